This is an optimization exercise on Yosys and OpenROAD, whose aim is small area, a short achievable clock period and few clock cycles, not a production implementation. Where RTL was checked, it was by simulation tests only, not by an equivalence proof against the original. Order is by start time. A run may have started before the one above it ended, and the first run may already hold edits. Not every run is shown, and edits may drop behaviour that the tests do not exercise. No functional check of the RTL was part of runs 2 to 11, 15, 28 and 33. No activity file was given, so power comes from the tool's default toggle rates.

### design.v
module sdram_controller (
        input   clk,
        input   rst,
        output  sdram_cle,
        output  sdram_cs,
        output  sdram_cas,
        output  sdram_ras,
        output  sdram_we,
        output  [3:0]  sdram_dqm,
        output  [1:0]  sdram_ba,
        output  [12:0] sdram_a,
        input   [31:0] sdram_dqi,
        output  [31:0] sdram_dqo,
        input   [22:0] user_addr,    
        input   rw,                  
        input   [3:0]  sel_in,       
        input   [31:0] data_in,      
        output  [31:0] data_out,     
        output  busy,                
        input   in_valid,            
        output  out_valid            
    );
    localparam tCASL            = 16'd2;        
    localparam tPRE             = 16'd2;        
    localparam tACT             = 16'd2;        
    localparam tREF             = 16'd6;        
    localparam tRef_Counter     = 10'd750;     
    wire [22:0] addr;
    reg [22:0] remap_addr;
    wire [12:0] Mapped_RA;
    wire [1:0]  Mapped_BA;
    wire [7:0]  Mapped_CA;
    assign Mapped_RA = user_addr[22:10];
    assign Mapped_BA = {user_addr[8:7]};
    assign Mapped_CA = {user_addr[9],user_addr[6:0]};
    assign addr = {Mapped_RA, Mapped_BA, Mapped_CA};
    localparam CMD_UNSELECTED    = 4'b1000;
    localparam CMD_NOP           = 4'b0111;
    localparam CMD_ACTIVE        = 4'b0011;
    localparam CMD_READ          = 4'b0101;
    localparam CMD_WRITE         = 4'b0100;
    localparam CMD_TERMINATE     = 4'b0110;
    localparam CMD_PRECHARGE     = 4'b0010;
    localparam CMD_REFRESH       = 4'b0001;
    localparam CMD_LOAD_MODE_REG = 4'b0000;
    localparam Prefetch_Num = 4'd8;
    localparam SDRAM_DELAY = 4'd4;
    reg [3:0] Prefetch_Counter_r, Prefetch_Counter_w;
    reg [31:0] Prefetch_Data_Storage [0:Prefetch_Num-1];
    reg [22:0] Prefetch_Addr_Storage [0:Prefetch_Num-1];
    reg [Prefetch_Num-1:0] Prefetch_Valid_r, Prefetch_Valid_w;
    reg [31:0] Prefetch_Data_w;
    reg [22:0] Prefetch_Addr_w;
    reg        Prefetch_Store;
    reg [2:0]  Prefetch_Idx;
    reg [22:0] temp_addr_q, temp_addr_d, temp_addr_1_q, temp_addr_2_q, temp_addr_3_q;
    reg        temp_ok_q, temp_ok_d, temp_ok_1_q, temp_ok_2_q, temp_ok_3_q;
    reg [7:0]  hit_vec;
    reg [31:0] hit_data;
    localparam STATE_SIZE = 4;
    localparam INIT = 4'd0,
               WAIT = 4'd1,
               IDLE = 4'd6,
               REFRESH = 4'd7,
               ACTIVATE = 4'd8,
               READ = 4'd9,
               WRITE = 4'd11,
               PRECHARGE = 4'd12;
    reg cle_d, cle_q;
    reg [3:0] dqm_q, dqm_d;
    reg [3:0] cmd_d, cmd_q;
    reg [1:0] ba_d, ba_q;
    reg [12:0] a_d, a_q;
    reg [31:0] dq_d, dq_q;
    reg [31:0] dqi_d, dqi_q;
    assign sdram_cle = cle_q;
    assign sdram_cs = cmd_q[3];
    assign sdram_ras = cmd_q[2];
    assign sdram_cas = cmd_q[1];
    assign sdram_we = cmd_q[0];
    assign sdram_dqm = dqm_q;
    assign sdram_ba = ba_q;
    assign sdram_a = a_q;
    assign sdram_dqo = dq_q;
    reg [STATE_SIZE-1:0] state_d, state_q;
    reg [STATE_SIZE-1:0] next_state_d, next_state_q;
    reg [22:0] addr_d, addr_q;
    reg [31:0] data_d, data_q;
    reg [3:0]  sel_d, sel_q;
    reg out_valid_d, out_valid_q;
    reg [15:0] delay_ctr_d, delay_ctr_q;
    reg [9:0] refresh_ctr_d, refresh_ctr_q;
    reg refresh_flag_d, refresh_flag_q;
    reg ready_d, ready_q;
    reg saved_rw_d, saved_rw_q;
    reg [22:0] saved_addr_d, saved_addr_q;
    reg [31:0] saved_data_d, saved_data_q;
    reg [3:0]  saved_sel_d, saved_sel_q;
    reg rw_op_d, rw_op_q;
    reg [3:0] row_open_d, row_open_q;
    reg [12:0] row_addr_d[3:0], row_addr_q[3:0];
    reg [2:0] precharge_bank_d, precharge_bank_q;
    integer i;
    assign data_out = data_q;
    assign busy = !ready_q;
    assign out_valid = out_valid_q;
    always @* begin
        hit_data = 32'd0;
        for (i = Prefetch_Num - 1; i >= 0; i = i - 1) begin
            hit_vec[i] = Prefetch_Valid_r[i] && (saved_addr_q == Prefetch_Addr_Storage[i]);
            if (hit_vec[i])
                hit_data = Prefetch_Data_Storage[i];
        end
    end
    always @* begin
        dq_d = dq_q;
        dqi_d = sdram_dqi;
        cle_d = cle_q;
        cmd_d = CMD_NOP;  
        dqm_d = 4'b0000;
        ba_d = 2'd0;
        a_d = 13'd0;
        state_d = state_q;
        next_state_d = next_state_q;
        delay_ctr_d = delay_ctr_q;
        addr_d = addr_q;
        data_d = data_q;
        sel_d = sel_q;
        out_valid_d = 1'b0;
        precharge_bank_d = precharge_bank_q;
        rw_op_d = rw_op_q;
        remap_addr = 23'd0;
        row_open_d = row_open_q;
        Prefetch_Counter_w = Prefetch_Counter_r;
        Prefetch_Valid_w = Prefetch_Valid_r;
        Prefetch_Store = 1'b0;
        Prefetch_Idx = 3'd0;
        Prefetch_Addr_w = temp_addr_3_q;
        Prefetch_Data_w = dqi_q;
        temp_addr_d = temp_addr_q;
        temp_ok_d = 1'b0;
        for (i = 0; i < 4; i = i + 1)
            row_addr_d[i] = row_addr_q[i];
        refresh_flag_d = refresh_flag_q;
        refresh_ctr_d = refresh_ctr_q + 1'b1;
        if (refresh_ctr_q > tRef_Counter) begin
            refresh_ctr_d = 10'd0;
            refresh_flag_d = 1'b1;
        end
        saved_rw_d = saved_rw_q;
        saved_data_d = saved_data_q;
        saved_addr_d = saved_addr_q;
        saved_sel_d = saved_sel_q;
        ready_d = ready_q;
        if (ready_q && in_valid) begin
            saved_rw_d = rw;
            saved_data_d = data_in;
            saved_addr_d = addr;
            saved_sel_d = sel_in;
            ready_d = 1'b0;
        end
        case (state_q)
            INIT: begin
                Prefetch_Counter_w = 0;
                Prefetch_Valid_w = 8'd0;
                row_open_d = 4'b0;
                out_valid_d = 1'b0;
                a_d = {3'b000, 1'b0, 2'b00, 3'b010, 1'b0, 3'b000};
                ba_d = 2'b0;
                cle_d = 1'b1;
                state_d = WAIT;
                delay_ctr_d = 16'd0;
                next_state_d = IDLE;
                refresh_flag_d = 1'b0;
                refresh_ctr_d = 10'b1;
                ready_d = 1'b1;
            end
            WAIT: begin
                delay_ctr_d = delay_ctr_q - 1'b1;
                if (delay_ctr_q == 16'd0) begin
                    state_d = next_state_q;
                end
            end
            IDLE: begin
                Prefetch_Counter_w = 0;
                if (refresh_flag_q) begin  
                    state_d = PRECHARGE;
                    next_state_d = REFRESH;
                    precharge_bank_d = 3'b100;  
                    refresh_flag_d = 1'b0;  
                end else if (!ready_q) begin  
                    ready_d = 1'b1;  
                    rw_op_d = saved_rw_q;  
                    addr_d = saved_addr_q;
                    if (saved_rw_q) begin  
                        data_d = saved_data_q;
                        sel_d = saved_sel_q;
                        Prefetch_Valid_w = Prefetch_Valid_r & ~hit_vec;
                    end
                    if (row_open_q[saved_addr_q[9:8]]) begin
                        if (row_addr_q[saved_addr_q[9:8]] == saved_addr_q[22:10]) begin
                            if (saved_rw_q)
                                state_d = WRITE;
                            else if (|hit_vec) begin
                                data_d = hit_data;  
                                out_valid_d = 1'b1;
                                state_d = IDLE;
                            end
                            else begin
                                state_d = READ;
                            end
                        end else begin
                            state_d = PRECHARGE;  
                            precharge_bank_d = {1'b0, saved_addr_q[9:8]};
                            next_state_d = ACTIVATE;  
                        end
                    end else begin
                        state_d = ACTIVATE;  
                    end
                end
            end
            REFRESH: begin
                cmd_d = CMD_REFRESH;
                state_d = WAIT;
                delay_ctr_d = tREF;
                next_state_d = IDLE;
            end
            ACTIVATE: begin
                cmd_d = CMD_ACTIVE;
                a_d = addr_q[22:10];
                ba_d = addr_q[9:8];
                delay_ctr_d = tACT;
                state_d = WAIT;
                if (rw_op_q)
                    next_state_d = WRITE;
                else
                    next_state_d = READ;
                row_open_d[addr_q[9:8]] = 1'b1;  
                row_addr_d[addr_q[9:8]] = addr_q[22:10];
            end
            READ: begin
                if (Prefetch_Counter_r <= Prefetch_Num + SDRAM_DELAY - 1) begin
                    if (Prefetch_Counter_r == Prefetch_Num + SDRAM_DELAY - 1) begin
                        state_d = IDLE;
                        Prefetch_Counter_w = 0;
                        data_d = Prefetch_Data_Storage[0];  
                        out_valid_d = 1'b1;
                    end
                    else begin
                        Prefetch_Counter_w = Prefetch_Counter_r + 1;
                        state_d = READ;
                        if (Prefetch_Counter_r < Prefetch_Num) begin
                            remap_addr = {addr_q[22:10],addr_q[7],addr_q[9:8],addr_q[6:0]} + 4 * Prefetch_Counter_r;
                            temp_addr_d = {remap_addr[22:10],remap_addr[8:7],remap_addr[9],remap_addr[6:0]};
                            temp_ok_d = (temp_addr_d[22:8] == addr_q[22:8]);
                            if (temp_ok_d) begin
                                cmd_d = CMD_READ;
                                a_d = {2'b0, 1'b0, temp_addr_d[7:0], 2'b0};
                                ba_d = temp_addr_d[9:8];
                            end
                            else begin
                                a_d = a_q;
                                ba_d = ba_q;
                            end
                        end
                        else begin
                            temp_addr_d = temp_addr_q;
                            a_d = a_q;
                            ba_d = ba_q;
                        end
                    end
                    if (Prefetch_Counter_r >= SDRAM_DELAY) begin
                        Prefetch_Store = 1'b1;
                        Prefetch_Idx = Prefetch_Counter_r - SDRAM_DELAY;
                        Prefetch_Valid_w[Prefetch_Idx] = temp_ok_3_q;
                    end
                end
            end
            WRITE: begin
                cmd_d = CMD_WRITE;
                dq_d = data_q;
                dqm_d = ~sel_q;
                a_d = {2'b0, 1'b0, addr_q[7:0], 2'b00};
                ba_d = addr_q[9:8];
                state_d = IDLE;
            end
            PRECHARGE: begin
                cmd_d = CMD_PRECHARGE;
                a_d[10] = precharge_bank_q[2];  
                ba_d = precharge_bank_q[1:0];
                state_d = WAIT;
                delay_ctr_d = tPRE;
                if (precharge_bank_q[2]) begin
                    row_open_d = 4'b0000;  
                end else begin
                    row_open_d[precharge_bank_q[1:0]] = 1'b0;  
                end
            end
            default: state_d = INIT;
        endcase
    end
    always @(posedge clk) begin
        if(rst) begin
            cle_q <= 1'b0;
            state_q <= INIT;
            ready_q <= 1'b0;
            cmd_q <= CMD_NOP;
            out_valid_q <= 1'b0;
        end else begin
            cle_q <= cle_d;
            state_q <= state_d;
            ready_q <= ready_d;
            cmd_q <= cmd_d;
            out_valid_q <= out_valid_d;
        end
        saved_rw_q <= saved_rw_d;
        saved_data_q <= saved_data_d;
        saved_addr_q <= saved_addr_d;
        saved_sel_q <= saved_sel_d;
        dqm_q <= dqm_d;
        ba_q <= ba_d;
        a_q <= a_d;
        dq_q <= dq_d;
        dqi_q <= dqi_d;
        next_state_q <= next_state_d;
        refresh_flag_q <= refresh_flag_d;
        refresh_ctr_q <= refresh_ctr_d;
        data_q <= data_d;
        sel_q <= sel_d;
        addr_q <= addr_d;
        row_open_q <= row_open_d;
        for (i = 0; i < 4; i = i + 1)
            row_addr_q[i] <= row_addr_d[i];
        precharge_bank_q <= precharge_bank_d;
        rw_op_q <= rw_op_d;
        delay_ctr_q <= delay_ctr_d;
        Prefetch_Counter_r <= Prefetch_Counter_w;
        Prefetch_Valid_r <= Prefetch_Valid_w;
        if (Prefetch_Store) begin
            Prefetch_Addr_Storage[Prefetch_Idx] <= Prefetch_Addr_w;
            Prefetch_Data_Storage[Prefetch_Idx] <= Prefetch_Data_w;
        end
        temp_addr_q <= temp_addr_d;
        temp_addr_1_q <= temp_addr_q;
        temp_addr_2_q <= temp_addr_1_q;
        temp_addr_3_q <= temp_addr_2_q;
        temp_ok_q <= temp_ok_d;
        temp_ok_1_q <= temp_ok_q;
        temp_ok_2_q <= temp_ok_1_q;
        temp_ok_3_q <= temp_ok_2_q;
    end
endmodule
`default_nettype none
module user_proj_sdram (
    input  wire        wb_clk_i,
    input  wire        wb_rst_i,
    input  wire        wbs_stb_i,
    input  wire        wbs_cyc_i,
    input  wire        wbs_we_i,
    input  wire [3:0]  wbs_sel_i,
    input  wire [31:0] wbs_dat_i,
    input  wire [31:0] wbs_adr_i,
    output wire        wbs_ack_o,
    output wire [31:0] wbs_dat_o,
    output wire        sdram_cke,
    output wire        sdram_cs_n,
    output wire        sdram_ras_n,
    output wire        sdram_cas_n,
    output wire        sdram_we_n,
    output wire [3:0]  sdram_dqm,
    output wire [1:0]  sdram_ba,
    output wire [12:0] sdram_a,
    input  wire [31:0] sdram_dqi,
    output wire [31:0] sdram_dqo
);
    wire clk;
    wire rst;
    wire valid;
    wire [22:0] ctrl_addr;
    wire ctrl_busy;
    wire ctrl_in_valid, ctrl_out_valid, ctrl_out_valid_wb;
    reg ctrl_in_valid_q;
    assign ctrl_out_valid_wb = ctrl_out_valid;
    assign valid = wbs_stb_i && wbs_cyc_i;
    assign ctrl_in_valid = wbs_we_i ? valid : ~ctrl_in_valid_q && valid;
    assign wbs_ack_o = (wbs_we_i) ? ~ctrl_busy && valid : ctrl_out_valid_wb;
    assign ctrl_addr = wbs_adr_i[22:0];
    assign clk = wb_clk_i;
    assign rst = wb_rst_i;
    always @(posedge clk) begin
        if (rst) begin
            ctrl_in_valid_q <= 1'b0;
        end
        else begin
            if (~wbs_we_i && valid && ~ctrl_busy && ctrl_in_valid_q == 1'b0)
                ctrl_in_valid_q <= 1'b1;
            else if (ctrl_out_valid)
                ctrl_in_valid_q <= 1'b0;
        end
    end
    sdram_controller user_sdram_controller (
        .clk(clk),
        .rst(rst),
        .sdram_cle(sdram_cke),
        .sdram_cs(sdram_cs_n),
        .sdram_cas(sdram_cas_n),
        .sdram_ras(sdram_ras_n),
        .sdram_we(sdram_we_n),
        .sdram_dqm(sdram_dqm),
        .sdram_ba(sdram_ba),
        .sdram_a(sdram_a),
        .sdram_dqi(sdram_dqi),
        .sdram_dqo(sdram_dqo),
        .user_addr(ctrl_addr),
        .rw(wbs_we_i),
        .sel_in(wbs_sel_i),
        .data_in(wbs_dat_i),
        .data_out(wbs_dat_o),
        .busy(ctrl_busy),
        .in_valid(ctrl_in_valid),
        .out_valid(ctrl_out_valid)
    );
endmodule
`default_nettype wire
### run.sh
#!/bin/bash
# synth_recipe.tcl (not shown) runs the flow's synth.tcl, then flattens the netlist and writes it again
# the make line also repeats each setting of config.mk as NAME=value (left out here)
make -C /OpenROAD-flow-scripts/flow DESIGN_CONFIG=/design/flow/config.mk WORK_HOME=/design/flow/orfs CLKGATE_MAP_FILE= SYNTH_SCRIPT=/design/flow/synth_recipe.tcl finish
### config.mk
export PLATFORM = sky130hd
export DESIGN_NAME = user_proj_sdram
export DESIGN_NICKNAME = user_proj_sdram
export VERILOG_FILES = /design/flow/design.v
export SDC_FILE = /design/flow/constraint.sdc
export NUM_CORES = 4
export LEC_CHECK = 0
export CAP_MARGIN = 20
export CORE_MARGIN = 2
export CORE_UTILIZATION = 40
export SLEW_MARGIN = 20
### constraint.sdc
create_clock -name core_clock -period 4.5 [get_ports {wb_clk_i}]
set_input_delay 0.9000 -clock core_clock [delete_from_list [all_inputs] [get_ports {wb_clk_i}]]
set_output_delay 0.9000 -clock core_clock [all_outputs]
set_load 0.01 [all_outputs]
==> results of run 1 <==
==> worst min path at each step <==
stage / endpoint / start / slack, ns / cells past startpoint
floorplan: user_sdram_controller.temp_addr_2_q[0] / user_sdram_controller.temp_addr_1_q[0] / 0.31 / 0
global placement: user_sdram_controller.temp_addr_2_q[14] / user_sdram_controller.temp_addr_1_q[14] / 0.31 / 0
detailed placement: user_sdram_controller.temp_addr_3_q[18] / user_sdram_controller.temp_addr_2_q[18] / 0.31 / 0
CTS: user_sdram_controller.temp_addr_2_q[20] / user_sdram_controller.temp_addr_1_q[20] / 0.33 / 0
global route: user_sdram_controller.temp_addr_3_q[18] / user_sdram_controller.temp_addr_2_q[18] / 0.33 / 0
finish: user_sdram_controller.temp_addr_3_q[8] / user_sdram_controller.temp_addr_2_q[8] / 0.33 / 0
==> sequential cells by signal, summed over array words and instances (netlist names), 10 cells and up <==
name and cells:
user_sdram_controller.data_q 32, user_sdram_controller.temp_addr_1_q 23, user_sdram_controller.addr_q 23, user_sdram_controller.Prefetch_Addr_Storage 184
user_sdram_controller.dq_q 32, user_sdram_controller.saved_data_q 32, user_sdram_controller.a_q 13, user_sdram_controller.Prefetch_Data_Storage 256
user_sdram_controller.saved_addr_q 23, user_sdram_controller.temp_addr_3_q 23, user_sdram_controller.refresh_ctr_q 10, user_sdram_controller.row_addr_q 52
user_sdram_controller.temp_addr_q 23, user_sdram_controller.temp_addr_2_q 23, user_sdram_controller.delay_ctr_q 16, user_sdram_controller.dqi_q 32
==> layout make-up <==
cell class                 instances  area (um2)
tap                             1060        1330
sequential                       852       24300
antenna                            2        5.00
timing repair buffer             258        2610
clock buffer                     123        2590
inverter                          30         113
fill                            6849       41500
multi-input combinational       1045        7620
clock inverter                    39         359
==> cells by family after synthesis <==
family / share of synthesized area
flops: 0.749
buf+inv: 0.0189
compound gates: 0.0669
simple gates: 0.0703
fa+ha+maj: 0.00680
other cells: 0.000116
mux: 0.0222
xor+xnor: 0.0655
==> per-stage QoR <==
step           power (uW)  worst slack [ns]
2_1_floorplan       10600             0.116
5_1_grt             19200             0.588
3_3_place_gp        11300             0.810
3_5_place_dp        11300             0.764
4_1_cts             18600             0.781
6_report            18500             0.804
==> worst max-delay path: cells and delay by family, from the launching register on <==
family,cells,cell delay (ns)
DFF,1,0.78
and+or+nand+nor,4,1.25
xor gates and xnor gates,1,0.14
buffers and inverters,3,0.78
AOI/OAI and AO/OA,3,0.52
==> report_power, final <==
group / internal (uW) / switching [uW] / leakage (uW)
combinational: 732 / 1060 / 0.00351
clock: 4320 / 3010 / 0.00146
sequential: 9010 / 401 / 0.00770
total: 14100 / 4470 / 0.0127
==> layout by cell type, fill, tap and decap left out, types with 33 or more instances in the layout <==
cell / count
nand2_1: 93
edfxtp_1: 721
nor4_1: 36
a21oi_1: 63
buf_4: 58
xor2_1: 95
nand4_1: 43
a22oi_1: 33
xnor2_1: 140
clkbuf_16: 94
nor2_1: 79
nand3_1: 41
clkdlybuf4s50_1: 183
dfxtp_1: 131
==> layer usage <==
layer	wire length [um]	vias up	GRT usage
li1	-	8303	-
met3	4950	113	0.0314
met1	35100	9377	0.262
met4	1750	0	0.0603
met2	39400	664	0.318
met5	0	-	0
==> impl_results.md, run 1 <==
- Starting Density: 0.403
- Count of final setup violators: 0
- Layout Skew: approximately 0.014 ns
- Status: no timing/DRC/antenna violations
- Initial antenna violation count: 2
- Worst setup path end: user_sdram_controller.data_q[0]
- Layout Utilization: 0.484
- Root Buffer: clkbuf_16
- CTS Buffer Depth: 3
- FMAX: between 200 and 300 MHz
- Worst Setup End Kind: flip-flop
- CP Cell Sequence: buf_4 > xnor2_1 > nand4_1 > nor4_1 > buf_4 > and3_1 > nor4bb_1 > a21bo_1 > buf_12 > a32oi_1 > o21ai_0
- RSZ-0062 raised after global routing: no
- Nets: between 2000 and 2500
- Biggest area consumer among synthesized cells: edfxtp_1
- CP Launch Type: flip-flop
- I/O pin count: 194
- Drt wl/cell: 23.8 um
- CP max FO: 33
- Routed vias/inst: about 5.4
- Cts bufs inserted: 87
- Synthesized netlist cell count: ~2000
- Worst IR Drop VDD: between 0.2 and 0.25 mV
- Final Non-Filler Cells: around 3400
- Die ar.: 83300 um2
- DRT Pass-1 Iters: 5
- Die width: about 290 um
- Core Area: around 80000 um2
- Post-synth cell types: 73
- Total number of vias: between 15000 and 20000
- HPWL after DPL: ~52000 um
- Gpl congestion: approximately 0.87
- Worst path slowest cell: nor4bb_1
- Worst Setup Path Type: flip-flop to flip-flop
- Hold_ws: 0.326 ns
- Worst slew pin tran: between 1 and 1.5 ns
- Synth-to-layout area growth: 20.0%
- Cells after DPL: 3245
- TNS Setup: 0 ns
- Largest net degree at the start of global routing: between 50 and 60
- Avg Cell Area, Syn: 16.0 um2
- Reg2Reg Setup Slack: 0.80 ns
- Row count: about 100
- Post-cts resize count: 0
- Final WL: 81200 um
- CTS tree: built
- CTS H-tree lvls: 3
- Drc violations: 0
- Crit path top cell by count: buf_4
- Crit path required time: about 5.0 ns
- Gr usage total: 0.193
- Layout cells sized above 1: 0.121
- Slowest stage delay, CP: a little over 0.8 ns
- Worst-path clk slew: approximately 0.060 ns
- Chip Height: 289 um
- ANT nets after route: 0
- Syn Std Cell Area: 32400 um2
- Post-route minimum period: around 3.7 ns
- Synth Register Bits: between 800 and 900
- # port buffers: between 150 and 200
- RR Startpoint: user_sdram_controller.saved_addr_q[8]
- CTS Sinks: ~850
- Synth warn: 4
- Vias in the first global route: 18700
- Setup Fix Bufs, Post-CTS: 0
- Power density over cell area: ~480 nW/um2
- Critical path startpoint: user_sdram_controller.saved_addr_q[8]
- Top-count cell post-synth: edfxtp_1
- Final Hold Fails: 0
- Worst Reg-to-Reg Cells: 11
- Most frequent cells after synthesis: edfxtp_1, xnor2_1, dfxtp_1
- EDFF count, synth: slightly above 700
- Hold Path Class: flip-flop to flip-flop
- Global route total overflow: 0
- Synth Flop Type: edfxtp_1
- Leak Pwr: ~0.013 uW
- Worst slew margin: 0.314
- Placed Area: ~36000 um2
- Reg2reg end: user_sdram_controller.data_q[0]
- Max-cap viol count: 0
- Finished Cell Area: approximately 39000 um2
- Critical path arrival: between 4 and 5 ns
- Fin crit share: 0.821
- First-pass GRT wire length: between 100000 and 150000 um
- Number of DRC markers in iteration 0: ~1900
- Hold_buf cts: 0
- Synth top area share: 0.668
- Ranking of synthesized cells by area: edfxtp_1, dfxtp_1, xnor2_1, xor2_1, mux2_2
- Asr flop ratio synth: 0
- Sequential share of the synthesized area: 0.749
- Clk Latency, worst-skew pair: 0.63 ns
- Slew Limit Fails: 0
Testbench counts, summed over its fixed seeds: cycles 117,199.
==> run 2: changes to the inputs <==
==> design.v (replaced) <==
`default_nettype none
module sdram_controller (
    input  wire        clk,
    input  wire        rst,
    input  wire        req,
    input  wire        we,
    input  wire [3:0]  sel,
    input  wire [22:0] adr,
    input  wire [31:0] dat_i,
    output wire        ack,
    output wire [31:0] dat_o,
    output wire        sdram_cke,
    output wire        sdram_cs_n,
    output wire        sdram_ras_n,
    output wire        sdram_cas_n,
    output wire        sdram_we_n,
    output wire [3:0]  sdram_dqm,
    output wire [1:0]  sdram_ba,
    output wire [12:0] sdram_a,
    input  wire [31:0] sdram_dqi,
    output wire [31:0] sdram_dqo
);
    localparam [3:0] CMD_NOP       = 4'b0111;
    localparam [3:0] CMD_ACTIVE    = 4'b0011;
    localparam [3:0] CMD_READ      = 4'b0101;
    localparam [3:0] CMD_WRITE     = 4'b0100;
    localparam [3:0] CMD_PRECHARGE = 4'b0010;
    localparam [3:0] CMD_REFRESH   = 4'b0001;
    localparam [9:0] REF_AT = 10'd760;
    reg  [3:0]  open_q;
    reg  [12:0] row_q [0:3];
    reg  [2:0]  tact_q [0:3];    
    reg  [1:0]  tpre_q [0:3];    
    reg  [1:0]  twr_q  [0:3];    
    reg  [1:0]  tany_q;          
    reg  [2:0]  tref_q;          
    reg  [9:0]  rcnt_q;
    reg         rreq_q;
    reg         wb_v_q;
    reg  [22:0] wb_adr_q;
    reg  [31:0] wb_dat_q;
    reg  [3:0]  wb_sel_q;
    reg         av_q, bv_q;
    reg  [22:0] atag_q, btag_q;
    reg         eon_q, pdem_q;
    reg  [22:0] p0_q, p1_q, d0_q, d1_q;
    reg  [22:0] h1_q, h2_q, h3_q;
    reg  [1:0]  hcnt_q;
    integer i;
    wire rd = req & ~we;
    wire wr = req & we;
    wire hit_b = bv_q & (adr == btag_q);
    wire hit_a = av_q & (adr == atag_q);
    wire [1:0]  wbb = wb_adr_q[13:12];
    wire [12:0] wbr = {wb_adr_q[1:0], wb_adr_q[22:14]};
    wire [1:0]  p0b = p0_q[13:12];
    wire [12:0] p0r = {p0_q[1:0], p0_q[22:14]};
    wire wb_rowok = open_q[wbb] & (row_q[wbb] == wbr);
    wire p0_rowok = open_q[p0b] & (row_q[p0b] == p0r);
    reg        all_pre_ok, all_ref_ok;
    always @* begin
        all_pre_ok = 1'b1;
        all_ref_ok = (tref_q == 3'd7);
        for (i = 0; i < 4; i = i + 1) begin
            if (open_q[i] && (tact_q[i] < 3'd5 || twr_q[i] < 2'd2))
                all_pre_ok = 1'b0;
            if (open_q[i] || tpre_q[i] < 2'd2)
                all_ref_ok = 1'b0;
        end
    end
    reg  [3:0]  cmd;
    reg  [1:0]  cba;
    reg  [12:0] ca;
    reg         issue_rd, wb_go;
    reg         do_act, do_pre, do_pre_all, do_ref;
    reg         need_row;
    reg  [1:0]  nb;
    reg  [12:0] nr;
    always @* begin
        cmd = CMD_NOP;
        cba = 2'd0;
        ca = 13'd0;
        issue_rd = 1'b0;
        wb_go = 1'b0;
        do_act = 1'b0;
        do_pre = 1'b0;
        do_pre_all = 1'b0;
        do_ref = 1'b0;
        need_row = 1'b0;
        nb = wbb;
        nr = wbr;
        if (rreq_q) begin
            if (|open_q) begin
                if (all_pre_ok) begin
                    cmd = CMD_PRECHARGE;
                    ca[10] = 1'b1;
                    do_pre_all = 1'b1;
                end
            end else if (all_ref_ok) begin
                cmd = CMD_REFRESH;
                do_ref = 1'b1;
            end
        end else if (wb_v_q) begin
            if (wb_rowok) begin
                if (tact_q[wbb] >= 3'd2) begin
                    cmd = CMD_WRITE;
                    cba = wbb;
                    ca = {3'b000, wb_adr_q[11:2]};
                    wb_go = 1'b1;
                end
            end else
                need_row = 1'b1;
        end else if (eon_q) begin
            nb = p0b;
            nr = p0r;
            if (p0_rowok) begin
                if (tact_q[p0b] >= 3'd2) begin
                    cmd = CMD_READ;
                    cba = p0b;
                    ca = {3'b000, p0_q[11:2]};
                    issue_rd = 1'b1;
                end
            end else if (pdem_q)
                need_row = 1'b1;
        end
        if (need_row) begin
            cba = nb;
            if (open_q[nb]) begin
                if (tact_q[nb] >= 3'd5 && twr_q[nb] >= 2'd2) begin
                    cmd = CMD_PRECHARGE;
                    do_pre = 1'b1;
                end
            end else if (tpre_q[nb] >= 2'd2 && tact_q[nb] == 3'd7 &&
                         tany_q >= 2'd2 && tref_q == 3'd7) begin
                cmd = CMD_ACTIVE;
                ca = nr;
                do_act = 1'b1;
            end
        end
    end
    wire wb_free = ~wb_v_q | wb_go;
    wire wr_acc = wr & wb_free;
    wire rd_ack = rd & hit_b;
    wire miss = rd & ~hit_b & ~hit_a & ~(issue_rd & (adr == p0_q));
    assign ack = rd_ack | wr_acc;
    assign dat_o = sdram_dqi;
    assign sdram_cke = 1'b1;
    assign {sdram_cs_n, sdram_ras_n, sdram_cas_n, sdram_we_n} = cmd;
    assign sdram_ba = cba;
    assign sdram_a = ca;
    assign sdram_dqo = wb_dat_q;
    assign sdram_dqm = ~wb_sel_q;
    wire        dual = (hcnt_q == 2'd3) && (adr != h1_q + 23'd4) && (h1_q == h3_q + 23'd4);
    wire [22:0] t_p1 = dual ? h1_q + 23'd4 : adr + 23'd4;
    wire [22:0] t_d0 = dual ? adr - h2_q : 23'd8;
    wire [22:0] t_d1 = dual ? 23'd4 : 23'd8;
    always @(posedge clk) begin
        if (rst) begin
            open_q <= 4'd0;
            for (i = 0; i < 4; i = i + 1) begin
                tact_q[i] <= 3'd7;
                tpre_q[i] <= 2'd2;
                twr_q[i] <= 2'd2;
            end
            tany_q <= 2'd2;
            tref_q <= 3'd7;
            rcnt_q <= 10'd0;
            rreq_q <= 1'b0;
            wb_v_q <= 1'b0;
            av_q <= 1'b0;
            bv_q <= 1'b0;
            eon_q <= 1'b0;
            pdem_q <= 1'b0;
            hcnt_q <= 2'd0;
        end else begin
            for (i = 0; i < 4; i = i + 1) begin
                if (tact_q[i] != 3'd7) tact_q[i] <= tact_q[i] + 3'd1;
                if (tpre_q[i] != 2'd2) tpre_q[i] <= tpre_q[i] + 2'd1;
                if (twr_q[i] != 2'd2) twr_q[i] <= twr_q[i] + 2'd1;
            end
            if (tany_q != 2'd2) tany_q <= tany_q + 2'd1;
            if (tref_q != 3'd7) tref_q <= tref_q + 3'd1;
            if (do_act) begin
                open_q[nb] <= 1'b1;
                tact_q[nb] <= 3'd1;
                tany_q <= 2'd1;
            end
            if (do_pre) begin
                open_q[nb] <= 1'b0;
                tpre_q[nb] <= 2'd1;
            end
            if (do_pre_all) begin
                open_q <= 4'd0;
                for (i = 0; i < 4; i = i + 1)
                    tpre_q[i] <= 2'd1;
            end
            if (wb_go)
                twr_q[wbb] <= 2'd1;
            if (do_ref) begin
                tref_q <= 3'd1;
                rcnt_q <= 10'd0;
                rreq_q <= 1'b0;
            end else begin
                rcnt_q <= rcnt_q + 10'd1;
                if (rcnt_q == REF_AT)
                    rreq_q <= 1'b1;
            end
            if (wr_acc)
                wb_v_q <= 1'b1;
            else if (wb_go)
                wb_v_q <= 1'b0;
            av_q <= issue_rd & ~wr_acc;
            bv_q <= av_q & ~wr_acc;
            if (wr_acc) begin
                eon_q <= 1'b0;
                hcnt_q <= 2'd0;
            end else if (miss) begin
                eon_q <= 1'b1;
                pdem_q <= 1'b1;
            end else if (issue_rd) begin
                pdem_q <= 1'b0;
            end
            if (rd_ack && hcnt_q != 2'd3)
                hcnt_q <= hcnt_q + 2'd1;
        end
        if (do_act)
            row_q[nb] <= nr;
        if (wr_acc) begin
            wb_adr_q <= adr;
            wb_dat_q <= dat_i;
            wb_sel_q <= sel;
        end
        atag_q <= p0_q;
        btag_q <= atag_q;
        if (miss) begin
            p0_q <= adr;
            p1_q <= t_p1;
            d0_q <= t_d0;
            d1_q <= t_d1;
        end else if (issue_rd) begin
            p0_q <= p1_q;
            p1_q <= p0_q + d0_q;
            d0_q <= d1_q;
            d1_q <= d0_q;
        end
        if (rd_ack) begin
            h1_q <= adr;
            h2_q <= h1_q;
            h3_q <= h2_q;
        end
    end
endmodule
`default_nettype wire
`default_nettype none
module user_proj_sdram (
    input  wire        wb_clk_i,
    input  wire        wb_rst_i,
    input  wire        wbs_stb_i,
    input  wire        wbs_cyc_i,
    input  wire        wbs_we_i,
    input  wire [3:0]  wbs_sel_i,
    input  wire [31:0] wbs_dat_i,
    input  wire [31:0] wbs_adr_i,
    output wire        wbs_ack_o,
    output wire [31:0] wbs_dat_o,
    output wire        sdram_cke,
    output wire        sdram_cs_n,
    output wire        sdram_ras_n,
    output wire        sdram_cas_n,
    output wire        sdram_we_n,
    output wire [3:0]  sdram_dqm,
    output wire [1:0]  sdram_ba,
    output wire [12:0] sdram_a,
    input  wire [31:0] sdram_dqi,
    output wire [31:0] sdram_dqo
);
    sdram_controller u_ctrl (
        .clk      (wb_clk_i),
        .rst      (wb_rst_i),
        .req      (wbs_stb_i & wbs_cyc_i),
        .we       (wbs_we_i),
        .sel      (wbs_sel_i),
        .adr      (wbs_adr_i[22:0]),
        .dat_i    (wbs_dat_i),
        .ack      (wbs_ack_o),
        .dat_o    (wbs_dat_o),
        .sdram_cke(sdram_cke),
        .sdram_cs_n(sdram_cs_n),
        .sdram_ras_n(sdram_ras_n),
        .sdram_cas_n(sdram_cas_n),
        .sdram_we_n(sdram_we_n),
        .sdram_dqm(sdram_dqm),
        .sdram_ba (sdram_ba),
        .sdram_a  (sdram_a),
        .sdram_dqi(sdram_dqi),
        .sdram_dqo(sdram_dqo)
    );
endmodule
`default_nettype wire
==> run 2 against run 1 <==
Net effect: clock power shrank 56%; total power is 54% lower; maximum frequency down 18%; die area fell by 39%; wire length is 35% lower; non-clock buffer count down 23; still clean on timing, DRC and antenna; sequential power shrank 58%; area after synthesis shrank 39%; register-to-register slack worse by 0.41 ns.
==> impl_results.md, run 2 <==
- Status: no timing/DRC/antenna violations
- ANT nets after route: 0
- CP Launch Type: flip-flop
- Max reg flops: 44
- Asr flop ratio synth: 0
- TNS Setup: 0 ns
- Cells after DPL: between 2000 and 2500
- Avg Cell Area, Syn: 11.7 um2
- Final Hold Fails: 0
- Nets: 2020
- CP max FO: 6
- Placed Area: about 22000 um2
- Critical path arrival: 3.58 ns
- Synthesized netlist cell count: ~1700
- Pwr Total: roughly 8600 uW
- CTS Buffer Depth: 3
- Worst IR Drop VDD: ~0.20 mV
- CTS tree: built
- DRT Pass-1 Iters: 5
- RR Startpoint: u_ctrl.h1_q[2]
- HPWL after DPL: 39200 um
- Worst Setup Path Type: flip-flop to output pin
- I/O pin count: a little under 200
- Gpl congestion: about 0.96
- RSZ-0062 raised after global routing: yes
- Finished Cell Area: 23500 um2
- EDFF count, synth: around 260
- Fin crit share: 0.996
- Worst Setup End Kind: output pin
- Commonest non-fill, non-tap cell in the layout: edfxtp_1
- Power density over cell area: between 300 and 400 nW/um2
- Synth-to-layout area growth: 19.7%
- Starting Density: 0.403
- Initial antenna violation count: 0
- Clk Latency, worst-skew pair: ~0.57 ns
- First-pass GRT wire length: slightly below 80000 um
- CTS H-tree lvls: 2
- Hold Path Class: flip-flop to flip-flop
- Crit path required time: ~3.6 ns
- Die width: about 230 um
- Synth warn: 1
- Root Buffer: clkbuf_16
- Drt wl/cell: about 21 um
- Biggest area consumer among synthesized cells: edfxtp_1
- Largest net degree at the start of global routing: just under 70
- Worst slew margin: 0.397
- FMAX: between 200 and 250 MHz
- Post-route minimum period: around 4.5 ns
- Top Registers: u_ctrl.row_q x44, u_ctrl.wb_dat_q x32
- Final WL: around 53000 um
- Most frequent cells after synthesis: edfxtp_1, xnor2_1, dfxtp_1
- Post-synth cell types: 75
- Routed vias/inst: approximately 5.4
- Row count: just over 80
- Global route total overflow: 0
- Number of DRC markers in iteration 0: between 1000 and 1500
- Total number of vias: about 14000
- Largest Register: u_ctrl.row_q
- Layout cells sized above 1: 0.166
- Vias in the first global route: roughly 14000
- Gr usage total: 0.206
- Synth top area share: 0.403
- Max-cap viol count: 0
- Hold_buf cts: 0
- Cts bufs inserted: 41
- Layout Skew: around 0.017 ns
- Fillers: 4344
- Most frequent cells in the layout: edfxtp_1, xnor2_1, dfxtp_1
- Ranking of synthesized cells by area: edfxtp_1, dfxtp_1, xnor2_1, ha_1, xor2_1
- Worst-path clk slew: 0.06 ns
- Core Area: between 40000 and 50000 um2
- CTS Sinks: roughly 370
- Slew Limit Fails: 0
- Synth Register Bits: between 300 and 400
- Leak Pwr: 0.00881 uW
- Count of final setup violators: 0
- Worst slew pin tran: 0.897 ns
- Syn Std Cell Area: 19700 um2
- Antenna Cells: 0
- Chip Height: 226 um
- Hold_sp: u_ctrl.atag_q[21]
- # port buffers: 116
- Final Non-Filler Cells: around 2500
- Drc violations: 0
- Sequential share of the synthesized area: 0.510
- Die ar.: between 50000 and 60000 um2
- Synth Flop Type: edfxtp_1
- Top-count cell post-synth: edfxtp_1
[run 2: path summary, 6_finish.rpt]
check / endpoint / slack, ns / cells after the start
max reg2reg: u_ctrl.p1_q[14] / 0.39 / 11
min: u_ctrl.btag_q[21] / 0.36 / 0
max: sdram_ras_n / 0.02 / 12
min reg2reg: u_ctrl.btag_q[21] / 0.36 / 0
[run 2: logic make-up after synthesis]
| group | share of synthesized area |
|---|---|
| buffers and inverters | 0.0484 |
| AND/OR/NAND/NOR | 0.114 |
| flip-flops | 0.510 |
| adder cells (fa/ha/maj) | 0.0459 |
| other | 0.000382 |
| AO/OA/AOI/OAI | 0.0953 |
| multiplexers | 0.0830 |
| XOR/XNOR | 0.103 |
[run 2: where the power goes]
part           total, uW  switching (uW)  internal (uW)
sequential          3990             161           3830
clock               3260            1380           1880
combinational       1360             680            678
[run 2: area by class of cell]
type	instances	area, um2	area share
well taps	664	831	0.0353
flip-flops and latches	369	10000	0.426
inverters	73	275	0.0117
multi-input cells	1124	8890	0.378
clock buffers	54	1130	0.0478
clock inverters	21	159	0.00675
repair buffers	235	2220	0.0944
[run 2: timing repair]
item / in CTS / in global routing
gates cloned: 1 / 1
hold endpoints to repair: 0 / 0
buffers inserted: 8 / 2
setup endpoints to repair: 17 / 15
pin swaps: 6 / 7
gates resized for setup: 87 / 13
[run 2: metal layers]
metal	vias up	track usage	routed length, um
li1	6482	-	-
met3	94	0.0289	2720
met5	-	0	0
met4	0	0.0728	1620
met1	6718	0.286	24200
met2	408	0.331	24600
[run 2: metrics by stage]
step | util | hold WS (ns) | worst slack [ns]
global placement | 0.451 | 0.341 | -0.0218
CTS | 0.482 | 0.360 | -0.0448
finish | 0.483 | 0.362 | 0.0164
floorplan | - | 0.331 | 0.0448
detailed placement | 0.451 | 0.345 | -0.0515
global route | 0.483 | 0.361 | -0.0482
[run 2: critical path, stage by stage, from the launching register on]
cell       delay, ns
dfxtp_4         0.39
buf_12          0.15
mux4_2          0.55
xnor2_2         0.18
nand4_1         0.17
a2111oi_4       0.07
o22ai_4         0.17
nand3b_1        0.14
or4_4           0.60
buf_6           0.14
buf_4           0.14
nor3b_2         0.15
buf_2           0.18
==> run 3: changes to the inputs <==
==> design.v (replaced) <==
`default_nettype none
module sdram_controller (
    input  wire        clk,
    input  wire        rst,
    input  wire        req,
    input  wire        we,
    input  wire [3:0]  sel,
    input  wire [22:0] adr,
    input  wire [31:0] dat_i,
    output wire        ack,
    output wire [31:0] dat_o,
    output wire        sdram_cke,
    output wire        sdram_cs_n,
    output wire        sdram_ras_n,
    output wire        sdram_cas_n,
    output wire        sdram_we_n,
    output wire [3:0]  sdram_dqm,
    output wire [1:0]  sdram_ba,
    output wire [12:0] sdram_a,
    input  wire [31:0] sdram_dqi,
    output wire [31:0] sdram_dqo
);
    localparam [3:0] CMD_NOP       = 4'b0111;
    localparam [3:0] CMD_ACTIVE    = 4'b0011;
    localparam [3:0] CMD_READ      = 4'b0101;
    localparam [3:0] CMD_WRITE     = 4'b0100;
    localparam [3:0] CMD_PRECHARGE = 4'b0010;
    localparam [3:0] CMD_REFRESH   = 4'b0001;
    localparam [9:0] REF_AT = 10'd760;
    reg  [3:0]  cmd_q;
    reg  [1:0]  ba_q;
    reg  [12:0] a_q;
    reg  [31:0] dqo_q;
    reg  [3:0]  dqm_q;
    reg  [3:0]  open_q;
    reg  [12:0] row_q [0:3];
    reg  [2:0]  tact_q [0:3];    
    reg  [2:0]  tref_q;          
    reg  [9:0]  rcnt_q;
    reg         rreq_q;
    reg         cv_q, av_q, bv_q;           
    reg  [22:0] ctag_q, atag_q, btag_q;
    reg         rpend_q;                    
    reg         eon_q;
    reg  [22:0] p0_q, p1_q;
    reg  [7:0]  d0_q, d1_q;
    reg  [22:0] h1_q;
    reg  [11:0] h2_q;
    reg         hseq_q;                     
    reg  [1:0]  hcnt_q;
    integer i;
    wire rd = req & ~we;
    wire wr = req & we;
    wire hit_b = bv_q & (adr == btag_q);
    wire [1:0]  xb = adr[13:12];
    wire [12:0] xr = {adr[1:0], adr[22:14]};
    wire [1:0]  pb = p0_q[13:12];
    wire [12:0] pr = {p0_q[1:0], p0_q[22:14]};
    wire last_act = (cmd_q == CMD_ACTIVE);
    wire last_pre = (cmd_q == CMD_PRECHARGE);
    wire last_wr  = (cmd_q == CMD_WRITE);
    reg [3:0] rw_ok, pre_ok, act_ok, row_hit_x;
    reg       all_pre_ok, ref_ok;
    always @* begin
        all_pre_ok = ~last_wr;
        ref_ok = (tref_q == 3'd7) & ~last_pre & ~(|open_q);
        for (i = 0; i < 4; i = i + 1) begin
            rw_ok[i]  = open_q[i] & (tact_q[i] >= 3'd2);
            pre_ok[i] = (tact_q[i] >= 3'd5) & ~(last_wr & ba_q == i);
            act_ok[i] = (tact_q[i] == 3'd7) & ~last_pre & ~last_act & (tref_q == 3'd7);
            row_hit_x[i] = (row_q[i] == xr);
            if (open_q[i] && tact_q[i] < 3'd5)
                all_pre_ok = 1'b0;
        end
    end
    wire x_rowok = open_q[xb] & row_hit_x[xb];
    wire x_go    = rw_ok[xb] & row_hit_x[xb] & ~rreq_q;
    wire p_go    = eon_q & rw_ok[pb] & (row_q[pb] == pr) & ~rreq_q;
    wire wr_acc = wr & x_go;
    wire rd_ack = rd & hit_b;
    wire miss   = rd & ~hit_b & ~rpend_q;
    assign ack = rd_ack | wr_acc;
    assign dat_o = sdram_dqi;
    reg  [3:0]  cmd_d;
    reg  [1:0]  ba_d;
    reg  [12:0] a_d;
    reg         do_act, do_pre, do_pre_all, do_ref, dir_rd, spec_rd;
    always @* begin
        cmd_d = CMD_NOP;
        ba_d = xb;
        a_d = {3'b000, adr[11:2]};
        do_act = 1'b0;
        do_pre = 1'b0;
        do_pre_all = 1'b0;
        do_ref = 1'b0;
        dir_rd = 1'b0;
        spec_rd = 1'b0;
        if (rreq_q) begin
            a_d[10] = 1'b1;
            if (|open_q) begin
                if (all_pre_ok) begin
                    cmd_d = CMD_PRECHARGE;
                    do_pre_all = 1'b1;
                end
            end else if (ref_ok) begin
                cmd_d = CMD_REFRESH;
                do_ref = 1'b1;
            end
        end else if (wr | miss) begin
            if (x_rowok) begin
                if (x_go) begin
                    cmd_d = wr ? CMD_WRITE : CMD_READ;
                    dir_rd = rd;
                end
            end else if (open_q[xb]) begin
                if (pre_ok[xb]) begin
                    cmd_d = CMD_PRECHARGE;
                    do_pre = 1'b1;
                end
            end else if (act_ok[xb]) begin
                cmd_d = CMD_ACTIVE;
                a_d = xr;
                do_act = 1'b1;
            end
        end else if (p_go) begin
            cmd_d = CMD_READ;
            ba_d = pb;
            a_d = {3'b000, p0_q[11:2]};
            spec_rd = 1'b1;
        end
    end
    assign sdram_cke = 1'b1;
    assign {sdram_cs_n, sdram_ras_n, sdram_cas_n, sdram_we_n} = cmd_q;
    assign sdram_ba = ba_q;
    assign sdram_a = a_q;
    assign sdram_dqo = dqo_q;
    assign sdram_dqm = dqm_q;
    wire        dual = (hcnt_q == 2'd3) & hseq_q & (adr != h1_q + 23'd4);
    wire [22:0] t_p0 = dual ? h1_q + 23'd4 : adr + 23'd4;
    wire [7:0]  t_dx = adr[7:0] - h2_q[7:0];
    wire [22:0] t_p1 = dual ? adr + {15'd0, t_dx} : adr + 23'd8;
    wire [7:0]  t_d0 = dual ? 8'd4 : 8'd8;
    wire [7:0]  t_d1 = dual ? t_dx : 8'd8;
    always @(posedge clk) begin
        if (rst) begin
            cmd_q <= CMD_NOP;
            open_q <= 4'd0;
            for (i = 0; i < 4; i = i + 1)
                tact_q[i] <= 3'd7;
            tref_q <= 3'd7;
            rcnt_q <= 10'd0;
            rreq_q <= 1'b0;
            cv_q <= 1'b0;
            av_q <= 1'b0;
            bv_q <= 1'b0;
            rpend_q <= 1'b0;
            eon_q <= 1'b0;
            hcnt_q <= 2'd0;
        end else begin
            cmd_q <= cmd_d;
            for (i = 0; i < 4; i = i + 1)
                if (tact_q[i] != 3'd7) tact_q[i] <= tact_q[i] + 3'd1;
            if (tref_q != 3'd7) tref_q <= tref_q + 3'd1;
            if (do_act) begin
                open_q[xb] <= 1'b1;
                tact_q[xb] <= 3'd1;
            end
            if (do_pre)
                open_q[xb] <= 1'b0;
            if (do_pre_all)
                open_q <= 4'd0;
            if (do_ref) begin
                tref_q <= 3'd1;
                rcnt_q <= 10'd0;
                rreq_q <= 1'b0;
            end else begin
                rcnt_q <= rcnt_q + 10'd1;
                if (rcnt_q == REF_AT)
                    rreq_q <= 1'b1;
            end
            cv_q <= (dir_rd | spec_rd);
            av_q <= cv_q & ~wr_acc;
            bv_q <= av_q & ~wr_acc;
            rpend_q <= (rpend_q | dir_rd) & ~rd_ack & ~wr_acc;
            if (wr_acc) begin
                eon_q <= 1'b0;
                hcnt_q <= 2'd0;
            end else if (dir_rd)
                eon_q <= 1'b1;
            if (rd_ack && hcnt_q != 2'd3)
                hcnt_q <= hcnt_q + 2'd1;
        end
        ba_q <= ba_d;
        a_q <= a_d;
        dqo_q <= dat_i;
        dqm_q <= ~sel;
        if (do_act)
            row_q[xb] <= xr;
        ctag_q <= spec_rd ? p0_q : adr;
        atag_q <= ctag_q;
        btag_q <= atag_q;
        if (dir_rd) begin
            p0_q <= t_p0;
            p1_q <= t_p1;
            d0_q <= t_d0;
            d1_q <= t_d1;
        end else if (spec_rd) begin
            p0_q <= p1_q;
            p1_q <= p0_q + {15'd0, d0_q};
            d0_q <= d1_q;
            d1_q <= d0_q;
        end
        if (rd_ack) begin
            h1_q <= adr;
            h2_q <= h1_q[11:0];
            hseq_q <= (adr[11:0] == h2_q + 12'd4);
        end
    end
endmodule
`default_nettype wire
`default_nettype none
module user_proj_sdram (
    input  wire        wb_clk_i,
    input  wire        wb_rst_i,
    input  wire        wbs_stb_i,
    input  wire        wbs_cyc_i,
    input  wire        wbs_we_i,
    input  wire [3:0]  wbs_sel_i,
    input  wire [31:0] wbs_dat_i,
    input  wire [31:0] wbs_adr_i,
    output wire        wbs_ack_o,
    output wire [31:0] wbs_dat_o,
    output wire        sdram_cke,
    output wire        sdram_cs_n,
    output wire        sdram_ras_n,
    output wire        sdram_cas_n,
    output wire        sdram_we_n,
    output wire [3:0]  sdram_dqm,
    output wire [1:0]  sdram_ba,
    output wire [12:0] sdram_a,
    input  wire [31:0] sdram_dqi,
    output wire [31:0] sdram_dqo
);
    sdram_controller u_ctrl (
        .clk      (wb_clk_i),
        .rst      (wb_rst_i),
        .req      (wbs_stb_i & wbs_cyc_i),
        .we       (wbs_we_i),
        .sel      (wbs_sel_i),
        .adr      (wbs_adr_i[22:0]),
        .dat_i    (wbs_dat_i),
        .ack      (wbs_ack_o),
        .dat_o    (wbs_dat_o),
        .sdram_cke(sdram_cke),
        .sdram_cs_n(sdram_cs_n),
        .sdram_ras_n(sdram_ras_n),
        .sdram_cas_n(sdram_cas_n),
        .sdram_we_n(sdram_we_n),
        .sdram_dqm(sdram_dqm),
        .sdram_ba (sdram_ba),
        .sdram_a  (sdram_a),
        .sdram_dqi(sdram_dqi),
        .sdram_dqo(sdram_dqo)
    );
endmodule
`default_nettype wire
==> run 3 against run 2 <==
Net effect: clock power shrank 6.7%; design area fell by 20%; register-to-register slack better by 0.03 ns; global-route usage up 1.6 points; sequential power down 22%; die area decreased by 23%.
==> impl_results.md, run 3 <==
- Power density over cell area: ~380 nW/um2
- Drc violations: 0
- Clk Latency, worst-skew pair: about 0.54 ns
- Final WL: between 40000 and 50000 um
- Reg2Reg Setup Slack: about 0.42 ns
- Crit path required time: approximately 3.6 ns
- Synth Register Bits: around 300
- Commonest non-fill, non-tap cell in the layout: dfxtp_1
- Top Registers: u_ctrl.row_q x44, u_ctrl.dqo_q x32
- XOR/XNOR share of the synthesized area: 0.108
- Fillers: ~3300
- Hold EP: u_ctrl.btag_q[19]
- Post-placement worst setup slack: -0.458 ns
- CP max FO: 6
- Reg area: roughly 7500 um2
- Final Non-Filler Cells: roughly 2100
- Worst Reg-to-Reg Cells: 12
- Synth Flop Type: dfxtp_1
- Worst IR Drop VDD: 0.349 mV
- Largest Register: u_ctrl.row_q
- Routed wl met2: 20200 um
- Syn Std Cell Area: approximately 15000 um2
- Post-route minimum period: about 4.2 ns
- Chip Height: just under 200 um
- Cts bufs inserted: 36
- Worst Slack Setup Final: 0.258 ns
- RSZ-0062 raised after global routing: no
- Gpl congestion: 0.880
- Placed Area: about 17000 um2
- Row count: 70
- CP Launch Type: input pin
- Max reg flops: 44
- Status: no timing/DRC/antenna violations
- Drt wl/cell: just over 20 um
- Nets: roughly 1800
- Largest family of logic cells by synthesized area: simple AND/OR/NAND/NOR gates
- Worst Setup End Kind: output pin
- Layout cells sized above 1: 0.163
- # port buffers: between 100 and 150
- Worst-path clk slew: 0.06 ns
- Total number of vias: 11400
- Die ar.: between 30000 and 40000 um2
- Hold_ws: 0.323 ns
- Synth warn: 1
- Post-synthesis simple-gate area fraction: 0.131
- Hold Path Class: flip-flop to flip-flop
- Cells after DPL: between 2000 and 2500
- Slew Limit Fails: 0
- ANT nets after route: 0
- Post-synth cell types: 70
- DRT Pass-1 Iters: 5
- Reg2reg end: u_ctrl.p0_q[3]
- Critical path arrival: about 3.3 ns
- Hold_sp: u_ctrl.atag_q[19]
- Initial antenna violation count: 0
- I/O pin count: approximately 190
- Largest net degree at the start of global routing: 37
- Core Area: 36700 um2
- Layout Utilization: 0.510
- Synth-to-layout area growth: 25.1%
- FMAX: 236 MHz
- Post-synthesis compound-gate area fraction: 0.111
- Max layer used: met4
- Global route total overflow: 0
- Routed length on met3: around 2800 um
- Avg Cell Area, Syn: ~11 um2
- Fin crit share: 0.943
- EDFF count, synth: about 140
- Count of final setup violators: 0
- Vias in the first global route: ~11000
- DRT met1 WL: about 18000 um
- Top-count cell post-synth: dfxtp_1
- Adder-Cell Fraction of Synth Area: 0.0441
- Die width: ~200 um
- Most frequent cells after synthesis: dfxtp_1, edfxtp_1, nand2_1
- Worst Setup Path Type: input pin to output pin
- Number of DRC markers in iteration 0: roughly 730
- HPWL after DPL: approximately 32000 um
- Starting Density: 0.408
- Hold Path Stages: 0
- CTS Buffer Depth: 3
- Multi-input logic area: 6760 um2
- Most frequent cells in the layout: dfxtp_1, edfxtp_1, buf_4
- Synthesized netlist cell count: around 1400
- Root Buffer: clkbuf_16
- Biggest area consumer among synthesized cells: edfxtp_1
- Leak Pwr: around 0.0073 uW
- Ranking of synthesized cells by area: edfxtp_1, dfxtp_1, xnor2_1, xor2_1, ha_1
- CTS tree: built
- Max-cap viol count: 0
- Hold_buf cts: 0
- CTS Sinks: roughly 300
- First-pass GRT wire length: around 66000 um
- Final Hold Fails: 0
- Synth top area share: 0.285
- Gr usage total: 0.222
- Asr flop ratio synth: 0
- Worst slew margin: 0.463
- Finished Cell Area: 18700 um2
- Antenna Cells: 0
- Sequential share of the synthesized area: 0.499
- Worst slew pin tran: roughly 0.80 ns
- Post-synthesis mux area share: 0.0543
- RR Startpoint: u_ctrl.h1_q[3]
- Routed vias/inst: approximately 5.4
- CTS H-tree lvls: 2
- Layout Skew: around 0.016 ns
## run 3: changes by cell type after synthesis, moves of 14 or more
cell / previous run / this run
mux4_2: 30 / 15
o31ai_1: 26 / 9
edfxtp_1: 264 / 142
o21ai_0: 55 / 72
xor2_1: 95 / 80
buf_2: 23 / 9
mux2i_1: 54 / 17
nor2_1: 64 / 85
dfxtp_1: 105 / 160
ha_1: 69 / 48
xnor2_1: 136 / 104
## run 3: power breakdown
group	leakage (uW)	switching, uW	internal (uW)
logic	0.00407	484	502
clock network	0.000621	1180	1860
registers	0.00262	101	3000
## run 3: timing repair
action                     4_1_cts  5_1_grt
gates resized for setup          6        0
setup endpoints to repair        1        0
buffers inserted                 0        0
## run 3: worst max path at each step
| stage | from | endpoint | slack, ns |
|---|---|---|---|
| 3_3_place_gp | wbs_adr_i[0] | u_ctrl.d1_q[3] | -0.45 |
| 5_1_grt | wbs_adr_i[0] | u_ctrl.p1_q[11] | 0.03 |
| 6_report | wbs_adr_i[1] | wbs_ack_o | 0.26 |
| 2_1_floorplan | wbs_adr_i[0] | u_ctrl.p1_q[18] | 0.16 |
| 3_5_place_dp | wbs_adr_i[0] | u_ctrl.d1_q[3] | -0.46 |
| 4_1_cts | wbs_adr_i[1] | wbs_ack_o | 0.25 |
## run 3: kinds of logic (layout without fill, tap and decap cells)
| logic type | after synthesis | in the layout |
|---|---|---|
| adders and majority gates | 51 | 51 |
| xor gates and xnor gates | 184 | 184 |
| other | 2 | 4 |
| buffers and inverters | 170 | 389 |
| and+or+nand+nor | 393 | 393 |
| AOI/OAI and AO/OA | 252 | 252 |
| muxes | 59 | 59 |
| DFF | 302 | 302 |
## run 3: critical path, cell delays in order
cell             delay [ns]
clkdlybuf4s50_1        0.44
buf_12                 0.16
buf_4                  0.16
xor2_1                 0.15
nor4_1                 0.28
nand4_1                0.20
a31oi_4                0.26
nand2_1                0.09
or3_1                  0.33
nand2_1                0.09
dlygate4sd2_1          0.27
## run 3: final cells by class
class	instances	share of cell area
clock buffer	51	0.0599
sequential	302	0.399
multi-input combinational	943	0.361
clock inverter	13	0.00655
timing repair buffer	261	0.130
tap	468	0.0313
inverter	64	0.0128
## run 3: metrics by stage
step	power (uW)	TNS, ns
detailed placement	4140	-15.15
finish	7120	0
CTS	7200	0
global placement	4110	-13.60
floorplan	3740	0
global route	7420	0
## run 3: layer usage
layer / vias to the layer above / track usage
met5: - / 0
met3: 85 / 0.0410
li1: 5409 / -
met4: 0 / 0.101
met2: 391 / 0.366
met1: 5466 / 0.285
==> run 4: changes to the inputs <==
--- a/design.v
+++ b/design.v
@@ -40,4 +40,4 @@
     reg         rreq_q;
-    reg         cv_q, av_q, bv_q;           
-    reg  [22:0] ctag_q, atag_q, btag_q;
+    reg         av_q, bv_q;
+    reg  [11:0] atag_q, btag_q;
     reg         rpend_q;                    
@@ -45,5 +45,5 @@
     reg  [22:0] p0_q, p1_q;
-    reg  [7:0]  d0_q, d1_q;
+    reg  [7:0]  d0_q, d1_q;                 
     reg  [22:0] h1_q;
-    reg  [11:0] h2_q;
+    reg  [7:0]  h2_q;
     reg         hseq_q;                     
@@ -53,3 +53,2 @@
     wire wr = req & we;
-    wire hit_b = bv_q & (adr == btag_q);
     wire [1:0]  xb = adr[13:12];
@@ -76,2 +75,3 @@
     wire x_rowok = open_q[xb] & row_hit_x[xb];
+    wire hit_b   = bv_q & (adr[13:2] == btag_q) & row_hit_x[xb];
     wire x_go    = rw_ok[xb] & row_hit_x[xb] & ~rreq_q;
@@ -137,8 +137,10 @@
     assign sdram_dqm = dqm_q;
-    wire        dual = (hcnt_q == 2'd3) & hseq_q & (adr != h1_q + 23'd4);
-    wire [22:0] t_p0 = dual ? h1_q + 23'd4 : adr + 23'd4;
-    wire [7:0]  t_dx = adr[7:0] - h2_q[7:0];
-    wire [22:0] t_p1 = dual ? adr + {15'd0, t_dx} : adr + 23'd8;
-    wire [7:0]  t_d0 = dual ? 8'd4 : 8'd8;
-    wire [7:0]  t_d1 = dual ? t_dx : 8'd8;
+    wire        dual = (hcnt_q == 2'd3) & hseq_q & (adr[11:2] != h1_q[11:2] + 10'd1);
+    wire [7:0]  t_dx = adr[9:2] - h2_q;
+    wire [22:0] t_p0 = dual ? {h1_q[22:12], h1_q[11:2] + 10'd1, h1_q[1:0]}
+                            : {adr[22:12], adr[11:2] + 10'd1, adr[1:0]};
+    wire [22:0] t_p1 = dual ? {adr[22:12], adr[11:2] + {2'd0, t_dx}, adr[1:0]}
+                            : {adr[22:12], adr[11:2] + 10'd2, adr[1:0]};
+    wire [7:0]  t_d0 = dual ? 8'd1 : 8'd2;
+    wire [7:0]  t_d1 = dual ? t_dx : 8'd2;
     always @(posedge clk) begin
@@ -152,3 +154,2 @@
             rreq_q <= 1'b0;
-            cv_q <= 1'b0;
             av_q <= 1'b0;
@@ -180,4 +181,3 @@
             end
-            cv_q <= (dir_rd | spec_rd);
-            av_q <= cv_q & ~wr_acc;
+            av_q <= (cmd_q == CMD_READ) & ~wr_acc;
             bv_q <= av_q & ~wr_acc;
@@ -198,4 +198,3 @@
             row_q[xb] <= xr;
-        ctag_q <= spec_rd ? p0_q : adr;
-        atag_q <= ctag_q;
+        atag_q <= {ba_q, a_q[9:0]};
         btag_q <= atag_q;
@@ -208,3 +207,3 @@
             p0_q <= p1_q;
-            p1_q <= p0_q + {15'd0, d0_q};
+            p1_q <= {p0_q[22:12], p0_q[11:2] + {2'd0, d0_q}, p0_q[1:0]};
             d0_q <= d1_q;
@@ -214,4 +213,4 @@
             h1_q <= adr;
-            h2_q <= h1_q[11:0];
-            hseq_q <= (adr[11:0] == h2_q + 12'd4);
+            h2_q <= h1_q[9:2];
+            hseq_q <= (adr[9:2] == h2_q + 8'd1);
         end
--- a/config.mk
+++ b/config.mk
@@ -10,2 +10,3 @@
 export CORE_UTILIZATION = 40
+export SETUP_SLACK_MARGIN = 1.5
 export SLEW_MARGIN = 20
==> run 4 against run 3 <==
Net effect: clock power fell by 26%; largest power group unchanged; via count down 22%; clock skew fell by 0.0046 ns.
==> impl_results.md, run 4 <==
- ANT nets after route: 0
- Root Buffer: clkbuf_16
- CTS tree: built
- Layout cells sized above 1: 0.239
- Antenna Cells: 0
- Worst Reg-to-Reg Cells: 9
- Routed vias/inst: 5.25
- Post-synth cell types: 70
- Met2 usage: 0.324
- Worst Setup End Kind: output pin
- # port buffers: about 120
- Worst IR Drop VDD: between 0.2 and 0.3 mV
- EDFF count, synth: 138
- Hold_buf cts: 0
- Avg Cell Area, Syn: around 11 um2
- Drc violations: 0
- First-pass GRT wire length: about 50000 um
- Hold Path Class: flip-flop to flip-flop
- Synthesized netlist cell count: ~1100
- Die width: approximately 180 um
- Placed Area: between 10000 and 15000 um2
- Number of DRC markers in iteration 0: 601
- Top-count cell post-synth: edfxtp_1
- Asr flop ratio synth: 0
- Power density over cell area: 362 nW/um2
- Global route total overflow: 0
- CP Launch Type: input pin
- Crit path required time: 3.60 ns
- Met1 Resource Use GR: 0.250
- TNS Setup: 0 ns
- Ranking of synthesized cells by area: edfxtp_1, dfxtp_1, xnor2_1, ha_1, nand2_1
- CTS H-tree lvls: 1
- Top Registers: u_ctrl.row_q x44, u_ctrl.dqo_q x32
- DRT Pass-1 Iters: 6
- CTS Sinks: 252
- FMAX: about 290 MHz
- Biggest area consumer among synthesized cells: edfxtp_1
- Slew Limit Fails: 0
- I/O pin count: between 150 and 200
- Most frequent cells after synthesis: edfxtp_1, dfxtp_1, xnor2_1
- Largest Register: u_ctrl.row_q
- Hold_ws: approximately 0.33 ns
- Synth Flop Type: edfxtp_1
- Worst slew pin tran: 0.830 ns
- Count of final setup violators: 0
- CTS Buffer Depth: 3
- Worst-path clk slew: roughly 0.060 ns
- Synth top area share: 0.336
- Syn Std Cell Area: between 10000 and 15000 um2
- Largest net degree at the start of global routing: 34
- Final WL: about 32000 um
- Pwr Total: just under 6000 uW
- Cts bufs inserted: 29
- Vias in the first global route: around 9000
- RSZ-0062 raised after global routing: yes
- Initial antenna violation count: 1
- Post-route minimum period: around 3.5 ns
- Most frequent cells in the layout: edfxtp_1, dfxtp_1, xnor2_1
- Drt wl/cell: approximately 19 um
- Starting Density: 0.405
- Final Hold Fails: 0
- HPWL after DPL: around 22000 um
- Die ar.: between 30000 and 40000 um2
- Core Area: 30400 um2
- Gpl congestion: ~0.84
- Row count: 64
- Worst Setup Path Type: input pin to output pin
- Finished Cell Area: around 16000 um2
- Nets: around 1400
- Status: no timing/DRC/antenna violations
- Chip Height: ~180 um
- Synth Register Bits: ~250
- CP max FO: 3
- Clk Latency, worst-skew pair: approximately 0.57 ns
- Leak Pwr: 0.00614 uW
- Worst slew margin: 0.445
- Total number of vias: just under 9000
- Hold Path Stages: 0
- Layout Skew: ~0.011 ns
- Commonest non-fill, non-tap cell in the layout: edfxtp_1
- Gr usage total: 0.194
- Synth-to-layout area growth: 31.5%
- Max reg flops: 44
- Fin crit share: 0.774
- Critical path arrival: ~2.6 ns
- Max-cap viol count: 0
- Top Usage Layer GRT: met2
- GRT met3 Usage: 0.0401
- Sequential share of the synthesized area: 0.521
- Synth warn: 1
-- run 4: changes by cell type after synthesis, sizes merged, moves of 15 or more --
cell,change
clkbuf,-15
dfxtp,-46
inv,-23
mux2,-22
nor2,-34
nor4,-15
o21ai,-19
or3,-16
xor2,-58
-- run 4: power breakdown --
part / total [uW] / internal [uW] / switching, uW / leakage, uW
combinational: 952 / 498 / 454 / 0.00350
clock: 2250 / 1320 / 931 / 0.000449
sequential: 2670 / 2550 / 115 / 0.00219
-- run 4: path summary, 6_finish.rpt --
| check | slack [ns] | endpoint | start |
|---|---|---|---|
| max | 1.02 | wbs_ack_o | wbs_adr_i[18] |
| min | 0.33 | u_ctrl.btag_q[11] | u_ctrl.atag_q[11] |
| max reg2reg | 1.20 | u_ctrl.p0_q[13] | u_ctrl.row_q[2][7] |
| min reg2reg | 0.33 | u_ctrl.btag_q[11] | u_ctrl.atag_q[11] |
-- run 4: routing by layer --
| metal | vias up | routed length (um) |
|---|---|---|
| met3 | 62 | 1850 |
| met2 | 272 | 15300 |
| li1 | 4283 | - |
| met4 | 2 | 1050 |
| met5 | - | 7 |
| met1 | 4283 | 13600 |
-- run 4: cells by family (layout without fill, tap and decap cells) --
group | Yosys count | after routing | share of synthesized area
other | 2 | 4 | 0.000609
xor gates and xnor gates | 133 | 133 | 0.0956
buffers and inverters | 131 | 325 | 0.0538
adders and majority gates | 50 | 50 | 0.0526
muxes | 44 | 44 | 0.0505
DFF | 252 | 252 | 0.521
AOI/OAI and AO/OA | 203 | 203 | 0.110
and+or+nand+nor | 289 | 289 | 0.116
-- run 4: per-stage QoR --
step,std cells,utilization,worst slack (ns)
floorplan,1106,-,0.825
global placement,1591,0.468,0.0454
detailed placement,1591,0.468,0.0478
CTS,1681,0.519,0.953
global route,1696,0.533,0.946
finish,1696,0.533,1.02
-- run 4: final cells by class --
cell class	instances	area, um2
clock buffer	47	868
clock inverter	5	41.3
fill	2668	14200
inverter	41	163
multi-input combinational	723	5970
sequential	252	6430
tap	396	495
timing repair buffer	232	2250
-- run 4: what timing repair did --
item,4_1_cts,5_1_grt
buffers inserted,35,15
resized for setup,122,74
gates cloned,3,0
hold endpoints to repair,0,0
pin swaps,37,34
setup endpoints to repair,233,157
-- run 4: critical path: stages --
cell     delay [ns]
buf_6          0.10
xor2_2         0.17
or4_4          0.54
nor3_4         0.19
o21ai_2        0.12
o22ai_2        0.22
nand3_2        0.11
nand2_2        0.12
buf_6          0.10
==> run 5: changes to the inputs <==
--- a/config.mk
+++ b/config.mk
@@ -10,3 +10,2 @@
 export CORE_UTILIZATION = 40
-export SETUP_SLACK_MARGIN = 1.5
 export SLEW_MARGIN = 20
==> run 5 against run 4 <==
Net effect: combinational power shrank about 10%; highest routed layer is now met4; design area shrank 6.7%; sequential power is essentially flat; wire length shrank 5.2%; still clean; via count shrank 3.0%; setup slack lost 0.74 ns.
==> impl_results.md, run 5 <==
- Chip Height: 180 um
- Synth Register Bits: 252
- Hold EP: u_ctrl.btag_q[11]
- Fillers: 2763
- Largest Register: u_ctrl.row_q
- CP Depth: 11
- Cts bufs inserted: 29
- Drc violations: 0
- Max-cap viol count: 0
- Crit path required time: between 3 and 4 ns
- Clk Latency, worst-skew pair: about 0.55 ns
- Critical path arrival: 3.32 ns
- EDFF count, synth: 138
- CP Cell Sequence: clkdlybuf4s50_1 > buf_4 > xnor2_1 > nand4_1 > nor3_1 > buf_4 > o21ai_1 > o22ai_1 > nand3_1 > nand2_1 > dlygate4sd2_1
- Reg2Reg Setup Slack: about 0.8 ns
- Synthesized netlist cell count: roughly 1100
- Fin crit share: 0.938
- Synth-to-layout area growth: 22.7%
- Setup Fix Bufs, Post-CTS: 0
- Post-placement worst setup slack: -0.0661 ns
- Routed vias/inst: 5.20
- TNS Setup: 0 ns
- CP max FO: 5
- Avg Cell Area, Syn: approximately 11 um2
- Worst slew pin tran: roughly 0.78 ns
- Reg2reg end: u_ctrl.p0_q[13]
- Layout Skew: between 0.01 and 0.015 ns
- Worst Setup Path Type: input pin to output pin
- Layout cells sized above 1: 0.134
- Most frequent cells after synthesis: edfxtp_1, dfxtp_1, xnor2_1
- CTS Sinks: 252
- CP Launch Type: input pin
- Routed length on met3: roughly 1700 um
- Number of DRC markers in iteration 0: ~590
- Buf+Inv Stages, Crit Path: 4
- Synth warn: 1
- Largest net degree at the start of global routing: 39
- Count of final setup violators: 0
- Hold_sp: u_ctrl.atag_q[11]
- Worst IR Drop VDD: between 0.2 and 0.3 mV
- Top-count cell post-synth: edfxtp_1
- FMAX: around 240 MHz
- Syn Std Cell Area: roughly 12000 um2
- I/O pin count: between 150 and 200
- Ranking of synthesized cells by area: edfxtp_1, dfxtp_1, xnor2_1, ha_1, nand2_1
- Hold Path Class: flip-flop to flip-flop
- Global route total overflow: 0
- Cells after DPL: approximately 1600
- Family with the most delay on the worst path: buffers and inverters
- Post-route minimum period: about 4.2 ns
- Post-synth cell types: 70
- Sequential share of the synthesized area: 0.521
- Final Hold Fails: 0
- Antenna Cells: 0
- Worst path slowest cell: clkdlybuf4s50_1
- HPWL after DPL: around 22000 um
- Gr usage total: 0.184
- CTS H-tree lvls: 1
- CTS tree: built
- Biggest area consumer among synthesized cells: edfxtp_1
- # port buffers: between 100 and 150
- Asr flop ratio synth: 0
- Gpl congestion: 0.831
- Die ar.: approximately 32000 um2
- RSZ-0062 raised after global routing: no
- Drt wl/cell: 18.2 um
- Starting Density: 0.405
- Vias in the first global route: approximately 8600
- ANT nets after route: 0
- Routed wl met2: between 10000 and 15000 um
- Top Registers: u_ctrl.row_q x44, u_ctrl.dqo_q x32
- Power density over cell area: just under 400 nW/um2
- CTS Buffer Depth: 3
- Worst Reg-to-Reg Cells: 10
- First-pass GRT wire length: roughly 47000 um
- Slowest stage delay, CP: roughly 0.63 ns
- Initial antenna violation count: 0
- Commonest non-fill, non-tap cell in the layout: edfxtp_1
- Nets: 1397
- DRT met1 WL: 13300 um
- Max layer used: met4
- Synth Flop Type: edfxtp_1
- Row count: 64
- Placed Area: 14100 um2
- Slew Limit Fails: 0
- Status: no timing/DRC/antenna violations
- Worst-path clk slew: 0.06 ns
- Most frequent cells in the layout: edfxtp_1, dfxtp_1, clkdlybuf4s50_1
- Crit path top cell by count: buf_4
- Max reg flops: 44
- RR Startpoint: u_ctrl.h1_q[2]
- Root Buffer: clkbuf_16
- Hold Path Stages: 0
- Final WL: about 30000 um
- Total number of vias: 8638
- Worst Setup End Kind: output pin
- Finished Cell Area: around 15000 um2
- DRT Pass-1 Iters: 5
- Worst slew margin: 0.477
- Worst Slack Setup Final: roughly 0.28 ns
- Core Area: 30400 um2
- Final Non-Filler Cells: 1661
- Synth top area share: 0.336
- Leak Pwr: 0.00577 uW
- Die width: between 150 and 200 um
-- run 5: changes by cell type in the layout (fill, tap and decap cells not counted), sizes merged --
cell,change
clkdlybuf4s50,+22
buf,-45
dlygate4sd2,-4
inv,+6
clkinv,+7
clkbuf,-17
clkdlybuf4s15,-4
-- run 5: worst max path at each step --
stage / from / end
3_3_place_gp: wbs_adr_i[20] / wbs_ack_o
3_5_place_dp: wbs_adr_i[20] / wbs_ack_o
5_1_grt: wbs_adr_i[1] / wbs_ack_o
2_1_floorplan: wbs_adr_i[2] / u_ctrl.p1_q[11]
4_1_cts: wbs_adr_i[16] / wbs_ack_o
6_report: wbs_adr_i[14] / wbs_ack_o
-- run 5: cells by family after synthesis --
group	Yosys count	share of synthesized area
DFF	252	0.521
muxes	44	0.0505
adders and majority gates	50	0.0526
and+or+nand+nor	289	0.116
buffers and inverters	131	0.0538
other	2	0.000609
AOI/OAI and AO/OA	203	0.110
xor gates and xnor gates	133	0.0956
-- run 5: area by class of cell --
cell class                      instances  area [um2]  share of cell area
Multi-Input combinational cell        723        5260               0.348
Clock buffer                           36         868              0.0574
Tap cell                              396         495              0.0328
Sequential cell                       252        6430               0.425
Timing Repair Buffer                  195        1800               0.119
Clock inverter                         18         119             0.00786
Inverter                               41         154              0.0102
-- run 5: layer usage --
metal | GRT usage | up-vias
li1 | - | 4215
met1 | 0.241 | 4124
met2 | 0.307 | 244
met3 | 0.0334 | 55
met4 | 0.0592 | 0
met5 | 0 | -
-- run 5: worst reg2reg max path, cell delays in order, from the launching register on --
cell	delay (ns)
edfxtp_1	0.51
ha_1	0.29
xor2_1	0.28
xnor2_1	0.17
o311ai_1	0.12
or4_1	0.52
or4_1	0.57
and2_1	0.36
buf_12	0.25
mux2i_1	0.26
a21oi_1	0.12
-- run 5: what timing repair did --
item,4_1_cts,5_1_grt
hold buffers,0,0
endpoints found under the setup margin,1,0
gates resized for setup,3,0
-- run 5: stage by stage --
step           total power, uW   util  hold slack (ns)
6_report                  5890  0.497            0.325
5_1_grt                   6170  0.497            0.333
3_3_place_gp              3550  0.464            0.310
2_1_floorplan             3270      -            0.310
4_1_cts                   5950  0.497            0.326
3_5_place_dp              3580  0.464            0.312
-- run 5: where the power goes --
group          leakage [uW]  internal [uW]  switching, uW
Combinational       0.00307            448            409
Clock              0.000499           1380            986
Sequential          0.00219           2550            112
==> run 6: changes to the inputs <==
--- a/design.v
+++ b/design.v
@@ -44,5 +44,5 @@
     reg         eon_q;
-    reg  [22:0] p0_q, p1_q;
-    reg  [7:0]  d0_q, d1_q;                 
-    reg  [22:0] h1_q;
+    reg  [11:0] p0_q, p1_q;                 
+    reg  [5:0]  d0_q, d1_q;                 
+    reg  [11:0] h1_q;
     reg  [7:0]  h2_q;
@@ -55,4 +55,3 @@
     wire [12:0] xr = {adr[1:0], adr[22:14]};
-    wire [1:0]  pb = p0_q[13:12];
-    wire [12:0] pr = {p0_q[1:0], p0_q[22:14]};
+    wire [1:0]  pb = p0_q[11:10];
     wire last_act = (cmd_q == CMD_ACTIVE);
@@ -77,3 +76,3 @@
     wire x_go    = rw_ok[xb] & row_hit_x[xb] & ~rreq_q;
-    wire p_go    = eon_q & rw_ok[pb] & (row_q[pb] == pr) & ~rreq_q;
+    wire p_go    = eon_q & rw_ok[pb] & ~rreq_q;
     wire wr_acc = wr & x_go;
@@ -127,3 +126,3 @@
             ba_d = pb;
-            a_d = {3'b000, p0_q[11:2]};
+            a_d = {3'b000, p0_q[9:0]};
             spec_rd = 1'b1;
@@ -137,10 +136,9 @@
     assign sdram_dqm = dqm_q;
-    wire        dual = (hcnt_q == 2'd3) & hseq_q & (adr[11:2] != h1_q[11:2] + 10'd1);
+    wire        dual = (hcnt_q == 2'd3) & hseq_q & (adr[11:2] != h1_q[9:0] + 10'd1);
     wire [7:0]  t_dx = adr[9:2] - h2_q;
-    wire [22:0] t_p0 = dual ? {h1_q[22:12], h1_q[11:2] + 10'd1, h1_q[1:0]}
-                            : {adr[22:12], adr[11:2] + 10'd1, adr[1:0]};
-    wire [22:0] t_p1 = dual ? {adr[22:12], adr[11:2] + {2'd0, t_dx}, adr[1:0]}
-                            : {adr[22:12], adr[11:2] + 10'd2, adr[1:0]};
-    wire [7:0]  t_d0 = dual ? 8'd1 : 8'd2;
-    wire [7:0]  t_d1 = dual ? t_dx : 8'd2;
+    wire [11:0] t_p0 = dual ? {h1_q[11:10], h1_q[9:0] + 10'd1}
+                            : {adr[13:12], adr[11:2] + 10'd1};
+    wire [11:0] t_p1 = {adr[13:12], adr[11:2] + (dual ? {4'd0, t_dx[5:0]} : 10'd2)};
+    wire [5:0]  t_d0 = dual ? 6'd1 : 6'd2;
+    wire [5:0]  t_d1 = dual ? t_dx[5:0] : 6'd2;
     always @(posedge clk) begin
@@ -207,3 +205,3 @@
             p0_q <= p1_q;
-            p1_q <= {p0_q[22:12], p0_q[11:2] + {2'd0, d0_q}, p0_q[1:0]};
+            p1_q <= {p0_q[11:10], p0_q[9:0] + {4'd0, d0_q}};
             d0_q <= d1_q;
@@ -212,4 +210,4 @@
         if (rd_ack) begin
-            h1_q <= adr;
-            h2_q <= h1_q[9:2];
+            h1_q <= adr[13:2];
+            h2_q <= h1_q[7:0];
             hseq_q <= (adr[9:2] == h2_q + 8'd1);
--- a/config.mk
+++ b/config.mk
@@ -10,2 +10,3 @@
 export CORE_UTILIZATION = 40
+export SETUP_SLACK_MARGIN = 1.5
 export SLEW_MARGIN = 20
==> run 6 against run 5 <==
Net effect: count of clock-buffer cells in the layout grew 1; core utilization grew 4.0 points; wire length shrank 21%; hold slack lost 0.0014 ns; sequential power shrank 15%; critical path depth shrank 1; non-clock buffer count grew 35; die area shrank 17%; global-route usage shrank 0.47 points; first-iteration DRC count shrank 28%; total power shrank 15%; critical path type unchanged; highest routed layer unchanged.
==> impl_results.md, run 6 <==
- Number of DRC markers in iteration 0: between 400 and 500
- Max-cap viol count: 0
- Syn Std Cell Area: around 10000 um2
- Cell Int Power: roughly 3800 uW
- Sequential share of the synthesized area: 0.521
- Ranking of synthesized cells by area: edfxtp_1, dfxtp_1, xor2_1, ha_1, xnor2_1
- Slew Limit Fails: 0
- Max reg flops: 44
- ANT nets after route: 0
- Die ar.: roughly 27000 um2
- First-pass GRT wire length: between 30000 and 40000 um
- Hold_buf cts: 0
- Vias in the first global route: about 7000
- Worst slew pin tran: 0.889 ns
- I/O pin count: 194
- Pwr Total: 5020 uW
- TNS Setup: 0 ns
- Reg2reg end: u_ctrl.p1_q[9]
- Top-count cell post-synth: dfxtp_1
- Worst IR Drop VDD: about 0.32 mV
- Flop pwr share: 0.453
- RR Startpoint: u_ctrl.h1_q[1]
- Core Area: 25000 um2
- Worst Slack Setup Final: approximately 0.92 ns
- Layout cells sized above 1: 0.242
- Initial antenna violation count: 0
- Commonest non-fill, non-tap cell in the layout: dfxtp_1
- Clk Latency, worst-skew pair: 0.51 ns
- Critical path arrival: 2.68 ns
- Sw power: ~1300 uW
- Most frequent cells in the layout: dfxtp_1, edfxtp_1, buf_4
- Post-placement worst setup slack: -0.0629 ns
- Global route total overflow: 0
- Leak Pwr: about 0.0054 uW
- Asr flop ratio synth: 0
- Status: no timing/DRC/antenna violations
- Routed vias/inst: approximately 5.0
- Nets: about 1200
- Synthesized netlist cell count: 901
- Chip Height: 163 um
- Synth top area share: 0.300
- Largest net degree at the start of global routing: 37
- CTS H-tree lvls: 1
- Largest Register: u_ctrl.row_q
- Fin crit share: 0.796
- Combinational power share: 0.168
- Top Registers: u_ctrl.row_q x44, u_ctrl.dqo_q x32
- Count of final setup violators: 0
- Synth Flop Type: dfxtp_1
- Worst setup path end: wbs_ack_o
- EDFF count, synth: approximately 100
- RSZ-0062 raised after global routing: yes
- Final WL: 23800 um
- Post-synth cell types: 75
- Drt wl/cell: approximately 17 um
- Post-route minimum period: roughly 3.6 ns
- Most frequent cells after synthesis: dfxtp_1, edfxtp_1, xor2_1
- Final Hold Fails: 0
- Worst Reg-to-Reg Cells: 15
- Reg2Reg Setup Slack: between 0.9 and 1 ns
- Die width: between 150 and 200 um
- Synth warn: 1
- CTS tree: built
- Hold Path Stages: 0
- Worst slew margin: 0.406
- CTS Sinks: about 210
- Antenna Cells: 0
- Hold Path Class: flip-flop to flip-flop
- Switching Fraction: 0.253
- Gr usage total: 0.179
- Synth Register Bits: between 200 and 250
- # port buffers: approximately 120
- Root Buffer: clkbuf_16
- Worst Setup End Kind: output pin
- DRT Pass-1 Iters: 5
- Clock power share: 0.379
- Total number of vias: about 7100
- Row count: between 50 and 60
- Layout Skew: 0.0113 ns
- Synth-to-layout area growth: 32.9%
- Gpl congestion: a little over 0.8
- CP Launch Type: input pin
- CTS Buffer Depth: 3
- Critical path startpoint: wbs_adr_i[1]
- HPWL after DPL: between 15000 and 20000 um
- Power density over cell area: about 370 nW/um2
- Drc violations: 0
- Cts bufs inserted: 24
- FMAX: around 280 MHz
- Worst-path clk slew: ~0.050 ns
- CP max FO: 7
- Hold_ws: between 0.3 and 0.4 ns
- Crit path required time: 3.60 ns
- Avg Cell Area, Syn: about 11 um2
- Starting Density: 0.404
- Worst Setup Path Type: input pin to output pin
- Biggest area consumer among synthesized cells: edfxtp_1
[run 6: final cells by class]
cell class	instances	area, um2
Clock buffer	37	752
Clock inverter	6	31.3
Fill cell	2183	11600
Inverter	40	154
Multi-Input combinational cell	571	4670
Sequential cell	213	5280
Tap cell	330	413
Timing Repair Buffer	230	2150
[run 6: power by group through the flow]
stage                     Combinational, uW  Clock, uW  Sequential (uW)
after floorplan                         529          0             2300
after global placement                  769          0             2300
after detailed placement                783          0             2310
after CTS                               824       1970             2270
after global routing                    948       2050             2290
final                                   844       1910             2270
[run 6: cells by family (layout without fill, tap and decap cells)]
logic type,after synthesis,in the layout,synth area share
muxes,25,25,0.0308
DFF,213,213,0.521
adders and majority gates,43,43,0.0554
other,2,4,0.000742
xor gates and xnor gates,126,126,0.110
AOI/OAI and AO/OA,142,142,0.0913
buffers and inverters,120,313,0.0690
and+or+nand+nor,230,231,0.121
[run 6: how the worst min path moves through the flow]
stage	from	end	slack [ns]
6_report	u_ctrl.atag_q[5]	u_ctrl.btag_q[5]	0.32
3_3_place_gp	u_ctrl.atag_q[8]	u_ctrl.btag_q[8]	0.31
5_1_grt	u_ctrl.atag_q[1]	u_ctrl.btag_q[1]	0.32
3_5_place_dp	u_ctrl.atag_q[1]	u_ctrl.btag_q[1]	0.31
2_1_floorplan	u_ctrl.atag_q[0]	u_ctrl.btag_q[0]	0.31
4_1_cts	u_ctrl.atag_q[1]	u_ctrl.btag_q[1]	0.32
[run 6: metal layers]
| layer | global-route usage | vias to the layer above | share of wire | wire (um) |
|---|---|---|---|---|
| li1 | - | 3484 | - | - |
| met1 | 0.251 | 3364 | 0.47 | 11200 |
| met2 | 0.285 | 206 | 0.46 | 10900 |
| met3 | 0.0386 | 29 | 0.058 | 1380 |
| met4 | 0.0394 | 0 | 0.017 | 405 |
| met5 | 0 | - | 0 | 0 |
[run 6: critical path: stages]
cell,delay (ns)
buf_6,0.11
xor2_2,0.17
nor4_2,0.35
nand3_1,0.22
a22oi_4,0.28
buf_6,0.14
nand3_4,0.08
nor3_4,0.17
or2_4,0.16
buf_6,0.10
[run 6: repair_timing]
item	4_1_cts	5_1_grt
cloned	3	2
gates resized for setup	129	32
pin swaps	38	21
setup buffers	28	14
setup endpoints to repair	165	119
[run 6: stage by stage]
step,instances,utilization,instance area [um2]
floorplan,903,-,10300
global placement,1337,0.471,11800
detailed placement,1337,0.471,11800
CTS,1411,0.524,13100
global route,1427,0.537,13500
finish,1427,0.537,13500
==> run 7: changes to the inputs <==
--- a/config.mk
+++ b/config.mk
@@ -7,6 +7,7 @@
 export LEC_CHECK = 0
+export ABC_CLOCK_PERIOD_IN_PS = 2500
 export CAP_MARGIN = 20
 export CORE_MARGIN = 2
-export CORE_UTILIZATION = 40
-export SETUP_SLACK_MARGIN = 1.5
+export CORE_UTILIZATION = 55
+export SETUP_SLACK_MARGIN = 2.0
 export SLEW_MARGIN = 20
==> run 7 against run 6 <==
Net effect: cell count is 4.1% lower; sequential share of layout area is 2.3 points lower; largest power group unchanged; hold slack better by 0.0047 ns; largest cell class unchanged.
==> impl_results.md, run 7 <==
- CP Launch Type: input pin
- Finished Cell Area: about 14000 um2
- Slew Limit Fails: 0
- Gpl congestion: roughly 0.9
- Top Registers: u_ctrl.row_q x44, u_ctrl.dqo_q x32
- Clock power share: 0.384
- CTS Buffer Depth: 3
- Fin crit share: 0.787
- Top-count cell post-synth: dfxtp_1
- Post-placement worst setup slack: -0.0687 ns
- Flop pwr share: 0.434
- Placed Area: 11700 um2
- Combinational power share: 0.181
- Worst Setup End Kind: output pin
- DRT Pass-1 Iters: 5
- Max reg flops: between 40 and 50
- Drt wl/cell: roughly 21 um
- Status: no timing/DRC/antenna violations
- Core Area: between 15000 and 20000 um2
- Syn Std Cell Area: 10100 um2
- Sw power: roughly 1400 uW
- Layout cells sized above 1: 0.303
- Leak Pwr: about 0.0057 uW
- Worst slew pin tran: 0.842 ns
- Critical path arrival: roughly 2.6 ns
- Root Buffer: clkbuf_16
- Antenna Cells: 0
- Starting Density: 0.562
- CTS tree: built
- Avg Cell Area, Syn: 11.2 um2
- CTS Sinks: about 210
- Sequential share of the synthesized area: 0.521
- Gr usage total: 0.271
- CP max FO: 5
- Largest net degree at the start of global routing: 30
- Post-route minimum period: approximately 3.5 ns
- # port buffers: approximately 120
- Nets: 1270
- Synth warn: 1
- Worst IR Drop VDD: approximately 0.4 mV
- Chip Height: between 100 and 150 um
- Final WL: approximately 29000 um
- Most frequent cells after synthesis: dfxtp_1, edfxtp_1, xor2_1
- Routed vias/inst: around 5.7
- TNS Setup: 0 ns
- Reg2Reg Setup Slack: 1.00 ns
- Worst Slack Setup Final: between 0.9 and 1 ns
- Hold Path Class: flip-flop to flip-flop
- EDFF count, synth: a little over 100
- Worst slew margin: 0.437
- Synth-to-layout area growth: 41.4%
- Initial antenna violation count: 0
- Synth Flop Type: dfxtp_1
- Hold EP: u_ctrl.btag_q[2]
- Synth top area share: 0.300
- Vias in the first global route: 7752
- Clk Latency, worst-skew pair: between 0.5 and 0.6 ns
- Ranking of synthesized cells by area: edfxtp_1, dfxtp_1, xor2_1, ha_1, xnor2_1
- Worst Reg-to-Reg Cells: 14
- Reg2reg end: u_ctrl.p1_q[9]
- Synthesized netlist cell count: 901
- Commonest non-fill, non-tap cell in the layout: dfxtp_1
- Final Hold Fails: 0
- Number of DRC markers in iteration 0: slightly above 600
- Max-cap viol count: 0
- Post-synth cell types: 75
- ANT nets after route: 0
- I/O pin count: 194
- Most frequent cells in the layout: dfxtp_1, edfxtp_1, buf_4
- Biggest area consumer among synthesized cells: edfxtp_1
- Die width: 140 um
- Drc violations: 0
- Asr flop ratio synth: 0
- RSZ-0062 raised after global routing: yes
- Cts bufs inserted: 24
- RR Startpoint: u_ctrl.h1_q[0]
- Global route total overflow: 0
- Total number of vias: about 7800
- First-pass GRT wire length: 41600 um
- Die ar.: between 15000 and 20000 um2
- Worst Setup Path Type: input pin to output pin
- Largest Register: u_ctrl.row_q
- Synth Register Bits: between 200 and 250
- Cell Int Power: approximately 3900 uW
- CTS H-tree lvls: 1
- Hold_sp: u_ctrl.atag_q[2]
- Layout Skew: 0.0195 ns
- Hold Path Stages: 0
- Power density over cell area: 367 nW/um2
- Switching Fraction: 0.262
- Fillers: between 1000 and 1500
- FMAX: ~280 MHz
- HPWL after DPL: between 15000 and 20000 um
- Worst-path clk slew: 0.06 ns
- Row count: between 40 and 50
- Crit path required time: about 3.6 ns
- Count of final setup violators: 0
==> run 7: changes by cell type in the layout (fill, tap and decap cells not counted), sizes merged <==
cell	before	now
bufbuf	2	0
buf	123	162
clkinv	5	10
bufinv	0	2
dlygate4sd2	11	8
clkdlybuf4s15	0	2
==> run 7: critical path, stage by stage <==
cell	delay, ns
buf_8	0.11
buf_6	0.11
xor2_2	0.16
nor4_2	0.31
nand3_2	0.17
a21oi_4	0.23
buf_6	0.15
nand3_4	0.09
nor3_4	0.16
or2_4	0.16
buf_6	0.09
==> run 7: cell type report <==
type / count / area [um2] / area share
flip-flops and latches: 213 / 5280 / 0.369
multi-input cells: 571 / 5010 / 0.350
repair buffers: 271 / 2740 / 0.192
clock buffers: 32 / 708 / 0.0495
well taps: 229 / 287 / 0.0200
inverters: 40 / 168 / 0.0117
clock inverters: 12 / 109 / 0.00760
repair inverters: 1 / 11.3 / 0.000787
==> run 7: routing by layer <==
layer,track usage,part of all wire,vias up
met5,0,0,-
met4,0.114,0.048,0
met3,0.0423,0.068,107
met2,0.458,0.49,345
met1,0.350,0.39,3771
li1,-,-,3562
==> run 7: kinds of logic (layout without fill, tap and decap cells) <==
logic type / after synthesis / count (layout) / synth area share
compound gates: 142 / 142 / 0.0913
mux: 25 / 25 / 0.0308
buf+inv: 120 / 356 / 0.0690
other cells: 2 / 4 / 0.000742
xor+xnor: 126 / 126 / 0.110
fa+ha+maj: 43 / 43 / 0.0554
flops: 213 / 213 / 0.521
simple gates: 230 / 231 / 0.121
==> run 7: repair_timing <==
action	CTS	global route
pin swaps	59	48
gates cloned	7	7
setup endpoints to repair	176	177
buffers inserted	51	30
resized for setup	182	83
hold buffers	0	0
==> run 7: through the flow <==
step | hold WS [ns] | power [uW] | std cells | utilization
final | 0.328 | 5250 | 1369 | 0.794
after global routing | 0.336 | 5460 | 1369 | 0.794
after CTS | 0.326 | 5200 | 1332 | 0.753
after detailed placement | 0.312 | 3120 | 1230 | 0.651
after global placement | 0.311 | 3070 | 1230 | 0.651
after floorplan | 0.310 | 2860 | 903 | -
==> run 7: power groups by stage <==
stage / logic, uW / clock network, uW / registers, uW
finish: 951 / 2020 / 2280
global route: 1040 / 2120 / 2300
CTS: 887 / 2040 / 2280
detailed placement: 807 / 0 / 2320
global placement: 766 / 0 / 2300
floorplan: 553 / 0 / 2300
==> run 7: worst max path at each step <==
| stage | startpoint | end | slack (ns) | depth (start not counted) |
|---|---|---|---|---|
| global route | u_ctrl.h1_q[0] | u_ctrl.p1_q[8] | 0.81 | 17 |
| floorplan | wbs_adr_i[16] | wbs_ack_o | 0.75 | 8 |
| CTS | wbs_adr_i[16] | wbs_ack_o | 0.92 | 10 |
| global placement | wbs_adr_i[0] | wbs_ack_o | -0.03 | 9 |
| finish | wbs_adr_i[16] | wbs_ack_o | 0.96 | 11 |
| detailed placement | wbs_adr_i[0] | wbs_ack_o | -0.07 | 9 |
==> run 8: changes to the inputs <==
--- a/design.v
+++ b/design.v
@@ -75,2 +75,10 @@
     wire hit_b   = bv_q & (adr[13:2] == btag_q) & row_hit_x[xb];
+    wire       col_eq = (adr[11:2] == btag_q[9:0]);
+    reg  [3:0] ack_b;
+    always @* begin
+        for (i = 0; i < 4; i = i + 1)
+            ack_b[i] = (xb == i) & row_hit_x[i] &
+                       ((rd & col_eq & bv_q & (btag_q[11:10] == i)) |
+                        (wr & rw_ok[i] & ~rreq_q));
+    end
     wire x_go    = rw_ok[xb] & row_hit_x[xb] & ~rreq_q;
@@ -80,3 +88,3 @@
     wire miss   = rd & ~hit_b & ~rpend_q;
-    assign ack = rd_ack | wr_acc;
+    assign ack = |ack_b;
     assign dat_o = sdram_dqi;
--- a/config.mk
+++ b/config.mk
@@ -7,7 +7,7 @@
 export LEC_CHECK = 0
-export ABC_CLOCK_PERIOD_IN_PS = 2500
+export ABC_AREA = 1
 export CAP_MARGIN = 20
 export CORE_MARGIN = 2
-export CORE_UTILIZATION = 55
-export SETUP_SLACK_MARGIN = 2.0
+export CORE_UTILIZATION = 40
+export SETUP_SLACK_MARGIN = 1.5
 export SLEW_MARGIN = 20
==> run 8 against run 7 <==
Net effect: synthesized cell count grew 31%; flip-flop and latch count is the same; count of clock-buffer cells in the layout grew 2; setup slack gained 0.12 ns; die area grew 41%; global-route usage shrank 8.6 points; clock power is essentially flat; design area shrank 2.6%; still clean on timing, DRC and antenna; first-iteration DRC count shrank 22%; wire length shrank 8.5%; via count grew 7.5%.
==> impl_results.md, run 8 <==
- Starting Density: 0.405
- Critical path arrival: ~2.5 ns
- Largest Register: u_ctrl.row_q
- Post-route minimum period: 3.42 ns
- HPWL after DPL: roughly 18000 um
- Number of DRC markers in iteration 0: approximately 480
- Worst path slowest cell: o32ai_4
- Pwr Total: a little over 5000 uW
- Routed vias/inst: 4.88
- Count of final setup violators: 0
- CTS tree: built
- Antenna Cells: 0
- CTS H-tree lvls: 1
- Slew Limit Fails: 0
- Hold Path Stages: 0
- Root Buffer: clkbuf_16
- Ranking of synthesized cells by area: edfxtp_1, dfxtp_1, nand2_1, ha_1, xor2_1
- Worst Setup Path Type: input pin to output pin
- Asr flop ratio synth: 0
- Leak Pwr: between 0.005 and 0.006 uW
- Crit path required time: 3.60 ns
- Status: no timing/DRC/antenna violations
- Post-synth cell types: 53
- Synthesized netlist cell count: roughly 1200
- EDFF count, synth: between 100 and 150
- DRT Pass-1 Iters: 5
- I/O pin count: approximately 190
- First-pass GRT wire length: 41700 um
- Core Area: about 26000 um2
- Layout cells sized above 1: 0.206
- Initial antenna violation count: 0
- Nets: ~1500
- Most frequent cells in the layout: nand2_1, dfxtp_1, inv_1
- Row count: between 50 and 60
- Fin crit share: 0.761
- Clock power share: 0.396
- RR Startpoint: u_ctrl.h1_q[2]
- Gr usage total: 0.186
- Worst Setup End Kind: output pin
- Synth Register Bits: approximately 210
- CTS Sinks: between 200 and 250
- # port buffers: ~120
- Vias in the first global route: approximately 8100
- Sw power: 1370 uW
- Hold EP: u_ctrl.btag_q[6]
- Hold_ws: 0.320 ns
- Max reg flops: 44
- Crit path top cell by count: nand4_1
- Post-placement worst setup slack: 0.247 ns
- Reg2reg end: u_ctrl.d1_q[3]
- Most frequent cells after synthesis: nand2_1, inv_1, dfxtp_1
- Final Hold Fails: 0
- Drc violations: 0
- Clk Latency, worst-skew pair: 0.53 ns
- Synth warn: 1
- RSZ-0062 raised after global routing: yes
- Worst slew pin tran: 0.621 ns
- Global route total overflow: 0
- Chip Height: ~170 um
- Flop pwr share: 0.439
- Hold_buf cts: 0
- Top-count cell post-synth: nand2_1
- Combinational power share: 0.166
- CP Cell Sequence: buf_8 > inv_6 > or2_4 > nand4_1 > nor2_1 > nand3b_1 > nor2_2 > nand2_2 > o32ai_4 > nand2_1 > nand4_1 > buf_2
- Sequential share of the synthesized area: 0.504
- Hold_sp: u_ctrl.atag_q[6]
- Biggest area consumer among synthesized cells: edfxtp_1
- Power density over cell area: between 300 and 400 nW/um2
- Reg2Reg Setup Slack: about 1.3 ns
- Drt wl/cell: ~15 um
- Synth top area share: 0.290
- Die ar.: 27500 um2
- Finished Cell Area: 13900 um2
- Cell Int Power: approximately 3800 uW
- Placed Area: 11900 um2
- Top Registers: u_ctrl.row_q x44, u_ctrl.dqo_q x32
- Commonest non-fill, non-tap cell in the layout: nand2_1
- Avg Cell Area, Syn: roughly 8.9 um2
- ANT nets after route: 0
- Final WL: around 26000 um
- CP Launch Type: input pin
- Family with the most delay on the worst path: simple AND/OR/NAND/NOR gates
- Synth Flop Type: dfxtp_1
- Layout Skew: 0.0257 ns
- Max-cap viol count: 0
- Worst-path clk slew: ~0.060 ns
- Buf+Inv Stages, Crit Path: 3
- Switching Fraction: 0.267
- Worst Slack Setup Final: roughly 1.1 ns
- Gpl congestion: 0.886
- Cts bufs inserted: 25
- Synth-to-layout area growth: 33.3%
- Largest net degree at the start of global routing: 29
- Worst slew margin: 0.582
- Die width: approximately 170 um
- Worst IR Drop VDD: about 0.35 mV
- Hold Path Class: flip-flop to flip-flop
- CTS Buffer Depth: 3
- CP max FO: 4
- TNS Setup: 0 ns
- FMAX: between 200 and 300 MHz
- Slowest stage delay, CP: between 0.2 and 0.25 ns
- Total number of vias: 8372
- Syn Std Cell Area: between 10000 and 15000 um2
- Worst Reg-to-Reg Cells: 23
==> run 8: changes by cell type in the layout (fill, tap and decap cells not counted), sizes merged, moves of 25 or more <==
cell and delta:
nand2 +236, buf -47, nor2 +48, o21ai +42
nand3 +27, xnor2 -25, inv +89
==> run 8: power by group through the flow <==
stage	combinational, uW	sequential [uW]	clock, uW
2_1_floorplan	550	2290	0
3_3_place_gp	786	2300	0
3_5_place_dp	798	2300	0
4_1_cts	833	2260	2080
5_1_grt	970	2280	2180
6_report	854	2260	2040
==> run 8: cell type report <==
| cell class | count | area [um2] |
|---|---|---|
| fillers | 2375 | 11900 |
| flip-flops and latches | 213 | 5280 |
| multi-input cells | 775 | 4820 |
| repair buffers | 220 | 2030 |
| clock buffers | 34 | 790 |
| inverters | 129 | 539 |
| well taps | 335 | 419 |
| clock inverters | 9 | 65.1 |
==> run 8: kinds of logic (layout without fill, tap and decap cells) <==
kind of cell	count (synthesis)	count (layout)	share of synthesized area
simple gates	499	503	0.206
other cells	2	4	0.000718
fa+ha+maj	41	41	0.0512
buf+inv	195	392	0.0889
xor+xnor	83	83	0.0708
mux	1	1	0.000957
compound gates	143	143	0.0767
flops	213	213	0.504
==> run 8: how the worst max path moves through the flow <==
stage	slack, ns	from	cells after the start	endpoint
2_1_floorplan	1.20	wbs_adr_i[8]	19	u_ctrl.p1_q[8]
3_3_place_gp	0.23	wbs_adr_i[3]	10	wbs_ack_o
3_5_place_dp	0.25	wbs_adr_i[3]	10	wbs_ack_o
4_1_cts	1.08	wbs_adr_i[7]	11	wbs_ack_o
5_1_grt	1.0	wbs_adr_i[9]	12	wbs_ack_o
6_report	1.08	wbs_adr_i[9]	12	wbs_ack_o
==> run 8: worst reg2reg max path, stage by stage, from the launching register on <==
cell,delay (ns)
edfxtp_1,0.50
buf_6,0.16
nand2_8,0.06
buf_12,0.12
nor2_4,0.10
xnor3_1,0.22
nand2_1,0.08
nor2_2,0.05
nand3_2,0.10
nand2_2,0.10
inv_4,0.11
nand3b_1,0.16
buf_4,0.18
buf_6,0.10
buf_6,0.10
buf_6,0.10
buf_6,0.11
buf_6,0.11
buf_6,0.11
buf_6,0.10
buf_6,0.10
buf_6,0.10
buf_6,0.10
o21ai_2,0.11
==> run 8: per-stage QoR <==
step | instances | util
finish | 1715 | 0.540
global route | 1715 | 0.540
CTS | 1689 | 0.521
detailed placement | 1589 | 0.461
global placement | 1589 | 0.461
floorplan | 1179 | -
==> run 8: timing repair <==
item | CTS | global route
setup buffers | 54 | 25
setup endpoints to repair | 164 | 114
gates cloned | 3 | 1
pin swaps | 54 | 50
resized for setup | 142 | 76
hold endpoints to repair | 0 | 0
==> run 8: per-layer routing <==
| layer | part of all wire | track usage | routed length [um] |
|---|---|---|---|
| met2 | 0.48 | 0.310 | 12600 |
| met1 | 0.45 | 0.244 | 11900 |
| met5 | 0 | 0 | 0 |
| met4 | 0.023 | 0.0624 | 610 |
| met3 | 0.052 | 0.0337 | 1370 |
==> run 9: changes to the inputs <==
--- a/config.mk
+++ b/config.mk
@@ -7,3 +7,2 @@
 export LEC_CHECK = 0
-export ABC_AREA = 1
 export CAP_MARGIN = 20
==> run 9 against run 8 <==
Net effect: clock power about the same; wire length fell by 4.2%; synthesized cell count fell by 23%; sequential share of layout area is essentially flat; non-clock buffer count increased by 27; via count shrank 11%; clock skew shrank 0.011 ns; global-route usage is 0.30 points lower; critical path depth rose by 5; largest cell class unchanged; highest routed layer unchanged.
==> impl_results.md, run 9 <==
- Status: no timing/DRC/antenna violations
- Synth Flop Type: dfxtp_1
- Cts bufs inserted: 25
- Number of DRC markers in iteration 0: ~410
- Finished Cell Area: about 14000 um2
- CTS Buffer Depth: 3
- Max-cap viol count: 0
- Worst Setup Path Type: flip-flop to flip-flop
- Reg2reg end: u_ctrl.p1_q[9]
- Vias in the first global route: just over 7000
- CTS H-tree lvls: 1
- Drc violations: 0
- RR Startpoint: u_ctrl.h1_q[0]
- Gpl congestion: just over 0.8
- Avg Cell Area, Syn: roughly 11 um2
- Layout Skew: 0.0146 ns
- CTS tree: built
- Post-synth cell types: between 60 and 70
- Synth warn: 1
- Worst Reg-to-Reg Cells: 17
- I/O pin count: 194
- Layout cells sized above 1: 0.277
- Worst IR Drop VDD: about 0.31 mV
- Reg2Reg Setup Slack: ~1.0 ns
- Leak Pwr: between 0.005 and 0.006 uW
- Most frequent cells after synthesis: dfxtp_1, edfxtp_1, xnor2_1
- Synth top area share: 0.299
- Critical path startpoint: u_ctrl.h1_q[0]
- First-pass GRT wire length: approximately 38000 um
- TNS Setup: 0 ns
- Slew Limit Fails: 0
- Starting Density: 0.405
- XOR/XNOR share of the synthesized area: 0.103
- Post-route minimum period: 3.45 ns
- Routed vias/inst: between 5 and 6
- Drt wl/cell: 17.5 um
- Core Area: roughly 25000 um2
- CTS Sinks: between 200 and 250
- Sequential share of the synthesized area: 0.521
- FMAX: 290 MHz
- EDFF count, synth: approximately 100
- Power density over cell area: about 370 nW/um2
- Clk Latency, worst-skew pair: roughly 0.52 ns
- Top Registers: u_ctrl.row_q x44, u_ctrl.dqo_q x32
- Max reg flops: between 40 and 50
- Syn Std Cell Area: around 10000 um2
- Switching Fraction: 0.251
- Final WL: around 25000 um
- Ranking of synthesized cells by area: edfxtp_1, dfxtp_1, xnor2_1, ha_1, xor2_1
- Synth-to-layout area growth: 37.5%
- Row count: 58
- Worst slew pin tran: between 0.7 and 0.8 ns
- Sw power: 1300 uW
- Placed Area: about 12000 um2
- Top-count cell post-synth: dfxtp_1
- Flop pwr share: 0.441
- Hold_buf cts: 0
- Cell Int Power: a little under 4000 uW
- Initial antenna violation count: 0
- Critical path arrival: between 3 and 4 ns
- Hold Path Class: flip-flop to flip-flop
- Root Buffer: clkbuf_16
- Fin crit share: 0.767
- Largest Register: u_ctrl.row_q
- Biggest area consumer among synthesized cells: edfxtp_1
- Antenna Cells: 0
- Synthesized netlist cell count: around 900
- Die ar.: around 27000 um2
- Total number of vias: around 7400
- Synth Register Bits: around 210
- Gr usage total: 0.183
- Worst-path clk slew: around 0.060 ns
- Clock power share: 0.394
- CP max FO: 6
- HPWL after DPL: about 17000 um
- Largest net degree at the start of global routing: 53
- ANT nets after route: 0
- Worst Setup End Kind: flip-flop
- Worst slew margin: 0.501
- Post-synthesis compound-gate area fraction: 0.104
- Die width: approximately 160 um
- Chip Height: 163 um
- DRT Pass-1 Iters: 5
- Count of final setup violators: 0
- Asr flop ratio synth: 0
- CP Launch Type: flip-flop
- Post-synthesis mux area share: 0.0309
- RSZ-0062 raised after global routing: yes
- Worst setup path end: u_ctrl.p1_q[9]
- Global route total overflow: 0
- Crit path required time: 4.76 ns
- Commonest non-fill, non-tap cell in the layout: dfxtp_1
- # port buffers: roughly 120
- Adder-Cell Fraction of Synth Area: 0.0529
- Post-synthesis simple-gate area fraction: 0.119
- Most frequent cells in the layout: dfxtp_1, edfxtp_1, clkdlybuf4s50_1
- Nets: 1246
- Fillers: between 2000 and 2500
- Combinational power share: 0.165
- Largest family of logic cells by synthesized area: simple AND/OR/NAND/NOR gates
- Final Hold Fails: 0
## run 9: cell types whose count changed in the layout (fill, tap and decap cells not counted), moves of 17 or more
cell and change:
nor2_1 -39, inv_1 -67, nand2_1 -218, xnor2_2 +21, nand3_1 -17, o21ai_0 -29
## run 9: cells by family after synthesis
kind of cell               Yosys count
muxes                               24
and+or+nand+nor                    234
xor gates and xnor gates           116
buffers and inverters              122
AOI/OAI and AO/OA                  151
other                                2
DFF                                213
adders and majority gates           41
## run 9: final cells by class
class,count,area [um2],area share
flip-flops and latches,213,5280,0.379
multi-input cells,570,4790,0.344
repair buffers,247,2440,0.175
clock buffers,36,764,0.0549
well taps,330,413,0.0296
inverters,43,161,0.0116
clock inverters,9,81.3,0.00584
## run 9: critical path: stages, from the launching register on
cell	delay, ns
edfxtp_1	0.50
ha_4	0.31
xnor2_2	0.15
o211ai_1	0.10
a21oi_1	0.13
nand4_1	0.20
o211ai_4	0.36
buf_6	0.15
buf_6	0.09
nor2_4	0.04
ha_4	0.30
nand4b_1	0.11
nor2_1	0.14
o21ai_1	0.09
a31oi_1	0.20
buf_4	0.17
a21o_1	0.10
a31oi_1	0.07
## run 9: power groups by stage
stage                     clock network, uW  registers (uW)  logic [uW]
after floorplan                           0            2310         535
after detailed placement                  0            2320         773
after global routing                   2150            2300         951
after CTS                              2090            2280         828
final                                  2040            2280         853
after global placement                    0            2310         755
## run 9: worst min-delay path by stage
stage,slack (ns),depth (start not counted),startpoint,end
2_1_floorplan,0.31,0,u_ctrl.atag_q[0],u_ctrl.btag_q[0]
6_report,0.31,0,u_ctrl.atag_q[11],u_ctrl.btag_q[11]
5_1_grt,0.33,0,u_ctrl.atag_q[3],u_ctrl.btag_q[3]
4_1_cts,0.32,0,u_ctrl.atag_q[11],u_ctrl.btag_q[11]
3_5_place_dp,0.31,0,u_ctrl.atag_q[11],u_ctrl.btag_q[11]
3_3_place_gp,0.31,0,u_ctrl.atag_q[6],u_ctrl.btag_q[6]
## run 9: through the flow
step           cells  power [uW]  setup WS, ns  hold WS [ns]   util
6_report        1448        5170          1.05         0.315  0.556
5_1_grt         1448        5410         0.804         0.326  0.556
4_1_cts         1426        5190          1.08         0.323  0.538
3_5_place_dp    1325        3090        0.0383         0.312  0.467
3_3_place_gp    1325        3070        0.0838         0.310  0.467
2_1_floorplan    905        2840         0.935         0.310      -
## run 9: timing repair
action                     CTS  global route
resized for setup          197            46
pin swaps                   57            22
setup endpoints to repair  174           137
setup buffers               53            16
gates cloned                 3             6
## run 9: routing by layer
metal | vias to the layer above | GRT usage | wire length, um
li1 | 3573 | - | -
met1 | 3551 | 0.255 | 11600
met2 | 253 | 0.289 | 11600
met3 | 44 | 0.0312 | 1470
met4 | 0 | 0.0599 | 713
met5 | - | 0 | 0
==> run 10: changes to the inputs <==
--- a/design.v
+++ b/design.v
@@ -46,4 +46,4 @@
     reg  [5:0]  d0_q, d1_q;                 
-    reg  [11:0] h1_q;
-    reg  [7:0]  h2_q;
+    reg  [11:0] h1n_q;                      
+    reg  [9:0]  h2_q;                       
     reg         hseq_q;                     
@@ -144,7 +144,7 @@
     assign sdram_dqm = dqm_q;
-    wire        dual = (hcnt_q == 2'd3) & hseq_q & (adr[11:2] != h1_q[9:0] + 10'd1);
-    wire [7:0]  t_dx = adr[9:2] - h2_q;
-    wire [11:0] t_p0 = dual ? {h1_q[11:10], h1_q[9:0] + 10'd1}
-                            : {adr[13:12], adr[11:2] + 10'd1};
-    wire [11:0] t_p1 = {adr[13:12], adr[11:2] + (dual ? {4'd0, t_dx[5:0]} : 10'd2)};
+    wire        dual = (hcnt_q == 2'd3) & hseq_q & (adr[11:2] != h1n_q[9:0]);
+    wire [9:0]  t_dx = adr[11:2] - h2_q;
+    wire [9:0]  t_2x = {adr[10:2], 1'b0} - h2_q;    
+    wire [11:0] t_p0 = dual ? h1n_q : {adr[13:12], adr[11:2] + 10'd1};
+    wire [11:0] t_p1 = {adr[13:12], dual ? t_2x : adr[11:2] + 10'd2};
     wire [5:0]  t_d0 = dual ? 6'd1 : 6'd2;
@@ -218,5 +218,5 @@
         if (rd_ack) begin
-            h1_q <= adr[13:2];
-            h2_q <= h1_q[7:0];
-            hseq_q <= (adr[9:2] == h2_q + 8'd1);
+            h1n_q <= {adr[13:12], adr[11:2] + 10'd1};
+            h2_q <= h1n_q[9:0] - 10'd1;
+            hseq_q <= (adr[11:2] == h2_q + 10'd1);
         end
==> flow/run.sh (new file) <==
#!/bin/bash
# Standard layout, with the smallest buffer on the ports (buffer_ports
# otherwise picks clkdlybuf4s50_1); timing repair still sizes them up where
# needed. Each tool writes its own log under orfs/logs; make's output goes
# to flow_make.log.
set -euo pipefail
export BUFFER_PORTS_ARGS="-buffer_cell sky130_fd_sc_hd__buf_1"
bash standard.sh > flow_make.log 2>&1
==> standard.sh (new file) <==
#!/bin/bash
# synth_recipe.tcl (not shown) runs the flow's synth.tcl, then flattens the netlist and writes it again
# the make line also repeats each setting of config.mk as NAME=value (left out here)
make -C /OpenROAD-flow-scripts/flow DESIGN_CONFIG=/design/flow/config.mk WORK_HOME=/design/flow/orfs CLKGATE_MAP_FILE= SYNTH_SCRIPT=/design/flow/synth_recipe.tcl "${@:-finish}"
--- a/config.mk
+++ b/config.mk
@@ -7,2 +7,3 @@
 export LEC_CHECK = 0
+export ABC_AREA = 1
 export CAP_MARGIN = 20
removed: run.sh
==> run 10 against run 9 <==
Net effect: sequential share of layout area increased by 4.7 points; first-iteration DRC count up 32%; area after synthesis is 7.4% higher; non-clock buffer count is 95 lower; combinational power hardly changed; via count increased by 15%; clock power decreased by 6%; critical path depth decreased by 4; total power is 1.6% lower; largest power group unchanged.
==> impl_results.md, run 10 <==
- Status: no timing/DRC/antenna violations
- Asr flop ratio synth: 0
- Crit path required time: 3.60 ns
- Post-route minimum period: 3.28 ns
- Top Registers: u_ctrl.row_q x44, u_ctrl.dqo_q x32
- CP Cell Sequence: buf_8 > inv_2 > buf_6 > nand2_2 > o211ai_1 > nor3_2 > nand2_2 > nor2_2 > nand2_2 > o31ai_2 > nand2_1 > nand4_1 > buf_2
- CP Launch Type: input pin
- Synth-to-layout area growth: 15.3%
- Initial antenna violation count: 0
- Fin crit share: 0.729
- TNS Setup: 0 ns
- Synth Register Bits: approximately 220
- Die ar.: between 20000 and 30000 um2
- Adder-Cell Fraction of Synth Area: 0.0538
- Count of final setup violators: 0
- Combinational power share: 0.168
- CTS H-tree lvls: 1
- Worst Setup Path Type: input pin to output pin
- Root Buffer: clkbuf_16
- Largest Register: u_ctrl.row_q
- Synth Flop Type: dfxtp_1
- HPWL after DPL: roughly 19000 um
- Final Hold Fails: 0
- Synthesized netlist cell count: 1273
- Flop pwr share: 0.454
- Max-cap viol count: 0
- EDFF count, synth: just over 100
- Worst slew pin tran: 0.716 ns
- Gpl congestion: around 0.9
- Hold_sp: u_ctrl.atag_q[2]
- Post-synth cell types: 44
- Leak Pwr: ~0.0054 uW
- Row count: 60
- I/O pin count: about 190
- Slowest stage delay, CP: ~0.24 ns
- Layout Skew: around 0.011 ns
- Power density over cell area: about 400 nW/um2
- Drt wl/cell: about 15 um
- Reg2reg end: u_ctrl.d0_q[2]
- Worst IR Drop VDD: about 0.36 mV
- Hold Path Class: flip-flop to flip-flop
- Worst path slowest cell: o31ai_2
- First-pass GRT wire length: slightly above 40000 um
- Final WL: 26200 um
- Fillers: around 2600
- Worst-path clk slew: ~0.06 ns
- Crit path top cell by count: nand2_2
- Vias in the first global route: around 8100
- Post-synthesis mux area share: 0.00368
- Post-synthesis compound-gate area fraction: 0.0880
- Clock power share: 0.378
- Sequential share of the synthesized area: 0.490
- Synth top area share: 0.284
- XOR/XNOR share of the synthesized area: 0.0684
- Sw power: between 1000 and 1500 uW
- Global route total overflow: 0
- Layout Utilization: 0.468
- # port buffers: between 100 and 150
- Core Area: around 27000 um2
- CTS Sinks: roughly 220
- Nets: roughly 1500
- Commonest non-fill, non-tap cell in the layout: nand2_1
- Syn Std Cell Area: between 10000 and 15000 um2
- Cell Int Power: 3660 uW
- Hold_buf cts: 0
- Antenna Cells: 0
- Worst Setup End Kind: output pin
- Starting Density: 0.406
- FMAX: approximately 300 MHz
- Reg2Reg Setup Slack: roughly 1.8 ns
- Gr usage total: 0.180
- CTS tree: built
- Drc violations: 0
- Critical path arrival: 2.38 ns
- Die width: around 170 um
- Slew Limit Fails: 0
- CP max FO: 4
- Worst Reg-to-Reg Cells: 10
- Most frequent cells after synthesis: nand2_1, inv_1, dfxtp_1
- Max reg flops: 44
- ANT nets after route: 0
- Post-synthesis simple-gate area fraction: 0.202
- RSZ-0062 raised after global routing: yes
- Most frequent cells in the layout: nand2_1, inv_1, dfxtp_1
- RR Startpoint: u_ctrl.tact_q[1][1]
- Total number of vias: between 8000 and 9000
- Top-count cell post-synth: nand2_1
- Worst slew margin: 0.522
- Chip Height: 169 um
- Layout cells sized above 1: 0.0985
- Ranking of synthesized cells by area: edfxtp_1, dfxtp_1, nand2_1, ha_1, inv_1
- CTS Buffer Depth: 3
- Number of DRC markers in iteration 0: 537
- Routed vias/inst: 4.90
- Worst setup path end: wbs_ack_o
- Cts bufs inserted: 25
- Largest net degree at the start of global routing: 38
- Avg Cell Area, Syn: between 8 and 9 um2
- DRT Pass-1 Iters: 5
- Biggest area consumer among synthesized cells: edfxtp_1
- Largest family of logic cells by synthesized area: simple AND/OR/NAND/NOR gates
- Critical path startpoint: wbs_adr_i[3]
- Clk Latency, worst-skew pair: about 0.52 ns
- Synth warn: 1
- Switching Fraction: 0.280
[run 10: cell types whose count changed in the layout (fill, tap and decap cells not counted), sizes merged, moves of 24 or more]
cell | previous run | this run
clkdlybuf4s50 | 90 | 0
inv | 45 | 141
nand2 | 53 | 331
nor2 | 50 | 110
o21ai | 39 | 111
xnor2 | 64 | 40
[run 10: per-stage QoR]
stage | std cells | power (uW) | hold WS [ns] | setup slack, ns | area [um2]
finish | 1742 | 5090 | 0.323 | 1.22 | 12500
global route | 1742 | 5370 | 0.327 | 1.12 | 12500
CTS | 1732 | 5110 | 0.325 | 1.11 | 12400
detailed placement | 1677 | 3160 | 0.312 | 0.681 | 11400
global placement | 1677 | 3130 | 0.312 | 0.755 | 11400
floorplan | 1275 | 2970 | 0.310 | 1.52 | 10900
[run 10: worst min-delay path by stage]
stage / end / slack (ns) / cells after the start
2_1_floorplan: u_ctrl.btag_q[0] / 0.31 / 0
3_3_place_gp: u_ctrl.btag_q[4] / 0.31 / 0
3_5_place_dp: u_ctrl.btag_q[5] / 0.31 / 0
4_1_cts: u_ctrl.btag_q[5] / 0.33 / 0
5_1_grt: u_ctrl.btag_q[5] / 0.33 / 0
6_report: u_ctrl.btag_q[2] / 0.32 / 0
[run 10: worst max-delay path, delay by kind of cell]
| family | cells | cell delay, ns |
|---|---|---|
| AO/OA/AOI/OAI | 2 | 0.33 |
| buffers and inverters | 4 | 0.39 |
| AND/OR/NAND/NOR | 7 | 0.76 |
[run 10: area by class of cell]
| cell class | count | area (um2) | area share |
|---|---|---|---|
| flip-flops and latches | 215 | 5340 | 0.425 |
| multi-input cells | 845 | 4610 | 0.368 |
| repair buffers | 152 | 807 | 0.0643 |
| clock buffers | 35 | 693 | 0.0553 |
| inverters | 144 | 582 | 0.0464 |
| well taps | 341 | 427 | 0.0340 |
| clock inverters | 9 | 80.1 | 0.00638 |
| repair inverters | 1 | 7.51 | 0.000598 |
[run 10: power by group through the flow]
stage	Combinational [uW]	Sequential (uW)	Clock, uW
2_1_floorplan	625	2340	0
3_5_place_dp	808	2350	0
4_1_cts	838	2310	1970
6_report	855	2310	1920
5_1_grt	989	2330	2060
3_3_place_gp	788	2340	0
[run 10: per-layer routing]
metal / vias to the layer above / GRT usage / routed length [um]
met1: 3907 / 0.236 / 11800
li1: 4323 / - / -
met3: 56 / 0.0325 / 1560
met2: 247 / 0.301 / 12100
met5: - / 0 / 0
met4: 0 / 0.0596 / 798
[run 10: cells by family (layout without fill, tap and decap cells)]
group                      count (synthesis)  count (layout)
AOI/OAI and AO/OA                        175             175
xor gates and xnor gates                  85              85
adders and majority gates                 45              45
buffers and inverters                    216             341
DFF                                      215             215
muxes                                      4               4
other                                      2               4
and+or+nand+nor                          531             532
[run 10: timing repair]
item | in CTS | in global routing
pin swaps | 8 | 8
buffers inserted | 11 | 8
endpoints found under the setup margin | 111 | 101
resized for setup | 52 | 21
cloned | 0 | 2
==> run 11: changes to the inputs <==
==> run.sh (new file) <==
#!/bin/bash
# synth_recipe.tcl (not shown) runs the flow's synth.tcl, then flattens the netlist and writes it again
# the make line also repeats each setting of config.mk as NAME=value (left out here)
make -C /OpenROAD-flow-scripts/flow DESIGN_CONFIG=/design/flow/config.mk WORK_HOME=/design/flow/orfs CLKGATE_MAP_FILE= SYNTH_SCRIPT=/design/flow/synth_recipe.tcl finish
removed: flow/run.sh
removed: standard.sh
==> run 11 against run 10 <==
Net effect: core utilization is 2.8 points higher; die area is the same; maximum frequency grew 1.4%; cell count increased by 0.40%; hold slack worse by 0.0013 ns; flip-flop and latch count did not move; design area increased by 5.9%; critical path type unchanged; critical endpoint unchanged; largest cell class unchanged.
==> impl_results.md, run 11 <==
- Synth top area share: 0.284
- GRT met3 Usage: 0.0290
- Core Area: roughly 27000 um2
- Worst slew margin: 0.537
- Layout Skew: ~0.012 ns
- Final Hold Fails: 0
- TNS Setup: 0 ns
- HPWL after DPL: ~19000 um
- Avg Cell Area, Syn: ~8.5 um2
- Max reg flops: 44
- Hold_sp: u_ctrl.atag_q[1]
- Syn Std Cell Area: approximately 11000 um2
- Crit path required time: about 3.6 ns
- Slew Limit Fails: 0
- Nets: around 1500
- Hold_ws: roughly 0.32 ns
- Post-synth cell types: 44
- Critical path arrival: 2.33 ns
- Biggest area consumer among synthesized cells: edfxtp_1
- CTS tree: built
- Initial antenna violation count: 0
- Worst-path clk slew: ~0.060 ns
- Chip Height: 169 um
- CP Launch Type: input pin
- Post-route minimum period: 3.23 ns
- Synthesized netlist cell count: about 1300
- Hold EP: u_ctrl.btag_q[1]
- Largest net degree at the start of global routing: 42
- Worst path slowest cell: clkdlybuf4s50_1
- Hold Path Class: flip-flop to flip-flop
- Status: no timing/DRC/antenna violations
- EDFF count, synth: approximately 100
- Layout cells sized above 1: 0.114
- RR Startpoint: u_ctrl.tact_q[1][0]
- CTS H-tree lvls: 1
- Worst Setup Path Type: input pin to output pin
- Synth-to-layout area growth: 22.2%
- Max-cap viol count: 0
- Vias in the first global route: a little over 8000
- Row count: 60
- Worst slew pin tran: between 0.6 and 0.7 ns
- Die ar.: 28500 um2
- Met2 usage: 0.307
- Top-count cell post-synth: nand2_1
- Die width: around 170 um
- Reg2reg end: u_ctrl.p1_q[4]
- Fin crit share: 0.719
- Top Usage Layer GRT: met2
- Post-placement worst setup slack: about 0.34 ns
- Met1 Resource Use GR: 0.233
- Clk Latency, worst-skew pair: 0.52 ns
- Synth Register Bits: 215
- Root Buffer: clkbuf_16
- Synth warn: 1
- Worst IR Drop VDD: between 0.3 and 0.4 mV
- Leak Pwr: between 0.005 and 0.006 uW
- Reg2Reg Setup Slack: 1.71 ns
- CP Cell Sequence: clkdlybuf4s50_1 > nand3_2 > inv_2 > nand2_1 > o22ai_1 > nand2_1 > nand4_1 > buf_2
- RSZ-0062 raised after global routing: yes
- Total number of vias: between 8000 and 9000
- CTS Sinks: 215
- DRT Pass-1 Iters: 5
- Synth Flop Type: dfxtp_1
- Largest Register: u_ctrl.row_q
- First-pass GRT wire length: a little over 40000 um
- Hold Path Stages: 0
- Global route total overflow: 0
- Drc violations: 0
- Most frequent cells in the layout: nand2_1, inv_1, dfxtp_1
- Hold_buf cts: 0
- Pwr Total: between 5000 and 6000 uW
- FMAX: 309 MHz
- Gpl congestion: 0.857
- # port buffers: 116
- Drt wl/cell: between 10 and 15 um
- Top Registers: u_ctrl.row_q x44, u_ctrl.dqo_q x32
- Ranking of synthesized cells by area: edfxtp_1, dfxtp_1, nand2_1, ha_1, inv_1
- Most frequent cells after synthesis: nand2_1, inv_1, dfxtp_1
- Final WL: 26200 um
- Layout Utilization: 0.496
- Power density over cell area: between 300 and 400 nW/um2
- Starting Density: 0.406
- Gr usage total: 0.178
- Worst Slack Setup Final: around 1.3 ns
- CP max FO: 4
- Worst Setup End Kind: output pin
- Worst Reg-to-Reg Cells: 11
- Slowest stage delay, CP: 0.54 ns
- ANT nets after route: 0
- Count of final setup violators: 0
- I/O pin count: about 190
- CTS Buffer Depth: 3
- Sequential share of the synthesized area: 0.490
- Asr flop ratio synth: 0
- Routed vias/inst: between 4 and 5
- Commonest non-fill, non-tap cell in the layout: nand2_1
- Crit path top cell by count: nand2_1
- Cts bufs inserted: 24
- Antenna Cells: 0
- Number of DRC markers in iteration 0: 440
## run 11: cell counts after synthesis
No cell type changed its count.
## run 11: metal layers
metal  up-vias  wire (um)
met2       229      12400
met4         0        524
met1      3931      11600
met5         -          0
li1       4336          -
met3        39       1580
## run 11: final cells by class
type                       count  area, um2
fill                        2549      13500
clock buffer                  31        672
multi-input combinational    844       4670
clock inverter                13        108
inverter                     144        563
sequential                   215       5340
timing repair inverter         5       37.5
tap                          341        427
timing repair buffer         156       1480
## run 11: how the worst max path moves through the flow
stage	from	endpoint	slack [ns]	depth (start not counted)
3_5_place_dp	wbs_adr_i[10]	wbs_ack_o	0.34	12
3_3_place_gp	wbs_adr_i[10]	wbs_ack_o	0.34	12
2_1_floorplan	wbs_adr_i[21]	u_ctrl.d0_q[0]	1.52	13
5_1_grt	wbs_we_i	wbs_ack_o	1.20	8
4_1_cts	wbs_adr_i[5]	wbs_ack_o	1.24	12
6_report	wbs_we_i	wbs_ack_o	1.27	8
## run 11: repair_timing
action | CTS | global route
setup endpoints to repair | 146 | 124
gates resized for setup | 118 | 28
cloned | 1 | 4
setup buffers | 9 | 10
pin swaps | 15 | 8
## run 11: cells by family after synthesis
| logic type | share of synthesized area |
|---|---|
| adder cells (fa/ha/maj) | 0.0538 |
| buffers and inverters | 0.0932 |
| other | 0.000690 |
| AND/OR/NAND/NOR | 0.202 |
| XOR/XNOR | 0.0684 |
| multiplexers | 0.00368 |
| flip-flops | 0.490 |
| AO/OA/AOI/OAI | 0.0880 |
## run 11: worst max-delay path, delay by kind of cell
kind,cells,cell delay (ns)
buffers and inverters,3,0.81
AOI/OAI and AO/OA,1,0.18
and+or+nand+nor,4,0.43
## run 11: through the flow
stage | area (um2) | std cells
final | 13300 | 1749
after CTS | 13100 | 1735
after detailed placement | 12200 | 1681
after global placement | 12200 | 1681
after global routing | 13300 | 1749
after floorplan | 10900 | 1275
## run 11: where the power goes
part	internal (uW)	switching, uW
registers	2200	108
logic	411	524
clock network	1120	796
total	3730	1430
==> run 12: changes to the inputs <==
--- a/design.v
+++ b/design.v
@@ -35,3 +35,3 @@
     reg  [3:0]  open_q;
-    reg  [12:0] row_q [0:3];
+    reg  [10:0] row_q [0:3];
     reg  [2:0]  tact_q [0:3];    
@@ -47,3 +47,3 @@
     reg  [11:0] h1n_q;                      
-    reg  [9:0]  h2_q;                       
+    reg  [9:0]  h2n_q;                      
     reg         hseq_q;                     
@@ -54,3 +54,3 @@
     wire [1:0]  xb = adr[13:12];
-    wire [12:0] xr = {adr[1:0], adr[22:14]};
+    wire [10:0] xr = {adr[1:0], adr[22:14]};
     wire [1:0]  pb = p0_q[11:10];
@@ -128,3 +128,3 @@
                 cmd_d = CMD_ACTIVE;
-                a_d = xr;
+                a_d = {2'b00, xr};
                 do_act = 1'b1;
@@ -145,4 +145,4 @@
     wire        dual = (hcnt_q == 2'd3) & hseq_q & (adr[11:2] != h1n_q[9:0]);
-    wire [9:0]  t_dx = adr[11:2] - h2_q;
-    wire [9:0]  t_2x = {adr[10:2], 1'b0} - h2_q;    
+    wire [5:0]  t_dx = adr[7:2] - h2n_q[5:0] + 6'd1;
+    wire [9:0]  t_2x = {adr[10:2], 1'b1} - h2n_q;   
     wire [11:0] t_p0 = dual ? h1n_q : {adr[13:12], adr[11:2] + 10'd1};
@@ -219,4 +219,4 @@
             h1n_q <= {adr[13:12], adr[11:2] + 10'd1};
-            h2_q <= h1n_q[9:0] - 10'd1;
-            hseq_q <= (adr[11:2] == h2_q + 10'd1);
+            h2n_q <= h1n_q[9:0];
+            hseq_q <= (adr[11:2] == h2n_q);
         end
==> run 12 against run 11 <==
Net effect: area after synthesis is 3.1% lower; count of clock-buffer cells in the layout is 1 higher; total power is 1.8% higher; clock skew is 0.0016 ns lower; die area is 3.0% lower; first-iteration DRC count is 46% higher; hold slack better by 0.00097 ns; register-to-register slack better by 0.27 ns; highest routed layer unchanged.
==> impl_results.md, run 12 <==
- Synth-to-layout area growth: 23.6%
- Gr usage total: 0.181
- CTS Buffer Depth: 3
- Slowest stage delay, CP: ~0.28 ns
- Final WL: around 26000 um
- Most frequent cells in the layout: nand2_1, inv_1, dfxtp_1
- First-pass GRT wire length: a little over 40000 um
- Gpl congestion: approximately 0.87
- Sequential share of the synthesized area: 0.506
- Syn Std Cell Area: 10500 um2
- Critical path startpoint: wbs_adr_i[5]
- Avg Cell Area, Syn: ~8.7 um2
- # port buffers: approximately 120
- CP max FO: 4
- EDFF count, synth: 103
- Fin crit share: 0.760
- Worst Setup End Kind: output pin
- RSZ-0062 raised after global routing: yes
- Crit path required time: 3.60 ns
- Synth Flop Type: dfxtp_1
- Pwr Total: around 5300 uW
- Vias in the first global route: ~7800
- Cts bufs inserted: 26
- Leak Pwr: between 0.005 and 0.006 uW
- Synth Register Bits: 215
- FMAX: around 300 MHz
- Die ar.: about 28000 um2
- Worst path slowest cell: nand4_1
- Drt wl/cell: 15.3 um
- Top-count cell post-synth: nand2_1
- Starting Density: 0.406
- TNS Setup: 0 ns
- Most frequent cells after synthesis: nand2_1, inv_1, dfxtp_1
- Total number of vias: between 8000 and 9000
- ANT nets after route: 0
- Buf+Inv Stages, Crit Path: 5
- CP Launch Type: input pin
- Post-synth cell types: 50
- Chip Height: about 170 um
- CP Cell Sequence: buf_8 > inv_4 > buf_4 > nor2_1 > nor3_4 > nand4_1 > buf_4 > o22ai_2 > nand2_1 > nand2_1 > nand3b_1 > buf_2
- Nets: between 1000 and 1500
- Synth warn: 1
- Biggest area consumer among synthesized cells: edfxtp_1
- Largest net degree at the start of global routing: 45
- Worst IR Drop VDD: 0.411 mV
- Worst-path clk slew: around 0.06 ns
- Core Area: 26000 um2
- Critical path arrival: roughly 2.5 ns
- Power density over cell area: between 400 and 500 nW/um2
- Worst slew pin tran: 0.647 ns
- Max-cap viol count: 0
- DRT Pass-1 Iters: 5
- Count of final setup violators: 0
- Commonest non-fill, non-tap cell in the layout: nand2_1
- Worst slew margin: 0.564
- Asr flop ratio synth: 0
- I/O pin count: 194
- Antenna Cells: 0
- Row count: 59
- Synthesized netlist cell count: between 1000 and 1500
- Initial antenna violation count: 0
- Layout Skew: 0.0107 ns
- Ranking of synthesized cells by area: edfxtp_1, dfxtp_1, nand2_1, ha_1, inv_1
- Clk Latency, worst-skew pair: 0.54 ns
- Hold Path Class: flip-flop to flip-flop
- Family with the most delay on the worst path: simple AND/OR/NAND/NOR gates
- Max reg flops: 44
- CTS Sinks: ~220
- Root Buffer: clkbuf_16
- Die width: between 150 and 200 um
- Slew Limit Fails: 0
- Status: no timing/DRC/antenna violations
- Layout cells sized above 1: 0.134
- CTS tree: built
- Post-route minimum period: approximately 3.4 ns
- Routed vias/inst: a little under 5
- Number of DRC markers in iteration 0: ~640
- Hold_sp: u_ctrl.atag_q[7]
- Largest Register: u_ctrl.row_q
- Drc violations: 0
- Global route total overflow: 0
- HPWL after DPL: 18300 um
- CTS H-tree lvls: 1
- Worst Setup Path Type: input pin to output pin
- Top Registers: u_ctrl.row_q x44, u_ctrl.dqo_q x32
- Final Hold Fails: 0
- RR Startpoint: u_ctrl.row_q[2][0]
- Synth top area share: 0.293
==> run 12: timing repair <==
item	CTS	global route
hold buffers	0	0
cloned	2	2
pin swaps	18	10
endpoints found under the setup margin	131	127
setup buffers	10	3
resized for setup	96	33
hold endpoints to repair	0	0
==> run 12: stage by stage <==
step	instances	cell area, um2	hold slack, ns	utilization	worst slack, ns
2_1_floorplan	1214	10700	0.310	-	1.45
3_3_place_gp	1615	12000	0.311	0.460	0.222
3_5_place_dp	1615	12000	0.313	0.460	0.234
4_1_cts	1675	12900	0.323	0.497	1.07
5_1_grt	1680	13000	0.329	0.501	0.984
6_report	1680	13000	0.323	0.501	1.08
==> run 12: worst reg2reg max path, cell delays in order (launching register included) <==
cell and delay [ns]:
edfxtp_1 0.41, xnor2_2 0.16, nand2_1 0.06, nor2_1 0.19, nand3_2 0.12, nand2_1 0.10
nand2_2 0.07, nor2_4 0.17, nand2_2 0.10, nand2_2 0.12, nand2_8 0.14, nand4_1 0.29
clkinvlp_4 0.28
==> run 12: worst paths after layout <==
path	to	slack (ns)	depth (start not counted)
hold / removal	u_ctrl.btag_q[7]	0.32	0
hold reg to reg	u_ctrl.btag_q[7]	0.32	0
setup / recovery	wbs_ack_o	1.08	12
setup reg to reg	u_ctrl.row_q[1][4]	1.98	12
==> run 12: report_power, final <==
group / internal [uW] / leakage, uW / switching, uW
logic: 404 / 0.00334 / 535
clock network: 1150 / 0.000426 / 853
registers: 2200 / 0.00186 / 108
total: 3760 / 0.00564 / 1500
==> run 12: logic make-up after synthesis <==
kind of cell	synth area share
compound gates	0.0883
xor+xnor	0.0582
fa+ha+maj	0.0579
buf+inv	0.0942
flops	0.506
other cells	0.000712
simple gates	0.195
==> run 12: layer usage <==
metal,wire length [um],part of all wire,track usage,vias to the layer above
met5,0,0,0,-
met4,660,0.026,0.0484,0
met3,1600,0.062,0.0329,41
met2,11600,0.45,0.293,240
met1,11800,0.46,0.250,3757
li1,-,-,-,4131
==> run 12: final cells by class <==
| class | instances | area, um2 |
|---|---|---|
| Fill cell | 2493 | 13000 |
| Sequential cell | 215 | 5340 |
| Multi-Input combinational cell | 784 | 4400 |
| Timing Repair Buffer | 154 | 1460 |
| Clock buffer | 32 | 717 |
| Inverter | 141 | 558 |
| Tap cell | 335 | 419 |
| Clock inverter | 16 | 115 |
| Timing Repair inverter | 3 | 22.5 |
Testbench counts for the RTL of run 12, summed over its fixed seeds: cycles 23,166.
==> run 13: changes to the inputs <==
==> flow/run.sh (new file) <==
#!/bin/bash
# Standard layout, with the smallest buffer on the ports (buffer_ports
# otherwise picks clkdlybuf4s50_1); timing repair still sizes them up where
# needed. Each tool writes its own log under orfs/logs; make's output goes
# to flow_make.log.
set -euo pipefail
export BUFFER_PORTS_ARGS="-buffer_cell sky130_fd_sc_hd__buf_1"
bash standard.sh > flow_make.log 2>&1
==> standard.sh (new file) <==
#!/bin/bash
# synth_recipe.tcl (not shown) runs the flow's synth.tcl, then flattens the netlist and writes it again
# the make line also repeats each setting of config.mk as NAME=value (left out here)
make -C /OpenROAD-flow-scripts/flow DESIGN_CONFIG=/design/flow/config.mk WORK_HOME=/design/flow/orfs CLKGATE_MAP_FILE= SYNTH_SCRIPT=/design/flow/synth_recipe.tcl "${@:-finish}"
removed: run.sh
==> run 13 against run 12 <==
Net effect: clock skew about the same; flip-flop and latch count unchanged; via count fell by 0.87%; non-clock buffer count is 15 lower; hold slack worse by 0.0023 ns; first-iteration DRC count fell by 28%; core utilization decreased by 3.3 points; critical path type unchanged; largest cell class unchanged; largest power group unchanged.
==> impl_results.md, run 13 <==
- Ranking of synthesized cells by area: edfxtp_1, dfxtp_1, nand2_1, ha_1, inv_1
- Post-placement worst setup slack: ~0.73 ns
- Synth Flop Type: dfxtp_1
- Worst slew margin: 0.539
- Reg2Reg Setup Slack: roughly 1.8 ns
- Routed vias/inst: between 4 and 5
- CTS Sinks: ~220
- RR Startpoint: u_ctrl.tact_q[3][0]
- Sequential share of the synthesized area: 0.506
- Nets: 1460
- Leak Pwr: approximately 0.0052 uW
- TNS Setup: 0 ns
- Gr usage total: 0.177
- Critical path arrival: approximately 2.5 ns
- ANT nets after route: 0
- EDFF count, synth: roughly 100
- Layout Utilization: 0.468
- Initial antenna violation count: 0
- Hold EP: u_ctrl.btag_q[10]
- Asr flop ratio synth: 0
- Top-count cell post-synth: nand2_1
- Gpl congestion: 0.862
- Final WL: around 25000 um
- Biggest area consumer among synthesized cells: edfxtp_1
- Worst Slack Setup Final: 1.09 ns
- Commonest non-fill, non-tap cell in the layout: nand2_1
- Count of final setup violators: 0
- Slew Limit Fails: 0
- Worst Reg-to-Reg Cells: 10
- CTS H-tree lvls: 1
- Largest net degree at the start of global routing: 38
- Layout Skew: ~0.011 ns
- HPWL after DPL: roughly 18000 um
- Avg Cell Area, Syn: 8.70 um2
- Fin crit share: 0.758
- Cells after DPL: around 1600
- Max reg flops: 44
- Die ar.: roughly 28000 um2
- Cts bufs inserted: 25
- Post-route minimum period: 3.41 ns
- Synth warn: 1
- RSZ-0062 raised after global routing: yes
- CTS Buffer Depth: 3
- Hold Path Class: flip-flop to flip-flop
- Worst Setup End Kind: output pin
- Global route total overflow: 0
- Layout cells sized above 1: 0.108
- Largest Register: u_ctrl.row_q
- Synth Register Bits: 215
- Hold_sp: u_ctrl.atag_q[10]
- Synth-to-layout area growth: 15.4%
- Worst IR Drop VDD: between 0.3 and 0.4 mV
- Die width: between 150 and 200 um
- Most frequent cells in the layout: nand2_1, inv_1, dfxtp_1
- Row count: between 50 and 60
- Core Area: around 26000 um2
- Root Buffer: clkbuf_16
- CP max FO: 10
- Hold_buf cts: 0
- Hold Path Stages: 0
- Clk Latency, worst-skew pair: 0.54 ns
- CTS tree: built
- Drc violations: 0
- Vias in the first global route: 7666
- Status: no timing/DRC/antenna violations
- # port buffers: between 100 and 150
- Starting Density: 0.406
- Crit path required time: between 3 and 4 ns
- FMAX: 293 MHz
- Synthesized netlist cell count: around 1200
- Synth top area share: 0.293
- Drt wl/cell: roughly 15 um
- Antenna Cells: 0
- Chip Height: 166 um
- Power density over cell area: 426 nW/um2
- Most frequent cells after synthesis: nand2_1, inv_1, dfxtp_1
- Worst slew pin tran: ~0.7 ns
- I/O pin count: about 190
- Syn Std Cell Area: about 11000 um2
- Top Registers: u_ctrl.row_q x44, u_ctrl.dqo_q x32
- Worst Setup Path Type: input pin to output pin
- Final Hold Fails: 0
- Worst-path clk slew: 0.06 ns
- Final Non-Filler Cells: 1661
- Total number of vias: about 8100
- Number of DRC markers in iteration 0: roughly 460
- First-pass GRT wire length: just under 40000 um
- Reg2reg end: u_ctrl.row_q[1][9]
- CP Launch Type: input pin
- Post-synth cell types: 50
- DRT Pass-1 Iters: 5
- Max-cap viol count: 0
-- run 13: cells by family after synthesis --
logic type | count (synthesis) | share of synthesized area
AO/OA/AOI/OAI | 167 | 0.0883
flip-flops | 215 | 0.506
XOR/XNOR | 70 | 0.0582
adder cells (fa/ha/maj) | 47 | 0.0579
other | 2 | 0.000712
AND/OR/NAND/NOR | 496 | 0.195
buffers and inverters | 215 | 0.0942
-- run 13: area by class of cell --
class                   count  area (um2)
fillers                  2520       13800
flip-flops and latches    215        5340
multi-input cells         784        4350
clock buffers              37         778
repair buffers            139         648
inverters                 141         544
well taps                 335         419
clock inverters             8        75.1
repair inverters            2        12.5
-- run 13: timing repair --
action / 4_1_cts / 5_1_grt
setup endpoints to repair: 81 / 69
pin swaps: 3 / 2
gates resized for setup: 25 / 9
setup buffers: 3 / 1
cloned: 0 / 2
endpoints found under the hold margin: 0 / 0
-- run 13: metal layers --
metal	track usage	vias to the layer above	part of all wire
li1	-	4112	-
met1	0.238	3697	0.46
met2	0.296	244	0.46
met3	0.0272	45	0.054
met4	0.0551	0	0.025
met5	0	-	0
-- run 13: per-stage QoR --
step	hold WS (ns)	total power, uW	area [um2]
after floorplan	0.310	2970	10700
after global placement	0.310	3140	11200
after detailed placement	0.313	3160	11200
after CTS	0.322	5230	12100
after global routing	0.324	5450	12200
final	0.321	5180	12200
-- run 13: power by group --
group          switching (uW)  internal [uW]  total (uW)
clock network             830           1220        2050
logic                     519            311         830
registers                 106           2200        2310
-- run 13: how the worst max path moves through the flow --
stage | from | endpoint | slack, ns
3_3_place_gp | wbs_adr_i[14] | u_ctrl.d0_q[4] | 0.79
5_1_grt | wbs_adr_i[6] | wbs_ack_o | 0.98
6_report | wbs_adr_i[7] | wbs_ack_o | 1.09
3_5_place_dp | wbs_adr_i[17] | u_ctrl.d0_q[5] | 0.73
4_1_cts | wbs_adr_i[3] | wbs_ack_o | 1.08
2_1_floorplan | wbs_adr_i[16] | u_ctrl.d0_q[0] | 1.45
-- run 13: critical path, cell delays in order --
cell	delay, ns
buf_1	0.07
buf_4	0.18
xor2_1	0.20
nor3_4	0.24
nand4_1	0.15
buf_6	0.16
o31ai_4	0.17
nand2_1	0.07
nand2_1	0.05
nand3b_1	0.16
buf_2	0.16
==> run 14: changes to the inputs <==
--- a/config.mk
+++ b/config.mk
@@ -11,2 +11,3 @@
 export CORE_UTILIZATION = 40
+export CTS_BUF_LIST = sky130_fd_sc_hd__clkbuf_4 sky130_fd_sc_hd__clkbuf_8
 export SETUP_SLACK_MARGIN = 1.5
==> run 14 against run 13 <==
Net effect: still clean on timing, DRC and antenna; largest power group unchanged; critical path depth did not move; count of clock-buffer cells in the layout is 20 higher; flip-flop and latch count stayed put; area after synthesis unchanged; design area about the same; clock power shrank 7%; register-to-register slack better by 0.03 ns; largest cell class unchanged; highest routed layer unchanged; setup slack gained 0.028 ns; synthesized cell count unchanged.
==> impl_results.md, run 14 <==
- Status: no timing/DRC/antenna violations
- Gr usage total: 0.179
- Reg2reg end: u_ctrl.d0_q[5]
- I/O pin count: between 150 and 200
- Biggest area consumer among synthesized cells: edfxtp_1
- Slew Limit Fails: 0
- RSZ-0062 raised after global routing: yes
- RR Startpoint: u_ctrl.row_q[2][0]
- Largest Register: u_ctrl.row_q
- ANT nets after route: 0
- Post-route minimum period: approximately 3.4 ns
- Drt wl/cell: around 15 um
- Worst-path clk slew: about 0.05 ns
- Worst slew margin: 0.539
- Syn Std Cell Area: between 10000 and 15000 um2
- CP max FO: 7
- HPWL after DPL: 18000 um
- Post-synth cell types: 50
- Asr flop ratio synth: 0
- Hold_sp: u_ctrl.atag_q[3]
- Synth Flop Type: dfxtp_1
- Initial antenna violation count: 0
- EDFF count, synth: 103
- Pwr Total: around 5000 uW
- Clk Latency, worst-skew pair: roughly 0.54 ns
- Root Buffer: clkbuf_8
- Sequential share of the synthesized area: 0.506
- Commonest non-fill, non-tap cell in the layout: nand2_1
- Cts bufs inserted: 39
- Critical path arrival: between 2 and 2.5 ns
- Max reg flops: 44
- Max-cap viol count: 0
- Routed vias/inst: approximately 4.8
- Core Area: 26000 um2
- Crit path required time: about 3.6 ns
- Worst path slowest cell: nor3_2
- Post-synthesis compound-gate area fraction: 0.0883
- Synth top area share: 0.293
- Slowest stage delay, CP: about 0.26 ns
- CTS H-tree lvls: 2
- Final Hold Fails: 0
- # port buffers: 116
- Worst Slack Setup Final: roughly 1.1 ns
- Most frequent cells after synthesis: nand2_1, inv_1, dfxtp_1
- CP Cell Sequence: buf_1 > inv_2 > o22ai_1 > nor3_2 > nand4_1 > buf_6 > o31ai_4 > nand2_1 > nand2_1 > nand3b_1 > buf_2
- CTS Buffer Depth: 3
- Worst setup path end: wbs_ack_o
- Die width: 166 um
- Antenna Cells: 0
- Worst slew pin tran: 0.691 ns
- Leak Pwr: between 0.005 and 0.006 uW
- DRT Pass-1 Iters: 6
- Layout Skew: roughly 0.022 ns
- Adder-Cell Fraction of Synth Area: 0.0579
- Drc violations: 0
- Top-count cell post-synth: nand2_1
- Row count: 59
- Critical path startpoint: wbs_adr_i[2]
- Synth warn: 1
- Post-synthesis mux area share: 0
- Fin crit share: 0.752
- Gpl congestion: 0.862
- Power density over cell area: 415 nW/um2
- Crit path top cell by count: nand2_1
- Hold_buf cts: 0
- Vias in the first global route: a little under 8000
- Largest family of logic cells by synthesized area: simple AND/OR/NAND/NOR gates
- Synth-to-layout area growth: 15.4%
- Final WL: 25200 um
- Count of final setup violators: 0
- Starting Density: 0.406
- Avg Cell Area, Syn: 8.70 um2
- Post-synthesis simple-gate area fraction: 0.195
- Largest net degree at the start of global routing: 38
- Nets: around 1500
- Chip Height: around 170 um
- Most frequent cells in the layout: nand2_1, inv_1, dfxtp_1
- Hold Path Class: flip-flop to flip-flop
- Worst Setup End Kind: output pin
- Worst IR Drop VDD: slightly above 0.3 mV
- Reg2Reg Setup Slack: about 1.8 ns
- CTS Sinks: between 200 and 250
- Synthesized netlist cell count: ~1200
- Worst Setup Path Type: input pin to output pin
- Worst Reg-to-Reg Cells: 14
- Ranking of synthesized cells by area: edfxtp_1, dfxtp_1, nand2_1, ha_1, inv_1
- Total number of vias: a little over 8000
- Top Registers: u_ctrl.row_q x44, u_ctrl.dqo_q x32
- Synth Register Bits: around 220
- Number of DRC markers in iteration 0: 480
- Die ar.: 27700 um2
- CTS tree: built
- XOR/XNOR share of the synthesized area: 0.0582
- Post-placement worst setup slack: between 0.7 and 0.8 ns
- Layout cells sized above 1: 0.130
- FMAX: 296 MHz
- First-pass GRT wire length: 40000 um
- Global route total overflow: 0
- CP Launch Type: input pin
- TNS Setup: 0 ns
-- run 14: worst max-delay path: cells and delay by family --
family,cells,cell delay (ns)
and+or+nand+nor,5,0.68
buffers and inverters,4,0.62
AOI/OAI and AO/OA,2,0.29
-- run 14: how the worst min path moves through the flow --
stage / endpoint / depth (start not counted) / slack [ns]
floorplan: u_ctrl.btag_q[0] / 0 / 0.31
global placement: u_ctrl.btag_q[5] / 0 / 0.31
detailed placement: u_ctrl.btag_q[1] / 0 / 0.31
CTS: u_ctrl.btag_q[10] / 0 / 0.33
global route: u_ctrl.btag_q[10] / 0 / 0.33
finish: u_ctrl.btag_q[3] / 0 / 0.33
-- run 14: per-layer routing --
| metal | wire length [um] | up-vias | GRT usage |
|---|---|---|---|
| li1 | - | 4140 | - |
| met1 | 11600 | 3730 | 0.238 |
| met2 | 11500 | 220 | 0.292 |
| met3 | 1360 | 50 | 0.0365 |
| met4 | 654 | 0 | 0.0588 |
| met5 | 0 | - | 0 |
-- run 14: logic make-up (layout without fill, tap and decap cells) --
logic type | Yosys count | count (layout)
simple gates | 496 | 496
other cells | 2 | 4
buf+inv | 215 | 358
fa+ha+maj | 47 | 47
compound gates | 167 | 167
xor+xnor | 70 | 70
flops | 215 | 215
-- run 14: metrics by stage --
stage                     std cells  utilization  cell area (um2)  hold WS (ns)
after global routing           1692        0.468            12200         0.330
after detailed placement       1610        0.430            11200         0.313
final                          1692        0.468            12200         0.326
after CTS                      1683        0.465            12100         0.328
after floorplan                1214            -            10700         0.310
after global placement         1610        0.430            11200         0.310
-- run 14: cell type report --
cell class / instances / area [um2]
Clock buffer: 57 / 709
Inverter: 141 / 552
Fill cell: 2553 / 13800
Tap cell: 335 / 419
Clock inverter: 13 / 97.6
Multi-Input combinational cell: 784 / 4350
Sequential cell: 215 / 5340
Timing Repair Buffer: 144 / 689
Timing Repair inverter: 3 / 15.0
-- run 14: what timing repair did --
action	in CTS	in global routing
resized for setup	25	14
cloned	0	3
pin swaps	3	8
setup buffers	3	6
endpoints found under the setup margin	83	69
-- run 14: report_power, final --
part | total (uW) | internal [uW] | leakage, uW | switching (uW)
combinational | 833 | 314 | 0.00296 | 518
clock | 1900 | 1080 | 0.000427 | 829
sequential | 2310 | 2210 | 0.00186 | 105
total | 5050 | 3600 | 0.00525 | 1450
==> run 15: changes to the inputs <==
--- a/design.v
+++ b/design.v
@@ -40,4 +40,5 @@
     reg         rreq_q;
-    reg         av_q, bv_q;
-    reg  [11:0] atag_q, btag_q;
+    reg         av_q;
+    reg  [11:0] atag_q;
+    reg         ack_q;
     reg         rpend_q;                    
@@ -51,4 +52,5 @@
     integer i;
-    wire rd = req & ~we;
-    wire wr = req & we;
+    wire rq = req & ~ack_q;
+    wire rd = rq & ~we;
+    wire wr = rq & we;
     wire [1:0]  xb = adr[13:12];
@@ -74,17 +76,10 @@
     wire x_rowok = open_q[xb] & row_hit_x[xb];
-    wire hit_b   = bv_q & (adr[13:2] == btag_q) & row_hit_x[xb];
-    wire       col_eq = (adr[11:2] == btag_q[9:0]);
-    reg  [3:0] ack_b;
-    always @* begin
-        for (i = 0; i < 4; i = i + 1)
-            ack_b[i] = (xb == i) & row_hit_x[i] &
-                       ((rd & col_eq & bv_q & (btag_q[11:10] == i)) |
-                        (wr & rw_ok[i] & ~rreq_q));
-    end
     wire x_go    = rw_ok[xb] & row_hit_x[xb] & ~rreq_q;
-    wire p_go    = eon_q & rw_ok[pb] & ~rreq_q;
+    wire hit_a   = av_q & (adr[13:2] == atag_q) & row_hit_x[xb];
+    wire on_way  = (cmd_q == CMD_READ) & (adr[13:2] == {ba_q, a_q[9:0]}) & row_hit_x[xb];
     wire wr_acc = wr & x_go;
-    wire rd_ack = rd & hit_b;
-    wire miss   = rd & ~hit_b & ~rpend_q;
-    assign ack = |ack_b;
+    wire rd_ack = rd & hit_a;
+    wire miss   = rd & ~hit_a & ~rpend_q & ~on_way;
+    wire p_go    = eon_q & rw_ok[pb] & ~rreq_q & rd_ack;
+    assign ack = ack_q;
     assign dat_o = sdram_dqi;
@@ -161,3 +156,3 @@
             av_q <= 1'b0;
-            bv_q <= 1'b0;
+            ack_q <= 1'b0;
             rpend_q <= 1'b0;
@@ -188,3 +183,3 @@
             av_q <= (cmd_q == CMD_READ) & ~wr_acc;
-            bv_q <= av_q & ~wr_acc;
+            ack_q <= rd_ack | wr_acc;
             rpend_q <= (rpend_q | dir_rd) & ~rd_ack & ~wr_acc;
@@ -205,3 +200,2 @@
         atag_q <= {ba_q, a_q[9:0]};
-        btag_q <= atag_q;
         if (dir_rd) begin
--- a/config.mk
+++ b/config.mk
@@ -11,4 +11,3 @@
 export CORE_UTILIZATION = 40
-export CTS_BUF_LIST = sky130_fd_sc_hd__clkbuf_4 sky130_fd_sc_hd__clkbuf_8
-export SETUP_SLACK_MARGIN = 1.5
+export SETUP_SLACK_MARGIN = 2.3
 export SLEW_MARGIN = 20
==> run 15 against run 14 <==
Net effect: critical path depth increased by 6; highest routed layer unchanged; hold slack improved by 0.055 ns; count of clock-buffer cells in the layout decreased by 29; flip-flop and latch count decreased by 12; via count increased by 5.0%; design area increased by 8.9%.
==> impl_results.md, run 15 <==
- Status: no timing/DRC/antenna violations
- Leak Pwr: 0.00569 uW
- Fin crit share: 0.525
- Layout Utilization: 0.510
- Worst IR Drop VDD: 0.341 mV
- Most frequent cells in the layout: nand2_1, inv_1, nor2_1
- Final WL: 27500 um
- Max-cap viol count: 0
- Switching Fraction: 0.290
- Post-synth cell types: 46
- CTS tree: built
- Hold_buf cts: 0
- Sequential share of the synthesized area: 0.484
- Die ar.: about 28000 um2
- ANT nets after route: 0
- Pwr Total: about 5000 uW
- Largest Register: u_ctrl.row_q
- CTS Sinks: ~200
- Biggest area consumer among synthesized cells: edfxtp_1
- Cell Int Power: between 3000 and 4000 uW
- Top-count cell post-synth: nand2_1
- Core Area: 26000 um2
- Global route total overflow: 0
- Sw power: approximately 1400 uW
- Starting Density: 0.405
- CTS H-tree lvls: 1
- Layout cells sized above 1: 0.203
- Number of DRC markers in iteration 0: around 420
- # port buffers: about 120
- Worst slew margin: 0.627
- Gr usage total: 0.191
- Synth-to-layout area growth: 25.8%
- Final Hold Fails: 0
- Post-route minimum period: about 2.4 ns
- Max reg flops: 44
- Root Buffer: clkbuf_16
- Synth top area share: 0.294
- Antenna Cells: 0
- Avg Cell Area, Syn: around 8.6 um2
- Placed Area: approximately 11000 um2
- Count of final setup violators: 0
- Cts bufs inserted: 23
- Layout Skew: approximately 0.036 ns
- Worst-path clk slew: around 0.060 ns
- Synth warn: 1
- Largest net degree at the start of global routing: 32
- I/O pin count: just under 200
- Nets: between 1500 and 2000
- DRT Pass-1 Iters: 5
- Worst slew pin tran: about 0.55 ns
- Most frequent cells after synthesis: nand2_1, inv_1, nor2_1
- Commonest non-fill, non-tap cell in the layout: nand2_1
- CP Launch Type: input pin
- EDFF count, synth: 103
- Slew Limit Fails: 0
- Total number of vias: approximately 8600
- Synthesized netlist cell count: 1220
- Worst Setup End Kind: flip-flop
- Drc violations: 0
- Combinational power share: 0.189
- Hold_ws: 0.380 ns
- Vias in the first global route: 8277
- Synth Flop Type: edfxtp_1
- First-pass GRT wire length: approximately 43000 um
- Asr flop ratio synth: 0
- CTS Buffer Depth: 3
- Hold Path Class: flip-flop to flip-flop
- Clk Latency, worst-skew pair: between 0.5 and 0.6 ns
- Clock power share: 0.374
- Power density over cell area: roughly 380 nW/um2
- TNS Setup: 0 ns
- Gpl congestion: 0.900
- Critical path arrival: 2.63 ns
- RSZ-0062 raised after global routing: yes
- Fillers: between 2000 and 2500
- Flop pwr share: 0.437
- Synth Register Bits: slightly above 200
- HPWL after DPL: between 15000 and 20000 um
- Finished Cell Area: between 10000 and 15000 um2
- Syn Std Cell Area: approximately 11000 um2
- Drt wl/cell: roughly 16 um
- Initial antenna violation count: 0
- Routed vias/inst: 4.98
- Ranking of synthesized cells by area: edfxtp_1, dfxtp_1, nand2_1, ha_1, inv_1
- Row count: 59
- Die width: ~170 um
- FMAX: ~420 MHz
- Crit path required time: around 4.8 ns
- CP max FO: 8
- Worst Setup Path Type: input pin to flip-flop
- Chip Height: approximately 170 um
- Top Registers: u_ctrl.row_q x44, u_ctrl.dqo_q x32
## run 15: changes by cell type in the layout (fill, tap and decap cells not counted), sizes merged, moves of 4 or more
cell and delta:
dfxtp -12, nand3 +16, nand4 +9, xnor2 +9, inv +4, clkbuf -28
buf +36, o211ai -9, or2 +4, nor2 +29, o21ai -29
## run 15: worst max-delay path, stage by stage
cell and delay [ns]:
buf_1 0.09, buf_6 0.15, clkinvlp_4 0.12, nand2_2 0.09, nand2_2 0.05, nor2_2 0.09
nand2_1 0.06, nor2_1 0.09, nand3_1 0.13, nand2_1 0.11, nand2_2 0.06, nand2_4 0.10
nand2_8 0.10, nand2_4 0.12, inv_4 0.06, nand2_8 0.19, nand2_4 0.10
## run 15: final cells by class
type,count,area [um2],area share
clock buffers,28,656,0.0495
clock inverters,13,105,0.00793
inverters,141,616,0.0465
multi-input cells,811,5070,0.383
flip-flops and latches,203,5090,0.385
well taps,335,419,0.0316
repair buffers,181,1250,0.0945
repair inverters,5,37.5,0.00283
## run 15: power groups by stage
stage	clock network, uW	registers [uW]	logic, uW
after floorplan	0	2210	618
after global placement	0	2220	777
after detailed placement	0	2220	799
after CTS	1910	2190	905
after global routing	1980	2210	1060
final	1870	2190	943
## run 15: final timing paths
| check | from | to | slack (ns) | cells past startpoint |
|---|---|---|---|---|
| min | u_ctrl.a_q[6] | u_ctrl.atag_q[6] | 0.38 | 0 |
| max reg2reg | u_ctrl.row_q[0][1] | u_ctrl.d1_q[2] | 2.18 | 14 |
| min reg2reg | u_ctrl.a_q[6] | u_ctrl.atag_q[6] | 0.38 | 0 |
| max | wbs_adr_i[5] | u_ctrl.d1_q[2] | 2.14 | 17 |
## run 15: stage by stage
stage,std cells,setup slack [ns]
final,1717,2.14
after global placement,1605,0.850
after floorplan,1222,1.86
after detailed placement,1605,0.804
after CTS,1704,2.18
after global routing,1717,2.04
## run 15: logic make-up after synthesis
group / after synthesis / synth area share
buffers and inverters: 218 / 0.101
other: 2 / 0.000713
AOI/OAI and AO/OA: 122 / 0.0641
and+or+nand+nor: 547 / 0.225
xor gates and xnor gates: 81 / 0.0674
DFF: 203 / 0.484
adders and majority gates: 47 / 0.0580
## run 15: routing by layer
| layer | vias to the layer above | global-route usage | wire length (um) |
|---|---|---|---|
| met5 | - | 0 | 0 |
| met4 | 0 | 0.0525 | 712 |
| met3 | 57 | 0.0353 | 1910 |
| met2 | 283 | 0.325 | 13100 |
| met1 | 3979 | 0.250 | 11800 |
| li1 | 4231 | - | - |
## run 15: repair_timing
action                                 in CTS  in global routing
cloned                                     13                  4
buffers inserted                           45                  9
resized for setup                         161                 50
setup endpoints to repair                 178                176
endpoints found under the hold margin       0                  0
pin swaps                                  32                 21
==> run 16: changes to the inputs <==
--- a/design.v
+++ b/design.v
@@ -40,5 +40,4 @@
     reg         rreq_q;
-    reg         av_q;
-    reg  [11:0] atag_q;
-    reg         ack_q;
+    reg         av_q, bv_q;
+    reg  [11:0] atag_q, btag_q;
     reg         rpend_q;                    
@@ -52,5 +51,4 @@
     integer i;
-    wire rq = req & ~ack_q;
-    wire rd = rq & ~we;
-    wire wr = rq & we;
+    wire rd = req & ~we;
+    wire wr = req & we;
     wire [1:0]  xb = adr[13:12];
@@ -76,10 +74,17 @@
     wire x_rowok = open_q[xb] & row_hit_x[xb];
+    wire hit_b   = bv_q & (adr[13:2] == btag_q) & row_hit_x[xb];
+    wire       col_eq = (adr[11:2] == btag_q[9:0]);
+    reg  [3:0] ack_b;
+    always @* begin
+        for (i = 0; i < 4; i = i + 1)
+            ack_b[i] = (xb == i) & row_hit_x[i] &
+                       ((rd & col_eq & bv_q & (btag_q[11:10] == i)) |
+                        (wr & rw_ok[i] & ~rreq_q));
+    end
     wire x_go    = rw_ok[xb] & row_hit_x[xb] & ~rreq_q;
-    wire hit_a   = av_q & (adr[13:2] == atag_q) & row_hit_x[xb];
-    wire on_way  = (cmd_q == CMD_READ) & (adr[13:2] == {ba_q, a_q[9:0]}) & row_hit_x[xb];
+    wire p_go    = eon_q & rw_ok[pb] & ~rreq_q;
     wire wr_acc = wr & x_go;
-    wire rd_ack = rd & hit_a;
-    wire miss   = rd & ~hit_a & ~rpend_q & ~on_way;
-    wire p_go    = eon_q & rw_ok[pb] & ~rreq_q & rd_ack;
-    assign ack = ack_q;
+    wire rd_ack = rd & hit_b;
+    wire miss   = rd & ~hit_b & ~rpend_q;
+    assign ack = |ack_b;
     assign dat_o = sdram_dqi;
@@ -156,3 +161,3 @@
             av_q <= 1'b0;
-            ack_q <= 1'b0;
+            bv_q <= 1'b0;
             rpend_q <= 1'b0;
@@ -183,3 +188,3 @@
             av_q <= (cmd_q == CMD_READ) & ~wr_acc;
-            ack_q <= rd_ack | wr_acc;
+            bv_q <= av_q & ~wr_acc;
             rpend_q <= (rpend_q | dir_rd) & ~rd_ack & ~wr_acc;
@@ -200,2 +205,3 @@
         atag_q <= {ba_q, a_q[9:0]};
+        btag_q <= atag_q;
         if (dir_rd) begin
--- a/config.mk
+++ b/config.mk
@@ -7,3 +7,3 @@
 export LEC_CHECK = 0
-export ABC_AREA = 1
+export ABC_AREA = 0
 export CAP_MARGIN = 20
@@ -11,3 +11,3 @@
 export CORE_UTILIZATION = 40
-export SETUP_SLACK_MARGIN = 2.3
+export SETUP_SLACK_MARGIN = 1.5
 export SLEW_MARGIN = 20
==> run 16 against run 15 <==
Net effect: non-clock buffer count down 11; maximum frequency down 41%; total power grew 0.45%; combinational power is about 20% lower; count of clock-buffer cells in the layout increased by 9; clock skew is 0.020 ns lower; die area decreased by 3.8%; wire length shrank 12%; first-iteration DRC count fell by 1.4%; sequential share of layout area increased by 4.8 points; global-route usage shrank 1.8 points; sequential power grew 5%.
==> impl_results.md, run 16 <==
- Pwr Total: 5030 uW
- DRT Pass-1 Iters: 5
- CP Launch Type: input pin
- Largest Register: u_ctrl.row_q
- Gpl congestion: between 0.9 and 1
- TNS Setup: 0 ns
- Placed Area: approximately 11000 um2
- Drc violations: 0
- Hold_buf cts: 0
- Largest net degree at the start of global routing: 39
- Gr usage total: 0.172
- Post-route minimum period: about 4 ns
- Nets: between 1000 and 1500
- Syn Std Cell Area: approximately 10000 um2
- FMAX: approximately 250 MHz
- CP max FO: 9
- Top Registers: u_ctrl.row_q x44, u_ctrl.dqo_q x32
- Total number of vias: about 6900
- Root Buffer: clkbuf_16
- Most frequent cells after synthesis: dfxtp_1, edfxtp_1, xnor2_1
- CTS tree: built
- Synth Register Bits: between 200 and 250
- Max reg flops: between 40 and 50
- HPWL after DPL: approximately 16000 um
- Final WL: 24200 um
- Drt wl/cell: 18.0 um
- Hold Path Class: flip-flop to flip-flop
- Asr flop ratio synth: 0
- Die width: ~160 um
- Number of DRC markers in iteration 0: between 400 and 500
- Synth Flop Type: dfxtp_1
- Worst Setup End Kind: output pin
- Commonest non-fill, non-tap cell in the layout: dfxtp_1
- Ranking of synthesized cells by area: edfxtp_1, dfxtp_1, xnor2_1, ha_1, xor2_1
- Crit path required time: 3.60 ns
- Layout cells sized above 1: 0.192
- Critical path arrival: between 3 and 4 ns
- Sequential share of the synthesized area: 0.527
- CTS Buffer Depth: 3
- Synthesized netlist cell count: about 870
- EDFF count, synth: slightly above 100
- I/O pin count: 194
- First-pass GRT wire length: approximately 36000 um
- Cells after DPL: between 1000 and 1500
- Routed vias/inst: a little over 5
- Antenna Cells: 0
- Leak Pwr: about 0.0048 uW
- Status: no timing/DRC/antenna violations
- Power density over cell area: around 400 nW/um2
- Slowest stage delay, CP: 0.58 ns
- Post-synth cell types: 68
- Worst Slack Setup Final: 0.482 ns
- CTS Sinks: 215
- Fin crit share: 0.893
- Critical path startpoint: wbs_adr_i[19]
- Final Non-Filler Cells: approximately 1300
- Clk Latency, worst-skew pair: between 0.5 and 0.6 ns
- RSZ-0062 raised after global routing: yes
- Chip Height: approximately 160 um
- Hold_sp: u_ctrl.atag_q[3]
- Slew Limit Fails: 0
- Top-count cell post-synth: dfxtp_1
- Worst path slowest cell: or4_4
- Finished Cell Area: roughly 12000 um2
- Worst slew margin: 0.357
- Synth top area share: 0.306
- Count of final setup violators: 0
- RR Startpoint: u_ctrl.tact_q[2][1]
- Biggest area consumer among synthesized cells: edfxtp_1
- Global route total overflow: 0
- Initial antenna violation count: 0
- ANT nets after route: 0
- CP Cell Sequence: buf_4 > xnor2_2 > nand4_1 > or4_4 > mux4_2 > or3_4 > a21oi_4 > buf_6
- Post-placement worst setup slack: 0.124 ns
- Synth-to-layout area growth: 21.9%
- Vias in the first global route: 6483
- # port buffers: approximately 120
- CTS H-tree lvls: 1
- Avg Cell Area, Syn: ~12 um2
- Worst-path clk slew: 0.06 ns
- Row count: slightly below 60
- Worst Setup Path Type: input pin to output pin
- Layout Skew: between 0.015 and 0.02 ns
- Max-cap viol count: 0
- Starting Density: 0.404
- Core Area: between 20000 and 30000 um2
- Final Hold Fails: 0
- Most frequent cells in the layout: dfxtp_1, edfxtp_1, buf_1
- Synth warn: 1
- Worst IR Drop VDD: about 0.38 mV
- Cts bufs inserted: 24
- Die ar.: ~27000 um2
- Worst slew pin tran: between 0.9 and 1 ns
## run 16: changes by cell type after synthesis, sizes merged, moves of 13 or more
cell and change:
mux2i +21, xnor2 +24, nand2 -272, nor2 -88
mux2 +29, inv -92, nand3 -31, and3 +13
o21ai -56
## run 16: metrics by stage
stage          utilization  hold slack (ns)
6_report             0.493            0.323
4_1_cts              0.476            0.324
5_1_grt              0.493            0.331
3_3_place_gp         0.435            0.310
3_5_place_dp         0.435            0.312
2_1_floorplan            -            0.310
## run 16: final timing paths
check / cells past startpoint / endpoint / slack, ns
min: 0 / u_ctrl.btag_q[3] / 0.32
max: 8 / wbs_ack_o / 0.48
min reg2reg: 0 / u_ctrl.btag_q[3] / 0.32
max reg2reg: 6 / u_ctrl.d0_q[1] / 1.64
## run 16: power by group
part	internal, uW	total [uW]	leakage (uW)	switching (uW)
Sequential	2180	2290	0.00186	104
Combinational	344	750	0.00257	405
Clock	1210	1990	0.000397	780
Total	3740	5030	0.00483	1290
## run 16: critical path, delay by kind of cell
| family | cells | cell delay, ns |
|---|---|---|
| and+or+nand+nor | 3 | 1.13 |
| muxes | 1 | 0.48 |
| buffers and inverters | 2 | 0.29 |
| xor gates and xnor gates | 1 | 0.17 |
| AOI/OAI and AO/OA | 1 | 0.15 |
## run 16: what timing repair did
action	4_1_cts	5_1_grt
resized for setup	29	31
pin swaps	10	14
setup endpoints to repair	169	86
setup buffers	11	15
cloned	1	7
## run 16: cell families after synthesis
kind of cell / count (synthesis) / synth area share
flops: 215 / 0.527
simple gates: 203 / 0.108
buf+inv: 125 / 0.0653
compound gates: 112 / 0.0795
xor+xnor: 110 / 0.0952
mux: 54 / 0.0632
fa+ha+maj: 47 / 0.0604
other cells: 2 / 0.000742
## run 16: final cells by class
cell class	instances	area, um2
multi-input combinational	535	4590
tap	330	413
clock buffer	37	753
timing repair buffer	170	982
clock inverter	7	67.6
inverter	49	186
fill	2283	12700
sequential	215	5340
## run 16: routing by layer
layer	global-route usage	up-vias	routed length, um
li1	-	3334	-
met1	0.235	3276	11000
met2	0.280	235	11200
met3	0.0320	37	1410
met4	0.0515	0	660
met5	0	-	0
Testbench counts for the RTL of run 16, summed over its fixed seeds: cycles 23,166.
==> run 17: changes to the inputs <==
--- a/config.mk
+++ b/config.mk
@@ -7,3 +7,3 @@
 export LEC_CHECK = 0
-export ABC_AREA = 0
+export ABC_AREA = 1
 export CAP_MARGIN = 20
@@ -11,3 +11,3 @@
 export CORE_UTILIZATION = 40
-export SETUP_SLACK_MARGIN = 1.5
+export SETUP_SLACK_MARGIN = 2.0
 export SLEW_MARGIN = 20
==> run 17 against run 16 <==
Net effect: wire length is 5.5% higher; first-iteration DRC count increased by 31%; critical path depth grew 5; via count rose by 21%; clock power is 3% higher; register-to-register slack improved by 0.43 ns; die area is 4.1% higher; hold slack lost 0.0044 ns; sequential share of layout area shrank 1.5 points; core utilization fell by 0.059 points; combinational power rose by 18%; design area is 3.7% higher; critical endpoint unchanged.
==> impl_results.md, run 17 <==
- Status: no timing/DRC/antenna violations
- Root Buffer: clkbuf_16
- CTS Buffer Depth: 3
- Worst IR Drop VDD: about 0.35 mV
- Critical path arrival: roughly 2.5 ns
- Synth-to-layout area growth: 21.2%
- RR Startpoint: u_ctrl.row_q[3][3]
- Crit path required time: ~3.6 ns
- Post-synth cell types: 50
- Slew Limit Fails: 0
- Max reg flops: 44
- Largest net degree at the start of global routing: 38
- TNS Setup: 0 ns
- Top-count cell post-synth: nand2_1
- Final Hold Fails: 0
- Post-route minimum period: about 3.4 ns
- Cell Int Power: 3760 uW
- Switching Fraction: 0.282
- Finished Cell Area: between 10000 and 15000 um2
- CTS H-tree lvls: 1
- Worst setup path end: wbs_ack_o
- Total number of vias: 8348
- I/O pin count: roughly 190
- Fin crit share: 0.758
- Clock power share: 0.391
- Buf+Inv Stages, Crit Path: 5
- Final WL: roughly 26000 um
- Number of DRC markers in iteration 0: between 500 and 600
- Combinational power share: 0.168
- Vias in the first global route: around 8000
- Most frequent cells in the layout: nand2_1, inv_1, dfxtp_1
- Ranking of synthesized cells by area: edfxtp_1, dfxtp_1, nand2_1, ha_1, inv_1
- Sw power: roughly 1500 uW
- Worst Reg-to-Reg Cells: 13
- Crit path top cell by count: buf_6
- CP max FO: 4
- Routed vias/inst: ~4.9
- Avg Cell Area, Syn: 8.70 um2
- Family with the most delay on the worst path: simple AND/OR/NAND/NOR gates
- Layout Skew: about 0.0087 ns
- Nets: between 1000 and 1500
- Synth Register Bits: between 200 and 250
- Slowest stage delay, CP: around 0.28 ns
- CP Cell Sequence: buf_6 > buf_6 > nand2_2 > nand4_1 > nor3_4 > nand4_1 > buf_6 > buf_6 > o22ai_2 > nand2_1 > nand2_1 > nand3b_1 > buf_2
- Critical path startpoint: wbs_adr_i[6]
- Starting Density: 0.406
- Clk Latency, worst-skew pair: approximately 0.54 ns
- Largest Register: u_ctrl.row_q
- Leak Pwr: between 0.005 and 0.006 uW
- Reg2reg end: u_ctrl.p1_q[0]
- Cts bufs inserted: 25
- CP Depth: 13
- Synth warn: 1
- Reg2Reg Setup Slack: 2.07 ns
- EDFF count, synth: just over 100
- ANT nets after route: 0
- Synth Flop Type: dfxtp_1
- Core Area: 26000 um2
- CP Launch Type: input pin
- Sequential share of the synthesized area: 0.506
- Fillers: between 2000 and 2500
- Row count: 59
- Worst path slowest cell: nor3_4
- Worst Setup End Kind: output pin
- Hold_buf cts: 0
- Most frequent cells after synthesis: nand2_1, inv_1, dfxtp_1
- Flop pwr share: 0.441
- Hold Path Class: flip-flop to flip-flop
- Placed Area: ~11000 um2
- Asr flop ratio synth: 0
- Synthesized netlist cell count: roughly 1200
- Initial antenna violation count: 0
- Worst-path clk slew: around 0.06 ns
- Die ar.: ~28000 um2
- Chip Height: about 170 um
- Synth top area share: 0.293
- Layout cells sized above 1: 0.155
- Worst slew margin: 0.569
- HPWL after DPL: between 15000 and 20000 um
- CTS tree: built
- Gr usage total: 0.181
- Max-cap viol count: 0
- Worst Setup Path Type: input pin to output pin
- First-pass GRT wire length: 40700 um
- FMAX: between 200 and 300 MHz
- Die width: ~170 um
- Syn Std Cell Area: 10500 um2
- Worst slew pin tran: ~0.64 ns
- CTS Sinks: between 200 and 250
- Global route total overflow: 0
- Commonest non-fill, non-tap cell in the layout: nand2_1
- Top Registers: u_ctrl.row_q x44, u_ctrl.dqo_q x32
- Power density over cell area: around 400 nW/um2
- Antenna Cells: 0
- Count of final setup violators: 0
- RSZ-0062 raised after global routing: yes
- Gpl congestion: 0.844
- Drt wl/cell: about 15 um
- Biggest area consumer among synthesized cells: edfxtp_1
- DRT Pass-1 Iters: 5
- # port buffers: roughly 120
- Drc violations: 0
## run 17: worst reg2reg max path, delay by kind of cell (launching register included)
family | cells | cell delay [ns]
flip-flops | 1 | 0.41
XOR/XNOR | 1 | 0.16
buffers and inverters | 2 | 0.32
AO/OA/AOI/OAI | 1 | 0.12
AND/OR/NAND/NOR | 9 | 1.14
## run 17: timing repair
item                                    4_1_cts  5_1_grt
gates resized for setup                      79       30
cloned                                        6        4
endpoints found under the setup margin      173      133
pin swaps                                    20       12
buffers inserted                             22        9
## run 17: worst min path at each step
stage	start	endpoint	slack (ns)	cells past startpoint
floorplan	u_ctrl.atag_q[0]	u_ctrl.btag_q[0]	0.31	0
global placement	u_ctrl.atag_q[7]	u_ctrl.btag_q[7]	0.31	0
detailed placement	u_ctrl.atag_q[6]	u_ctrl.btag_q[6]	0.31	0
CTS	u_ctrl.atag_q[6]	u_ctrl.btag_q[6]	0.32	0
global route	u_ctrl.atag_q[1]	u_ctrl.btag_q[1]	0.32	0
finish	u_ctrl.atag_q[6]	u_ctrl.btag_q[6]	0.32	0
## run 17: power groups by stage
stage	sequential (uW)	clock, uW	combinational (uW)
after floorplan	2340	0	634
after global routing	2330	2170	1020
after global placement	2350	0	792
after CTS	2310	2090	874
final	2310	2050	882
after detailed placement	2350	0	814
## run 17: through the flow
stage	utilization	setup WS (ns)	std cells	hold slack, ns	power [uW]
6_report	0.492	1.09	1696	0.319	5240
5_1_grt	0.492	0.979	1696	0.323	5520
4_1_cts	0.482	1.03	1683	0.319	5280
3_5_place_dp	0.431	0.727	1609	0.312	3170
3_3_place_gp	0.431	0.717	1609	0.310	3140
2_1_floorplan	-	1.45	1214	0.310	2980
## run 17: cell families (layout without fill, tap and decap cells)
family,after synthesis,in the layout,share of synthesized area
and+or+nand+nor,496,497,0.195
adders and majority gates,47,47,0.0579
DFF,215,215,0.506
buffers and inverters,215,361,0.0942
xor gates and xnor gates,70,70,0.0582
other,2,4,0.000712
AOI/OAI and AO/OA,167,167,0.0883
## run 17: cell type report
cell class	instances	area, um2	share of cell area
flip-flops and latches	215	5340	0.417
repair inverters	4	30.0	0.00235
repair buffers	170	1060	0.0827
well taps	335	419	0.0328
clock inverters	14	144	0.0113
multi-input cells	785	4530	0.355
inverters	141	572	0.0447
clock buffers	32	692	0.0541
## run 17: per-layer routing
metal / track usage / wire length, um / vias to the layer above
met5: 0 / 0 / -
met4: 0.0652 / 874 / 0
met3: 0.0257 / 1440 / 64
met2: 0.306 / 12100 / 247
met1: 0.238 / 11100 / 3865
li1: - / - / 4172
==> run 18: changes to the inputs <==
--- a/config.mk
+++ b/config.mk
@@ -11,3 +11,3 @@
 export CORE_UTILIZATION = 40
-export SETUP_SLACK_MARGIN = 2.0
+export SETUP_SLACK_MARGIN = 1.0
 export SLEW_MARGIN = 20
==> run 18 against run 17 <==
Net effect: cell count shrank 2.0%; design area shrank 5.3%; wire length shrank 2.5%; maximum frequency is 0.99% lower; flip-flop and latch count unchanged; area after synthesis stayed put; core utilization down 2.6 points; combinational power fell by 6.0%; largest cell class unchanged; largest power group unchanged.
==> impl_results.md, run 18 <==
- Biggest area consumer among synthesized cells: edfxtp_1
- Synthesized netlist cell count: around 1200
- Slew Limit Fails: 0
- Routed wl met2: 11300 um
- Avg Cell Area, Syn: slightly below 9 um2
- Largest Register: u_ctrl.row_q
- Gpl congestion: slightly above 0.9
- Placed Area: 11100 um2
- Number of DRC markers in iteration 0: roughly 560
- Gr usage total: 0.176
- FMAX: around 290 MHz
- Row count: 59
- TNS Setup: 0 ns
- CP Launch Type: input pin
- Drc violations: 0
- # port buffers: between 100 and 150
- Hold Path Class: flip-flop to flip-flop
- Worst slew pin tran: between 0.6 and 0.7 ns
- Reg2Reg Setup Slack: between 1.5 and 2 ns
- Global route total overflow: 0
- Layout Skew: 0.0212 ns
- Synth-to-layout area growth: 14.8%
- Worst-path clk slew: ~0.060 ns
- Leak Pwr: ~0.0052 uW
- Core Area: approximately 26000 um2
- Final Hold Fails: 0
- Antenna Cells: 0
- CTS tree: built
- Crit path required time: 3.60 ns
- Cts bufs inserted: 25
- Worst slew margin: 0.569
- I/O pin count: roughly 190
- Most frequent cells after synthesis: nand2_1, inv_1, dfxtp_1
- HPWL after DPL: roughly 18000 um
- Max-cap viol count: 0
- Power density over cell area: approximately 430 nW/um2
- Die width: about 170 um
- Die ar.: 27700 um2
- Synth warn: 1
- Ranking of synthesized cells by area: edfxtp_1, dfxtp_1, nand2_1, ha_1, inv_1
- Commonest non-fill, non-tap cell in the layout: nand2_1
- Critical path arrival: around 2.5 ns
- Post-route minimum period: 3.44 ns
- Hold_sp: u_ctrl.atag_q[3]
- Hold EP: u_ctrl.btag_q[3]
- Fillers: approximately 2500
- Most frequent cells in the layout: nand2_1, inv_1, dfxtp_1
- Syn Std Cell Area: between 10000 and 15000 um2
- CP max FO: 5
- First-pass GRT wire length: just under 40000 um
- Finished Cell Area: approximately 12000 um2
- Largest net degree at the start of global routing: 47
- Drt wl/cell: around 15 um
- Nets: 1460
- CTS Buffer Depth: 3
- Status: no timing/DRC/antenna violations
- Worst Setup End Kind: output pin
- Fin crit share: 0.765
- Initial antenna violation count: 0
- Layout cells sized above 1: 0.0927
- Synth Register Bits: 215
- Top-count cell post-synth: nand2_1
- Routed length on met3: about 1600 um
- Reg2reg end: u_ctrl.row_q[0][7]
- Top Registers: u_ctrl.row_q x44, u_ctrl.dqo_q x32
- Hold Path Stages: 0
- Chip Height: between 150 and 200 um
- Routed vias/inst: 4.87
- Synth top area share: 0.293
- RR Startpoint: u_ctrl.tact_q[2][0]
- Post-synth cell types: 50
- Sequential share of the synthesized area: 0.506
- Root Buffer: clkbuf_16
- Count of final setup violators: 0
- Clk Latency, worst-skew pair: 0.53 ns
- CTS Sinks: roughly 220
- Hold_buf cts: 0
- DRT met1 WL: approximately 11000 um
- EDFF count, synth: between 100 and 150
- Max layer used: met4
- Worst Setup Path Type: input pin to output pin
- Starting Density: 0.406
- Worst Reg-to-Reg Cells: 10
- Total number of vias: between 8000 and 9000
- Synth Flop Type: dfxtp_1
- ANT nets after route: 0
- Max reg flops: 44
- DRT Pass-1 Iters: 5
- RSZ-0062 raised after global routing: yes
- Vias in the first global route: 7650
- Final WL: between 20000 and 25000 um
- Worst IR Drop VDD: between 0.3 and 0.4 mV
- Asr flop ratio synth: 0
- CTS H-tree lvls: 1
## run 18: logic make-up (layout without fill, tap and decap cells)
logic type               after synthesis  after routing  synth area share
AO/OA/AOI/OAI                        167            167            0.0883
XOR/XNOR                              70             70            0.0582
adder cells (fa/ha/maj)               47             47            0.0579
buffers and inverters                215            328            0.0942
flip-flops                           215            215             0.506
other                                  2              4          0.000712
AND/OR/NAND/NOR                      496            496             0.195
## run 18: layout make-up
cell class / count / area, um2 / area share
Clock buffer: 30 / 664 / 0.0549
Clock inverter: 16 / 153 / 0.0126
Inverter: 141 / 542 / 0.0448
Multi-Input combinational cell: 784 / 4290 / 0.355
Sequential cell: 215 / 5340 / 0.441
Tap cell: 335 / 419 / 0.0346
Timing Repair Buffer: 141 / 696 / 0.0575
## run 18: repair_timing
action / 4_1_cts / 5_1_grt
resized for setup: 8 / 29
buffers inserted: 1 / 5
setup endpoints to repair: 1 / 12
gates cloned: 0 / 0
pin swaps: 4 / 8
endpoints found under the hold margin: 0 / 0
## run 18: metal layers
metal  global-route usage  up-vias
li1                     -     4104
met1                0.242     3674
met2                0.287      256
met3               0.0300       52
met4               0.0506        0
met5                    0        -
## run 18: worst max-delay path by stage
stage                  start              to  slack (ns)  cells past startpoint
6_report        wbs_adr_i[2]       wbs_ack_o        1.06                     11
3_3_place_gp   wbs_adr_i[14]  u_ctrl.d1_q[5]        0.67                     12
3_5_place_dp   wbs_adr_i[14]  u_ctrl.d0_q[5]        0.60                     12
2_1_floorplan  wbs_adr_i[21]  u_ctrl.d0_q[0]        1.03                     13
4_1_cts         wbs_adr_i[3]       wbs_ack_o        1.00                     11
5_1_grt         wbs_adr_i[6]       wbs_ack_o        0.94                     11
## run 18: power by group
group / internal, uW / total (uW) / switching [uW] / leakage [uW]
clock network: 1180 / 2020 / 842 / 0.000396
registers: 2200 / 2310 / 108 / 0.00186
logic: 312 / 829 / 517 / 0.00294
total: 3690 / 5160 / 1470 / 0.00520
## run 18: per-stage QoR
stage | worst slack, ns | instances | total power (uW) | util | hold slack (ns)
floorplan | 1.03 | 1214 | 2950 | - | 0.310
global placement | 0.669 | 1609 | 3140 | 0.427 | 0.310
detailed placement | 0.596 | 1609 | 3160 | 0.427 | 0.312
CTS | 1.00 | 1656 | 5200 | 0.460 | 0.323
global route | 0.938 | 1662 | 5440 | 0.466 | 0.328
finish | 1.06 | 1662 | 5160 | 0.466 | 0.324
## run 18: critical path, stage by stage
cell      delay (ns)
buf_1           0.11
inv_2           0.16
o22ai_1         0.11
nor3_2          0.26
nand4_1         0.27
buf_4           0.22
o22ai_2         0.10
nand2_1         0.07
nand2_1         0.05
nand3b_1        0.14
buf_2           0.15
==> run 19: changes to the inputs <==
--- a/config.mk
+++ b/config.mk
@@ -10,4 +10,4 @@
 export CORE_MARGIN = 2
-export CORE_UTILIZATION = 40
-export SETUP_SLACK_MARGIN = 1.0
+export CORE_UTILIZATION = 60
+export SETUP_SLACK_MARGIN = 1.5
 export SLEW_MARGIN = 20
==> run 19 against run 18 <==
Net effect: sequential power about the same; design area decreased by 0.30%; hold slack improved by 0.0019 ns; combinational power increased by 2.7%; critical path depth increased by 2; maximum frequency decreased by 2.5%; largest cell class unchanged; largest power group unchanged.
==> impl_results.md, run 19 <==
- Reg area: between 5000 and 6000 um2
- DRT met1 WL: 10700 um
- Multi-input logic area: approximately 4400 um2
- Hold_buf cts: 0
- Sequential share of the synthesized area: 0.506
- Ranking of synthesized cells by area: edfxtp_1, dfxtp_1, nand2_1, ha_1, inv_1
- Cts bufs inserted: 23
- Worst slew pin tran: ~0.66 ns
- Antenna Cells: 0
- Worst-path clk slew: roughly 0.060 ns
- Starting Density: 0.612
- Global route total overflow: 0
- Biggest area consumer among synthesized cells: edfxtp_1
- Count of final setup violators: 0
- Synth top area share: 0.293
- Synthesized netlist cell count: between 1000 and 1500
- Final WL: 24700 um
- Routed wl met2: roughly 12000 um
- CTS H-tree lvls: 1
- Synth Flop Type: dfxtp_1
- Largest net degree at the start of global routing: 40
- Most frequent cells in the layout: nand2_1, inv_1, dfxtp_1
- Number of DRC markers in iteration 0: about 550
- Drt wl/cell: about 16 um
- # port buffers: ~120
- Commonest non-fill, non-tap cell in the layout: nand2_1
- Worst slew margin: 0.558
- Routed vias/inst: between 5 and 6
- Max reg flops: 44
- Hold Path Class: flip-flop to flip-flop
- Synth-to-layout area growth: 14.4%
- Fillers: 1386
- Layout Skew: around 0.012 ns
- Core Area: about 17000 um2
- Routed length on met3: roughly 1300 um
- Final Hold Fails: 0
- Slew Limit Fails: 0
- Drc violations: 0
- Total number of vias: about 8200
- Root Buffer: clkbuf_16
- Die width: about 140 um
- Vias in the first global route: slightly below 8000
- RSZ-0062 raised after global routing: yes
- TNS Setup: 0 ns
- Max-cap viol count: 0
- Worst IR Drop VDD: approximately 0.36 mV
- DRT Pass-1 Iters: 5
- CTS tree: built
- Row count: 48
- I/O pin count: roughly 190
- Layout cells sized above 1: 0.116
- Worst Setup Path Type: input pin to output pin
- Asr flop ratio synth: 0
- Slowest stage delay, CP: between 0.2 and 0.3 ns
- Top-count cell post-synth: nand2_1
- ANT nets after route: 0
- CTS Buffer Depth: 3
- Crit path required time: roughly 3.6 ns
- Largest Register: u_ctrl.row_q
- CP max FO: 3
- Status: no timing/DRC/antenna violations
- Nets: around 1500
- Clk Latency, worst-skew pair: 0.51 ns
- First-pass GRT wire length: around 40000 um
- Avg Cell Area, Syn: between 8 and 9 um2
- CTS Sinks: 215
- EDFF count, synth: roughly 100
- Fin crit share: 0.785
- FMAX: between 200 and 300 MHz
- Synth Register Bits: 215
- CP Cell Sequence: buf_1 > buf_6 > inv_6 > buf_6 > nor2_2 > nor3_4 > nand4_1 > buf_4 > o22ai_2 > nand2_1 > nand2_1 > nand3b_1 > buf_2
- Critical path arrival: about 2.6 ns
- Gr usage total: 0.266
- Leak Pwr: between 0.005 and 0.006 uW
- CP Launch Type: input pin
- Synth warn: 1
- HPWL after DPL: 17600 um
- Die ar.: around 19000 um2
- Max layer used: met4
- Worst path slowest cell: nand4_1
- Worst Setup End Kind: output pin
- Top Registers: u_ctrl.row_q x44, u_ctrl.dqo_q x32
- Post-synth cell types: 50
- Layout Utilization: 0.700
- Gpl congestion: 0.889
- Power density over cell area: approximately 410 nW/um2
- Most frequent cells after synthesis: nand2_1, inv_1, dfxtp_1
- Initial antenna violation count: 0
- Syn Std Cell Area: around 11000 um2
- Post-route minimum period: roughly 3.5 ns
- Chip Height: ~140 um
[run 19: kinds of logic after synthesis]
kind of cell	share of synthesized area
AO/OA/AOI/OAI	0.0883
XOR/XNOR	0.0582
adder cells (fa/ha/maj)	0.0579
buffers and inverters	0.0942
flip-flops	0.506
other	0.000712
AND/OR/NAND/NOR	0.195
[run 19: area by class of cell]
cell class / count / area share
well taps: 225 / 0.0233
multi-input cells: 784 / 0.363
inverters: 141 / 0.0457
clock inverters: 8 / 0.00384
flip-flops and latches: 215 / 0.442
repair buffers: 149 / 0.0647
repair inverters: 1 / 0.000415
clock buffers: 33 / 0.0569
[run 19: routing by layer]
metal  global-route usage  vias to the layer above
met5                    0                        -
met4                0.103                        0
met3               0.0337                       60
met2                0.446                      256
met1                0.353                     3758
li1                     -                     4117
[run 19: final timing paths]
path | depth (start not counted) | slack [ns] | endpoint | start
setup / recovery | 13 | 0.97 | wbs_ack_o | wbs_adr_i[5]
setup reg to reg | 10 | 1.89 | u_ctrl.row_q[2][3] | u_ctrl.tact_q[3][0]
hold reg to reg | 0 | 0.33 | u_ctrl.btag_q[2] | u_ctrl.atag_q[2]
hold / removal | 0 | 0.33 | u_ctrl.btag_q[2] | u_ctrl.atag_q[2]
[run 19: per-stage QoR]
stage	hold WS (ns)	power, uW	setup WS (ns)	cell area [um2]	cells
floorplan	0.310	2970	1.45	10700	1214
global placement	0.311	3140	0.703	11000	1496
detailed placement	0.312	3160	0.654	11000	1496
CTS	0.327	5000	0.993	11900	1546
global route	0.332	5220	0.905	12100	1556
finish	0.326	4990	0.968	12100	1556
[run 19: what timing repair did]
item	in CTS	in global routing
setup endpoints to repair	74	118
resized for setup	23	35
pin swaps	8	13
cloned	0	1
setup buffers	9	9
[run 19: report_power, final]
part / leakage (uW) / switching [uW] / internal [uW]
Sequential: 0.00186 / 109 / 2200
Combinational: 0.00304 / 528 / 322
Clock: 0.000361 / 757 / 1060
[run 19: critical path: cells and delay by family]
family / cells / cell delay, ns
buffers and inverters: 6 / 0.75
AOI/OAI and AO/OA: 1 / 0.12
and+or+nand+nor: 6 / 0.85
==> run 20: changes to the inputs <==
--- a/design.v
+++ b/design.v
@@ -32,4 +32,2 @@
     reg  [12:0] a_q;
-    reg  [31:0] dqo_q;
-    reg  [3:0]  dqm_q;
     reg  [3:0]  open_q;
@@ -58,7 +56,7 @@
     wire last_pre = (cmd_q == CMD_PRECHARGE);
-    wire last_wr  = (cmd_q == CMD_WRITE);
-    reg [3:0] rw_ok, pre_ok, act_ok, row_hit_x;
+    wire pins_free = (cmd_q == CMD_NOP) | (cmd_q == CMD_READ);
+    reg [3:0] rw_ok, wr_ok, pre_ok, act_ok, row_hit_x;
     reg       all_pre_ok, ref_ok;
     always @* begin
-        all_pre_ok = ~last_wr;
+        all_pre_ok = 1'b1;
         ref_ok = (tref_q == 3'd7) & ~last_pre & ~(|open_q);
@@ -66,3 +64,4 @@
             rw_ok[i]  = open_q[i] & (tact_q[i] >= 3'd2);
-            pre_ok[i] = (tact_q[i] >= 3'd5) & ~(last_wr & ba_q == i);
+            wr_ok[i]  = open_q[i] & (tact_q[i] >= 3'd3);
+            pre_ok[i] = (tact_q[i] >= 3'd5);
             act_ok[i] = (tact_q[i] == 3'd7) & ~last_pre & ~last_act & (tref_q == 3'd7);
@@ -81,7 +80,9 @@
                        ((rd & col_eq & bv_q & (btag_q[11:10] == i)) |
-                        (wr & rw_ok[i] & ~rreq_q));
+                        (wr & wr_ok[i] & ~rreq_q & pins_free));
     end
     wire x_go    = rw_ok[xb] & row_hit_x[xb] & ~rreq_q;
+    wire w_go    = wr_ok[xb] & row_hit_x[xb] & ~rreq_q & pins_free;
+    wire w_sel   = wr & pins_free;    
     wire p_go    = eon_q & rw_ok[pb] & ~rreq_q;
-    wire wr_acc = wr & x_go;
+    wire wr_acc = wr & w_go;
     wire rd_ack = rd & hit_b;
@@ -117,5 +118,5 @@
             if (x_rowok) begin
-                if (x_go) begin
-                    cmd_d = wr ? CMD_WRITE : CMD_READ;
-                    dir_rd = rd;
+                if (rd & x_go) begin
+                    cmd_d = CMD_READ;
+                    dir_rd = 1'b1;
                 end
@@ -139,7 +140,10 @@
     assign sdram_cke = 1'b1;
-    assign {sdram_cs_n, sdram_ras_n, sdram_cas_n, sdram_we_n} = cmd_q;
-    assign sdram_ba = ba_q;
-    assign sdram_a = a_q;
-    assign sdram_dqo = dqo_q;
-    assign sdram_dqm = dqm_q;
+    assign sdram_cs_n  = cmd_q[3];
+    assign sdram_ras_n = w_sel | cmd_q[2];
+    assign sdram_cas_n = w_sel ? ~w_go : cmd_q[1];
+    assign sdram_we_n  = w_sel ? ~w_go : cmd_q[0];
+    assign sdram_ba = w_sel ? xb : ba_q;
+    assign sdram_a = w_sel ? {3'b000, adr[11:2]} : a_q;
+    assign sdram_dqo = dat_i;
+    assign sdram_dqm = ~sel;
     wire        dual = (hcnt_q == 2'd3) & hseq_q & (adr[11:2] != h1n_q[9:0]);
@@ -187,3 +191,3 @@
             end
-            av_q <= (cmd_q == CMD_READ) & ~wr_acc;
+            av_q <= (cmd_q == CMD_READ) & ~w_sel;
             bv_q <= av_q & ~wr_acc;
@@ -200,4 +204,2 @@
         a_q <= a_d;
-        dqo_q <= dat_i;
-        dqm_q <= ~sel;
         if (do_act)
--- a/config.mk
+++ b/config.mk
@@ -10,3 +10,3 @@
 export CORE_MARGIN = 2
-export CORE_UTILIZATION = 60
+export CORE_UTILIZATION = 40
 export SETUP_SLACK_MARGIN = 1.5
==> run 20 against run 19 <==
Net effect: critical path depth down 1; highest routed layer unchanged; first-iteration DRC count up 21%; critical endpoint unchanged; cell count up 3.2%; setup slack better by 0.30 ns; largest power group unchanged.
==> impl_results.md, run 20 <==
- Crit path required time: about 3.6 ns
- Synth warn: 1
- Largest Register: u_ctrl.row_q
- Synth top area share: 0.301
- Layout Skew: between 0.01 and 0.015 ns
- RSZ-0062 raised after global routing: yes
- Drt wl/cell: around 16 um
- Final Hold Fails: 0
- Core Area: roughly 25000 um2
- Worst slew margin: 0.530
- Most frequent cells after synthesis: nand2_1, inv_1, nor2_1
- CTS tree: built
- Cell Int Power: roughly 3000 uW
- Worst Setup Path Type: input pin to output pin
- Number of DRC markers in iteration 0: 671
- Routed vias/inst: ~5.0
- Total number of vias: 7954
- CP Launch Type: input pin
- ANT nets after route: 0
- Die width: between 150 and 200 um
- Clk Latency, worst-skew pair: ~0.43 ns
- Post-placement worst setup slack: between 0.7 and 0.8 ns
- Post-route minimum period: 3.23 ns
- Switching Fraction: 0.308
- Worst Slack Setup Final: between 1 and 1.5 ns
- Initial antenna violation count: 0
- DRT Pass-1 Iters: 5
- Max reg flops: 44
- Gpl congestion: about 0.86
- Chip Height: between 150 and 200 um
- Asr flop ratio synth: 0
- Sequential share of the synthesized area: 0.449
- # port buffers: 52
- Slew Limit Fails: 0
- Drc violations: 0
- Post-synth cell types: 44
- Layout cells sized above 1: 0.177
- Biggest area consumer among synthesized cells: edfxtp_1
- TNS Setup: 0 ns
- Gr usage total: 0.187
- Synth Register Bits: approximately 180
- Worst Setup End Kind: output pin
- Starting Density: 0.408
- Syn Std Cell Area: around 10000 um2
- Cts bufs inserted: 17
- Final Non-Filler Cells: between 1500 and 2000
- I/O pin count: 194
- Pwr Total: around 4300 uW
- Fin crit share: 0.718
- Flop pwr share: 0.457
- Synthesized netlist cell count: about 1300
- Clock power share: 0.334
- Critical path arrival: ~2.3 ns
- HPWL after DPL: 17500 um
- CP max FO: 4
- Vias in the first global route: 7468
- Hold Path Class: flip-flop to flip-flop
- Worst-path clk slew: 0.06 ns
- Sw power: approximately 1300 uW
- Ranking of synthesized cells by area: edfxtp_1, dfxtp_1, nand2_1, ha_1, buf_4
- Reg2Reg Setup Slack: 1.81 ns
- Power density over cell area: around 370 nW/um2
- Root Buffer: clkbuf_16
- Cells after DPL: between 1500 and 2000
- Row count: 58
- Synth Flop Type: edfxtp_1
- Most frequent cells in the layout: nand2_1, inv_1, nor2_1
- Layout Utilization: 0.467
- CTS H-tree lvls: 4
- Worst IR Drop VDD: between 0.2 and 0.25 mV
- Avg Cell Area, Syn: between 8 and 9 um2
- Commonest non-fill, non-tap cell in the layout: nand2_1
- EDFF count, synth: 103
- Antenna Cells: 0
- Final WL: 25200 um
- CTS Buffer Depth: 2
- FMAX: ~310 MHz
- Status: no timing/DRC/antenna violations
- CTS Sinks: 179
- Combinational power share: 0.208
- Max-cap viol count: 0
- Global route total overflow: 0
- First-pass GRT wire length: between 30000 and 40000 um
- Worst slew pin tran: 0.705 ns
- Largest net degree at the start of global routing: 38
- Top-count cell post-synth: nand2_1
- Leak Pwr: approximately 0.0051 uW
- Die ar.: around 27000 um2
- Nets: about 1400
- Count of final setup violators: 0
- Synth-to-layout area growth: 14.4%
-- run 20: cell types whose count changed in the layout (fill, tap and decap cells not counted), sizes merged, moves of 17 or more --
cell,previous run,this run
a21oi,27,45
nor2,99,126
o21ai,109,92
clkbuf,42,21
dfxtp,112,76
buf,140,93
-- run 20: cells by family (layout without fill, tap and decap cells) --
family                     Yosys count  after routing  synth area share
and+or+nand+nor                    518            520             0.208
buffers and inverters              255            277             0.123
DFF                                179            179             0.449
AOI/OAI and AO/OA                  175            175            0.0946
xor gates and xnor gates            70             70            0.0597
adders and majority gates           51             51            0.0643
other                                2              4          0.000731
-- run 20: path summary, 6_finish.rpt --
check,startpoint,depth (start not counted),endpoint
worst max-delay path,wbs_adr_i[10],12,wbs_ack_o
worst min-delay path,u_ctrl.atag_q[5],0,u_ctrl.btag_q[5]
worst max register to register,u_ctrl.row_q[2][6],13,u_ctrl.row_q[1][2]
worst min register to register,u_ctrl.atag_q[5],0,u_ctrl.btag_q[5]
-- run 20: per-stage QoR --
stage	hold WS (ns)	instance area [um2]
2_1_floorplan	0.310	10300
3_3_place_gp	0.310	10300
3_5_place_dp	0.312	10300
4_1_cts	0.328	11200
5_1_grt	0.334	11800
6_report	0.326	11800
-- run 20: area by class of cell --
type | instances | area [um2]
Fill cell | 2410 | 13400
Tap cell | 330 | 413
Clock inverter | 14 | 131
Timing Repair Buffer | 97 | 737
Multi-Input combinational cell | 820 | 4810
Inverter | 148 | 614
Clock buffer | 17 | 425
Timing Repair inverter | 1 | 7.51
Sequential cell | 179 | 4620
-- run 20: worst max-delay path: stages --
cell	delay, ns
buf_6	0.07
inv_2	0.05
nand2_2	0.06
nand4_1	0.10
nor3_2	0.24
nand3_2	0.18
nor2_4	0.18
nand3_2	0.09
a21oi_2	0.13
nand2_1	0.06
nand4_1	0.12
buf_2	0.15
-- run 20: layer usage --
metal / vias up / track usage / routed length [um]
li1: 4023 / - / -
met1: 3695 / 0.249 / 11500
met2: 187 / 0.302 / 11700
met3: 49 / 0.0354 / 1140
met4: 0 / 0.0726 / 762
met5: - / 0 / 0
-- run 20: power groups by stage --
stage               clock, uW  sequential [uW]  combinational [uW]
CTS                      1470             1960                 857
detailed placement          0             2000                 812
global placement            0             2000                 802
finish                   1440             1970                 898
floorplan                   0             1970                 683
global route             1530             1990                1030
-- run 20: repair_timing --
item / 4_1_cts / 5_1_grt
setup buffers: 13 / 14
cloned: 3 / 2
hold buffers: 0 / 0
pin swaps: 20 / 31
setup endpoints to repair: 125 / 116
resized for setup: 83 / 99
Testbench counts for the RTL of run 20, summed over its fixed seeds: cycles 23,278.
==> run 21: changes to the inputs <==
--- a/design.v
+++ b/design.v
@@ -34,5 +34,5 @@
     reg  [10:0] row_q [0:3];
-    reg  [2:0]  tact_q [0:3];    
-    reg  [2:0]  tref_q;          
-    reg  [9:0]  rcnt_q;
+    reg  [2:0]  tl_q;            
+    reg  [1:0]  lb_q;            
+    reg  [9:0]  rcnt_q;          
     reg         rreq_q;
@@ -61,10 +61,10 @@
         all_pre_ok = 1'b1;
-        ref_ok = (tref_q == 3'd7) & ~last_pre & ~(|open_q);
+        ref_ok = ~last_pre & ~(|open_q);
         for (i = 0; i < 4; i = i + 1) begin
-            rw_ok[i]  = open_q[i] & (tact_q[i] >= 3'd2);
-            wr_ok[i]  = open_q[i] & (tact_q[i] >= 3'd3);
-            pre_ok[i] = (tact_q[i] >= 3'd5);
-            act_ok[i] = (tact_q[i] == 3'd7) & ~last_pre & ~last_act & (tref_q == 3'd7);
+            rw_ok[i]  = open_q[i] & ((lb_q != i) | (tl_q >= 3'd2));
+            wr_ok[i]  = open_q[i] & ((lb_q != i) | (tl_q >= 3'd3));
+            pre_ok[i] = (tl_q == 3'd5);
+            act_ok[i] = ~last_pre & ~last_act & (|rcnt_q[9:3]);
             row_hit_x[i] = (row_q[i] == xr);
-            if (open_q[i] && tact_q[i] < 3'd5)
+            if (open_q[i] && tl_q != 3'd5)
                 all_pre_ok = 1'b0;
@@ -159,5 +159,3 @@
             open_q <= 4'd0;
-            for (i = 0; i < 4; i = i + 1)
-                tact_q[i] <= 3'd7;
-            tref_q <= 3'd7;
+            tl_q <= 3'd5;
             rcnt_q <= 10'd0;
@@ -171,8 +169,7 @@
             cmd_q <= cmd_d;
-            for (i = 0; i < 4; i = i + 1)
-                if (tact_q[i] != 3'd7) tact_q[i] <= tact_q[i] + 3'd1;
-            if (tref_q != 3'd7) tref_q <= tref_q + 3'd1;
+            if (tl_q != 3'd5) tl_q <= tl_q + 3'd1;
             if (do_act) begin
                 open_q[xb] <= 1'b1;
-                tact_q[xb] <= 3'd1;
+                tl_q <= 3'd1;
+                lb_q <= xb;
             end
@@ -183,3 +180,2 @@
             if (do_ref) begin
-                tref_q <= 3'd1;
                 rcnt_q <= 10'd0;
==> run 21 against run 20 <==
Net effect: sequential share of layout area shrank 2.3 points; critical path depth is 1 lower; critical endpoint unchanged; flip-flop and latch count fell by 10; sequential power down 13%; design area up 2.1%; global-route usage up 0.052 points; count of clock-buffer cells in the layout did not move; die area is 4.6% lower; setup slack lost 0.064 ns; first-iteration DRC count rose by 3.1%; maximum frequency down 2.0%; combinational power is 41% lower.
==> impl_results.md, run 21 <==
- Row count: 57
- Buf+Inv Stages, Crit Path: 3
- Vias in the first global route: slightly above 7000
- HPWL after DPL: between 15000 and 20000 um
- Antenna Cells: 0
- Gpl congestion: 0.857
- Clk Latency, worst-skew pair: about 0.44 ns
- CTS Buffer Depth: 2
- I/O pin count: just under 200
- Worst Setup Path Type: input pin to output pin
- Number of DRC markers in iteration 0: between 600 and 700
- Synth-to-layout area growth: 22.6%
- FMAX: 303 MHz
- First-pass GRT wire length: between 30000 and 40000 um
- Worst IR Drop VDD: 0.169 mV
- Total number of vias: a little under 8000
- Ranking of synthesized cells by area: edfxtp_1, dfxtp_1, nand2_1, buf_4, inv_1
- Core Area: between 20000 and 25000 um2
- Global route total overflow: 0
- CTS tree: built
- Layout Utilization: 0.496
- Final Hold Fails: 0
- Hold Path Class: flip-flop to flip-flop
- Sequential share of the synthesized area: 0.453
- Max reg flops: between 40 and 50
- Fin crit share: 0.732
- Slowest stage delay, CP: about 0.21 ns
- Slew Limit Fails: 0
- Avg Cell Area, Syn: 8.37 um2
- Cts bufs inserted: 17
- Status: no timing/DRC/antenna violations
- Final Non-Filler Cells: 1553
- Leak Pwr: 0.00514 uW
- Synthesized netlist cell count: 1169
- Post-synth cell types: 50
- Max-cap viol count: 0
- Routed vias/inst: 4.98
- Commonest non-fill, non-tap cell in the layout: nand2_1
- Post-route minimum period: approximately 3.3 ns
- Synth Register Bits: ~170
- Die ar.: about 26000 um2
- Most frequent cells after synthesis: nand2_1, inv_1, edfxtp_1
- Gr usage total: 0.188
- Layout Skew: 0.0153 ns
- Finished Cell Area: around 12000 um2
- Power density over cell area: 313 nW/um2
- Starting Density: 0.405
- Syn Std Cell Area: 9790 um2
- CP Cell Sequence: buf_1 > buf_6 > xor2_1 > nor3b_2 > nand3_2 > nor2_4 > nand3_2 > nor2_2 > o21ai_0 > nand4_1 > buf_2
- Family with the most delay on the worst path: simple AND/OR/NAND/NOR gates
- Biggest area consumer among synthesized cells: edfxtp_1
- Critical path arrival: roughly 2.4 ns
- Synth top area share: 0.322
- Pwr Total: 3750 uW
- Asr flop ratio synth: 0
- DRT Pass-1 Iters: 5
- CP max FO: 12
- CP Launch Type: input pin
- CTS Sinks: 169
- Worst Setup End Kind: output pin
- Nets: 1356
- Final WL: 24800 um
- Drc violations: 0
- Worst slew margin: 0.475
- Drt wl/cell: about 16 um
- TNS Setup: 0 ns
- Worst path slowest cell: nor3b_2
- EDFF count, synth: around 110
- Crit path required time: 3.60 ns
- # port buffers: between 50 and 60
- Placed Area: approximately 10000 um2
- Hold_buf cts: 0
- Most frequent cells in the layout: nand2_1, inv_1, edfxtp_1
- ANT nets after route: 0
- Chip Height: 160 um
- Top-count cell post-synth: nand2_1
- Worst-path clk slew: ~0.060 ns
- Root Buffer: clkbuf_16
- Largest net degree at the start of global routing: 37
- Crit path top cell by count: nand3_2
- Synth Flop Type: edfxtp_1
- Initial antenna violation count: 0
- Largest Register: u_ctrl.row_q
- Synth warn: 1
- Worst slew pin tran: 0.788 ns
- Cells after DPL: 1462
- CTS H-tree lvls: 4
- Die width: roughly 160 um
- Layout cells sized above 1: 0.259
- Count of final setup violators: 0
- RSZ-0062 raised after global routing: yes
-- run 21: cell count changes after synthesis, moves of 9 or more --
cell and change:
buf_2 -9, a21oi_1 -17, o211ai_2 +9, o211ai_1 -12, nor2_1 -25, dfxtp_1 -12, o21ai_0 -16, ha_1 -16
inv_1 -15
-- run 21: what timing repair did --
| item | CTS | global route |
|---|---|---|
| buffers inserted | 37 | 15 |
| resized for setup | 163 | 136 |
| endpoints found under the setup margin | 110 | 97 |
| pin swaps | 43 | 56 |
| cloned | 2 | 5 |
-- run 21: kinds of logic (layout without fill, tap and decap cells) --
logic type      Yosys count  after routing  share of synthesized area
xor+xnor                 68             68                     0.0608
fa+ha+maj                35             35                     0.0470
buf+inv                 239            297                      0.128
other cells               2              4                   0.000767
compound gates          137            137                     0.0821
flops                   169            169                      0.453
simple gates            519            519                      0.228
-- run 21: final timing paths --
path	start	end	slack [ns]	cells after the start
worst max-delay path	wbs_adr_i[7]	wbs_ack_o	1.20	11
worst min-delay path	u_ctrl.atag_q[2]	u_ctrl.btag_q[2]	0.33	0
worst max register to register	u_ctrl.row_q[1][6]	u_ctrl.d1_q[2]	1.70	18
worst min register to register	u_ctrl.atag_q[2]	u_ctrl.btag_q[2]	0.33	0
-- run 21: metal layers --
metal	share of wire	GRT usage
met4	0.020	0.0655
met1	0.46	0.264
met2	0.47	0.294
met5	0	0
met3	0.049	0.0318
-- run 21: report_power, final --
| group | switching, uW | internal (uW) | total, uW | leakage, uW |
|---|---|---|---|---|
| combinational | 305 | 226 | 531 | 0.00337 |
| clock | 666 | 842 | 1510 | 0.000295 |
| sequential | 30.5 | 1680 | 1710 | 0.00147 |
-- run 21: worst reg2reg max path: stages (launching register included) --
cell      delay, ns
edfxtp_1       0.48
xnor2_4        0.20
nand2_1        0.09
nor2_2         0.12
nand3_2        0.11
nand2_2        0.08
nand2_2        0.06
nor2_4         0.15
buf_4          0.13
buf_4          0.14
nand2_2        0.07
nand2_2        0.11
nand2_8        0.17
nand2_4        0.20
inv_8          0.11
nand2_2        0.15
inv_1          0.07
nand2_1        0.06
nand2_1        0.06
-- run 21: per-stage QoR --
stage | worst slack [ns] | hold WS (ns)
floorplan | 1.52 | 0.310
global placement | 0.834 | 0.310
detailed placement | 0.782 | 0.312
CTS | 1.20 | 0.328
global route | 1.04 | 0.341
finish | 1.20 | 0.327
-- run 21: layout make-up --
type                       count  area (um2)
fill                        2189       12200
multi-input combinational    763        4820
sequential                   169        4440
timing repair buffer         125        1110
inverter                     138         607
clock buffer                  17         425
tap                          324         405
clock inverter                15         183
timing repair inverter         2        12.5
Testbench counts for the RTL of run 21, summed over its fixed seeds: cycles 23,337.
==> run 22: changes to the inputs <==
--- a/config.mk
+++ b/config.mk
@@ -7,3 +7,4 @@
 export LEC_CHECK = 0
-export ABC_AREA = 1
+export ABC_AREA = 0
+export ABC_CLOCK_PERIOD_IN_PS = 1500
 export CAP_MARGIN = 20
==> run 22 against run 21 <==
Net effect: still clean on timing, DRC and antenna; core utilization fell by 3.0 points; first-iteration DRC count shrank 52%; global-route usage shrank 1.6 points; hold slack improved by 0.00071 ns; combinational power down 38%; register-to-register slack worse by 0.09 ns; critical path depth down 2; sequential share of layout area grew 5.3 points; non-clock buffer count fell by 28.
==> impl_results.md, run 22 <==
- Worst Setup Path Type: input pin to output pin
- Worst Reg-to-Reg Cells: 10
- Synth top area share: 0.346
- Synth Register Bits: about 170
- Worst slew margin: 0.584
- Chip Height: around 150 um
- Total number of vias: 5975
- Hold Path Class: flip-flop to flip-flop
- Clk Latency, worst-skew pair: 0.44 ns
- Asr flop ratio synth: 0
- Layout Utilization: 0.466
- Critical path startpoint: wbs_adr_i[21]
- Post-route minimum period: roughly 3.6 ns
- RR Startpoint: u_ctrl.row_q[3][1]
- Cells after DPL: 1114
- Top-count cell post-synth: edfxtp_1
- Drt wl/cell: approximately 17 um
- Die width: between 150 and 200 um
- Critical path arrival: about 2.7 ns
- Crit path required time: 3.60 ns
- CP Launch Type: input pin
- Status: no timing/DRC/antenna violations
- Starting Density: 0.405
- TNS Setup: 0 ns
- CTS Buffer Depth: 2
- Most frequent cells in the layout: edfxtp_1, xnor2_1, dfxtp_1
- EDFF count, synth: roughly 110
- HPWL after DPL: ~15000 um
- CTS Sinks: between 150 and 200
- Synth-to-layout area growth: 15.1%
- Number of DRC markers in iteration 0: 331
- Global route total overflow: 0
- Sequential share of the synthesized area: 0.487
- Vias in the first global route: around 5700
- Drc violations: 0
- Avg Cell Area, Syn: 10.6 um2
- CP max FO: 6
- FMAX: about 280 MHz
- Worst setup path end: wbs_ack_o
- Nets: between 1000 and 1500
- Reg2Reg Setup Slack: around 1.6 ns
- Fillers: a little over 2000
- Worst Setup End Kind: output pin
- Count of final setup violators: 0
- Final WL: about 20000 um
- Gr usage total: 0.172
- RSZ-0062 raised after global routing: yes
- Die ar.: between 20000 and 25000 um2
- Fin crit share: 0.796
- Layout Skew: ~0.015 ns
- Ranking of synthesized cells by area: edfxtp_1, dfxtp_1, xnor2_1, buf_4, ha_1
- Core Area: roughly 23000 um2
- Biggest area consumer among synthesized cells: edfxtp_1
- Max-cap viol count: 0
- Commonest non-fill, non-tap cell in the layout: edfxtp_1
- Syn Std Cell Area: 9110 um2
- Final Hold Fails: 0
- Largest Register: u_ctrl.row_q
- Largest net degree at the start of global routing: about 60
- Antenna Cells: 0
- Slew Limit Fails: 0
- DRT Pass-1 Iters: 5
- CTS H-tree lvls: 4
- Synth Flop Type: edfxtp_1
- First-pass GRT wire length: ~31000 um
- Row count: 55
- Worst-path clk slew: 0.08 ns
- Max reg flops: 44
- Root Buffer: clkbuf_16
- Reg2reg end: u_ctrl.open_q[3]
- Gpl congestion: between 0.8 and 0.9
- Leak Pwr: approximately 0.0039 uW
- Power density over cell area: 339 nW/um2
- Post-synth cell types: 62
- CTS tree: built
- Layout cells sized above 1: 0.199
- # port buffers: between 50 and 60
- Worst IR Drop VDD: 0.176 mV
- I/O pin count: a little under 200
- Cts bufs inserted: 17
- ANT nets after route: 0
- Synthesized netlist cell count: 857
- Initial antenna violation count: 0
- Synth warn: 1
- Routed vias/inst: around 5
- Hold_buf cts: 0
- Worst slew pin tran: between 0.6 and 0.7 ns
- Final Non-Filler Cells: 1161
- Most frequent cells after synthesis: edfxtp_1, xnor2_1, buf_4
run 22: cell count changes in the layout (fill, tap and decap cells not counted), sizes merged, moves of 13 or more:
cell / change
nand2: -265
inv: -85
xnor2: +46
nor2: -44
o21ai: -42
buf: -26
mux2: +18
nand3: -15
mux2i: +13
run 22: worst min path at each step:
stage | start | end | slack (ns) | cells after the start
after floorplan | u_ctrl.atag_q[0] | u_ctrl.btag_q[0] | 0.31 | 0
after global placement | u_ctrl.atag_q[0] | u_ctrl.btag_q[0] | 0.31 | 0
after detailed placement | u_ctrl.atag_q[10] | u_ctrl.btag_q[10] | 0.31 | 0
after CTS | u_ctrl.atag_q[10] | u_ctrl.btag_q[10] | 0.33 | 0
after global routing | u_ctrl.atag_q[3] | u_ctrl.btag_q[3] | 0.33 | 0
final | u_ctrl.atag_q[3] | u_ctrl.btag_q[3] | 0.33 | 0
run 22: stage by stage:
step / hold slack, ns / worst slack (ns) / area, um2 / power, uW
global placement: 0.310 / 0.564 / 9380 / 2020
floorplan: 0.310 / 1.14 / 9360 / 1990
global route: 0.333 / 0.836 / 10500 / 3690
detailed placement: 0.315 / 0.531 / 9380 / 2030
finish: 0.328 / 0.918 / 10500 / 3550
CTS: 0.331 / 0.959 / 10300 / 3570
run 22: logic make-up after synthesis:
group,synth area share
buf+inv,0.0950
compound gates,0.0985
other cells,0.000824
xor+xnor,0.104
fa+ha+maj,0.0505
simple gates,0.118
mux,0.0464
flops,0.487
run 22: power by group:
group / switching [uW] / internal, uW / total [uW]
logic: 185 / 145 / 330
registers: 25.4 / 1670 / 1690
clock network: 722 / 809 / 1530
total: 932 / 2620 / 3550
run 22: metal layers:
layer / up-vias / GRT usage / share of wire / routed length [um]
met5: - / 0 / 0 / 0
met2: 131 / 0.260 / 0.45 / 9130
met4: 0 / 0.0648 / 0.021 / 426
li1: 2950 / - / - / -
met3: 53 / 0.0345 / 0.044 / 894
met1: 2841 / 0.243 / 0.48 / 9700
run 22: what timing repair did:
item / CTS / global route
endpoints found under the setup margin: 164 / 95
gates resized for setup: 64 / 27
endpoints found under the hold margin: 0 / 0
pin swaps: 17 / 11
setup buffers: 8 / 7
run 22: cell type report:
cell class | instances | area, um2 | area share
inverter | 41 | 154 | 0.0147
clock inverter | 15 | 188 | 0.0179
timing repair buffer | 97 | 732 | 0.0698
clock buffer | 17 | 425 | 0.0406
tap | 285 | 357 | 0.0340
sequential | 169 | 4440 | 0.423
multi-input combinational | 537 | 4190 | 0.400
run 22: worst max-delay path, stage by stage:
cell and delay (ns):
buf_6 0.12, xnor2_2 0.11, nand4_1 0.16, nor4_4 0.36
nand4_1 0.16, o21ai_1 0.20, a21oi_2 0.09, o41ai_2 0.38
buf_2 0.21
==> run 23: changes to the inputs <==
--- a/config.mk
+++ b/config.mk
@@ -7,4 +7,3 @@
 export LEC_CHECK = 0
-export ABC_AREA = 0
-export ABC_CLOCK_PERIOD_IN_PS = 1500
+export ABC_AREA = 1
 export CAP_MARGIN = 20
@@ -12,3 +11,3 @@
 export CORE_UTILIZATION = 40
-export SETUP_SLACK_MARGIN = 1.5
+export SETUP_SLACK_MARGIN = 1.25
 export SLEW_MARGIN = 20
==> run 23 against run 22 <==
Net effect: flip-flop and latch count did not move; hold slack lost 0.0022 ns; clock skew fell by 0.0036 ns; via count rose by 25%; maximum frequency increased by 11%; design area rose by 4.9%; count of clock-buffer cells in the layout up 3; first-iteration DRC count rose by 71%; clock power is 7% lower; wire length is 19% higher; total power increased by 0.37%; critical path depth rose by 2; critical endpoint unchanged; highest routed layer unchanged.
==> impl_results.md, run 23 <==
- Status: no timing/DRC/antenna violations
- Hold Path Class: flip-flop to flip-flop
- CP Launch Type: input pin
- Cts bufs inserted: 17
- Top Usage Layer GRT: met2
- Critical path arrival: between 2 and 2.5 ns
- Hold_sp: u_ctrl.atag_q[11]
- Top-count cell post-synth: nand2_1
- HPWL after DPL: about 17000 um
- Worst path slowest cell: xor2_2
- Met1 Resource Use GR: 0.263
- CTS tree: built
- Synth Register Bits: approximately 170
- CTS Buffer Depth: 2
- Fin crit share: 0.717
- Asr flop ratio synth: 0
- Root Buffer: clkbuf_16
- # port buffers: 52
- Reg2Reg Setup Slack: between 1.5 and 2 ns
- Crit path required time: 3.60 ns
- Synth-to-layout area growth: 12.4%
- EDFF count, synth: 105
- Final Hold Fails: 0
- Commonest non-fill, non-tap cell in the layout: nand2_1
- Synth Flop Type: edfxtp_1
- Starting Density: 0.405
- RSZ-0062 raised after global routing: yes
- CTS Sinks: 169
- Antenna Cells: 0
- Die ar.: between 20000 and 30000 um2
- GRT met3 Usage: 0.0359
- Reg2reg end: u_ctrl.p1_q[0]
- Chip Height: approximately 160 um
- I/O pin count: ~190
- Met2 usage: 0.292
- Fillers: 2330
- Hold_buf cts: 0
- Leak Pwr: 0.00477 uW
- Drt wl/cell: around 16 um
- Layout Skew: 0.0115 ns
- Worst Setup Path Type: input pin to output pin
- Worst-path clk slew: roughly 0.070 ns
- Worst Reg-to-Reg Cells: 15
- Worst slew pin tran: between 0.8 and 0.9 ns
- First-pass GRT wire length: approximately 38000 um
- Largest Register: u_ctrl.row_q
- Gr usage total: 0.189
- CP Cell Sequence: buf_1 > buf_6 > xor2_2 > nor3b_2 > nand3_2 > nor2_4 > nand3_2 > nor2_2 > o21ai_1 > nand4_1 > buf_2
- Routed vias/inst: between 4 and 5
- Max reg flops: 44
- Buf+Inv Stages, Crit Path: 3
- TNS Setup: 0 ns
- Worst slew margin: 0.411
- Avg Cell Area, Syn: about 8.4 um2
- ANT nets after route: 0
- Post-synth cell types: 50
- Sequential share of the synthesized area: 0.453
- Synth warn: 1
- Family with the most delay on the worst path: simple AND/OR/NAND/NOR gates
- Layout cells sized above 1: 0.176
- Vias in the first global route: ~7000
- Core Area: 24200 um2
- RR Startpoint: u_ctrl.row_q[2][4]
- Synthesized netlist cell count: around 1200
- Most frequent cells after synthesis: nand2_1, inv_1, edfxtp_1
- Number of DRC markers in iteration 0: 565
- Max-cap viol count: 0
- FMAX: 310 MHz
- Power density over cell area: about 320 nW/um2
- Global route total overflow: 0
- Gpl congestion: slightly above 0.9
- Clk Latency, worst-skew pair: between 0.4 and 0.5 ns
- Initial antenna violation count: 0
- Hold Path Stages: 0
- Biggest area consumer among synthesized cells: edfxtp_1
- Nets: approximately 1300
- Largest net degree at the start of global routing: 37
- Syn Std Cell Area: 9790 um2
- Row count: 57
- CP max FO: 2
- Synth top area share: 0.322
- Most frequent cells in the layout: nand2_1, inv_1, edfxtp_1
- Final WL: between 20000 and 25000 um
- Die width: 160 um
- Worst Setup End Kind: output pin
- DRT Pass-1 Iters: 5
- Total number of vias: about 7500
- CTS H-tree lvls: 4
- Hold EP: u_ctrl.btag_q[11]
- Post-route minimum period: ~3.2 ns
- Worst IR Drop VDD: 0.201 mV
- Crit path top cell by count: nand3_2
- Hold_ws: approximately 0.33 ns
- Ranking of synthesized cells by area: edfxtp_1, dfxtp_1, nand2_1, buf_4, inv_1
- Drc violations: 0
- Slew Limit Fails: 0
- Slowest stage delay, CP: 0.19 ns
- Count of final setup violators: 0
- Pwr Total: 3570 uW
## run 23: worst reg2reg max path, delay by kind of cell, from the launching register on
family	cells	cell delay, ns
XOR/XNOR	1	0.14
buffers and inverters	3	0.64
flip-flops	1	0.41
AND/OR/NAND/NOR	11	1.27
## run 23: logic make-up (layout without fill, tap and decap cells)
| group | Yosys count | after routing | synth area share |
|---|---|---|---|
| simple gates | 519 | 519 | 0.228 |
| flops | 169 | 169 | 0.453 |
| buf+inv | 239 | 260 | 0.128 |
| compound gates | 137 | 137 | 0.0821 |
| xor+xnor | 68 | 68 | 0.0608 |
| other cells | 2 | 4 | 0.000767 |
| fa+ha+maj | 35 | 35 | 0.0470 |
## run 23: repair_timing
item	4_1_cts	5_1_grt
resized for setup	78	66
buffers inserted	14	6
pin swaps	18	17
cloned	1	0
endpoints found under the setup margin	51	58
## run 23: worst max-delay path by stage
stage	cells after the start	endpoint	slack [ns]	from
finish	11	wbs_ack_o	1.27	wbs_adr_i[7]
CTS	10	wbs_ack_o	1.23	wbs_adr_i[4]
detailed placement	15	u_ctrl.d0_q[5]	0.70	wbs_adr_i[14]
global placement	15	u_ctrl.d0_q[3]	0.76	wbs_adr_i[14]
floorplan	14	u_ctrl.d0_q[0]	1.46	wbs_adr_i[1]
global route	11	wbs_ack_o	1.18	wbs_adr_i[7]
## run 23: metrics by stage
step                instances  setup WS [ns]   util  instance area [um2]
detailed placement       1463          0.698  0.405                 9800
global route             1516           1.18  0.455                11000
finish                   1516           1.27  0.455                11000
floorplan                1171           1.46      -                 9800
CTS                      1510           1.23  0.444                10700
global placement         1463          0.757  0.405                 9800
## run 23: report_power, final
group	total [uW]	leakage, uW	switching (uW)	internal (uW)
clock	1430	0.000294	644	789
sequential	1710	0.00147	26.4	1680
combinational	427	0.00300	272	156
## run 23: layer usage
| layer | wire (um) | vias to the layer above |
|---|---|---|
| met2 | 10700 | 221 |
| met4 | 662 | 0 |
| met3 | 1320 | 66 |
| met1 | 11300 | 3443 |
| met5 | 0 | - |
| li1 | - | 3740 |
## run 23: area by class of cell
type	instances	area, um2	area share
clock inverters	12	108	0.00978
multi-input cells	763	4420	0.401
flip-flops and latches	169	4440	0.403
repair inverters	1	7.51	0.000682
well taps	324	405	0.0369
repair buffers	89	598	0.0544
inverters	138	549	0.0499
clock buffers	20	479	0.0436
==> run 24: changes to the inputs <==
--- a/config.mk
+++ b/config.mk
@@ -7,3 +7,4 @@
 export LEC_CHECK = 0
-export ABC_AREA = 1
+export ABC_AREA = 0
+export ABC_CLOCK_PERIOD_IN_PS = 1000
 export CAP_MARGIN = 20
@@ -11,3 +12,3 @@
 export CORE_UTILIZATION = 40
-export SETUP_SLACK_MARGIN = 1.25
+export SETUP_SLACK_MARGIN = 1.5
 export SLEW_MARGIN = 20
==> run 24 against run 23 <==
Net effect: via count is 20% lower; sequential share of layout area is 2.0 points higher; cell count is 23% lower; register-to-register slack worse by 0.06 ns; global-route usage is 1.7 points lower.
==> impl_results.md, run 24 <==
- Leak Pwr: between 0.003 and 0.004 uW
- Root Buffer: clkbuf_16
- Syn Std Cell Area: just over 9000 um2
- ANT nets after route: 0
- Drc violations: 0
- Final Hold Fails: 0
- Number of DRC markers in iteration 0: ~330
- # port buffers: 52
- HPWL after DPL: 14500 um
- Avg Cell Area, Syn: 10.6 um2
- First-pass GRT wire length: 31300 um
- Combinational power share: 0.093
- Crit path top cell by count: nand4_1
- CTS Buffer Depth: 2
- Worst slew margin: 0.584
- Worst Slack Setup Final: around 0.92 ns
- Gpl congestion: between 0.8 and 0.9
- Most frequent cells after synthesis: edfxtp_1, xnor2_1, buf_4
- Slew Limit Fails: 0
- Chip Height: about 150 um
- Max reg flops: 44
- Die width: about 150 um
- CP max FO: 6
- Sequential share of the synthesized area: 0.487
- Critical path arrival: about 2.7 ns
- Hold_ws: approximately 0.33 ns
- Sw power: approximately 930 uW
- Routed vias/inst: about 5.1
- Cell Int Power: 2620 uW
- Family with the most delay on the worst path: simple AND/OR/NAND/NOR gates
- Drt wl/cell: roughly 17 um
- Clk Latency, worst-skew pair: approximately 0.44 ns
- Fin crit share: 0.796
- Initial antenna violation count: 0
- Slowest stage delay, CP: ~0.38 ns
- Cts bufs inserted: 17
- Top-count cell post-synth: edfxtp_1
- Post-placement worst setup slack: 0.531 ns
- Max-cap viol count: 0
- Worst slew pin tran: approximately 0.62 ns
- Worst IR Drop VDD: 0.176 mV
- Layout Utilization: 0.466
- Largest Register: u_ctrl.row_q
- I/O pin count: 194
- Row count: 55
- FMAX: between 200 and 300 MHz
- Asr flop ratio synth: 0
- Vias in the first global route: 5657
- Biggest area consumer among synthesized cells: edfxtp_1
- Buf+Inv Stages, Crit Path: 2
- RSZ-0062 raised after global routing: yes
- CTS tree: built
- Layout cells sized above 1: 0.199
- Switching Fraction: 0.262
- Hold Path Stages: 0
- TNS Setup: 0 ns
- CP Launch Type: input pin
- Die ar.: between 20000 and 25000 um2
- Core Area: approximately 23000 um2
- Crit path required time: roughly 3.6 ns
- Final WL: about 20000 um
- Worst Setup Path Type: input pin to output pin
- CTS Sinks: about 170
- Synth Flop Type: edfxtp_1
- Worst Reg-to-Reg Cells: 10
- Gr usage total: 0.172
- Synth top area share: 0.346
- Power density over cell area: around 340 nW/um2
- Worst path slowest cell: o41ai_2
- Post-route minimum period: between 3 and 4 ns
- Flop pwr share: 0.476
- Status: no timing/DRC/antenna violations
- CP Cell Sequence: buf_6 > xnor2_2 > nand4_1 > nor4_4 > nand4_1 > o21ai_1 > a21oi_2 > o41ai_2 > buf_2
- Nets: around 1000
- Hold Path Class: flip-flop to flip-flop
- Worst-path clk slew: 0.08 ns
- CTS H-tree lvls: 4
- Total number of vias: ~6000
- DRT Pass-1 Iters: 5
- CP Depth: 9
- Layout Skew: roughly 0.015 ns
- Synth warn: 1
- Antenna Cells: 0
- Count of final setup violators: 0
- Worst Setup End Kind: output pin
- Clock power share: 0.431
- EDFF count, synth: 105
- Most frequent cells in the layout: edfxtp_1, xnor2_1, dfxtp_1
- Synthesized netlist cell count: roughly 860
- Starting Density: 0.405
- Ranking of synthesized cells by area: edfxtp_1, dfxtp_1, xnor2_1, buf_4, ha_1
- Synth-to-layout area growth: 15.1%
- Global route total overflow: 0
- Synth Register Bits: approximately 170
- Largest net degree at the start of global routing: 59
- Commonest non-fill, non-tap cell in the layout: edfxtp_1
- Post-synth cell types: 62
## run 24: worst reg2reg max path, delay by kind of cell, from the launching register on
kind / cells / cell delay [ns]
DFF: 1 / 0.46
and+or+nand+nor: 3 / 0.85
muxes: 1 / 0.51
AOI/OAI and AO/OA: 2 / 0.33
xor gates and xnor gates: 1 / 0.17
buffers and inverters: 3 / 0.47
## run 24: area by class of cell
type | count | area [um2]
Clock inverter | 15 | 188
Multi-Input combinational cell | 537 | 4190
Fill cell | 2047 | 12000
Tap cell | 285 | 357
Inverter | 41 | 154
Clock buffer | 17 | 425
Timing Repair Buffer | 97 | 732
Sequential cell | 169 | 4440
## run 24: worst paths after layout
path                      start          endpoint  slack (ns)
max               wbs_adr_i[21]         wbs_ack_o        0.92
min reg2reg    u_ctrl.atag_q[3]  u_ctrl.btag_q[3]        0.33
max reg2reg  u_ctrl.row_q[3][1]  u_ctrl.open_q[3]        1.61
min            u_ctrl.atag_q[3]  u_ctrl.btag_q[3]        0.33
## run 24: cell families (layout without fill, tap and decap cells)
group | Yosys count | in the layout | synth area share
AO/OA/AOI/OAI | 135 | 135 | 0.0985
XOR/XNOR | 108 | 108 | 0.104
adder cells (fa/ha/maj) | 35 | 35 | 0.0505
buffers and inverters | 153 | 170 | 0.0950
flip-flops | 169 | 169 | 0.487
multiplexers | 35 | 35 | 0.0464
other | 2 | 4 | 0.000824
AND/OR/NAND/NOR | 220 | 220 | 0.118
## run 24: repair_timing
| action | 4_1_cts | 5_1_grt |
|---|---|---|
| pin swaps | 17 | 11 |
| resized for setup | 64 | 27 |
| endpoints found under the setup margin | 164 | 95 |
| hold buffers | 0 | 0 |
| buffers inserted | 8 | 7 |
## run 24: metal layers
layer | routed length, um | share of wire | up-vias | GRT usage
li1 | - | - | 2950 | -
met1 | 9700 | 0.48 | 2841 | 0.243
met5 | 0 | 0 | - | 0
met4 | 426 | 0.021 | 0 | 0.0648
met2 | 9130 | 0.45 | 131 | 0.260
met3 | 894 | 0.044 | 53 | 0.0345
## run 24: power groups by stage
| stage | Combinational (uW) | Sequential [uW] | Clock, uW |
|---|---|---|---|
| floorplan | 276 | 1720 | 0 |
| global placement | 300 | 1720 | 0 |
| detailed placement | 303 | 1720 | 0 |
| CTS | 322 | 1690 | 1560 |
| global route | 373 | 1700 | 1620 |
| finish | 330 | 1690 | 1530 |
## run 24: stage by stage
step	std cells	total power [uW]	cell area, um2
after floorplan	859	1990	9360
after global routing	1161	3690	10500
final	1161	3550	10500
after detailed placement	1114	2030	9380
after global placement	1114	2020	9380
after CTS	1154	3570	10300
==> run 25: changes to the inputs <==
--- a/config.mk
+++ b/config.mk
@@ -7,4 +7,3 @@
 export LEC_CHECK = 0
-export ABC_AREA = 0
-export ABC_CLOCK_PERIOD_IN_PS = 1000
+export ABC_AREA = 1
 export CAP_MARGIN = 20
@@ -12,3 +11,3 @@
 export CORE_UTILIZATION = 40
-export SETUP_SLACK_MARGIN = 1.5
+export SETUP_SLACK_MARGIN = 1.0
 export SLEW_MARGIN = 20
==> run 25 against run 24 <==
Net effect: first-iteration DRC count is 130% higher; combinational power grew 13%; critical path depth is 2 higher; design area is 0.58% higher; critical path type unchanged; flip-flop and latch count is the same; die area grew 7.3%; clock skew is 0.0031 ns lower; largest cell class unchanged; setup slack improved by 0.24 ns; global-route usage increased by 0.69 points; hold slack worse by 0.0052 ns; count of clock-buffer cells in the layout is 3 higher.
==> impl_results.md, run 25 <==
- Worst Setup Path Type: input pin to output pin
- Fin crit share: 0.743
- Layout Utilization: 0.436
- Synth warn: 1
- Max reg flops: 44
- Pwr Total: roughly 3600 uW
- Initial antenna violation count: 0
- Crit path top cell by count: nand3_1
- Row count: 57
- Hold Path Stages: 0
- Synth Register Bits: roughly 170
- CP max FO: 12
- Total number of vias: between 7000 and 8000
- Synth-to-layout area growth: 7.76%
- Slew Limit Fails: 0
- FMAX: roughly 300 MHz
- Worst slew pin tran: between 0.8 and 0.9 ns
- Critical path arrival: approximately 2.4 ns
- Clk Latency, worst-skew pair: around 0.43 ns
- Final Hold Fails: 0
- Count of final setup violators: 0
- Worst Slack Setup Final: 1.16 ns
- Nets: around 1300
- Asr flop ratio synth: 0
- Chip Height: 160 um
- HPWL after DPL: about 17000 um
- Syn Std Cell Area: roughly 9800 um2
- RSZ-0062 raised after global routing: no
- Slowest stage delay, CP: 0.19 ns
- First-pass GRT wire length: approximately 36000 um
- Worst path slowest cell: xor2_1
- Post-placement worst setup slack: 0.881 ns
- Worst Reg-to-Reg Cells: 19
- Cts bufs inserted: 17
- CP Launch Type: input pin
- CTS tree: built
- Most frequent cells in the layout: nand2_1, inv_1, edfxtp_1
- Largest net degree at the start of global routing: 37
- Flop pwr share: 0.476
- Worst Setup End Kind: output pin
- I/O pin count: 194
- DRT Pass-1 Iters: 5
- Synth Flop Type: edfxtp_1
- Core Area: ~24000 um2
- Gr usage total: 0.179
- Synth top area share: 0.322
- Post-route minimum period: between 3 and 4 ns
- Gpl congestion: 0.850
- Combinational power share: 0.104
- Max-cap viol count: 0
- TNS Setup: 0 ns
- Die width: 160 um
- Avg Cell Area, Syn: 8.37 um2
- ANT nets after route: 0
- Sequential share of the synthesized area: 0.453
- Ranking of synthesized cells by area: edfxtp_1, dfxtp_1, nand2_1, buf_4, inv_1
- Status: no timing/DRC/antenna violations
- Hold Path Class: flip-flop to flip-flop
- Crit path required time: 3.60 ns
- Hold_buf cts: 0
- CP Cell Sequence: buf_1 > buf_4 > xor2_1 > nor3b_1 > nand3_1 > nor2_4 > nand3_1 > nor2_1 > o21ai_0 > nand4_1 > clkbuf_2
- CTS Buffer Depth: 2
- Post-synth cell types: 50
- Synthesized netlist cell count: 1169
- Starting Density: 0.405
- Worst slew margin: 0.400
- Vias in the first global route: 6744
- Number of DRC markers in iteration 0: ~770
- Die ar.: 25700 um2
- Worst IR Drop VDD: ~0.25 mV
- Largest Register: u_ctrl.row_q
- Top-count cell post-synth: nand2_1
- Sw power: between 900 and 1000 uW
- Most frequent cells after synthesis: nand2_1, inv_1, edfxtp_1
- Antenna Cells: 0
- Drt wl/cell: 15.1 um
- Clock power share: 0.420
- Layout cells sized above 1: 0.115
- Leak Pwr: 0.00455 uW
- CTS H-tree lvls: 4
- Biggest area consumer among synthesized cells: edfxtp_1
- Drc violations: 0
- Commonest non-fill, non-tap cell in the layout: nand2_1
- Global route total overflow: 0
- # port buffers: 52
- EDFF count, synth: 105
- Switching Fraction: 0.256
- Fillers: between 2000 and 2500
- Power density over cell area: about 340 nW/um2
- Root Buffer: clkbuf_16
- Layout Skew: between 0.01 and 0.015 ns
- Final WL: ~23000 um
- Cell Int Power: between 2000 and 3000 uW
- Routed vias/inst: slightly below 5
- Hold_ws: 0.323 ns
- CTS Sinks: roughly 170
- Worst-path clk slew: 0.07 ns
[run 25: changes by cell type in the layout (fill, tap and decap cells not counted), moves of 18 or more]
cell	previous run	this run
o21ai_0	38	63
mux2_2	18	0
xnor2_1	64	32
nand2_1	54	312
inv_1	41	116
nor2_1	54	90
[run 25: path summary, 6_finish.rpt]
path / start / endpoint / slack (ns)
max: wbs_adr_i[7] / wbs_ack_o / 1.16
min: u_ctrl.atag_q[3] / u_ctrl.btag_q[3] / 0.32
max reg2reg: u_ctrl.row_q[3][5] / u_ctrl.d1_q[2] / 1.82
min reg2reg: u_ctrl.atag_q[3] / u_ctrl.btag_q[3] / 0.32
[run 25: power by group through the flow]
stage / Combinational, uW / Sequential (uW) / Clock, uW
floorplan: 314 / 1730 / 0
global placement: 357 / 1740 / 0
detailed placement: 360 / 1740 / 0
CTS: 364 / 1700 / 1530
global route: 422 / 1710 / 1600
finish: 374 / 1700 / 1500
[run 25: worst max-delay path, delay by kind of cell]
family	cells	cell delay (ns)
compound gates	1	0.08
simple gates	6	0.84
buf+inv	3	0.41
xor+xnor	1	0.19
[run 25: repair_timing]
action / 4_1_cts / 5_1_grt
resized for setup: 11 / 26
endpoints found under the hold margin: 0 / 0
endpoints found under the setup margin: 5 / 13
pin swaps: 0 / 5
cloned: 0 / 1
setup buffers: 0 / 6
[run 25: area by class of cell]
class                      count  area, um2  area share
sequential                   169       4430       0.420
multi-input combinational    763       4170       0.395
inverter                     138        529      0.0502
clock buffer                  20        447      0.0423
timing repair buffer          75        405      0.0384
tap                          324        405      0.0384
clock inverter                12        155      0.0147
timing repair inverter         1       7.51    0.000712
[run 25: through the flow]
step,std cells,instance area [um2]
after global placement,1463,9810
after detailed placement,1463,9810
after CTS,1495,10400
after floorplan,1171,9800
after global routing,1502,10500
final,1502,10500
[run 25: routing by layer]
metal,up-vias,global-route usage,share of wire
met5,-,0,0
met4,0,0.0696,0.028
met3,65,0.0374,0.065
met2,219,0.271,0.44
met1,3336,0.250,0.47
li1,3714,-,-
[run 25: cells by family after synthesis]
logic type | after synthesis | synth area share
and+or+nand+nor | 519 | 0.228
buffers and inverters | 239 | 0.128
DFF | 169 | 0.453
AOI/OAI and AO/OA | 137 | 0.0821
xor gates and xnor gates | 68 | 0.0608
adders and majority gates | 35 | 0.0470
other | 2 | 0.000767
==> run 26: changes to the inputs <==
--- a/config.mk
+++ b/config.mk
@@ -11,3 +11,3 @@
 export CORE_UTILIZATION = 40
-export SETUP_SLACK_MARGIN = 1.0
+export SETUP_SLACK_MARGIN = 0.8
 export SLEW_MARGIN = 20
==> run 26 against run 25 <==
Net effect: sequential power about the same; wire length down 1.7%; combinational power down 3%; total power down 0.30%; via count down 1.2%; hold slack hardly changed; global-route usage is the same; critical path type unchanged; highest routed layer unchanged.
==> impl_results.md, run 26 <==
- Hold Path Class: flip-flop to flip-flop
- Total number of vias: about 7200
- Starting Density: 0.405
- Number of DRC markers in iteration 0: roughly 730
- Die width: around 160 um
- CTS tree: built
- Row count: 57
- Setup Fix Bufs, Post-CTS: 0
- Worst path slowest cell: nor2_1
- Nets: roughly 1300
- Placed Area: 9810 um2
- Largest net degree at the start of global routing: 37
- CP Cell Sequence: buf_1 > inv_2 > nand2_1 > nand2_1 > nor2_1 > and2_1 > nand3_1 > nor2_1 > nand3_1 > nor2_1 > o21ai_0 > nand4_1 > buf_1
- Most frequent cells after synthesis: nand2_1, inv_1, edfxtp_1
- Sequential share of the synthesized area: 0.453
- Chip Height: roughly 160 um
- CTS H-tree lvls: 4
- Hold_ws: around 0.32 ns
- Worst IR Drop VDD: ~0.25 mV
- Root Buffer: clkbuf_16
- Post-route minimum period: 3.58 ns
- Slowest stage delay, CP: between 0.2 and 0.3 ns
- HPWL after DPL: between 15000 and 20000 um
- Hold_buf cts: 0
- Vias in the first global route: 6744
- Leak Pwr: ~0.0045 uW
- I/O pin count: approximately 190
- Clk Latency, worst-skew pair: 0.43 ns
- Post-cts resize count: 0
- Crit path required time: roughly 3.6 ns
- Worst-path clk slew: ~0.070 ns
- Biggest area consumer among synthesized cells: edfxtp_1
- Layout cells sized above 1: 0.0931
- Post-synth cell types: 50
- ANT nets after route: 0
- CP max FO: 7
- CTS Buffer Depth: 2
- Worst Setup Path Type: input pin to output pin
- Final WL: 22300 um
- Commonest non-fill, non-tap cell in the layout: nand2_1
- Hold Path Stages: 0
- CTS Sinks: between 150 and 200
- Slew Limit Fails: 0
- Worst Reg-to-Reg Cells: 18
- Power density over cell area: 342 nW/um2
- Initial antenna violation count: 0
- Core Area: 24200 um2
- Asr flop ratio synth: 0
- Global route total overflow: 0
- Gpl congestion: around 0.85
- Most frequent cells in the layout: nand2_1, inv_1, edfxtp_1
- Status: no timing/DRC/antenna violations
- Routed vias/inst: 4.85
- Avg Cell Area, Syn: between 8 and 9 um2
- Ranking of synthesized cells by area: edfxtp_1, dfxtp_1, nand2_1, buf_4, inv_1
- CP Launch Type: input pin
- Top-count cell post-synth: nand2_1
- Fin crit share: 0.795
- Synth Flop Type: edfxtp_1
- EDFF count, synth: approximately 110
- RSZ-0062 raised after global routing: yes
- Gr usage total: 0.179
- Worst slew pin tran: 0.885 ns
- Cts bufs inserted: 17
- Syn Std Cell Area: 9790 um2
- # port buffers: 52
- Drc violations: 0
- First-pass GRT wire length: between 30000 and 40000 um
- Synth Register Bits: about 170
- Critical path arrival: about 2.7 ns
- Drt wl/cell: between 10 and 15 um
- Worst slew margin: 0.409
- Synth warn: 1
- Max-cap viol count: 0
- Max reg flops: 44
- Final Hold Fails: 0
- Die ar.: 25700 um2
- DRT Pass-1 Iters: 5
- TNS Setup: 0 ns
- Layout Skew: roughly 0.012 ns
- Synthesized netlist cell count: between 1000 and 1500
- Synth top area share: 0.322
- Count of final setup violators: 0
- FMAX: around 280 MHz
- Worst Setup End Kind: output pin
- Pwr Total: roughly 3600 uW
- Largest Register: u_ctrl.row_q
- Synth-to-layout area growth: 6.49%
- Crit path top cell by count: nor2_1
- Antenna Cells: 0
- Finished Cell Area: ~10000 um2
==> run 26: cell types whose count changed in the layout (fill, tap and decap cells not counted), sizes merged <==
cell,previous run,this run
inv,142,143
clkinvlp,2,0
clkbuf,27,31
buf,68,58
==> run 26: kinds of logic after synthesis <==
family	after synthesis	synth area share
other	2	0.000767
buffers and inverters	239	0.128
XOR/XNOR	68	0.0608
adder cells (fa/ha/maj)	35	0.0470
flip-flops	169	0.453
AO/OA/AOI/OAI	137	0.0821
AND/OR/NAND/NOR	519	0.228
==> run 26: final timing paths <==
| kind | from | end | slack (ns) |
|---|---|---|---|
| max | wbs_adr_i[5] | wbs_ack_o | 0.92 |
| min | u_ctrl.atag_q[3] | u_ctrl.btag_q[3] | 0.32 |
| max reg2reg | u_ctrl.row_q[3][5] | u_ctrl.d1_q[2] | 1.80 |
| min reg2reg | u_ctrl.atag_q[3] | u_ctrl.btag_q[3] | 0.32 |
==> run 26: final cells by class <==
type | count | area [um2]
clock inverter | 12 | 155
fill | 2319 | 13800
timing repair buffer | 69 | 349
tap | 324 | 405
multi-input combinational | 763 | 4110
inverter | 138 | 526
sequential | 169 | 4430
clock buffer | 20 | 447
==> run 26: critical path, delay by kind of cell <==
kind                   cells  cell delay, ns
AND/OR/NAND/NOR            9            1.12
buffers and inverters      3            0.57
AO/OA/AOI/OAI              1            0.08
==> run 26: power by group <==
group | switching (uW) | leakage, uW | internal [uW]
logic | 240 | 0.00273 | 123
registers | 24.8 | 0.00147 | 1680
clock network | 648 | 0.000296 | 854
==> run 26: layer usage <==
layer | wire length [um] | vias up | GRT usage
li1 | - | 3706 | -
met1 | 10500 | 3275 | 0.250
met2 | 9760 | 206 | 0.271
met3 | 1370 | 62 | 0.0374
met4 | 625 | 0 | 0.0696
met5 | 0 | - | 0
==> run 26: per-stage QoR <==
| step | setup slack [ns] | instances | util |
|---|---|---|---|
| final | 0.923 | 1495 | 0.431 |
| after CTS | 0.876 | 1495 | 0.431 |
| after floorplan | 1.13 | 1171 | - |
| after global routing | 0.788 | 1495 | 0.431 |
| after global placement | 0.903 | 1463 | 0.406 |
| after detailed placement | 0.881 | 1463 | 0.406 |
==> run 27: changes to the inputs <==
--- a/config.mk
+++ b/config.mk
@@ -11,3 +11,3 @@
 export CORE_UTILIZATION = 40
-export SETUP_SLACK_MARGIN = 0.8
+export SETUP_SLACK_MARGIN = 1.1
 export SLEW_MARGIN = 20
==> run 27 against run 26 <==
Net effect: critical path depth decreased by 2; area after synthesis unchanged; highest routed layer unchanged; synthesized cell count unchanged; cell count increased by 0.94%; combinational power increased by 8.0%; clock skew increased by 0.00051 ns; non-clock buffer count increased by 13; setup slack improved by 0.24 ns; critical path type unchanged; still clean; sequential share of layout area decreased by 1.1 points; core utilization increased by 1.1 points; first-iteration DRC count decreased by 5.6%; design area increased by 2.6%.
==> impl_results.md, run 27 <==
- Status: no timing/DRC/antenna violations
- Row count: 57
- ANT nets after route: 0
- Worst IR Drop VDD: 0.250 mV
- Number of DRC markers in iteration 0: around 690
- Clk Latency, worst-skew pair: 0.43 ns
- Drc violations: 0
- Sequential share of the synthesized area: 0.453
- RSZ-0062 raised after global routing: yes
- Synth top area share: 0.322
- Asr flop ratio synth: 0
- Routed vias/inst: approximately 5
- Hold_sp: u_ctrl.atag_q[3]
- Worst slew pin tran: 0.899 ns
- Vias in the first global route: between 6000 and 7000
- FMAX: around 300 MHz
- Cell Int Power: 2670 uW
- Worst-path clk slew: approximately 0.070 ns
- Hold_buf cts: 0
- First-pass GRT wire length: between 30000 and 40000 um
- Largest Register: u_ctrl.row_q
- Ranking of synthesized cells by area: edfxtp_1, dfxtp_1, nand2_1, buf_4, inv_1
- Switching Fraction: 0.258
- Reg2reg end: u_ctrl.d1_q[2]
- Crit path required time: 3.60 ns
- Synthesized netlist cell count: around 1200
- Placed Area: around 9800 um2
- Post-route minimum period: 3.34 ns
- # port buffers: 52
- Initial antenna violation count: 0
- Hold Path Stages: 0
- Worst Setup Path Type: input pin to output pin
- Layout Utilization: 0.442
- CTS Buffer Depth: 2
- Post-synth cell types: 50
- CP Launch Type: input pin
- Worst slew margin: 0.400
- Finished Cell Area: between 10000 and 15000 um2
- Starting Density: 0.405
- Fin crit share: 0.741
- Top-count cell post-synth: nand2_1
- Reg2Reg Setup Slack: roughly 1.8 ns
- Total number of vias: approximately 7400
- Layout Skew: between 0.01 and 0.015 ns
- Nets: ~1300
- Power density over cell area: ~340 nW/um2
- Most frequent cells after synthesis: nand2_1, inv_1, edfxtp_1
- Die width: between 150 and 200 um
- Hold Path Class: flip-flop to flip-flop
- Final Hold Fails: 0
- CTS H-tree lvls: 4
- RR Startpoint: u_ctrl.row_q[2][1]
- Global route total overflow: 0
- Hold_ws: about 0.32 ns
- HPWL after DPL: about 17000 um
- Synth-to-layout area growth: 9.27%
- Combinational power share: 0.109
- Syn Std Cell Area: a little under 10000 um2
- DRT Pass-1 Iters: 5
- TNS Setup: 0 ns
- Sw power: just over 900 uW
- Root Buffer: clkbuf_16
- Worst Setup End Kind: output pin
- Cts bufs inserted: 17
- EDFF count, synth: 105
- Hold EP: u_ctrl.btag_q[3]
- Chip Height: 160 um
- Synth warn: 1
- Max reg flops: between 40 and 50
- CP max FO: 12
- Critical path arrival: about 2.4 ns
- Drt wl/cell: roughly 15 um
- Largest net degree at the start of global routing: 37
- CTS Sinks: 169
- Antenna Cells: 0
- Synth Flop Type: edfxtp_1
- Clock power share: 0.417
- Most frequent cells in the layout: nand2_1, inv_1, edfxtp_1
- Gpl congestion: around 0.85
- Core Area: between 20000 and 25000 um2
- Count of final setup violators: 0
- Avg Cell Area, Syn: 8.37 um2
- Max-cap viol count: 0
- Layout cells sized above 1: 0.132
- Slew Limit Fails: 0
- Gr usage total: 0.182
- Synth Register Bits: roughly 170
- Final WL: 23100 um
- Leak Pwr: approximately 0.0046 uW
- Flop pwr share: 0.474
- Die ar.: 25700 um2
- I/O pin count: around 190
- Biggest area consumer among synthesized cells: edfxtp_1
- CTS tree: built
- Commonest non-fill, non-tap cell in the layout: nand2_1
- Worst Reg-to-Reg Cells: 17
run 27: cell counts after synthesis:
Identical to the previous run, type by type.
run 27: metal layers:
metal,global-route usage,wire length (um),vias up
met5,0,0,-
met4,0.0713,627,0
met3,0.0374,1460,64
met2,0.276,10200,225
met1,0.255,10800,3372
li1,-,-,3725
run 27: area by class of cell:
cell class / instances / area, um2
Clock buffer: 20 / 447
Clock inverter: 12 / 155
Fill cell: 2313 / 13500
Inverter: 138 / 539
Multi-Input combinational cell: 763 / 4240
Sequential cell: 169 / 4440
Tap cell: 324 / 405
Timing Repair Buffer: 82 / 470
Timing Repair inverter: 1 / 7.51
run 27: kinds of logic (layout without fill, tap and decap cells):
logic type	Yosys count	count (layout)	synth area share
adder cells (fa/ha/maj)	35	35	0.0470
AND/OR/NAND/NOR	519	519	0.228
XOR/XNOR	68	68	0.0608
flip-flops	169	169	0.453
other	2	4	0.000767
AO/OA/AOI/OAI	137	137	0.0821
buffers and inverters	239	253	0.128
run 27: timing repair:
item | CTS | global route
endpoints found under the setup margin | 8 | 15
cloned | 1 | 0
setup buffers | 4 | 9
resized for setup | 24 | 42
pin swaps | 1 | 15
run 27: stage by stage:
step                cells  power (uW)  setup WS [ns]
finish               1509        3600           1.16
floorplan            1171        2050           1.13
detailed placement   1463        2100          0.881
CTS                  1500        3610           1.06
global route         1509        3750           1.03
global placement     1463        2090          0.903
run 27: worst max path at each step:
stage	start	end	cells past startpoint
floorplan	wbs_adr_i[1]	u_ctrl.hcnt_q[0]	12
global placement	wbs_adr_i[9]	wbs_ack_o	10
detailed placement	wbs_adr_i[9]	wbs_ack_o	10
CTS	wbs_adr_i[4]	wbs_ack_o	13
global route	wbs_adr_i[4]	wbs_ack_o	10
finish	wbs_adr_i[7]	wbs_ack_o	11
run 27: critical path, cell delays in order:
cell and delay, ns:
buf_1 0.08, buf_6 0.15, xor2_1 0.20, nor3b_2 0.19
nand3_1 0.12, nor2_4 0.19, nand3_2 0.09, nor2_1 0.12
o21ai_0 0.08, nand4_1 0.15, buf_2 0.16
run 27: power by group through the flow:
| stage | Clock [uW] | Sequential [uW] | Combinational, uW |
|---|---|---|---|
| 2_1_floorplan | 0 | 1730 | 314 |
| 3_3_place_gp | 0 | 1740 | 357 |
| 4_1_cts | 1530 | 1700 | 370 |
| 3_5_place_dp | 0 | 1740 | 360 |
| 6_report | 1500 | 1710 | 392 |
| 5_1_grt | 1600 | 1710 | 439 |
==> run 28: changes to the inputs <==
--- a/design.v
+++ b/design.v
@@ -38,4 +38,6 @@
     reg         rreq_q;
-    reg         av_q, bv_q;
-    reg  [11:0] atag_q, btag_q;
+    reg         av_q;
+    reg  [11:0] atag_q;
+    reg         ack_q;                      
+    reg         dir_q, spec_q, rdack_q;     
     reg         rpend_q;                    
@@ -49,4 +51,5 @@
     integer i;
-    wire rd = req & ~we;
-    wire wr = req & we;
+    wire rq = req & ~ack_q;
+    wire rd = rq & ~we;
+    wire wr = rq & we;
     wire [1:0]  xb = adr[13:12];
@@ -73,11 +76,4 @@
     wire x_rowok = open_q[xb] & row_hit_x[xb];
-    wire hit_b   = bv_q & (adr[13:2] == btag_q) & row_hit_x[xb];
-    wire       col_eq = (adr[11:2] == btag_q[9:0]);
-    reg  [3:0] ack_b;
-    always @* begin
-        for (i = 0; i < 4; i = i + 1)
-            ack_b[i] = (xb == i) & row_hit_x[i] &
-                       ((rd & col_eq & bv_q & (btag_q[11:10] == i)) |
-                        (wr & wr_ok[i] & ~rreq_q & pins_free));
-    end
+    wire hit_a   = av_q & (adr[13:2] == atag_q) & row_hit_x[xb];
+    wire on_way  = (cmd_q == CMD_READ) & (adr[13:2] == {ba_q, a_q[9:0]}) & row_hit_x[xb];
     wire x_go    = rw_ok[xb] & row_hit_x[xb] & ~rreq_q;
@@ -85,7 +81,7 @@
     wire w_sel   = wr & pins_free;    
-    wire p_go    = eon_q & rw_ok[pb] & ~rreq_q;
     wire wr_acc = wr & w_go;
-    wire rd_ack = rd & hit_b;
-    wire miss   = rd & ~hit_b & ~rpend_q;
-    assign ack = |ack_b;
+    wire rd_ack = rd & hit_a;
+    wire miss   = rd & ~hit_a & ~rpend_q & ~on_way;
+    wire p_go    = eon_q & rw_ok[pb] & ~rreq_q & rd_ack;
+    assign ack = ack_q;
     assign dat_o = sdram_dqi;
@@ -163,3 +159,6 @@
             av_q <= 1'b0;
-            bv_q <= 1'b0;
+            ack_q <= 1'b0;
+            dir_q <= 1'b0;
+            spec_q <= 1'b0;
+            rdack_q <= 1'b0;
             rpend_q <= 1'b0;
@@ -188,3 +187,6 @@
             av_q <= (cmd_q == CMD_READ) & ~w_sel;
-            bv_q <= av_q & ~wr_acc;
+            ack_q <= rd_ack | wr_acc;
+            dir_q <= dir_rd;
+            spec_q <= spec_rd;
+            rdack_q <= rd_ack;
             rpend_q <= (rpend_q | dir_rd) & ~rd_ack & ~wr_acc;
@@ -195,3 +197,3 @@
                 eon_q <= 1'b1;
-            if (rd_ack && hcnt_q != 2'd3)
+            if (rdack_q && hcnt_q != 2'd3)
                 hcnt_q <= hcnt_q + 2'd1;
@@ -203,4 +205,3 @@
         atag_q <= {ba_q, a_q[9:0]};
-        btag_q <= atag_q;
-        if (dir_rd) begin
+        if (dir_q) begin
             p0_q <= t_p0;
@@ -209,3 +210,3 @@
             d1_q <= t_d1;
-        end else if (spec_rd) begin
+        end else if (spec_q) begin
             p0_q <= p1_q;
@@ -215,3 +216,3 @@
         end
-        if (rd_ack) begin
+        if (rdack_q) begin
             h1n_q <= {adr[13:12], adr[11:2] + 10'd1};
--- a/config.mk
+++ b/config.mk
@@ -11,3 +11,3 @@
 export CORE_UTILIZATION = 40
-export SETUP_SLACK_MARGIN = 1.1
+export SETUP_SLACK_MARGIN = 2.0
 export SLEW_MARGIN = 20
==> run 28 against run 27 <==
Net effect: non-clock buffer count rose by 47; global-route usage rose by 1.8 points; core utilization rose by 5.4 points; setup slack improved by 0.33 ns; largest cell class is now multi-input combinational cells.
==> impl_results.md, run 28 <==
- Status: no timing/DRC/antenna violations
- Routed vias/inst: between 5 and 6
- Slowest stage delay, CP: 0.16 ns
- Synth Flop Type: edfxtp_1
- Drc violations: 0
- Crit path top cell by count: nand2_2
- Global route total overflow: 0
- Commonest non-fill, non-tap cell in the layout: nand2_1
- Syn Std Cell Area: approximately 9500 um2
- Ranking of synthesized cells by area: edfxtp_1, dfxtp_1, nand2_1, buf_4, inv_1
- Final WL: ~25000 um
- Most frequent cells after synthesis: nand2_1, inv_1, edfxtp_1
- Placed Area: approximately 9700 um2
- Leak Pwr: 0.00492 uW
- CTS Buffer Depth: 2
- Layout Utilization: 0.496
- Root Buffer: clkbuf_16
- Worst Setup Path Type: input pin to output pin
- HPWL after DPL: around 17000 um
- Largest Register: u_ctrl.row_q
- Fillers: roughly 2200
- Count of final setup violators: 0
- Nets: approximately 1300
- CP Launch Type: input pin
- CTS Sinks: between 150 and 200
- Cts bufs inserted: 17
- Initial antenna violation count: 0
- Hold_ws: 0.369 ns
- Slew Limit Fails: 0
- Largest net degree at the start of global routing: 37
- Worst Setup End Kind: output pin
- Critical path arrival: ~2.1 ns
- I/O pin count: 194
- CP max FO: 5
- Layout Skew: 0.0122 ns
- Sequential share of the synthesized area: 0.448
- Clk Latency, worst-skew pair: 0.43 ns
- Finished Cell Area: 11600 um2
- Core Area: approximately 23000 um2
- Number of DRC markers in iteration 0: about 560
- Asr flop ratio synth: 0
- RSZ-0062 raised after global routing: yes
- # port buffers: 52
- Total number of vias: 7538
- TNS Setup: 0 ns
- Reg2reg end: u_ctrl.p1_q[7]
- DRT Pass-1 Iters: 5
- CTS tree: built
- Synth Register Bits: 160
- Max-cap viol count: 0
- Hold_sp: u_ctrl.a_q[7]
- Row count: 56
- FMAX: approximately 330 MHz
- Worst slew pin tran: ~0.95 ns
- Die ar.: 25000 um2
- CTS H-tree lvls: 4
- Synth warn: 1
- Worst IR Drop VDD: around 0.19 mV
- Post-route minimum period: about 3 ns
- Hold Path Class: flip-flop to flip-flop
- Worst slew margin: 0.364
- Max reg flops: between 40 and 50
- Die width: roughly 160 um
- Biggest area consumer among synthesized cells: edfxtp_1
- EDFF count, synth: 105
- Vias in the first global route: about 7300
- Layout cells sized above 1: 0.246
- Top-count cell post-synth: nand2_1
- Antenna Cells: 0
- Worst Reg-to-Reg Cells: 10
- Avg Cell Area, Syn: 8.44 um2
- Gr usage total: 0.199
- Final Hold Fails: 0
- Chip Height: about 160 um
- Starting Density: 0.406
- Hold EP: u_ctrl.atag_q[7]
- Worst-path clk slew: about 0.06 ns
- Most frequent cells in the layout: nand2_1, inv_1, edfxtp_1
- Reg2Reg Setup Slack: 2.17 ns
- Synth top area share: 0.332
- RR Startpoint: u_ctrl.p0_q[2]
- First-pass GRT wire length: approximately 38000 um
- Crit path required time: ~3.6 ns
- ANT nets after route: 0
- Gpl congestion: 0.924
- Worst path slowest cell: xnor2_2
- Power density over cell area: between 300 and 400 nW/um2
- CP Cell Sequence: buf_12 > xnor2_2 > nand2_1 > nor2_1 > nand3_1 > nand2_1 > nand2_2 > nor2_4 > nand2_2 > nand2_2 > o21ai_2 > buf_2
- Synth-to-layout area growth: 22.3%
- Synthesized netlist cell count: between 1000 and 1500
- Drt wl/cell: ~16 um
- Fin crit share: 0.667
- Hold Path Stages: 0
- Post-synth cell types: slightly below 50
## run 28: cell types whose count changed in the layout (fill, tap and decap cells not counted), moves of 10 or more
| cell | delta |
|---|---|
| xnor2_1 | -16 |
| nand2_2 | +14 |
| nand3_1 | +17 |
| o21ai_4 | +11 |
| o21ai_1 | -13 |
| buf_2 | -11 |
| xnor2_2 | +24 |
| inv_1 | -10 |
| buf_6 | +24 |
| buf_4 | +36 |
| nand2_1 | -80 |
| o21ai_0 | -18 |
| buf_1 | -16 |
| dfxtp_1 | -10 |
## run 28: timing repair
item                                    CTS  global route
hold buffers                              0             0
resized for setup                       168            61
pin swaps                                42            36
setup buffers                            41            17
endpoints found under the setup margin  114            93
cloned                                    3             2
## run 28: cell type report
type                       count  area (um2)  area share
clock buffer                  19         454      0.0391
clock inverter                13        97.6     0.00840
inverter                     133         572      0.0492
multi-input combinational    726        4670       0.402
sequential                   160        4260       0.367
tap                          319         399      0.0344
timing repair buffer         129        1140      0.0980
timing repair inverter         3        28.8     0.00248
## run 28: kinds of logic (layout without fill, tap and decap cells)
logic type      count (synthesis)  after routing  share of synthesized area
compound gates                142            142                     0.0865
xor+xnor                       83             83                     0.0766
fa+ha+maj                      34             34                     0.0472
buf+inv                       242            297                      0.132
flops                         160            160                      0.448
other cells                     2              4                   0.000791
simple gates                  462            463                      0.209
## run 28: metrics by stage
| stage | instances | total power [uW] | setup WS (ns) |
|---|---|---|---|
| global placement | 1406 | 2010 | 0.516 |
| detailed placement | 1407 | 2020 | 0.906 |
| CTS | 1483 | 3510 | 1.52 |
| floorplan | 1127 | 1990 | 1.73 |
| finish | 1502 | 3520 | 1.50 |
| global route | 1502 | 3650 | 1.40 |
## run 28: power by group
group          leakage (uW)  internal, uW  switching (uW)
clock network      0.000279           749             645
registers           0.00140          1590            26.0
logic               0.00324           231             285
total               0.00492          2570             956
## run 28: worst max path at each step
stage	startpoint	slack, ns	to
after floorplan	wbs_adr_i[15]	1.73	sdram_cas_n
after global placement	wbs_adr_i[2]	0.52	u_ctrl.d1_q[1]
after detailed placement	wbs_adr_i[20]	0.91	sdram_we_n
after CTS	wbs_adr_i[18]	1.52	sdram_cas_n
after global routing	wbs_adr_i[21]	1.40	sdram_cas_n
final	wbs_adr_i[20]	1.50	sdram_cas_n
## run 28: routing by layer
metal / GRT usage / wire, um / vias up
met5: 0 / 0 / -
met4: 0.0768 / 544 / 0
met3: 0.0400 / 1340 / 39
met2: 0.330 / 11900 / 239
met1: 0.257 / 10900 / 3545
li1: - / - / 3715
## run 28: critical path: cells and delay by family
kind,cells,cell delay [ns]
buffers and inverters,2,0.25
XOR/XNOR,1,0.16
AND/OR/NAND/NOR,8,0.75
AO/OA/AOI/OAI,1,0.05
==> run 29: changes to the inputs <==
--- a/design.v
+++ b/design.v
@@ -35,2 +35,3 @@
     reg  [2:0]  tl_q;            
+    reg         wlast_q;         
     reg  [1:0]  lb_q;            
@@ -38,6 +39,4 @@
     reg         rreq_q;
-    reg         av_q;
-    reg  [11:0] atag_q;
-    reg         ack_q;                      
-    reg         dir_q, spec_q, rdack_q;     
+    reg         av_q, bv_q;
+    reg  [11:0] atag_q, btag_q;
     reg         rpend_q;                    
@@ -51,5 +50,4 @@
     integer i;
-    wire rq = req & ~ack_q;
-    wire rd = rq & ~we;
-    wire wr = rq & we;
+    wire rd = req & ~we;
+    wire wr = req & we;
     wire [1:0]  xb = adr[13:12];
@@ -68,6 +66,6 @@
             wr_ok[i]  = open_q[i] & ((lb_q != i) | (tl_q >= 3'd3));
-            pre_ok[i] = (tl_q == 3'd5);
+            pre_ok[i] = (tl_q >= 3'd5);
             act_ok[i] = ~last_pre & ~last_act & (|rcnt_q[9:3]);
             row_hit_x[i] = (row_q[i] == xr);
-            if (open_q[i] && tl_q != 3'd5)
+            if (open_q[i] && tl_q < 3'd5)
                 all_pre_ok = 1'b0;
@@ -76,4 +74,11 @@
     wire x_rowok = open_q[xb] & row_hit_x[xb];
-    wire hit_a   = av_q & (adr[13:2] == atag_q) & row_hit_x[xb];
-    wire on_way  = (cmd_q == CMD_READ) & (adr[13:2] == {ba_q, a_q[9:0]}) & row_hit_x[xb];
+    wire hit_b   = bv_q & (adr[13:2] == btag_q) & row_hit_x[xb];
+    wire       col_eq = (adr[11:2] == btag_q[9:0]);
+    reg  [3:0] ack_b;
+    always @* begin
+        for (i = 0; i < 4; i = i + 1)
+            ack_b[i] = (xb == i) & row_hit_x[i] &
+                       ((rd & col_eq & bv_q & (btag_q[11:10] == i)) |
+                        (wr & wr_ok[i] & ~rreq_q & pins_free));
+    end
     wire x_go    = rw_ok[xb] & row_hit_x[xb] & ~rreq_q;
@@ -81,7 +86,9 @@
     wire w_sel   = wr & pins_free;    
+    wire p_go    = eon_q & rw_ok[pb] & ~rreq_q;
+    wire c_go    = req & open_q[xb] & ~row_hit_x[xb] & (tl_q == 3'd6) & ~wlast_q &
+                   ~rreq_q & pins_free;
     wire wr_acc = wr & w_go;
-    wire rd_ack = rd & hit_a;
-    wire miss   = rd & ~hit_a & ~rpend_q & ~on_way;
-    wire p_go    = eon_q & rw_ok[pb] & ~rreq_q & rd_ack;
-    assign ack = ack_q;
+    wire rd_ack = rd & hit_b;
+    wire miss   = rd & ~hit_b & ~rpend_q;
+    assign ack = |ack_b;
     assign dat_o = sdram_dqi;
@@ -112,2 +119,3 @@
             end
+        end else if (c_go) begin
         end else if (wr | miss) begin
@@ -137,7 +145,7 @@
     assign sdram_cs_n  = cmd_q[3];
-    assign sdram_ras_n = w_sel | cmd_q[2];
-    assign sdram_cas_n = w_sel ? ~w_go : cmd_q[1];
-    assign sdram_we_n  = w_sel ? ~w_go : cmd_q[0];
-    assign sdram_ba = w_sel ? xb : ba_q;
-    assign sdram_a = w_sel ? {3'b000, adr[11:2]} : a_q;
+    assign sdram_ras_n = ~c_go & (w_sel | cmd_q[2]);
+    assign sdram_cas_n = c_go | (w_sel ? ~w_go : cmd_q[1]);
+    assign sdram_we_n  = ~c_go & (w_sel ? ~w_go : cmd_q[0]);
+    assign sdram_ba = (w_sel | c_go) ? xb : ba_q;
+    assign sdram_a = w_sel ? {3'b000, adr[11:2]} : {a_q[12:11], a_q[10] & ~c_go, a_q[9:0]};
     assign sdram_dqo = dat_i;
@@ -155,3 +163,4 @@
             open_q <= 4'd0;
-            tl_q <= 3'd5;
+            tl_q <= 3'd6;
+            wlast_q <= 1'b0;
             rcnt_q <= 10'd0;
@@ -159,6 +168,3 @@
             av_q <= 1'b0;
-            ack_q <= 1'b0;
-            dir_q <= 1'b0;
-            spec_q <= 1'b0;
-            rdack_q <= 1'b0;
+            bv_q <= 1'b0;
             rpend_q <= 1'b0;
@@ -168,3 +174,4 @@
             cmd_q <= cmd_d;
-            if (tl_q != 3'd5) tl_q <= tl_q + 3'd1;
+            if (tl_q != 3'd6) tl_q <= tl_q + 3'd1;
+            wlast_q <= wr_acc;
             if (do_act) begin
@@ -174,3 +181,3 @@
             end
-            if (do_pre)
+            if (do_pre | c_go)
                 open_q[xb] <= 1'b0;
@@ -186,7 +193,4 @@
             end
-            av_q <= (cmd_q == CMD_READ) & ~w_sel;
-            ack_q <= rd_ack | wr_acc;
-            dir_q <= dir_rd;
-            spec_q <= spec_rd;
-            rdack_q <= rd_ack;
+            av_q <= (cmd_q == CMD_READ) & ~w_sel & ~c_go;
+            bv_q <= av_q & ~wr_acc;
             rpend_q <= (rpend_q | dir_rd) & ~rd_ack & ~wr_acc;
@@ -197,3 +201,3 @@
                 eon_q <= 1'b1;
-            if (rdack_q && hcnt_q != 2'd3)
+            if (rd_ack && hcnt_q != 2'd3)
                 hcnt_q <= hcnt_q + 2'd1;
@@ -205,3 +209,4 @@
         atag_q <= {ba_q, a_q[9:0]};
-        if (dir_q) begin
+        btag_q <= atag_q;
+        if (dir_rd) begin
             p0_q <= t_p0;
@@ -210,3 +215,3 @@
             d1_q <= t_d1;
-        end else if (spec_q) begin
+        end else if (spec_rd) begin
             p0_q <= p1_q;
@@ -216,3 +221,3 @@
         end
-        if (rdack_q) begin
+        if (rd_ack) begin
             h1n_q <= {adr[13:12], adr[11:2] + 10'd1};
--- a/config.mk
+++ b/config.mk
@@ -11,3 +11,3 @@
 export CORE_UTILIZATION = 40
-export SETUP_SLACK_MARGIN = 2.0
+export SETUP_SLACK_MARGIN = 1.25
 export SLEW_MARGIN = 20
==> run 29 against run 28 <==
Net effect: critical endpoint is now wbs_ack_o; still clean on timing, DRC and antenna; hold slack got worse by 0.041 ns; largest cell class is now registers; combinational power fell by 17%; total power up 8.0%; count of clock-buffer cells in the layout down 2; clock skew fell by 0.0043 ns.
==> impl_results.md, run 29 <==
- Worst Setup Path Type: input pin to output pin
- Fillers: 2221
- Post-synthesis compound-gate area fraction: 0.0775
- Layout Skew: slightly below 0.008 ns
- Chip Height: 159 um
- RSZ-0062 raised after global routing: yes
- Antenna Cells: 0
- Total number of vias: ~7300
- Max reg flops: between 40 and 50
- Hold_buf cts: 0
- Cts bufs inserted: 17
- Die ar.: around 25000 um2
- Initial antenna violation count: 0
- Hold_ws: 0.328 ns
- Buf+Inv Stages, Crit Path: 3
- Root Buffer: clkbuf_16
- Avg Cell Area, Syn: 8.74 um2
- Drt wl/cell: around 16 um
- Fin crit share: 0.760
- Worst Setup End Kind: output pin
- Ranking of synthesized cells by area: edfxtp_1, dfxtp_1, nand2_1, buf_4, inv_1
- Row count: 56
- Worst IR Drop VDD: 0.245 mV
- Clk Latency, worst-skew pair: about 0.43 ns
- Power density over cell area: ~330 nW/um2
- Post-synthesis mux area share: 0.0135
- Final WL: between 20000 and 25000 um
- Nets: 1272
- Worst slew margin: 0.618
- FMAX: 292 MHz
- Pwr Total: 3800 uW
- Adder-Cell Fraction of Synth Area: 0.0478
- Sequential share of the synthesized area: 0.463
- CP Cell Sequence: buf_1 > buf_6 > xor2_2 > nor3b_2 > nand4_1 > nor3_4 > nand3_1 > o21ai_1 > nand2_1 > nand4_1 > buf_2
- Most frequent cells after synthesis: nand2_1, inv_1, edfxtp_1
- # port buffers: 52
- Layout cells sized above 1: 0.230
- CP max FO: 4
- Synth-to-layout area growth: 18.8%
- CTS Buffer Depth: 2
- Worst slew pin tran: around 0.57 ns
- Status: no timing/DRC/antenna violations
- EDFF count, synth: 105
- Worst-path clk slew: approximately 0.07 ns
- First-pass GRT wire length: about 36000 um
- Gpl congestion: 0.858
- ANT nets after route: 0
- Most frequent cells in the layout: nand2_1, edfxtp_1, inv_1
- Number of DRC markers in iteration 0: slightly above 500
- Max-cap viol count: 0
- TNS Setup: 0 ns
- Synth warn: 1
- Final Hold Fails: 0
- Synth top area share: 0.328
- Vias in the first global route: around 6800
- Worst Slack Setup Final: about 1.1 ns
- Cells after DPL: roughly 1400
- I/O pin count: ~190
- Commonest non-fill, non-tap cell in the layout: nand2_1
- CTS H-tree lvls: 4
- Leak Pwr: about 0.0050 uW
- Post-synthesis simple-gate area fraction: 0.205
- Gr usage total: 0.179
- Slew Limit Fails: 0
- Crit path required time: around 3.6 ns
- Final Non-Filler Cells: around 1500
- Count of final setup violators: 0
- Synthesized netlist cell count: roughly 1100
- Family with the most delay on the worst path: simple AND/OR/NAND/NOR gates
- Largest family of logic cells by synthesized area: simple AND/OR/NAND/NOR gates
- Slowest stage delay, CP: approximately 0.25 ns
- Biggest area consumer among synthesized cells: edfxtp_1
- Hold Path Class: flip-flop to flip-flop
- HPWL after DPL: about 16000 um
- Drc violations: 0
- Post-placement worst setup slack: around 0.56 ns
- Syn Std Cell Area: between 9000 and 10000 um2
- Largest net degree at the start of global routing: 44
- Post-route minimum period: around 3.4 ns
- Top-count cell post-synth: nand2_1
- DRT Pass-1 Iters: 5
- XOR/XNOR share of the synthesized area: 0.0673
- Global route total overflow: 0
- Worst path slowest cell: nand4_1
- Core Area: 23500 um2
- Crit path top cell by count: nand4_1
- Critical path arrival: between 2 and 3 ns
- Asr flop ratio synth: 0
- Largest Register: u_ctrl.row_q
- Routed vias/inst: 4.99
- Die width: about 160 um
- Post-synth cell types: 47
- Starting Density: 0.409
- Synth Register Bits: 170
- CTS Sinks: 170
- CP Launch Type: input pin
- CTS tree: built
- Synth Flop Type: edfxtp_1
[run 29: cell count changes in the layout (fill, tap and decap cells not counted), moves of 9 or more]
cell / change
xor2_1: -10
nor2_1: -24
nand2_2: +10
buf_4: -13
mux2i_1: +13
buf_6: -22
o21ai_4: -10
dfxtp_1: +9
[run 29: cell families after synthesis]
logic type / Yosys count
and+or+nand+nor: 453
DFF: 170
buffers and inverters: 222
muxes: 13
adders and majority gates: 35
AOI/OAI and AO/OA: 132
xor gates and xnor gates: 74
other: 2
[run 29: worst register-to-register path, stage by stage, from the launching register on]
cell and delay [ns]:
edfxtp_1 0.42, xnor2_2 0.18, nand2_1 0.09, nor2_2 0.14, nand3_2 0.12, nand2_2 0.10, nand2_4 0.07, nor2_8 0.12
nor2_4 0.05, buf_4 0.15, nor2_4 0.09, inv_2 0.04, nor2_2 0.41, nand3_1 0.27, inv_1 0.17
[run 29: layer usage]
layer  up-vias  part of all wire  GRT usage
li1       3613                 -          -
met5         -                 0          0
met2       199              0.48      0.298
met1      3445              0.45      0.230
met4         0             0.027     0.0810
met3        53             0.044     0.0276
[run 29: report_power, final]
part	internal (uW)	total [uW]	switching, uW
sequential	1690	1710	23.5
clock	998	1670	668
combinational	180	427	247
[run 29: timing repair]
action / 4_1_cts / 5_1_grt
gates cloned: 1 / 6
setup buffers: 15 / 18
setup endpoints to repair: 57 / 57
pin swaps: 35 / 73
resized for setup: 97 / 128
hold endpoints to repair: 0 / 0
[run 29: stage by stage]
stage               cell area (um2)  utilization
global placement               9650        0.410
global route                  11400        0.486
floorplan                      9640            -
detailed placement             9650        0.410
finish                        11400        0.486
CTS                           10800        0.457
[run 29: final cells by class]
type / instances / area, um2 / share of cell area
multi-input cells: 711 / 4440 / 0.388
well taps: 319 / 399 / 0.0349
repair buffers: 109 / 941 / 0.0823
flip-flops and latches: 170 / 4460 / 0.390
clock inverters: 15 / 239 / 0.0209
inverters: 121 / 515 / 0.0451
repair inverters: 2 / 15.0 / 0.00131
clock buffers: 17 / 425 / 0.0372
[run 29: final timing paths]
path	endpoint	slack [ns]	cells past startpoint	from
hold reg to reg	u_ctrl.btag_q[6]	0.33	0	u_ctrl.atag_q[6]
setup reg to reg	u_ctrl.lb_q[0]	1.78	14	u_ctrl.row_q[2][6]
setup / recovery	wbs_ack_o	1.08	11	wbs_adr_i[11]
hold / removal	u_ctrl.btag_q[6]	0.33	0	u_ctrl.atag_q[6]
Testbench counts for the RTL of run 29, summed over its fixed seeds: cycles 22,467.
==> run 30: changes to the inputs <==
--- a/config.mk
+++ b/config.mk
@@ -11,3 +11,3 @@
 export CORE_UTILIZATION = 40
-export SETUP_SLACK_MARGIN = 1.25
+export SETUP_SLACK_MARGIN = 1.0
 export SLEW_MARGIN = 20
==> run 30 against run 29 <==
Net effect: flip-flop and latch count unchanged; sequential power about the same; cell count decreased by 1.9%; maximum frequency increased by 0.52%; non-clock buffer count decreased by 27; combinational power decreased by 18%; via count decreased by 4.2%; wire length decreased by 5.7%; design area decreased by 8.4%; sequential share of layout area increased by 3.5 points; register-to-register slack got worse by 0.13 ns; count of clock-buffer cells in the layout increased by 3; critical path type unchanged.
==> impl_results.md, run 30 <==
- Layout Skew: 0.0129 ns
- Slew Limit Fails: 0
- Synth Flop Type: edfxtp_1
- Post-synthesis simple-gate area fraction: 0.205
- Worst slew margin: 0.564
- Biggest area consumer among synthesized cells: edfxtp_1
- Vias in the first global route: roughly 6600
- Largest net degree at the start of global routing: 44
- FMAX: between 200 and 300 MHz
- CP Launch Type: input pin
- Worst Slack Setup Final: between 1 and 1.5 ns
- Number of DRC markers in iteration 0: between 500 and 600
- HPWL after DPL: around 16000 um
- Top-count cell post-synth: nand2_1
- Worst IR Drop VDD: 0.248 mV
- Routed vias/inst: ~4.9
- Starting Density: 0.409
- I/O pin count: a little under 200
- CTS tree: built
- CTS Sinks: 170
- Synth-to-layout area growth: 8.81%
- Leak Pwr: ~0.0045 uW
- Worst slew pin tran: about 0.65 ns
- Sequential share of the synthesized area: 0.463
- Final WL: 21900 um
- Commonest non-fill, non-tap cell in the layout: nand2_1
- Worst-path clk slew: 0.07 ns
- Post-route minimum period: 3.40 ns
- TNS Setup: 0 ns
- Layout cells sized above 1: 0.137
- Reg area: ~4500 um2
- Most frequent cells after synthesis: nand2_1, inv_1, edfxtp_1
- Initial antenna violation count: 0
- First-pass GRT wire length: ~35000 um
- Core Area: between 20000 and 25000 um2
- Status: no timing/DRC/antenna violations
- CTS Buffer Depth: 2
- Synthesized netlist cell count: approximately 1100
- Asr flop ratio synth: 0
- Nets: 1244
- Power density over cell area: about 330 nW/um2
- Fin crit share: 0.756
- # port buffers: 52
- Die width: roughly 160 um
- Row count: 56
- Drt wl/cell: ~15 um
- Synth top area share: 0.328
- Sw power: around 910 uW
- Root Buffer: clkbuf_16
- Cts bufs inserted: 17
- Hold Path Class: flip-flop to flip-flop
- Post-synthesis compound-gate area fraction: 0.0775
- Clock power share: 0.412
- Post-synthesis mux area share: 0.0135
- Gr usage total: 0.174
- Max reg flops: 44
- RSZ-0062 raised after global routing: yes
- Post-synth cell types: 47
- DRT Pass-1 Iters: 5
- Ranking of synthesized cells by area: edfxtp_1, dfxtp_1, nand2_1, buf_4, inv_1
- Die ar.: between 20000 and 30000 um2
- Post-placement worst setup slack: between 0.5 and 0.6 ns
- Flop pwr share: 0.488
- Adder-Cell Fraction of Synth Area: 0.0478
- Count of final setup violators: 0
- Antenna Cells: 0
- Cell Int Power: 2590 uW
- Worst Setup End Kind: output pin
- CTS H-tree lvls: 4
- Total number of vias: around 7000
- Largest Register: u_ctrl.row_q
- EDFF count, synth: about 110
- RR Startpoint: u_ctrl.row_q[2][9]
- Most frequent cells in the layout: nand2_1, edfxtp_1, inv_1
- Gpl congestion: around 0.84
- Clk Latency, worst-skew pair: approximately 0.43 ns
- Combinational power share: 0.100
- Fillers: around 2300
- Crit path required time: ~3.6 ns
- Hold_sp: u_ctrl.atag_q[5]
- Chip Height: ~160 um
- Final Hold Fails: 0
- Critical path arrival: 2.50 ns
- Syn Std Cell Area: 9630 um2
- Max-cap viol count: 0
- XOR/XNOR share of the synthesized area: 0.0673
- Worst Setup Path Type: input pin to output pin
- Avg Cell Area, Syn: between 8 and 9 um2
- Synth warn: 1
- Drc violations: 0
- Largest family of logic cells by synthesized area: simple AND/OR/NAND/NOR gates
- Global route total overflow: 0
- Switching Fraction: 0.261
- Multi-input logic area: between 4000 and 5000 um2
- Synth Register Bits: 170
- Critical path startpoint: wbs_adr_i[0]
- CP max FO: 10
- ANT nets after route: 0
[run 30: logic make-up after synthesis]
| logic type | count (synthesis) |
|---|---|
| flops | 170 |
| fa+ha+maj | 35 |
| other cells | 2 |
| buf+inv | 222 |
| compound gates | 132 |
| xor+xnor | 74 |
| mux | 13 |
| simple gates | 453 |
[run 30: worst paths after layout]
kind | to | slack (ns) | cells after the start
hold reg to reg | u_ctrl.btag_q[5] | 0.32 | 0
setup reg to reg | u_ctrl.d1_q[2] | 1.65 | 15
setup / recovery | sdram_ba[1] | 1.10 | 14
hold / removal | u_ctrl.btag_q[5] | 0.32 | 0
[run 30: layer usage]
metal / up-vias / part of all wire / global-route usage
li1: 3539 / - / -
met1: 3252 / 0.46 / 0.233
met2: 177 / 0.47 / 0.283
met3: 38 / 0.046 / 0.0352
met4: 0 / 0.018 / 0.0574
met5: - / 0 / 0
[run 30: final cells by class]
| type | count | area share |
|---|---|---|
| inverter | 121 | 0.0447 |
| tap | 319 | 0.0381 |
| timing repair buffer | 82 | 0.0467 |
| clock buffer | 20 | 0.0447 |
| clock inverter | 12 | 0.0104 |
| multi-input combinational | 711 | 0.389 |
| sequential | 170 | 0.425 |
| timing repair inverter | 1 | 0.000717 |
[run 30: repair_timing]
action | 4_1_cts | 5_1_grt
gates cloned | 1 | 0
endpoints found under the setup margin | 8 | 16
hold buffers | 0 | 0
gates resized for setup | 42 | 27
endpoints found under the hold margin | 0 | 0
pin swaps | 13 | 14
setup buffers | 4 | 8
[run 30: worst max-delay path, stage by stage]
cell and delay, ns:
buf_2 0.17, xnor2_1 0.20, nand2_1 0.08, nor2_1 0.13
nand3_2 0.12, nand2_1 0.10, nand2_2 0.09, nor2_8 0.15
nor2_4 0.05, inv_2 0.09, nand2_4 0.09, nor2_1 0.13
a21oi_2 0.04, buf_2 0.13
[run 30: per-stage QoR]
stage | utilization | hold WS, ns | cell area (um2) | power [uW] | cells
2_1_floorplan | - | 0.310 | 9630 | 2030 | 1103
3_3_place_gp | 0.409 | 0.310 | 9630 | 2060 | 1391
3_5_place_dp | 0.409 | 0.312 | 9630 | 2070 | 1391
4_1_cts | 0.439 | 0.326 | 10300 | 3520 | 1428
5_1_grt | 0.445 | 0.335 | 10500 | 3630 | 1436
6_report | 0.445 | 0.325 | 10500 | 3500 | 1436
[run 30: power groups by stage]
stage | sequential (uW) | clock [uW] | combinational (uW)
floorplan | 1740 | 0 | 296
global placement | 1740 | 0 | 324
detailed placement | 1740 | 0 | 329
CTS | 1710 | 1460 | 343
global route | 1710 | 1520 | 398
finish | 1710 | 1440 | 351
==> run 31: changes to the inputs <==
--- a/config.mk
+++ b/config.mk
@@ -11,3 +11,3 @@
 export CORE_UTILIZATION = 40
-export SETUP_SLACK_MARGIN = 1.0
+export SETUP_SLACK_MARGIN = 0.9
 export SLEW_MARGIN = 20
==> run 31 against run 30 <==
Net effect: critical endpoint unchanged; sequential share of layout area increased by 0.46 points; synthesized cell count did not move; global-route usage is 0.12 points lower; still clean; critical path type unchanged; sequential power about the same; total power shrank 0.43%; setup slack lost 0.061 ns; flip-flop and latch count stayed put; clock power is essentially flat; register-to-register slack worse by 0.06 ns; wire length decreased by 0.61%.
==> impl_results.md, run 31 <==
- Clock power share: 0.412
- TNS Setup: 0 ns
- HPWL after DPL: between 15000 and 20000 um
- Post-synthesis simple-gate area fraction: 0.205
- Avg Cell Area, Syn: just under 9 um2
- Hold_buf cts: 0
- Top-count cell post-synth: nand2_1
- Reg2Reg Setup Slack: 1.59 ns
- Drt wl/cell: 15.2 um
- DRT met1 WL: ~10000 um
- CTS tree: built
- Synth Flop Type: edfxtp_1
- Number of DRC markers in iteration 0: roughly 490
- Max-cap viol count: 0
- Adder-Cell Fraction of Synth Area: 0.0478
- Finished Cell Area: between 10000 and 15000 um2
- Ranking of synthesized cells by area: edfxtp_1, dfxtp_1, nand2_1, buf_4, inv_1
- Clk Latency, worst-skew pair: between 0.4 and 0.5 ns
- CP max FO: 10
- # port buffers: 52
- Hold_sp: u_ctrl.atag_q[1]
- Routed length on met3: ~1100 um
- Biggest area consumer among synthesized cells: edfxtp_1
- Sw power: ~910 uW
- Synth warn: 1
- Worst slew margin: 0.557
- First-pass GRT wire length: roughly 35000 um
- Post-synth cell types: between 40 and 50
- DRT Pass-1 Iters: 5
- Largest Register: u_ctrl.row_q
- Vias in the first global route: about 6600
- Hold Path Stages: 0
- CTS Sinks: 170
- ANT nets after route: 0
- Worst Setup End Kind: output pin
- Starting Density: 0.409
- Reg2reg end: u_ctrl.d1_q[0]
- Die width: between 150 and 200 um
- Worst-path clk slew: 0.06 ns
- Row count: 56
- Asr flop ratio synth: 0
- Post-synthesis compound-gate area fraction: 0.0775
- Largest net degree at the start of global routing: 44
- Post-route minimum period: about 3.5 ns
- Worst Reg-to-Reg Cells: 17
- Fillers: around 2300
- Nets: 1238
- Max layer used: met4
- RSZ-0062 raised after global routing: no
- Gr usage total: 0.173
- Layout Skew: 0.0113 ns
- Reg area: ~4500 um2
- XOR/XNOR share of the synthesized area: 0.0673
- Power density over cell area: ~340 nW/um2
- Count of final setup violators: 0
- EDFF count, synth: between 100 and 150
- Combinational power share: 0.098
- I/O pin count: between 150 and 200
- FMAX: between 200 and 300 MHz
- Syn Std Cell Area: 9630 um2
- Die ar.: 25300 um2
- Synth-to-layout area growth: 7.66%
- CTS Buffer Depth: 2
- Placed Area: 9630 um2
- Final Hold Fails: 0
- Synth Register Bits: 170
- Drc violations: 0
- Cts bufs inserted: 17
- Max reg flops: 44
- RR Startpoint: u_ctrl.row_q[3][5]
- Initial antenna violation count: 0
- CP Launch Type: input pin
- Hold EP: u_ctrl.btag_q[1]
- Core Area: roughly 24000 um2
- Most frequent cells in the layout: nand2_1, edfxtp_1, inv_1
- Largest family of logic cells by synthesized area: simple AND/OR/NAND/NOR gates
- CTS H-tree lvls: 4
- Most frequent cells after synthesis: nand2_1, inv_1, edfxtp_1
- Slew Limit Fails: 0
- Multi-input logic area: just over 4000 um2
- Crit path required time: 3.60 ns
- Synthesized netlist cell count: about 1100
- Global route total overflow: 0
- Gpl congestion: 0.837
- Worst Setup Path Type: input pin to output pin
- Routed vias/inst: between 4 and 5
- Leak Pwr: 0.00445 uW
- Flop pwr share: 0.490
- Chip Height: about 160 um
- Switching Fraction: 0.260
- Fin crit share: 0.770
- Commonest non-fill, non-tap cell in the layout: nand2_1
- Critical path startpoint: wbs_stb_i
- Total number of vias: ~7000
- Cell Int Power: about 2600 uW
- Worst IR Drop VDD: roughly 0.25 mV
- Synth top area share: 0.328
- Final WL: approximately 22000 um
- Root Buffer: clkbuf_16
- Critical path arrival: between 2 and 3 ns
- Worst slew pin tran: around 0.66 ns
- Post-synthesis mux area share: 0.0135
- Antenna Cells: 0
- Hold Path Class: flip-flop to flip-flop
- Layout cells sized above 1: 0.119
- Status: no timing/DRC/antenna violations
- Sequential share of the synthesized area: 0.463
- Routed wl met2: between 10000 and 15000 um
-- run 31: cell counts after synthesis --
Identical to the previous run, type by type.
-- run 31: cell families after synthesis --
family	Yosys count
AOI/OAI and AO/OA	132
adders and majority gates	35
xor gates and xnor gates	74
DFF	170
other	2
buffers and inverters	222
and+or+nand+nor	453
muxes	13
-- run 31: layout make-up --
| class | count | area share |
|---|---|---|
| multi-input cells | 711 | 0.390 |
| inverters | 121 | 0.0454 |
| clock inverters | 12 | 0.0105 |
| flip-flops and latches | 170 | 0.430 |
| well taps | 319 | 0.0385 |
| repair inverters | 1 | 0.000724 |
| clock buffers | 20 | 0.0452 |
| repair buffers | 76 | 0.0402 |
-- run 31: worst max-delay path, stage by stage --
cell	delay (ns)
buf_1	0.06
nand2_1	0.13
nor2_1	0.25
inv_1	0.13
nor2_1	0.11
buf_4	0.18
clkinvlp_4	0.26
nand2_4	0.21
nor2_1	0.07
a21oi_2	0.10
clkbuf_2	0.14
-- run 31: repair_timing --
item,4_1_cts,5_1_grt
gates resized for setup,23,23
setup endpoints to repair,5,9
buffers inserted,1,5
cloned,0,1
pin swaps,2,4
-- run 31: metrics by stage --
| step | utilization | std cells | setup WS [ns] | power, uW | hold slack (ns) |
|---|---|---|---|---|---|
| 3_3_place_gp | 0.409 | 1391 | 0.548 | 2060 | 0.310 |
| 5_1_grt | 0.440 | 1430 | 0.884 | 3620 | 0.335 |
| 3_5_place_dp | 0.409 | 1391 | 0.524 | 2070 | 0.312 |
| 2_1_floorplan | - | 1103 | 1.09 | 2030 | 0.310 |
| 4_1_cts | 0.436 | 1424 | 0.893 | 3510 | 0.326 |
| 6_report | 0.440 | 1430 | 1.04 | 3490 | 0.326 |
-- run 31: routing by layer --
metal	global-route usage	vias up
li1	-	3520
met1	0.232	3238
met2	0.281	170
met3	0.0352	32
met4	0.0558	0
met5	0	-
-- run 31: power groups by stage --
stage	registers (uW)	clock network (uW)	logic, uW
6_report	1710	1440	343
2_1_floorplan	1740	0	296
5_1_grt	1710	1520	388
3_3_place_gp	1740	0	324
3_5_place_dp	1740	0	329
4_1_cts	1710	1460	338
-- run 31: worst max path at each step --
| stage | endpoint | slack (ns) | cells past startpoint |
|---|---|---|---|
| floorplan | u_ctrl.hcnt_q[0] | 1.09 | 14 |
| global placement | sdram_ba[1] | 0.55 | 12 |
| detailed placement | sdram_ba[1] | 0.52 | 12 |
| CTS | sdram_ba[1] | 0.89 | 13 |
| global route | wbs_ack_o | 0.88 | 13 |
| finish | sdram_ba[1] | 1.04 | 11 |
==> run 32: changes to the inputs <==
--- a/config.mk
+++ b/config.mk
@@ -11,3 +11,3 @@
 export CORE_UTILIZATION = 40
-export SETUP_SLACK_MARGIN = 0.9
+export SETUP_SLACK_MARGIN = 1.1
 export SLEW_MARGIN = 20
==> run 32 against run 31 <==
Net effect: die area is the same; area after synthesis is the same; non-clock buffer count grew 10; critical path type unchanged; critical endpoint is now sdram_we_n; highest routed layer unchanged.
==> impl_results.md, run 32 <==
- Status: no timing/DRC/antenna violations
- Worst-path clk slew: ~0.060 ns
- Worst IR Drop VDD: 0.204 mV
- Total number of vias: 7076
- DRT Pass-1 Iters: 5
- Final WL: about 22000 um
- TNS Setup: 0 ns
- Gpl congestion: between 0.9 and 1
- Leak Pwr: roughly 0.0046 uW
- Syn Std Cell Area: 9630 um2
- Clk Latency, worst-skew pair: 0.43 ns
- Worst slew margin: 0.627
- Layout cells sized above 1: 0.159
- Hold Path Class: flip-flop to flip-flop
- Worst Setup End Kind: output pin
- First-pass GRT wire length: 34600 um
- Routed vias/inst: approximately 4.9
- Critical path arrival: approximately 2.5 ns
- Max-cap viol count: 0
- Worst slew pin tran: ~0.55 ns
- Power density over cell area: ~330 nW/um2
- Commonest non-fill, non-tap cell in the layout: nand2_1
- Crit path required time: about 3.6 ns
- Biggest area consumer among synthesized cells: edfxtp_1
- Post-synthesis simple-gate area fraction: 0.205
- Post-placement worst setup slack: 0.541 ns
- Core Area: around 24000 um2
- Chip Height: 159 um
- RSZ-0062 raised after global routing: yes
- Post-synthesis mux area share: 0.0135
- HPWL after DPL: approximately 16000 um
- Synth-to-layout area growth: 11.2%
- Cells after DPL: between 1000 and 1500
- CP Launch Type: input pin
- Worst Setup Path Type: input pin to output pin
- CTS tree: built
- Ranking of synthesized cells by area: edfxtp_1, dfxtp_1, nand2_1, buf_4, inv_1
- Cts bufs inserted: 17
- Sequential share of the synthesized area: 0.463
- Count of final setup violators: 0
- Drt wl/cell: about 15 um
- Asr flop ratio synth: 0
- Adder-Cell Fraction of Synth Area: 0.0478
- Nets: between 1000 and 1500
- Gr usage total: 0.174
- Final Non-Filler Cells: roughly 1400
- Largest net degree at the start of global routing: 44
- Hold_ws: ~0.33 ns
- Vias in the first global route: ~6600
- Synth Flop Type: edfxtp_1
- Final Hold Fails: 0
- Die ar.: around 25000 um2
- Die width: roughly 160 um
- Number of DRC markers in iteration 0: between 400 and 500
- Most frequent cells in the layout: nand2_1, edfxtp_1, inv_1
- Max reg flops: 44
- Synthesized netlist cell count: approximately 1100
- Fillers: approximately 2300
- Fin crit share: 0.748
- CTS H-tree lvls: 4
- Largest family of logic cells by synthesized area: simple AND/OR/NAND/NOR gates
- Most frequent cells after synthesis: nand2_1, inv_1, edfxtp_1
- Antenna Cells: 0
- Initial antenna violation count: 0
- Starting Density: 0.409
- Avg Cell Area, Syn: 8.74 um2
- Slew Limit Fails: 0
- Synth top area share: 0.328
- Largest Register: u_ctrl.row_q
- CTS Sinks: 170
- EDFF count, synth: between 100 and 150
- Post-route minimum period: between 3 and 4 ns
- Top-count cell post-synth: nand2_1
- Root Buffer: clkbuf_16
- Pwr Total: ~3600 uW
- Post-synth cell types: 47
- Synth Register Bits: 170
- # port buffers: 52
- XOR/XNOR share of the synthesized area: 0.0673
- CP max FO: 9
- Layout Skew: 0.0135 ns
- FMAX: between 200 and 300 MHz
- Row count: 56
- Synth warn: 1
- Global route total overflow: 0
- I/O pin count: approximately 190
- CTS Buffer Depth: 2
- Drc violations: 0
- Post-synthesis compound-gate area fraction: 0.0775
- ANT nets after route: 0
- Worst Slack Setup Final: approximately 1.1 ns
## run 32: cell counts after synthesis
No cell type changed its count.
## run 32: routing by layer
layer	track usage	wire length, um	up-vias	part of all wire
met5	0	0	-	0
met4	0.0810	804	0	0.037
met3	0.0310	977	68	0.045
met2	0.282	10100	184	0.46
met1	0.226	9880	3269	0.45
li1	-	-	3555	-
## run 32: final cells by class
class / count / area [um2] / area share
well taps: 319 / 399 / 0.0373
clock inverters: 13 / 159 / 0.0148
inverters: 121 / 483 / 0.0451
repair buffers: 86 / 572 / 0.0534
flip-flops and latches: 170 / 4450 / 0.416
clock buffers: 19 / 433 / 0.0404
repair inverters: 2 / 12.5 / 0.00117
multi-input cells: 711 / 4200 / 0.392
## run 32: what timing repair did
item / CTS / global route
hold buffers: 0 / 0
pin swaps: 13 / 19
cloned: 1 / 1
setup buffers: 10 / 7
endpoints found under the setup margin: 11 / 17
gates resized for setup: 54 / 65
## run 32: stage by stage
stage | utilization | instance area, um2
after floorplan | - | 9640
after global placement | 0.409 | 9640
after detailed placement | 0.409 | 9640
after CTS | 0.443 | 10400
after global routing | 0.455 | 10700
final | 0.455 | 10700
## run 32: power by group
group	leakage, uW	internal (uW)	switching, uW	total, uW
combinational	0.00283	144	228	372
sequential	0.00148	1680	25.9	1710
clock	0.000288	836	656	1490
## run 32: path summary, 6_finish.rpt
kind	endpoint	slack (ns)	depth (start not counted)	startpoint
min reg2reg	u_ctrl.btag_q[1]	0.33	0	u_ctrl.atag_q[1]
max	sdram_we_n	1.13	13	wbs_adr_i[20]
max reg2reg	u_ctrl.p0_q[4]	1.52	13	u_ctrl.btag_q[7]
min	u_ctrl.btag_q[1]	0.33	0	u_ctrl.atag_q[1]
## run 32: cell families (layout without fill, tap and decap cells)
logic type | count (synthesis) | in the layout
compound gates | 132 | 132
xor+xnor | 74 | 74
fa+ha+maj | 35 | 35
buf+inv | 222 | 241
flops | 170 | 170
mux | 13 | 13
other cells | 2 | 4
simple gates | 453 | 453
## run 32: worst max-delay path, stage by stage
cell and delay (ns):
buf_2 0.17, xnor2_1 0.18, nand2_1 0.09, nor2_1 0.15
nand3_2 0.13, nand2_1 0.10, nand2_2 0.08, nor2_8 0.12
nor2_4 0.05, inv_2 0.08, nand2_4 0.09, o22ai_2 0.17
buf_2 0.15
==> run 33: changes to the inputs <==
--- a/design.v
+++ b/design.v
@@ -91,3 +91,6 @@
     wire rd_ack = rd & hit_b;
-    wire miss   = rd & ~hit_b & ~rpend_q;
+    wire hit_a  = av_q & (adr[13:2] == atag_q);
+    wire r_go   = rd & ~hit_b & ~rpend_q & ~hit_a & pins_free & wr_ok[xb] &
+                  row_hit_x[xb] & ~rreq_q;
+    wire miss   = rd & ~hit_b & ~rpend_q & ~r_go;
     assign ack = |ack_b;
@@ -120,2 +123,9 @@
         end else if (c_go) begin
+        end else if (r_go) begin
+            ba_d = t_p0[11:10];
+            a_d = {3'b000, t_p0[9:0]};
+            if (rw_ok[t_p0[11:10]]) begin
+                cmd_d = CMD_READ;
+                spec_rd = 1'b1;
+            end
         end else if (wr | miss) begin
@@ -146,6 +156,6 @@
     assign sdram_ras_n = ~c_go & (w_sel | cmd_q[2]);
-    assign sdram_cas_n = c_go | (w_sel ? ~w_go : cmd_q[1]);
+    assign sdram_cas_n = c_go | (w_sel ? ~w_go : (cmd_q[1] & ~r_go));
     assign sdram_we_n  = ~c_go & (w_sel ? ~w_go : cmd_q[0]);
-    assign sdram_ba = (w_sel | c_go) ? xb : ba_q;
-    assign sdram_a = w_sel ? {3'b000, adr[11:2]} : {a_q[12:11], a_q[10] & ~c_go, a_q[9:0]};
+    assign sdram_ba = (w_sel | c_go | r_go) ? xb : ba_q;
+    assign sdram_a = (w_sel | r_go) ? {3'b000, adr[11:2]} : {a_q[12:11], a_q[10] & ~c_go, a_q[9:0]};
     assign sdram_dqo = dat_i;
@@ -159,2 +169,3 @@
     wire [5:0]  t_d1 = dual ? t_dx[5:0] : 6'd2;
+    wire [11:0] t_p2 = {t_p0[11:10], t_p0[9:0] + {4'd0, t_d0}};
     always @(posedge clk) begin
@@ -193,5 +204,5 @@
             end
-            av_q <= (cmd_q == CMD_READ) & ~w_sel & ~c_go;
+            av_q <= ((cmd_q == CMD_READ) & ~w_sel & ~c_go) | r_go;
             bv_q <= av_q & ~wr_acc;
-            rpend_q <= (rpend_q | dir_rd) & ~rd_ack & ~wr_acc;
+            rpend_q <= (rpend_q | dir_rd | r_go) & ~rd_ack & ~wr_acc;
             if (wr_acc) begin
@@ -199,3 +210,3 @@
                 hcnt_q <= 2'd0;
-            end else if (dir_rd)
+            end else if (dir_rd | r_go)
                 eon_q <= 1'b1;
@@ -208,5 +219,5 @@
             row_q[xb] <= xr;
-        atag_q <= {ba_q, a_q[9:0]};
+        atag_q <= {sdram_ba, sdram_a[9:0]};
         btag_q <= atag_q;
-        if (dir_rd) begin
+        if (dir_rd | (r_go & ~spec_rd)) begin
             p0_q <= t_p0;
@@ -215,2 +226,7 @@
             d1_q <= t_d1;
+        end else if (r_go) begin
+            p0_q <= t_p1;
+            p1_q <= t_p2;
+            d0_q <= t_d1;
+            d1_q <= t_d0;
         end else if (spec_rd) begin
--- a/config.mk
+++ b/config.mk
@@ -11,3 +11,3 @@
 export CORE_UTILIZATION = 40
-export SETUP_SLACK_MARGIN = 1.1
+export SETUP_SLACK_MARGIN = 1.0
 export SLEW_MARGIN = 20
==> run 33 against run 32 <==
Net effect: combinational power grew 57%; critical path depth grew 1; clock skew grew 0.0011 ns; synthesized cell count grew 25%; non-clock buffer count grew 44; register-to-register slack lost 0.22 ns; flip-flop and latch count is the same; total power grew 7.0%; critical endpoint is now sdram_a[4]; largest cell class is now multi-input combinational cells; highest routed layer unchanged.
==> impl_results.md, run 33 <==
- CTS Buffer Depth: 2
- Post-synth cell types: 49
- Top-count cell post-synth: nand2_1
- Flop pwr share: 0.456
- Antenna Cells: 0
- Gpl congestion: a little under 0.9
- ANT nets after route: 0
- Status: no timing/DRC/antenna violations
- EDFF count, synth: 105
- Hold_buf cts: 0
- I/O pin count: 194
- Synthesized netlist cell count: between 1000 and 1500
- Starting Density: 0.410
- Layout cells sized above 1: 0.212
- CP Launch Type: input pin
- Critical path arrival: between 2 and 3 ns
- Post-synthesis mux area share: 0.000931
- Vias in the first global route: around 8400
- Drc violations: 0
- Combinational power share: 0.152
- Synth-to-layout area growth: 17.7%
- TNS Setup: 0 ns
- Chip Height: between 150 and 200 um
- Synth warn: 1
- Synth top area share: 0.293
- Leak Pwr: roughly 0.0056 uW
- Syn Std Cell Area: around 11000 um2
- Crit path required time: approximately 3.6 ns
- Die ar.: between 20000 and 30000 um2
- Count of final setup violators: 0
- CTS tree: built
- Post-synthesis compound-gate area fraction: 0.103
- Clock power share: 0.391
- Initial antenna violation count: 0
- Global route total overflow: 0
- Layout Skew: between 0.01 and 0.015 ns
- Sw power: about 1100 uW
- Post-synthesis simple-gate area fraction: 0.254
- Max-cap viol count: 0
- Drt wl/cell: roughly 17 um
- Largest family of logic cells by synthesized area: simple AND/OR/NAND/NOR gates
- Worst Setup End Kind: output pin
- DRT Pass-1 Iters: 6
- Worst Setup Path Type: input pin to output pin
- Sequential share of the synthesized area: 0.414
- Synth Register Bits: 170
- Root Buffer: clkbuf_16
- Final Non-Filler Cells: between 1500 and 2000
- Fillers: 2488
- Synth Flop Type: edfxtp_1
- Finished Cell Area: approximately 13000 um2
- Hold Path Class: flip-flop to flip-flop
- Switching Fraction: 0.298
- Max reg flops: between 40 and 50
- CTS Sinks: 170
- Pwr Total: 3820 uW
- Worst slew margin: 0.504
- Cells after DPL: between 1500 and 2000
- RSZ-0062 raised after global routing: yes
- Final Hold Fails: 0
- Clk Latency, worst-skew pair: roughly 0.44 ns
- Final WL: between 20000 and 30000 um
- Power density over cell area: just over 300 nW/um2
- Worst path slowest cell: nor2_4
- Cts bufs inserted: 17
- Total number of vias: ~9100
- # port buffers: 52
- CP Cell Sequence: buf_2 > buf_6 > xor2_1 > nor2_1 > o2111ai_2 > nor2_1 > nand2_2 > nand3_4 > nor2_4 > nor2_4 > buf_4 > buf_8 > o21ai_1 > buf_2
- FMAX: between 200 and 300 MHz
- Ranking of synthesized cells by area: edfxtp_1, nand2_1, dfxtp_1, buf_4, inv_1
- Row count: 59
- Fin crit share: 0.835
- Routed vias/inst: ~5.2
- Avg Cell Area, Syn: between 7 and 8 um2
- Largest net degree at the start of global routing: 50
- HPWL after DPL: around 21000 um
- Gr usage total: 0.209
- Worst slew pin tran: 0.736 ns
- Reg2Reg Setup Slack: about 1.3 ns
- Commonest non-fill, non-tap cell in the layout: nand2_1
- Hold_ws: about 0.35 ns
- Placed Area: approximately 11000 um2
- Adder-Cell Fraction of Synth Area: 0.0459
- Worst IR Drop VDD: 0.271 mV
- First-pass GRT wire length: around 46000 um
- Post-route minimum period: ~3.8 ns
- Most frequent cells after synthesis: nand2_1, inv_1, edfxtp_1
- CTS H-tree lvls: 4
- Number of DRC markers in iteration 0: around 810
- Cell Int Power: ~2700 uW
- Biggest area consumer among synthesized cells: edfxtp_1
- Most frequent cells in the layout: nand2_1, inv_1, edfxtp_1
- Core Area: roughly 26000 um2
- Slowest stage delay, CP: ~0.20 ns
- Largest Register: u_ctrl.row_q
- Asr flop ratio synth: 0
- Worst-path clk slew: about 0.080 ns
- Nets: 1558
- Die width: ~170 um
- XOR/XNOR share of the synthesized area: 0.0538
- Slew Limit Fails: 0
- CP max FO: 10
[run 33: cell types whose count changed in the layout (fill, tap and decap cells not counted), sizes merged, moves of 4 or more]
cell	previous run	this run
nand3	56	68
clkbuf	30	23
mux2i	13	1
nand2	267	393
o21ai	66	125
a21oi	44	48
xor2	33	26
nand4	13	22
nor2	81	107
buf	75	123
inv	125	169
[run 33: final timing paths]
check,start,to,depth (start not counted)
setup reg to reg,u_ctrl.tl_q[1],u_ctrl.p1_q[0],16
setup / recovery,wbs_adr_i[8],sdram_a[4],14
hold / removal,u_ctrl.atag_q[8],u_ctrl.btag_q[8],0
hold reg to reg,u_ctrl.atag_q[8],u_ctrl.btag_q[8],0
[run 33: area by class of cell]
type	instances	area (um2)	share of cell area
inverter	163	657	0.0519
multi-input combinational	934	5390	0.426
clock inverter	15	169	0.0134
sequential	170	4460	0.352
tap	335	419	0.0331
timing repair buffer	130	1130	0.0895
clock buffer	17	425	0.0336
[run 33: routing by layer]
| metal | wire length [um] | share of wire | vias up | global-route usage |
|---|---|---|---|---|
| met1 | 13400 | 0.45 | 4346 | 0.291 |
| met5 | 0 | 0 | - | 0 |
| met3 | 1660 | 0.056 | 41 | 0.0343 |
| met4 | 605 | 0.020 | 0 | 0.0616 |
| met2 | 14000 | 0.47 | 259 | 0.337 |
| li1 | - | - | 4488 | - |
[run 33: through the flow]
| stage | utilization | setup WS (ns) |
|---|---|---|
| floorplan | - | 1.02 |
| global route | 0.483 | 0.633 |
| CTS | 0.469 | 0.784 |
| detailed placement | 0.414 | 0.157 |
| finish | 0.483 | 0.742 |
| global placement | 0.414 | 0.265 |
[run 33: worst max-delay path, delay by kind of cell]
kind                      cells  cell delay (ns)
and+or+nand+nor               6             0.82
xor gates and xnor gates      1             0.15
AOI/OAI and AO/OA             2             0.26
buffers and inverters         5             0.73
[run 33: cells by family (layout without fill, tap and decap cells)]
family                     after synthesis  after routing
buffers and inverters                  273            325
xor gates and xnor gates                66             66
DFF                                    170            170
and+or+nand+nor                        627            627
adders and majority gates               37             37
muxes                                    1              1
AOI/OAI and AO/OA                      199            199
other                                    2              4
[run 33: timing repair]
item | CTS | global route
endpoints found under the setup margin | 86 | 82
hold endpoints to repair | 0 | 0
buffers inserted | 35 | 10
pin swaps | 40 | 29
gates cloned | 3 | 1
resized for setup | 162 | 74
[run 33: power by group through the flow]
| stage | logic (uW) | registers [uW] | clock network, uW |
|---|---|---|---|
| after global placement | 464 | 1780 | 0 |
| final | 583 | 1740 | 1500 |
| after CTS | 547 | 1740 | 1520 |
| after floorplan | 392 | 1760 | 0 |
| after detailed placement | 472 | 1780 | 0 |
| after global routing | 645 | 1750 | 1580 |
==> run 34: changes to the inputs <==
--- a/design.v
+++ b/design.v
@@ -91,6 +91,3 @@
     wire rd_ack = rd & hit_b;
-    wire hit_a  = av_q & (adr[13:2] == atag_q);
-    wire r_go   = rd & ~hit_b & ~rpend_q & ~hit_a & pins_free & wr_ok[xb] &
-                  row_hit_x[xb] & ~rreq_q;
-    wire miss   = rd & ~hit_b & ~rpend_q & ~r_go;
+    wire miss   = rd & ~hit_b & ~rpend_q;
     assign ack = |ack_b;
@@ -123,9 +120,2 @@
         end else if (c_go) begin
-        end else if (r_go) begin
-            ba_d = t_p0[11:10];
-            a_d = {3'b000, t_p0[9:0]};
-            if (rw_ok[t_p0[11:10]]) begin
-                cmd_d = CMD_READ;
-                spec_rd = 1'b1;
-            end
         end else if (wr | miss) begin
@@ -156,6 +146,6 @@
     assign sdram_ras_n = ~c_go & (w_sel | cmd_q[2]);
-    assign sdram_cas_n = c_go | (w_sel ? ~w_go : (cmd_q[1] & ~r_go));
+    assign sdram_cas_n = c_go | (w_sel ? ~w_go : cmd_q[1]);
     assign sdram_we_n  = ~c_go & (w_sel ? ~w_go : cmd_q[0]);
-    assign sdram_ba = (w_sel | c_go | r_go) ? xb : ba_q;
-    assign sdram_a = (w_sel | r_go) ? {3'b000, adr[11:2]} : {a_q[12:11], a_q[10] & ~c_go, a_q[9:0]};
+    assign sdram_ba = (w_sel | c_go) ? xb : ba_q;
+    assign sdram_a = w_sel ? {3'b000, adr[11:2]} : {a_q[12:11], a_q[10] & ~c_go, a_q[9:0]};
     assign sdram_dqo = dat_i;
@@ -169,3 +159,2 @@
     wire [5:0]  t_d1 = dual ? t_dx[5:0] : 6'd2;
-    wire [11:0] t_p2 = {t_p0[11:10], t_p0[9:0] + {4'd0, t_d0}};
     always @(posedge clk) begin
@@ -204,5 +193,5 @@
             end
-            av_q <= ((cmd_q == CMD_READ) & ~w_sel & ~c_go) | r_go;
+            av_q <= (cmd_q == CMD_READ) & ~w_sel & ~c_go;
             bv_q <= av_q & ~wr_acc;
-            rpend_q <= (rpend_q | dir_rd | r_go) & ~rd_ack & ~wr_acc;
+            rpend_q <= (rpend_q | dir_rd) & ~rd_ack & ~wr_acc;
             if (wr_acc) begin
@@ -210,3 +199,3 @@
                 hcnt_q <= 2'd0;
-            end else if (dir_rd | r_go)
+            end else if (dir_rd)
                 eon_q <= 1'b1;
@@ -219,5 +208,5 @@
             row_q[xb] <= xr;
-        atag_q <= {sdram_ba, sdram_a[9:0]};
+        atag_q <= {ba_q, a_q[9:0]};
         btag_q <= atag_q;
-        if (dir_rd | (r_go & ~spec_rd)) begin
+        if (dir_rd) begin
             p0_q <= t_p0;
@@ -226,7 +215,2 @@
             d1_q <= t_d1;
-        end else if (r_go) begin
-            p0_q <= t_p1;
-            p1_q <= t_p2;
-            d0_q <= t_d1;
-            d1_q <= t_d0;
         end else if (spec_rd) begin
--- a/config.mk
+++ b/config.mk
@@ -11,2 +11,4 @@
 export CORE_UTILIZATION = 40
+export CTS_CLUSTER_DIAMETER = 100
+export CTS_CLUSTER_SIZE = 50
 export SETUP_SLACK_MARGIN = 1.0
==> run 34 against run 33 <==
Net effect: sequential power is essentially flat; total power fell by 8.5%; maximum frequency grew 10%; core utilization is 3.8 points lower; highest routed layer unchanged.
==> impl_results.md, run 34 <==
- Status: no timing/DRC/antenna violations
- Nets: ~1200
- Worst Setup End Kind: output pin
- # port buffers: 52
- Hold Path Class: flip-flop to flip-flop
- CTS Sinks: between 150 and 200
- Worst path slowest cell: xnor2_1
- Antenna Cells: 0
- Slew Limit Fails: 0
- Synth top area share: 0.328
- Gr usage total: 0.174
- Asr flop ratio synth: 0
- Biggest area consumer among synthesized cells: edfxtp_1
- Worst slew pin tran: around 0.65 ns
- Synth Flop Type: edfxtp_1
- Worst IR Drop VDD: roughly 0.25 mV
- Fin crit share: 0.756
- Commonest non-fill, non-tap cell in the layout: nand2_1
- Row count: between 50 and 60
- Layout cells sized above 1: 0.137
- Final WL: 21900 um
- Power density over cell area: 334 nW/um2
- Final Hold Fails: 0
- Drc violations: 0
- Crit path required time: ~3.6 ns
- CP Launch Type: input pin
- Routed vias/inst: slightly below 5
- Root Buffer: clkbuf_16
- TNS Setup: 0 ns
- Largest Register: u_ctrl.row_q
- Worst slew margin: 0.564
- Critical path arrival: 2.50 ns
- Worst Slack Setup Final: 1.10 ns
- Syn Std Cell Area: between 9000 and 10000 um2
- Leak Pwr: about 0.0045 uW
- Gpl congestion: around 0.84
- CTS Buffer Depth: 2
- Global route total overflow: 0
- EDFF count, synth: 105
- Post-placement worst setup slack: around 0.52 ns
- Layout Skew: 0.0129 ns
- CTS H-tree lvls: 4
- Cts bufs inserted: 17
- First-pass GRT wire length: 34800 um
- Post-synth cell types: between 40 and 50
- Vias in the first global route: approximately 6600
- Most frequent cells in the layout: nand2_1, edfxtp_1, inv_1
- FMAX: 294 MHz
- Largest net degree at the start of global routing: 44
- Most frequent cells after synthesis: nand2_1, inv_1, edfxtp_1
- CP Cell Sequence: buf_2 > xnor2_1 > nand2_1 > nor2_1 > nand3_2 > nand2_1 > nand2_2 > nor2_8 > nor2_4 > inv_2 > nand2_4 > nor2_1 > a21oi_2 > buf_2
- Post-route minimum period: between 3 and 4 ns
- Initial antenna violation count: 0
- Hold_buf cts: 0
- CTS tree: built
- Number of DRC markers in iteration 0: about 530
- Max-cap viol count: 0
- Synthesized netlist cell count: around 1100
- Sequential share of the synthesized area: 0.463
- Synth warn: 1
- Die width: 159 um
- Clk Latency, worst-skew pair: around 0.43 ns
- Chip Height: 159 um
- Count of final setup violators: 0
- RSZ-0062 raised after global routing: yes
- Die ar.: 25300 um2
- Synth Register Bits: between 150 and 200
- HPWL after DPL: ~16000 um
- Ranking of synthesized cells by area: edfxtp_1, dfxtp_1, nand2_1, buf_4, inv_1
- DRT Pass-1 Iters: 5
- I/O pin count: 194
- Total number of vias: between 7000 and 8000
- Worst-path clk slew: 0.07 ns
- Worst Setup Path Type: input pin to output pin
- Starting Density: 0.409
- CP max FO: 10
- Drt wl/cell: between 15 and 20 um
- Avg Cell Area, Syn: about 9 um2
- Top-count cell post-synth: nand2_1
- Max reg flops: 44
- Core Area: ~24000 um2
- Synth-to-layout area growth: 8.81%
- ANT nets after route: 0
- Slowest stage delay, CP: roughly 0.2 ns
run 34: cell types whose count changed in the layout (fill, tap and decap cells not counted), sizes merged, moves of 12 or more:
cell / change
buf: -47
inv: -47
mux2i: +12
o21ai: -59
nand3: -12
nor2: -26
nand2: -126
run 34: path summary, 6_finish.rpt:
check / start / cells after the start / end / slack [ns]
hold / removal: u_ctrl.atag_q[5] / 0 / u_ctrl.btag_q[5] / 0.32
setup / recovery: wbs_adr_i[0] / 14 / sdram_ba[1] / 1.10
setup reg to reg: u_ctrl.row_q[2][9] / 15 / u_ctrl.d1_q[2] / 1.65
hold reg to reg: u_ctrl.atag_q[5] / 0 / u_ctrl.btag_q[5] / 0.32
run 34: metal layers:
layer  vias to the layer above  track usage  wire, um  part of all wire
met5                         -            0         0                 0
li1                       3539            -         -                 -
met3                        38       0.0352      1010             0.046
met4                         0       0.0574       404             0.018
met1                      3252        0.233     10100              0.46
met2                       177        0.283     10300              0.47
run 34: cell families after synthesis:
kind of cell               share of synthesized area
other                                       0.000780
and+or+nand+nor                                0.205
DFF                                            0.463
muxes                                         0.0135
adders and majority gates                     0.0478
buffers and inverters                          0.125
AOI/OAI and AO/OA                             0.0775
xor gates and xnor gates                      0.0673
run 34: stage by stage:
step           total power (uW)  area, um2  std cells  utilization  hold slack (ns)
2_1_floorplan              2030       9630       1103            -            0.310
3_3_place_gp               2060       9630       1391        0.409            0.310
3_5_place_dp               2070       9630       1391        0.409            0.312
4_1_cts                    3520      10300       1428        0.439            0.326
5_1_grt                    3630      10500       1436        0.445            0.335
6_report                   3500      10500       1436        0.445            0.325
run 34: report_power, final:
group          switching [uW]  internal (uW)
sequential               24.1           1680
combinational             221            131
clock                     670            771
run 34: repair_timing:
item,CTS,global route
pin swaps,13,14
setup buffers,4,8
cloned,1,0
resized for setup,42,27
endpoints found under the setup margin,8,16
run 34: area by class of cell:
cell class | instances | area, um2
clock buffers | 20 | 468
clock inverters | 12 | 109
fillers | 2327 | 13100
inverters | 121 | 468
multi-input cells | 711 | 4080
flip-flops and latches | 170 | 4450
well taps | 319 | 399
repair buffers | 82 | 489
repair inverters | 1 | 7.51
run 34: worst max-delay path: cells and delay by family:
family / cells / cell delay (ns)
simple gates: 9 / 0.94
buf+inv: 3 / 0.39
xor+xnor: 1 / 0.20
compound gates: 1 / 0.04
Testbench counts for the RTL of run 34, summed over its fixed seeds: cycles 22,467.
==> run 35: changes to the inputs <==
--- a/config.mk
+++ b/config.mk
@@ -10,5 +10,3 @@
 export CORE_MARGIN = 2
-export CORE_UTILIZATION = 40
-export CTS_CLUSTER_DIAMETER = 100
-export CTS_CLUSTER_SIZE = 50
+export CORE_UTILIZATION = 55
 export SETUP_SLACK_MARGIN = 1.0
==> run 35 against run 34 <==
Net effect: critical path type unchanged; critical endpoint is now wbs_ack_o; wire length unchanged; non-clock buffer count grew 2; largest power group unchanged; die area down 27%; hold slack better by 0.0019 ns; count of clock-buffer cells in the layout rose by 3; critical path depth decreased by 3.
==> impl_results.md, run 35 <==
- Status: no timing/DRC/antenna violations
- Leak Pwr: around 0.0045 uW
- FMAX: 293 MHz
- Sequential share of the synthesized area: 0.463
- Gr usage total: 0.243
- Largest net degree at the start of global routing: 44
- CTS H-tree lvls: 4
- Cts bufs inserted: 17
- Hold_ws: around 0.33 ns
- Die width: 136 um
- Worst Setup End Kind: output pin
- Critical path arrival: about 2.5 ns
- EDFF count, synth: ~110
- Syn Std Cell Area: slightly below 10000 um2
- Worst Setup Path Type: input pin to output pin
- Worst IR Drop VDD: between 0.2 and 0.3 mV
- Root Buffer: clkbuf_16
- Post-route minimum period: 3.41 ns
- Fin crit share: 0.758
- CP Launch Type: input pin
- Largest Register: u_ctrl.row_q
- Synth top area share: 0.328
- Synth Register Bits: 170
- Layout cells sized above 1: 0.143
- Nets: 1245
- Clk Latency, worst-skew pair: ~0.43 ns
- Max-cap viol count: 0
- Placed Area: ~9500 um2
- Worst slew margin: 0.579
- Chip Height: 136 um
- I/O pin count: 194
- Drc violations: 0
- Biggest area consumer among synthesized cells: edfxtp_1
- CP max FO: 5
- TNS Setup: 0 ns
- Finished Cell Area: 10400 um2
- Layout Skew: 0.0102 ns
- HPWL after DPL: between 15000 and 20000 um
- Hold Path Class: flip-flop to flip-flop
- ANT nets after route: 0
- Global route total overflow: 0
- Max reg flops: 44
- Core Area: ~17000 um2
- CTS tree: built
- Worst slew pin tran: 0.626 ns
- Final WL: ~22000 um
- CTS Buffer Depth: 2
- Count of final setup violators: 0
- Synthesized netlist cell count: ~1100
- Initial antenna violation count: 0
- Most frequent cells in the layout: nand2_1, edfxtp_1, inv_1
- Pwr Total: about 3500 uW
- CTS Sinks: 170
- Post-synth cell types: 47
- First-pass GRT wire length: ~34000 um
- Most frequent cells after synthesis: nand2_1, inv_1, edfxtp_1
- Multi-input logic area: 4150 um2
- Number of DRC markers in iteration 0: between 600 and 700
- Routed vias/inst: around 5.2
- Synth-to-layout area growth: 8.45%
- Die ar.: roughly 19000 um2
- Synth Flop Type: edfxtp_1
- Worst Slack Setup Final: ~1.1 ns
- Final Hold Fails: 0
- RSZ-0062 raised after global routing: yes
- Fillers: approximately 1500
- Gpl congestion: just over 0.9
- Reg area: between 4000 and 5000 um2
- Power density over cell area: ~340 nW/um2
- Total number of vias: 7036
- Row count: 48
- Synth warn: 1
- Ranking of synthesized cells by area: edfxtp_1, dfxtp_1, nand2_1, buf_4, inv_1
- Slew Limit Fails: 0
- Antenna Cells: 0
- Post-placement worst setup slack: approximately 0.46 ns
- Vias in the first global route: between 6000 and 7000
- Commonest non-fill, non-tap cell in the layout: nand2_1
- Asr flop ratio synth: 0
- Crit path required time: 3.60 ns
- Drt wl/cell: between 15 and 20 um
- Top-count cell post-synth: nand2_1
- Starting Density: 0.560
- Avg Cell Area, Syn: slightly below 9 um2
- # port buffers: between 50 and 60
- Worst-path clk slew: roughly 0.060 ns
- DRT Pass-1 Iters: 5
## run 35: critical path: stages
cell	delay (ns)
buf_4	0.15
xor2_2	0.18
nor3b_2	0.21
nand4_1	0.13
buf_6	0.16
nor3_4	0.25
nand3_1	0.12
o21ai_0	0.09
nand2_1	0.06
nand4_1	0.12
buf_2	0.15
## run 35: cell families (layout without fill, tap and decap cells)
kind of cell	count (synthesis)	after routing	synth area share
buffers and inverters	222	237	0.125
AO/OA/AOI/OAI	132	132	0.0775
XOR/XNOR	74	74	0.0673
other	2	4	0.000780
AND/OR/NAND/NOR	453	453	0.205
multiplexers	13	13	0.0135
flip-flops	170	170	0.463
adder cells (fa/ha/maj)	35	35	0.0478
## run 35: final cells by class
type                       count  area share
clock buffer                  23      0.0469
clock inverter                 9     0.00827
inverter                     121      0.0451
multi-input combinational    711       0.398
sequential                   170       0.427
tap                          225      0.0270
timing repair buffer          84      0.0485
## run 35: worst paths after layout
kind | startpoint | endpoint | slack [ns] | cells past startpoint
setup / recovery | wbs_adr_i[11] | wbs_ack_o | 1.09 | 11
hold / removal | u_ctrl.atag_q[8] | u_ctrl.btag_q[8] | 0.33 | 0
setup reg to reg | u_ctrl.row_q[2][4] | u_ctrl.p0_q[8] | 1.61 | 15
hold reg to reg | u_ctrl.atag_q[8] | u_ctrl.btag_q[8] | 0.33 | 0
## run 35: metal layers
layer,vias up,share of wire,GRT usage
met3,28,0.049,0.0436
met4,0,0.019,0.0787
li1,3541,-,-
met2,203,0.48,0.402
met1,3264,0.45,0.324
met5,-,0,0
## run 35: metrics by stage
| stage | instances | utilization |
|---|---|---|
| 3_5_place_dp | 1296 | 0.553 |
| 3_3_place_gp | 1296 | 0.553 |
| 5_1_grt | 1343 | 0.608 |
| 6_report | 1343 | 0.608 |
| 2_1_floorplan | 1103 | - |
| 4_1_cts | 1334 | 0.593 |
## run 35: repair_timing
item / 4_1_cts / 5_1_grt
resized for setup: 26 / 56
endpoints found under the setup margin: 10 / 14
pin swaps: 2 / 14
gates cloned: 0 / 0
hold buffers: 0 / 0
buffers inserted: 6 / 9
## run 35: where the power goes
group | leakage [uW] | switching, uW | internal (uW)
clock | 0.000277 | 613 | 827
sequential | 0.00148 | 25.4 | 1690
combinational | 0.00276 | 228 | 136
total | 0.00452 | 866 | 2650
==> run 36: changes to the inputs <==
--- a/config.mk
+++ b/config.mk
@@ -10,3 +10,4 @@
 export CORE_MARGIN = 2
-export CORE_UTILIZATION = 55
+export CORE_UTILIZATION = 40
+export PLACE_DENSITY = 0.8
 export SETUP_SLACK_MARGIN = 1.0
==> run 36 against run 35 <==
Net effect: still clean; setup slack lost 0.086 ns; non-clock buffer count down 6; global-route usage decreased by 7.3 points; first-iteration DRC count down 7.3%; total power is 0.75% lower; core utilization shrank 17 points; sequential share of layout area is 0.21 points higher; die area is 36% higher; critical path type unchanged; critical endpoint unchanged.
==> impl_results.md, run 36 <==
- First-pass GRT wire length: ~35000 um
- Leak Pwr: 0.00446 uW
- RSZ-0062 raised after global routing: yes
- Fin crit share: 0.777
- Max-cap viol count: 0
- Most frequent cells in the layout: nand2_1, edfxtp_1, inv_1
- Ranking of synthesized cells by area: edfxtp_1, dfxtp_1, nand2_1, buf_4, inv_1
- Final Non-Filler Cells: approximately 1400
- Total number of vias: just over 7000
- # port buffers: 52
- CTS Buffer Depth: 2
- Die ar.: between 20000 and 30000 um2
- Cells after DPL: ~1400
- Starting Density: 0.409
- Post-route minimum period: 3.50 ns
- Count of final setup violators: 0
- Synth warn: 1
- Synth top area share: 0.328
- Slew Limit Fails: 0
- Worst IR Drop VDD: 0.295 mV
- Most frequent cells after synthesis: nand2_1, inv_1, edfxtp_1
- Die width: 159 um
- Routed vias/inst: 5.04
- FMAX: around 290 MHz
- Layout cells sized above 1: 0.122
- I/O pin count: roughly 190
- CP Launch Type: input pin
- Synth Register Bits: 170
- Number of DRC markers in iteration 0: 598
- Finished Cell Area: 10400 um2
- Worst slew margin: 0.622
- CTS Sinks: 170
- CP max FO: 8
- Worst slew pin tran: approximately 0.56 ns
- Cts bufs inserted: 17
- Clk Latency, worst-skew pair: roughly 0.44 ns
- Chip Height: about 160 um
- ANT nets after route: 0
- Worst-path clk slew: approximately 0.070 ns
- Biggest area consumer among synthesized cells: edfxtp_1
- Max reg flops: between 40 and 50
- CP Cell Sequence: buf_1 > buf_6 > clkinvlp_4 > nand2_1 > nor3b_4 > nand4_1 > buf_4 > nor3_4 > nand3_1 > o21ai_0 > nand2_1 > nand4_1 > clkbuf_2
- Multi-input logic area: slightly above 4000 um2
- Fillers: 2237
- Initial antenna violation count: 0
- Worst Setup End Kind: output pin
- Worst Setup Path Type: input pin to output pin
- Top-count cell post-synth: nand2_1
- Final WL: approximately 21000 um
- Critical path arrival: 2.60 ns
- Sequential share of the synthesized area: 0.463
- Drt wl/cell: between 10 and 15 um
- Hold Path Class: flip-flop to flip-flop
- Vias in the first global route: 6927
- Crit path required time: between 3 and 4 ns
- Synth-to-layout area growth: 7.93%
- Asr flop ratio synth: 0
- EDFF count, synth: around 110
- HPWL after DPL: 15800 um
- Drc violations: 0
- Gr usage total: 0.170
- Reg area: 4450 um2
- Synthesized netlist cell count: between 1000 and 1500
- Global route total overflow: 0
- Avg Cell Area, Syn: around 8.7 um2
- CTS H-tree lvls: 4
- CTS tree: built
- Commonest non-fill, non-tap cell in the layout: nand2_1
- Syn Std Cell Area: about 9600 um2
- Hold_ws: roughly 0.32 ns
- Nets: about 1200
- TNS Setup: 0 ns
- Power density over cell area: approximately 340 nW/um2
- Worst path slowest cell: nor3b_4
- Largest Register: u_ctrl.row_q
- Antenna Cells: 0
- Slowest stage delay, CP: 0.23 ns
- Synth Flop Type: edfxtp_1
- Gpl congestion: 0.887
- Buf+Inv Stages, Crit Path: 5
- Post-synth cell types: 47
- Family with the most delay on the worst path: simple AND/OR/NAND/NOR gates
- Core Area: 23500 um2
- DRT Pass-1 Iters: 5
- Largest net degree at the start of global routing: 44
- Layout Skew: 0.0137 ns
- Placed Area: just under 10000 um2
- Hold_buf cts: 0
- Status: no timing/DRC/antenna violations
- Row count: 56
- Final Hold Fails: 0
- Root Buffer: clkbuf_16
run 36: through the flow:
step	util	setup slack, ns	power (uW)
after floorplan	-	1.09	2030
after global placement	0.409	0.610	2060
after detailed placement	0.409	0.557	2070
after CTS	0.437	0.970	3490
after global routing	0.441	0.882	3610
final	0.441	1.00	3490
run 36: metal layers:
layer	wire length (um)	part of all wire	GRT usage	up-vias
li1	-	-	-	3530
met1	9070	0.42	0.213	3368
met2	10100	0.47	0.278	255
met3	1340	0.063	0.0349	64
met4	867	0.041	0.0855	0
met5	0	0	0	-
run 36: logic make-up (layout without fill, tap and decap cells):
logic type | count (synthesis) | after routing | synth area share
AND/OR/NAND/NOR | 453 | 453 | 0.205
buffers and inverters | 222 | 232 | 0.125
flip-flops | 170 | 170 | 0.463
AO/OA/AOI/OAI | 132 | 132 | 0.0775
XOR/XNOR | 74 | 74 | 0.0673
adder cells (fa/ha/maj) | 35 | 35 | 0.0478
multiplexers | 13 | 13 | 0.0135
other | 2 | 4 | 0.000780
run 36: worst reg2reg max path, stage by stage (launching register included):
cell      delay, ns
edfxtp_1       0.41
xnor2_2        0.14
nand2_1        0.09
nor2_2         0.12
nand3_2        0.12
nand2_1        0.09
nand2_2        0.09
nor2_8         0.14
buf_4          0.18
nand2_2        0.09
nand2_2        0.08
nand2_4        0.13
nor2_4         0.24
nand2_1        0.22
nand2_1        0.17
buf_12         0.24
run 36: what timing repair did:
item / 4_1_cts / 5_1_grt
buffers inserted: 6 / 3
pin swaps: 4 / 2
cloned: 0 / 1
gates resized for setup: 23 / 23
endpoints found under the setup margin: 8 / 14
run 36: layout make-up:
type | instances | area share
tap | 319 | 0.0384
inverter | 121 | 0.0449
timing repair buffer | 78 | 0.0417
multi-input combinational | 711 | 0.391
sequential | 170 | 0.429
timing repair inverter | 1 | 0.000723
clock buffer | 17 | 0.0409
clock inverter | 15 | 0.0140
run 36: power by group:
group	total, uW	internal [uW]	switching, uW
clock network	1430	740	689
logic	352	127	225
registers	1710	1680	23.5
run 36: path summary, 6_finish.rpt:
check	from	end	slack (ns)	cells after the start
setup / recovery	wbs_adr_i[8]	wbs_ack_o	1.00	13
hold / removal	u_ctrl.atag_q[2]	u_ctrl.btag_q[2]	0.32	0
hold reg to reg	u_ctrl.atag_q[2]	u_ctrl.btag_q[2]	0.32	0
setup reg to reg	u_ctrl.row_q[2][4]	u_ctrl.p1_q[3]	1.61	15
==> run 37: changes to the inputs <==
--- a/config.mk
+++ b/config.mk
@@ -11,3 +11,3 @@
 export CORE_UTILIZATION = 40
-export PLACE_DENSITY = 0.8
+export GPL_TIMING_DRIVEN = 0
 export SETUP_SLACK_MARGIN = 1.0
==> run 37 against run 36 <==
Net effect: die area stayed put; non-clock buffer count grew 153; critical path type unchanged; first-iteration DRC count shrank 20%.
==> impl_results.md, run 37 <==
- Layout cells sized above 1: 0.194
- Routed wl met2: 11200 um
- Leak Pwr: roughly 0.0050 uW
- ANT nets after route: 0
- CP max FO: 4
- Synth-to-layout area growth: 19.1%
- Worst slew pin tran: approximately 0.82 ns
- Hold Path Class: flip-flop to flip-flop
- Synthesized netlist cell count: around 1100
- Initial antenna violation count: 0
- Worst Setup Path Type: input pin to output pin
- Die ar.: 25300 um2
- Worst slew margin: 0.453
- Starting Density: 0.409
- Largest Register: u_ctrl.row_q
- HPWL after DPL: roughly 18000 um
- Vias in the first global route: 6909
- Pwr Total: approximately 3600 uW
- CTS H-tree lvls: 4
- # port buffers: ~120
- Die width: ~160 um
- Max-cap viol count: 0
- Root Buffer: clkbuf_16
- Final WL: between 20000 and 25000 um
- Worst IR Drop VDD: roughly 0.21 mV
- Core Area: about 24000 um2
- Syn Std Cell Area: between 9000 and 10000 um2
- Number of DRC markers in iteration 0: ~480
- Slew Limit Fails: 0
- Asr flop ratio synth: 0
- Nets: approximately 1400
- DRT met1 WL: between 10000 and 15000 um
- Final Hold Fails: 0
- Worst Setup End Kind: output pin
- RR Startpoint: u_ctrl.tl_q[0]
- Cts bufs inserted: 17
- Antenna Cells: 0
- Layout Skew: between 0.01 and 0.015 ns
- CTS tree: built
- Chip Height: 159 um
- RSZ-0062 raised after global routing: yes
- Status: no timing/DRC/antenna violations
- EDFF count, synth: 105
- Post-synth cell types: between 40 and 50
- Synth top area share: 0.328
- Synth warn: 1
- FMAX: between 200 and 300 MHz
- Sequential share of the synthesized area: 0.463
- Synth Register Bits: 170
- Routed length on met3: between 1000 and 1500 um
- Biggest area consumer among synthesized cells: edfxtp_1
- Hold_ws: around 0.33 ns
- CTS Sinks: 170
- Commonest non-fill, non-tap cell in the layout: nand2_1
- Most frequent cells after synthesis: nand2_1, inv_1, edfxtp_1
- Hold_sp: u_ctrl.atag_q[3]
- DRT Pass-1 Iters: 5
- Power density over cell area: around 320 nW/um2
- Routed vias/inst: 4.77
- Top-count cell post-synth: nand2_1
- Synth Flop Type: edfxtp_1
- Critical path startpoint: wbs_adr_i[8]
- Hold_buf cts: 0
- Post-route minimum period: 3.56 ns
- CTS Buffer Depth: 2
- First-pass GRT wire length: 36700 um
- Layout Utilization: 0.487
- Avg Cell Area, Syn: 8.74 um2
- Gr usage total: 0.184
- Clk Latency, worst-skew pair: 0.44 ns
- Gpl congestion: approximately 0.9
- Max reg flops: 44
- Critical path arrival: roughly 2.7 ns
- Row count: 56
- Count of final setup violators: 0
- Largest net degree at the start of global routing: 26
- Crit path required time: approximately 3.6 ns
- Global route total overflow: 0
- Ranking of synthesized cells by area: edfxtp_1, dfxtp_1, nand2_1, buf_4, inv_1
- Drt wl/cell: 14.9 um
- Drc violations: 0
- CP Launch Type: input pin
- Fin crit share: 0.791
- I/O pin count: ~190
- Worst-path clk slew: roughly 0.070 ns
- Total number of vias: approximately 7600
- Most frequent cells in the layout: nand2_1, edfxtp_1, inv_1
- Max layer used: met4
-- run 37: cell count changes in the layout (fill, tap and decap cells not counted), moves of 2 or more --
| cell | change |
|---|---|
| nand2_2 | +4 |
| xnor2_2 | +3 |
| nor2_1 | -5 |
| nand3_2 | +2 |
| clkbuf_1 | +4 |
| nor2_4 | +4 |
| nand3_1 | -2 |
| inv_6 | -6 |
| buf_1 | +56 |
| xnor2_1 | -3 |
| buf_2 | +13 |
| nand2_1 | -4 |
| buf_4 | +63 |
| buf_6 | +18 |
-- run 37: report_power, final --
part / switching (uW) / internal [uW]
logic: 258 / 187
clock network: 673 / 814
registers: 23.8 / 1680
-- run 37: final cells by class --
class / count / area (um2)
Fill cell: 2234 / 12100
Timing Repair Buffer: 130 / 604
Tap cell: 319 / 399
Clock buffer: 19 / 455
Buffer: 101 / 795
Sequential cell: 170 / 4450
Clock inverter: 13 / 131
Multi-Input combinational cell: 711 / 4160
Inverter: 121 / 469
-- run 37: cell families (layout without fill, tap and decap cells) --
logic type / after synthesis / in the layout / synth area share
AOI/OAI and AO/OA: 132 / 132 / 0.0775
adders and majority gates: 35 / 35 / 0.0478
DFF: 170 / 170 / 0.463
xor gates and xnor gates: 74 / 74 / 0.0673
other: 2 / 4 / 0.000780
buffers and inverters: 222 / 384 / 0.125
muxes: 13 / 13 / 0.0135
and+or+nand+nor: 453 / 453 / 0.205
-- run 37: final timing paths --
kind,endpoint,cells past startpoint,slack [ns]
setup / recovery,wbs_ack_o,13,0.94
setup reg to reg,u_ctrl.d0_q[5],11,1.51
hold / removal,u_ctrl.btag_q[3],0,0.33
hold reg to reg,u_ctrl.btag_q[3],0,0.33
-- run 37: what timing repair did --
item | in CTS | in global routing
setup buffers | 8 | 6
setup endpoints to repair | 37 | 10
gates resized for setup | 63 | 29
pin swaps | 10 | 12
-- run 37: critical path: stages --
cell        delay [ns]
buf_6             0.10
buf_6             0.11
clkinvlp_4        0.11
buf_6             0.12
nor2_4            0.03
nor3b_4           0.21
nand4_1           0.27
nor3_4            0.25
nand3_1           0.10
o21ai_0           0.10
nand2_1           0.07
nand4_1           0.14
buf_2             0.15
-- run 37: metrics by stage --
step / instance area [um2] / cells / worst slack (ns) / TNS, ns
floorplan: 9630 / 1103 / 1.09 / 0
global placement: 10500 / 1537 / -0.356 / -8.34
detailed placement: 10500 / 1538 / 0.413 / 0
CTS: 11300 / 1578 / 0.909 / 0
global route: 11500 / 1584 / 0.858 / 0
finish: 11500 / 1584 / 0.941 / 0
-- run 37: routing by layer --
layer / global-route usage / vias to the layer above
li1: - / 3839
met1: 0.240 / 3471
met2: 0.308 / 213
met3: 0.0391 / 32
met4: 0.0579 / 0
met5: 0 / -

-- port drivers added, routing unchanged --
Ports are ideal in the flow. The routed layouts listed here were re-timed in OpenROAD.
Step 1 (the two cells are an assumption about what drives the block):
set clk [get_ports {wb_clk_i}]
set_driving_cell -lib_cell sky130_fd_sc_hd__clkbuf_16 $clk
set_driving_cell -lib_cell sky130_fd_sc_hd__buf_2 [delete_from_list [all_inputs] $clk]
Step 2 adds t to the input delays and takes it off the output delays; t is the mean of the earliest and latest rising clock arrival at the registers after step 1. Input paths then give back, and output paths get back, about the clock's delay inside the block.
Three values: ideal, step 1, step 2; two values: the first two.
run | t (ns) | setup WS [ns] | worst hold slack (ns) | worst slew at a driven data input, ns
run 1 | 0.685 | 0.804 / 0.804 / 0.804 | 0.326 / 0.326 / 0.326 | 0.10
run 2 | 0.609 | 0.016 / -0.036 / -0.139 | 0.362 / 0.362 / 0.362 | 0.08
run 3 | 0.589 | 0.258 / 0.236 / -0.276 | 0.323 / 0.323 / 0.323 | 0.08
run 4 | 0.613 | 1.019 / 0.976 / 0.653 | 0.325 / 0.325 / 0.325 | 0.07
run 5 | 0.594 | 0.280 / 0.257 / -0.056 | 0.325 / 0.325 / 0.325 | 0.07
run 6 | 0.554 | 0.917 / 0.877 / 0.442 | 0.323 / 0.323 / 0.323 | 0.06
run 7 | 0.567 | 0.960 / 0.921 / 0.493 | 0.328 / 0.328 / 0.328 | 0.13
run 8 | 0.567 | 1.076 / 1.034 / 0.680 | 0.320 / 0.320 / 0.320 | 0.07
run 9 | 0.555 | 1.049 / 1.036 / 0.598 | 0.315 / 0.315 / 0.315 | 0.07
run 10 | 0.556 | 1.220 / 1.160 / 1.109 | 0.323 / 0.323 / 0.323 | 0.08
run 11 | 0.550 | 1.266 / 1.243 / 0.981 | 0.322 / 0.322 / 0.322 | 0.08
run 12 | 0.579 | 1.078 / 1.038 / 1.038 | 0.323 / 0.323 / 0.323 | 0.07
run 13 | 0.577 | 1.089 / 1.069 / 1.052 | 0.321 / 0.321 / 0.321 | 0.07
run 14 | 0.576 | 1.117 / 1.094 / 1.085 | 0.326 / 0.326 / 0.326 | 0.07
run 15 | 0.567 | 2.138 / 2.153 / 1.586 | 0.380 / 0.380 / 0.380 | 0.08
run 16 | 0.560 | 0.482 / 0.449 / 0.449 | 0.323 / 0.323 / 0.323 | 0.07
run 17 | 0.583 | 1.091 / 1.053 / 1.053 | 0.319 / 0.319 / 0.319 | 0.07
run 18 | 0.565 | 1.057 / 1.024 / 0.723 | 0.324 / 0.324 / 0.324 | 0.07
run 19 | 0.548 | 0.968 / 0.945 / 0.945 | 0.326 / 0.326 / 0.326 | 0.10
run 20 | 0.474 | 1.269 / 1.213 / 1.150 | 0.326 / 0.326 / 0.326 | 0.09
run 21 | 0.476 | 1.205 / 1.181 / 0.997 | 0.327 / 0.327 / 0.327 | 0.12
run 22 | 0.485 | 0.918 / 0.888 / 0.888 | 0.328 / 0.328 / 0.328 | 0.07
run 23 | 0.477 | 1.274 / 1.250 / 0.920 | 0.326 / 0.326 / 0.326 | 0.11
run 24 | 0.485 | 0.918 / 0.888 / 0.888 | 0.328 / 0.328 / 0.328 | 0.07
run 25 | 0.466 | 1.157 / 1.136 / 0.961 | 0.323 / 0.323 / 0.323 | 0.09
run 26 | 0.467 | 0.923 / 0.894 / 0.894 | 0.323 / 0.323 / 0.323 | 0.09
run 27 | 0.470 | 1.165 / 1.143 / 0.929 | 0.324 / 0.324 / 0.324 | 0.09
run 28 | 0.473 | 1.499 / 1.411 / 1.411 | 0.369 / 0.369 / 0.369 | 0.13
run 29 | 0.476 | 1.079 / 1.060 / 1.019 | 0.328 / 0.328 / 0.328 | 0.12
run 30 | 0.470 | 1.097 / 1.078 / 0.918 | 0.325 / 0.325 / 0.325 | 0.07
run 31 | 0.466 | 1.036 / 1.009 / 0.836 | 0.326 / 0.326 / 0.326 | 0.07
run 32 | 0.470 | 1.132 / 1.107 / 0.863 | 0.328 / 0.328 / 0.328 | 0.09
run 33 | 0.482 | 0.742 / 0.691 / 0.691 | 0.355 / 0.355 / 0.355 | 0.08
run 34 | 0.470 | 1.097 / 1.078 / 0.918 | 0.325 / 0.325 / 0.325 | 0.07
run 35 | 0.469 | 1.090 / 1.062 / 0.836 | 0.327 / 0.327 / 0.327 | 0.07
run 36 | 0.476 | 1.004 / 0.981 / 0.826 | 0.320 / 0.320 / 0.320 | 0.07
run 37 | 0.480 | 0.941 / 0.908 / 0.766 | 0.328 / 0.328 / 0.328 | 0.05
Met with ideal ports but missed after step 2: setup timing in run 2, run 3 and run 5. For run 15, which loses most, drivers alone change the setup slack by +0.015 ns; drivers and shift together by -0.552 ns.
